This design comes from an exercise in tuning for small area, a short achievable clock period and few clock cycles per item on the open sky130 flow, not from production work.
RTL that was checked went through simulation tests only; none was proved equivalent to the original.
The runs stand in the order in which they began. Some may have run side by side, so a run need not build on the results above it, and the first need not be the original design.
The series may have gaps, and a smaller design here may also do less where the tests do not look.
No functional check of the RTL was part of runs 2, 7 to 10, 12, 15, 17, 18 and 20.
Power and IR drop assume default switching activity.

`run.sh`:
```
#!/bin/bash
# synth_recipe.tcl (not shown) runs the flow's synth.tcl, then flattens the netlist and writes it again
# the make line also repeats each setting of config.mk as NAME=value (left out here)
make -C /OpenROAD-flow-scripts/flow DESIGN_CONFIG=/design/flow/config.mk WORK_HOME=/design/flow/orfs CLKGATE_MAP_FILE= SYNTH_SCRIPT=/design/flow/synth_recipe.tcl finish
```
`config.mk`:
```
export PLATFORM = sky130hd
export DESIGN_NAME = multserial
export DESIGN_NICKNAME = multserial
export VERILOG_FILES = /design/flow/design.v
export SDC_FILE = /design/flow/constraint.sdc
export NUM_CORES = 4
export LEC_CHECK = 0
export CAP_MARGIN = 20
export CORE_MARGIN = 2
export CORE_UTILIZATION = 40
export PLACE_DENSITY = 0.6
export SLEW_MARGIN = 20
```
`constraint.sdc`:
```
create_clock -name core_clock -period 5.0 [get_ports {CLK}]
set_input_delay 1.0000 -clock core_clock [delete_from_list [all_inputs] [get_ports {CLK}]]
set_output_delay 1.0000 -clock core_clock [all_outputs]
set_load 0.01 [all_outputs]
```
`design.v`:
```
module multserial(input wire CLK,
                  input wire RST,
                  input wire MST,
                  input wire MSGN,
                  input wire [31:0] SRCA,
                  input wire [31:0] SRCB,
                  output wire [63:0] PROD,
                  output wire PRODV);
    reg [2:0] state;  
    reg msgn;  
    reg [31:0] A, B;
    reg [63:0] P, T;  
    reg [63:0] temp_b;  
    reg prodv;
    assign PRODV = prodv;
    assign PROD = P;
    always @(posedge CLK) begin
        A <= SRCA;
        B <= SRCB;
        if(RST) begin  
            state <= 4;
            prodv <= 1'b0;
        end else begin
        case (state)
            0: begin  
                P <= 64'b0;
                prodv <= 1'b0;
                if(B < A)begin
                    temp_b[31:0] <= B;
                    T[31:0] <= A;
                    if(msgn) begin
                        temp_b[63:32] <= {32{B[31]}};
                        T[63:32] <= {32{A[31]}};
                    end else begin
                        temp_b[63:32] <= 32'b0;
                        T[63:32] <= 32'b0;
                    end
                end else begin
                    temp_b[31:0] <= A;
                    T[31:0] <= B;
                    if(msgn) begin
                        temp_b[63:32] <= {32{A[31]}};
                        T[63:32] <= {32{B[31]}};
                    end else begin
                        temp_b[63:32] <= 32'b0;
                        T[63:32] <= 32'b0;
                    end
                end
                state <= 1;
            end
            1: begin  
                if(temp_b[0] == 1'b1) begin
                    P <= P + T;
                end else begin  
                    P <= P;
                end
                if(temp_b == 0) begin  
                    state <= 2;
                end else begin  
                    temp_b <= temp_b>>1;  
                    T <= T<<1;  
                    state <= 1;
                end
            end
            2: begin  
                prodv <= 1'b1;
                state <= 3;
            end
            3: begin  
                if(MST) begin  
                    state <= 0;
                    msgn <= MSGN;
                    prodv <= 1'b0;
                end else begin
                    state <= 3;
                end
            end
            4: begin  
                temp_b <= 0;
                msgn <= 0;
                P <= 0;
                T <= 0;
                prodv <= 0;
                if(MST) begin
                    state <= 0;
                    msgn <= MSGN;
                end
                else begin
                    state <= 3;
                end
            end
            default: begin
                if(MST) begin  
                    state <= 0;
                    msgn <= MSGN;
                    prodv <= 1'b0;
                end else begin
                    state <= 3;
                end
            end
        endcase
        end
    end
endmodule
```
==> metrics.cfg, run 1 <==
[cts]
clockBufferDepth=3
hold_buffers=0
htreeDepth=1
clock-sinks=261
cts_root_buf=clkbuf_16
cts_resized=0
cts_setup_buffers=0
cts_tree=done
clk_transition_reported_paths_ns=0.06
clk_latency_ns=0.59
cts_made_buffers=30

[timing]
rsz0062_at_grt=no
period_share_pct=72.0
fin_setup_tns_ns=0
fmax_mhz=278
fin_ws_ns=1.40
period_needed_ns=3.60
slew_violations=0
worst_hold_slack_ns=0.529
slew_headroom_pct=31.7
clock-skew-final_ns=0.0365
hold_viol=0
setup_viol=0
worstMarginPinSlew_ns=1.02

[power]
max-vdd-ir-drop_mv=0.330
leakage_uw=0.00705
powerDensity_nw_per_um2=409

[route]
firstDrtPassIters=5
viasPerCell=5.40
routed_wl_mm=36.0
ant_nets=0
drt-initial-drc-count=766
post_drt_wl_per_cell_um=18.4
vias=10600
route.detailed.drc=0

[final_layout]
drive_gt1_share_pct=6.40
n_fill_cell=3283
n_antenna_cell=0
multi_input_area_um2=6520
fin_nets=1638
ff_latch_area_um2=7160
final_cell_mix=edfxtp_1 (193), clkdlybuf4s50_1 (132), nor2_1 (127), nand2_1 (120), a21oi_1 (111)
area_growth_pct=20.2
final_common_cell=edfxtp_1

[global_route]
grt_usage_pct=19.4
antenna_found_initial=0
grt_overflow_total=0
use_met1_pct=26.3
grt_start_max_net_pins=67
grt_busiest_layer=met2
use_met3_pct=2.25
grt_pass1_vias=10700
gr-usage-met2_pct=32.7
grt_pass1_wl_mm=56.8

[critical_path]
r2r-end=T[6]
required_ns=5.30
worstSetupPathType=reg2reg
startpoint_type=flop
critical_path.endpoint_type=flop
reg2reg_from=A[31]
r2r_cells=10
r2r_slack_ns=1.40
crit_arrival_ns=3.90
cp_max_fo=53

[floorplanning]
start_util_pct=40.3
die_w_um=193
core-area_um2=35300
dieArea_um2=37100
rows=69
die_y_um=193
ios=133

[logic_synthesis]
yosysTopAreaCellShare_pct=40.7
yosys_warnings=1
ys_ff_latch=261
synth_edf_count=193
synthFlopType=edfxtp_1
avgSynthCellArea_um2=10.4
ys_async_sr_fraction_pct=0
synthTopCellsByArea=edfxtp_1 (41%), dfxtp_1 (9.6%), ha_1 (8.3%)
syn_inst=1373
ys_seq_area_share_pct=50.3
yosys.area.top_type=edfxtp_1
netlist_area_um2=14200
yosysUniqueCellTypes=74

[placed_design]
portBuffers=132
gp_congestion=0.856
dp_slack_ns=1.44
dp_hpwl_mm=27.0

[hold_path]
min_to=prodv
min_from=prodv
hold_depth=2
hp-class=reg2reg

[job]
cap_violations=0

[status]
status=finished clean

[worst max-delay path: stages (launching register included)]
cell	delay (ns)
dfxtp_1	0.35
inv_1	0.05
ha_1	0.29
nand4_1	0.20
nor4_1	0.37
nor4b_1	0.35
a221o_4	0.57
buf_4	0.59
nor2_1	0.08
a21oi_1	0.26
o21ai_0	0.15
[cell usage after synthesis, drive strengths merged, types with 36 or more instances]
cell type  instances
a21o             107
a21oi            113
clkbuf            46
dfxtp             68
edfxtp           193
ha                94
inv               48
mux2i             36
nand2            121
nand4             36
nor2             132
o21ai            107
[per-stage QoR]
step / total power, uW / std cells / instance area (um2) / util [%]
floorplan: 3920 / 1373 / 14200 / -
global placement: 4410 / 1904 / 15900 / 45.0
detailed placement: 4430 / 1904 / 15900 / 45.0
CTS: 7060 / 1960 / 17100 / 48.5
global route: 7340 / 1960 / 17100 / 48.5
finish: 6990 / 1960 / 17100 / 48.5
[power by group]
group / switching [uW] / total (uW) / internal [uW]
clock: 927 / 2600 / 1680
sequential: 139 / 2740 / 2600
combinational: 955 / 1650 / 692
[kinds of logic after synthesis]
family                     count (synthesis)  share of synthesized area, %
buffers and inverters                    122                          4.24
AOI/OAI and AO/OA                        416                          18.6
and+or+nand+nor                          390                          12.7
adders and majority gates                 95                          8.40
DFF                                      261                          50.3
xor gates and xnor gates                  53                          3.26
muxes                                     36                          2.53
[layout make-up]
cell class | instances | share of cell area [%]
Clock inverter | 17 | 1.71
Timing Repair Buffer | 144 | 8.47
Inverter | 48 | 1.05
Multi-Input combinational cell | 990 | 38.1
Sequential cell | 261 | 41.8
Tap cell | 461 | 3.37
Clock buffer | 39 | 5.44
[flip-flops by register name (all words and copies together), names as in the netlist]
signal	cells
msgn	1
B	32
prodv	1
temp_b	64
P	64
A	32
T	64
state	3
[worst max path at each step]
stage | start | depth (start not counted) | end | slack (ns)
floorplan | state[1] | 6 | P[0] | 0.72
global placement | A[31] | 10 | T[6] | 1.51
detailed placement | A[30] | 10 | T[6] | 1.44
CTS | A[30] | 10 | T[6] | 1.39
global route | A[30] | 10 | T[6] | 1.05
finish | A[31] | 10 | T[6] | 1.40
[routing by layer]
| metal | vias to the layer above | routed length (um) |
|---|---|---|
| li1 | 5281 | - |
| met1 | 5033 | 16700 |
| met2 | 223 | 16900 |
| met3 | 52 | 1350 |
| met4 | 0 | 1050 |
| met5 | - | 0 |
Testbench counts, summed over its fixed seeds: cycles 55,565, items 2,000.
==> run 2: changes to the inputs <==
==> design.v (replaced) <==
module multserial(input wire CLK,
                  input wire RST,
                  input wire MST,
                  input wire MSGN,
                  input wire [31:0] SRCA,
                  input wire [31:0] SRCB,
                  output wire [63:0] PROD,
                  output wire PRODV);
    wire [32:0] a = {MSGN & SRCA[31], SRCA};
    wire [34:0] b = {MSGN & SRCB[31], MSGN & SRCB[31], SRCB, 1'b0};   
    wire [33:0] a1 = {a[32], a};         
    wire [33:0] a2 = {a, 1'b0};          
    wire [16:0] neg, one, two;
    wire [33:0] pp0;
    wire [33:0] pp1;
    wire [33:0] pp2;
    wire [33:0] pp3;
    wire [33:0] pp4;
    wire [33:0] pp5;
    wire [33:0] pp6;
    wire [33:0] pp7;
    wire [33:0] pp8;
    wire [33:0] pp9;
    wire [33:0] pp10;
    wire [33:0] pp11;
    wire [33:0] pp12;
    wire [33:0] pp13;
    wire [33:0] pp14;
    wire [33:0] pp15;
    wire [33:0] pp16;
    genvar gi;
    generate for (gi = 0; gi < 17; gi = gi + 1) begin : booth
        wire x2 = b[2*gi+2], x1 = b[2*gi+1], x0 = b[2*gi];
        assign neg[gi] = x2;
        assign one[gi] = x1 ^ x0;
        assign two[gi] = (x2 & ~x1 & ~x0) | (~x2 & x1 & x0);
    end endgenerate
    assign pp0 = ({34{one[0]}} & a1 | {34{two[0]}} & a2) ^ {34{neg[0]}};
    assign pp1 = ({34{one[1]}} & a1 | {34{two[1]}} & a2) ^ {34{neg[1]}};
    assign pp2 = ({34{one[2]}} & a1 | {34{two[2]}} & a2) ^ {34{neg[2]}};
    assign pp3 = ({34{one[3]}} & a1 | {34{two[3]}} & a2) ^ {34{neg[3]}};
    assign pp4 = ({34{one[4]}} & a1 | {34{two[4]}} & a2) ^ {34{neg[4]}};
    assign pp5 = ({34{one[5]}} & a1 | {34{two[5]}} & a2) ^ {34{neg[5]}};
    assign pp6 = ({34{one[6]}} & a1 | {34{two[6]}} & a2) ^ {34{neg[6]}};
    assign pp7 = ({34{one[7]}} & a1 | {34{two[7]}} & a2) ^ {34{neg[7]}};
    assign pp8 = ({34{one[8]}} & a1 | {34{two[8]}} & a2) ^ {34{neg[8]}};
    assign pp9 = ({34{one[9]}} & a1 | {34{two[9]}} & a2) ^ {34{neg[9]}};
    assign pp10 = ({34{one[10]}} & a1 | {34{two[10]}} & a2) ^ {34{neg[10]}};
    assign pp11 = ({34{one[11]}} & a1 | {34{two[11]}} & a2) ^ {34{neg[11]}};
    assign pp12 = ({34{one[12]}} & a1 | {34{two[12]}} & a2) ^ {34{neg[12]}};
    assign pp13 = ({34{one[13]}} & a1 | {34{two[13]}} & a2) ^ {34{neg[13]}};
    assign pp14 = ({34{one[14]}} & a1 | {34{two[14]}} & a2) ^ {34{neg[14]}};
    assign pp15 = ({34{one[15]}} & a1 | {34{two[15]}} & a2) ^ {34{neg[15]}};
    assign pp16 = ({34{one[16]}} & a1 | {34{two[16]}} & a2) ^ {34{neg[16]}};
    wire hs_0 = neg[12] ^ pp0[24];
    wire hc_0 = neg[12] & pp0[24];
    wire hs_1 = pp0[25] ^ pp1[23];
    wire hc_1 = pp0[25] & pp1[23];
    wire fs_0 = neg[13] ^ pp0[26] ^ pp1[24];
    wire fc_0 = (neg[13] & pp0[26]) | (neg[13] & pp1[24]) | (pp0[26] & pp1[24]);
    wire hs_2 = pp2[22] ^ pp3[20];
    wire hc_2 = pp2[22] & pp3[20];
    wire fs_1 = pp0[27] ^ pp1[25] ^ pp2[23];
    wire fc_1 = (pp0[27] & pp1[25]) | (pp0[27] & pp2[23]) | (pp1[25] & pp2[23]);
    wire hs_3 = pp3[21] ^ pp4[19];
    wire hc_3 = pp3[21] & pp4[19];
    wire fs_2 = neg[14] ^ pp0[28] ^ pp1[26];
    wire fc_2 = (neg[14] & pp0[28]) | (neg[14] & pp1[26]) | (pp0[28] & pp1[26]);
    wire fs_3 = pp2[24] ^ pp3[22] ^ pp4[20];
    wire fc_3 = (pp2[24] & pp3[22]) | (pp2[24] & pp4[20]) | (pp3[22] & pp4[20]);
    wire hs_4 = pp5[18] ^ pp6[16];
    wire hc_4 = pp5[18] & pp6[16];
    wire fs_4 = pp0[29] ^ pp1[27] ^ pp2[25];
    wire fc_4 = (pp0[29] & pp1[27]) | (pp0[29] & pp2[25]) | (pp1[27] & pp2[25]);
    wire fs_5 = pp3[23] ^ pp4[21] ^ pp5[19];
    wire fc_5 = (pp3[23] & pp4[21]) | (pp3[23] & pp5[19]) | (pp4[21] & pp5[19]);
    wire hs_5 = pp6[17] ^ pp7[15];
    wire hc_5 = pp6[17] & pp7[15];
    wire fs_6 = neg[15] ^ pp0[30] ^ pp1[28];
    wire fc_6 = (neg[15] & pp0[30]) | (neg[15] & pp1[28]) | (pp0[30] & pp1[28]);
    wire fs_7 = pp2[26] ^ pp3[24] ^ pp4[22];
    wire fc_7 = (pp2[26] & pp3[24]) | (pp2[26] & pp4[22]) | (pp3[24] & pp4[22]);
    wire fs_8 = pp5[20] ^ pp6[18] ^ pp7[16];
    wire fc_8 = (pp5[20] & pp6[18]) | (pp5[20] & pp7[16]) | (pp6[18] & pp7[16]);
    wire hs_6 = pp8[14] ^ pp9[12];
    wire hc_6 = pp8[14] & pp9[12];
    wire fs_9 = pp0[31] ^ pp1[29] ^ pp2[27];
    wire fc_9 = (pp0[31] & pp1[29]) | (pp0[31] & pp2[27]) | (pp1[29] & pp2[27]);
    wire fs_10 = pp3[25] ^ pp4[23] ^ pp5[21];
    wire fc_10 = (pp3[25] & pp4[23]) | (pp3[25] & pp5[21]) | (pp4[23] & pp5[21]);
    wire fs_11 = pp6[19] ^ pp7[17] ^ pp8[15];
    wire fc_11 = (pp6[19] & pp7[17]) | (pp6[19] & pp8[15]) | (pp7[17] & pp8[15]);
    wire hs_7 = pp9[13] ^ pp10[11];
    wire hc_7 = pp9[13] & pp10[11];
    wire fs_12 = neg[16] ^ pp0[32] ^ pp1[30];
    wire fc_12 = (neg[16] & pp0[32]) | (neg[16] & pp1[30]) | (pp0[32] & pp1[30]);
    wire fs_13 = pp2[28] ^ pp3[26] ^ pp4[24];
    wire fc_13 = (pp2[28] & pp3[26]) | (pp2[28] & pp4[24]) | (pp3[26] & pp4[24]);
    wire fs_14 = pp5[22] ^ pp6[20] ^ pp7[18];
    wire fc_14 = (pp5[22] & pp6[20]) | (pp5[22] & pp7[18]) | (pp6[20] & pp7[18]);
    wire fs_15 = pp8[16] ^ pp9[14] ^ pp10[12];
    wire fc_15 = (pp8[16] & pp9[14]) | (pp8[16] & pp10[12]) | (pp9[14] & pp10[12]);
    wire hs_8 = pp11[10] ^ pp12[8];
    wire hc_8 = pp11[10] & pp12[8];
    wire fs_16 = 1'b1 ^ ~pp0[33] ^ pp1[31];
    wire fc_16 = (1'b1 & ~pp0[33]) | (1'b1 & pp1[31]) | (~pp0[33] & pp1[31]);
    wire fs_17 = pp2[29] ^ pp3[27] ^ pp4[25];
    wire fc_17 = (pp2[29] & pp3[27]) | (pp2[29] & pp4[25]) | (pp3[27] & pp4[25]);
    wire fs_18 = pp5[23] ^ pp6[21] ^ pp7[19];
    wire fc_18 = (pp5[23] & pp6[21]) | (pp5[23] & pp7[19]) | (pp6[21] & pp7[19]);
    wire fs_19 = pp8[17] ^ pp9[15] ^ pp10[13];
    wire fc_19 = (pp8[17] & pp9[15]) | (pp8[17] & pp10[13]) | (pp9[15] & pp10[13]);
    wire fs_20 = pp11[11] ^ pp12[9] ^ pp13[7];
    wire fc_20 = (pp11[11] & pp12[9]) | (pp11[11] & pp13[7]) | (pp12[9] & pp13[7]);
    wire fs_21 = 1'b1 ^ pp1[32] ^ pp2[30];
    wire fc_21 = (1'b1 & pp1[32]) | (1'b1 & pp2[30]) | (pp1[32] & pp2[30]);
    wire fs_22 = pp3[28] ^ pp4[26] ^ pp5[24];
    wire fc_22 = (pp3[28] & pp4[26]) | (pp3[28] & pp5[24]) | (pp4[26] & pp5[24]);
    wire fs_23 = pp6[22] ^ pp7[20] ^ pp8[18];
    wire fc_23 = (pp6[22] & pp7[20]) | (pp6[22] & pp8[18]) | (pp7[20] & pp8[18]);
    wire fs_24 = pp9[16] ^ pp10[14] ^ pp11[12];
    wire fc_24 = (pp9[16] & pp10[14]) | (pp9[16] & pp11[12]) | (pp10[14] & pp11[12]);
    wire hs_9 = pp12[10] ^ pp13[8];
    wire hc_9 = pp12[10] & pp13[8];
    wire fs_25 = ~pp1[33] ^ pp2[31] ^ pp3[29];
    wire fc_25 = (~pp1[33] & pp2[31]) | (~pp1[33] & pp3[29]) | (pp2[31] & pp3[29]);
    wire fs_26 = pp4[27] ^ pp5[25] ^ pp6[23];
    wire fc_26 = (pp4[27] & pp5[25]) | (pp4[27] & pp6[23]) | (pp5[25] & pp6[23]);
    wire fs_27 = pp7[21] ^ pp8[19] ^ pp9[17];
    wire fc_27 = (pp7[21] & pp8[19]) | (pp7[21] & pp9[17]) | (pp8[19] & pp9[17]);
    wire fs_28 = pp10[15] ^ pp11[13] ^ pp12[11];
    wire fc_28 = (pp10[15] & pp11[13]) | (pp10[15] & pp12[11]) | (pp11[13] & pp12[11]);
    wire fs_29 = 1'b1 ^ pp2[32] ^ pp3[30];
    wire fc_29 = (1'b1 & pp2[32]) | (1'b1 & pp3[30]) | (pp2[32] & pp3[30]);
    wire fs_30 = pp4[28] ^ pp5[26] ^ pp6[24];
    wire fc_30 = (pp4[28] & pp5[26]) | (pp4[28] & pp6[24]) | (pp5[26] & pp6[24]);
    wire fs_31 = pp7[22] ^ pp8[20] ^ pp9[18];
    wire fc_31 = (pp7[22] & pp8[20]) | (pp7[22] & pp9[18]) | (pp8[20] & pp9[18]);
    wire hs_10 = pp10[16] ^ pp11[14];
    wire hc_10 = pp10[16] & pp11[14];
    wire fs_32 = ~pp2[33] ^ pp3[31] ^ pp4[29];
    wire fc_32 = (~pp2[33] & pp3[31]) | (~pp2[33] & pp4[29]) | (pp3[31] & pp4[29]);
    wire fs_33 = pp5[27] ^ pp6[25] ^ pp7[23];
    wire fc_33 = (pp5[27] & pp6[25]) | (pp5[27] & pp7[23]) | (pp6[25] & pp7[23]);
    wire fs_34 = pp8[21] ^ pp9[19] ^ pp10[17];
    wire fc_34 = (pp8[21] & pp9[19]) | (pp8[21] & pp10[17]) | (pp9[19] & pp10[17]);
    wire fs_35 = 1'b1 ^ pp3[32] ^ pp4[30];
    wire fc_35 = (1'b1 & pp3[32]) | (1'b1 & pp4[30]) | (pp3[32] & pp4[30]);
    wire fs_36 = pp5[28] ^ pp6[26] ^ pp7[24];
    wire fc_36 = (pp5[28] & pp6[26]) | (pp5[28] & pp7[24]) | (pp6[26] & pp7[24]);
    wire hs_11 = pp8[22] ^ pp9[20];
    wire hc_11 = pp8[22] & pp9[20];
    wire fs_37 = ~pp3[33] ^ pp4[31] ^ pp5[29];
    wire fc_37 = (~pp3[33] & pp4[31]) | (~pp3[33] & pp5[29]) | (pp4[31] & pp5[29]);
    wire fs_38 = pp6[27] ^ pp7[25] ^ pp8[23];
    wire fc_38 = (pp6[27] & pp7[25]) | (pp6[27] & pp8[23]) | (pp7[25] & pp8[23]);
    wire fs_39 = 1'b1 ^ pp4[32] ^ pp5[30];
    wire fc_39 = (1'b1 & pp4[32]) | (1'b1 & pp5[30]) | (pp4[32] & pp5[30]);
    wire hs_12 = pp6[28] ^ pp7[26];
    wire hc_12 = pp6[28] & pp7[26];
    wire fs_40 = ~pp4[33] ^ pp5[31] ^ pp6[29];
    wire fc_40 = (~pp4[33] & pp5[31]) | (~pp4[33] & pp6[29]) | (pp5[31] & pp6[29]);
    wire hs_13 = 1'b1 ^ pp5[32];
    wire hc_13 = 1'b1 & pp5[32];
    wire hs_14 = neg[8] ^ pp0[16];
    wire hc_14 = neg[8] & pp0[16];
    wire hs_15 = pp0[17] ^ pp1[15];
    wire hc_15 = pp0[17] & pp1[15];
    wire fs_41 = neg[9] ^ pp0[18] ^ pp1[16];
    wire fc_41 = (neg[9] & pp0[18]) | (neg[9] & pp1[16]) | (pp0[18] & pp1[16]);
    wire hs_16 = pp2[14] ^ pp3[12];
    wire hc_16 = pp2[14] & pp3[12];
    wire fs_42 = pp0[19] ^ pp1[17] ^ pp2[15];
    wire fc_42 = (pp0[19] & pp1[17]) | (pp0[19] & pp2[15]) | (pp1[17] & pp2[15]);
    wire hs_17 = pp3[13] ^ pp4[11];
    wire hc_17 = pp3[13] & pp4[11];
    wire fs_43 = neg[10] ^ pp0[20] ^ pp1[18];
    wire fc_43 = (neg[10] & pp0[20]) | (neg[10] & pp1[18]) | (pp0[20] & pp1[18]);
    wire fs_44 = pp2[16] ^ pp3[14] ^ pp4[12];
    wire fc_44 = (pp2[16] & pp3[14]) | (pp2[16] & pp4[12]) | (pp3[14] & pp4[12]);
    wire hs_18 = pp5[10] ^ pp6[8];
    wire hc_18 = pp5[10] & pp6[8];
    wire fs_45 = pp0[21] ^ pp1[19] ^ pp2[17];
    wire fc_45 = (pp0[21] & pp1[19]) | (pp0[21] & pp2[17]) | (pp1[19] & pp2[17]);
    wire fs_46 = pp3[15] ^ pp4[13] ^ pp5[11];
    wire fc_46 = (pp3[15] & pp4[13]) | (pp3[15] & pp5[11]) | (pp4[13] & pp5[11]);
    wire hs_19 = pp6[9] ^ pp7[7];
    wire hc_19 = pp6[9] & pp7[7];
    wire fs_47 = neg[11] ^ pp0[22] ^ pp1[20];
    wire fc_47 = (neg[11] & pp0[22]) | (neg[11] & pp1[20]) | (pp0[22] & pp1[20]);
    wire fs_48 = pp2[18] ^ pp3[16] ^ pp4[14];
    wire fc_48 = (pp2[18] & pp3[16]) | (pp2[18] & pp4[14]) | (pp3[16] & pp4[14]);
    wire fs_49 = pp5[12] ^ pp6[10] ^ pp7[8];
    wire fc_49 = (pp5[12] & pp6[10]) | (pp5[12] & pp7[8]) | (pp6[10] & pp7[8]);
    wire hs_20 = pp8[6] ^ pp9[4];
    wire hc_20 = pp8[6] & pp9[4];
    wire fs_50 = pp0[23] ^ pp1[21] ^ pp2[19];
    wire fc_50 = (pp0[23] & pp1[21]) | (pp0[23] & pp2[19]) | (pp1[21] & pp2[19]);
    wire fs_51 = pp3[17] ^ pp4[15] ^ pp5[13];
    wire fc_51 = (pp3[17] & pp4[15]) | (pp3[17] & pp5[13]) | (pp4[15] & pp5[13]);
    wire fs_52 = pp6[11] ^ pp7[9] ^ pp8[7];
    wire fc_52 = (pp6[11] & pp7[9]) | (pp6[11] & pp8[7]) | (pp7[9] & pp8[7]);
    wire hs_21 = pp9[5] ^ pp10[3];
    wire hc_21 = pp9[5] & pp10[3];
    wire fs_53 = pp1[22] ^ pp2[20] ^ pp3[18];
    wire fc_53 = (pp1[22] & pp2[20]) | (pp1[22] & pp3[18]) | (pp2[20] & pp3[18]);
    wire fs_54 = pp4[16] ^ pp5[14] ^ pp6[12];
    wire fc_54 = (pp4[16] & pp5[14]) | (pp4[16] & pp6[12]) | (pp5[14] & pp6[12]);
    wire fs_55 = pp7[10] ^ pp8[8] ^ pp9[6];
    wire fc_55 = (pp7[10] & pp8[8]) | (pp7[10] & pp9[6]) | (pp8[8] & pp9[6]);
    wire fs_56 = pp10[4] ^ pp11[2] ^ pp12[0];
    wire fc_56 = (pp10[4] & pp11[2]) | (pp10[4] & pp12[0]) | (pp11[2] & pp12[0]);
    wire fs_57 = pp2[21] ^ pp3[19] ^ pp4[17];
    wire fc_57 = (pp2[21] & pp3[19]) | (pp2[21] & pp4[17]) | (pp3[19] & pp4[17]);
    wire fs_58 = pp5[15] ^ pp6[13] ^ pp7[11];
    wire fc_58 = (pp5[15] & pp6[13]) | (pp5[15] & pp7[11]) | (pp6[13] & pp7[11]);
    wire fs_59 = pp8[9] ^ pp9[7] ^ pp10[5];
    wire fc_59 = (pp8[9] & pp9[7]) | (pp8[9] & pp10[5]) | (pp9[7] & pp10[5]);
    wire fs_60 = pp11[3] ^ pp12[1] ^ hc_0;
    wire fc_60 = (pp11[3] & pp12[1]) | (pp11[3] & hc_0) | (pp12[1] & hc_0);
    wire fs_61 = pp4[18] ^ pp5[16] ^ pp6[14];
    wire fc_61 = (pp4[18] & pp5[16]) | (pp4[18] & pp6[14]) | (pp5[16] & pp6[14]);
    wire fs_62 = pp7[12] ^ pp8[10] ^ pp9[8];
    wire fc_62 = (pp7[12] & pp8[10]) | (pp7[12] & pp9[8]) | (pp8[10] & pp9[8]);
    wire fs_63 = pp10[6] ^ pp11[4] ^ pp12[2];
    wire fc_63 = (pp10[6] & pp11[4]) | (pp10[6] & pp12[2]) | (pp11[4] & pp12[2]);
    wire fs_64 = pp13[0] ^ hc_1 ^ hs_2;
    wire fc_64 = (pp13[0] & hc_1) | (pp13[0] & hs_2) | (hc_1 & hs_2);
    wire fs_65 = pp5[17] ^ pp6[15] ^ pp7[13];
    wire fc_65 = (pp5[17] & pp6[15]) | (pp5[17] & pp7[13]) | (pp6[15] & pp7[13]);
    wire fs_66 = pp8[11] ^ pp9[9] ^ pp10[7];
    wire fc_66 = (pp8[11] & pp9[9]) | (pp8[11] & pp10[7]) | (pp9[9] & pp10[7]);
    wire fs_67 = pp11[5] ^ pp12[3] ^ pp13[1];
    wire fc_67 = (pp11[5] & pp12[3]) | (pp11[5] & pp13[1]) | (pp12[3] & pp13[1]);
    wire fs_68 = hc_2 ^ hs_3 ^ fc_0;
    wire fc_68 = (hc_2 & hs_3) | (hc_2 & fc_0) | (hs_3 & fc_0);
    wire fs_69 = pp7[14] ^ pp8[12] ^ pp9[10];
    wire fc_69 = (pp7[14] & pp8[12]) | (pp7[14] & pp9[10]) | (pp8[12] & pp9[10]);
    wire fs_70 = pp10[8] ^ pp11[6] ^ pp12[4];
    wire fc_70 = (pp10[8] & pp11[6]) | (pp10[8] & pp12[4]) | (pp11[6] & pp12[4]);
    wire fs_71 = pp13[2] ^ pp14[0] ^ hc_3;
    wire fc_71 = (pp13[2] & pp14[0]) | (pp13[2] & hc_3) | (pp14[0] & hc_3);
    wire fs_72 = hs_4 ^ fc_1 ^ fs_2;
    wire fc_72 = (hs_4 & fc_1) | (hs_4 & fs_2) | (fc_1 & fs_2);
    wire fs_73 = pp8[13] ^ pp9[11] ^ pp10[9];
    wire fc_73 = (pp8[13] & pp9[11]) | (pp8[13] & pp10[9]) | (pp9[11] & pp10[9]);
    wire fs_74 = pp11[7] ^ pp12[5] ^ pp13[3];
    wire fc_74 = (pp11[7] & pp12[5]) | (pp11[7] & pp13[3]) | (pp12[5] & pp13[3]);
    wire fs_75 = pp14[1] ^ hc_4 ^ hs_5;
    wire fc_75 = (pp14[1] & hc_4) | (pp14[1] & hs_5) | (hc_4 & hs_5);
    wire fs_76 = fc_2 ^ fc_3 ^ fs_4;
    wire fc_76 = (fc_2 & fc_3) | (fc_2 & fs_4) | (fc_3 & fs_4);
    wire fs_77 = pp10[10] ^ pp11[8] ^ pp12[6];
    wire fc_77 = (pp10[10] & pp11[8]) | (pp10[10] & pp12[6]) | (pp11[8] & pp12[6]);
    wire fs_78 = pp13[4] ^ pp14[2] ^ pp15[0];
    wire fc_78 = (pp13[4] & pp14[2]) | (pp13[4] & pp15[0]) | (pp14[2] & pp15[0]);
    wire fs_79 = hc_5 ^ hs_6 ^ fc_4;
    wire fc_79 = (hc_5 & hs_6) | (hc_5 & fc_4) | (hs_6 & fc_4);
    wire fs_80 = fc_5 ^ fs_6 ^ fs_7;
    wire fc_80 = (fc_5 & fs_6) | (fc_5 & fs_7) | (fs_6 & fs_7);
    wire fs_81 = pp11[9] ^ pp12[7] ^ pp13[5];
    wire fc_81 = (pp11[9] & pp12[7]) | (pp11[9] & pp13[5]) | (pp12[7] & pp13[5]);
    wire fs_82 = pp14[3] ^ pp15[1] ^ hc_6;
    wire fc_82 = (pp14[3] & pp15[1]) | (pp14[3] & hc_6) | (pp15[1] & hc_6);
    wire fs_83 = hs_7 ^ fc_6 ^ fc_7;
    wire fc_83 = (hs_7 & fc_6) | (hs_7 & fc_7) | (fc_6 & fc_7);
    wire fs_84 = fc_8 ^ fs_10 ^ fs_11;
    wire fc_84 = (fc_8 & fs_10) | (fc_8 & fs_11) | (fs_10 & fs_11);
    wire fs_85 = pp13[6] ^ pp14[4] ^ pp15[2];
    wire fc_85 = (pp13[6] & pp14[4]) | (pp13[6] & pp15[2]) | (pp14[4] & pp15[2]);
    wire fs_86 = pp16[0] ^ hc_7 ^ hs_8;
    wire fc_86 = (pp16[0] & hc_7) | (pp16[0] & hs_8) | (hc_7 & hs_8);
    wire fs_87 = fc_10 ^ fc_11 ^ fc_9;
    wire fc_87 = (fc_10 & fc_11) | (fc_10 & fc_9) | (fc_11 & fc_9);
    wire fs_88 = fs_12 ^ fs_13 ^ fs_14;
    wire fc_88 = (fs_12 & fs_13) | (fs_12 & fs_14) | (fs_13 & fs_14);
    wire fs_89 = pp14[5] ^ pp15[3] ^ pp16[1];
    wire fc_89 = (pp14[5] & pp15[3]) | (pp14[5] & pp16[1]) | (pp15[3] & pp16[1]);
    wire fs_90 = hc_8 ^ fc_12 ^ fc_13;
    wire fc_90 = (hc_8 & fc_12) | (hc_8 & fc_13) | (fc_12 & fc_13);
    wire fs_91 = fc_14 ^ fc_15 ^ fs_16;
    wire fc_91 = (fc_14 & fc_15) | (fc_14 & fs_16) | (fc_15 & fs_16);
    wire fs_92 = fs_17 ^ fs_18 ^ fs_19;
    wire fc_92 = (fs_17 & fs_18) | (fs_17 & fs_19) | (fs_18 & fs_19);
    wire fs_93 = pp14[6] ^ pp15[4] ^ pp16[2];
    wire fc_93 = (pp14[6] & pp15[4]) | (pp14[6] & pp16[2]) | (pp15[4] & pp16[2]);
    wire fs_94 = hs_9 ^ fc_16 ^ fc_17;
    wire fc_94 = (hs_9 & fc_16) | (hs_9 & fc_17) | (fc_16 & fc_17);
    wire fs_95 = fc_18 ^ fc_19 ^ fc_20;
    wire fc_95 = (fc_18 & fc_19) | (fc_18 & fc_20) | (fc_19 & fc_20);
    wire fs_96 = fs_21 ^ fs_22 ^ fs_23;
    wire fc_96 = (fs_21 & fs_22) | (fs_21 & fs_23) | (fs_22 & fs_23);
    wire fs_97 = pp13[9] ^ pp14[7] ^ pp15[5];
    wire fc_97 = (pp13[9] & pp14[7]) | (pp13[9] & pp15[5]) | (pp14[7] & pp15[5]);
    wire fs_98 = pp16[3] ^ hc_9 ^ fc_21;
    wire fc_98 = (pp16[3] & hc_9) | (pp16[3] & fc_21) | (hc_9 & fc_21);
    wire fs_99 = fc_22 ^ fc_23 ^ fc_24;
    wire fc_99 = (fc_22 & fc_23) | (fc_22 & fc_24) | (fc_23 & fc_24);
    wire fs_100 = fs_25 ^ fs_26 ^ fs_27;
    wire fc_100 = (fs_25 & fs_26) | (fs_25 & fs_27) | (fs_26 & fs_27);
    wire fs_101 = pp12[12] ^ pp13[10] ^ pp14[8];
    wire fc_101 = (pp12[12] & pp13[10]) | (pp12[12] & pp14[8]) | (pp13[10] & pp14[8]);
    wire fs_102 = pp15[6] ^ pp16[4] ^ hs_10;
    wire fc_102 = (pp15[6] & pp16[4]) | (pp15[6] & hs_10) | (pp16[4] & hs_10);
    wire fs_103 = fc_25 ^ fc_26 ^ fc_27;
    wire fc_103 = (fc_25 & fc_26) | (fc_25 & fc_27) | (fc_26 & fc_27);
    wire fs_104 = fc_28 ^ fs_29 ^ fs_30;
    wire fc_104 = (fc_28 & fs_29) | (fc_28 & fs_30) | (fs_29 & fs_30);
    wire fs_105 = pp11[15] ^ pp12[13] ^ pp13[11];
    wire fc_105 = (pp11[15] & pp12[13]) | (pp11[15] & pp13[11]) | (pp12[13] & pp13[11]);
    wire fs_106 = pp14[9] ^ pp15[7] ^ pp16[5];
    wire fc_106 = (pp14[9] & pp15[7]) | (pp14[9] & pp16[5]) | (pp15[7] & pp16[5]);
    wire fs_107 = hc_10 ^ fc_29 ^ fc_30;
    wire fc_107 = (hc_10 & fc_29) | (hc_10 & fc_30) | (fc_29 & fc_30);
    wire fs_108 = fc_31 ^ fs_32 ^ fs_33;
    wire fc_108 = (fc_31 & fs_32) | (fc_31 & fs_33) | (fs_32 & fs_33);
    wire fs_109 = pp10[18] ^ pp11[16] ^ pp12[14];
    wire fc_109 = (pp10[18] & pp11[16]) | (pp10[18] & pp12[14]) | (pp11[16] & pp12[14]);
    wire fs_110 = pp13[12] ^ pp14[10] ^ pp15[8];
    wire fc_110 = (pp13[12] & pp14[10]) | (pp13[12] & pp15[8]) | (pp14[10] & pp15[8]);
    wire fs_111 = pp16[6] ^ hs_11 ^ fc_32;
    wire fc_111 = (pp16[6] & hs_11) | (pp16[6] & fc_32) | (hs_11 & fc_32);
    wire fs_112 = fc_33 ^ fc_34 ^ fs_35;
    wire fc_112 = (fc_33 & fc_34) | (fc_33 & fs_35) | (fc_34 & fs_35);
    wire fs_113 = pp9[21] ^ pp10[19] ^ pp11[17];
    wire fc_113 = (pp9[21] & pp10[19]) | (pp9[21] & pp11[17]) | (pp10[19] & pp11[17]);
    wire fs_114 = pp12[15] ^ pp13[13] ^ pp14[11];
    wire fc_114 = (pp12[15] & pp13[13]) | (pp12[15] & pp14[11]) | (pp13[13] & pp14[11]);
    wire fs_115 = pp15[9] ^ pp16[7] ^ hc_11;
    wire fc_115 = (pp15[9] & pp16[7]) | (pp15[9] & hc_11) | (pp16[7] & hc_11);
    wire fs_116 = fc_35 ^ fc_36 ^ fs_37;
    wire fc_116 = (fc_35 & fc_36) | (fc_35 & fs_37) | (fc_36 & fs_37);
    wire fs_117 = pp8[24] ^ pp9[22] ^ pp10[20];
    wire fc_117 = (pp8[24] & pp9[22]) | (pp8[24] & pp10[20]) | (pp9[22] & pp10[20]);
    wire fs_118 = pp11[18] ^ pp12[16] ^ pp13[14];
    wire fc_118 = (pp11[18] & pp12[16]) | (pp11[18] & pp13[14]) | (pp12[16] & pp13[14]);
    wire fs_119 = pp14[12] ^ pp15[10] ^ pp16[8];
    wire fc_119 = (pp14[12] & pp15[10]) | (pp14[12] & pp16[8]) | (pp15[10] & pp16[8]);
    wire fs_120 = hs_12 ^ fc_37 ^ fc_38;
    wire fc_120 = (hs_12 & fc_37) | (hs_12 & fc_38) | (fc_37 & fc_38);
    wire fs_121 = pp7[27] ^ pp8[25] ^ pp9[23];
    wire fc_121 = (pp7[27] & pp8[25]) | (pp7[27] & pp9[23]) | (pp8[25] & pp9[23]);
    wire fs_122 = pp10[21] ^ pp11[19] ^ pp12[17];
    wire fc_122 = (pp10[21] & pp11[19]) | (pp10[21] & pp12[17]) | (pp11[19] & pp12[17]);
    wire fs_123 = pp13[15] ^ pp14[13] ^ pp15[11];
    wire fc_123 = (pp13[15] & pp14[13]) | (pp13[15] & pp15[11]) | (pp14[13] & pp15[11]);
    wire fs_124 = pp16[9] ^ hc_12 ^ fc_39;
    wire fc_124 = (pp16[9] & hc_12) | (pp16[9] & fc_39) | (hc_12 & fc_39);
    wire fs_125 = pp6[30] ^ pp7[28] ^ pp8[26];
    wire fc_125 = (pp6[30] & pp7[28]) | (pp6[30] & pp8[26]) | (pp7[28] & pp8[26]);
    wire fs_126 = pp9[24] ^ pp10[22] ^ pp11[20];
    wire fc_126 = (pp9[24] & pp10[22]) | (pp9[24] & pp11[20]) | (pp10[22] & pp11[20]);
    wire fs_127 = pp12[18] ^ pp13[16] ^ pp14[14];
    wire fc_127 = (pp12[18] & pp13[16]) | (pp12[18] & pp14[14]) | (pp13[16] & pp14[14]);
    wire fs_128 = pp15[12] ^ pp16[10] ^ hs_13;
    wire fc_128 = (pp15[12] & pp16[10]) | (pp15[12] & hs_13) | (pp16[10] & hs_13);
    wire fs_129 = ~pp5[33] ^ pp6[31] ^ pp7[29];
    wire fc_129 = (~pp5[33] & pp6[31]) | (~pp5[33] & pp7[29]) | (pp6[31] & pp7[29]);
    wire fs_130 = pp8[27] ^ pp9[25] ^ pp10[23];
    wire fc_130 = (pp8[27] & pp9[25]) | (pp8[27] & pp10[23]) | (pp9[25] & pp10[23]);
    wire fs_131 = pp11[21] ^ pp12[19] ^ pp13[17];
    wire fc_131 = (pp11[21] & pp12[19]) | (pp11[21] & pp13[17]) | (pp12[19] & pp13[17]);
    wire fs_132 = pp14[15] ^ pp15[13] ^ pp16[11];
    wire fc_132 = (pp14[15] & pp15[13]) | (pp14[15] & pp16[11]) | (pp15[13] & pp16[11]);
    wire fs_133 = 1'b1 ^ pp6[32] ^ pp7[30];
    wire fc_133 = (1'b1 & pp6[32]) | (1'b1 & pp7[30]) | (pp6[32] & pp7[30]);
    wire fs_134 = pp8[28] ^ pp9[26] ^ pp10[24];
    wire fc_134 = (pp8[28] & pp9[26]) | (pp8[28] & pp10[24]) | (pp9[26] & pp10[24]);
    wire fs_135 = pp11[22] ^ pp12[20] ^ pp13[18];
    wire fc_135 = (pp11[22] & pp12[20]) | (pp11[22] & pp13[18]) | (pp12[20] & pp13[18]);
    wire hs_22 = pp14[16] ^ pp15[14];
    wire hc_22 = pp14[16] & pp15[14];
    wire fs_136 = ~pp6[33] ^ pp7[31] ^ pp8[29];
    wire fc_136 = (~pp6[33] & pp7[31]) | (~pp6[33] & pp8[29]) | (pp7[31] & pp8[29]);
    wire fs_137 = pp9[27] ^ pp10[25] ^ pp11[23];
    wire fc_137 = (pp9[27] & pp10[25]) | (pp9[27] & pp11[23]) | (pp10[25] & pp11[23]);
    wire fs_138 = pp12[21] ^ pp13[19] ^ pp14[17];
    wire fc_138 = (pp12[21] & pp13[19]) | (pp12[21] & pp14[17]) | (pp13[19] & pp14[17]);
    wire fs_139 = 1'b1 ^ pp7[32] ^ pp8[30];
    wire fc_139 = (1'b1 & pp7[32]) | (1'b1 & pp8[30]) | (pp7[32] & pp8[30]);
    wire fs_140 = pp9[28] ^ pp10[26] ^ pp11[24];
    wire fc_140 = (pp9[28] & pp10[26]) | (pp9[28] & pp11[24]) | (pp10[26] & pp11[24]);
    wire hs_23 = pp12[22] ^ pp13[20];
    wire hc_23 = pp12[22] & pp13[20];
    wire fs_141 = ~pp7[33] ^ pp8[31] ^ pp9[29];
    wire fc_141 = (~pp7[33] & pp8[31]) | (~pp7[33] & pp9[29]) | (pp8[31] & pp9[29]);
    wire fs_142 = pp10[27] ^ pp11[25] ^ pp12[23];
    wire fc_142 = (pp10[27] & pp11[25]) | (pp10[27] & pp12[23]) | (pp11[25] & pp12[23]);
    wire fs_143 = 1'b1 ^ pp8[32] ^ pp9[30];
    wire fc_143 = (1'b1 & pp8[32]) | (1'b1 & pp9[30]) | (pp8[32] & pp9[30]);
    wire hs_24 = pp10[28] ^ pp11[26];
    wire hc_24 = pp10[28] & pp11[26];
    wire fs_144 = ~pp8[33] ^ pp9[31] ^ pp10[29];
    wire fc_144 = (~pp8[33] & pp9[31]) | (~pp8[33] & pp10[29]) | (pp9[31] & pp10[29]);
    wire hs_25 = 1'b1 ^ pp9[32];
    wire hc_25 = 1'b1 & pp9[32];
    wire hs_26 = neg[5] ^ pp0[10];
    wire hc_26 = neg[5] & pp0[10];
    wire hs_27 = pp0[11] ^ pp1[9];
    wire hc_27 = pp0[11] & pp1[9];
    wire fs_145 = neg[6] ^ pp0[12] ^ pp1[10];
    wire fc_145 = (neg[6] & pp0[12]) | (neg[6] & pp1[10]) | (pp0[12] & pp1[10]);
    wire hs_28 = pp2[8] ^ pp3[6];
    wire hc_28 = pp2[8] & pp3[6];
    wire fs_146 = pp0[13] ^ pp1[11] ^ pp2[9];
    wire fc_146 = (pp0[13] & pp1[11]) | (pp0[13] & pp2[9]) | (pp1[11] & pp2[9]);
    wire hs_29 = pp3[7] ^ pp4[5];
    wire hc_29 = pp3[7] & pp4[5];
    wire fs_147 = neg[7] ^ pp0[14] ^ pp1[12];
    wire fc_147 = (neg[7] & pp0[14]) | (neg[7] & pp1[12]) | (pp0[14] & pp1[12]);
    wire fs_148 = pp2[10] ^ pp3[8] ^ pp4[6];
    wire fc_148 = (pp2[10] & pp3[8]) | (pp2[10] & pp4[6]) | (pp3[8] & pp4[6]);
    wire hs_30 = pp5[4] ^ pp6[2];
    wire hc_30 = pp5[4] & pp6[2];
    wire fs_149 = pp0[15] ^ pp1[13] ^ pp2[11];
    wire fc_149 = (pp0[15] & pp1[13]) | (pp0[15] & pp2[11]) | (pp1[13] & pp2[11]);
    wire fs_150 = pp3[9] ^ pp4[7] ^ pp5[5];
    wire fc_150 = (pp3[9] & pp4[7]) | (pp3[9] & pp5[5]) | (pp4[7] & pp5[5]);
    wire hs_31 = pp6[3] ^ pp7[1];
    wire hc_31 = pp6[3] & pp7[1];
    wire fs_151 = pp1[14] ^ pp2[12] ^ pp3[10];
    wire fc_151 = (pp1[14] & pp2[12]) | (pp1[14] & pp3[10]) | (pp2[12] & pp3[10]);
    wire fs_152 = pp4[8] ^ pp5[6] ^ pp6[4];
    wire fc_152 = (pp4[8] & pp5[6]) | (pp4[8] & pp6[4]) | (pp5[6] & pp6[4]);
    wire fs_153 = pp7[2] ^ pp8[0] ^ hs_14;
    wire fc_153 = (pp7[2] & pp8[0]) | (pp7[2] & hs_14) | (pp8[0] & hs_14);
    wire fs_154 = pp2[13] ^ pp3[11] ^ pp4[9];
    wire fc_154 = (pp2[13] & pp3[11]) | (pp2[13] & pp4[9]) | (pp3[11] & pp4[9]);
    wire fs_155 = pp5[7] ^ pp6[5] ^ pp7[3];
    wire fc_155 = (pp5[7] & pp6[5]) | (pp5[7] & pp7[3]) | (pp6[5] & pp7[3]);
    wire fs_156 = pp8[1] ^ hc_14 ^ hs_15;
    wire fc_156 = (pp8[1] & hc_14) | (pp8[1] & hs_15) | (hc_14 & hs_15);
    wire fs_157 = pp4[10] ^ pp5[8] ^ pp6[6];
    wire fc_157 = (pp4[10] & pp5[8]) | (pp4[10] & pp6[6]) | (pp5[8] & pp6[6]);
    wire fs_158 = pp7[4] ^ pp8[2] ^ pp9[0];
    wire fc_158 = (pp7[4] & pp8[2]) | (pp7[4] & pp9[0]) | (pp8[2] & pp9[0]);
    wire fs_159 = hc_15 ^ hs_16 ^ fs_41;
    wire fc_159 = (hc_15 & hs_16) | (hc_15 & fs_41) | (hs_16 & fs_41);
    wire fs_160 = pp5[9] ^ pp6[7] ^ pp7[5];
    wire fc_160 = (pp5[9] & pp6[7]) | (pp5[9] & pp7[5]) | (pp6[7] & pp7[5]);
    wire fs_161 = pp8[3] ^ pp9[1] ^ hc_16;
    wire fc_161 = (pp8[3] & pp9[1]) | (pp8[3] & hc_16) | (pp9[1] & hc_16);
    wire fs_162 = hs_17 ^ fc_41 ^ fs_42;
    wire fc_162 = (hs_17 & fc_41) | (hs_17 & fs_42) | (fc_41 & fs_42);
    wire fs_163 = pp7[6] ^ pp8[4] ^ pp9[2];
    wire fc_163 = (pp7[6] & pp8[4]) | (pp7[6] & pp9[2]) | (pp8[4] & pp9[2]);
    wire fs_164 = pp10[0] ^ hc_17 ^ hs_18;
    wire fc_164 = (pp10[0] & hc_17) | (pp10[0] & hs_18) | (hc_17 & hs_18);
    wire fs_165 = fc_42 ^ fs_43 ^ fs_44;
    wire fc_165 = (fc_42 & fs_43) | (fc_42 & fs_44) | (fs_43 & fs_44);
    wire fs_166 = pp8[5] ^ pp9[3] ^ pp10[1];
    wire fc_166 = (pp8[5] & pp9[3]) | (pp8[5] & pp10[1]) | (pp9[3] & pp10[1]);
    wire fs_167 = hc_18 ^ hs_19 ^ fc_43;
    wire fc_167 = (hc_18 & hs_19) | (hc_18 & fc_43) | (hs_19 & fc_43);
    wire fs_168 = fc_44 ^ fs_45 ^ fs_46;
    wire fc_168 = (fc_44 & fs_45) | (fc_44 & fs_46) | (fs_45 & fs_46);
    wire fs_169 = pp10[2] ^ pp11[0] ^ hc_19;
    wire fc_169 = (pp10[2] & pp11[0]) | (pp10[2] & hc_19) | (pp11[0] & hc_19);
    wire fs_170 = hs_20 ^ fc_45 ^ fc_46;
    wire fc_170 = (hs_20 & fc_45) | (hs_20 & fc_46) | (fc_45 & fc_46);
    wire fs_171 = fs_47 ^ fs_48 ^ fs_49;
    wire fc_171 = (fs_47 & fs_48) | (fs_47 & fs_49) | (fs_48 & fs_49);
    wire fs_172 = pp11[1] ^ hc_20 ^ hs_21;
    wire fc_172 = (pp11[1] & hc_20) | (pp11[1] & hs_21) | (hc_20 & hs_21);
    wire fs_173 = fc_47 ^ fc_48 ^ fc_49;
    wire fc_173 = (fc_47 & fc_48) | (fc_47 & fc_49) | (fc_48 & fc_49);
    wire fs_174 = fs_50 ^ fs_51 ^ fs_52;
    wire fc_174 = (fs_50 & fs_51) | (fs_50 & fs_52) | (fs_51 & fs_52);
    wire fs_175 = hc_21 ^ hs_0 ^ fc_50;
    wire fc_175 = (hc_21 & hs_0) | (hc_21 & fc_50) | (hs_0 & fc_50);
    wire fs_176 = fc_51 ^ fc_52 ^ fs_53;
    wire fc_176 = (fc_51 & fc_52) | (fc_51 & fs_53) | (fc_52 & fs_53);
    wire fs_177 = fs_54 ^ fs_55 ^ fs_56;
    wire fc_177 = (fs_54 & fs_55) | (fs_54 & fs_56) | (fs_55 & fs_56);
    wire fs_178 = hs_1 ^ fc_53 ^ fc_54;
    wire fc_178 = (hs_1 & fc_53) | (hs_1 & fc_54) | (fc_53 & fc_54);
    wire fs_179 = fc_55 ^ fc_56 ^ fs_57;
    wire fc_179 = (fc_55 & fc_56) | (fc_55 & fs_57) | (fc_56 & fs_57);
    wire fs_180 = fs_58 ^ fs_59 ^ fs_60;
    wire fc_180 = (fs_58 & fs_59) | (fs_58 & fs_60) | (fs_59 & fs_60);
    wire fs_181 = fc_57 ^ fc_58 ^ fc_59;
    wire fc_181 = (fc_57 & fc_58) | (fc_57 & fc_59) | (fc_58 & fc_59);
    wire fs_182 = fs_0 ^ fs_61 ^ fs_62;
    wire fc_182 = (fs_0 & fs_61) | (fs_0 & fs_62) | (fs_61 & fs_62);
    wire fs_183 = fs_63 ^ fc_60 ^ fs_64;
    wire fc_183 = (fs_63 & fc_60) | (fs_63 & fs_64) | (fc_60 & fs_64);
    wire fs_184 = fc_61 ^ fc_62 ^ fc_63;
    wire fc_184 = (fc_61 & fc_62) | (fc_61 & fc_63) | (fc_62 & fc_63);
    wire fs_185 = fs_1 ^ fs_65 ^ fs_66;
    wire fc_185 = (fs_1 & fs_65) | (fs_1 & fs_66) | (fs_65 & fs_66);
    wire fs_186 = fs_67 ^ fc_64 ^ fs_68;
    wire fc_186 = (fs_67 & fc_64) | (fs_67 & fs_68) | (fc_64 & fs_68);
    wire fs_187 = fc_65 ^ fc_66 ^ fc_67;
    wire fc_187 = (fc_65 & fc_66) | (fc_65 & fc_67) | (fc_66 & fc_67);
    wire fs_188 = fs_3 ^ fs_69 ^ fs_70;
    wire fc_188 = (fs_3 & fs_69) | (fs_3 & fs_70) | (fs_69 & fs_70);
    wire fs_189 = fs_71 ^ fc_68 ^ fs_72;
    wire fc_189 = (fs_71 & fc_68) | (fs_71 & fs_72) | (fc_68 & fs_72);
    wire fs_190 = fc_69 ^ fc_70 ^ fs_5;
    wire fc_190 = (fc_69 & fc_70) | (fc_69 & fs_5) | (fc_70 & fs_5);
    wire fs_191 = fs_73 ^ fs_74 ^ fc_71;
    wire fc_191 = (fs_73 & fs_74) | (fs_73 & fc_71) | (fs_74 & fc_71);
    wire fs_192 = fs_75 ^ fc_72 ^ fs_76;
    wire fc_192 = (fs_75 & fc_72) | (fs_75 & fs_76) | (fc_72 & fs_76);
    wire fs_193 = fc_73 ^ fc_74 ^ fs_77;
    wire fc_193 = (fc_73 & fc_74) | (fc_73 & fs_77) | (fc_74 & fs_77);
    wire fs_194 = fs_78 ^ fs_8 ^ fc_75;
    wire fc_194 = (fs_78 & fs_8) | (fs_78 & fc_75) | (fs_8 & fc_75);
    wire fs_195 = fc_76 ^ fs_79 ^ fs_80;
    wire fc_195 = (fc_76 & fs_79) | (fc_76 & fs_80) | (fs_79 & fs_80);
    wire fs_196 = fc_77 ^ fc_78 ^ fs_81;
    wire fc_196 = (fc_77 & fc_78) | (fc_77 & fs_81) | (fc_78 & fs_81);
    wire fs_197 = fs_9 ^ fs_82 ^ fc_79;
    wire fc_197 = (fs_9 & fs_82) | (fs_9 & fc_79) | (fs_82 & fc_79);
    wire fs_198 = fc_80 ^ fs_83 ^ fs_84;
    wire fc_198 = (fc_80 & fs_83) | (fc_80 & fs_84) | (fs_83 & fs_84);
    wire fs_199 = fc_81 ^ fs_15 ^ fs_85;
    wire fc_199 = (fc_81 & fs_15) | (fc_81 & fs_85) | (fs_15 & fs_85);
    wire fs_200 = fc_82 ^ fc_83 ^ fs_86;
    wire fc_200 = (fc_82 & fc_83) | (fc_82 & fs_86) | (fc_83 & fs_86);
    wire fs_201 = fc_84 ^ fs_87 ^ fs_88;
    wire fc_201 = (fc_84 & fs_87) | (fc_84 & fs_88) | (fs_87 & fs_88);
    wire fs_202 = fc_85 ^ fs_20 ^ fs_89;
    wire fc_202 = (fc_85 & fs_20) | (fc_85 & fs_89) | (fs_20 & fs_89);
    wire fs_203 = fc_86 ^ fc_87 ^ fc_88;
    wire fc_203 = (fc_86 & fc_87) | (fc_86 & fc_88) | (fc_87 & fc_88);
    wire fs_204 = fs_90 ^ fs_91 ^ fs_92;
    wire fc_204 = (fs_90 & fs_91) | (fs_90 & fs_92) | (fs_91 & fs_92);
    wire fs_205 = fc_89 ^ fs_24 ^ fs_93;
    wire fc_205 = (fc_89 & fs_24) | (fc_89 & fs_93) | (fs_24 & fs_93);
    wire fs_206 = fc_90 ^ fc_91 ^ fc_92;
    wire fc_206 = (fc_90 & fc_91) | (fc_90 & fc_92) | (fc_91 & fc_92);
    wire fs_207 = fs_94 ^ fs_95 ^ fs_96;
    wire fc_207 = (fs_94 & fs_95) | (fs_94 & fs_96) | (fs_95 & fs_96);
    wire fs_208 = fc_93 ^ fs_28 ^ fs_97;
    wire fc_208 = (fc_93 & fs_28) | (fc_93 & fs_97) | (fs_28 & fs_97);
    wire fs_209 = fc_94 ^ fc_95 ^ fc_96;
    wire fc_209 = (fc_94 & fc_95) | (fc_94 & fc_96) | (fc_95 & fc_96);
    wire fs_210 = fs_98 ^ fs_99 ^ fs_100;
    wire fc_210 = (fs_98 & fs_99) | (fs_98 & fs_100) | (fs_99 & fs_100);
    wire fs_211 = fc_97 ^ fs_101 ^ fs_31;
    wire fc_211 = (fc_97 & fs_101) | (fc_97 & fs_31) | (fs_101 & fs_31);
    wire fs_212 = fc_98 ^ fc_99 ^ fs_102;
    wire fc_212 = (fc_98 & fc_99) | (fc_98 & fs_102) | (fc_99 & fs_102);
    wire fs_213 = fc_100 ^ fs_103 ^ fs_104;
    wire fc_213 = (fc_100 & fs_103) | (fc_100 & fs_104) | (fs_103 & fs_104);
    wire fs_214 = fc_101 ^ fs_105 ^ fs_106;
    wire fc_214 = (fc_101 & fs_105) | (fc_101 & fs_106) | (fs_105 & fs_106);
    wire fs_215 = fs_34 ^ fc_102 ^ fc_103;
    wire fc_215 = (fs_34 & fc_102) | (fs_34 & fc_103) | (fc_102 & fc_103);
    wire fs_216 = fc_104 ^ fs_107 ^ fs_108;
    wire fc_216 = (fc_104 & fs_107) | (fc_104 & fs_108) | (fs_107 & fs_108);
    wire fs_217 = fc_105 ^ fc_106 ^ fs_109;
    wire fc_217 = (fc_105 & fc_106) | (fc_105 & fs_109) | (fc_106 & fs_109);
    wire fs_218 = fs_110 ^ fs_36 ^ fc_107;
    wire fc_218 = (fs_110 & fs_36) | (fs_110 & fc_107) | (fs_36 & fc_107);
    wire fs_219 = fc_108 ^ fs_111 ^ fs_112;
    wire fc_219 = (fc_108 & fs_111) | (fc_108 & fs_112) | (fs_111 & fs_112);
    wire fs_220 = fc_109 ^ fc_110 ^ fs_113;
    wire fc_220 = (fc_109 & fc_110) | (fc_109 & fs_113) | (fc_110 & fs_113);
    wire fs_221 = fs_114 ^ fs_38 ^ fs_115;
    wire fc_221 = (fs_114 & fs_38) | (fs_114 & fs_115) | (fs_38 & fs_115);
    wire fs_222 = fc_111 ^ fc_112 ^ fs_116;
    wire fc_222 = (fc_111 & fc_112) | (fc_111 & fs_116) | (fc_112 & fs_116);
    wire fs_223 = fc_113 ^ fc_114 ^ fs_117;
    wire fc_223 = (fc_113 & fc_114) | (fc_113 & fs_117) | (fc_114 & fs_117);
    wire fs_224 = fs_118 ^ fs_119 ^ fs_39;
    wire fc_224 = (fs_118 & fs_119) | (fs_118 & fs_39) | (fs_119 & fs_39);
    wire fs_225 = fc_115 ^ fc_116 ^ fs_120;
    wire fc_225 = (fc_115 & fc_116) | (fc_115 & fs_120) | (fc_116 & fs_120);
    wire fs_226 = fc_117 ^ fc_118 ^ fc_119;
    wire fc_226 = (fc_117 & fc_118) | (fc_117 & fc_119) | (fc_118 & fc_119);
    wire fs_227 = fs_121 ^ fs_122 ^ fs_123;
    wire fc_227 = (fs_121 & fs_122) | (fs_121 & fs_123) | (fs_122 & fs_123);
    wire fs_228 = fs_40 ^ fc_120 ^ fs_124;
    wire fc_228 = (fs_40 & fc_120) | (fs_40 & fs_124) | (fc_120 & fs_124);
    wire fs_229 = fc_121 ^ fc_122 ^ fc_123;
    wire fc_229 = (fc_121 & fc_122) | (fc_121 & fc_123) | (fc_122 & fc_123);
    wire fs_230 = fc_40 ^ fs_125 ^ fs_126;
    wire fc_230 = (fc_40 & fs_125) | (fc_40 & fs_126) | (fs_125 & fs_126);
    wire fs_231 = fs_127 ^ fc_124 ^ fs_128;
    wire fc_231 = (fs_127 & fc_124) | (fs_127 & fs_128) | (fc_124 & fs_128);
    wire fs_232 = hc_13 ^ fc_125 ^ fc_126;
    wire fc_232 = (hc_13 & fc_125) | (hc_13 & fc_126) | (fc_125 & fc_126);
    wire fs_233 = fc_127 ^ fs_129 ^ fs_130;
    wire fc_233 = (fc_127 & fs_129) | (fc_127 & fs_130) | (fs_129 & fs_130);
    wire fs_234 = fs_131 ^ fs_132 ^ fc_128;
    wire fc_234 = (fs_131 & fs_132) | (fs_131 & fc_128) | (fs_132 & fc_128);
    wire fs_235 = pp16[12] ^ hs_22 ^ fc_129;
    wire fc_235 = (pp16[12] & hs_22) | (pp16[12] & fc_129) | (hs_22 & fc_129);
    wire fs_236 = fc_130 ^ fc_131 ^ fc_132;
    wire fc_236 = (fc_130 & fc_131) | (fc_130 & fc_132) | (fc_131 & fc_132);
    wire fs_237 = fs_133 ^ fs_134 ^ fs_135;
    wire fc_237 = (fs_133 & fs_134) | (fs_133 & fs_135) | (fs_134 & fs_135);
    wire fs_238 = pp15[15] ^ pp16[13] ^ hc_22;
    wire fc_238 = (pp15[15] & pp16[13]) | (pp15[15] & hc_22) | (pp16[13] & hc_22);
    wire fs_239 = fc_133 ^ fc_134 ^ fc_135;
    wire fc_239 = (fc_133 & fc_134) | (fc_133 & fc_135) | (fc_134 & fc_135);
    wire fs_240 = fs_136 ^ fs_137 ^ fs_138;
    wire fc_240 = (fs_136 & fs_137) | (fs_136 & fs_138) | (fs_137 & fs_138);
    wire fs_241 = pp14[18] ^ pp15[16] ^ pp16[14];
    wire fc_241 = (pp14[18] & pp15[16]) | (pp14[18] & pp16[14]) | (pp15[16] & pp16[14]);
    wire fs_242 = hs_23 ^ fc_136 ^ fc_137;
    wire fc_242 = (hs_23 & fc_136) | (hs_23 & fc_137) | (fc_136 & fc_137);
    wire fs_243 = fc_138 ^ fs_139 ^ fs_140;
    wire fc_243 = (fc_138 & fs_139) | (fc_138 & fs_140) | (fs_139 & fs_140);
    wire fs_244 = pp13[21] ^ pp14[19] ^ pp15[17];
    wire fc_244 = (pp13[21] & pp14[19]) | (pp13[21] & pp15[17]) | (pp14[19] & pp15[17]);
    wire fs_245 = pp16[15] ^ hc_23 ^ fc_139;
    wire fc_245 = (pp16[15] & hc_23) | (pp16[15] & fc_139) | (hc_23 & fc_139);
    wire fs_246 = fc_140 ^ fs_141 ^ fs_142;
    wire fc_246 = (fc_140 & fs_141) | (fc_140 & fs_142) | (fs_141 & fs_142);
    wire fs_247 = pp12[24] ^ pp13[22] ^ pp14[20];
    wire fc_247 = (pp12[24] & pp13[22]) | (pp12[24] & pp14[20]) | (pp13[22] & pp14[20]);
    wire fs_248 = pp15[18] ^ pp16[16] ^ hs_24;
    wire fc_248 = (pp15[18] & pp16[16]) | (pp15[18] & hs_24) | (pp16[16] & hs_24);
    wire fs_249 = fc_141 ^ fc_142 ^ fs_143;
    wire fc_249 = (fc_141 & fc_142) | (fc_141 & fs_143) | (fc_142 & fs_143);
    wire fs_250 = pp11[27] ^ pp12[25] ^ pp13[23];
    wire fc_250 = (pp11[27] & pp12[25]) | (pp11[27] & pp13[23]) | (pp12[25] & pp13[23]);
    wire fs_251 = pp14[21] ^ pp15[19] ^ pp16[17];
    wire fc_251 = (pp14[21] & pp15[19]) | (pp14[21] & pp16[17]) | (pp15[19] & pp16[17]);
    wire fs_252 = hc_24 ^ fc_143 ^ fs_144;
    wire fc_252 = (hc_24 & fc_143) | (hc_24 & fs_144) | (fc_143 & fs_144);
    wire fs_253 = pp10[30] ^ pp11[28] ^ pp12[26];
    wire fc_253 = (pp10[30] & pp11[28]) | (pp10[30] & pp12[26]) | (pp11[28] & pp12[26]);
    wire fs_254 = pp13[24] ^ pp14[22] ^ pp15[20];
    wire fc_254 = (pp13[24] & pp14[22]) | (pp13[24] & pp15[20]) | (pp14[22] & pp15[20]);
    wire fs_255 = pp16[18] ^ hs_25 ^ fc_144;
    wire fc_255 = (pp16[18] & hs_25) | (pp16[18] & fc_144) | (hs_25 & fc_144);
    wire fs_256 = ~pp9[33] ^ pp10[31] ^ pp11[29];
    wire fc_256 = (~pp9[33] & pp10[31]) | (~pp9[33] & pp11[29]) | (pp10[31] & pp11[29]);
    wire fs_257 = pp12[27] ^ pp13[25] ^ pp14[23];
    wire fc_257 = (pp12[27] & pp13[25]) | (pp12[27] & pp14[23]) | (pp13[25] & pp14[23]);
    wire fs_258 = pp15[21] ^ pp16[19] ^ hc_25;
    wire fc_258 = (pp15[21] & pp16[19]) | (pp15[21] & hc_25) | (pp16[19] & hc_25);
    wire fs_259 = 1'b1 ^ pp10[32] ^ pp11[30];
    wire fc_259 = (1'b1 & pp10[32]) | (1'b1 & pp11[30]) | (pp10[32] & pp11[30]);
    wire fs_260 = pp12[28] ^ pp13[26] ^ pp14[24];
    wire fc_260 = (pp12[28] & pp13[26]) | (pp12[28] & pp14[24]) | (pp13[26] & pp14[24]);
    wire hs_32 = pp15[22] ^ pp16[20];
    wire hc_32 = pp15[22] & pp16[20];
    wire fs_261 = ~pp10[33] ^ pp11[31] ^ pp12[29];
    wire fc_261 = (~pp10[33] & pp11[31]) | (~pp10[33] & pp12[29]) | (pp11[31] & pp12[29]);
    wire fs_262 = pp13[27] ^ pp14[25] ^ pp15[23];
    wire fc_262 = (pp13[27] & pp14[25]) | (pp13[27] & pp15[23]) | (pp14[25] & pp15[23]);
    wire fs_263 = 1'b1 ^ pp11[32] ^ pp12[30];
    wire fc_263 = (1'b1 & pp11[32]) | (1'b1 & pp12[30]) | (pp11[32] & pp12[30]);
    wire hs_33 = pp13[28] ^ pp14[26];
    wire hc_33 = pp13[28] & pp14[26];
    wire fs_264 = ~pp11[33] ^ pp12[31] ^ pp13[29];
    wire fc_264 = (~pp11[33] & pp12[31]) | (~pp11[33] & pp13[29]) | (pp12[31] & pp13[29]);
    wire hs_34 = 1'b1 ^ pp12[32];
    wire hc_34 = 1'b1 & pp12[32];
    wire hs_35 = neg[3] ^ pp0[6];
    wire hc_35 = neg[3] & pp0[6];
    wire hs_36 = pp0[7] ^ pp1[5];
    wire hc_36 = pp0[7] & pp1[5];
    wire fs_265 = neg[4] ^ pp0[8] ^ pp1[6];
    wire fc_265 = (neg[4] & pp0[8]) | (neg[4] & pp1[6]) | (pp0[8] & pp1[6]);
    wire hs_37 = pp2[4] ^ pp3[2];
    wire hc_37 = pp2[4] & pp3[2];
    wire fs_266 = pp0[9] ^ pp1[7] ^ pp2[5];
    wire fc_266 = (pp0[9] & pp1[7]) | (pp0[9] & pp2[5]) | (pp1[7] & pp2[5]);
    wire hs_38 = pp3[3] ^ pp4[1];
    wire hc_38 = pp3[3] & pp4[1];
    wire fs_267 = pp1[8] ^ pp2[6] ^ pp3[4];
    wire fc_267 = (pp1[8] & pp2[6]) | (pp1[8] & pp3[4]) | (pp2[6] & pp3[4]);
    wire fs_268 = pp4[2] ^ pp5[0] ^ hs_26;
    wire fc_268 = (pp4[2] & pp5[0]) | (pp4[2] & hs_26) | (pp5[0] & hs_26);
    wire fs_269 = pp2[7] ^ pp3[5] ^ pp4[3];
    wire fc_269 = (pp2[7] & pp3[5]) | (pp2[7] & pp4[3]) | (pp3[5] & pp4[3]);
    wire fs_270 = pp5[1] ^ hc_26 ^ hs_27;
    wire fc_270 = (pp5[1] & hc_26) | (pp5[1] & hs_27) | (hc_26 & hs_27);
    wire fs_271 = pp4[4] ^ pp5[2] ^ pp6[0];
    wire fc_271 = (pp4[4] & pp5[2]) | (pp4[4] & pp6[0]) | (pp5[2] & pp6[0]);
    wire fs_272 = hc_27 ^ hs_28 ^ fs_145;
    wire fc_272 = (hc_27 & hs_28) | (hc_27 & fs_145) | (hs_28 & fs_145);
    wire fs_273 = pp5[3] ^ pp6[1] ^ hc_28;
    wire fc_273 = (pp5[3] & pp6[1]) | (pp5[3] & hc_28) | (pp6[1] & hc_28);
    wire fs_274 = hs_29 ^ fc_145 ^ fs_146;
    wire fc_274 = (hs_29 & fc_145) | (hs_29 & fs_146) | (fc_145 & fs_146);
    wire fs_275 = pp7[0] ^ hc_29 ^ hs_30;
    wire fc_275 = (pp7[0] & hc_29) | (pp7[0] & hs_30) | (hc_29 & hs_30);
    wire fs_276 = fc_146 ^ fs_147 ^ fs_148;
    wire fc_276 = (fc_146 & fs_147) | (fc_146 & fs_148) | (fs_147 & fs_148);
    wire fs_277 = hc_30 ^ hs_31 ^ fc_147;
    wire fc_277 = (hc_30 & hs_31) | (hc_30 & fc_147) | (hs_31 & fc_147);
    wire fs_278 = fc_148 ^ fs_149 ^ fs_150;
    wire fc_278 = (fc_148 & fs_149) | (fc_148 & fs_150) | (fs_149 & fs_150);
    wire fs_279 = hc_31 ^ fc_149 ^ fc_150;
    wire fc_279 = (hc_31 & fc_149) | (hc_31 & fc_150) | (fc_149 & fc_150);
    wire fs_280 = fs_151 ^ fs_152 ^ fs_153;
    wire fc_280 = (fs_151 & fs_152) | (fs_151 & fs_153) | (fs_152 & fs_153);
    wire fs_281 = fc_151 ^ fc_152 ^ fs_154;
    wire fc_281 = (fc_151 & fc_152) | (fc_151 & fs_154) | (fc_152 & fs_154);
    wire fs_282 = fs_155 ^ fc_153 ^ fs_156;
    wire fc_282 = (fs_155 & fc_153) | (fs_155 & fs_156) | (fc_153 & fs_156);
    wire fs_283 = fc_154 ^ fc_155 ^ fs_157;
    wire fc_283 = (fc_154 & fc_155) | (fc_154 & fs_157) | (fc_155 & fs_157);
    wire fs_284 = fs_158 ^ fc_156 ^ fs_159;
    wire fc_284 = (fs_158 & fc_156) | (fs_158 & fs_159) | (fc_156 & fs_159);
    wire fs_285 = fc_157 ^ fc_158 ^ fs_160;
    wire fc_285 = (fc_157 & fc_158) | (fc_157 & fs_160) | (fc_158 & fs_160);
    wire fs_286 = fs_161 ^ fc_159 ^ fs_162;
    wire fc_286 = (fs_161 & fc_159) | (fs_161 & fs_162) | (fc_159 & fs_162);
    wire fs_287 = fc_160 ^ fs_163 ^ fc_161;
    wire fc_287 = (fc_160 & fs_163) | (fc_160 & fc_161) | (fs_163 & fc_161);
    wire fs_288 = fs_164 ^ fc_162 ^ fs_165;
    wire fc_288 = (fs_164 & fc_162) | (fs_164 & fs_165) | (fc_162 & fs_165);
    wire fs_289 = fc_163 ^ fs_166 ^ fc_164;
    wire fc_289 = (fc_163 & fs_166) | (fc_163 & fc_164) | (fs_166 & fc_164);
    wire fs_290 = fc_165 ^ fs_167 ^ fs_168;
    wire fc_290 = (fc_165 & fs_167) | (fc_165 & fs_168) | (fs_167 & fs_168);
    wire fs_291 = fc_166 ^ fs_169 ^ fc_167;
    wire fc_291 = (fc_166 & fs_169) | (fc_166 & fc_167) | (fs_169 & fc_167);
    wire fs_292 = fc_168 ^ fs_170 ^ fs_171;
    wire fc_292 = (fc_168 & fs_170) | (fc_168 & fs_171) | (fs_170 & fs_171);
    wire fs_293 = fc_169 ^ fc_170 ^ fs_172;
    wire fc_293 = (fc_169 & fc_170) | (fc_169 & fs_172) | (fc_170 & fs_172);
    wire fs_294 = fc_171 ^ fs_173 ^ fs_174;
    wire fc_294 = (fc_171 & fs_173) | (fc_171 & fs_174) | (fs_173 & fs_174);
    wire fs_295 = fc_172 ^ fc_173 ^ fc_174;
    wire fc_295 = (fc_172 & fc_173) | (fc_172 & fc_174) | (fc_173 & fc_174);
    wire fs_296 = fs_175 ^ fs_176 ^ fs_177;
    wire fc_296 = (fs_175 & fs_176) | (fs_175 & fs_177) | (fs_176 & fs_177);
    wire fs_297 = fc_175 ^ fc_176 ^ fc_177;
    wire fc_297 = (fc_175 & fc_176) | (fc_175 & fc_177) | (fc_176 & fc_177);
    wire fs_298 = fs_178 ^ fs_179 ^ fs_180;
    wire fc_298 = (fs_178 & fs_179) | (fs_178 & fs_180) | (fs_179 & fs_180);
    wire fs_299 = fc_178 ^ fc_179 ^ fs_181;
    wire fc_299 = (fc_178 & fc_179) | (fc_178 & fs_181) | (fc_179 & fs_181);
    wire fs_300 = fs_182 ^ fc_180 ^ fs_183;
    wire fc_300 = (fs_182 & fc_180) | (fs_182 & fs_183) | (fc_180 & fs_183);
    wire fs_301 = fc_181 ^ fc_182 ^ fs_184;
    wire fc_301 = (fc_181 & fc_182) | (fc_181 & fs_184) | (fc_182 & fs_184);
    wire fs_302 = fs_185 ^ fc_183 ^ fs_186;
    wire fc_302 = (fs_185 & fc_183) | (fs_185 & fs_186) | (fc_183 & fs_186);
    wire fs_303 = fc_184 ^ fc_185 ^ fs_187;
    wire fc_303 = (fc_184 & fc_185) | (fc_184 & fs_187) | (fc_185 & fs_187);
    wire fs_304 = fs_188 ^ fc_186 ^ fs_189;
    wire fc_304 = (fs_188 & fc_186) | (fs_188 & fs_189) | (fc_186 & fs_189);
    wire fs_305 = fc_187 ^ fc_188 ^ fs_190;
    wire fc_305 = (fc_187 & fc_188) | (fc_187 & fs_190) | (fc_188 & fs_190);
    wire fs_306 = fs_191 ^ fc_189 ^ fs_192;
    wire fc_306 = (fs_191 & fc_189) | (fs_191 & fs_192) | (fc_189 & fs_192);
    wire fs_307 = fc_190 ^ fc_191 ^ fs_193;
    wire fc_307 = (fc_190 & fc_191) | (fc_190 & fs_193) | (fc_191 & fs_193);
    wire fs_308 = fs_194 ^ fc_192 ^ fs_195;
    wire fc_308 = (fs_194 & fc_192) | (fs_194 & fs_195) | (fc_192 & fs_195);
    wire fs_309 = fc_193 ^ fs_196 ^ fc_194;
    wire fc_309 = (fc_193 & fs_196) | (fc_193 & fc_194) | (fs_196 & fc_194);
    wire fs_310 = fs_197 ^ fc_195 ^ fs_198;
    wire fc_310 = (fs_197 & fc_195) | (fs_197 & fs_198) | (fc_195 & fs_198);
    wire fs_311 = fc_196 ^ fs_199 ^ fc_197;
    wire fc_311 = (fc_196 & fs_199) | (fc_196 & fc_197) | (fs_199 & fc_197);
    wire fs_312 = fs_200 ^ fc_198 ^ fs_201;
    wire fc_312 = (fs_200 & fc_198) | (fs_200 & fs_201) | (fc_198 & fs_201);
    wire fs_313 = fc_199 ^ fs_202 ^ fc_200;
    wire fc_313 = (fc_199 & fs_202) | (fc_199 & fc_200) | (fs_202 & fc_200);
    wire fs_314 = fc_201 ^ fs_203 ^ fs_204;
    wire fc_314 = (fc_201 & fs_203) | (fc_201 & fs_204) | (fs_203 & fs_204);
    wire fs_315 = fc_202 ^ fs_205 ^ fc_203;
    wire fc_315 = (fc_202 & fs_205) | (fc_202 & fc_203) | (fs_205 & fc_203);
    wire fs_316 = fc_204 ^ fs_206 ^ fs_207;
    wire fc_316 = (fc_204 & fs_206) | (fc_204 & fs_207) | (fs_206 & fs_207);
    wire fs_317 = fc_205 ^ fs_208 ^ fc_206;
    wire fc_317 = (fc_205 & fs_208) | (fc_205 & fc_206) | (fs_208 & fc_206);
    wire fs_318 = fc_207 ^ fs_209 ^ fs_210;
    wire fc_318 = (fc_207 & fs_209) | (fc_207 & fs_210) | (fs_209 & fs_210);
    wire fs_319 = fc_208 ^ fs_211 ^ fc_209;
    wire fc_319 = (fc_208 & fs_211) | (fc_208 & fc_209) | (fs_211 & fc_209);
    wire fs_320 = fs_212 ^ fc_210 ^ fs_213;
    wire fc_320 = (fs_212 & fc_210) | (fs_212 & fs_213) | (fc_210 & fs_213);
    wire fs_321 = fc_211 ^ fs_214 ^ fc_212;
    wire fc_321 = (fc_211 & fs_214) | (fc_211 & fc_212) | (fs_214 & fc_212);
    wire fs_322 = fs_215 ^ fc_213 ^ fs_216;
    wire fc_322 = (fs_215 & fc_213) | (fs_215 & fs_216) | (fc_213 & fs_216);
    wire fs_323 = fc_214 ^ fs_217 ^ fc_215;
    wire fc_323 = (fc_214 & fs_217) | (fc_214 & fc_215) | (fs_217 & fc_215);
    wire fs_324 = fs_218 ^ fc_216 ^ fs_219;
    wire fc_324 = (fs_218 & fc_216) | (fs_218 & fs_219) | (fc_216 & fs_219);
    wire fs_325 = fc_217 ^ fs_220 ^ fc_218;
    wire fc_325 = (fc_217 & fs_220) | (fc_217 & fc_218) | (fs_220 & fc_218);
    wire fs_326 = fs_221 ^ fc_219 ^ fs_222;
    wire fc_326 = (fs_221 & fc_219) | (fs_221 & fs_222) | (fc_219 & fs_222);
    wire fs_327 = fc_220 ^ fs_223 ^ fs_224;
    wire fc_327 = (fc_220 & fs_223) | (fc_220 & fs_224) | (fs_223 & fs_224);
    wire fs_328 = fc_221 ^ fc_222 ^ fs_225;
    wire fc_328 = (fc_221 & fc_222) | (fc_221 & fs_225) | (fc_222 & fs_225);
    wire fs_329 = fc_223 ^ fc_224 ^ fs_226;
    wire fc_329 = (fc_223 & fc_224) | (fc_223 & fs_226) | (fc_224 & fs_226);
    wire fs_330 = fs_227 ^ fc_225 ^ fs_228;
    wire fc_330 = (fs_227 & fc_225) | (fs_227 & fs_228) | (fc_225 & fs_228);
    wire fs_331 = fc_226 ^ fc_227 ^ fs_229;
    wire fc_331 = (fc_226 & fc_227) | (fc_226 & fs_229) | (fc_227 & fs_229);
    wire fs_332 = fs_230 ^ fc_228 ^ fs_231;
    wire fc_332 = (fs_230 & fc_228) | (fs_230 & fs_231) | (fc_228 & fs_231);
    wire fs_333 = fc_229 ^ fc_230 ^ fs_232;
    wire fc_333 = (fc_229 & fc_230) | (fc_229 & fs_232) | (fc_230 & fs_232);
    wire fs_334 = fs_233 ^ fs_234 ^ fc_231;
    wire fc_334 = (fs_233 & fs_234) | (fs_233 & fc_231) | (fs_234 & fc_231);
    wire fs_335 = fc_232 ^ fc_233 ^ fs_235;
    wire fc_335 = (fc_232 & fc_233) | (fc_232 & fs_235) | (fc_233 & fs_235);
    wire fs_336 = fs_236 ^ fs_237 ^ fc_234;
    wire fc_336 = (fs_236 & fs_237) | (fs_236 & fc_234) | (fs_237 & fc_234);
    wire fs_337 = fs_238 ^ fc_235 ^ fc_236;
    wire fc_337 = (fs_238 & fc_235) | (fs_238 & fc_236) | (fc_235 & fc_236);
    wire fs_338 = fc_237 ^ fs_239 ^ fs_240;
    wire fc_338 = (fc_237 & fs_239) | (fc_237 & fs_240) | (fs_239 & fs_240);
    wire fs_339 = fs_241 ^ fc_238 ^ fc_239;
    wire fc_339 = (fs_241 & fc_238) | (fs_241 & fc_239) | (fc_238 & fc_239);
    wire fs_340 = fc_240 ^ fs_242 ^ fs_243;
    wire fc_340 = (fc_240 & fs_242) | (fc_240 & fs_243) | (fs_242 & fs_243);
    wire fs_341 = fc_241 ^ fs_244 ^ fc_242;
    wire fc_341 = (fc_241 & fs_244) | (fc_241 & fc_242) | (fs_244 & fc_242);
    wire fs_342 = fc_243 ^ fs_245 ^ fs_246;
    wire fc_342 = (fc_243 & fs_245) | (fc_243 & fs_246) | (fs_245 & fs_246);
    wire fs_343 = fc_244 ^ fs_247 ^ fc_245;
    wire fc_343 = (fc_244 & fs_247) | (fc_244 & fc_245) | (fs_247 & fc_245);
    wire fs_344 = fs_248 ^ fc_246 ^ fs_249;
    wire fc_344 = (fs_248 & fc_246) | (fs_248 & fs_249) | (fc_246 & fs_249);
    wire fs_345 = fc_247 ^ fs_250 ^ fs_251;
    wire fc_345 = (fc_247 & fs_250) | (fc_247 & fs_251) | (fs_250 & fs_251);
    wire fs_346 = fc_248 ^ fc_249 ^ fs_252;
    wire fc_346 = (fc_248 & fc_249) | (fc_248 & fs_252) | (fc_249 & fs_252);
    wire fs_347 = fc_250 ^ fc_251 ^ fs_253;
    wire fc_347 = (fc_250 & fc_251) | (fc_250 & fs_253) | (fc_251 & fs_253);
    wire fs_348 = fs_254 ^ fc_252 ^ fs_255;
    wire fc_348 = (fs_254 & fc_252) | (fs_254 & fs_255) | (fc_252 & fs_255);
    wire fs_349 = fc_253 ^ fc_254 ^ fs_256;
    wire fc_349 = (fc_253 & fc_254) | (fc_253 & fs_256) | (fc_254 & fs_256);
    wire fs_350 = fs_257 ^ fs_258 ^ fc_255;
    wire fc_350 = (fs_257 & fs_258) | (fs_257 & fc_255) | (fs_258 & fc_255);
    wire fs_351 = hs_32 ^ fc_256 ^ fc_257;
    wire fc_351 = (hs_32 & fc_256) | (hs_32 & fc_257) | (fc_256 & fc_257);
    wire fs_352 = fs_259 ^ fs_260 ^ fc_258;
    wire fc_352 = (fs_259 & fs_260) | (fs_259 & fc_258) | (fs_260 & fc_258);
    wire fs_353 = pp16[21] ^ hc_32 ^ fc_259;
    wire fc_353 = (pp16[21] & hc_32) | (pp16[21] & fc_259) | (hc_32 & fc_259);
    wire fs_354 = fc_260 ^ fs_261 ^ fs_262;
    wire fc_354 = (fc_260 & fs_261) | (fc_260 & fs_262) | (fs_261 & fs_262);
    wire fs_355 = pp15[24] ^ pp16[22] ^ hs_33;
    wire fc_355 = (pp15[24] & pp16[22]) | (pp15[24] & hs_33) | (pp16[22] & hs_33);
    wire fs_356 = fc_261 ^ fc_262 ^ fs_263;
    wire fc_356 = (fc_261 & fc_262) | (fc_261 & fs_263) | (fc_262 & fs_263);
    wire fs_357 = pp14[27] ^ pp15[25] ^ pp16[23];
    wire fc_357 = (pp14[27] & pp15[25]) | (pp14[27] & pp16[23]) | (pp15[25] & pp16[23]);
    wire fs_358 = hc_33 ^ fc_263 ^ fs_264;
    wire fc_358 = (hc_33 & fc_263) | (hc_33 & fs_264) | (fc_263 & fs_264);
    wire fs_359 = pp13[30] ^ pp14[28] ^ pp15[26];
    wire fc_359 = (pp13[30] & pp14[28]) | (pp13[30] & pp15[26]) | (pp14[28] & pp15[26]);
    wire fs_360 = pp16[24] ^ hs_34 ^ fc_264;
    wire fc_360 = (pp16[24] & hs_34) | (pp16[24] & fc_264) | (hs_34 & fc_264);
    wire fs_361 = ~pp12[33] ^ pp13[31] ^ pp14[29];
    wire fc_361 = (~pp12[33] & pp13[31]) | (~pp12[33] & pp14[29]) | (pp13[31] & pp14[29]);
    wire fs_362 = pp15[27] ^ pp16[25] ^ hc_34;
    wire fc_362 = (pp15[27] & pp16[25]) | (pp15[27] & hc_34) | (pp16[25] & hc_34);
    wire fs_363 = 1'b1 ^ pp13[32] ^ pp14[30];
    wire fc_363 = (1'b1 & pp13[32]) | (1'b1 & pp14[30]) | (pp13[32] & pp14[30]);
    wire hs_39 = pp15[28] ^ pp16[26];
    wire hc_39 = pp15[28] & pp16[26];
    wire fs_364 = ~pp13[33] ^ pp14[31] ^ pp15[29];
    wire fc_364 = (~pp13[33] & pp14[31]) | (~pp13[33] & pp15[29]) | (pp14[31] & pp15[29]);
    wire hs_40 = 1'b1 ^ pp14[32];
    wire hc_40 = 1'b1 & pp14[32];
    wire hs_41 = neg[2] ^ pp0[4];
    wire hc_41 = neg[2] & pp0[4];
    wire hs_42 = pp0[5] ^ pp1[3];
    wire hc_42 = pp0[5] & pp1[3];
    wire fs_365 = pp1[4] ^ pp2[2] ^ pp3[0];
    wire fc_365 = (pp1[4] & pp2[2]) | (pp1[4] & pp3[0]) | (pp2[2] & pp3[0]);
    wire fs_366 = pp2[3] ^ pp3[1] ^ hc_35;
    wire fc_366 = (pp2[3] & pp3[1]) | (pp2[3] & hc_35) | (pp3[1] & hc_35);
    wire fs_367 = pp4[0] ^ hc_36 ^ hs_37;
    wire fc_367 = (pp4[0] & hc_36) | (pp4[0] & hs_37) | (hc_36 & hs_37);
    wire fs_368 = hc_37 ^ hs_38 ^ fc_265;
    wire fc_368 = (hc_37 & hs_38) | (hc_37 & fc_265) | (hs_38 & fc_265);
    wire fs_369 = hc_38 ^ fc_266 ^ fs_267;
    wire fc_369 = (hc_38 & fc_266) | (hc_38 & fs_267) | (fc_266 & fs_267);
    wire fs_370 = fc_267 ^ fs_269 ^ fc_268;
    wire fc_370 = (fc_267 & fs_269) | (fc_267 & fc_268) | (fs_269 & fc_268);
    wire fs_371 = fc_269 ^ fs_271 ^ fc_270;
    wire fc_371 = (fc_269 & fs_271) | (fc_269 & fc_270) | (fs_271 & fc_270);
    wire fs_372 = fc_271 ^ fs_273 ^ fc_272;
    wire fc_372 = (fc_271 & fs_273) | (fc_271 & fc_272) | (fs_273 & fc_272);
    wire fs_373 = fc_273 ^ fs_275 ^ fc_274;
    wire fc_373 = (fc_273 & fs_275) | (fc_273 & fc_274) | (fs_275 & fc_274);
    wire fs_374 = fc_275 ^ fc_276 ^ fs_277;
    wire fc_374 = (fc_275 & fc_276) | (fc_275 & fs_277) | (fc_276 & fs_277);
    wire fs_375 = fc_277 ^ fc_278 ^ fs_279;
    wire fc_375 = (fc_277 & fc_278) | (fc_277 & fs_279) | (fc_278 & fs_279);
    wire fs_376 = fc_279 ^ fs_281 ^ fc_280;
    wire fc_376 = (fc_279 & fs_281) | (fc_279 & fc_280) | (fs_281 & fc_280);
    wire fs_377 = fc_281 ^ fs_283 ^ fc_282;
    wire fc_377 = (fc_281 & fs_283) | (fc_281 & fc_282) | (fs_283 & fc_282);
    wire fs_378 = fc_283 ^ fs_285 ^ fc_284;
    wire fc_378 = (fc_283 & fs_285) | (fc_283 & fc_284) | (fs_285 & fc_284);
    wire fs_379 = fc_285 ^ fs_287 ^ fc_286;
    wire fc_379 = (fc_285 & fs_287) | (fc_285 & fc_286) | (fs_287 & fc_286);
    wire fs_380 = fc_287 ^ fs_289 ^ fc_288;
    wire fc_380 = (fc_287 & fs_289) | (fc_287 & fc_288) | (fs_289 & fc_288);
    wire fs_381 = fc_289 ^ fs_291 ^ fc_290;
    wire fc_381 = (fc_289 & fs_291) | (fc_289 & fc_290) | (fs_291 & fc_290);
    wire fs_382 = fc_291 ^ fs_293 ^ fc_292;
    wire fc_382 = (fc_291 & fs_293) | (fc_291 & fc_292) | (fs_293 & fc_292);
    wire fs_383 = fc_293 ^ fc_294 ^ fs_295;
    wire fc_383 = (fc_293 & fc_294) | (fc_293 & fs_295) | (fc_294 & fs_295);
    wire fs_384 = fc_295 ^ fc_296 ^ fs_297;
    wire fc_384 = (fc_295 & fc_296) | (fc_295 & fs_297) | (fc_296 & fs_297);
    wire fs_385 = fc_297 ^ fs_299 ^ fc_298;
    wire fc_385 = (fc_297 & fs_299) | (fc_297 & fc_298) | (fs_299 & fc_298);
    wire fs_386 = fc_299 ^ fs_301 ^ fc_300;
    wire fc_386 = (fc_299 & fs_301) | (fc_299 & fc_300) | (fs_301 & fc_300);
    wire fs_387 = fc_301 ^ fs_303 ^ fc_302;
    wire fc_387 = (fc_301 & fs_303) | (fc_301 & fc_302) | (fs_303 & fc_302);
    wire fs_388 = fc_303 ^ fs_305 ^ fc_304;
    wire fc_388 = (fc_303 & fs_305) | (fc_303 & fc_304) | (fs_305 & fc_304);
    wire fs_389 = fc_305 ^ fs_307 ^ fc_306;
    wire fc_389 = (fc_305 & fs_307) | (fc_305 & fc_306) | (fs_307 & fc_306);
    wire fs_390 = fc_307 ^ fs_309 ^ fc_308;
    wire fc_390 = (fc_307 & fs_309) | (fc_307 & fc_308) | (fs_309 & fc_308);
    wire fs_391 = fc_309 ^ fs_311 ^ fc_310;
    wire fc_391 = (fc_309 & fs_311) | (fc_309 & fc_310) | (fs_311 & fc_310);
    wire fs_392 = fc_311 ^ fs_313 ^ fc_312;
    wire fc_392 = (fc_311 & fs_313) | (fc_311 & fc_312) | (fs_313 & fc_312);
    wire fs_393 = fc_313 ^ fs_315 ^ fc_314;
    wire fc_393 = (fc_313 & fs_315) | (fc_313 & fc_314) | (fs_315 & fc_314);
    wire fs_394 = fc_315 ^ fs_317 ^ fc_316;
    wire fc_394 = (fc_315 & fs_317) | (fc_315 & fc_316) | (fs_317 & fc_316);
    wire fs_395 = fc_317 ^ fs_319 ^ fc_318;
    wire fc_395 = (fc_317 & fs_319) | (fc_317 & fc_318) | (fs_319 & fc_318);
    wire fs_396 = fc_319 ^ fs_321 ^ fc_320;
    wire fc_396 = (fc_319 & fs_321) | (fc_319 & fc_320) | (fs_321 & fc_320);
    wire fs_397 = fc_321 ^ fs_323 ^ fc_322;
    wire fc_397 = (fc_321 & fs_323) | (fc_321 & fc_322) | (fs_323 & fc_322);
    wire fs_398 = fc_323 ^ fs_325 ^ fc_324;
    wire fc_398 = (fc_323 & fs_325) | (fc_323 & fc_324) | (fs_325 & fc_324);
    wire fs_399 = fs_327 ^ fc_325 ^ fc_326;
    wire fc_399 = (fs_327 & fc_325) | (fs_327 & fc_326) | (fc_325 & fc_326);
    wire fs_400 = fc_327 ^ fs_329 ^ fc_328;
    wire fc_400 = (fc_327 & fs_329) | (fc_327 & fc_328) | (fs_329 & fc_328);
    wire fs_401 = fc_329 ^ fs_331 ^ fc_330;
    wire fc_401 = (fc_329 & fs_331) | (fc_329 & fc_330) | (fs_331 & fc_330);
    wire fs_402 = fc_331 ^ fs_333 ^ fc_332;
    wire fc_402 = (fc_331 & fs_333) | (fc_331 & fc_332) | (fs_333 & fc_332);
    wire fs_403 = fc_333 ^ fs_335 ^ fc_334;
    wire fc_403 = (fc_333 & fs_335) | (fc_333 & fc_334) | (fs_335 & fc_334);
    wire fs_404 = fc_335 ^ fs_337 ^ fc_336;
    wire fc_404 = (fc_335 & fs_337) | (fc_335 & fc_336) | (fs_337 & fc_336);
    wire fs_405 = fc_337 ^ fs_339 ^ fc_338;
    wire fc_405 = (fc_337 & fs_339) | (fc_337 & fc_338) | (fs_339 & fc_338);
    wire fs_406 = fc_339 ^ fs_341 ^ fc_340;
    wire fc_406 = (fc_339 & fs_341) | (fc_339 & fc_340) | (fs_341 & fc_340);
    wire fs_407 = fc_341 ^ fs_343 ^ fc_342;
    wire fc_407 = (fc_341 & fs_343) | (fc_341 & fc_342) | (fs_343 & fc_342);
    wire fs_408 = fs_345 ^ fc_343 ^ fc_344;
    wire fc_408 = (fs_345 & fc_343) | (fs_345 & fc_344) | (fc_343 & fc_344);
    wire fs_409 = fc_345 ^ fs_347 ^ fc_346;
    wire fc_409 = (fc_345 & fs_347) | (fc_345 & fc_346) | (fs_347 & fc_346);
    wire fs_410 = fc_347 ^ fs_349 ^ fc_348;
    wire fc_410 = (fc_347 & fs_349) | (fc_347 & fc_348) | (fs_349 & fc_348);
    wire fs_411 = fc_349 ^ fs_351 ^ fs_352;
    wire fc_411 = (fc_349 & fs_351) | (fc_349 & fs_352) | (fs_351 & fs_352);
    wire fs_412 = fc_351 ^ fs_353 ^ fc_352;
    wire fc_412 = (fc_351 & fs_353) | (fc_351 & fc_352) | (fs_353 & fc_352);
    wire fs_413 = fc_353 ^ fs_355 ^ fc_354;
    wire fc_413 = (fc_353 & fs_355) | (fc_353 & fc_354) | (fs_355 & fc_354);
    wire fs_414 = fs_357 ^ fc_355 ^ fc_356;
    wire fc_414 = (fs_357 & fc_355) | (fs_357 & fc_356) | (fc_355 & fc_356);
    wire fs_415 = fc_357 ^ fs_359 ^ fc_358;
    wire fc_415 = (fc_357 & fs_359) | (fc_357 & fc_358) | (fs_359 & fc_358);
    wire fs_416 = fc_359 ^ fs_361 ^ fs_362;
    wire fc_416 = (fc_359 & fs_361) | (fc_359 & fs_362) | (fs_361 & fs_362);
    wire fs_417 = hs_39 ^ fc_361 ^ fs_363;
    wire fc_417 = (hs_39 & fc_361) | (hs_39 & fs_363) | (fc_361 & fs_363);
    wire fs_418 = pp16[27] ^ hc_39 ^ fc_363;
    wire fc_418 = (pp16[27] & hc_39) | (pp16[27] & fc_363) | (hc_39 & fc_363);
    wire fs_419 = pp15[30] ^ pp16[28] ^ hs_40;
    wire fc_419 = (pp15[30] & pp16[28]) | (pp15[30] & hs_40) | (pp16[28] & hs_40);
    wire fs_420 = ~pp14[33] ^ pp15[31] ^ pp16[29];
    wire fc_420 = (~pp14[33] & pp15[31]) | (~pp14[33] & pp16[29]) | (pp15[31] & pp16[29]);
    wire hs_43 = 1'b1 ^ pp15[32];
    wire hc_43 = 1'b1 & pp15[32];
    wire hs_44 = neg[1] ^ pp0[2];
    wire hc_44 = neg[1] & pp0[2];
    wire hs_45 = pp0[3] ^ pp1[1];
    wire hc_45 = pp0[3] & pp1[1];
    wire fs_421 = pp1[2] ^ pp2[0] ^ hs_41;
    wire fc_421 = (pp1[2] & pp2[0]) | (pp1[2] & hs_41) | (pp2[0] & hs_41);
    wire fs_422 = pp2[1] ^ hc_41 ^ hs_42;
    wire fc_422 = (pp2[1] & hc_41) | (pp2[1] & hs_42) | (hc_41 & hs_42);
    wire fs_423 = hc_42 ^ hs_35 ^ fs_365;
    wire fc_423 = (hc_42 & hs_35) | (hc_42 & fs_365) | (hs_35 & fs_365);
    wire fs_424 = hs_36 ^ fc_365 ^ fs_366;
    wire fc_424 = (hs_36 & fc_365) | (hs_36 & fs_366) | (fc_365 & fs_366);
    wire fs_425 = fs_265 ^ fc_366 ^ fs_367;
    wire fc_425 = (fs_265 & fc_366) | (fs_265 & fs_367) | (fc_366 & fs_367);
    wire fs_426 = fs_266 ^ fc_367 ^ fs_368;
    wire fc_426 = (fs_266 & fc_367) | (fs_266 & fs_368) | (fc_367 & fs_368);
    wire fs_427 = fc_368 ^ fs_268 ^ fs_369;
    wire fc_427 = (fc_368 & fs_268) | (fc_368 & fs_369) | (fs_268 & fs_369);
    wire fs_428 = fs_270 ^ fc_369 ^ fs_370;
    wire fc_428 = (fs_270 & fc_369) | (fs_270 & fs_370) | (fc_369 & fs_370);
    wire fs_429 = fs_272 ^ fc_370 ^ fs_371;
    wire fc_429 = (fs_272 & fc_370) | (fs_272 & fs_371) | (fc_370 & fs_371);
    wire fs_430 = fs_274 ^ fc_371 ^ fs_372;
    wire fc_430 = (fs_274 & fc_371) | (fs_274 & fs_372) | (fc_371 & fs_372);
    wire fs_431 = fs_276 ^ fc_372 ^ fs_373;
    wire fc_431 = (fs_276 & fc_372) | (fs_276 & fs_373) | (fc_372 & fs_373);
    wire fs_432 = fs_278 ^ fc_373 ^ fs_374;
    wire fc_432 = (fs_278 & fc_373) | (fs_278 & fs_374) | (fc_373 & fs_374);
    wire fs_433 = fc_374 ^ fs_280 ^ fs_375;
    wire fc_433 = (fc_374 & fs_280) | (fc_374 & fs_375) | (fs_280 & fs_375);
    wire fs_434 = fc_375 ^ fs_282 ^ fs_376;
    wire fc_434 = (fc_375 & fs_282) | (fc_375 & fs_376) | (fs_282 & fs_376);
    wire fs_435 = fs_284 ^ fc_376 ^ fs_377;
    wire fc_435 = (fs_284 & fc_376) | (fs_284 & fs_377) | (fc_376 & fs_377);
    wire fs_436 = fs_286 ^ fc_377 ^ fs_378;
    wire fc_436 = (fs_286 & fc_377) | (fs_286 & fs_378) | (fc_377 & fs_378);
    wire fs_437 = fs_288 ^ fc_378 ^ fs_379;
    wire fc_437 = (fs_288 & fc_378) | (fs_288 & fs_379) | (fc_378 & fs_379);
    wire fs_438 = fs_290 ^ fc_379 ^ fs_380;
    wire fc_438 = (fs_290 & fc_379) | (fs_290 & fs_380) | (fc_379 & fs_380);
    wire fs_439 = fs_292 ^ fc_380 ^ fs_381;
    wire fc_439 = (fs_292 & fc_380) | (fs_292 & fs_381) | (fc_380 & fs_381);
    wire fs_440 = fs_294 ^ fc_381 ^ fs_382;
    wire fc_440 = (fs_294 & fc_381) | (fs_294 & fs_382) | (fc_381 & fs_382);
    wire fs_441 = fs_296 ^ fc_382 ^ fs_383;
    wire fc_441 = (fs_296 & fc_382) | (fs_296 & fs_383) | (fc_382 & fs_383);
    wire fs_442 = fs_298 ^ fc_383 ^ fs_384;
    wire fc_442 = (fs_298 & fc_383) | (fs_298 & fs_384) | (fc_383 & fs_384);
    wire fs_443 = fc_384 ^ fs_300 ^ fs_385;
    wire fc_443 = (fc_384 & fs_300) | (fc_384 & fs_385) | (fs_300 & fs_385);
    wire fs_444 = fs_302 ^ fc_385 ^ fs_386;
    wire fc_444 = (fs_302 & fc_385) | (fs_302 & fs_386) | (fc_385 & fs_386);
    wire fs_445 = fs_304 ^ fc_386 ^ fs_387;
    wire fc_445 = (fs_304 & fc_386) | (fs_304 & fs_387) | (fc_386 & fs_387);
    wire fs_446 = fs_306 ^ fc_387 ^ fs_388;
    wire fc_446 = (fs_306 & fc_387) | (fs_306 & fs_388) | (fc_387 & fs_388);
    wire fs_447 = fs_308 ^ fc_388 ^ fs_389;
    wire fc_447 = (fs_308 & fc_388) | (fs_308 & fs_389) | (fc_388 & fs_389);
    wire fs_448 = fs_310 ^ fc_389 ^ fs_390;
    wire fc_448 = (fs_310 & fc_389) | (fs_310 & fs_390) | (fc_389 & fs_390);
    wire fs_449 = fs_312 ^ fc_390 ^ fs_391;
    wire fc_449 = (fs_312 & fc_390) | (fs_312 & fs_391) | (fc_390 & fs_391);
    wire fs_450 = fs_314 ^ fc_391 ^ fs_392;
    wire fc_450 = (fs_314 & fc_391) | (fs_314 & fs_392) | (fc_391 & fs_392);
    wire fs_451 = fs_316 ^ fc_392 ^ fs_393;
    wire fc_451 = (fs_316 & fc_392) | (fs_316 & fs_393) | (fc_392 & fs_393);
    wire fs_452 = fs_318 ^ fc_393 ^ fs_394;
    wire fc_452 = (fs_318 & fc_393) | (fs_318 & fs_394) | (fc_393 & fs_394);
    wire fs_453 = fs_320 ^ fc_394 ^ fs_395;
    wire fc_453 = (fs_320 & fc_394) | (fs_320 & fs_395) | (fc_394 & fs_395);
    wire fs_454 = fs_322 ^ fc_395 ^ fs_396;
    wire fc_454 = (fs_322 & fc_395) | (fs_322 & fs_396) | (fc_395 & fs_396);
    wire fs_455 = fs_324 ^ fc_396 ^ fs_397;
    wire fc_455 = (fs_324 & fc_396) | (fs_324 & fs_397) | (fc_396 & fs_397);
    wire fs_456 = fs_326 ^ fc_397 ^ fs_398;
    wire fc_456 = (fs_326 & fc_397) | (fs_326 & fs_398) | (fc_397 & fs_398);
    wire fs_457 = fs_328 ^ fc_398 ^ fs_399;
    wire fc_457 = (fs_328 & fc_398) | (fs_328 & fs_399) | (fc_398 & fs_399);
    wire fs_458 = fs_330 ^ fc_399 ^ fs_400;
    wire fc_458 = (fs_330 & fc_399) | (fs_330 & fs_400) | (fc_399 & fs_400);
    wire fs_459 = fs_332 ^ fc_400 ^ fs_401;
    wire fc_459 = (fs_332 & fc_400) | (fs_332 & fs_401) | (fc_400 & fs_401);
    wire fs_460 = fs_334 ^ fc_401 ^ fs_402;
    wire fc_460 = (fs_334 & fc_401) | (fs_334 & fs_402) | (fc_401 & fs_402);
    wire fs_461 = fs_336 ^ fc_402 ^ fs_403;
    wire fc_461 = (fs_336 & fc_402) | (fs_336 & fs_403) | (fc_402 & fs_403);
    wire fs_462 = fs_338 ^ fc_403 ^ fs_404;
    wire fc_462 = (fs_338 & fc_403) | (fs_338 & fs_404) | (fc_403 & fs_404);
    wire fs_463 = fs_340 ^ fc_404 ^ fs_405;
    wire fc_463 = (fs_340 & fc_404) | (fs_340 & fs_405) | (fc_404 & fs_405);
    wire fs_464 = fs_342 ^ fc_405 ^ fs_406;
    wire fc_464 = (fs_342 & fc_405) | (fs_342 & fs_406) | (fc_405 & fs_406);
    wire fs_465 = fs_344 ^ fc_406 ^ fs_407;
    wire fc_465 = (fs_344 & fc_406) | (fs_344 & fs_407) | (fc_406 & fs_407);
    wire fs_466 = fs_346 ^ fc_407 ^ fs_408;
    wire fc_466 = (fs_346 & fc_407) | (fs_346 & fs_408) | (fc_407 & fs_408);
    wire fs_467 = fs_348 ^ fc_408 ^ fs_409;
    wire fc_467 = (fs_348 & fc_408) | (fs_348 & fs_409) | (fc_408 & fs_409);
    wire fs_468 = fs_350 ^ fc_409 ^ fs_410;
    wire fc_468 = (fs_350 & fc_409) | (fs_350 & fs_410) | (fc_409 & fs_410);
    wire fs_469 = fc_350 ^ fs_411 ^ fc_410;
    wire fc_469 = (fc_350 & fs_411) | (fc_350 & fc_410) | (fs_411 & fc_410);
    wire fs_470 = fs_354 ^ fc_411 ^ fs_412;
    wire fc_470 = (fs_354 & fc_411) | (fs_354 & fs_412) | (fc_411 & fs_412);
    wire fs_471 = fs_356 ^ fc_412 ^ fs_413;
    wire fc_471 = (fs_356 & fc_412) | (fs_356 & fs_413) | (fc_412 & fs_413);
    wire fs_472 = fs_358 ^ fc_413 ^ fs_414;
    wire fc_472 = (fs_358 & fc_413) | (fs_358 & fs_414) | (fc_413 & fs_414);
    wire fs_473 = fs_360 ^ fc_414 ^ fs_415;
    wire fc_473 = (fs_360 & fc_414) | (fs_360 & fs_415) | (fc_414 & fs_415);
    wire fs_474 = fc_360 ^ fs_416 ^ fc_415;
    wire fc_474 = (fc_360 & fs_416) | (fc_360 & fc_415) | (fs_416 & fc_415);
    wire fs_475 = fc_362 ^ fs_417 ^ fc_416;
    wire fc_475 = (fc_362 & fs_417) | (fc_362 & fc_416) | (fs_417 & fc_416);
    wire fs_476 = fs_364 ^ fc_417 ^ fs_418;
    wire fc_476 = (fs_364 & fc_417) | (fs_364 & fs_418) | (fc_417 & fs_418);
    wire fs_477 = fc_364 ^ fc_418 ^ fs_419;
    wire fc_477 = (fc_364 & fc_418) | (fc_364 & fs_419) | (fc_418 & fs_419);
    wire fs_478 = hc_40 ^ fs_420 ^ fc_419;
    wire fc_478 = (hc_40 & fs_420) | (hc_40 & fc_419) | (fs_420 & fc_419);
    wire fs_479 = pp16[30] ^ hs_43 ^ fc_420;
    wire fc_479 = (pp16[30] & hs_43) | (pp16[30] & fc_420) | (hs_43 & fc_420);
    wire fs_480 = ~pp15[33] ^ pp16[31] ^ hc_43;
    wire fc_480 = (~pp15[33] & pp16[31]) | (~pp15[33] & hc_43) | (pp16[31] & hc_43);
    wire [63:0] s_d, c_d;
    assign s_d[0] = neg[0];
    assign c_d[0] = pp0[0];
    assign s_d[1] = pp0[1];
    assign c_d[1] = 1'b0;
    assign s_d[2] = pp1[0];
    assign c_d[2] = hs_44;
    assign s_d[3] = hc_44;
    assign c_d[3] = hs_45;
    assign s_d[4] = hc_45;
    assign c_d[4] = fs_421;
    assign s_d[5] = fc_421;
    assign c_d[5] = fs_422;
    assign s_d[6] = fc_422;
    assign c_d[6] = fs_423;
    assign s_d[7] = fc_423;
    assign c_d[7] = fs_424;
    assign s_d[8] = fc_424;
    assign c_d[8] = fs_425;
    assign s_d[9] = fc_425;
    assign c_d[9] = fs_426;
    assign s_d[10] = fc_426;
    assign c_d[10] = fs_427;
    assign s_d[11] = fc_427;
    assign c_d[11] = fs_428;
    assign s_d[12] = fc_428;
    assign c_d[12] = fs_429;
    assign s_d[13] = fc_429;
    assign c_d[13] = fs_430;
    assign s_d[14] = fc_430;
    assign c_d[14] = fs_431;
    assign s_d[15] = fc_431;
    assign c_d[15] = fs_432;
    assign s_d[16] = fc_432;
    assign c_d[16] = fs_433;
    assign s_d[17] = fc_433;
    assign c_d[17] = fs_434;
    assign s_d[18] = fc_434;
    assign c_d[18] = fs_435;
    assign s_d[19] = fc_435;
    assign c_d[19] = fs_436;
    assign s_d[20] = fc_436;
    assign c_d[20] = fs_437;
    assign s_d[21] = fc_437;
    assign c_d[21] = fs_438;
    assign s_d[22] = fc_438;
    assign c_d[22] = fs_439;
    assign s_d[23] = fc_439;
    assign c_d[23] = fs_440;
    assign s_d[24] = fc_440;
    assign c_d[24] = fs_441;
    assign s_d[25] = fc_441;
    assign c_d[25] = fs_442;
    assign s_d[26] = fc_442;
    assign c_d[26] = fs_443;
    assign s_d[27] = fc_443;
    assign c_d[27] = fs_444;
    assign s_d[28] = fc_444;
    assign c_d[28] = fs_445;
    assign s_d[29] = fc_445;
    assign c_d[29] = fs_446;
    assign s_d[30] = fc_446;
    assign c_d[30] = fs_447;
    assign s_d[31] = fc_447;
    assign c_d[31] = fs_448;
    assign s_d[32] = fc_448;
    assign c_d[32] = fs_449;
    assign s_d[33] = fc_449;
    assign c_d[33] = fs_450;
    assign s_d[34] = fc_450;
    assign c_d[34] = fs_451;
    assign s_d[35] = fc_451;
    assign c_d[35] = fs_452;
    assign s_d[36] = fc_452;
    assign c_d[36] = fs_453;
    assign s_d[37] = fc_453;
    assign c_d[37] = fs_454;
    assign s_d[38] = fc_454;
    assign c_d[38] = fs_455;
    assign s_d[39] = fc_455;
    assign c_d[39] = fs_456;
    assign s_d[40] = fc_456;
    assign c_d[40] = fs_457;
    assign s_d[41] = fc_457;
    assign c_d[41] = fs_458;
    assign s_d[42] = fc_458;
    assign c_d[42] = fs_459;
    assign s_d[43] = fc_459;
    assign c_d[43] = fs_460;
    assign s_d[44] = fc_460;
    assign c_d[44] = fs_461;
    assign s_d[45] = fc_461;
    assign c_d[45] = fs_462;
    assign s_d[46] = fc_462;
    assign c_d[46] = fs_463;
    assign s_d[47] = fc_463;
    assign c_d[47] = fs_464;
    assign s_d[48] = fc_464;
    assign c_d[48] = fs_465;
    assign s_d[49] = fc_465;
    assign c_d[49] = fs_466;
    assign s_d[50] = fc_466;
    assign c_d[50] = fs_467;
    assign s_d[51] = fc_467;
    assign c_d[51] = fs_468;
    assign s_d[52] = fc_468;
    assign c_d[52] = fs_469;
    assign s_d[53] = fs_470;
    assign c_d[53] = fc_469;
    assign s_d[54] = fc_470;
    assign c_d[54] = fs_471;
    assign s_d[55] = fc_471;
    assign c_d[55] = fs_472;
    assign s_d[56] = fc_472;
    assign c_d[56] = fs_473;
    assign s_d[57] = fc_473;
    assign c_d[57] = fs_474;
    assign s_d[58] = fs_475;
    assign c_d[58] = fc_474;
    assign s_d[59] = fs_476;
    assign c_d[59] = fc_475;
    assign s_d[60] = fc_476;
    assign c_d[60] = fs_477;
    assign s_d[61] = fs_478;
    assign c_d[61] = fc_477;
    assign s_d[62] = fs_479;
    assign c_d[62] = fc_478;
    assign s_d[63] = fs_480;
    assign c_d[63] = fc_479;
    reg [63:0] s_q, c_q;
    reg prodv;
    always @(posedge CLK) begin
        if (RST) prodv <= 1'b0;
        else if (MST) prodv <= 1'b1;
        if (MST) begin
            s_q <= s_d;
            c_q <= c_d;
        end
    end
    assign PROD = s_q + c_q;
    assign PRODV = prodv;
endmodule
--- a/config.mk
+++ b/config.mk
@@ -5,6 +5,7 @@
 export SDC_FILE = /design/flow/constraint.sdc
 export NUM_CORES = 4
 export LEC_CHECK = 0
+export ABC_AREA = 1
 export CAP_MARGIN = 20
 export CORE_MARGIN = 2
 export CORE_UTILIZATION = 40
==> run 2 against run 1 <==
Compared with the run above: still clean; utilization is 2.4 points higher; combinational power increased to 15 times the previous value; critical path depth rose by 5; final cell count increased to 2.8 times the previous value; sequential power increased by about 20%; non-clock buffer count increased by 471; sequential share of layout area fell by 32 points; area after synthesis is 120% higher; register-to-register slack improved by 3.0 ns; via count rose to 2.8 times the previous value.
==> metrics.cfg, run 2 <==
[floorplanning]
start_util_pct=40.4  ; +0.070 points
die_y_um=286  ; +49%
rows=103  ; +49%
ios=133  ; unchanged
core-area_um2=79000  ; +120%
dieArea_um2=82000  ; +120%
die_w_um=286  ; +49%

[logic_synthesis]
yosysTopAreaCellShare_pct=29.4  ; -11 points
synth_edf_count=127  ; -34%
yosys_warnings=1  ; unchanged
syn_inst=3976  ; +190%
ys_ff_latch=128  ; -51%
ys_async_sr_fraction_pct=0  ; unchanged
netlist_area_um2=31900  ; +120%
synth_most_common_cell=inv_1
synthTopCellsByArea=fa_1 (29%), xor2_1 (15%), edfxtp_1 (12%)
yosys-top-cells-count=inv_1 (886), nand2_1 (633), xor2_1 (557)
yosysUniqueCellTypes=41  ; -45%
synthFlopType=edfxtp_1
yosys.area.top_type=fa_1
avgSynthCellArea_um2=8.02  ; -23%
ys_seq_area_share_pct=12.0  ; -38 points

[power]
leakage_uw=0.0196  ; +180%
max-vdd-ir-drop_mv=0.591  ; +79%
powerDensity_nw_per_um2=724  ; +77%

[job]
cap_violations=0  ; unchanged

[route]
drt-initial-drc-count=2997  ; +290%
routed_wl_mm=122  ; +240%
ant_nets=0  ; unchanged
firstDrtPassIters=6  ; +1
viasPerCell=5.42  ; +0.27%
post_drt_wl_per_cell_um=22.6  ; +23%
route.detailed.drc=0  ; unchanged
vias=29300  ; +180%

[cts]
clockBufferDepth=2  ; -1
clk_latency_ns=0.44  ; -0.15 ns
hold_buffers=0  ; unchanged
cts_made_buffers=17  ; -43%
clock-sinks=128  ; -51%
cts_tree=done
cts_root_buf=clkbuf_16
htreeDepth=4  ; +3
clk_transition_reported_paths_ns=0.06  ; about the same

[timing]
rsz0062_at_grt=yes
period_needed_ns=4.95  ; +1.35 ns
hold_viol=0  ; unchanged
fmax_mhz=202  ; -27%
fin_setup_tns_ns=0  ; unchanged
period_share_pct=99.1  ; +27 points
slew_violations=0  ; unchanged
worstMarginPinSlew_ns=0.808  ; -0.215 ns
clock-skew-final_ns=0  ; -0.0365 ns
worst_hold_slack_ns=0.476  ; -0.0530 ns
setup_viol=0  ; unchanged
slew_headroom_pct=46.1  ; +14 points

[critical_path]
worst_path_most_repeated_cell=fa_1
cpPeakStageDelay_ns=0.57  ; -0.02 ns
critical_path.endpoint_type=flop
slowest_stage=fa_1
worstSetupPathType=in2reg
cp_max_fo=13  ; -75%
startpoint_type=primary input
crit_arrival_ns=5.13  ; +1.23 ns
path_cells=clkdlybuf4s50_1 > inv_1 > buf_12 > buf_6 > o22ai_2 > xor2_1 > fa_1 > fa_1 > inv_2 > fa_1 > fa_2 > inv_1 > fa_1 > inv_1 > fa_1
r2r_slack_ns=4.44  ; +3.04 ns
required_ns=5.18  ; -0.12 ns

[placed_design]
gp_congestion=1.01  ; +18%
dp_hpwl_mm=96.1  ; +260%
place_area_um2=37300  ; +130%
portBuffers=132  ; unchanged

[final_layout]
top_register=s_q
fin_nets=5000  ; +210%
top_regs=s_q: 64 flops, c_q: 63 flops, prodv: 1 flops
largest_reg_flops=64
drive_gt1_share_pct=20.5  ; +14 points
design_area_um2=40200  ; +130%
final_common_cell=inv_1
final_cell_mix=inv_1 (836), nand2_1 (602), xor2_1 (532), o22ai_1 (416), fa_1 (415)
final_util_pct=50.8  ; +2.4 points
area_growth_pct=25.9

[global_route]
grt_pass1_vias=29400  ; +170%
grt_overflow_total=0  ; unchanged
antenna_found_initial=3  ; +3
grt_pass1_wl_mm=181  ; +220%
grt_start_max_net_pins=129  ; +93%
grt_usage_pct=29.4  ; +10 points

[status]
status=finished clean

[hold_path]
hp-class=reg2reg

## run 2: cell count changes after synthesis, moves of 66 or more
cell      delta
a21o_1     -106
o21ai_0     -69
xor2_1     +537
fa_1       +468
nand2_1    +513
buf_2      +101
o22ai_1    +504
edfxtp_1    -66
dfxtp_1     -67
inv_1      +838
## run 2: where the power goes
group	internal [uW]	switching, uW	total, uW
clock	791	526	1320
sequential	3020	271	3290
combinational	9880	14600	24500
## run 2: cells by family after synthesis
family / share of synthesized area [%]
compound gates: 12.2
simple gates: 11.9
flops: 12.0
fa+ha+maj: 33.9
xor+xnor: 15.4
buf+inv: 14.5
## run 2: repair_timing
item,CTS,global route
gates cloned,8,6
setup buffers,24,43
pin swaps,94,96
setup endpoints to repair,59,59
resized for setup,177,207
## run 2: path summary, 6_finish.rpt
kind             from       to  depth (start not counted)
min reg2reg     prodv    prodv                          2
min             prodv    prodv                          2
max reg2reg     prodv    prodv                          2
max          SRCA[26]  c_q[30]                         15
## run 2: metrics by stage
| step | worst slack (ns) | std cells | total power, uW |
|---|---|---|---|
| floorplan | -0.0177 | 3976 | 17300 |
| global placement | -0.762 | 5300 | 26100 |
| detailed placement | -0.837 | 5300 | 26600 |
| CTS | -0.00747 | 5362 | 28500 |
| global route | -0.0562 | 5410 | 32000 |
| finish | 0.0471 | 5411 | 29100 |
## run 2: critical path: cells and delay by family
kind                     cells  cell delay [ns]
buffers and inverters        7             0.94
XOR/XNOR                     1             0.24
AO/OA/AOI/OAI                1             0.13
adder cells (fa/ha/maj)      6             2.77
## run 2: final cells by class
type                       count  area [um2]
clock buffer                  17         425
multi-input combinational   2686       24900
sequential                   128        3830
fill                        7462       38800
antenna                        1        2.50
inverter                     900        3400
clock inverter                14         181
tap                         1050        1310
timing repair buffer         615        6160
## run 2: metal layers
| layer | up-vias | part of all wire (%) | GRT usage, % |
|---|---|---|---|
| met1 | 14200 | 40 | 39.9 |
| met3 | 326 | 10 | 5.64 |
| met5 | - | 0.034 | 0 |
| met4 | 4 | 4.7 | 12.3 |
| met2 | 1661 | 44 | 45.9 |
| li1 | 13100 | - | - |
==> run 3: too many edits to list; what changed since run 2 <==
design.v: 1250 -> 1664 lines; modules unchanged: 0
  multserial: edited, 1250 -> 1327 lines, shown in part
  benc: new, 5 lines
  xnr: new, 3 lines
  bsel: new, 3 lines
  bseln: new, 3 lines
  fa: new, 4 lines
  ha: new, 4 lines
  pnode: new, 4 lines
  gnode: new, 3 lines
  cpa: new, 308 lines, not shown
==> module multserial, changes in run 3, first 22 of 2271 lines <==
@@ -8,1104 +8,1181 @@
                   output wire PRODV);
     wire [32:0] a = {MSGN & SRCA[31], SRCA};
     wire [34:0] b = {MSGN & SRCB[31], MSGN & SRCB[31], SRCB, 1'b0};   
-    wire [33:0] a1 = {a[32], a};         
-    wire [33:0] a2 = {a, 1'b0};          
-    wire [16:0] neg, one, two;
+    wire [16:0] neg, onen, twon;
+    benc u_benc0 (.x2(b[2]), .x1(b[1]), .x0(b[0]), .neg(neg[0]), .onen(onen[0]), .twon(twon[0]));
+    benc u_benc1 (.x2(b[4]), .x1(b[3]), .x0(b[2]), .neg(neg[1]), .onen(onen[1]), .twon(twon[1]));
+    benc u_benc2 (.x2(b[6]), .x1(b[5]), .x0(b[4]), .neg(neg[2]), .onen(onen[2]), .twon(twon[2]));
+    benc u_benc3 (.x2(b[8]), .x1(b[7]), .x0(b[6]), .neg(neg[3]), .onen(onen[3]), .twon(twon[3]));
+    benc u_benc4 (.x2(b[10]), .x1(b[9]), .x0(b[8]), .neg(neg[4]), .onen(onen[4]), .twon(twon[4]));
+    benc u_benc5 (.x2(b[12]), .x1(b[11]), .x0(b[10]), .neg(neg[5]), .onen(onen[5]), .twon(twon[5]));
+    benc u_benc6 (.x2(b[14]), .x1(b[13]), .x0(b[12]), .neg(neg[6]), .onen(onen[6]), .twon(twon[6]));
+    benc u_benc7 (.x2(b[16]), .x1(b[15]), .x0(b[14]), .neg(neg[7]), .onen(onen[7]), .twon(twon[7]));
+    benc u_benc8 (.x2(b[18]), .x1(b[17]), .x0(b[16]), .neg(neg[8]), .onen(onen[8]), .twon(twon[8]));
+    benc u_benc9 (.x2(b[20]), .x1(b[19]), .x0(b[18]), .neg(neg[9]), .onen(onen[9]), .twon(twon[9]));
+    benc u_benc10 (.x2(b[22]), .x1(b[21]), .x0(b[20]), .neg(neg[10]), .onen(onen[10]), .twon(twon[10]));
+    benc u_benc11 (.x2(b[24]), .x1(b[23]), .x0(b[22]), .neg(neg[11]), .onen(onen[11]), .twon(twon[11]));
+    benc u_benc12 (.x2(b[26]), .x1(b[25]), .x0(b[24]), .neg(neg[12]), .onen(onen[12]), .twon(twon[12]));
+    benc u_benc13 (.x2(b[28]), .x1(b[27]), .x0(b[26]), .neg(neg[13]), .onen(onen[13]), .twon(twon[13]));
==> module benc as of run 3 <==
module benc(input wire x2, input wire x1, input wire x0, output wire neg, output wire onen, output wire twon);
    assign neg = x2 & ~(x1 & x0);
    assign onen = ~(x1 ^ x0);
    assign twon = ~((x2 & ~x1 & ~x0) | (~x2 & x1 & x0));
endmodule
==> module xnr as of run 3 <==
module xnr(input wire a, input wire b, output wire y);
    assign y = ~(a ^ b);
endmodule
==> module bsel as of run 3 <==
module bsel(input wire onen, input wire twon, input wire xn1, input wire xn2, output wire pp);
    assign pp = ~((onen | xn1) & (twon | xn2));
endmodule
==> module bseln as of run 3 <==
module bseln(input wire onen, input wire twon, input wire xn1, input wire xn2, output wire ppn);
    assign ppn = (onen | xn1) & (twon | xn2);
endmodule
==> module fa as of run 3 <==
module fa(input wire a, input wire b, input wire c, output wire s, output wire co);
    assign s = a ^ b ^ c;
    assign co = (a & b) | (a & c) | (b & c);
endmodule
==> module ha as of run 3 <==
module ha(input wire a, input wire b, output wire s, output wire co);
    assign s = a ^ b;
    assign co = a & b;
endmodule
==> module pnode as of run 3 <==
module pnode(input wire gh, input wire ph, input wire gl, input wire pl, output wire g, output wire p);
    assign g = gh | (ph & gl);
    assign p = ph & pl;
endmodule
==> module gnode as of run 3 <==
module gnode(input wire gh, input wire ph, input wire gl, output wire g);
    assign g = gh | (ph & gl);
endmodule
--- a/config.mk
+++ b/config.mk
@@ -5,9 +5,9 @@
 export SDC_FILE = /design/flow/constraint.sdc
 export NUM_CORES = 4
 export LEC_CHECK = 0
-export ABC_AREA = 1
 export CAP_MARGIN = 20
 export CORE_MARGIN = 2
 export CORE_UTILIZATION = 40
 export PLACE_DENSITY = 0.6
 export SLEW_MARGIN = 20
+export SYNTH_HIERARCHICAL = 1
==> run 3 against run 2 <==
Compared with the run above: the layout now fails its checks (negative setup slack); worst setup slack got worse by 0.061 ns; final cell count fell by 29%; clock skew did not move; die area fell by 17%; sequential cell count did not move; largest power group unchanged.
==> metrics.cfg, run 3 <==
[final_layout]
final_cell_mix=xnor2_1 (507), o22ai_1 (502), fa_1 (412), buf_4 (401), edfxtp_1 (127)
top_regs=s_q: 64 flops, c_q: 63 flops, prodv: 1 flops
largest_reg_flops=64  ; unchanged
fin_nets=3619  ; -28%
final_common_cell=xnor2_1
final_util_pct=55.7  ; +4.9 points
drive_gt1_share_pct=28.6  ; +8.1 points
area_growth_pct=38.6
top_register=s_q

[timing]
slew_violations=0  ; unchanged
slew_headroom_pct=44.0  ; -2.1 points
setup_viol=3  ; +3
period_share_pct=100  ; +1.2 points
clock-skew-final_ns=0  ; unchanged
fmax_mhz=199  ; -1.2%
period_needed_ns=5.01  ; +0.0612 ns
fin_ws_ns=-0.0141  ; -0.0612 ns
hold_viol=0  ; unchanged
worst_hold_slack_ns=0.473  ; -0.00352 ns
rsz0062_at_grt=yes
worstMarginPinSlew_ns=0.839  ; +0.0317 ns

[cts]
hold_buffers=0  ; unchanged
htreeDepth=4  ; unchanged
cts_tree=done
clockBufferDepth=2  ; unchanged
clk_latency_ns=0.48  ; +0.04 ns
clock-sinks=128  ; unchanged
clk_transition_reported_paths_ns=0.06  ; about the same
cts_root_buf=clkbuf_16
cts_made_buffers=17  ; unchanged

[placed_design]
dp_hpwl_mm=86.0  ; -11%
dp_slack_ns=-0.690  ; +0.147 ns
portBuffers=132  ; unchanged
gp_congestion=1.02  ; +1.3%

[status]
status=finished with violations
so.violations=negative setup slack

[floorplanning]
dieArea_um2=67800  ; -17%
core-area_um2=65400  ; -17%
die_y_um=260  ; -9.1%
die_w_um=260  ; -9.1%
start_util_pct=40.2  ; -0.17 points
ios=133  ; unchanged
rows=94  ; -8.7%

[critical_path]
crit_buf_inv=3  ; -4
cp_max_fo=5  ; -8
startpoint_type=primary input
worstSetupPathType=in2reg
cpPeakStageDelay_ns=0.54  ; -0.03 ns
path_cells=clkdlybuf4s50_1 > ha_2 > nor2b_4 > buf_4 > xnor2_1 > buf_4 > o22ai_1 > fa_2 > fa_1 > fa_1 > fa_2 > fa_1 > fa_2
critical_path.endpoint_type=flop
crit_arrival_ns=5.24  ; +0.11 ns
slowest_stage=fa_1
crit_family=adder cells
required_ns=5.22  ; +0.04 ns

[logic_synthesis]
syn_inst=2225  ; -44%
synth_edf_count=127  ; unchanged
synth_most_common_cell=xnor2_1
avgSynthCellArea_um2=11.8  ; +47%
netlist_area_um2=26300  ; -18%
yosysTopAreaCellShare_pct=36.6  ; +7.2 points
ys_seq_area_share_pct=14.6  ; +2.6 points
yosys-top-cells-count=xnor2_1 (593), o22ai_1 (560), fa_1 (481)
yosys.area.top_type=fa_1
synthTopCellsByArea=fa_1 (37%), xnor2_1 (20%), edfxtp_1 (15%)
yosysUniqueCellTypes=17  ; -59%
synthFlopType=edfxtp_1
yosys_warnings=7  ; +6
ys_ff_latch=128  ; unchanged
ys_async_sr_fraction_pct=0  ; unchanged

[route]
vias=23000  ; -22%
ant_nets=0  ; unchanged
firstDrtPassIters=6  ; unchanged
route.detailed.drc=0  ; unchanged
routed_wl_mm=104  ; -15%
drt-initial-drc-count=2125  ; -29%
post_drt_wl_per_cell_um=27.3  ; +21%
viasPerCell=6.01  ; +11%

[global_route]
grt_pass1_wl_mm=154  ; -15%
grt_usage_pct=31.1  ; +1.7 points
grt_overflow_total=0  ; unchanged
grt_start_max_net_pins=73  ; -43%
antenna_found_initial=1  ; -2
grt_pass1_vias=24700  ; -16%

[job]
cap_violations=0  ; unchanged

[power]
powerDensity_nw_per_um2=632  ; -13%
leakage_uw=0.0146  ; -26%
max-vdd-ir-drop_mv=0.621  ; +5.1%

[hold_path]
hp-class=reg2reg

[run 3: changes by cell type after synthesis, sizes merged, moves of 48 or more]
cell    previous run  this run
nor2             147         0
nand2            660         0
xnor2              2       593
nand3             67         0
clkbuf            64         0
inv              897        17
xor2             558        63
o22ai            512       560
buf              201         1
and2               1        54
a21o               0       114
[run 3: stage by stage]
stage / instances / power [uW] / setup TNS [ns] / area, um2
finish: 3821 / 23000 / -0.0151 / 36400
global route: 3820 / 25400 / -0.201 / 36400
CTS: 3799 / 23400 / 0 / 35600
detailed placement: 3756 / 21800 / -35.12 / 34600
global placement: 3756 / 21300 / -31.93 / 34600
floorplan: 2260 / 14300 / -12.22 / 27100
[run 3: power by group]
group	switching, uW	internal, uW
Sequential	194	2910
Clock	580	788
Combinational	9350	9190
[run 3: routing by layer]
metal | GRT usage, % | share of wire (%) | vias to the layer above | wire length (um)
met3 | 5.29 | 7.1 | 300 | 7380
met4 | 16.5 | 5.7 | 0 | 5980
met5 | 0 | 0 | - | 0
li1 | - | - | 9761 | -
met2 | 53.9 | 50 | 1201 | 52000
met1 | 37.0 | 37 | 11700 | 39000
[run 3: cell families after synthesis]
logic type               share of synthesized area (%)
AO/OA/AOI/OAI                                     17.7
XOR/XNOR                                          21.8
adder cells (fa/ha/maj)                           42.7
buffers and inverters                            0.271
flip-flops                                        14.6
other                                           0.0286
AND/OR/NAND/NOR                                   2.90
[run 3: path summary, 6_finish.rpt]
check	from	end	slack (ns)	cells past startpoint
min	prodv	prodv	0.47	1
min reg2reg	prodv	prodv	0.47	1
max reg2reg	prodv	prodv	4.42	1
max	SRCB[6]	c_q[39]	-0.01	13
[run 3: area by class of cell]
| type | instances | area [um2] |
|---|---|---|
| fill | 5637 | 29000 |
| multi-input combinational | 2114 | 24000 |
| timing repair buffer | 665 | 6860 |
| sequential | 128 | 3830 |
| tap | 864 | 1080 |
| clock buffer | 17 | 425 |
| clock inverter | 15 | 183 |
| inverter | 17 | 63.8 |
| antenna | 1 | 2.50 |
[run 3: repair_timing]
action | 4_1_cts | 5_1_grt
resized for setup | 63 | 123
buffers inserted | 9 | 20
setup endpoints to repair | 44 | 46
gates cloned | 2 | 1
pin swaps | 18 | 38
[run 3: Yosys stat by module, one instance, submodules excluded]
module,times used,cells
xnr,593,1
benc,17,6
pnode,52,2
bsel,560,1
fa,481,1
bseln,16,1
ha,110,1
cpa,1,64
gnode,62,1
multserial,1,133
Testbench counts for the RTL of run 3, summed over its fixed seeds: cycles 2,000, items 2,000.
==> run 4: changes to the inputs <==
--- a/config.mk
+++ b/config.mk
@@ -7,7 +7,7 @@
 export LEC_CHECK = 0
 export CAP_MARGIN = 20
 export CORE_MARGIN = 2
-export CORE_UTILIZATION = 40
-export PLACE_DENSITY = 0.6
+export CORE_UTILIZATION = 65
+export PLACE_DENSITY = 0.75
 export SLEW_MARGIN = 20
 export SYNTH_HIERARCHICAL = 1
==> run 4 against run 3 <==
Compared with the run above: the layout still fails its checks (negative setup slack); non-clock buffer count is 77 lower; critical endpoint is now c_q[36]; global-route usage is 21 points higher; largest cell class unchanged; routed wire length is 5.9% higher; sequential share of layout area is 0.44 points higher; worst hold slack better by 0.017 ns; die area is 38% lower; cell area is 4.0% lower; count of clock-buffer cells in the layout is 2 higher; via count is 12% higher; first-iteration DRC count is 110% higher; critical path depth is 1 lower.
==> metrics.cfg, run 4 <==
[critical_path]
crit_buf_inv=2  ; -1
path_cells=dlygate4sd2_1 > ha_4 > nor2b_4 > clkbuf_16 > xnor2_2 > o22ai_1 > fa_2 > fa_2 > fa_2 > fa_2 > fa_2 > fa_1
critical_path.endpoint_type=flop
crit_arrival_ns=5.37  ; +0.13 ns
cpPeakStageDelay_ns=0.60  ; +0.06 ns
startpoint_type=primary input
required_ns=5.22  ; about the same
cp_max_fo=8  ; +3
crit_family=adder cells
cp-startpoint=SRCB[19]
slowest_stage=fa_2
reg2reg_from=prodv
worstSetupPathType=in2reg
worst_path_most_repeated_cell=fa_2

[cts]
clk_transition_reported_paths_ns=0.07  ; about the same
clk_latency_ns=0.48  ; about the same
cts_root_buf=clkbuf_16
cts_made_buffers=17  ; unchanged
clockBufferDepth=2  ; unchanged
hold_buffers=0  ; unchanged
htreeDepth=4  ; unchanged
cts_tree=done
clock-sinks=128  ; unchanged

[final_layout]
top_register=s_q
final_common_cell=xnor2_1
top_regs=s_q: 64 flops, c_q: 63 flops, prodv: 1 flops
largest_reg_flops=64  ; unchanged
n_fill_cell=1837  ; -67%
fin_nets=3542  ; -2.1%
design_area_um2=35000  ; -4.0%
area_growth_pct=33.0
final_cell_mix=xnor2_1 (523), o22ai_1 (517), fa_1 (408), buf_4 (350), edfxtp_1 (127)
drive_gt1_share_pct=26.1  ; -2.5 points

[route]
vias=25600  ; +12%
route.detailed.drc=0  ; unchanged
routed_wl_mm=111  ; +5.9%
ant_nets=0  ; unchanged
viasPerCell=7.53  ; +25%
drt-initial-drc-count=4553  ; +110%
post_drt_wl_per_cell_um=32.5  ; +19%
firstDrtPassIters=17  ; +11

[logic_synthesis]
ys_async_sr_fraction_pct=0  ; unchanged
yosysUniqueCellTypes=17  ; unchanged
yosys-top-cells-count=xnor2_1 (593), o22ai_1 (560), fa_1 (481)
yosys_warnings=7  ; unchanged
synthTopCellsByArea=fa_1 (37%), xnor2_1 (20%), edfxtp_1 (15%)
ys_seq_area_share_pct=14.6  ; unchanged
ys_ff_latch=128  ; unchanged
netlist_area_um2=26300  ; unchanged
yosys.area.top_type=fa_1
yosysTopAreaCellShare_pct=36.6  ; unchanged
syn_inst=2225  ; unchanged
avgSynthCellArea_um2=11.8  ; unchanged
synthFlopType=edfxtp_1
synth_most_common_cell=xnor2_1
synth_edf_count=127  ; unchanged

[global_route]
grt_pass1_wl_mm=158  ; +2.9%
grt_pass1_vias=27000  ; +9.5%
grt_usage_pct=51.9  ; +21 points
grt_start_max_net_pins=68  ; -6.8%
antenna_found_initial=4  ; +3
grt_overflow_total=0  ; unchanged

[power]
leakage_uw=0.0140  ; -4.2%
max-vdd-ir-drop_mv=0.863  ; +39%
powerDensity_nw_per_um2=680  ; +7.6%
power_uw=23800  ; +3.3%

[timing]
period_needed_ns=5.15  ; +0.140 ns
period_share_pct=103  ; +2.8 points
slew_violations=0  ; unchanged
fin_ws_ns=-0.154  ; -0.140 ns
slew_headroom_pct=38.7  ; -5.3 points
rsz0062_at_grt=yes
setup_viol=17  ; +14
fin_setup_tns_ns=-0.905  ; -0.890 ns
fmax_mhz=194  ; -2.7%
worstMarginPinSlew_ns=0.919  ; +0.0795 ns
clock-skew-final_ns=0  ; unchanged
hold_viol=0  ; unchanged

[placed_design]
dp_hpwl_mm=79.2  ; -7.9%
gp_congestion=1.07  ; +4.7%
portBuffers=132  ; unchanged
place_area_um2=33300  ; -3.8%

[floorplanning]
die_y_um=205  ; -21%
die_w_um=205  ; -21%
dieArea_um2=42100  ; -38%
core-area_um2=39800  ; -39%
start_util_pct=66.0  ; +26 points
rows=73  ; -22%
ios=133  ; unchanged

[job]
cap_violations=0  ; unchanged

[hold_path]
hp-class=reg2reg
min_from=prodv

[status]
so.violations=negative setup slack
status=finished with violations

-- run 4: cell counts after synthesis --
No cell type changed its count.
-- run 4: kinds of logic after synthesis --
logic type / count (synthesis) / synth area share (%)
other: 2 / 0.0286
flip-flops: 128 / 14.6
adder cells (fa/ha/maj): 608 / 42.7
buffers and inverters: 18 / 0.271
AO/OA/AOI/OAI: 708 / 17.7
AND/OR/NAND/NOR: 105 / 2.90
XOR/XNOR: 656 / 21.8
-- run 4: path summary, 6_finish.rpt --
path	to	slack (ns)	depth (start not counted)
setup / recovery	c_q[36]	-0.15	12
hold / removal	prodv	0.49	1
setup reg to reg	prodv	4.41	1
hold reg to reg	prodv	0.49	1
-- run 4: cell type report --
| type | instances | area (um2) | share of cell area [%] |
|---|---|---|---|
| sequential | 128 | 3830 | 11.0 |
| timing repair buffer | 588 | 5980 | 17.1 |
| inverter | 17 | 71.3 | 0.204 |
| clock buffer | 19 | 433 | 1.24 |
| antenna | 3 | 7.51 | 0.0215 |
| clock inverter | 13 | 161 | 0.461 |
| tap | 525 | 657 | 1.88 |
| multi-input combinational | 2114 | 23800 | 68.1 |
-- run 4: what timing repair did --
item                       CTS  global route
cloned                       3             4
setup buffers               13             9
gates resized for setup     88            95
pin swaps                   32            37
setup endpoints to repair   60            57
-- run 4: Yosys stat by module (local to each module, per instance), excerpt --
module      cells  cell area, um2  flops+latches  times used
benc            6            50.0              0          17
bsel            1            6.26              0         560
cpa            64             559              0           1
gnode           1            7.51              0          62
multserial    133            3860            128           1
xnr             1            8.76              0         593
-- run 4: metal layers --
metal | track usage [%] | share of wire (%) | vias to the layer above
li1 | - | - | 9604
met3 | 19.8 | 14 | 1122
met5 | 2.74 | 0.15 | -
met2 | 81.4 | 45 | 2658
met1 | 53.9 | 29 | 12300
met4 | 46.6 | 12 | 8
-- run 4: stage by stage --
stage	hold WS [ns]	std cells	utilization (%)	worst slack, ns
global route	0.505	3406	87.8	-0.147
global placement	0.454	3343	83.6	-0.600
detailed placement	0.475	3343	83.6	-0.765
CTS	0.487	3391	86.4	-0.0376
floorplan	0.516	2260	-	-0.487
finish	0.490	3407	87.8	-0.154
-- run 4: report_power, final --
| group | internal [uW] | total (uW) | switching, uW |
|---|---|---|---|
| Combinational | 9330 | 19300 | 10000 |
| Sequential | 2910 | 3100 | 185 |
| Clock | 782 | 1350 | 563 |
| Total | 13000 | 23800 | 10800 |
==> run 5: changes to the inputs <==
==> flow/run.sh (new file) <==
#!/bin/bash
set -e
cp standard.sh flow/standard.sh.seen 2>/dev/null || true
export BUFFER_PORTS_ARGS="-buffer_cell sky130_fd_sc_hd__buf_2"
bash standard.sh finish > standard.log 2>&1
==> flow/standard.sh.seen (new file) <==
#!/bin/bash
# The standard flow's own layout of this design, on the ORFS make targets given (by default finish). After
# finish it leaves the final layout's DEF at /design/flow/out/final.def.
set -euo pipefail
make -C /OpenROAD-flow-scripts/flow DESIGN_CONFIG=/design/flow/config.mk WORK_HOME=/design/flow/orfs CLKGATE_MAP_FILE= SYNTH_SCRIPT=/design/flow/synth_recipe.tcl CAP_MARGIN=20 CORE_MARGIN=2 CORE_UTILIZATION=40 PLACE_DENSITY=0.6 SLEW_MARGIN=20 SYNTH_HIERARCHICAL=1 "${@:-finish}"
if [[ -f /design/flow/orfs/results/sky130hd/multserial/base/6_final.odb ]]; then
  : # left out here: write the final layout as DEF
fi
==> standard.sh (new file) <==
#!/bin/bash
# synth_recipe.tcl (not shown) runs the flow's synth.tcl, then flattens the netlist and writes it again
# the make line also repeats each setting of config.mk as NAME=value (left out here)
make -C /OpenROAD-flow-scripts/flow DESIGN_CONFIG=/design/flow/config.mk WORK_HOME=/design/flow/orfs CLKGATE_MAP_FILE= SYNTH_SCRIPT=/design/flow/synth_recipe.tcl "${@:-finish}"
--- a/config.mk
+++ b/config.mk
@@ -7,7 +7,7 @@
 export LEC_CHECK = 0
 export CAP_MARGIN = 20
 export CORE_MARGIN = 2
-export CORE_UTILIZATION = 65
-export PLACE_DENSITY = 0.75
+export CORE_UTILIZATION = 40
+export PLACE_DENSITY = 0.6
 export SLEW_MARGIN = 20
 export SYNTH_HIERARCHICAL = 1
removed: run.sh
==> run 5 against run 4 <==
Compared with the run above: largest cell class unchanged; combinational power is 13% lower; sequential share of layout area is 0.74 points higher; non-clock buffer count is 125 lower; now clean on timing, DRC and antenna; sequential power hardly changed.
==> metrics.cfg, run 5 <==
[final_layout]
drive_gt1_share_pct=24.1  ; -2.0 points
final_common_cell=xnor2_1
design_area_um2=32800  ; -6.3%
top_register=s_q
finalNonFillerCells=3617  ; +6.2%
fin_nets=3417  ; -3.5%
top_regs=s_q: 64 flops, c_q: 63 flops, prodv: 1 flops
largest_reg_flops=64  ; unchanged
final_cell_mix=xnor2_1 (550), o22ai_1 (545), fa_1 (432), buf_4 (266), buf_2 (131)
n_antenna_cell=0  ; -3
area_growth_pct=24.6

[cts]
clock-sinks=128  ; unchanged
cts_made_buffers=17  ; unchanged
clk_latency_ns=0.47  ; about the same
htreeDepth=4  ; unchanged
clk_transition_reported_paths_ns=0.06  ; about the same
hold_buffers=0  ; unchanged
clockBufferDepth=2  ; unchanged
cts_tree=done
cts_root_buf=clkbuf_16
cts_setup_buffers=0  ; -13

[floorplanning]
die_y_um=260  ; +27%
die_w_um=260  ; +27%
ios=133  ; unchanged
start_util_pct=40.2  ; -26 points
core-area_um2=65400  ; +64%
rows=94  ; +29%
dieArea_um2=67800  ; +61%

[route]
ant_nets=0  ; unchanged
firstDrtPassIters=5  ; -12
vias=21800  ; -15%
post_drt_wl_per_cell_um=26.4  ; -19%
viasPerCell=6.03  ; -20%
drt-initial-drc-count=2243  ; -51%
routed_wl_mm=95.5  ; -14%
route.detailed.drc=0  ; unchanged

[job]
cap_violations=0  ; unchanged

[power]
powerDensity_nw_per_um2=645  ; -5.1%
leakage_uw=0.0129  ; -8.0%
power_uw=21100  ; -11%
max-vdd-ir-drop_mv=0.420  ; -51%

[hold_path]
hp-class=reg2reg
hold_depth=1  ; unchanged

[critical_path]
cpPeakStageDelay_ns=0.39  ; -0.21 ns
crit_arrival_ns=3.80  ; -1.57 ns
r2r_cells=1  ; unchanged
cp_max_fo=5  ; -3
startpoint_type=flop
critical_path.endpoint_type=output port
worst_path_most_repeated_cell=a21o_1
slowest_stage=edfxtp_1
worstSetupPathType=reg2out
required_ns=4.00  ; -1.22 ns
path_cells=ha_1 > a21o_1 > a21o_1 > a21o_2 > a21o_4 > a21o_4 > a21o_4 > a21o_4 > a21o_1 > a21o_1 > a21o_1 > xor2_1 > buf_2

[timing]
rsz0062_at_grt=no
period_needed_ns=4.80  ; -0.355 ns
period_share_pct=96.0  ; -7.1 points
clock-skew-final_ns=0  ; unchanged
fin_setup_tns_ns=0  ; +0.905 ns
hold_viol=0  ; unchanged
slew_violations=0  ; unchanged
worstMarginPinSlew_ns=0.692  ; -0.227 ns
fmax_mhz=208  ; +7.4%
setup_viol=0  ; -17
slew_headroom_pct=53.9  ; +15 points
fin_ws_ns=0.201  ; +0.355 ns

[placed_design]
dp.cells=3586  ; +7.3%
portBuffers=132  ; unchanged
gp_congestion=1.07  ; -0.61%
dp_hpwl_mm=78.8  ; -0.51%
dp_slack_ns=-0.215  ; +0.550 ns
place_area_um2=32200  ; -3.3%

[logic_synthesis]
synthAdderAreaFrac_pct=42.7  ; unchanged
yosys-top-cells-count=xnor2_1 (593), o22ai_1 (560), fa_1 (481)
yosysUniqueCellTypes=17  ; unchanged
synthMuxAreaShare_pct=0  ; unchanged
synth_edf_count=127  ; unchanged
ys_ff_latch=128  ; unchanged
avgSynthCellArea_um2=11.8  ; unchanged
syn_inst=2225  ; unchanged
yosys.area.top_type=fa_1
yosysTopAreaCellShare_pct=36.6  ; unchanged
synthFlopType=edfxtp_1
synth_most_common_cell=xnor2_1
synth_top_family_by_area=adder cells
synthXorXnorAreaFrac_pct=21.8  ; unchanged
yosys_warnings=7  ; unchanged
ys_seq_area_share_pct=14.6  ; unchanged
synthSimpleGateAreaFrac_pct=2.90  ; unchanged
ys_async_sr_fraction_pct=0  ; unchanged
synthTopCellsByArea=fa_1 (37%), xnor2_1 (20%), edfxtp_1 (15%)
synth-compound-area-share_pct=17.7  ; unchanged
netlist_area_um2=26300  ; unchanged

[global_route]
grt_usage_pct=28.7  ; -23 points
grt_pass1_vias=23400  ; -14%
grt_overflow_total=0  ; unchanged
grt_start_max_net_pins=64  ; -5.9%
antenna_found_initial=1  ; -3
grt_pass1_wl_mm=143  ; -9.6%

[status]
status=finished clean

==> run 5: changes by cell type in the layout (fill, tap and decap cells not counted), moves of 22 or more <==
cell             change
buf_4               -84
o22ai_2             -26
fa_1                +24
fa_2                -24
buf_2              +131
o22ai_1             +28
xnor2_2             -22
xnor2_1             +27
clkdlybuf4s50_1     -91
==> run 5: kinds of logic (layout without fill, tap and decap cells) <==
logic type,Yosys count,count (layout)
flops,128,128
xor+xnor,656,656
buf+inv,18,511
compound gates,708,708
other cells,2,37
simple gates,105,105
fa+ha+maj,608,608
==> run 5: Yosys stat by module, one instance, submodules excluded <==
module      flip-flops and latches  copies in the design
benc                             0                    17
gnode                            0                    62
cpa                              0                     1
bseln                            0                    16
multserial                     128                     1
xnr                              0                   593
ha                               0                   110
bsel                             0                   560
fa                               0                   481
pnode                            0                    52
==> run 5: final cells by class <==
| type | instances | area [um2] |
|---|---|---|
| fill | 5884 | 32600 |
| multi-input combinational | 2114 | 23300 |
| tap | 864 | 1080 |
| clock buffer | 17 | 425 |
| timing repair buffer | 463 | 3970 |
| inverter | 17 | 63.8 |
| sequential | 128 | 3830 |
| clock inverter | 14 | 130 |
==> run 5: critical path: cells and delay by family (launching register included) <==
family | cells | cell delay [ns]
xor+xnor | 1 | 0.14
fa+ha+maj | 1 | 0.34
buf+inv | 1 | 0.15
compound gates | 10 | 2.28
flops | 1 | 0.39
==> run 5: per-stage QoR <==
stage | hold slack, ns | utilization [%]
detailed placement | 0.464 | 49.2
floorplan | 0.516 | -
finish | 0.470 | 50.1
CTS | 0.481 | 50.1
global route | 0.513 | 50.1
global placement | 0.453 | 49.2
==> run 5: timing repair <==
action / CTS / global route
cloned: 0 / 0
gates resized for setup: 3 / 4
setup endpoints to repair: 2 / 1
==> run 5: worst paths after layout <==
path	from	end	slack, ns
worst max register to register	prodv	prodv	4.42
worst max-delay path	s_q[1]	PROD[63]	0.20
worst min-delay path	prodv	prodv	0.47
worst min register to register	prodv	prodv	0.47
==> run 5: power breakdown <==
| group | leakage (uW) | switching, uW | internal [uW] |
|---|---|---|---|
| Combinational | 0.0113 | 8960 | 7830 |
| Sequential | 0.00125 | 177 | 2910 |
| Clock | 0.000272 | 582 | 685 |
==> run 5: layer usage <==
| layer | up-vias | part of all wire, % | wire (um) | track usage, % |
|---|---|---|---|---|
| li1 | 9357 | - | - | - |
| met1 | 11000 | 38 | 36500 | 35.4 |
| met2 | 1172 | 49 | 46400 | 48.4 |
| met3 | 253 | 7.5 | 7140 | 4.71 |
| met4 | 0 | 5.7 | 5410 | 15.6 |
| met5 | - | 0 | 0 | 0 |
==> run 6: changes to the inputs <==
==> flow/run.sh (replaced) <==
#!/bin/bash
set -e
export BUFFER_PORTS_ARGS="-buffer_cell sky130_fd_sc_hd__buf_2"
bash standard.sh finish > standard.log 2>&1
removed: flow/standard.sh.seen
==> run 6 against run 5 <==
Compared with the run above: count of clock-buffer cells in the layout unchanged; global-route usage is the same; synthesized cell count unchanged; via count unchanged; cell area unchanged; clock power hardly changed; sequential cell count did not move; critical endpoint unchanged; highest routed layer unchanged.
==> metrics.cfg, run 6 <==
[status]
status=finished clean

[route]
ant_nets=0  ; unchanged
drt-initial-drc-count=2243  ; unchanged
routed_wl_mm=95.5  ; unchanged
firstDrtPassIters=5  ; unchanged
post_drt_wl_per_cell_um=26.4  ; unchanged
route.detailed.drc=0  ; unchanged
viasPerCell=6.03  ; unchanged
vias=21800  ; unchanged

[critical_path]
path_cells=ha_1 > a21o_1 > a21o_1 > a21o_2 > a21o_4 > a21o_4 > a21o_4 > a21o_4 > a21o_1 > a21o_1 > a21o_1 > xor2_1 > buf_2
startpoint_type=flop
cp_max_fo=5  ; unchanged
cpPeakStageDelay_ns=0.39  ; about the same
slowest_stage=edfxtp_1
worstSetupPathType=reg2out
crit_family=compound AO/OA/AOI/OAI gates
worst_path_most_repeated_cell=a21o_1
crit_arrival_ns=3.80  ; about the same
r2r-end=prodv
critical_path.endpoint_type=output port
required_ns=4.00  ; about the same
crit_buf_inv=1  ; unchanged
reg2reg_from=prodv
r2r_cells=1  ; unchanged
r2r_slack_ns=4.42  ; about the same

[timing]
hold_viol=0  ; unchanged
period_needed_ns=4.80  ; unchanged
clock-skew-final_ns=0  ; unchanged
fmax_mhz=208  ; unchanged
worstMarginPinSlew_ns=0.692  ; unchanged
slew_headroom_pct=53.9  ; unchanged
setup_viol=0  ; unchanged
period_share_pct=96.0  ; unchanged
rsz0062_at_grt=no
slew_violations=0  ; unchanged

[cts]
cts_resized=3  ; unchanged
cts_tree=done
clock-sinks=128  ; unchanged
clk_latency_ns=0.47  ; about the same
cts_made_buffers=17  ; unchanged
cts_setup_buffers=0  ; unchanged
clk_transition_reported_paths_ns=0.06  ; about the same
cts_root_buf=clkbuf_16
hold_buffers=0  ; unchanged
htreeDepth=4  ; unchanged
clockBufferDepth=2  ; unchanged

[power]
power_uw=21100  ; unchanged
powerDensity_nw_per_um2=645  ; unchanged
switchingPower_uw=9720  ; unchanged
pwr-share-clk_pct=6.0  ; about the same
max-vdd-ir-drop_mv=0.420  ; unchanged
sw_frac_of_total_pct=46.0  ; unchanged
pwr-share-seq_pct=14.6  ; about the same
leakage_uw=0.0129  ; unchanged
internal_power_uw=11400  ; unchanged
pwr-share-comb_pct=79.4  ; about the same

[global_route]
grt_pass1_vias=23400  ; unchanged
antenna_found_initial=1  ; unchanged
grt_overflow_total=0  ; unchanged
grt_start_max_net_pins=64  ; unchanged
grt_usage_pct=28.7  ; unchanged
grt_pass1_wl_mm=143  ; unchanged

[floorplanning]
core-area_um2=65400  ; unchanged
ios=133  ; unchanged
die_w_um=260  ; unchanged
dieArea_um2=67800  ; unchanged
die_y_um=260  ; unchanged
start_util_pct=40.2  ; unchanged
rows=94  ; unchanged

[final_layout]
fin_nets=3417  ; unchanged
drive_gt1_share_pct=24.1  ; unchanged
n_antenna_cell=0  ; unchanged
ff_latch_area_um2=3830  ; unchanged
top_regs=s_q: 64 flops, c_q: 63 flops, prodv: 1 flops
area_growth_pct=24.6  ; unchanged
top_register=s_q
design_area_um2=32800  ; unchanged
final_common_cell=xnor2_1
largest_reg_flops=64  ; unchanged
final_cell_mix=xnor2_1 (550), o22ai_1 (545), fa_1 (432), buf_4 (266), buf_2 (131)
multi_input_area_um2=23300  ; unchanged
n_fill_cell=5884  ; unchanged

[placed_design]
gp_congestion=1.07  ; unchanged
dp_hpwl_mm=78.8  ; unchanged
portBuffers=132  ; unchanged
place_area_um2=32200  ; unchanged

[hold_path]
hold_depth=1  ; unchanged
min_to=prodv
min_from=prodv
hp-class=reg2reg

[logic_synthesis]
yosys-top-cells-count=xnor2_1 (593), o22ai_1 (560), fa_1 (481)
ys_ff_latch=128  ; unchanged
ys_async_sr_fraction_pct=0  ; unchanged
ys_seq_area_share_pct=14.6  ; unchanged
synth_most_common_cell=xnor2_1
yosysTopAreaCellShare_pct=36.6  ; unchanged
synthTopCellsByArea=fa_1 (37%), xnor2_1 (20%), edfxtp_1 (15%)
synth_edf_count=127  ; unchanged
syn_inst=2225  ; unchanged
netlist_area_um2=26300  ; unchanged
synthFlopType=edfxtp_1
yosys_warnings=7  ; unchanged
yosysUniqueCellTypes=17  ; unchanged
avgSynthCellArea_um2=11.8  ; unchanged
yosys.area.top_type=fa_1

[job]
cap_violations=0  ; unchanged

-- run 6: cell counts in the layout (fill, tap and decap cells not counted) --
No cell type changed its count.
-- run 6: routing by layer --
metal	vias to the layer above	global-route usage, %	part of all wire, %
met5	-	0	0
met4	0	15.6	5.7
met3	253	4.71	7.5
met2	1172	48.4	49
met1	11000	35.4	38
li1	9357	-	-
-- run 6: layout make-up --
cell class                 count  share of cell area, %
multi-input combinational   2114                   71.0
sequential                   128                   11.7
tap                          864                   3.30
inverter                      17                  0.195
timing repair buffer         463                   12.1
clock buffer                  17                   1.30
clock inverter                14                  0.397
-- run 6: cells by family after synthesis --
logic type               count (synthesis)  synth area share, %
AND/OR/NAND/NOR                        105                 2.90
buffers and inverters                   18                0.271
XOR/XNOR                               656                 21.8
other                                    2               0.0286
AO/OA/AOI/OAI                          708                 17.7
flip-flops                             128                 14.6
adder cells (fa/ha/maj)                608                 42.7
-- run 6: Yosys stat by module, one instance, submodules excluded --
module	cells inside	cell area, um2	flip-flops and latches	copies in the design
benc	6	50.0	0	17
bsel	1	6.26	0	560
bseln	1	8.76	0	16
cpa	64	559	0	1
fa	1	20.0	0	481
gnode	1	7.51	0	62
ha	1	12.5	0	110
multserial	133	3860	128	1
pnode	2	13.8	0	52
xnr	1	8.76	0	593
-- run 6: how the worst max path moves through the flow --
| stage | cells past startpoint | to | startpoint | slack (ns) |
|---|---|---|---|---|
| floorplan | 11 | c_q[33] | MSGN | -0.49 |
| global placement | 13 | c_q[36] | MSGN | -0.18 |
| detailed placement | 13 | c_q[36] | MSGN | -0.21 |
| CTS | 13 | PROD[63] | s_q[1] | 0.02 |
| global route | 13 | PROD[63] | s_q[1] | 0.02 |
| finish | 13 | PROD[63] | s_q[1] | 0.20 |
-- run 6: stage by stage --
stage / util, % / instances / hold WS [ns] / setup WS, ns / TNS [ns]
after floorplan: - / 2260 / 0.516 / -0.487 / -12.22
after global placement: 49.2 / 3586 / 0.453 / -0.184 / -2.58
after detailed placement: 49.2 / 3586 / 0.464 / -0.215 / -3.69
after CTS: 50.1 / 3617 / 0.481 / 0.0235 / 0
after global routing: 50.1 / 3617 / 0.513 / 0.0242 / 0
final: 50.1 / 3617 / 0.470 / 0.201 / 0
-- run 6: power groups by stage --
stage / Sequential [uW] / Clock, uW / Combinational, uW
floorplan: 3030 / 0 / 11300
global placement: 3110 / 0 / 16700
detailed placement: 3110 / 0 / 17100
CTS: 3090 / 1310 / 17200
global route: 3140 / 1340 / 19000
finish: 3080 / 1270 / 16800
==> run 7: too many edits to list; what changed since run 6 <==
design.v: 1664 -> 1642 lines; modules unchanged: 8
  multserial: edited, 1327 -> 1341 lines, shown in part
  fa1: new, 4 lines
  cpa: edited, 308 -> 268 lines
==> module multserial, changes in run 7, first 39 of 761 lines <==
@@ -180,7 +180,7 @@
     wire hs_8, hc_8;
     ha u_ha8 (.a(pp4[24]), .b(pp5[22]), .s(hs_8), .co(hc_8));
     wire fs_16, fc_16;
-    fa u_fa16 (.a(1'b1), .b(pp10[13]), .c(pp11[11]), .s(fs_16), .co(fc_16));
+    fa1 u_fa16 (.a(pp10[13]), .b(pp11[11]), .s(fs_16), .co(fc_16));
     wire fs_17, fc_17;
     fa u_fa17 (.a(pp12[9]), .b(pp13[7]), .c(pp14[5]), .s(fs_17), .co(fc_17));
     wire fs_18, fc_18;
@@ -190,7 +190,7 @@
     wire fs_20, fc_20;
     fa u_fa20 (.a(pp5[23]), .b(pp6[21]), .c(pp7[19]), .s(fs_20), .co(fc_20));
     wire fs_21, fc_21;
-    fa u_fa21 (.a(1'b1), .b(pp10[14]), .c(pp11[12]), .s(fs_21), .co(fc_21));
+    fa1 u_fa21 (.a(pp10[14]), .b(pp11[12]), .s(fs_21), .co(fc_21));
     wire fs_22, fc_22;
     fa u_fa22 (.a(pp12[10]), .b(pp13[8]), .c(pp14[6]), .s(fs_22), .co(fc_22));
     wire fs_23, fc_23;
@@ -208,7 +208,7 @@
     wire fs_28, fc_28;
     fa u_fa28 (.a(pp4[27]), .b(pp5[25]), .c(pp6[23]), .s(fs_28), .co(fc_28));
     wire fs_29, fc_29;
-    fa u_fa29 (.a(1'b1), .b(pp10[16]), .c(pp11[14]), .s(fs_29), .co(fc_29));
+    fa1 u_fa29 (.a(pp10[16]), .b(pp11[14]), .s(fs_29), .co(fc_29));
     wire fs_30, fc_30;
     fa u_fa30 (.a(pp12[12]), .b(pp13[10]), .c(pp14[8]), .s(fs_30), .co(fc_30));
     wire fs_31, fc_31;
@@ -222,7 +222,7 @@
     wire fs_34, fc_34;
     fa u_fa34 (.a(pp16[5]), .b(pp3[31]), .c(pp4[29]), .s(fs_34), .co(fc_34));
     wire fs_35, fc_35;
-    fa u_fa35 (.a(1'b1), .b(pp10[18]), .c(pp11[16]), .s(fs_35), .co(fc_35));
+    fa1 u_fa35 (.a(pp10[18]), .b(pp11[16]), .s(fs_35), .co(fc_35));
     wire fs_36, fc_36;
     fa u_fa36 (.a(pp12[14]), .b(pp13[12]), .c(pp14[10]), .s(fs_36), .co(fc_36));
     wire hs_11, hc_11;
@@ -232,13 +232,13 @@
     wire fs_38, fc_38;
     fa u_fa38 (.a(pp13[13]), .b(pp14[11]), .c(pp15[9]), .s(fs_38), .co(fc_38));
==> module fa1 as of run 7 <==
module fa1(input wire a, input wire b, output wire s, output wire co);
    assign s = ~(a ^ b);
    assign co = a | b;
endmodule
==> module cpa as of run 7 <==
module cpa(input wire [55:0] x, input wire [55:0] y, input wire ci, output wire [55:0] s);
    wire [55:0] p, g;
    ha u_pg [55:0] (.a(x), .b(y), .s(p), .co(g));
    wire u1_1_g;
    gnode n_u1_1 (.gh(g[0]), .ph(p[0]), .gl(ci), .g(u1_1_g));
    wire u1_3_g, u1_3_p;
    pnode n_u1_3 (.gh(g[2]), .ph(p[2]), .gl(g[1]), .pl(p[1]), .g(u1_3_g), .p(u1_3_p));
    wire u1_5_g, u1_5_p;
    pnode n_u1_5 (.gh(g[4]), .ph(p[4]), .gl(g[3]), .pl(p[3]), .g(u1_5_g), .p(u1_5_p));
    wire u1_7_g, u1_7_p;
    pnode n_u1_7 (.gh(g[6]), .ph(p[6]), .gl(g[5]), .pl(p[5]), .g(u1_7_g), .p(u1_7_p));
    wire u1_9_g, u1_9_p;
    pnode n_u1_9 (.gh(g[8]), .ph(p[8]), .gl(g[7]), .pl(p[7]), .g(u1_9_g), .p(u1_9_p));
    wire u1_11_g, u1_11_p;
    pnode n_u1_11 (.gh(g[10]), .ph(p[10]), .gl(g[9]), .pl(p[9]), .g(u1_11_g), .p(u1_11_p));
    wire u1_13_g, u1_13_p;
    pnode n_u1_13 (.gh(g[12]), .ph(p[12]), .gl(g[11]), .pl(p[11]), .g(u1_13_g), .p(u1_13_p));
    wire u1_15_g, u1_15_p;
    pnode n_u1_15 (.gh(g[14]), .ph(p[14]), .gl(g[13]), .pl(p[13]), .g(u1_15_g), .p(u1_15_p));
    wire u1_17_g, u1_17_p;
    pnode n_u1_17 (.gh(g[16]), .ph(p[16]), .gl(g[15]), .pl(p[15]), .g(u1_17_g), .p(u1_17_p));
    wire u1_19_g, u1_19_p;
    pnode n_u1_19 (.gh(g[18]), .ph(p[18]), .gl(g[17]), .pl(p[17]), .g(u1_19_g), .p(u1_19_p));
    wire u1_21_g, u1_21_p;
    pnode n_u1_21 (.gh(g[20]), .ph(p[20]), .gl(g[19]), .pl(p[19]), .g(u1_21_g), .p(u1_21_p));
    wire u1_23_g, u1_23_p;
    pnode n_u1_23 (.gh(g[22]), .ph(p[22]), .gl(g[21]), .pl(p[21]), .g(u1_23_g), .p(u1_23_p));
    wire u1_25_g, u1_25_p;
    pnode n_u1_25 (.gh(g[24]), .ph(p[24]), .gl(g[23]), .pl(p[23]), .g(u1_25_g), .p(u1_25_p));
    wire u1_27_g, u1_27_p;
    pnode n_u1_27 (.gh(g[26]), .ph(p[26]), .gl(g[25]), .pl(p[25]), .g(u1_27_g), .p(u1_27_p));
    wire u1_29_g, u1_29_p;
    pnode n_u1_29 (.gh(g[28]), .ph(p[28]), .gl(g[27]), .pl(p[27]), .g(u1_29_g), .p(u1_29_p));
    wire u1_31_g, u1_31_p;
    pnode n_u1_31 (.gh(g[30]), .ph(p[30]), .gl(g[29]), .pl(p[29]), .g(u1_31_g), .p(u1_31_p));
    wire u1_33_g, u1_33_p;
    pnode n_u1_33 (.gh(g[32]), .ph(p[32]), .gl(g[31]), .pl(p[31]), .g(u1_33_g), .p(u1_33_p));
    wire u1_35_g, u1_35_p;
    pnode n_u1_35 (.gh(g[34]), .ph(p[34]), .gl(g[33]), .pl(p[33]), .g(u1_35_g), .p(u1_35_p));
    wire u1_37_g, u1_37_p;
    pnode n_u1_37 (.gh(g[36]), .ph(p[36]), .gl(g[35]), .pl(p[35]), .g(u1_37_g), .p(u1_37_p));
    wire u1_39_g, u1_39_p;
    pnode n_u1_39 (.gh(g[38]), .ph(p[38]), .gl(g[37]), .pl(p[37]), .g(u1_39_g), .p(u1_39_p));
    wire u1_41_g, u1_41_p;
    pnode n_u1_41 (.gh(g[40]), .ph(p[40]), .gl(g[39]), .pl(p[39]), .g(u1_41_g), .p(u1_41_p));
    wire u1_43_g, u1_43_p;
    pnode n_u1_43 (.gh(g[42]), .ph(p[42]), .gl(g[41]), .pl(p[41]), .g(u1_43_g), .p(u1_43_p));
    wire u1_45_g, u1_45_p;
    pnode n_u1_45 (.gh(g[44]), .ph(p[44]), .gl(g[43]), .pl(p[43]), .g(u1_45_g), .p(u1_45_p));
    wire u1_47_g, u1_47_p;
    pnode n_u1_47 (.gh(g[46]), .ph(p[46]), .gl(g[45]), .pl(p[45]), .g(u1_47_g), .p(u1_47_p));
    wire u1_49_g, u1_49_p;
    pnode n_u1_49 (.gh(g[48]), .ph(p[48]), .gl(g[47]), .pl(p[47]), .g(u1_49_g), .p(u1_49_p));
    wire u1_51_g, u1_51_p;
    pnode n_u1_51 (.gh(g[50]), .ph(p[50]), .gl(g[49]), .pl(p[49]), .g(u1_51_g), .p(u1_51_p));
    wire u1_53_g, u1_53_p;
    pnode n_u1_53 (.gh(g[52]), .ph(p[52]), .gl(g[51]), .pl(p[51]), .g(u1_53_g), .p(u1_53_p));
    wire u1_55_g, u1_55_p;
    pnode n_u1_55 (.gh(g[54]), .ph(p[54]), .gl(g[53]), .pl(p[53]), .g(u1_55_g), .p(u1_55_p));
    wire u2_3_g;
    gnode n_u2_3 (.gh(u1_3_g), .ph(u1_3_p), .gl(u1_1_g), .g(u2_3_g));
    wire u2_7_g, u2_7_p;
    pnode n_u2_7 (.gh(u1_7_g), .ph(u1_7_p), .gl(u1_5_g), .pl(u1_5_p), .g(u2_7_g), .p(u2_7_p));
    wire u2_11_g, u2_11_p;
    pnode n_u2_11 (.gh(u1_11_g), .ph(u1_11_p), .gl(u1_9_g), .pl(u1_9_p), .g(u2_11_g), .p(u2_11_p));
    wire u2_15_g, u2_15_p;
    pnode n_u2_15 (.gh(u1_15_g), .ph(u1_15_p), .gl(u1_13_g), .pl(u1_13_p), .g(u2_15_g), .p(u2_15_p));
    wire u2_19_g, u2_19_p;
    pnode n_u2_19 (.gh(u1_19_g), .ph(u1_19_p), .gl(u1_17_g), .pl(u1_17_p), .g(u2_19_g), .p(u2_19_p));
    wire u2_23_g, u2_23_p;
    pnode n_u2_23 (.gh(u1_23_g), .ph(u1_23_p), .gl(u1_21_g), .pl(u1_21_p), .g(u2_23_g), .p(u2_23_p));
    wire u2_27_g, u2_27_p;
    pnode n_u2_27 (.gh(u1_27_g), .ph(u1_27_p), .gl(u1_25_g), .pl(u1_25_p), .g(u2_27_g), .p(u2_27_p));
    wire u2_31_g, u2_31_p;
    pnode n_u2_31 (.gh(u1_31_g), .ph(u1_31_p), .gl(u1_29_g), .pl(u1_29_p), .g(u2_31_g), .p(u2_31_p));
    wire u2_35_g, u2_35_p;
    pnode n_u2_35 (.gh(u1_35_g), .ph(u1_35_p), .gl(u1_33_g), .pl(u1_33_p), .g(u2_35_g), .p(u2_35_p));
    wire u2_39_g, u2_39_p;
    pnode n_u2_39 (.gh(u1_39_g), .ph(u1_39_p), .gl(u1_37_g), .pl(u1_37_p), .g(u2_39_g), .p(u2_39_p));
    wire u2_43_g, u2_43_p;
    pnode n_u2_43 (.gh(u1_43_g), .ph(u1_43_p), .gl(u1_41_g), .pl(u1_41_p), .g(u2_43_g), .p(u2_43_p));
    wire u2_47_g, u2_47_p;
    pnode n_u2_47 (.gh(u1_47_g), .ph(u1_47_p), .gl(u1_45_g), .pl(u1_45_p), .g(u2_47_g), .p(u2_47_p));
    wire u2_51_g, u2_51_p;
    pnode n_u2_51 (.gh(u1_51_g), .ph(u1_51_p), .gl(u1_49_g), .pl(u1_49_p), .g(u2_51_g), .p(u2_51_p));
    wire u2_55_g, u2_55_p;
    pnode n_u2_55 (.gh(u1_55_g), .ph(u1_55_p), .gl(u1_53_g), .pl(u1_53_p), .g(u2_55_g), .p(u2_55_p));
    wire u4_7_g;
    gnode n_u4_7 (.gh(u2_7_g), .ph(u2_7_p), .gl(u2_3_g), .g(u4_7_g));
    wire u4_15_g, u4_15_p;
    pnode n_u4_15 (.gh(u2_15_g), .ph(u2_15_p), .gl(u2_11_g), .pl(u2_11_p), .g(u4_15_g), .p(u4_15_p));
    wire u4_23_g, u4_23_p;
    pnode n_u4_23 (.gh(u2_23_g), .ph(u2_23_p), .gl(u2_19_g), .pl(u2_19_p), .g(u4_23_g), .p(u4_23_p));
    wire u4_31_g, u4_31_p;
    pnode n_u4_31 (.gh(u2_31_g), .ph(u2_31_p), .gl(u2_27_g), .pl(u2_27_p), .g(u4_31_g), .p(u4_31_p));
    wire u4_39_g, u4_39_p;
    pnode n_u4_39 (.gh(u2_39_g), .ph(u2_39_p), .gl(u2_35_g), .pl(u2_35_p), .g(u4_39_g), .p(u4_39_p));
    wire u4_47_g, u4_47_p;
    pnode n_u4_47 (.gh(u2_47_g), .ph(u2_47_p), .gl(u2_43_g), .pl(u2_43_p), .g(u4_47_g), .p(u4_47_p));
    wire u4_55_g, u4_55_p;
    pnode n_u4_55 (.gh(u2_55_g), .ph(u2_55_p), .gl(u2_51_g), .pl(u2_51_p), .g(u4_55_g), .p(u4_55_p));
    wire u8_15_g;
    gnode n_u8_15 (.gh(u4_15_g), .ph(u4_15_p), .gl(u4_7_g), .g(u8_15_g));
    wire u8_31_g, u8_31_p;
    pnode n_u8_31 (.gh(u4_31_g), .ph(u4_31_p), .gl(u4_23_g), .pl(u4_23_p), .g(u8_31_g), .p(u8_31_p));
    wire u8_47_g, u8_47_p;
    pnode n_u8_47 (.gh(u4_47_g), .ph(u4_47_p), .gl(u4_39_g), .pl(u4_39_p), .g(u8_47_g), .p(u8_47_p));
    wire u16_31_g;
    gnode n_u16_31 (.gh(u8_31_g), .ph(u8_31_p), .gl(u8_15_g), .g(u16_31_g));
    wire d16_47_g;
    gnode n_d16_47 (.gh(u8_47_g), .ph(u8_47_p), .gl(u16_31_g), .g(d16_47_g));
    wire d8_23_g;
    gnode n_d8_23 (.gh(u4_23_g), .ph(u4_23_p), .gl(u8_15_g), .g(d8_23_g));
    wire d8_39_g;
    gnode n_d8_39 (.gh(u4_39_g), .ph(u4_39_p), .gl(u16_31_g), .g(d8_39_g));
    wire d8_55_g;
    gnode n_d8_55 (.gh(u4_55_g), .ph(u4_55_p), .gl(d16_47_g), .g(d8_55_g));
    wire d4_11_g;
    gnode n_d4_11 (.gh(u2_11_g), .ph(u2_11_p), .gl(u4_7_g), .g(d4_11_g));
    wire d4_19_g;
    gnode n_d4_19 (.gh(u2_19_g), .ph(u2_19_p), .gl(u8_15_g), .g(d4_19_g));
    wire d4_27_g;
    gnode n_d4_27 (.gh(u2_27_g), .ph(u2_27_p), .gl(d8_23_g), .g(d4_27_g));
    wire d4_35_g;
    gnode n_d4_35 (.gh(u2_35_g), .ph(u2_35_p), .gl(u16_31_g), .g(d4_35_g));
    wire d4_43_g;
    gnode n_d4_43 (.gh(u2_43_g), .ph(u2_43_p), .gl(d8_39_g), .g(d4_43_g));
    wire d4_51_g;
    gnode n_d4_51 (.gh(u2_51_g), .ph(u2_51_p), .gl(d16_47_g), .g(d4_51_g));
    wire d2_5_g;
    gnode n_d2_5 (.gh(u1_5_g), .ph(u1_5_p), .gl(u2_3_g), .g(d2_5_g));
    wire d2_9_g;
    gnode n_d2_9 (.gh(u1_9_g), .ph(u1_9_p), .gl(u4_7_g), .g(d2_9_g));
    wire d2_13_g;
    gnode n_d2_13 (.gh(u1_13_g), .ph(u1_13_p), .gl(d4_11_g), .g(d2_13_g));
    wire d2_17_g;
    gnode n_d2_17 (.gh(u1_17_g), .ph(u1_17_p), .gl(u8_15_g), .g(d2_17_g));
    wire d2_21_g;
    gnode n_d2_21 (.gh(u1_21_g), .ph(u1_21_p), .gl(d4_19_g), .g(d2_21_g));
    wire d2_25_g;
    gnode n_d2_25 (.gh(u1_25_g), .ph(u1_25_p), .gl(d8_23_g), .g(d2_25_g));
    wire d2_29_g;
    gnode n_d2_29 (.gh(u1_29_g), .ph(u1_29_p), .gl(d4_27_g), .g(d2_29_g));
    wire d2_33_g;
    gnode n_d2_33 (.gh(u1_33_g), .ph(u1_33_p), .gl(u16_31_g), .g(d2_33_g));
    wire d2_37_g;
    gnode n_d2_37 (.gh(u1_37_g), .ph(u1_37_p), .gl(d4_35_g), .g(d2_37_g));
    wire d2_41_g;
    gnode n_d2_41 (.gh(u1_41_g), .ph(u1_41_p), .gl(d8_39_g), .g(d2_41_g));
    wire d2_45_g;
    gnode n_d2_45 (.gh(u1_45_g), .ph(u1_45_p), .gl(d4_43_g), .g(d2_45_g));
    wire d2_49_g;
    gnode n_d2_49 (.gh(u1_49_g), .ph(u1_49_p), .gl(d16_47_g), .g(d2_49_g));
    wire d2_53_g;
    gnode n_d2_53 (.gh(u1_53_g), .ph(u1_53_p), .gl(d4_51_g), .g(d2_53_g));
    wire d1_2_g;
    gnode n_d1_2 (.gh(g[1]), .ph(p[1]), .gl(u1_1_g), .g(d1_2_g));
    wire d1_4_g;
    gnode n_d1_4 (.gh(g[3]), .ph(p[3]), .gl(u2_3_g), .g(d1_4_g));
    wire d1_6_g;
    gnode n_d1_6 (.gh(g[5]), .ph(p[5]), .gl(d2_5_g), .g(d1_6_g));
    wire d1_8_g;
    gnode n_d1_8 (.gh(g[7]), .ph(p[7]), .gl(u4_7_g), .g(d1_8_g));
    wire d1_10_g;
    gnode n_d1_10 (.gh(g[9]), .ph(p[9]), .gl(d2_9_g), .g(d1_10_g));
    wire d1_12_g;
    gnode n_d1_12 (.gh(g[11]), .ph(p[11]), .gl(d4_11_g), .g(d1_12_g));
    wire d1_14_g;
    gnode n_d1_14 (.gh(g[13]), .ph(p[13]), .gl(d2_13_g), .g(d1_14_g));
    wire d1_16_g;
    gnode n_d1_16 (.gh(g[15]), .ph(p[15]), .gl(u8_15_g), .g(d1_16_g));
    wire d1_18_g;
    gnode n_d1_18 (.gh(g[17]), .ph(p[17]), .gl(d2_17_g), .g(d1_18_g));
    wire d1_20_g;
    gnode n_d1_20 (.gh(g[19]), .ph(p[19]), .gl(d4_19_g), .g(d1_20_g));
    wire d1_22_g;
    gnode n_d1_22 (.gh(g[21]), .ph(p[21]), .gl(d2_21_g), .g(d1_22_g));
    wire d1_24_g;
    gnode n_d1_24 (.gh(g[23]), .ph(p[23]), .gl(d8_23_g), .g(d1_24_g));
    wire d1_26_g;
    gnode n_d1_26 (.gh(g[25]), .ph(p[25]), .gl(d2_25_g), .g(d1_26_g));
    wire d1_28_g;
    gnode n_d1_28 (.gh(g[27]), .ph(p[27]), .gl(d4_27_g), .g(d1_28_g));
    wire d1_30_g;
    gnode n_d1_30 (.gh(g[29]), .ph(p[29]), .gl(d2_29_g), .g(d1_30_g));
    wire d1_32_g;
    gnode n_d1_32 (.gh(g[31]), .ph(p[31]), .gl(u16_31_g), .g(d1_32_g));
    wire d1_34_g;
    gnode n_d1_34 (.gh(g[33]), .ph(p[33]), .gl(d2_33_g), .g(d1_34_g));
    wire d1_36_g;
    gnode n_d1_36 (.gh(g[35]), .ph(p[35]), .gl(d4_35_g), .g(d1_36_g));
    wire d1_38_g;
    gnode n_d1_38 (.gh(g[37]), .ph(p[37]), .gl(d2_37_g), .g(d1_38_g));
    wire d1_40_g;
    gnode n_d1_40 (.gh(g[39]), .ph(p[39]), .gl(d8_39_g), .g(d1_40_g));
    wire d1_42_g;
    gnode n_d1_42 (.gh(g[41]), .ph(p[41]), .gl(d2_41_g), .g(d1_42_g));
    wire d1_44_g;
    gnode n_d1_44 (.gh(g[43]), .ph(p[43]), .gl(d4_43_g), .g(d1_44_g));
    wire d1_46_g;
    gnode n_d1_46 (.gh(g[45]), .ph(p[45]), .gl(d2_45_g), .g(d1_46_g));
    wire d1_48_g;
    gnode n_d1_48 (.gh(g[47]), .ph(p[47]), .gl(d16_47_g), .g(d1_48_g));
    wire d1_50_g;
    gnode n_d1_50 (.gh(g[49]), .ph(p[49]), .gl(d2_49_g), .g(d1_50_g));
    wire d1_52_g;
    gnode n_d1_52 (.gh(g[51]), .ph(p[51]), .gl(d4_51_g), .g(d1_52_g));
    wire d1_54_g;
    gnode n_d1_54 (.gh(g[53]), .ph(p[53]), .gl(d2_53_g), .g(d1_54_g));
    wire d1_56_g;
    gnode n_d1_56 (.gh(g[55]), .ph(p[55]), .gl(d8_55_g), .g(d1_56_g));
    assign s[0] = p[0] ^ ci;
    assign s[1] = p[1] ^ u1_1_g;
    assign s[2] = p[2] ^ d1_2_g;
    assign s[3] = p[3] ^ u2_3_g;
    assign s[4] = p[4] ^ d1_4_g;
    assign s[5] = p[5] ^ d2_5_g;
    assign s[6] = p[6] ^ d1_6_g;
    assign s[7] = p[7] ^ u4_7_g;
    assign s[8] = p[8] ^ d1_8_g;
    assign s[9] = p[9] ^ d2_9_g;
    assign s[10] = p[10] ^ d1_10_g;
    assign s[11] = p[11] ^ d4_11_g;
    assign s[12] = p[12] ^ d1_12_g;
    assign s[13] = p[13] ^ d2_13_g;
    assign s[14] = p[14] ^ d1_14_g;
    assign s[15] = p[15] ^ u8_15_g;
    assign s[16] = p[16] ^ d1_16_g;
    assign s[17] = p[17] ^ d2_17_g;
    assign s[18] = p[18] ^ d1_18_g;
    assign s[19] = p[19] ^ d4_19_g;
    assign s[20] = p[20] ^ d1_20_g;
    assign s[21] = p[21] ^ d2_21_g;
    assign s[22] = p[22] ^ d1_22_g;
    assign s[23] = p[23] ^ d8_23_g;
    assign s[24] = p[24] ^ d1_24_g;
    assign s[25] = p[25] ^ d2_25_g;
    assign s[26] = p[26] ^ d1_26_g;
    assign s[27] = p[27] ^ d4_27_g;
    assign s[28] = p[28] ^ d1_28_g;
    assign s[29] = p[29] ^ d2_29_g;
    assign s[30] = p[30] ^ d1_30_g;
    assign s[31] = p[31] ^ u16_31_g;
    assign s[32] = p[32] ^ d1_32_g;
    assign s[33] = p[33] ^ d2_33_g;
    assign s[34] = p[34] ^ d1_34_g;
    assign s[35] = p[35] ^ d4_35_g;
    assign s[36] = p[36] ^ d1_36_g;
    assign s[37] = p[37] ^ d2_37_g;
    assign s[38] = p[38] ^ d1_38_g;
    assign s[39] = p[39] ^ d8_39_g;
    assign s[40] = p[40] ^ d1_40_g;
    assign s[41] = p[41] ^ d2_41_g;
    assign s[42] = p[42] ^ d1_42_g;
    assign s[43] = p[43] ^ d4_43_g;
    assign s[44] = p[44] ^ d1_44_g;
    assign s[45] = p[45] ^ d2_45_g;
    assign s[46] = p[46] ^ d1_46_g;
    assign s[47] = p[47] ^ d16_47_g;
    assign s[48] = p[48] ^ d1_48_g;
    assign s[49] = p[49] ^ d2_49_g;
    assign s[50] = p[50] ^ d1_50_g;
    assign s[51] = p[51] ^ d4_51_g;
    assign s[52] = p[52] ^ d1_52_g;
    assign s[53] = p[53] ^ d2_53_g;
    assign s[54] = p[54] ^ d1_54_g;
    assign s[55] = p[55] ^ d8_55_g;
endmodule
==> run 7 against run 6 <==
Compared with the run above: utilization rose by 0.30 points; sequential cell count fell by 6; sequential power fell by 1%; first-iteration DRC count fell by 7.0%; combinational power barely moved; area after synthesis fell by 0.82%; largest cell class unchanged; cell area fell by 0.82%; sequential share of layout area fell by 0.46 points; global-route usage fell by 0.32 points; non-clock buffer count rose by 43; critical path depth fell by 1; clock power rose by 4%.
==> metrics.cfg, run 7 <==
[final_layout]
design_area_um2=32500  ; -0.82%
fin_nets=3454  ; +1.1%
multi_input_area_um2=22800  ; -2.2%
ff_latch_area_um2=3650  ; -4.7%
final_common_cell=xnor2_1
final_cell_mix=xnor2_1 (561), o22ai_1 (552), fa_1 (451), buf_4 (320), buf_2 (131)
n_fill_cell=5841  ; -0.73%
drive_gt1_share_pct=23.7  ; -0.41 points
largest_reg_flops=64  ; unchanged
top_register=s_q
top_regs=s_q: 64 flops, c_q: 56 flops
final_util_pct=50.4  ; +0.30 points
area_growth_pct=24.6  ; about the same

[logic_synthesis]
synthTopCellsByArea=fa_1 (37%), xnor2_1 (20%), edfxtp_1 (14%)
yosysUniqueCellTypes=17  ; unchanged
avgSynthCellArea_um2=11.6  ; -1.8%
ys_async_sr_fraction_pct=0  ; unchanged
ys_seq_area_share_pct=14.0  ; -0.57 points
yosysTopAreaCellShare_pct=36.5  ; -0.080 points
yosys_warnings=7  ; unchanged
yosys-top-cells-count=xnor2_1 (593), o22ai_1 (560), fa_1 (476)
ys_ff_latch=122  ; -4.7%
synth_edf_count=121  ; -4.7%
yosys.area.top_type=fa_1
netlist_area_um2=26100  ; -0.82%
synthFlopType=edfxtp_1
syn_inst=2247  ; +0.99%
synth_most_common_cell=xnor2_1

[hold_path]
hp-class=reg2reg
hold_depth=1  ; unchanged

[placed_design]
dp_hpwl_mm=78.1  ; -0.88%
gp_congestion=0.974  ; -8.7%
portBuffers=132  ; unchanged
place_area_um2=31800  ; -1.1%

[timing]
fmax_mhz=204  ; -2.0%
period_needed_ns=4.90  ; +0.100 ns
rsz0062_at_grt=no
slew_headroom_pct=44.1  ; -9.8 points
setup_viol=0  ; unchanged
period_share_pct=98.0  ; +2.0 points
hold_viol=0  ; unchanged
slew_violations=0  ; unchanged
worstMarginPinSlew_ns=0.839  ; +0.147 ns
clock-skew-final_ns=0  ; unchanged

[global_route]
grt_usage_pct=28.4  ; -0.32 points
antenna_found_initial=1  ; unchanged
grt_pass1_wl_mm=142  ; -0.55%
grt_overflow_total=0  ; unchanged
grt_start_max_net_pins=68  ; +6.3%
grt_pass1_vias=22900  ; -2.2%

[route]
vias=21700  ; -0.37%
drt-initial-drc-count=2086  ; -7.0%
firstDrtPassIters=8  ; +3
post_drt_wl_per_cell_um=25.4  ; -3.6%
route.detailed.drc=0  ; unchanged
ant_nets=0  ; unchanged
viasPerCell=5.95  ; -1.3%
routed_wl_mm=92.9  ; -2.7%

[cts]
clockBufferDepth=2  ; unchanged
clock-sinks=122  ; -4.7%
clk_latency_ns=0.50  ; +0.03 ns
clk_transition_reported_paths_ns=0.06  ; about the same
cts_made_buffers=17  ; unchanged
cts_resized=0  ; -3
htreeDepth=4  ; unchanged
cts_root_buf=clkbuf_16
cts_tree=done

[floorplanning]
die_w_um=259  ; -0.41%
core-area_um2=64500  ; -1.4%
start_util_pct=40.5  ; +0.24 points
rows=93  ; -1.1%
dieArea_um2=67300  ; -0.81%
ios=133  ; unchanged
die_y_um=259  ; -0.41%

[status]
status=finished clean

[job]
cap_violations=0  ; unchanged

[power]
max-vdd-ir-drop_mv=0.403  ; -4.0%
powerDensity_nw_per_um2=657  ; +1.9%
leakage_uw=0.0129  ; +0.27%

[critical_path]
required_ns=5.24  ; +1.24 ns
worstSetupPathType=in2reg
r2r_cells=1  ; unchanged
critical_path.endpoint_type=flop
crit_arrival_ns=5.14  ; +1.34 ns
startpoint_type=primary input
cp_max_fo=7  ; +2

run 7: cell types whose count changed after synthesis, moves of 4 or more:
cell,delta
and2_1,-4
a21o_1,-11
inv_1,+49
fa_1,-5
buf_4,+7
xor2_1,-7
edfxtp_1,-6
run 7: power breakdown:
group	total, uW	internal [uW]	switching, uW
clock	1320	779	544
combinational	17000	7830	9170
sequential	3040	2870	175
total	21400	11500	9890
run 7: layout make-up:
| type | count | share of cell area [%] |
|---|---|---|
| multi-input combinational | 2070 | 70.0 |
| sequential | 122 | 11.2 |
| timing repair buffer | 506 | 12.8 |
| tap | 855 | 3.29 |
| clock inverter | 15 | 0.543 |
| antenna | 1 | 0.00770 |
| inverter | 66 | 0.762 |
| clock buffer | 17 | 1.31 |
run 7: cell families after synthesis:
kind of cell	after synthesis	share of synthesized area [%]
compound gates	697	17.5
other cells	1	0.0144
simple gates	101	2.83
buf+inv	74	1.18
xor+xnor	649	21.8
fa+ha+maj	603	42.6
flops	122	14.0
run 7: layer usage:
layer,track usage [%],routed length (um),vias up
met5,0,0,-
met4,10.8,3660,0
met3,6.06,7890,194
met2,43.3,41100,1077
met1,39.8,40300,11100
li1,-,-,9399
run 7: per-module statistics from Yosys (local to each module, per instance):
module      flops+latches  area (um2)  copies in the design
multserial            122        3760                     1
gnode                   0        7.51                    55
xnr                     0        8.76                   593
bseln                   0        8.76                    16
cpa                     0         490                     1
fa                      0        20.0                   476
benc                    0        50.0                    17
ha                      0        12.5                    99
pnode                   0        13.8                    48
bsel                    0        6.26                   560
fa1                     0        27.5                    11
run 7: stage by stage:
step	total power [uW]	worst slack (ns)	hold WS [ns]	setup TNS, ns	cells
final	21400	0.101	0.467	0	3652
after global routing	23800	0.0258	0.505	0	3651
after CTS	21700	0.0891	0.471	0	3645
after detailed placement	20200	-0.325	0.456	-9.92	3613
after global placement	19600	-0.325	0.448	-7.78	3613
after floorplan	14100	-0.434	0.516	-10.47	2266
run 7: worst max-delay path: stages:
cell	delay [ns]
buf_2	0.15
ha_4	0.17
nor2b_4	0.27
buf_4	0.23
xnor2_1	0.17
o22ai_1	0.16
fa_1	0.46
fa_1	0.44
fa_1	0.46
fa_1	0.66
fa_1	0.51
fa_1	0.45
run 7: repair_timing:
| action | CTS | global route |
|---|---|---|
| hold buffers | 0 | 0 |
| setup endpoints to repair | 0 | 1 |
| setup buffers | 0 | 6 |
run 7: worst paths after layout:
kind | endpoint | slack [ns] | startpoint
max | c_q[29] | 0.10 | SRCB[29]
min reg2reg | prodv | 0.47 | prodv
min | prodv | 0.47 | prodv
max reg2reg | prodv | 4.43 | prodv
==> run 8: changes to the inputs <==
--- a/config.mk
+++ b/config.mk
@@ -5,9 +5,9 @@
 export SDC_FILE = /design/flow/constraint.sdc
 export NUM_CORES = 4
 export LEC_CHECK = 0
-export CAP_MARGIN = 20
+export CAP_MARGIN = 0
 export CORE_MARGIN = 2
 export CORE_UTILIZATION = 40
 export PLACE_DENSITY = 0.6
-export SLEW_MARGIN = 20
+export SLEW_MARGIN = 0
 export SYNTH_HIERARCHICAL = 1
==> run 8 against run 7 <==
Compared with the run above: final cell count did not move; clock skew is the same; area after synthesis did not move; total power did not move; non-clock buffer count unchanged; combinational power about the same; critical endpoint unchanged; largest power group unchanged; highest routed layer unchanged.
==> metrics.cfg, run 8 <==
[final_layout]
design_area_um2=32500  ; unchanged
largest_reg_flops=64  ; unchanged
drive_gt1_share_pct=23.7  ; unchanged
final_cell_mix=xnor2_1 (561), o22ai_1 (552), fa_1 (451), buf_4 (320), buf_2 (131)
multi_input_area_um2=22800  ; unchanged
n_fill_cell=5841  ; unchanged
final_common_cell=xnor2_1
area_growth_pct=24.6  ; unchanged
final_util_pct=50.4  ; unchanged
ff_latch_area_um2=3650  ; unchanged
fin_nets=3454  ; unchanged
top_register=s_q
top_regs=s_q: 64 flops, c_q: 56 flops

[logic_synthesis]
synth_most_common_cell=xnor2_1
synthFlopType=edfxtp_1
synthXorXnorAreaFrac_pct=21.8  ; unchanged
synthSimpleGateAreaFrac_pct=2.83  ; unchanged
synthTopCellsByArea=fa_1 (37%), xnor2_1 (20%), edfxtp_1 (14%)
ys_async_sr_fraction_pct=0  ; unchanged
synthAdderAreaFrac_pct=42.6  ; unchanged
yosys.area.top_type=fa_1
yosys_warnings=7  ; unchanged
ys_ff_latch=122  ; unchanged
ys_seq_area_share_pct=14.0  ; unchanged
yosysUniqueCellTypes=17  ; unchanged
synth-compound-area-share_pct=17.5  ; unchanged
synthMuxAreaShare_pct=0  ; unchanged
synth_edf_count=121  ; unchanged
synth_top_family_by_area=adder cells
yosys-top-cells-count=xnor2_1 (593), o22ai_1 (560), fa_1 (476)
syn_inst=2247  ; unchanged
netlist_area_um2=26100  ; unchanged
avgSynthCellArea_um2=11.6  ; unchanged
yosysTopAreaCellShare_pct=36.5  ; unchanged

[global_route]
antenna_found_initial=1  ; unchanged
grt_overflow_total=0  ; unchanged
grt_pass1_vias=22900  ; unchanged
grt_pass1_wl_mm=142  ; unchanged
grt_start_max_net_pins=68  ; unchanged
grt_usage_pct=28.4  ; unchanged

[power]
internal_power_uw=11500  ; unchanged
switchingPower_uw=9890  ; unchanged
max-vdd-ir-drop_mv=0.403  ; unchanged
pwr-share-seq_pct=14.2  ; about the same
pwr-share-comb_pct=79.6  ; about the same
leakage_uw=0.0129  ; unchanged
sw_frac_of_total_pct=46.3  ; unchanged
pwr-share-clk_pct=6.2  ; about the same
power_uw=21400  ; unchanged
powerDensity_nw_per_um2=657  ; unchanged

[critical_path]
worstSetupPathType=in2reg
required_ns=5.24  ; about the same
startpoint_type=primary input
critical_path.endpoint_type=flop
cp_max_fo=7  ; unchanged
crit_arrival_ns=5.14  ; about the same

[timing]
worstMarginPinSlew_ns=0.839  ; unchanged
fmax_mhz=204  ; unchanged
rsz0062_at_grt=no
hold_viol=0  ; unchanged
fin_setup_tns_ns=0  ; unchanged
slew_headroom_pct=44.1  ; unchanged
slew_violations=0  ; unchanged
fin_ws_ns=0.101  ; unchanged
period_needed_ns=4.90  ; unchanged
clock-skew-final_ns=0  ; unchanged
period_share_pct=98.0  ; unchanged
setup_viol=0  ; unchanged

[placed_design]
dp_slack_ns=-0.325  ; unchanged
portBuffers=132  ; unchanged
place_area_um2=31800  ; unchanged
gp_congestion=0.974  ; unchanged
dp_hpwl_mm=78.1  ; unchanged

[cts]
cts_root_buf=clkbuf_16
cts_tree=done
clk_transition_reported_paths_ns=0.06  ; about the same
htreeDepth=4  ; unchanged
clockBufferDepth=2  ; unchanged
clk_latency_ns=0.50  ; about the same
clock-sinks=122  ; unchanged
cts_made_buffers=17  ; unchanged

[route]
viasPerCell=5.95  ; unchanged
drt-initial-drc-count=2086  ; unchanged
firstDrtPassIters=8  ; unchanged
post_drt_wl_per_cell_um=25.4  ; unchanged
ant_nets=0  ; unchanged
route.detailed.drc=0  ; unchanged
routed_wl_mm=92.9  ; unchanged
vias=21700  ; unchanged

[floorplanning]
die_w_um=259  ; unchanged
start_util_pct=40.5  ; unchanged
core-area_um2=64500  ; unchanged
ios=133  ; unchanged
die_y_um=259  ; unchanged
dieArea_um2=67300  ; unchanged
rows=93  ; unchanged

[hold_path]
hp-class=reg2reg

[status]
status=finished clean

[job]
cap_violations=0  ; unchanged

[run 8: per-module statistics from Yosys (local to each module, per instance), a selection]
module | cells inside | copies in the design | flip-flops and latches
bsel | 1 | 560 | 0
bseln | 1 | 16 | 0
cpa | 56 | 1 | 0
fa | 1 | 476 | 0
fa1 | 5 | 11 | 0
ha | 1 | 99 | 0
multserial | 139 | 1 | 122
xnr | 1 | 593 | 0
[run 8: final timing paths]
check | start | end | cells after the start | slack [ns]
setup / recovery | SRCB[29] | c_q[29] | 12 | 0.10
setup reg to reg | prodv | prodv | 1 | 4.43
hold / removal | prodv | prodv | 1 | 0.47
hold reg to reg | prodv | prodv | 1 | 0.47
[run 8: power by group through the flow]
stage                     combinational (uW)  sequential, uW  clock (uW)
after CTS                              17300            3050        1370
final                                  17000            3040        1320
after global routing                   19300            3100        1400
after detailed placement               17100            3070           0
after floorplan                        11100            2990           0
after global placement                 16600            3060           0
[run 8: cell type report]
| type | instances | share of cell area, % |
|---|---|---|
| Tap cell | 855 | 3.29 |
| Inverter | 66 | 0.762 |
| Antenna cell | 1 | 0.00770 |
| Clock buffer | 17 | 1.31 |
| Clock inverter | 15 | 0.543 |
| Timing Repair Buffer | 506 | 12.8 |
| Sequential cell | 122 | 11.2 |
| Multi-Input combinational cell | 2070 | 70.0 |
[run 8: critical path, stage by stage]
cell and delay (ns):
buf_2 0.15, ha_4 0.17, nor2b_4 0.27, buf_4 0.23, xnor2_1 0.17, o22ai_1 0.16
fa_1 0.46, fa_1 0.44, fa_1 0.46, fa_1 0.66, fa_1 0.51, fa_1 0.45
[run 8: metrics by stage]
| step | std cells | hold slack, ns |
|---|---|---|
| after floorplan | 2266 | 0.516 |
| after global placement | 3613 | 0.448 |
| after detailed placement | 3613 | 0.456 |
| after CTS | 3645 | 0.471 |
| after global routing | 3651 | 0.505 |
| final | 3652 | 0.467 |
[run 8: kinds of logic (layout without fill, tap and decap cells)]
family,Yosys count,after routing
and+or+nand+nor,101,101
adders and majority gates,603,603
buffers and inverters,74,604
AOI/OAI and AO/OA,697,697
xor gates and xnor gates,649,649
other,1,21
DFF,122,122
[run 8: what timing repair did]
action,in CTS,in global routing
setup buffers,0,6
gates resized for setup,0,0
hold buffers,0,0
endpoints found under the setup margin,0,1
[run 8: routing by layer]
metal,track usage [%],wire (um),vias up
met5,0,0,-
met1,39.8,40300,11100
met4,10.8,3660,0
met2,43.3,41100,1077
li1,-,-,9399
met3,6.06,7890,194
==> run 9: changes to the inputs <==
==> flow/run.sh (replaced) <==
#!/bin/bash
set -e
export BUFFER_PORTS_ARGS="-buffer_cell sky130_fd_sc_hd__buf_2"
export RECOVER_POWER=100
bash standard.sh finish > standard.log 2>&1
--- a/config.mk
+++ b/config.mk
@@ -5,9 +5,9 @@
 export SDC_FILE = /design/flow/constraint.sdc
 export NUM_CORES = 4
 export LEC_CHECK = 0
-export CAP_MARGIN = 0
+export CAP_MARGIN = 20
 export CORE_MARGIN = 2
 export CORE_UTILIZATION = 40
 export PLACE_DENSITY = 0.6
-export SLEW_MARGIN = 0
+export SLEW_MARGIN = 20
 export SYNTH_HIERARCHICAL = 1
==> run 9 against run 8 <==
Compared with the run above: critical path type unchanged; now fails the layout checks on max-capacitance violations, max-slew violations; clock power about the same; non-clock buffer count unchanged; die area unchanged; final cell count about the same; sequential power about the same; highest routed layer unchanged; worst setup slack better by 0.019 ns; critical path depth unchanged; combinational power about the same; area after synthesis unchanged; register-to-register slack worse by 0.02 ns; fmax up 0.39%; count of clock-buffer cells in the layout unchanged.
==> metrics.cfg, run 9 <==
[status]
status=finished with violations
so.violations=max-capacitance violations, max-slew violations

[timing]
worst_hold_slack_ns=0.471  ; +0.00409 ns
period_needed_ns=4.88  ; -0.0189 ns
slew_violations=57  ; +57
rsz0062_at_grt=no
setup_viol=0  ; unchanged
clock-skew-final_ns=0  ; unchanged
worstMarginPinSlew_ns=3.35  ; +2.52 ns
fin_ws_ns=0.119  ; +0.0189 ns
hold_viol=0  ; unchanged
slew_headroom_pct=-124  ; -170 points
fin_setup_tns_ns=0  ; unchanged
period_share_pct=97.6  ; -0.38 points
fmax_mhz=205  ; +0.39%

[cts]
cts_resized=0  ; unchanged
cts_root_buf=clkbuf_16
clk_latency_ns=0.50  ; about the same
htreeDepth=4  ; unchanged
cts_tree=done
clock-sinks=122  ; unchanged
clockBufferDepth=2  ; unchanged
clk_transition_reported_paths_ns=0.06  ; about the same
cts_made_buffers=17  ; unchanged

[logic_synthesis]
synth_most_common_cell=xnor2_1
synthXorXnorAreaFrac_pct=21.8  ; unchanged
synth_top_family_by_area=adder cells
synthMuxAreaShare_pct=0  ; unchanged
yosysTopAreaCellShare_pct=36.5  ; unchanged
synthTopCellsByArea=fa_1 (37%), xnor2_1 (20%), edfxtp_1 (14%)
ys_seq_area_share_pct=14.0  ; unchanged
yosys-top-cells-count=xnor2_1 (593), o22ai_1 (560), fa_1 (476)
ys_ff_latch=122  ; unchanged
yosysUniqueCellTypes=17  ; unchanged
netlist_area_um2=26100  ; unchanged
synthFlopType=edfxtp_1
synth_edf_count=121  ; unchanged
yosys_warnings=7  ; unchanged
synthAdderAreaFrac_pct=42.6  ; unchanged
yosys.area.top_type=fa_1
synthSimpleGateAreaFrac_pct=2.83  ; unchanged
synth-compound-area-share_pct=17.5  ; unchanged
ys_async_sr_fraction_pct=0  ; unchanged
avgSynthCellArea_um2=11.6  ; unchanged
syn_inst=2247  ; unchanged

[final_layout]
final_common_cell=xnor2_1
area_growth_pct=24.0
final_cell_mix=xnor2_1 (561), o22ai_1 (552), fa_1 (457), buf_4 (311), edfxtp_1 (121)
drive_gt1_share_pct=21.0  ; -2.7 points
ff_latch_area_um2=3650  ; unchanged
fin_nets=3454  ; unchanged
multi_input_area_um2=22700  ; -0.15%
top_register=s_q
n_fill_cell=5884  ; +0.74%
design_area_um2=32400  ; -0.46%
largest_reg_flops=64  ; unchanged
top_regs=s_q: 64 flops, c_q: 56 flops

[route]
post_drt_wl_per_cell_um=25.5  ; about the same
routed_wl_mm=93.0  ; +0.11%
ant_nets=0  ; unchanged
vias=21700  ; -0.25%
route.detailed.drc=0  ; unchanged
drt-initial-drc-count=2175  ; +4.3%
firstDrtPassIters=8  ; unchanged
viasPerCell=5.93  ; -0.28%

[placed_design]
dp_hpwl_mm=78.1  ; unchanged
portBuffers=132  ; unchanged
gp_congestion=0.974  ; unchanged
place_area_um2=31800  ; unchanged
dp_slack_ns=-0.325  ; unchanged

[job]
cap_violations=1  ; +1

[floorplanning]
ios=133  ; unchanged
start_util_pct=40.5  ; unchanged
die_y_um=259  ; unchanged
rows=93  ; unchanged
core-area_um2=64500  ; unchanged
die_w_um=259  ; unchanged
dieArea_um2=67300  ; unchanged

[global_route]
grt_usage_pct=28.4  ; unchanged
grt_start_max_net_pins=68  ; unchanged
grt_pass1_wl_mm=142  ; unchanged
grt_pass1_vias=22900  ; unchanged
antenna_found_initial=1  ; unchanged
grt_overflow_total=0  ; unchanged

[critical_path]
worst_path_most_repeated_cell=fa_1
startpoint_type=primary input
crit_family=adder cells
cpPeakStageDelay_ns=0.60  ; -0.06 ns
critical_path.endpoint_type=flop
cp-startpoint=SRCB[29]
r2r_slack_ns=4.41  ; -0.02 ns
r2r_cells=1  ; unchanged
crit_buf_inv=2  ; unchanged
path_cells=buf_2 > ha_4 > nor2b_4 > buf_4 > xnor2_1 > o22ai_1 > fa_1 > fa_1 > fa_1 > fa_1 > fa_1 > fa_1
cp_max_fo=7  ; unchanged
worstSetupPathType=in2reg
endpoint=c_q[29]
slowest_stage=fa_1
r2r-end=prodv
reg2reg_from=prodv
critical_path_cell_count=12  ; unchanged
required_ns=5.24  ; about the same
crit_arrival_ns=5.12  ; -0.02 ns

[power]
leakage_uw=0.0127  ; -1.5%
sw_frac_of_total_pct=47.0  ; +0.77 points
power_uw=21100  ; -1.4%
internal_power_uw=11200  ; -2.8%
pwr-share-seq_pct=14.5  ; +0.3 points
max-vdd-ir-drop_mv=0.362  ; -10%
switchingPower_uw=9910  ; +0.27%
pwr-share-comb_pct=79.3  ; -0.3 points
powerDensity_nw_per_um2=651  ; -0.91%
pwr-share-clk_pct=6.3  ; about the same

[hold_path]
min_from=prodv
hp-class=reg2reg

-- run 9: how the worst min path moves through the flow --
stage	slack (ns)	endpoint	depth (start not counted)
after floorplan	0.52	prodv	1
after global placement	0.45	prodv	1
after detailed placement	0.46	prodv	1
after CTS	0.47	prodv	1
after global routing	0.51	prodv	1
final	0.47	prodv	1
-- run 9: per-stage QoR --
| step | util (%) | cells |
|---|---|---|
| floorplan | - | 2266 |
| global placement | 49.4 | 3613 |
| detailed placement | 49.4 | 3613 |
| CTS | 50.3 | 3645 |
| global route | 50.2 | 3651 |
| finish | 50.2 | 3653 |
-- run 9: what timing repair did --
item | in CTS | in global routing
setup buffers | 0 | 6
setup endpoints to repair | 0 | 1
hold buffers | 0 | 0
-- run 9: cells by family (layout without fill, tap and decap cells) --
kind of cell	count (synthesis)	after routing
compound gates	697	697
xor+xnor	649	649
fa+ha+maj	603	603
flops	122	122
simple gates	101	101
buf+inv	74	604
other cells	1	22
-- run 9: per-layer routing --
| layer | share of wire (%) | vias to the layer above | track usage (%) |
|---|---|---|---|
| met5 | 0 | - | 0 |
| met4 | 3.9 | 0 | 10.8 |
| met3 | 8.6 | 181 | 6.06 |
| met2 | 44 | 1087 | 43.3 |
| met1 | 43 | 11000 | 39.8 |
| li1 | - | 9384 | - |
-- run 9: layout make-up --
cell class / instances / share of cell area (%)
Antenna cell: 2 / 0.0155
Inverter: 66 / 0.766
Clock inverter: 15 / 0.545
Multi-Input combinational cell: 2070 / 70.3
Sequential cell: 122 / 11.3
Timing Repair Buffer: 506 / 12.5
Clock buffer: 17 / 1.31
Tap cell: 855 / 3.31
-- run 9: power by group through the flow --
stage	clock network, uW	registers, uW	logic (uW)
finish	1320	3050	16700
global route	1400	3100	19000
CTS	1370	3050	17300
detailed placement	0	3070	17100
global placement	0	3060	16600
floorplan	0	2990	11100
-- run 9: Yosys stat by module (local to each module, per instance) --
module,flops+latches,cell area [um2],times used,cells
multserial,122,3760,1,139
fa1,0,27.5,11,5
benc,0,50.0,17,6
cpa,0,490,1,56
bsel,0,6.26,560,1
ha,0,12.5,99,1
xnr,0,8.76,593,1
bseln,0,8.76,16,1
pnode,0,13.8,48,2
gnode,0,7.51,55,1
fa,0,20.0,476,1
==> run 10: changes to the inputs <==
==> flow/run.sh (replaced) <==
#!/bin/bash
set -e
export BUFFER_PORTS_ARGS="-buffer_cell sky130_fd_sc_hd__buf_2"
bash standard.sh finish > standard.log 2>&1
--- a/config.mk
+++ b/config.mk
@@ -7,7 +7,7 @@
 export LEC_CHECK = 0
 export CAP_MARGIN = 20
 export CORE_MARGIN = 2
-export CORE_UTILIZATION = 40
-export PLACE_DENSITY = 0.6
+export CORE_UTILIZATION = 50
+export PLACE_DENSITY = 0.65
 export SLEW_MARGIN = 20
 export SYNTH_HIERARCHICAL = 1
==> run 10 against run 9 <==
Compared with the run above: the run now finishes clean; via count is 1.7% higher; synthesized cell count unchanged; register-to-register slack is essentially flat; critical path type unchanged; critical endpoint is now c_q[19]; largest cell class unchanged; largest power group unchanged.
==> metrics.cfg, run 10 <==
[critical_path]
worstSetupPathType=in2reg
required_ns=5.23  ; about the same
cp_max_fo=11  ; +4
crit_arrival_ns=5.08  ; -0.04 ns
startpoint_type=primary input
critical_path.endpoint_type=flop

[hold_path]
hp-class=reg2reg

[logic_synthesis]
ys_seq_area_share_pct=14.0  ; unchanged
netlist_area_um2=26100  ; unchanged
syn_inst=2247  ; unchanged
avgSynthCellArea_um2=11.6  ; unchanged
yosys.area.top_type=fa_1
synthFlopType=edfxtp_1
synth_edf_count=121  ; unchanged
yosys_warnings=7  ; unchanged
yosysUniqueCellTypes=17  ; unchanged
synthTopCellsByArea=fa_1 (37%), xnor2_1 (20%), edfxtp_1 (14%)
ys_async_sr_fraction_pct=0  ; unchanged
synth_most_common_cell=xnor2_1
yosys-top-cells-count=xnor2_1 (593), o22ai_1 (560), fa_1 (476)
ys_ff_latch=122  ; unchanged
yosysTopAreaCellShare_pct=36.5  ; unchanged

[final_layout]
largest_reg_flops=64  ; unchanged
n_antenna_cell=0  ; -2
fin_nets=3467  ; +0.38%
top_regs=s_q: 64 flops, c_q: 56 flops
drive_gt1_share_pct=24.1  ; +3.0 points
final_cell_mix=xnor2_1 (561), o22ai_1 (552), fa_1 (451), buf_4 (333), buf_2 (131)
top_register=s_q
final_common_cell=xnor2_1
area_growth_pct=24.1  ; about the same
final_util_pct=63.0  ; +13 points

[cts]
hold_buffers=0  ; unchanged
clk_latency_ns=0.50  ; about the same
cts_setup_buffers=0  ; unchanged
clk_transition_reported_paths_ns=0.06  ; about the same
cts_root_buf=clkbuf_16
clockBufferDepth=2  ; unchanged
htreeDepth=4  ; unchanged
clock-sinks=122  ; unchanged
cts_made_buffers=17  ; unchanged
cts_tree=done
cts_resized=0  ; unchanged

[route]
routed_wl_mm=92.3  ; -0.77%
viasPerCell=6.31  ; +6.4%
vias=22000  ; +1.7%
drt-initial-drc-count=2713  ; +25%
post_drt_wl_per_cell_um=26.5  ; +3.9%
firstDrtPassIters=6  ; -2
ant_nets=0  ; unchanged
route.detailed.drc=0  ; unchanged

[placed_design]
gp_congestion=1.01  ; +3.9%
dp_hpwl_mm=78.2  ; about the same
portBuffers=132  ; unchanged

[power]
powerDensity_nw_per_um2=670  ; +2.8%
power_uw=21700  ; +2.9%
max-vdd-ir-drop_mv=0.810  ; +120%
leakage_uw=0.0129  ; +2.0%

[timing]
fmax_mhz=206  ; +0.64%
rsz0062_at_grt=no
hold_viol=0  ; unchanged
period_share_pct=97.0  ; -0.62 points
worstMarginPinSlew_ns=1.08  ; -2.28 ns
slew_violations=0  ; -100%
clock-skew-final_ns=0  ; unchanged
setup_viol=0  ; unchanged
worst_hold_slack_ns=0.480  ; +0.00931 ns
slew_headroom_pct=28.1  ; +150 points
period_needed_ns=4.85  ; -0.0312 ns

[floorplanning]
rows=83  ; -11%
die_w_um=232  ; -10%
die_y_um=232  ; -10%
dieArea_um2=54000  ; -20%
ios=133  ; unchanged
core-area_um2=51400  ; -20%
start_util_pct=50.7  ; +10 points

[global_route]
grt_usage_pct=35.3  ; +6.9 points
grt_start_max_net_pins=69  ; +1.5%
grt_pass1_wl_mm=140  ; -1.6%
antenna_found_initial=0  ; -1
grt_pass1_vias=23000  ; +0.51%
grt_overflow_total=0  ; unchanged

[status]
status=finished clean

[job]
cap_violations=0  ; -1

[run 10: metal layers]
layer,track usage (%),wire length (um),up-vias
met1,48.4,37600,11200
li1,-,-,9398
met4,13.3,3290,0
met5,0,0,-
met2,53.6,41400,1223
met3,9.50,9990,186
[run 10: per-stage QoR]
step	TNS (ns)	std cells	instance area (um2)	setup slack [ns]
CTS	0	3489	32400	0.223
global placement	-6.33	3457	31800	-0.316
finish	0	3489	32400	0.151
floorplan	-10.47	2266	26700	-0.434
global route	0	3489	32400	0.0363
detailed placement	-8.95	3457	31800	-0.324
[run 10: area by class of cell]
cell class | count | area (um2)
Timing Repair Buffer | 519 | 4260
Multi-Input combinational cell | 2070 | 22800
Tap cell | 680 | 851
Clock inverter | 13 | 146
Inverter | 66 | 248
Sequential cell | 122 | 3650
Clock buffer | 19 | 443
Fill cell | 4172 | 19000
[run 10: worst max-delay path: stages]
cell and delay [ns]:
buf_2 0.10, buf_4 0.11, nor2b_4 0.48, buf_4 0.28, xnor2_1 0.12, o22ai_1 0.40, ha_1 0.33, fa_1 0.45
fa_1 0.41, fa_1 0.45, fa_1 0.51, fa_1 0.43
[run 10: modules after synthesis, one instance, submodules excluded, a selection]
module / flip-flops and latches / copies in the design / area (um2)
benc: 0 / 17 / 50.0
bsel: 0 / 560 / 6.26
bseln: 0 / 16 / 8.76
fa1: 0 / 11 / 27.5
ha: 0 / 99 / 12.5
multserial: 122 / 1 / 3760
pnode: 0 / 48 / 13.8
[run 10: final timing paths]
| check | start | end | slack, ns | cells past startpoint |
|---|---|---|---|---|
| setup / recovery | SRCB[1] | c_q[19] | 0.15 | 12 |
| hold / removal | prodv | prodv | 0.48 | 1 |
| setup reg to reg | prodv | prodv | 4.42 | 1 |
| hold reg to reg | prodv | prodv | 0.48 | 1 |
[run 10: logic make-up after synthesis]
group | Yosys count | synth area share (%)
flip-flops | 122 | 14.0
buffers and inverters | 74 | 1.18
XOR/XNOR | 649 | 21.8
adder cells (fa/ha/maj) | 603 | 42.6
AND/OR/NAND/NOR | 101 | 2.83
AO/OA/AOI/OAI | 697 | 17.5
other | 1 | 0.0144
[run 10: power breakdown]
part           switching [uW]  internal (uW)  total [uW]
Clock                     575            748        1320
Combinational            9350           7960       17300
Sequential                180           2870        3050
Total                   10100          11600       21700
==> run 11: too many edits to list; what changed since run 10 <==
design.v: 1642 -> 1667 lines; modules unchanged: 10
  multserial: edited, 1341 -> 1366 lines, shown in part
==> module multserial, changes in run 11, first 32 of 1983 lines <==
@@ -8,8 +8,10 @@
                   output wire PRODV);
     wire [32:0] a = {MSGN & SRCA[31], SRCA};
     wire [34:0] b = {MSGN & SRCB[31], MSGN & SRCB[31], SRCB, 1'b0};   
-    wire [16:0] neg, onen, twon;
-    benc u_benc0 (.x2(b[2]), .x1(b[1]), .x0(b[0]), .neg(neg[0]), .onen(onen[0]), .twon(twon[0]));
+    wire [15:0] neg, onen, twon;
+    assign neg[0] = b[2];
+    assign onen[0] = ~b[1];
+    assign twon[0] = ~(b[2] & ~b[1]);
     benc u_benc1 (.x2(b[4]), .x1(b[3]), .x0(b[2]), .neg(neg[1]), .onen(onen[1]), .twon(twon[1]));
     benc u_benc2 (.x2(b[6]), .x1(b[5]), .x0(b[4]), .neg(neg[2]), .onen(onen[2]), .twon(twon[2]));
     benc u_benc3 (.x2(b[8]), .x1(b[7]), .x0(b[6]), .neg(neg[3]), .onen(onen[3]), .twon(twon[3]));
@@ -25,110 +27,135 @@
     benc u_benc13 (.x2(b[28]), .x1(b[27]), .x0(b[26]), .neg(neg[13]), .onen(onen[13]), .twon(twon[13]));
     benc u_benc14 (.x2(b[30]), .x1(b[29]), .x0(b[28]), .neg(neg[14]), .onen(onen[14]), .twon(twon[14]));
     benc u_benc15 (.x2(b[32]), .x1(b[31]), .x0(b[30]), .neg(neg[15]), .onen(onen[15]), .twon(twon[15]));
-    benc u_benc16 (.x2(b[34]), .x1(b[33]), .x0(b[32]), .neg(neg[16]), .onen(onen[16]), .twon(twon[16]));
-    wire [34:0] av = {a[32], a, 1'b0};    
-    wire [34:0] xn0;
-    xnr u_xn0 [34:0] (.a(av), .b(neg[0]), .y(xn0));
+    wire [34:0] xn0;    
+    assign xn0[0] = ~neg[0];
+    xnr u_xn0 [32:0] (.a(a), .b(neg[0]), .y(xn0[33:1]));
+    assign xn0[34] = xn0[33];
     wire [33:0] pp0;
     bsel u_bs0 [33:0] (.onen(onen[0]), .twon(twon[0]), .xn1(xn0[34:1]), .xn2(xn0[33:0]), .pp(pp0));
     wire ppn0_33;
     bseln u_bsn0 (.onen(onen[0]), .twon(twon[0]), .xn1(xn0[34]), .xn2(xn0[33]), .ppn(ppn0_33));
-    wire [34:0] xn1;
-    xnr u_xn1 [34:0] (.a(av), .b(neg[1]), .y(xn1));
+    wire [34:0] xn1;    
--- a/config.mk
+++ b/config.mk
@@ -7,7 +7,7 @@
 export LEC_CHECK = 0
 export CAP_MARGIN = 20
 export CORE_MARGIN = 2
-export CORE_UTILIZATION = 50
-export PLACE_DENSITY = 0.65
+export CORE_UTILIZATION = 40
+export PLACE_DENSITY = 0.6
 export SLEW_MARGIN = 20
 export SYNTH_HIERARCHICAL = 1
==> run 11 against run 10 <==
Compared with the run above: combinational power fell by 8%; still clean; clock power barely moved; largest cell class unchanged; utilization fell by 14 points; sequential power fell by 3%; sequential share of layout area rose by 0.47 points; sequential cell count did not move; count of clock-buffer cells in the layout fell by 2; register-to-register slack got worse by 0.03 ns.
==> metrics.cfg, run 11 <==
[final_layout]
area_growth_pct=21.2
drive_gt1_share_pct=21.6  ; -2.5 points
n_fill_cell=5702  ; +37%
n_antenna_cell=0  ; unchanged
final_common_cell=o22ai_1
final_cell_mix=o22ai_1 (523), xnor2_1 (509), fa_1 (465), buf_4 (237), buf_2 (131)
largest_reg_flops=64  ; unchanged
top_register=s_q
top_regs=s_q: 64 flops, c_q: 56 flops
fin_nets=3286  ; -5.2%
final_util_pct=49.2  ; -14 points

[critical_path]
r2r-end=prodv
r2r_slack_ns=4.39  ; -0.03 ns
reg2reg_from=prodv
cp-startpoint=s_q[8]
r2r_cells=1  ; unchanged
cp_max_fo=6  ; -5
startpoint_type=flop
critical_path.endpoint_type=output port
crit_arrival_ns=3.81  ; -1.27 ns
endpoint=PROD[38]
required_ns=4.00  ; -1.23 ns
worstSetupPathType=reg2out

[cts]
cts_root_buf=clkbuf_16
clk_transition_reported_paths_ns=0.08  ; +0.02 ns
cts_tree=done
htreeDepth=4  ; unchanged
hold_buffers=0  ; unchanged
clock-sinks=122  ; unchanged
clockBufferDepth=2  ; unchanged
clk_latency_ns=0.48  ; -0.02 ns
cts_made_buffers=17  ; unchanged

[power]
power_uw=20300  ; -6.5%
leakage_uw=0.0124  ; -4.2%
powerDensity_nw_per_um2=652  ; -2.6%
max-vdd-ir-drop_mv=0.344  ; -58%

[timing]
worst_hold_slack_ns=0.483  ; +0.00279 ns
hold_viol=0  ; unchanged
slew_violations=0  ; unchanged
period_needed_ns=4.81  ; -0.0368 ns
fmax_mhz=208  ; +0.76%
period_share_pct=96.3  ; -0.74 points
slew_headroom_pct=34.8  ; +6.6 points
setup_viol=0  ; unchanged
fin_setup_tns_ns=0  ; unchanged
clock-skew-final_ns=0  ; unchanged
worstMarginPinSlew_ns=0.979  ; -0.0993 ns
fin_ws_ns=0.187  ; +0.0368 ns
rsz0062_at_grt=no

[hold_path]
min_from=prodv
hp-class=reg2reg

[route]
drt-initial-drc-count=2648  ; -2.4%
ant_nets=0  ; unchanged
post_drt_wl_per_cell_um=26.1  ; -1.2%
viasPerCell=6.13  ; -2.9%
firstDrtPassIters=8  ; +2
routed_wl_mm=90.9  ; -1.6%
route.detailed.drc=0  ; unchanged
vias=21300  ; -3.3%

[logic_synthesis]
ys_ff_latch=122  ; unchanged
yosysUniqueCellTypes=24  ; +7
synthTopCellsByArea=fa_1 (37%), xnor2_1 (18%), edfxtp_1 (14%)
synth_edf_count=121  ; unchanged
yosysTopAreaCellShare_pct=37.1  ; +0.56 points
ys_seq_area_share_pct=14.3  ; +0.25 points
synthFlopType=edfxtp_1
yosys.area.top_type=fa_1
syn_inst=2192  ; -2.4%
ys_async_sr_fraction_pct=0  ; unchanged
yosys-top-cells-count=o22ai_1 (528), xnor2_1 (528), fa_1 (475)
yosys_warnings=7  ; unchanged
avgSynthCellArea_um2=11.7  ; +0.74%
netlist_area_um2=25600  ; -1.7%

[global_route]
grt_overflow_total=0  ; unchanged
grt_pass1_wl_mm=139  ; -0.75%
grt_start_max_net_pins=65  ; -5.8%
grt_pass1_vias=22500  ; -2.2%
antenna_found_initial=2  ; +2
grt_usage_pct=28.0  ; -7.3 points

[placed_design]
gp_congestion=0.989  ; -2.3%
dp_hpwl_mm=74.4  ; -4.9%
dp_slack_ns=-0.193  ; +0.130 ns
portBuffers=132  ; unchanged

[floorplanning]
rows=92  ; +11%
core-area_um2=63200  ; +23%
die_w_um=257  ; +11%
die_y_um=257  ; +11%
start_util_pct=40.6  ; -10 points
ios=133  ; unchanged
dieArea_um2=66100  ; +22%

[job]
cap_violations=0  ; unchanged

[status]
status=finished clean

run 11: cell count changes after synthesis, sizes merged, moves of 2 or more:
cell and delta:
o22ai -32, xnor2 -65, and3b +32, buf +4
a21oi -2, nor3b -2, nor2b -4, inv +10
nand3b +5, clkbuf +3, ha -2
run 11: final cells by class:
| class | count | area, um2 | share of cell area, % |
|---|---|---|---|
| inverter | 76 | 285 | 0.918 |
| multi-input combinational | 1979 | 22000 | 70.7 |
| tap | 846 | 1060 | 3.41 |
| clock inverter | 15 | 175 | 0.564 |
| clock buffer | 17 | 425 | 1.37 |
| timing repair buffer | 422 | 3520 | 11.3 |
| sequential | 122 | 3650 | 11.8 |
run 11: worst min-delay path by stage:
stage               endpoint  slack (ns)  cells after the start
finish                 prodv        0.48                      1
global route           prodv        0.50                      1
detailed placement     prodv        0.47                      1
CTS                    prodv        0.49                      1
global placement       prodv        0.46                      1
floorplan              prodv        0.53                      1
run 11: critical path: stages, from the launching register on:
cell and delay [ns]:
edfxtp_1 0.38, ha_1 0.33, a21o_1 0.22, a21o_1 0.23, a21o_2 0.27, a21o_4 0.27
a21o_1 0.30, a21o_1 0.27, a21o_1 0.21, a21o_1 0.17, xor2_1 0.42, buf_2 0.23
run 11: repair_timing:
action | 4_1_cts | 5_1_grt
setup buffers | 0 | 0
setup endpoints to repair | 1 | 2
resized for setup | 1 | 4
run 11: routing by layer:
metal | part of all wire [%] | global-route usage (%)
met1 | 41 | 38.0
met2 | 44 | 42.2
met3 | 11 | 8.13
met4 | 4.1 | 10.9
met5 | 0.012 | 0
run 11: Yosys stat by module (local to each module, per instance), a selection:
module / cell area, um2 / flops+latches
bseln: 8.76 / 0
multserial: 4200 / 122
pnode: 13.8 / 0
fa: 20.0 / 0
benc: 50.0 / 0
gnode: 7.51 / 0
ha: 12.5 / 0
cpa: 490 / 0
fa1: 27.5 / 0
bsel: 6.26 / 0
run 11: cells by family after synthesis:
family	Yosys count	share of synthesized area, %
AO/OA/AOI/OAI	663	17.0
XOR/XNOR	584	20.0
adder cells (fa/ha/maj)	600	43.2
buffers and inverters	91	1.54
flip-flops	122	14.3
AND/OR/NAND/NOR	132	4.05
run 11: power breakdown:
group | internal [uW] | switching, uW
Sequential | 2790 | 173
Combinational | 7320 | 8650
Clock | 781 | 562
run 11: per-stage QoR:
stage	std cells	cell area, um2
2_1_floorplan	2192	26000
3_3_place_gp	3445	30500
3_5_place_dp	3445	30500
4_1_cts	3477	31100
5_1_grt	3477	31100
6_report	3477	31100
Testbench counts for the RTL of run 11, summed over its fixed seeds: cycles 2,000, items 2,000.
## Run 12: large edit since run 11, in outline
design.v: 1667 -> 2007 lines; modules unchanged: 9
  multserial: edited, 1366 -> 1587 lines, shown in part
  cpa: edited, 268 -> 387 lines, not shown
==> module multserial, changes in run 12, first 40 of 720 lines <==
@@ -1104,251 +1104,304 @@
     fa u_fa426 (.a(fc_367), .b(fs_267), .c(fs_368), .s(fs_426), .co(fc_426));
     wire fs_427, fc_427;
     fa u_fa427 (.a(fs_269), .b(fc_368), .c(fs_369), .s(fs_427), .co(fc_427));
+    wire hs_46, hc_46;
+    ha u_ha46 (.a(fs_271), .b(fc_369), .s(hs_46), .co(hc_46));
+    wire hs_47, hc_47;
+    ha u_ha47 (.a(fs_273), .b(fc_370), .s(hs_47), .co(hc_47));
+    wire hs_48, hc_48;
+    ha u_ha48 (.a(fs_275), .b(fc_371), .s(hs_48), .co(hc_48));
+    wire hs_49, hc_49;
+    ha u_ha49 (.a(fs_277), .b(fc_372), .s(hs_49), .co(hc_49));
+    wire hs_50, hc_50;
+    ha u_ha50 (.a(fc_373), .b(fs_279), .s(hs_50), .co(hc_50));
+    wire hs_51, hc_51;
+    ha u_ha51 (.a(fc_374), .b(fs_281), .s(hs_51), .co(hc_51));
+    wire hs_52, hc_52;
+    ha u_ha52 (.a(fs_283), .b(fc_375), .s(hs_52), .co(hc_52));
+    wire hs_53, hc_53;
+    ha u_ha53 (.a(fs_285), .b(fc_376), .s(hs_53), .co(hc_53));
+    wire hs_54, hc_54;
+    ha u_ha54 (.a(fs_287), .b(fc_377), .s(hs_54), .co(hc_54));
+    wire hs_55, hc_55;
+    ha u_ha55 (.a(fs_289), .b(fc_378), .s(hs_55), .co(hc_55));
+    wire hs_56, hc_56;
+    ha u_ha56 (.a(fs_291), .b(fc_379), .s(hs_56), .co(hc_56));
+    wire hs_57, hc_57;
+    ha u_ha57 (.a(fs_293), .b(fc_380), .s(hs_57), .co(hc_57));
+    wire hs_58, hc_58;
+    ha u_ha58 (.a(fs_295), .b(fc_381), .s(hs_58), .co(hc_58));
+    wire hs_59, hc_59;
+    ha u_ha59 (.a(fs_297), .b(fc_382), .s(hs_59), .co(hc_59));
+    wire hs_60, hc_60;
+    ha u_ha60 (.a(fc_383), .b(fs_299), .s(hs_60), .co(hc_60));
+    wire hs_61, hc_61;
+    ha u_ha61 (.a(fs_301), .b(fc_384), .s(hs_61), .co(hc_61));
+    wire hs_62, hc_62;
+    ha u_ha62 (.a(fs_303), .b(fc_385), .s(hs_62), .co(hc_62));
+    wire hs_63, hc_63;
+    ha u_ha63 (.a(fs_305), .b(fc_386), .s(hs_63), .co(hc_63));
--- a/config.mk
+++ b/config.mk
@@ -8,6 +8,6 @@
 export CAP_MARGIN = 20
 export CORE_MARGIN = 2
 export CORE_UTILIZATION = 40
-export PLACE_DENSITY = 0.6
+export PLACE_DENSITY = 0.7
 export SLEW_MARGIN = 20
 export SYNTH_HIERARCHICAL = 1
==> run 12 against run 11 <==
Compared with the run above: count of clock-buffer cells in the layout is 1 higher; cell area increased by 5.9%; die area up 12%; final cell count grew 5.7%; combinational power increased by 31%; area after synthesis increased by 12%; fmax rose by 0.86%; worst hold slack worse by 0.00089 ns; non-clock buffer count decreased by 125; sequential share of layout area grew 4.2 points; critical path depth did not move; critical path type unchanged; largest cell class unchanged; highest routed layer unchanged.
==> metrics.cfg, run 12 <==
[floorplanning]
core-area_um2=71200  ; +13%
die_w_um=272  ; +5.6%
ios=133  ; unchanged
dieArea_um2=73700  ; +12%
rows=98  ; +6.5%
die_y_um=272  ; +5.6%
start_util_pct=40.2  ; -0.36 points

[logic_synthesis]
ys_async_sr_fraction_pct=0  ; unchanged
synth_edf_count=174  ; +44%
yosys_warnings=7  ; unchanged
syn_inst=2409  ; +9.9%
yosysTopAreaCellShare_pct=33.1  ; -4.0 points
synthFlopType=edfxtp_1
avgSynthCellArea_um2=11.9  ; +1.7%
yosysUniqueCellTypes=25  ; +4.2%
yosys.area.top_type=fa_1
ys_seq_area_share_pct=18.3  ; +4.1 points
ys_ff_latch=175  ; +43%
synthTopCellsByArea=fa_1 (33%), edfxtp_1 (18%), xnor2_1 (16%)
yosys-top-cells-count=o22ai_1 (528), xnor2_1 (528), fa_1 (474)
netlist_area_um2=28600  ; +12%

[route]
route.detailed.drc=0  ; unchanged
ant_nets=0  ; unchanged
drt-initial-drc-count=2633  ; -0.57%
post_drt_wl_per_cell_um=24.9  ; -4.6%
vias=22200  ; +4.1%
firstDrtPassIters=6  ; -2
routed_wl_mm=91.6  ; +0.83%
viasPerCell=6.04  ; -1.5%

[power]
powerDensity_nw_per_um2=787  ; +21%
power_uw=25900  ; +28%
leakage_uw=0.0132  ; +6.5%
max-vdd-ir-drop_mv=0.526  ; +53%

[placed_design]
dp_hpwl_mm=72.1  ; -3.1%
gp_congestion=0.986  ; -0.29%
portBuffers=132  ; unchanged

[hold_path]
hp-class=reg2reg

[final_layout]
fin_nets=3431  ; +4.4%
top_regs=s_q: 64 flops, c_q: 57 flops, t_q: 52 flops
final_cell_mix=o22ai_1 (522), xnor2_1 (514), fa_1 (471), ha_1 (174), edfxtp_1 (174)
ff_latch_area_um2=5250  ; +44%
multi_input_area_um2=23300  ; +6.1%
n_fill_cell=6471  ; +13%
area_growth_pct=15.0
top_register=s_q
n_antenna_cell=0  ; unchanged
largest_reg_flops=64  ; unchanged
final_common_cell=o22ai_1
drive_gt1_share_pct=15.7  ; -5.8 points

[cts]
cts_tree=done
cts_root_buf=clkbuf_16
cts_made_buffers=17  ; unchanged
clock-sinks=175  ; +43%
htreeDepth=4  ; unchanged
clk_latency_ns=0.50  ; +0.02 ns
clockBufferDepth=2  ; unchanged
clk_transition_reported_paths_ns=0.08  ; about the same
hold_buffers=0  ; unchanged

[critical_path]
startpoint_type=flop
critical_path.endpoint_type=output port
reg2reg_from=prodv
worstSetupPathType=reg2out
r2r-end=prodv
path_cells=fa_1 > ha_1 > and2_1 > a21o_1 > a21o_1 > a21o_1 > a21o_1 > buf_4 > a21o_1 > xor2_1 > buf_2
r2r_cells=1  ; unchanged
r2r_slack_ns=4.39  ; about the same
cp-startpoint=s_q[17]
cpPeakStageDelay_ns=0.53  ; +0.11 ns
worst_path_most_repeated_cell=a21o_1
required_ns=4.00  ; about the same
crit_arrival_ns=3.77  ; -0.04 ns
slowest_stage=fa_1
cp_max_fo=26  ; +20
endpoint=PROD[45]

[global_route]
grt_usage_pct=25.2  ; -2.8 points
antenna_found_initial=3  ; +1
grt_pass1_vias=22600  ; +0.65%
grt_start_max_net_pins=116  ; +78%
grt_pass1_wl_mm=140  ; +0.64%
grt_overflow_total=0  ; unchanged

[timing]
rsz0062_at_grt=no
worstMarginPinSlew_ns=0.702  ; -0.277 ns
slew_headroom_pct=53.2  ; +18 points
worst_hold_slack_ns=0.482  ; -0.000889 ns
fmax_mhz=210  ; +0.86%
clock-skew-final_ns=0  ; unchanged
period_needed_ns=4.77  ; -0.0411 ns
setup_viol=0  ; unchanged
hold_viol=0  ; unchanged
period_share_pct=95.4  ; -0.82 points
slew_violations=0  ; unchanged
fin_setup_tns_ns=0  ; unchanged

[status]
status=finished clean

[job]
cap_violations=0  ; unchanged

-- run 12: repair_timing --
action,in CTS,in global routing
gates resized for setup,0,1
setup endpoints to repair,0,8
buffers inserted,0,0
-- run 12: worst min path at each step --
stage / start / end / slack (ns) / cells after the start
final: prodv / prodv / 0.48 / 1
after global routing: prodv / prodv / 0.51 / 1
after CTS: prodv / prodv / 0.49 / 1
after detailed placement: prodv / prodv / 0.47 / 1
after global placement: prodv / prodv / 0.46 / 1
after floorplan: prodv / prodv / 0.53 / 1
-- run 12: cell families (layout without fill, tap and decap cells) --
kind of cell               Yosys count  after routing  synth area share [%]
DFF                                175            175                  18.3
adders and majority gates          652            652                  40.9
AOI/OAI and AO/OA                  719            719                  16.7
other                                1              1                0.0131
and+or+nand+nor                    187            187                  4.83
xor gates and xnor gates           585            585                  17.9
buffers and inverters               90            405                  1.35
-- run 12: layer usage --
metal / part of all wire (%) / GRT usage, % / wire [um] / up-vias
li1: - / - / - / 9534
met1: 41 / 35.0 / 37800 / 11100
met2: 43 / 36.8 / 39400 / 1398
met3: 11 / 6.53 / 10200 / 190
met4: 4.6 / 11.6 / 4210 / 6
met5: 0.037 / 0 / 34 / -
-- run 12: final cells by class --
cell class / count / area share (%)
well taps: 950 / 3.61
multi-input cells: 2144 / 70.8
repair buffers: 297 / 7.08
inverters: 76 / 0.866
clock inverters: 14 / 0.452
clock buffers: 18 / 1.30
flip-flops and latches: 175 / 15.9
-- run 12: power by group --
group / switching, uW / total, uW / internal, uW
registers: 365 / 3630 / 3260
clock network: 687 / 1390 / 702
logic: 11500 / 20900 / 9420
total: 12500 / 25900 / 13400
-- run 12: critical path, delay by kind of cell (launching register included) --
family,cells,cell delay [ns]
adder cells (fa/ha/maj),2,0.88
AO/OA/AOI/OAI,5,1.13
buffers and inverters,2,0.40
flip-flops,1,0.42
AND/OR/NAND/NOR,1,0.18
XOR/XNOR,1,0.21
-- run 12: Yosys stat by module (local to each module, per instance), excerpt --
module,copies in the design,cells inside,flip-flops and latches,area [um2]
pnode,103,2,0,13.8
multserial,1,247,175,5790
gnode,56,1,0,7.51
ha,152,1,0,12.5
fa,474,1,0,20.0
xnr,528,1,0,8.76
bsel,528,1,0,6.26
benc,15,6,0,50.0
-- run 12: per-stage QoR --
| step | setup slack, ns | utilization, % | area (um2) | instances |
|---|---|---|---|---|
| floorplan | -0.0863 | - | 28900 | 2409 |
| global placement | 0.0386 | 45.4 | 32300 | 3642 |
| detailed placement | 0.0167 | 45.4 | 32300 | 3642 |
| CTS | 0.104 | 46.2 | 32900 | 3674 |
| global route | 0.00910 | 46.2 | 32900 | 3674 |
| finish | 0.229 | 46.2 | 32900 | 3674 |
==> run 13: changes to the inputs <==
==> design.v: back to that of run 11 <==
--- a/config.mk
+++ b/config.mk
@@ -8,6 +8,6 @@
 export CAP_MARGIN = 20
 export CORE_MARGIN = 2
 export CORE_UTILIZATION = 40
-export PLACE_DENSITY = 0.7
+export PLACE_DENSITY = 0.8
 export SLEW_MARGIN = 20
 export SYNTH_HIERARCHICAL = 1
==> run 13 against run 12 <==
Compared with the run above: via count shrank 2.1%; cell area shrank 5.6%; die area shrank 10%; sequential share of layout area shrank 4.2 points; register-to-register slack is essentially flat; sequential cell count shrank 53; area after synthesis shrank 10%; total power shrank 21%; worst hold slack gained 0.029 ns; first-iteration DRC count grew 24%; worst setup slack gained 0.065 ns; non-clock buffer count grew 111.
==> metrics.cfg, run 13 <==
[hold_path]
hp-class=reg2reg

[status]
status=finished clean

[route]
route.detailed.drc=0  ; unchanged
drt-initial-drc-count=3274  ; +24%
post_drt_wl_per_cell_um=25.6  ; +2.8%
vias=21700  ; -2.1%
ant_nets=0  ; unchanged
viasPerCell=6.26  ; +3.7%
routed_wl_mm=88.9  ; -2.9%
firstDrtPassIters=7  ; +1

[critical_path]
slowest_stage=fa_1
r2r_slack_ns=4.38  ; about the same
crit_family=adder cells
crit_arrival_ns=4.91  ; +1.14 ns
required_ns=5.21  ; +1.21 ns
crit_buf_inv=1  ; -1
cpPeakStageDelay_ns=0.52  ; about the same
startpoint_type=primary input
worst_path_most_repeated_cell=fa_1
critical_path.endpoint_type=flop
worstSetupPathType=in2reg
cp_max_fo=10  ; -62%
path_cells=buf_2 > ha_1 > nor2b_4 > xnor2_1 > o22ai_1 > fa_1 > fa_1 > fa_1 > fa_1 > fa_1 > fa_1

[timing]
slew_headroom_pct=42.8  ; -10 points
fin_ws_ns=0.293  ; +0.0646 ns
fmax_mhz=212  ; +1.4%
worstMarginPinSlew_ns=0.859  ; +0.157 ns
hold_viol=0  ; unchanged
setup_viol=0  ; unchanged
period_share_pct=94.1  ; -1.3 points
slew_violations=0  ; unchanged
period_needed_ns=4.71  ; -0.0646 ns
worst_hold_slack_ns=0.511  ; +0.0289 ns
clock-skew-final_ns=0  ; unchanged
rsz0062_at_grt=no

[floorplanning]
die_y_um=257  ; -5.3%
ios=133  ; unchanged
start_util_pct=40.6  ; +0.36 points
rows=92  ; -6.1%
core-area_um2=63200  ; -11%
die_w_um=257  ; -5.3%
dieArea_um2=66100  ; -10%

[placed_design]
gp_congestion=1.05  ; +6.6%
portBuffers=132  ; unchanged
place_area_um2=30500  ; -5.7%
dp_hpwl_mm=71.6  ; -0.65%
dp_slack_ns=-0.137  ; -0.154 ns

[cts]
clock-sinks=122  ; -30%
cts_setup_buffers=0  ; unchanged
clk_latency_ns=0.46  ; -0.04 ns
clockBufferDepth=2  ; unchanged
cts_root_buf=clkbuf_16
cts_made_buffers=17  ; unchanged
clk_transition_reported_paths_ns=0.07  ; about the same
htreeDepth=4  ; unchanged
cts_tree=done
hold_buffers=0  ; unchanged
cts_resized=0  ; unchanged

[logic_synthesis]
yosysTopAreaCellShare_pct=37.1  ; +4.0 points
syn_inst=2192  ; -9.0%
ys_seq_area_share_pct=14.3  ; -4.1 points
yosys.area.top_type=fa_1
synthFlopType=edfxtp_1
synthTopCellsByArea=fa_1 (37%), xnor2_1 (18%), edfxtp_1 (14%)
yosys_warnings=7  ; unchanged
yosysUniqueCellTypes=24  ; -4.0%
ys_ff_latch=122  ; -30%
yosys-top-cells-count=o22ai_1 (528), xnor2_1 (528), fa_1 (475)
netlist_area_um2=25600  ; -10%
synth_edf_count=121  ; -30%
ys_async_sr_fraction_pct=0  ; unchanged
avgSynthCellArea_um2=11.7  ; -1.6%

[power]
max-vdd-ir-drop_mv=0.358  ; -32%
leakage_uw=0.0124  ; -6.3%
powerDensity_nw_per_um2=660  ; -16%

[final_layout]
final_common_cell=o22ai_1
top_regs=s_q: 64 flops, c_q: 56 flops
fin_nets=3272  ; -4.6%
area_growth_pct=21.2
drive_gt1_share_pct=21.0  ; +5.3 points
final_util_pct=49.2  ; +3.0 points
final_cell_mix=o22ai_1 (523), xnor2_1 (509), fa_1 (465), buf_4 (211), buf_2 (131)
largest_reg_flops=64  ; unchanged
n_fill_cell=5459  ; -16%
design_area_um2=31100  ; -5.6%
top_register=s_q

[global_route]
grt_pass1_wl_mm=136  ; -2.5%
grt_start_max_net_pins=72  ; -38%
grt_pass1_vias=22400  ; -0.86%
antenna_found_initial=6  ; +3
grt_usage_pct=27.2  ; +2.0 points
grt_overflow_total=0  ; unchanged

[job]
cap_violations=0  ; unchanged

## run 13: changes by cell type in the layout (fill, tap and decap cells not counted), moves of 5 or more
cell      change
fa_2          +7
fa_1          -6
xnor2_1       -5
xnor2_2       +5
buf_4        +80
edfxtp_1     -53
buf_12       +32
diode_2       +6
a21o_1       -56
ha_1         -54
and2_1       -54
## run 13: report_power, final
part	internal [uW]	leakage (uW)	switching [uW]
combinational	7370	0.0109	8930
clock	680	0.000263	547
sequential	2790	0.00119	183
total	10800	0.0124	9660
## run 13: routing by layer
layer	up-vias	share of wire [%]	routed length (um)	GRT usage, %
li1	8936	-	-	-
met1	10600	36	32400	35.3
met2	1834	43	38600	40.8
met3	325	14	12800	8.56
met4	2	5.7	5060	13.9
met5	-	0.015	13	0
## run 13: Yosys stat by module (local to each module, per instance)
module	cells	times used	cell area [um2]	flops+latches
benc	6	15	50.0	0
bsel	1	528	6.26	0
bseln	1	16	8.76	0
cpa	56	1	490	0
fa	1	475	20.0	0
fa1	5	11	27.5	0
gnode	1	55	7.51	0
ha	1	99	12.5	0
multserial	194	1	4200	122
pnode	2	48	13.8	0
xnr	1	528	8.76	0
## run 13: cell type report
cell class | instances | area, um2 | area share (%)
multi-input combinational | 1979 | 21900 | 70.6
sequential | 122 | 3650 | 11.8
timing repair buffer | 408 | 3560 | 11.5
tap | 846 | 1060 | 3.41
clock buffer | 17 | 425 | 1.37
inverter | 76 | 285 | 0.918
clock inverter | 15 | 128 | 0.411
antenna | 6 | 15.0 | 0.0483
## run 13: logic make-up (layout without fill, tap and decap cells)
group | Yosys count | count (layout) | synth area share (%)
buffers and inverters | 91 | 516 | 1.54
AO/OA/AOI/OAI | 663 | 663 | 17.0
AND/OR/NAND/NOR | 132 | 132 | 4.05
other | 0 | 6 | 0
adder cells (fa/ha/maj) | 600 | 600 | 43.2
XOR/XNOR | 584 | 584 | 20.0
flip-flops | 122 | 122 | 14.3
## run 13: metrics by stage
step	instances	setup TNS (ns)	total power, uW
detailed placement	3431	-2.04	19100
floorplan	2192	-8.23	13400
global route	3467	0	22500
global placement	3431	-1.09	18500
CTS	3463	0	20600
finish	3469	0	20500
## run 13: path summary, 6_finish.rpt
path         endpoint  startpoint  cells past startpoint
min             prodv       prodv                      1
max reg2reg     prodv       prodv                      1
max           c_q[25]     SRCB[2]                     11
min reg2reg     prodv       prodv                      1
Testbench counts for the RTL of run 13, summed over its fixed seeds: cycles 2,000, items 2,000.
==> run 14: changes to the inputs <==
--- a/config.mk
+++ b/config.mk
@@ -8,6 +8,7 @@
 export CAP_MARGIN = 20
 export CORE_MARGIN = 2
 export CORE_UTILIZATION = 40
-export PLACE_DENSITY = 0.8
+export GPL_ROUTABILITY_DRIVEN = 0
+export PLACE_DENSITY = 0.7
 export SLEW_MARGIN = 20
 export SYNTH_HIERARCHICAL = 1
==> run 14 against run 13 <==
Compared with the run above: sequential cell count unchanged; count of clock-buffer cells in the layout is the same; worst hold slack worse by 0.028 ns; sequential power is essentially flat; via count up 0.34%; die area unchanged; combinational power about the same; utilization shrank 0.37 points.
==> metrics.cfg, run 14 <==
[status]
status=finished clean

[placed_design]
dp.cells=3417  ; -0.41%
place_area_um2=30200  ; -0.92%
portBuffers=132  ; unchanged
dp_hpwl_mm=69.2  ; -3.4%
dp_slack_ns=-0.199  ; -0.0624 ns

[route]
firstDrtPassIters=10  ; +3
route.detailed.drc=0  ; unchanged
viasPerCell=6.32  ; +0.92%
ant_nets=0  ; unchanged
drt-initial-drc-count=3334  ; +1.8%
routed_wl_mm=86.5  ; -2.7%
post_drt_wl_per_cell_um=25.1  ; -2.1%
vias=21800  ; +0.34%

[timing]
worstMarginPinSlew_ns=1.03  ; +0.167 ns
slew_headroom_pct=31.6  ; -11 points
fin_ws_ns=0.207  ; -0.0865 ns
period_needed_ns=4.79  ; +0.0865 ns
rsz0062_at_grt=no
fmax_mhz=209  ; -1.8%
period_share_pct=95.9  ; +1.7 points
slew_violations=0  ; unchanged
clock-skew-final_ns=0  ; unchanged
hold_viol=0  ; unchanged
setup_viol=0  ; unchanged

[final_layout]
final_cell_mix=o22ai_1 (523), xnor2_1 (509), fa_1 (465), buf_4 (211), buf_2 (131)
final_util_pct=48.8  ; -0.37 points
multi_input_area_um2=21900  ; unchanged
drive_gt1_share_pct=20.6  ; -0.39 points
fin_nets=3258  ; -0.43%
n_fill_cell=5540  ; +1.5%
top_register=s_q
finalNonFillerCells=3449  ; -0.58%
final_common_cell=o22ai_1
largest_reg_flops=64  ; unchanged
n_antenna_cell=0  ; -6
area_growth_pct=20.3
top_regs=s_q: 64 flops, c_q: 56 flops
design_area_um2=30800  ; -0.76%
ff_latch_area_um2=3650  ; unchanged

[logic_synthesis]
yosys_warnings=7  ; unchanged
yosysTopAreaCellShare_pct=37.1  ; unchanged
yosysUniqueCellTypes=24  ; unchanged
synthXorXnorAreaFrac_pct=20.0  ; unchanged
syn_inst=2192  ; unchanged
synth_top_family_by_area=adder cells
ys_seq_area_share_pct=14.3  ; unchanged
synthAdderAreaFrac_pct=43.2  ; unchanged
ys_ff_latch=122  ; unchanged
yosys-top-cells-count=o22ai_1 (528), xnor2_1 (528), fa_1 (475)
ys_async_sr_fraction_pct=0  ; unchanged
synthTopCellsByArea=fa_1 (37%), xnor2_1 (18%), edfxtp_1 (14%)
synthSimpleGateAreaFrac_pct=4.05  ; unchanged
synth_edf_count=121  ; unchanged
netlist_area_um2=25600  ; unchanged
synthFlopType=edfxtp_1
synthMuxAreaShare_pct=0  ; unchanged
avgSynthCellArea_um2=11.7  ; unchanged
yosys.area.top_type=fa_1
synth-compound-area-share_pct=17.0  ; unchanged

[cts]
cts_resized=0  ; unchanged
clk_latency_ns=0.49  ; +0.03 ns
hold_buffers=0  ; unchanged
htreeDepth=4  ; unchanged
cts_setup_buffers=0  ; unchanged
clk_transition_reported_paths_ns=0.06  ; about the same
clockBufferDepth=2  ; unchanged
cts_tree=done
clock-sinks=122  ; unchanged
cts_made_buffers=17  ; unchanged
cts_root_buf=clkbuf_16

[critical_path]
worstSetupPathType=in2reg
startpoint_type=primary input
crit_arrival_ns=5.02  ; +0.11 ns
required_ns=5.22  ; about the same
cp_max_fo=7  ; -3
critical_path.endpoint_type=flop

[power]
leakage_uw=0.0123  ; -0.80%
max-vdd-ir-drop_mv=0.444  ; +24%
power_uw=20400  ; -0.57%
powerDensity_nw_per_um2=661  ; +0.19%

[floorplanning]
dieArea_um2=66100  ; unchanged
core-area_um2=63200  ; unchanged
rows=92  ; unchanged
ios=133  ; unchanged
die_w_um=257  ; unchanged
die_y_um=257  ; unchanged
start_util_pct=40.6  ; unchanged

[global_route]
grt_start_max_net_pins=67  ; -6.9%
grt_usage_pct=26.4  ; -0.75 points
grt_overflow_total=0  ; unchanged
antenna_found_initial=0  ; -6
grt_pass1_vias=22800  ; +1.8%
grt_pass1_wl_mm=134  ; -2.0%

[hold_path]
hp-class=reg2reg

[job]
cap_violations=0  ; unchanged

[run 14: changes by cell type in the layout (fill, tap and decap cells not counted), sizes merged]
cell and delta:
diode -6, bufinv +2, buf -14, clkinvlp -2, clkinv -4, inv +4
[run 14: final cells by class]
class | instances | area share, %
clock buffers | 17 | 1.38
clock inverters | 15 | 0.609
inverters | 76 | 0.925
multi-input cells | 1979 | 71.2
flip-flops and latches | 122 | 11.8
well taps | 846 | 3.43
repair buffers | 394 | 10.6
[run 14: worst paths after layout]
check | startpoint | to | slack, ns | cells past startpoint
worst max-delay path | SRCB[27] | c_q[30] | 0.21 | 12
worst min-delay path | prodv | prodv | 0.48 | 1
worst max register to register | prodv | prodv | 4.39 | 1
worst min register to register | prodv | prodv | 0.48 | 1
[run 14: Yosys stat by module, one instance, submodules excluded]
module      cells  flip-flops and latches
gnode           1                       0
pnode           2                       0
fa              1                       0
bseln           1                       0
ha              1                       0
benc            6                       0
multserial    194                     122
bsel            1                       0
cpa            56                       0
xnr             1                       0
fa1             5                       0
[run 14: per-layer routing]
metal | wire length, um | vias up | track usage [%]
met4 | 5060 | 0 | 13.4
li1 | - | 8887 | -
met5 | 0 | - | 0
met1 | 32600 | 10800 | 34.1
met3 | 11100 | 377 | 8.60
met2 | 37800 | 1710 | 39.8
[run 14: logic make-up after synthesis]
family / Yosys count
adder cells (fa/ha/maj): 600
flip-flops: 122
buffers and inverters: 91
AND/OR/NAND/NOR: 132
AO/OA/AOI/OAI: 663
XOR/XNOR: 584
[run 14: worst max-delay path, stage by stage]
cell and delay [ns]:
buf_2 0.14, ha_2 0.19, nor2b_4 0.30, buf_4 0.21
xnor2_1 0.17, o22ai_1 0.17, fa_1 0.46, fa_1 0.59
fa_1 0.45, fa_1 0.41, fa_1 0.51, fa_1 0.42
[run 14: stage by stage]
step / setup TNS, ns / hold WS (ns)
detailed placement: -4.17 / 0.469
global placement: -2.83 / 0.462
finish: 0 / 0.483
floorplan: -8.23 / 0.525
global route: 0 / 0.503
CTS: 0 / 0.484
[run 14: power by group]
group,internal [uW],leakage (uW),switching (uW)
combinational,7340,0.0108,8740
clock,790,0.000297,547
sequential,2790,0.00119,171
total,10900,0.0123,9460
==> run 15: changes to the inputs <==
--- a/design.v
+++ b/design.v
@@ -8,153 +8,203 @@
                   output wire PRODV);
     wire [32:0] a = {MSGN & SRCA[31], SRCA};
     wire [34:0] b = {MSGN & SRCB[31], MSGN & SRCB[31], SRCB, 1'b0};   
-    wire [15:0] neg, onen, twon;
+    wire [15:0] neg, onen, twon, negh, onenh, twonh;
     assign neg[0] = b[2];
     assign onen[0] = ~b[1];
     assign twon[0] = ~(b[2] & ~b[1]);
+    assign negh[0] = b[2];
+    assign onenh[0] = ~b[1];
+    assign twonh[0] = ~(b[2] & ~b[1]);
     benc u_benc1 (.x2(b[4]), .x1(b[3]), .x0(b[2]), .neg(neg[1]), .onen(onen[1]), .twon(twon[1]));
+    benc u_bench1 (.x2(b[4]), .x1(b[3]), .x0(b[2]), .neg(negh[1]), .onen(onenh[1]), .twon(twonh[1]));
     benc u_benc2 (.x2(b[6]), .x1(b[5]), .x0(b[4]), .neg(neg[2]), .onen(onen[2]), .twon(twon[2]));
+    benc u_bench2 (.x2(b[6]), .x1(b[5]), .x0(b[4]), .neg(negh[2]), .onen(onenh[2]), .twon(twonh[2]));
     benc u_benc3 (.x2(b[8]), .x1(b[7]), .x0(b[6]), .neg(neg[3]), .onen(onen[3]), .twon(twon[3]));
+    benc u_bench3 (.x2(b[8]), .x1(b[7]), .x0(b[6]), .neg(negh[3]), .onen(onenh[3]), .twon(twonh[3]));
     benc u_benc4 (.x2(b[10]), .x1(b[9]), .x0(b[8]), .neg(neg[4]), .onen(onen[4]), .twon(twon[4]));
+    benc u_bench4 (.x2(b[10]), .x1(b[9]), .x0(b[8]), .neg(negh[4]), .onen(onenh[4]), .twon(twonh[4]));
     benc u_benc5 (.x2(b[12]), .x1(b[11]), .x0(b[10]), .neg(neg[5]), .onen(onen[5]), .twon(twon[5]));
+    benc u_bench5 (.x2(b[12]), .x1(b[11]), .x0(b[10]), .neg(negh[5]), .onen(onenh[5]), .twon(twonh[5]));
     benc u_benc6 (.x2(b[14]), .x1(b[13]), .x0(b[12]), .neg(neg[6]), .onen(onen[6]), .twon(twon[6]));
+    benc u_bench6 (.x2(b[14]), .x1(b[13]), .x0(b[12]), .neg(negh[6]), .onen(onenh[6]), .twon(twonh[6]));
     benc u_benc7 (.x2(b[16]), .x1(b[15]), .x0(b[14]), .neg(neg[7]), .onen(onen[7]), .twon(twon[7]));
+    benc u_bench7 (.x2(b[16]), .x1(b[15]), .x0(b[14]), .neg(negh[7]), .onen(onenh[7]), .twon(twonh[7]));
     benc u_benc8 (.x2(b[18]), .x1(b[17]), .x0(b[16]), .neg(neg[8]), .onen(onen[8]), .twon(twon[8]));
+    benc u_bench8 (.x2(b[18]), .x1(b[17]), .x0(b[16]), .neg(negh[8]), .onen(onenh[8]), .twon(twonh[8]));
     benc u_benc9 (.x2(b[20]), .x1(b[19]), .x0(b[18]), .neg(neg[9]), .onen(onen[9]), .twon(twon[9]));
+    benc u_bench9 (.x2(b[20]), .x1(b[19]), .x0(b[18]), .neg(negh[9]), .onen(onenh[9]), .twon(twonh[9]));
     benc u_benc10 (.x2(b[22]), .x1(b[21]), .x0(b[20]), .neg(neg[10]), .onen(onen[10]), .twon(twon[10]));
+    benc u_bench10 (.x2(b[22]), .x1(b[21]), .x0(b[20]), .neg(negh[10]), .onen(onenh[10]), .twon(twonh[10]));
     benc u_benc11 (.x2(b[24]), .x1(b[23]), .x0(b[22]), .neg(neg[11]), .onen(onen[11]), .twon(twon[11]));
+    benc u_bench11 (.x2(b[24]), .x1(b[23]), .x0(b[22]), .neg(negh[11]), .onen(onenh[11]), .twon(twonh[11]));
     benc u_benc12 (.x2(b[26]), .x1(b[25]), .x0(b[24]), .neg(neg[12]), .onen(onen[12]), .twon(twon[12]));
+    benc u_bench12 (.x2(b[26]), .x1(b[25]), .x0(b[24]), .neg(negh[12]), .onen(onenh[12]), .twon(twonh[12]));
     benc u_benc13 (.x2(b[28]), .x1(b[27]), .x0(b[26]), .neg(neg[13]), .onen(onen[13]), .twon(twon[13]));
+    benc u_bench13 (.x2(b[28]), .x1(b[27]), .x0(b[26]), .neg(negh[13]), .onen(onenh[13]), .twon(twonh[13]));
     benc u_benc14 (.x2(b[30]), .x1(b[29]), .x0(b[28]), .neg(neg[14]), .onen(onen[14]), .twon(twon[14]));
+    benc u_bench14 (.x2(b[30]), .x1(b[29]), .x0(b[28]), .neg(negh[14]), .onen(onenh[14]), .twon(twonh[14]));
     benc u_benc15 (.x2(b[32]), .x1(b[31]), .x0(b[30]), .neg(neg[15]), .onen(onen[15]), .twon(twon[15]));
+    benc u_bench15 (.x2(b[32]), .x1(b[31]), .x0(b[30]), .neg(negh[15]), .onen(onenh[15]), .twon(twonh[15]));
     wire [34:0] xn0;    
     assign xn0[0] = ~neg[0];
-    xnr u_xn0 [32:0] (.a(a), .b(neg[0]), .y(xn0[33:1]));
+    xnr u_xn0 [16:0] (.a(a[16:0]), .b(neg[0]), .y(xn0[17:1]));
+    xnr u_xnh0 [32:17] (.a(a[32:17]), .b(negh[0]), .y(xn0[33:18]));
     assign xn0[34] = xn0[33];
     wire [33:0] pp0;
-    bsel u_bs0 [33:0] (.onen(onen[0]), .twon(twon[0]), .xn1(xn0[34:1]), .xn2(xn0[33:0]), .pp(pp0));
+    bsel u_bs0 [16:0] (.onen(onen[0]), .twon(twon[0]), .xn1(xn0[17:1]), .xn2(xn0[16:0]), .pp(pp0[16:0]));
+    bsel u_bsh0 [33:17] (.onen(onenh[0]), .twon(twonh[0]), .xn1(xn0[34:18]), .xn2(xn0[33:17]), .pp(pp0[33:17]));
     wire ppn0_33;
-    bseln u_bsn0 (.onen(onen[0]), .twon(twon[0]), .xn1(xn0[34]), .xn2(xn0[33]), .ppn(ppn0_33));
+    bseln u_bsn0 (.onen(onenh[0]), .twon(twonh[0]), .xn1(xn0[34]), .xn2(xn0[33]), .ppn(ppn0_33));
     wire [34:0] xn1;    
     assign xn1[0] = ~neg[1];
-    xnr u_xn1 [32:0] (.a(a), .b(neg[1]), .y(xn1[33:1]));
+    xnr u_xn1 [16:0] (.a(a[16:0]), .b(neg[1]), .y(xn1[17:1]));
+    xnr u_xnh1 [32:17] (.a(a[32:17]), .b(negh[1]), .y(xn1[33:18]));
     assign xn1[34] = xn1[33];
     wire [33:0] pp1;
-    bsel u_bs1 [33:0] (.onen(onen[1]), .twon(twon[1]), .xn1(xn1[34:1]), .xn2(xn1[33:0]), .pp(pp1));
+    bsel u_bs1 [16:0] (.onen(onen[1]), .twon(twon[1]), .xn1(xn1[17:1]), .xn2(xn1[16:0]), .pp(pp1[16:0]));
+    bsel u_bsh1 [33:17] (.onen(onenh[1]), .twon(twonh[1]), .xn1(xn1[34:18]), .xn2(xn1[33:17]), .pp(pp1[33:17]));
     wire ppn1_33;
-    bseln u_bsn1 (.onen(onen[1]), .twon(twon[1]), .xn1(xn1[34]), .xn2(xn1[33]), .ppn(ppn1_33));
+    bseln u_bsn1 (.onen(onenh[1]), .twon(twonh[1]), .xn1(xn1[34]), .xn2(xn1[33]), .ppn(ppn1_33));
     wire [34:0] xn2;    
     assign xn2[0] = ~neg[2];
-    xnr u_xn2 [32:0] (.a(a), .b(neg[2]), .y(xn2[33:1]));
+    xnr u_xn2 [16:0] (.a(a[16:0]), .b(neg[2]), .y(xn2[17:1]));
+    xnr u_xnh2 [32:17] (.a(a[32:17]), .b(negh[2]), .y(xn2[33:18]));
     assign xn2[34] = xn2[33];
     wire [33:0] pp2;
-    bsel u_bs2 [33:0] (.onen(onen[2]), .twon(twon[2]), .xn1(xn2[34:1]), .xn2(xn2[33:0]), .pp(pp2));
+    bsel u_bs2 [16:0] (.onen(onen[2]), .twon(twon[2]), .xn1(xn2[17:1]), .xn2(xn2[16:0]), .pp(pp2[16:0]));
+    bsel u_bsh2 [33:17] (.onen(onenh[2]), .twon(twonh[2]), .xn1(xn2[34:18]), .xn2(xn2[33:17]), .pp(pp2[33:17]));
     wire ppn2_33;
-    bseln u_bsn2 (.onen(onen[2]), .twon(twon[2]), .xn1(xn2[34]), .xn2(xn2[33]), .ppn(ppn2_33));
+    bseln u_bsn2 (.onen(onenh[2]), .twon(twonh[2]), .xn1(xn2[34]), .xn2(xn2[33]), .ppn(ppn2_33));
     wire [34:0] xn3;    
     assign xn3[0] = ~neg[3];
-    xnr u_xn3 [32:0] (.a(a), .b(neg[3]), .y(xn3[33:1]));
+    xnr u_xn3 [16:0] (.a(a[16:0]), .b(neg[3]), .y(xn3[17:1]));
+    xnr u_xnh3 [32:17] (.a(a[32:17]), .b(negh[3]), .y(xn3[33:18]));
     assign xn3[34] = xn3[33];
     wire [33:0] pp3;
-    bsel u_bs3 [33:0] (.onen(onen[3]), .twon(twon[3]), .xn1(xn3[34:1]), .xn2(xn3[33:0]), .pp(pp3));
+    bsel u_bs3 [16:0] (.onen(onen[3]), .twon(twon[3]), .xn1(xn3[17:1]), .xn2(xn3[16:0]), .pp(pp3[16:0]));
+    bsel u_bsh3 [33:17] (.onen(onenh[3]), .twon(twonh[3]), .xn1(xn3[34:18]), .xn2(xn3[33:17]), .pp(pp3[33:17]));
     wire ppn3_33;
-    bseln u_bsn3 (.onen(onen[3]), .twon(twon[3]), .xn1(xn3[34]), .xn2(xn3[33]), .ppn(ppn3_33));
+    bseln u_bsn3 (.onen(onenh[3]), .twon(twonh[3]), .xn1(xn3[34]), .xn2(xn3[33]), .ppn(ppn3_33));
     wire [34:0] xn4;    
     assign xn4[0] = ~neg[4];
-    xnr u_xn4 [32:0] (.a(a), .b(neg[4]), .y(xn4[33:1]));
+    xnr u_xn4 [16:0] (.a(a[16:0]), .b(neg[4]), .y(xn4[17:1]));
+    xnr u_xnh4 [32:17] (.a(a[32:17]), .b(negh[4]), .y(xn4[33:18]));
     assign xn4[34] = xn4[33];
     wire [33:0] pp4;
-    bsel u_bs4 [33:0] (.onen(onen[4]), .twon(twon[4]), .xn1(xn4[34:1]), .xn2(xn4[33:0]), .pp(pp4));
+    bsel u_bs4 [16:0] (.onen(onen[4]), .twon(twon[4]), .xn1(xn4[17:1]), .xn2(xn4[16:0]), .pp(pp4[16:0]));
+    bsel u_bsh4 [33:17] (.onen(onenh[4]), .twon(twonh[4]), .xn1(xn4[34:18]), .xn2(xn4[33:17]), .pp(pp4[33:17]));
     wire ppn4_33;
-    bseln u_bsn4 (.onen(onen[4]), .twon(twon[4]), .xn1(xn4[34]), .xn2(xn4[33]), .ppn(ppn4_33));
+    bseln u_bsn4 (.onen(onenh[4]), .twon(twonh[4]), .xn1(xn4[34]), .xn2(xn4[33]), .ppn(ppn4_33));
     wire [34:0] xn5;    
     assign xn5[0] = ~neg[5];
-    xnr u_xn5 [32:0] (.a(a), .b(neg[5]), .y(xn5[33:1]));
+    xnr u_xn5 [16:0] (.a(a[16:0]), .b(neg[5]), .y(xn5[17:1]));
+    xnr u_xnh5 [32:17] (.a(a[32:17]), .b(negh[5]), .y(xn5[33:18]));
     assign xn5[34] = xn5[33];
     wire [33:0] pp5;
-    bsel u_bs5 [33:0] (.onen(onen[5]), .twon(twon[5]), .xn1(xn5[34:1]), .xn2(xn5[33:0]), .pp(pp5));
+    bsel u_bs5 [16:0] (.onen(onen[5]), .twon(twon[5]), .xn1(xn5[17:1]), .xn2(xn5[16:0]), .pp(pp5[16:0]));
+    bsel u_bsh5 [33:17] (.onen(onenh[5]), .twon(twonh[5]), .xn1(xn5[34:18]), .xn2(xn5[33:17]), .pp(pp5[33:17]));
     wire ppn5_33;
-    bseln u_bsn5 (.onen(onen[5]), .twon(twon[5]), .xn1(xn5[34]), .xn2(xn5[33]), .ppn(ppn5_33));
+    bseln u_bsn5 (.onen(onenh[5]), .twon(twonh[5]), .xn1(xn5[34]), .xn2(xn5[33]), .ppn(ppn5_33));
     wire [34:0] xn6;    
     assign xn6[0] = ~neg[6];
-    xnr u_xn6 [32:0] (.a(a), .b(neg[6]), .y(xn6[33:1]));
+    xnr u_xn6 [16:0] (.a(a[16:0]), .b(neg[6]), .y(xn6[17:1]));
+    xnr u_xnh6 [32:17] (.a(a[32:17]), .b(negh[6]), .y(xn6[33:18]));
     assign xn6[34] = xn6[33];
     wire [33:0] pp6;
-    bsel u_bs6 [33:0] (.onen(onen[6]), .twon(twon[6]), .xn1(xn6[34:1]), .xn2(xn6[33:0]), .pp(pp6));
+    bsel u_bs6 [16:0] (.onen(onen[6]), .twon(twon[6]), .xn1(xn6[17:1]), .xn2(xn6[16:0]), .pp(pp6[16:0]));
+    bsel u_bsh6 [33:17] (.onen(onenh[6]), .twon(twonh[6]), .xn1(xn6[34:18]), .xn2(xn6[33:17]), .pp(pp6[33:17]));
     wire ppn6_33;
-    bseln u_bsn6 (.onen(onen[6]), .twon(twon[6]), .xn1(xn6[34]), .xn2(xn6[33]), .ppn(ppn6_33));
+    bseln u_bsn6 (.onen(onenh[6]), .twon(twonh[6]), .xn1(xn6[34]), .xn2(xn6[33]), .ppn(ppn6_33));
     wire [34:0] xn7;    
     assign xn7[0] = ~neg[7];
-    xnr u_xn7 [32:0] (.a(a), .b(neg[7]), .y(xn7[33:1]));
+    xnr u_xn7 [16:0] (.a(a[16:0]), .b(neg[7]), .y(xn7[17:1]));
+    xnr u_xnh7 [32:17] (.a(a[32:17]), .b(negh[7]), .y(xn7[33:18]));
     assign xn7[34] = xn7[33];
     wire [33:0] pp7;
-    bsel u_bs7 [33:0] (.onen(onen[7]), .twon(twon[7]), .xn1(xn7[34:1]), .xn2(xn7[33:0]), .pp(pp7));
+    bsel u_bs7 [16:0] (.onen(onen[7]), .twon(twon[7]), .xn1(xn7[17:1]), .xn2(xn7[16:0]), .pp(pp7[16:0]));
+    bsel u_bsh7 [33:17] (.onen(onenh[7]), .twon(twonh[7]), .xn1(xn7[34:18]), .xn2(xn7[33:17]), .pp(pp7[33:17]));
     wire ppn7_33;
-    bseln u_bsn7 (.onen(onen[7]), .twon(twon[7]), .xn1(xn7[34]), .xn2(xn7[33]), .ppn(ppn7_33));
+    bseln u_bsn7 (.onen(onenh[7]), .twon(twonh[7]), .xn1(xn7[34]), .xn2(xn7[33]), .ppn(ppn7_33));
     wire [34:0] xn8;    
     assign xn8[0] = ~neg[8];
-    xnr u_xn8 [32:0] (.a(a), .b(neg[8]), .y(xn8[33:1]));
+    xnr u_xn8 [16:0] (.a(a[16:0]), .b(neg[8]), .y(xn8[17:1]));
+    xnr u_xnh8 [32:17] (.a(a[32:17]), .b(negh[8]), .y(xn8[33:18]));
     assign xn8[34] = xn8[33];
     wire [33:0] pp8;
-    bsel u_bs8 [33:0] (.onen(onen[8]), .twon(twon[8]), .xn1(xn8[34:1]), .xn2(xn8[33:0]), .pp(pp8));
+    bsel u_bs8 [16:0] (.onen(onen[8]), .twon(twon[8]), .xn1(xn8[17:1]), .xn2(xn8[16:0]), .pp(pp8[16:0]));
+    bsel u_bsh8 [33:17] (.onen(onenh[8]), .twon(twonh[8]), .xn1(xn8[34:18]), .xn2(xn8[33:17]), .pp(pp8[33:17]));
     wire ppn8_33;
-    bseln u_bsn8 (.onen(onen[8]), .twon(twon[8]), .xn1(xn8[34]), .xn2(xn8[33]), .ppn(ppn8_33));
+    bseln u_bsn8 (.onen(onenh[8]), .twon(twonh[8]), .xn1(xn8[34]), .xn2(xn8[33]), .ppn(ppn8_33));
     wire [34:0] xn9;    
     assign xn9[0] = ~neg[9];
-    xnr u_xn9 [32:0] (.a(a), .b(neg[9]), .y(xn9[33:1]));
+    xnr u_xn9 [16:0] (.a(a[16:0]), .b(neg[9]), .y(xn9[17:1]));
+    xnr u_xnh9 [32:17] (.a(a[32:17]), .b(negh[9]), .y(xn9[33:18]));
     assign xn9[34] = xn9[33];
     wire [33:0] pp9;
-    bsel u_bs9 [33:0] (.onen(onen[9]), .twon(twon[9]), .xn1(xn9[34:1]), .xn2(xn9[33:0]), .pp(pp9));
+    bsel u_bs9 [16:0] (.onen(onen[9]), .twon(twon[9]), .xn1(xn9[17:1]), .xn2(xn9[16:0]), .pp(pp9[16:0]));
+    bsel u_bsh9 [33:17] (.onen(onenh[9]), .twon(twonh[9]), .xn1(xn9[34:18]), .xn2(xn9[33:17]), .pp(pp9[33:17]));
     wire ppn9_33;
-    bseln u_bsn9 (.onen(onen[9]), .twon(twon[9]), .xn1(xn9[34]), .xn2(xn9[33]), .ppn(ppn9_33));
+    bseln u_bsn9 (.onen(onenh[9]), .twon(twonh[9]), .xn1(xn9[34]), .xn2(xn9[33]), .ppn(ppn9_33));
     wire [34:0] xn10;    
     assign xn10[0] = ~neg[10];
-    xnr u_xn10 [32:0] (.a(a), .b(neg[10]), .y(xn10[33:1]));
+    xnr u_xn10 [16:0] (.a(a[16:0]), .b(neg[10]), .y(xn10[17:1]));
+    xnr u_xnh10 [32:17] (.a(a[32:17]), .b(negh[10]), .y(xn10[33:18]));
     assign xn10[34] = xn10[33];
     wire [33:0] pp10;
-    bsel u_bs10 [33:0] (.onen(onen[10]), .twon(twon[10]), .xn1(xn10[34:1]), .xn2(xn10[33:0]), .pp(pp10));
+    bsel u_bs10 [16:0] (.onen(onen[10]), .twon(twon[10]), .xn1(xn10[17:1]), .xn2(xn10[16:0]), .pp(pp10[16:0]));
+    bsel u_bsh10 [33:17] (.onen(onenh[10]), .twon(twonh[10]), .xn1(xn10[34:18]), .xn2(xn10[33:17]), .pp(pp10[33:17]));
     wire ppn10_33;
-    bseln u_bsn10 (.onen(onen[10]), .twon(twon[10]), .xn1(xn10[34]), .xn2(xn10[33]), .ppn(ppn10_33));
+    bseln u_bsn10 (.onen(onenh[10]), .twon(twonh[10]), .xn1(xn10[34]), .xn2(xn10[33]), .ppn(ppn10_33));
     wire [34:0] xn11;    
     assign xn11[0] = ~neg[11];
-    xnr u_xn11 [32:0] (.a(a), .b(neg[11]), .y(xn11[33:1]));
+    xnr u_xn11 [16:0] (.a(a[16:0]), .b(neg[11]), .y(xn11[17:1]));
+    xnr u_xnh11 [32:17] (.a(a[32:17]), .b(negh[11]), .y(xn11[33:18]));
     assign xn11[34] = xn11[33];
     wire [33:0] pp11;
-    bsel u_bs11 [33:0] (.onen(onen[11]), .twon(twon[11]), .xn1(xn11[34:1]), .xn2(xn11[33:0]), .pp(pp11));
+    bsel u_bs11 [16:0] (.onen(onen[11]), .twon(twon[11]), .xn1(xn11[17:1]), .xn2(xn11[16:0]), .pp(pp11[16:0]));
+    bsel u_bsh11 [33:17] (.onen(onenh[11]), .twon(twonh[11]), .xn1(xn11[34:18]), .xn2(xn11[33:17]), .pp(pp11[33:17]));
     wire ppn11_33;
-    bseln u_bsn11 (.onen(onen[11]), .twon(twon[11]), .xn1(xn11[34]), .xn2(xn11[33]), .ppn(ppn11_33));
+    bseln u_bsn11 (.onen(onenh[11]), .twon(twonh[11]), .xn1(xn11[34]), .xn2(xn11[33]), .ppn(ppn11_33));
     wire [34:0] xn12;    
     assign xn12[0] = ~neg[12];
-    xnr u_xn12 [32:0] (.a(a), .b(neg[12]), .y(xn12[33:1]));
+    xnr u_xn12 [16:0] (.a(a[16:0]), .b(neg[12]), .y(xn12[17:1]));
+    xnr u_xnh12 [32:17] (.a(a[32:17]), .b(negh[12]), .y(xn12[33:18]));
     assign xn12[34] = xn12[33];
     wire [33:0] pp12;
-    bsel u_bs12 [33:0] (.onen(onen[12]), .twon(twon[12]), .xn1(xn12[34:1]), .xn2(xn12[33:0]), .pp(pp12));
+    bsel u_bs12 [16:0] (.onen(onen[12]), .twon(twon[12]), .xn1(xn12[17:1]), .xn2(xn12[16:0]), .pp(pp12[16:0]));
+    bsel u_bsh12 [33:17] (.onen(onenh[12]), .twon(twonh[12]), .xn1(xn12[34:18]), .xn2(xn12[33:17]), .pp(pp12[33:17]));
     wire ppn12_33;
-    bseln u_bsn12 (.onen(onen[12]), .twon(twon[12]), .xn1(xn12[34]), .xn2(xn12[33]), .ppn(ppn12_33));
+    bseln u_bsn12 (.onen(onenh[12]), .twon(twonh[12]), .xn1(xn12[34]), .xn2(xn12[33]), .ppn(ppn12_33));
     wire [34:0] xn13;    
     assign xn13[0] = ~neg[13];
-    xnr u_xn13 [32:0] (.a(a), .b(neg[13]), .y(xn13[33:1]));
+    xnr u_xn13 [16:0] (.a(a[16:0]), .b(neg[13]), .y(xn13[17:1]));
+    xnr u_xnh13 [32:17] (.a(a[32:17]), .b(negh[13]), .y(xn13[33:18]));
     assign xn13[34] = xn13[33];
     wire [33:0] pp13;
-    bsel u_bs13 [33:0] (.onen(onen[13]), .twon(twon[13]), .xn1(xn13[34:1]), .xn2(xn13[33:0]), .pp(pp13));
+    bsel u_bs13 [16:0] (.onen(onen[13]), .twon(twon[13]), .xn1(xn13[17:1]), .xn2(xn13[16:0]), .pp(pp13[16:0]));
+    bsel u_bsh13 [33:17] (.onen(onenh[13]), .twon(twonh[13]), .xn1(xn13[34:18]), .xn2(xn13[33:17]), .pp(pp13[33:17]));
     wire ppn13_33;
-    bseln u_bsn13 (.onen(onen[13]), .twon(twon[13]), .xn1(xn13[34]), .xn2(xn13[33]), .ppn(ppn13_33));
+    bseln u_bsn13 (.onen(onenh[13]), .twon(twonh[13]), .xn1(xn13[34]), .xn2(xn13[33]), .ppn(ppn13_33));
     wire [34:0] xn14;    
     assign xn14[0] = ~neg[14];
-    xnr u_xn14 [32:0] (.a(a), .b(neg[14]), .y(xn14[33:1]));
+    xnr u_xn14 [16:0] (.a(a[16:0]), .b(neg[14]), .y(xn14[17:1]));
+    xnr u_xnh14 [32:17] (.a(a[32:17]), .b(negh[14]), .y(xn14[33:18]));
     assign xn14[34] = xn14[33];
     wire [33:0] pp14;
-    bsel u_bs14 [33:0] (.onen(onen[14]), .twon(twon[14]), .xn1(xn14[34:1]), .xn2(xn14[33:0]), .pp(pp14));
+    bsel u_bs14 [16:0] (.onen(onen[14]), .twon(twon[14]), .xn1(xn14[17:1]), .xn2(xn14[16:0]), .pp(pp14[16:0]));
+    bsel u_bsh14 [33:17] (.onen(onenh[14]), .twon(twonh[14]), .xn1(xn14[34:18]), .xn2(xn14[33:17]), .pp(pp14[33:17]));
     wire ppn14_33;
-    bseln u_bsn14 (.onen(onen[14]), .twon(twon[14]), .xn1(xn14[34]), .xn2(xn14[33]), .ppn(ppn14_33));
+    bseln u_bsn14 (.onen(onenh[14]), .twon(twonh[14]), .xn1(xn14[34]), .xn2(xn14[33]), .ppn(ppn14_33));
     wire [34:0] xn15;    
     assign xn15[0] = ~neg[15];
-    xnr u_xn15 [32:0] (.a(a), .b(neg[15]), .y(xn15[33:1]));
+    xnr u_xn15 [16:0] (.a(a[16:0]), .b(neg[15]), .y(xn15[17:1]));
+    xnr u_xnh15 [32:17] (.a(a[32:17]), .b(negh[15]), .y(xn15[33:18]));
     assign xn15[34] = xn15[33];
     wire [33:0] pp15;
-    bsel u_bs15 [33:0] (.onen(onen[15]), .twon(twon[15]), .xn1(xn15[34:1]), .xn2(xn15[33:0]), .pp(pp15));
+    bsel u_bs15 [16:0] (.onen(onen[15]), .twon(twon[15]), .xn1(xn15[17:1]), .xn2(xn15[16:0]), .pp(pp15[16:0]));
+    bsel u_bsh15 [33:17] (.onen(onenh[15]), .twon(twonh[15]), .xn1(xn15[34:18]), .xn2(xn15[33:17]), .pp(pp15[33:17]));
     wire ppn15_33;
-    bseln u_bsn15 (.onen(onen[15]), .twon(twon[15]), .xn1(xn15[34]), .xn2(xn15[33]), .ppn(ppn15_33));
+    bseln u_bsn15 (.onen(onenh[15]), .twon(twonh[15]), .xn1(xn15[34]), .xn2(xn15[33]), .ppn(ppn15_33));
     wire [31:0] ppt = {32{~MSGN & SRCB[31]}} & SRCA[31:0];
     wire hs_0, hc_0;
     ha u_ha0 (.a(neg[12]), .b(pp0[24]), .s(hs_0), .co(hc_0));
--- a/config.mk
+++ b/config.mk
@@ -8,7 +8,6 @@
 export CAP_MARGIN = 20
 export CORE_MARGIN = 2
 export CORE_UTILIZATION = 40
-export GPL_ROUTABILITY_DRIVEN = 0
 export PLACE_DENSITY = 0.7
 export SLEW_MARGIN = 20
 export SYNTH_HIERARCHICAL = 1
==> run 15 against run 14 <==
Compared with the run above: sequential cell count unchanged; routed wire length grew 5.5%; sequential power barely moved; total power is 2.1% lower; final cell count up 3.9%; synthesized cell count rose by 4.1%; still clean; register-to-register slack barely moved; utilization down 0.71 points; count of clock-buffer cells in the layout increased by 3; fmax is 0.59% lower.
==> metrics.cfg, run 15 <==
[global_route]
antenna_found_initial=5  ; +5
grt_overflow_total=0  ; unchanged
grt_pass1_vias=23000  ; +1.0%
grt_pass1_wl_mm=140  ; +4.4%
grt_start_max_net_pins=66  ; -1.5%
grt_usage_pct=27.5  ; +1.1 points

[floorplanning]
dieArea_um2=68000  ; +2.9%
rows=94  ; +2.2%
start_util_pct=40.3  ; -0.29 points
die_y_um=261  ; +1.4%
core-area_um2=65500  ; +3.7%
die_w_um=261  ; +1.4%
ios=133  ; unchanged

[logic_synthesis]
yosysTopAreaCellShare_pct=36.0  ; -1.1 points
netlist_area_um2=26400  ; +2.9%
ys_seq_area_share_pct=13.8  ; -0.41 points
synthFlopType=edfxtp_1
yosys-top-cells-count=o22ai_1 (528), xnor2_1 (528), fa_1 (475)
avgSynthCellArea_um2=11.6  ; -1.1%
yosysUniqueCellTypes=24  ; unchanged
ys_async_sr_fraction_pct=0  ; unchanged
ys_ff_latch=122  ; unchanged
syn_inst=2282  ; +4.1%
synthTopCellsByArea=fa_1 (36%), xnor2_1 (18%), edfxtp_1 (14%)
yosys.area.top_type=fa_1
yosys_warnings=7  ; unchanged
synth_edf_count=121  ; unchanged

[cts]
clk_latency_ns=0.48  ; about the same
cts_tree=done
clock-sinks=122  ; unchanged
htreeDepth=4  ; unchanged
cts_made_buffers=17  ; unchanged
cts_setup_buffers=0  ; unchanged
cts_root_buf=clkbuf_16
clockBufferDepth=2  ; unchanged
clk_transition_reported_paths_ns=0.06  ; about the same

[timing]
rsz0062_at_grt=no
period_share_pct=96.4  ; +0.57 points
fin_ws_ns=0.178  ; -0.0284 ns
clock-skew-final_ns=0  ; unchanged
fmax_mhz=207  ; -0.59%
setup_viol=0  ; unchanged
period_needed_ns=4.82  ; +0.0284 ns
slew_violations=0  ; unchanged
worstMarginPinSlew_ns=0.958  ; -0.0677 ns
slew_headroom_pct=36.2  ; +4.5 points
hold_viol=0  ; unchanged

[route]
viasPerCell=6.13  ; -3.0%
firstDrtPassIters=5  ; -5
post_drt_wl_per_cell_um=25.5  ; +1.6%
drt-initial-drc-count=2382  ; -29%
ant_nets=0  ; unchanged
vias=22000  ; +0.74%
routed_wl_mm=91.3  ; +5.5%
route.detailed.drc=0  ; unchanged

[final_layout]
top_register=s_q
final_common_cell=o22ai_1
drive_gt1_share_pct=20.7  ; +0.062 points
fin_nets=3386  ; +3.9%
n_fill_cell=5891  ; +6.3%
final_util_pct=48.1  ; -0.71 points
area_growth_pct=19.4
top_regs=s_q: 64 flops, c_q: 56 flops
final_cell_mix=o22ai_1 (528), xnor2_1 (527), fa_1 (475), buf_4 (234), ha_1 (140)
largest_reg_flops=64  ; unchanged

[placed_design]
dp_hpwl_mm=75.9  ; +9.7%
dp_slack_ns=-0.232  ; -0.0323 ns
portBuffers=132  ; unchanged
gp_congestion=0.983

[critical_path]
critical_path.endpoint_type=output port
worstSetupPathType=reg2out
crit_arrival_ns=3.82  ; -1.20 ns
required_ns=4.00  ; -1.22 ns
cp_max_fo=5  ; -2
startpoint_type=flop

[power]
powerDensity_nw_per_um2=634  ; -4.1%
max-vdd-ir-drop_mv=0.598  ; +35%
leakage_uw=0.0126  ; +2.5%

[job]
cap_violations=0  ; unchanged

[status]
status=finished clean

[hold_path]
hp-class=reg2reg

==> run 15: cell types whose count changed after synthesis <==
cell | before | now
nor2b_1 | 30 | 60
nor3b_2 | 15 | 30
a21oi_2 | 15 | 30
ha_1 | 125 | 140
inv_1 | 76 | 91
==> run 15: critical path: stages (launching register included) <==
cell and delay, ns:
edfxtp_1 0.37, ha_1 0.34, a21o_1 0.23, a21o_1 0.23, a21o_1 0.28, a21o_1 0.30, a21o_2 0.30, a21o_1 0.30
a21o_1 0.24, a21o_1 0.19, a21o_1 0.16, xor2_1 0.21, buf_2 0.17
==> run 15: per-module statistics from Yosys (local to each module, per instance), excerpt <==
| module | cells | times used | area, um2 |
|---|---|---|---|
| fa | 1 | 475 | 20.0 |
| cpa | 56 | 1 | 490 |
| xnr | 1 | 528 | 8.76 |
| ha | 1 | 99 | 12.5 |
| multserial | 194 | 1 | 4200 |
| bsel | 1 | 528 | 6.26 |
| fa1 | 5 | 11 | 27.5 |
| pnode | 2 | 48 | 13.8 |
| bseln | 1 | 16 | 8.76 |
==> run 15: worst paths after layout <==
path,endpoint,slack (ns),from,depth (start not counted)
setup / recovery,PROD[62],0.18,s_q[8],12
hold reg to reg,prodv,0.48,prodv,1
setup reg to reg,prodv,4.39,prodv,1
hold / removal,prodv,0.48,prodv,1
==> run 15: cell type report <==
| type | count | area (um2) | area share, % |
|---|---|---|---|
| Antenna cell | 2 | 5.00 | 0.0159 |
| Clock buffer | 20 | 437 | 1.39 |
| Clock inverter | 12 | 100 | 0.318 |
| Inverter | 91 | 342 | 1.08 |
| Multi-Input combinational cell | 2054 | 22400 | 71.2 |
| Sequential cell | 122 | 3650 | 11.6 |
| Tap cell | 864 | 1080 | 3.43 |
| Timing Repair Buffer | 417 | 3450 | 11.0 |
==> run 15: per-stage QoR <==
stage	area [um2]	TNS (ns)	instances	hold slack, ns	power [uW]
final	31500	0	3582	0.482	20000
after global routing	31500	0	3581	0.535	22100
after CTS	31500	0	3580	0.491	20300
after detailed placement	31000	-5.40	3548	0.476	19000
after global placement	31000	-3.41	3548	0.471	18300
after floorplan	26500	-0.0602	2282	0.525	13400
==> run 15: logic make-up after synthesis <==
| group | synth area share [%] |
|---|---|
| AOI/OAI and AO/OA | 17.0 |
| adders and majority gates | 42.7 |
| xor gates and xnor gates | 19.4 |
| and+or+nand+nor | 5.36 |
| DFF | 13.8 |
| buffers and inverters | 1.71 |
==> run 15: timing repair <==
item,4_1_cts,5_1_grt
setup endpoints to repair,0,1
gates resized for setup,0,1
hold buffers,0,0
==> run 15: power by group <==
group | internal [uW] | leakage (uW) | switching, uW | total, uW
Sequential | 2790 | 0.00119 | 161 | 2950
Clock | 675 | 0.000253 | 530 | 1210
Combinational | 7260 | 0.0111 | 8550 | 15800
Total | 10700 | 0.0126 | 9240 | 20000
==> run 15: layer usage <==
layer / global-route usage [%] / up-vias / share of wire, %
met5: 0 / - / 0.047
met1: 35.4 / 11000 / 39
met2: 44.8 / 1393 / 47
met4: 10.4 / 6 / 4.1
li1: - / 9257 / -
met3: 6.62 / 258 / 10
==> run 16: changes to the inputs <==
==> design.v: back to that of run 11 <==
==> run 16 against run 15 <==
Compared with the run above: global-route usage rose by 0.25 points; largest cell class unchanged; worst hold slack is essentially flat; first-iteration DRC count rose by 12%; critical path depth unchanged; total power rose by 1.2%; still clean on timing, DRC and antenna.
==> metrics.cfg, run 16 <==
[status]
status=finished clean

[timing]
slew_headroom_pct=37.2  ; +1.0 points
setup_viol=0  ; unchanged
fmax_mhz=210  ; +1.2%
slew_violations=0  ; unchanged
fin_setup_tns_ns=0  ; unchanged
clock-skew-final_ns=0  ; unchanged
period_needed_ns=4.77  ; -0.0563 ns
rsz0062_at_grt=no
worstMarginPinSlew_ns=0.942  ; -0.0157 ns
period_share_pct=95.3  ; -1.1 points
hold_viol=0  ; unchanged

[power]
powerDensity_nw_per_um2=653  ; +3.0%
pwr-share-comb_pct=78.9  ; -0.3 points
power_uw=20200  ; +1.2%
max-vdd-ir-drop_mv=0.453  ; -24%
internal_power_uw=10800  ; +0.93%
sw_frac_of_total_pct=46.5  ; +0.16 points
switchingPower_uw=9390  ; +1.6%
leakage_uw=0.0123  ; -2.2%
pwr-share-seq_pct=14.6  ; -0.2 points
pwr-share-clk_pct=6.5  ; +0.5 points

[floorplanning]
die_y_um=257  ; -1.4%
die_w_um=257  ; -1.4%
dieArea_um2=66100  ; -2.8%
start_util_pct=40.6  ; +0.29 points
rows=92  ; -2.1%
core-area_um2=63200  ; -3.5%
ios=133  ; unchanged

[logic_synthesis]
ys_async_sr_fraction_pct=0  ; unchanged
syn_inst=2192  ; -3.9%
yosys.area.top_type=fa_1
ys_ff_latch=122  ; unchanged
synthTopCellsByArea=fa_1 (37%), xnor2_1 (18%), edfxtp_1 (14%)
synthFlopType=edfxtp_1
yosysTopAreaCellShare_pct=37.1  ; +1.1 points
ys_seq_area_share_pct=14.3  ; +0.41 points
yosysUniqueCellTypes=24  ; unchanged
yosys-top-cells-count=o22ai_1 (528), xnor2_1 (528), fa_1 (475)
synth_edf_count=121  ; unchanged
avgSynthCellArea_um2=11.7  ; +1.1%
netlist_area_um2=25600  ; -2.8%
yosys_warnings=7  ; unchanged

[cts]
htreeDepth=4  ; unchanged
clockBufferDepth=2  ; unchanged
cts_setup_buffers=0  ; unchanged
cts_tree=done
clk_transition_reported_paths_ns=0.06  ; about the same
cts_root_buf=clkbuf_16
cts_resized=0  ; unchanged
clock-sinks=122  ; unchanged
hold_buffers=0  ; unchanged
clk_latency_ns=0.49  ; about the same
cts_made_buffers=17  ; unchanged

[global_route]
antenna_found_initial=1  ; -4
grt_usage_pct=27.7  ; +0.25 points
grt_pass1_vias=22800  ; -0.91%
grt_pass1_wl_mm=139  ; -0.49%
grt_start_max_net_pins=66  ; unchanged
grt_overflow_total=0  ; unchanged

[route]
viasPerCell=6.24  ; +1.7%
ant_nets=0  ; unchanged
routed_wl_mm=90.2  ; -1.2%
route.detailed.drc=0  ; unchanged
drt-initial-drc-count=2671  ; +12%
vias=21600  ; -1.8%
post_drt_wl_per_cell_um=26.1  ; +2.4%
firstDrtPassIters=6  ; +1

[critical_path]
required_ns=4.00  ; about the same
critical_path.endpoint_type=output port
r2r_slack_ns=4.40  ; about the same
crit_arrival_ns=3.77  ; -0.05 ns
startpoint_type=flop
worstSetupPathType=reg2out
cp_max_fo=3  ; -2

[placed_design]
portBuffers=132  ; unchanged
dp_hpwl_mm=72.5  ; -4.5%
gp_congestion=0.990  ; +0.77%

[job]
cap_violations=0  ; unchanged

[final_layout]
largest_reg_flops=64  ; unchanged
area_growth_pct=20.8
top_regs=s_q: 64 flops, c_q: 56 flops
drive_gt1_share_pct=20.8  ; +0.12 points
n_fill_cell=5641  ; -4.2%
top_register=s_q
final_cell_mix=o22ai_1 (523), xnor2_1 (509), fa_1 (465), buf_4 (210), buf_2 (131)
multi_input_area_um2=21900  ; -2.2%
final_common_cell=o22ai_1
ff_latch_area_um2=3650  ; unchanged
fin_nets=3264  ; -3.6%

[hold_path]
hp-class=reg2reg

[run 16: cell type report]
cell class	count	area share (%)
diodes	2	0.0162
clock buffers	17	1.37
clock inverters	15	0.534
inverters	76	0.922
multi-input cells	1979	70.9
flip-flops and latches	122	11.8
well taps	846	3.42
repair buffers	400	11.0
[run 16: layer usage]
layer	GRT usage, %	up-vias	wire length [um]
li1	-	8924	-
met1	37.3	10900	35600
met2	41.9	1527	39900
met3	7.63	249	10600
met4	12.3	2	4030
met5	0	-	13
[run 16: final timing paths]
path / startpoint / to / cells past startpoint
max reg2reg: prodv / prodv / 1
min reg2reg: prodv / prodv / 1
max: c_q[22] / PROD[62] / 12
min: prodv / prodv / 1
[run 16: cell families (layout without fill, tap and decap cells)]
logic type | after synthesis | in the layout | share of synthesized area [%]
flip-flops | 122 | 122 | 14.3
AND/OR/NAND/NOR | 132 | 132 | 4.05
AO/OA/AOI/OAI | 663 | 663 | 17.0
XOR/XNOR | 584 | 584 | 20.0
adder cells (fa/ha/maj) | 600 | 600 | 43.2
buffers and inverters | 91 | 508 | 1.54
other | 0 | 2 | 0
[run 16: power groups by stage]
stage          Sequential (uW)  Combinational (uW)  Clock (uW)
2_1_floorplan             2910               10500           0
3_3_place_gp              2970               15400           0
3_5_place_dp              2980               15900           0
4_1_cts                   2970               16100        1340
5_1_grt                   3010               18000        1380
6_report                  2960               15900        1300
[run 16: critical path, stage by stage, from the launching register on]
cell,delay (ns)
edfxtp_1,0.55
ha_1,0.40
and2_1,0.18
and2_1,0.16
a21o_1,0.30
a21o_1,0.23
a21o_1,0.28
a21o_1,0.30
a21o_1,0.23
a21o_1,0.18
a21o_1,0.16
xor2_1,0.15
buf_2,0.14
[run 16: modules after synthesis, one instance, submodules excluded]
module | copies in the design | cell area [um2]
fa | 475 | 20.0
bsel | 528 | 6.26
benc | 15 | 50.0
bseln | 16 | 8.76
multserial | 1 | 4200
gnode | 55 | 7.51
ha | 99 | 12.5
xnr | 528 | 8.76
pnode | 48 | 13.8
cpa | 1 | 490
fa1 | 11 | 27.5
[run 16: through the flow]
step           instance area (um2)  hold WS, ns  instances  setup WS, ns  utilization, %
2_1_floorplan                26000        0.525       2192        -0.363               -
3_3_place_gp                 30400        0.460       3423        -0.136            48.0
3_5_place_dp                 30400        0.470       3423        -0.205            48.0
4_1_cts                      30900        0.480       3455         0.200            49.0
5_1_grt                      30900        0.510       3455        0.0556            49.0
6_report                     31000        0.481       3457         0.235            49.0
Testbench counts for the RTL of run 16, summed over its fixed seeds: cycles 2,000, items 2,000.
==> run 17: changes to the inputs <==
--- a/design.v
+++ b/design.v
@@ -1365,9 +1365,10 @@
     assign PRODV = prodv;
 endmodule
 module benc(input wire x2, input wire x1, input wire x0, output wire neg, output wire onen, output wire twon);
+    wire d = x1 ^ x0;
     assign neg = x2 & ~(x1 & x0);
-    assign onen = ~(x1 ^ x0);
-    assign twon = ~((x2 & ~x1 & ~x0) | (~x2 & x1 & x0));
+    assign onen = ~d;
+    assign twon = d | ~(x2 ^ x1);
 endmodule
 module xnr(input wire a, input wire b, output wire y);
     assign y = ~(a ^ b);
==> run 17 against run 16 <==
Compared with the run above: still clean; via count shrank 2.6%; critical path depth is the same; sequential share of layout area grew 0.18 points; worst hold slack is essentially flat; first-iteration DRC count grew 1.7%; clock skew is the same; global-route usage grew 0.078 points; final cell count shrank 0.58%; routed wire length is essentially flat; highest routed layer unchanged.
==> metrics.cfg, run 17 <==
[status]
status=finished clean

[cts]
cts_tree=done
clock-sinks=122  ; unchanged
cts_root_buf=clkbuf_16
clk_latency_ns=0.49  ; about the same
clockBufferDepth=2  ; unchanged
hold_buffers=0  ; unchanged
cts_setup_buffers=0  ; unchanged
cts_made_buffers=17  ; unchanged
clk_transition_reported_paths_ns=0.06  ; about the same
cts_resized=0  ; unchanged
htreeDepth=4  ; unchanged

[power]
leakage_uw=0.0121  ; -1.8%
max-vdd-ir-drop_mv=0.571  ; +26%
power_uw=21100  ; +4.7%
powerDensity_nw_per_um2=694  ; +6.3%

[logic_synthesis]
yosysUniqueCellTypes=23  ; -4.2%
synth_edf_count=121  ; unchanged
avgSynthCellArea_um2=11.7  ; -0.20%
yosysTopAreaCellShare_pct=37.4  ; +0.33 points
ys_ff_latch=122  ; unchanged
ys_seq_area_share_pct=14.4  ; +0.13 points
syn_inst=2177  ; -0.68%
yosys.area.top_type=fa_1
yosys-top-cells-count=o22ai_1 (528), xnor2_1 (528), fa_1 (475)
synthFlopType=edfxtp_1
synthTopCellsByArea=fa_1 (37%), xnor2_1 (18%), edfxtp_1 (14%)
yosys_warnings=7  ; unchanged
netlist_area_um2=25400  ; -0.88%
ys_async_sr_fraction_pct=0  ; unchanged

[final_layout]
final_common_cell=o22ai_1
area_growth_pct=20.0
top_regs=s_q: 64 flops, c_q: 56 flops
top_register=s_q
n_antenna_cell=0  ; -2
fin_nets=3246  ; -0.55%
drive_gt1_share_pct=20.4  ; -0.43 points
largest_reg_flops=64  ; unchanged
n_fill_cell=5668  ; +0.48%
final_cell_mix=o22ai_1 (525), xnor2_1 (512), fa_1 (470), buf_4 (225), buf_2 (131)

[route]
drt-initial-drc-count=2716  ; +1.7%
route.detailed.drc=0  ; unchanged
firstDrtPassIters=6  ; unchanged
viasPerCell=6.11  ; -2.0%
ant_nets=0  ; unchanged
post_drt_wl_per_cell_um=26.3  ; +0.57%
routed_wl_mm=90.2  ; about the same
vias=21000  ; -2.6%

[timing]
period_share_pct=96.4  ; +1.1 points
period_needed_ns=4.82  ; +0.0561 ns
worstMarginPinSlew_ns=0.984  ; +0.0420 ns
slew_headroom_pct=34.4  ; -2.8 points
fmax_mhz=207  ; -1.2%
rsz0062_at_grt=no
setup_viol=0  ; unchanged
clock-skew-final_ns=0  ; unchanged
hold_viol=0  ; unchanged
fin_setup_tns_ns=0  ; unchanged
slew_violations=0  ; unchanged

[global_route]
grt_pass1_wl_mm=137  ; -1.3%
grt_pass1_vias=22100  ; -3.1%
grt_usage_pct=27.8  ; +0.078 points
grt_start_max_net_pins=62  ; -6.1%
grt_overflow_total=0  ; unchanged
antenna_found_initial=3  ; +2

[critical_path]
required_ns=5.23  ; +1.23 ns
worstSetupPathType=in2reg
cp-startpoint=SRCB[28]
crit_family=adder cells
r2r_cells=1  ; unchanged
slowest_stage=fa_1
r2r_slack_ns=4.39  ; about the same
cp_max_fo=8  ; +5
startpoint_type=primary input
crit_arrival_ns=5.05  ; +1.28 ns
worst_path_most_repeated_cell=fa_1
cpPeakStageDelay_ns=0.52  ; -0.03 ns
reg2reg_from=prodv
path_cells=buf_2 > ha_1 > nor2b_4 > buf_4 > xnor2_1 > o22ai_1 > fa_1 > fa_1 > fa_1 > fa_1 > fa_1 > fa_1
crit_buf_inv=2  ; +1
r2r-end=prodv
critical_path.endpoint_type=flop

[floorplanning]
dieArea_um2=65500  ; -0.87%
ios=133  ; unchanged
start_util_pct=40.4  ; -0.21 points
die_w_um=256  ; -0.43%
rows=92  ; unchanged
die_y_um=256  ; -0.43%
core-area_um2=63000  ; -0.36%

[hold_path]
min_from=prodv
min_to=prodv
hold_depth=1  ; unchanged
hp-class=reg2reg

[placed_design]
gp_congestion=0.983  ; -0.72%
dp_hpwl_mm=72.2  ; -0.45%
portBuffers=132  ; unchanged

[job]
cap_violations=0  ; unchanged

-- run 17: cell count changes after synthesis --
cell | previous run | this run
a21oi_2 | 15 | 0
nand2_1 | 0 | 15
nor2b_1 | 30 | 15
nor3b_2 | 15 | 0
xor2_1 | 56 | 71
-- run 17: kinds of logic after synthesis --
group | count (synthesis) | share of synthesized area, %
xor gates and xnor gates | 599 | 20.6
AOI/OAI and AO/OA | 648 | 16.6
buffers and inverters | 91 | 1.55
DFF | 122 | 14.4
adders and majority gates | 600 | 43.6
and+or+nand+nor | 117 | 3.20
-- run 17: power by group --
group	switching, uW	leakage, uW	total [uW]	internal, uW
Sequential	172	0.00119	3070	2900
Combinational	9170	0.0106	16800	7640
Clock	580	0.000265	1270	689
-- run 17: layout make-up --
type | instances | area [um2] | share of cell area [%]
multi-input combinational | 1964 | 21700 | 71.2
sequential | 122 | 3650 | 12.0
timing repair buffer | 397 | 3170 | 10.4
tap | 846 | 1060 | 3.47
clock buffer | 18 | 429 | 1.41
inverter | 76 | 342 | 1.12
clock inverter | 14 | 135 | 0.443
-- run 17: worst max path at each step --
stage | endpoint | cells after the start
floorplan | c_q[28] | 10
global placement | c_q[30] | 12
detailed placement | c_q[30] | 12
CTS | PROD[54] | 12
global route | c_q[29] | 12
finish | c_q[29] | 12
-- run 17: modules after synthesis (local to each module, per instance), a selection --
module	flip-flops and latches	cells inside
multserial	122	194
cpa	0	56
benc	0	5
fa1	0	5
fa	0	1
pnode	0	2
ha	0	1
-- run 17: metrics by stage --
stage | instance area [um2] | setup WS, ns | instances | hold WS (ns) | utilization [%]
detailed placement | 29900 | -0.318 | 3405 | 0.473 | 47.5
floorplan | 25800 | -0.373 | 2177 | 0.525 | -
CTS | 30500 | 0.152 | 3437 | 0.482 | 48.4
global route | 30500 | 0.0622 | 3437 | 0.529 | 48.4
finish | 30500 | 0.178 | 3437 | 0.481 | 48.4
global placement | 29900 | -0.256 | 3405 | 0.460 | 47.5
-- run 17: layer usage --
| metal | global-route usage (%) | vias to the layer above | share of wire [%] |
|---|---|---|---|
| li1 | - | 8829 | - |
| met1 | 37.9 | 10600 | 41 |
| met2 | 42.2 | 1343 | 44 |
| met3 | 6.56 | 262 | 10 |
| met4 | 12.4 | 6 | 4.9 |
| met5 | 0 | - | 0.042 |
==> run 18: changes to the inputs <==
--- a/design.v
+++ b/design.v
@@ -1366,10 +1366,13 @@
 endmodule
 module benc(input wire x2, input wire x1, input wire x0, output wire neg, output wire onen, output wire twon);
     wire d = x1 ^ x0;
-    assign neg = x2 & ~(x1 & x0);
+    bneg u_neg (.x2(x2), .x1(x1), .x0(x0), .neg(neg));
     assign onen = ~d;
     assign twon = d | ~(x2 ^ x1);
 endmodule
+module bneg(input wire x2, input wire x1, input wire x0, output wire neg);
+    assign neg = x2 & ~(x1 & x0);
+endmodule
 module xnr(input wire a, input wire b, output wire y);
     assign y = ~(a ^ b);
 endmodule
@@ -1401,268 +1404,378 @@
 module cpa(input wire [55:0] x, input wire [55:0] y, input wire ci, output wire [55:0] s);
     wire [55:0] p, g;
     ha u_pg [55:0] (.a(x), .b(y), .s(p), .co(g));
-    wire u1_1_g;
-    gnode n_u1_1 (.gh(g[0]), .ph(p[0]), .gl(ci), .g(u1_1_g));
-    wire u1_3_g, u1_3_p;
-    pnode n_u1_3 (.gh(g[2]), .ph(p[2]), .gl(g[1]), .pl(p[1]), .g(u1_3_g), .p(u1_3_p));
-    wire u1_5_g, u1_5_p;
-    pnode n_u1_5 (.gh(g[4]), .ph(p[4]), .gl(g[3]), .pl(p[3]), .g(u1_5_g), .p(u1_5_p));
-    wire u1_7_g, u1_7_p;
-    pnode n_u1_7 (.gh(g[6]), .ph(p[6]), .gl(g[5]), .pl(p[5]), .g(u1_7_g), .p(u1_7_p));
-    wire u1_9_g, u1_9_p;
-    pnode n_u1_9 (.gh(g[8]), .ph(p[8]), .gl(g[7]), .pl(p[7]), .g(u1_9_g), .p(u1_9_p));
-    wire u1_11_g, u1_11_p;
-    pnode n_u1_11 (.gh(g[10]), .ph(p[10]), .gl(g[9]), .pl(p[9]), .g(u1_11_g), .p(u1_11_p));
-    wire u1_13_g, u1_13_p;
-    pnode n_u1_13 (.gh(g[12]), .ph(p[12]), .gl(g[11]), .pl(p[11]), .g(u1_13_g), .p(u1_13_p));
-    wire u1_15_g, u1_15_p;
-    pnode n_u1_15 (.gh(g[14]), .ph(p[14]), .gl(g[13]), .pl(p[13]), .g(u1_15_g), .p(u1_15_p));
-    wire u1_17_g, u1_17_p;
-    pnode n_u1_17 (.gh(g[16]), .ph(p[16]), .gl(g[15]), .pl(p[15]), .g(u1_17_g), .p(u1_17_p));
-    wire u1_19_g, u1_19_p;
-    pnode n_u1_19 (.gh(g[18]), .ph(p[18]), .gl(g[17]), .pl(p[17]), .g(u1_19_g), .p(u1_19_p));
-    wire u1_21_g, u1_21_p;
-    pnode n_u1_21 (.gh(g[20]), .ph(p[20]), .gl(g[19]), .pl(p[19]), .g(u1_21_g), .p(u1_21_p));
-    wire u1_23_g, u1_23_p;
-    pnode n_u1_23 (.gh(g[22]), .ph(p[22]), .gl(g[21]), .pl(p[21]), .g(u1_23_g), .p(u1_23_p));
-    wire u1_25_g, u1_25_p;
-    pnode n_u1_25 (.gh(g[24]), .ph(p[24]), .gl(g[23]), .pl(p[23]), .g(u1_25_g), .p(u1_25_p));
-    wire u1_27_g, u1_27_p;
-    pnode n_u1_27 (.gh(g[26]), .ph(p[26]), .gl(g[25]), .pl(p[25]), .g(u1_27_g), .p(u1_27_p));
-    wire u1_29_g, u1_29_p;
-    pnode n_u1_29 (.gh(g[28]), .ph(p[28]), .gl(g[27]), .pl(p[27]), .g(u1_29_g), .p(u1_29_p));
-    wire u1_31_g, u1_31_p;
-    pnode n_u1_31 (.gh(g[30]), .ph(p[30]), .gl(g[29]), .pl(p[29]), .g(u1_31_g), .p(u1_31_p));
-    wire u1_33_g, u1_33_p;
-    pnode n_u1_33 (.gh(g[32]), .ph(p[32]), .gl(g[31]), .pl(p[31]), .g(u1_33_g), .p(u1_33_p));
-    wire u1_35_g, u1_35_p;
-    pnode n_u1_35 (.gh(g[34]), .ph(p[34]), .gl(g[33]), .pl(p[33]), .g(u1_35_g), .p(u1_35_p));
-    wire u1_37_g, u1_37_p;
-    pnode n_u1_37 (.gh(g[36]), .ph(p[36]), .gl(g[35]), .pl(p[35]), .g(u1_37_g), .p(u1_37_p));
-    wire u1_39_g, u1_39_p;
-    pnode n_u1_39 (.gh(g[38]), .ph(p[38]), .gl(g[37]), .pl(p[37]), .g(u1_39_g), .p(u1_39_p));
-    wire u1_41_g, u1_41_p;
-    pnode n_u1_41 (.gh(g[40]), .ph(p[40]), .gl(g[39]), .pl(p[39]), .g(u1_41_g), .p(u1_41_p));
-    wire u1_43_g, u1_43_p;
-    pnode n_u1_43 (.gh(g[42]), .ph(p[42]), .gl(g[41]), .pl(p[41]), .g(u1_43_g), .p(u1_43_p));
-    wire u1_45_g, u1_45_p;
-    pnode n_u1_45 (.gh(g[44]), .ph(p[44]), .gl(g[43]), .pl(p[43]), .g(u1_45_g), .p(u1_45_p));
-    wire u1_47_g, u1_47_p;
-    pnode n_u1_47 (.gh(g[46]), .ph(p[46]), .gl(g[45]), .pl(p[45]), .g(u1_47_g), .p(u1_47_p));
-    wire u1_49_g, u1_49_p;
-    pnode n_u1_49 (.gh(g[48]), .ph(p[48]), .gl(g[47]), .pl(p[47]), .g(u1_49_g), .p(u1_49_p));
-    wire u1_51_g, u1_51_p;
-    pnode n_u1_51 (.gh(g[50]), .ph(p[50]), .gl(g[49]), .pl(p[49]), .g(u1_51_g), .p(u1_51_p));
-    wire u1_53_g, u1_53_p;
-    pnode n_u1_53 (.gh(g[52]), .ph(p[52]), .gl(g[51]), .pl(p[51]), .g(u1_53_g), .p(u1_53_p));
-    wire u1_55_g, u1_55_p;
-    pnode n_u1_55 (.gh(g[54]), .ph(p[54]), .gl(g[53]), .pl(p[53]), .g(u1_55_g), .p(u1_55_p));
-    wire u2_3_g;
-    gnode n_u2_3 (.gh(u1_3_g), .ph(u1_3_p), .gl(u1_1_g), .g(u2_3_g));
-    wire u2_7_g, u2_7_p;
-    pnode n_u2_7 (.gh(u1_7_g), .ph(u1_7_p), .gl(u1_5_g), .pl(u1_5_p), .g(u2_7_g), .p(u2_7_p));
-    wire u2_11_g, u2_11_p;
-    pnode n_u2_11 (.gh(u1_11_g), .ph(u1_11_p), .gl(u1_9_g), .pl(u1_9_p), .g(u2_11_g), .p(u2_11_p));
-    wire u2_15_g, u2_15_p;
-    pnode n_u2_15 (.gh(u1_15_g), .ph(u1_15_p), .gl(u1_13_g), .pl(u1_13_p), .g(u2_15_g), .p(u2_15_p));
-    wire u2_19_g, u2_19_p;
-    pnode n_u2_19 (.gh(u1_19_g), .ph(u1_19_p), .gl(u1_17_g), .pl(u1_17_p), .g(u2_19_g), .p(u2_19_p));
-    wire u2_23_g, u2_23_p;
-    pnode n_u2_23 (.gh(u1_23_g), .ph(u1_23_p), .gl(u1_21_g), .pl(u1_21_p), .g(u2_23_g), .p(u2_23_p));
-    wire u2_27_g, u2_27_p;
-    pnode n_u2_27 (.gh(u1_27_g), .ph(u1_27_p), .gl(u1_25_g), .pl(u1_25_p), .g(u2_27_g), .p(u2_27_p));
-    wire u2_31_g, u2_31_p;
-    pnode n_u2_31 (.gh(u1_31_g), .ph(u1_31_p), .gl(u1_29_g), .pl(u1_29_p), .g(u2_31_g), .p(u2_31_p));
-    wire u2_35_g, u2_35_p;
-    pnode n_u2_35 (.gh(u1_35_g), .ph(u1_35_p), .gl(u1_33_g), .pl(u1_33_p), .g(u2_35_g), .p(u2_35_p));
-    wire u2_39_g, u2_39_p;
-    pnode n_u2_39 (.gh(u1_39_g), .ph(u1_39_p), .gl(u1_37_g), .pl(u1_37_p), .g(u2_39_g), .p(u2_39_p));
-    wire u2_43_g, u2_43_p;
-    pnode n_u2_43 (.gh(u1_43_g), .ph(u1_43_p), .gl(u1_41_g), .pl(u1_41_p), .g(u2_43_g), .p(u2_43_p));
-    wire u2_47_g, u2_47_p;
-    pnode n_u2_47 (.gh(u1_47_g), .ph(u1_47_p), .gl(u1_45_g), .pl(u1_45_p), .g(u2_47_g), .p(u2_47_p));
-    wire u2_51_g, u2_51_p;
-    pnode n_u2_51 (.gh(u1_51_g), .ph(u1_51_p), .gl(u1_49_g), .pl(u1_49_p), .g(u2_51_g), .p(u2_51_p));
-    wire u2_55_g, u2_55_p;
-    pnode n_u2_55 (.gh(u1_55_g), .ph(u1_55_p), .gl(u1_53_g), .pl(u1_53_p), .g(u2_55_g), .p(u2_55_p));
-    wire u4_7_g;
-    gnode n_u4_7 (.gh(u2_7_g), .ph(u2_7_p), .gl(u2_3_g), .g(u4_7_g));
-    wire u4_15_g, u4_15_p;
-    pnode n_u4_15 (.gh(u2_15_g), .ph(u2_15_p), .gl(u2_11_g), .pl(u2_11_p), .g(u4_15_g), .p(u4_15_p));
-    wire u4_23_g, u4_23_p;
-    pnode n_u4_23 (.gh(u2_23_g), .ph(u2_23_p), .gl(u2_19_g), .pl(u2_19_p), .g(u4_23_g), .p(u4_23_p));
-    wire u4_31_g, u4_31_p;
-    pnode n_u4_31 (.gh(u2_31_g), .ph(u2_31_p), .gl(u2_27_g), .pl(u2_27_p), .g(u4_31_g), .p(u4_31_p));
-    wire u4_39_g, u4_39_p;
-    pnode n_u4_39 (.gh(u2_39_g), .ph(u2_39_p), .gl(u2_35_g), .pl(u2_35_p), .g(u4_39_g), .p(u4_39_p));
-    wire u4_47_g, u4_47_p;
-    pnode n_u4_47 (.gh(u2_47_g), .ph(u2_47_p), .gl(u2_43_g), .pl(u2_43_p), .g(u4_47_g), .p(u4_47_p));
-    wire u4_55_g, u4_55_p;
-    pnode n_u4_55 (.gh(u2_55_g), .ph(u2_55_p), .gl(u2_51_g), .pl(u2_51_p), .g(u4_55_g), .p(u4_55_p));
-    wire u8_15_g;
-    gnode n_u8_15 (.gh(u4_15_g), .ph(u4_15_p), .gl(u4_7_g), .g(u8_15_g));
-    wire u8_31_g, u8_31_p;
-    pnode n_u8_31 (.gh(u4_31_g), .ph(u4_31_p), .gl(u4_23_g), .pl(u4_23_p), .g(u8_31_g), .p(u8_31_p));
-    wire u8_47_g, u8_47_p;
-    pnode n_u8_47 (.gh(u4_47_g), .ph(u4_47_p), .gl(u4_39_g), .pl(u4_39_p), .g(u8_47_g), .p(u8_47_p));
-    wire u16_31_g;
-    gnode n_u16_31 (.gh(u8_31_g), .ph(u8_31_p), .gl(u8_15_g), .g(u16_31_g));
-    wire d16_47_g;
-    gnode n_d16_47 (.gh(u8_47_g), .ph(u8_47_p), .gl(u16_31_g), .g(d16_47_g));
-    wire d8_23_g;
-    gnode n_d8_23 (.gh(u4_23_g), .ph(u4_23_p), .gl(u8_15_g), .g(d8_23_g));
-    wire d8_39_g;
-    gnode n_d8_39 (.gh(u4_39_g), .ph(u4_39_p), .gl(u16_31_g), .g(d8_39_g));
-    wire d8_55_g;
-    gnode n_d8_55 (.gh(u4_55_g), .ph(u4_55_p), .gl(d16_47_g), .g(d8_55_g));
-    wire d4_11_g;
-    gnode n_d4_11 (.gh(u2_11_g), .ph(u2_11_p), .gl(u4_7_g), .g(d4_11_g));
-    wire d4_19_g;
-    gnode n_d4_19 (.gh(u2_19_g), .ph(u2_19_p), .gl(u8_15_g), .g(d4_19_g));
-    wire d4_27_g;
-    gnode n_d4_27 (.gh(u2_27_g), .ph(u2_27_p), .gl(d8_23_g), .g(d4_27_g));
-    wire d4_35_g;
-    gnode n_d4_35 (.gh(u2_35_g), .ph(u2_35_p), .gl(u16_31_g), .g(d4_35_g));
-    wire d4_43_g;
-    gnode n_d4_43 (.gh(u2_43_g), .ph(u2_43_p), .gl(d8_39_g), .g(d4_43_g));
-    wire d4_51_g;
-    gnode n_d4_51 (.gh(u2_51_g), .ph(u2_51_p), .gl(d16_47_g), .g(d4_51_g));
-    wire d2_5_g;
-    gnode n_d2_5 (.gh(u1_5_g), .ph(u1_5_p), .gl(u2_3_g), .g(d2_5_g));
-    wire d2_9_g;
-    gnode n_d2_9 (.gh(u1_9_g), .ph(u1_9_p), .gl(u4_7_g), .g(d2_9_g));
-    wire d2_13_g;
-    gnode n_d2_13 (.gh(u1_13_g), .ph(u1_13_p), .gl(d4_11_g), .g(d2_13_g));
-    wire d2_17_g;
-    gnode n_d2_17 (.gh(u1_17_g), .ph(u1_17_p), .gl(u8_15_g), .g(d2_17_g));
-    wire d2_21_g;
-    gnode n_d2_21 (.gh(u1_21_g), .ph(u1_21_p), .gl(d4_19_g), .g(d2_21_g));
-    wire d2_25_g;
-    gnode n_d2_25 (.gh(u1_25_g), .ph(u1_25_p), .gl(d8_23_g), .g(d2_25_g));
-    wire d2_29_g;
-    gnode n_d2_29 (.gh(u1_29_g), .ph(u1_29_p), .gl(d4_27_g), .g(d2_29_g));
-    wire d2_33_g;
-    gnode n_d2_33 (.gh(u1_33_g), .ph(u1_33_p), .gl(u16_31_g), .g(d2_33_g));
-    wire d2_37_g;
-    gnode n_d2_37 (.gh(u1_37_g), .ph(u1_37_p), .gl(d4_35_g), .g(d2_37_g));
-    wire d2_41_g;
-    gnode n_d2_41 (.gh(u1_41_g), .ph(u1_41_p), .gl(d8_39_g), .g(d2_41_g));
-    wire d2_45_g;
-    gnode n_d2_45 (.gh(u1_45_g), .ph(u1_45_p), .gl(d4_43_g), .g(d2_45_g));
-    wire d2_49_g;
-    gnode n_d2_49 (.gh(u1_49_g), .ph(u1_49_p), .gl(d16_47_g), .g(d2_49_g));
-    wire d2_53_g;
-    gnode n_d2_53 (.gh(u1_53_g), .ph(u1_53_p), .gl(d4_51_g), .g(d2_53_g));
-    wire d1_2_g;
-    gnode n_d1_2 (.gh(g[1]), .ph(p[1]), .gl(u1_1_g), .g(d1_2_g));
-    wire d1_4_g;
-    gnode n_d1_4 (.gh(g[3]), .ph(p[3]), .gl(u2_3_g), .g(d1_4_g));
-    wire d1_6_g;
-    gnode n_d1_6 (.gh(g[5]), .ph(p[5]), .gl(d2_5_g), .g(d1_6_g));
-    wire d1_8_g;
-    gnode n_d1_8 (.gh(g[7]), .ph(p[7]), .gl(u4_7_g), .g(d1_8_g));
-    wire d1_10_g;
-    gnode n_d1_10 (.gh(g[9]), .ph(p[9]), .gl(d2_9_g), .g(d1_10_g));
-    wire d1_12_g;
-    gnode n_d1_12 (.gh(g[11]), .ph(p[11]), .gl(d4_11_g), .g(d1_12_g));
-    wire d1_14_g;
-    gnode n_d1_14 (.gh(g[13]), .ph(p[13]), .gl(d2_13_g), .g(d1_14_g));
-    wire d1_16_g;
-    gnode n_d1_16 (.gh(g[15]), .ph(p[15]), .gl(u8_15_g), .g(d1_16_g));
-    wire d1_18_g;
-    gnode n_d1_18 (.gh(g[17]), .ph(p[17]), .gl(d2_17_g), .g(d1_18_g));
-    wire d1_20_g;
-    gnode n_d1_20 (.gh(g[19]), .ph(p[19]), .gl(d4_19_g), .g(d1_20_g));
-    wire d1_22_g;
-    gnode n_d1_22 (.gh(g[21]), .ph(p[21]), .gl(d2_21_g), .g(d1_22_g));
-    wire d1_24_g;
-    gnode n_d1_24 (.gh(g[23]), .ph(p[23]), .gl(d8_23_g), .g(d1_24_g));
-    wire d1_26_g;
-    gnode n_d1_26 (.gh(g[25]), .ph(p[25]), .gl(d2_25_g), .g(d1_26_g));
-    wire d1_28_g;
-    gnode n_d1_28 (.gh(g[27]), .ph(p[27]), .gl(d4_27_g), .g(d1_28_g));
-    wire d1_30_g;
-    gnode n_d1_30 (.gh(g[29]), .ph(p[29]), .gl(d2_29_g), .g(d1_30_g));
-    wire d1_32_g;
-    gnode n_d1_32 (.gh(g[31]), .ph(p[31]), .gl(u16_31_g), .g(d1_32_g));
-    wire d1_34_g;
-    gnode n_d1_34 (.gh(g[33]), .ph(p[33]), .gl(d2_33_g), .g(d1_34_g));
-    wire d1_36_g;
-    gnode n_d1_36 (.gh(g[35]), .ph(p[35]), .gl(d4_35_g), .g(d1_36_g));
-    wire d1_38_g;
-    gnode n_d1_38 (.gh(g[37]), .ph(p[37]), .gl(d2_37_g), .g(d1_38_g));
-    wire d1_40_g;
-    gnode n_d1_40 (.gh(g[39]), .ph(p[39]), .gl(d8_39_g), .g(d1_40_g));
-    wire d1_42_g;
-    gnode n_d1_42 (.gh(g[41]), .ph(p[41]), .gl(d2_41_g), .g(d1_42_g));
-    wire d1_44_g;
-    gnode n_d1_44 (.gh(g[43]), .ph(p[43]), .gl(d4_43_g), .g(d1_44_g));
-    wire d1_46_g;
-    gnode n_d1_46 (.gh(g[45]), .ph(p[45]), .gl(d2_45_g), .g(d1_46_g));
-    wire d1_48_g;
-    gnode n_d1_48 (.gh(g[47]), .ph(p[47]), .gl(d16_47_g), .g(d1_48_g));
-    wire d1_50_g;
-    gnode n_d1_50 (.gh(g[49]), .ph(p[49]), .gl(d2_49_g), .g(d1_50_g));
-    wire d1_52_g;
-    gnode n_d1_52 (.gh(g[51]), .ph(p[51]), .gl(d4_51_g), .g(d1_52_g));
-    wire d1_54_g;
-    gnode n_d1_54 (.gh(g[53]), .ph(p[53]), .gl(d2_53_g), .g(d1_54_g));
-    wire d1_56_g;
-    gnode n_d1_56 (.gh(g[55]), .ph(p[55]), .gl(d8_55_g), .g(d1_56_g));
+    wire s1_1_g;
+    gnode n_s1_1 (.gh(g[0]), .ph(p[0]), .gl(ci), .g(s1_1_g));
+    wire s1_3_g, s1_3_p;
+    pnode n_s1_3 (.gh(g[2]), .ph(p[2]), .gl(g[1]), .pl(p[1]), .g(s1_3_g), .p(s1_3_p));
+    wire s1_5_g, s1_5_p;
+    pnode n_s1_5 (.gh(g[4]), .ph(p[4]), .gl(g[3]), .pl(p[3]), .g(s1_5_g), .p(s1_5_p));
+    wire s1_7_g, s1_7_p;
+    pnode n_s1_7 (.gh(g[6]), .ph(p[6]), .gl(g[5]), .pl(p[5]), .g(s1_7_g), .p(s1_7_p));
+    wire s1_9_g, s1_9_p;
+    pnode n_s1_9 (.gh(g[8]), .ph(p[8]), .gl(g[7]), .pl(p[7]), .g(s1_9_g), .p(s1_9_p));
+    wire s1_11_g, s1_11_p;
+    pnode n_s1_11 (.gh(g[10]), .ph(p[10]), .gl(g[9]), .pl(p[9]), .g(s1_11_g), .p(s1_11_p));
+    wire s1_13_g, s1_13_p;
+    pnode n_s1_13 (.gh(g[12]), .ph(p[12]), .gl(g[11]), .pl(p[11]), .g(s1_13_g), .p(s1_13_p));
+    wire s1_15_g, s1_15_p;
+    pnode n_s1_15 (.gh(g[14]), .ph(p[14]), .gl(g[13]), .pl(p[13]), .g(s1_15_g), .p(s1_15_p));
+    wire s1_17_g, s1_17_p;
+    pnode n_s1_17 (.gh(g[16]), .ph(p[16]), .gl(g[15]), .pl(p[15]), .g(s1_17_g), .p(s1_17_p));
+    wire s1_19_g, s1_19_p;
+    pnode n_s1_19 (.gh(g[18]), .ph(p[18]), .gl(g[17]), .pl(p[17]), .g(s1_19_g), .p(s1_19_p));
+    wire s1_21_g, s1_21_p;
+    pnode n_s1_21 (.gh(g[20]), .ph(p[20]), .gl(g[19]), .pl(p[19]), .g(s1_21_g), .p(s1_21_p));
+    wire s1_23_g, s1_23_p;
+    pnode n_s1_23 (.gh(g[22]), .ph(p[22]), .gl(g[21]), .pl(p[21]), .g(s1_23_g), .p(s1_23_p));
+    wire s1_25_g, s1_25_p;
+    pnode n_s1_25 (.gh(g[24]), .ph(p[24]), .gl(g[23]), .pl(p[23]), .g(s1_25_g), .p(s1_25_p));
+    wire s1_27_g, s1_27_p;
+    pnode n_s1_27 (.gh(g[26]), .ph(p[26]), .gl(g[25]), .pl(p[25]), .g(s1_27_g), .p(s1_27_p));
+    wire s1_29_g, s1_29_p;
+    pnode n_s1_29 (.gh(g[28]), .ph(p[28]), .gl(g[27]), .pl(p[27]), .g(s1_29_g), .p(s1_29_p));
+    wire s1_31_g, s1_31_p;
+    pnode n_s1_31 (.gh(g[30]), .ph(p[30]), .gl(g[29]), .pl(p[29]), .g(s1_31_g), .p(s1_31_p));
+    wire s1_33_g, s1_33_p;
+    pnode n_s1_33 (.gh(g[32]), .ph(p[32]), .gl(g[31]), .pl(p[31]), .g(s1_33_g), .p(s1_33_p));
+    wire s1_35_g, s1_35_p;
+    pnode n_s1_35 (.gh(g[34]), .ph(p[34]), .gl(g[33]), .pl(p[33]), .g(s1_35_g), .p(s1_35_p));
+    wire s1_37_g, s1_37_p;
+    pnode n_s1_37 (.gh(g[36]), .ph(p[36]), .gl(g[35]), .pl(p[35]), .g(s1_37_g), .p(s1_37_p));
+    wire s1_39_g, s1_39_p;
+    pnode n_s1_39 (.gh(g[38]), .ph(p[38]), .gl(g[37]), .pl(p[37]), .g(s1_39_g), .p(s1_39_p));
+    wire s1_41_g, s1_41_p;
+    pnode n_s1_41 (.gh(g[40]), .ph(p[40]), .gl(g[39]), .pl(p[39]), .g(s1_41_g), .p(s1_41_p));
+    wire s1_43_g, s1_43_p;
+    pnode n_s1_43 (.gh(g[42]), .ph(p[42]), .gl(g[41]), .pl(p[41]), .g(s1_43_g), .p(s1_43_p));
+    wire s1_45_g, s1_45_p;
+    pnode n_s1_45 (.gh(g[44]), .ph(p[44]), .gl(g[43]), .pl(p[43]), .g(s1_45_g), .p(s1_45_p));
+    wire s1_47_g, s1_47_p;
+    pnode n_s1_47 (.gh(g[46]), .ph(p[46]), .gl(g[45]), .pl(p[45]), .g(s1_47_g), .p(s1_47_p));
+    wire s1_49_g, s1_49_p;
+    pnode n_s1_49 (.gh(g[48]), .ph(p[48]), .gl(g[47]), .pl(p[47]), .g(s1_49_g), .p(s1_49_p));
+    wire s1_51_g, s1_51_p;
+    pnode n_s1_51 (.gh(g[50]), .ph(p[50]), .gl(g[49]), .pl(p[49]), .g(s1_51_g), .p(s1_51_p));
+    wire s1_53_g, s1_53_p;
+    pnode n_s1_53 (.gh(g[52]), .ph(p[52]), .gl(g[51]), .pl(p[51]), .g(s1_53_g), .p(s1_53_p));
+    wire s1_55_g, s1_55_p;
+    pnode n_s1_55 (.gh(g[54]), .ph(p[54]), .gl(g[53]), .pl(p[53]), .g(s1_55_g), .p(s1_55_p));
+    wire s2_2_g;
+    gnode n_s2_2 (.gh(g[1]), .ph(p[1]), .gl(s1_1_g), .g(s2_2_g));
+    wire s2_3_g;
+    gnode n_s2_3 (.gh(s1_3_g), .ph(s1_3_p), .gl(s1_1_g), .g(s2_3_g));
+    wire s2_6_g, s2_6_p;
+    pnode n_s2_6 (.gh(g[5]), .ph(p[5]), .gl(s1_5_g), .pl(s1_5_p), .g(s2_6_g), .p(s2_6_p));
+    wire s2_7_g, s2_7_p;
+    pnode n_s2_7 (.gh(s1_7_g), .ph(s1_7_p), .gl(s1_5_g), .pl(s1_5_p), .g(s2_7_g), .p(s2_7_p));
+    wire s2_10_g, s2_10_p;
+    pnode n_s2_10 (.gh(g[9]), .ph(p[9]), .gl(s1_9_g), .pl(s1_9_p), .g(s2_10_g), .p(s2_10_p));
+    wire s2_11_g, s2_11_p;
+    pnode n_s2_11 (.gh(s1_11_g), .ph(s1_11_p), .gl(s1_9_g), .pl(s1_9_p), .g(s2_11_g), .p(s2_11_p));
+    wire s2_14_g, s2_14_p;
+    pnode n_s2_14 (.gh(g[13]), .ph(p[13]), .gl(s1_13_g), .pl(s1_13_p), .g(s2_14_g), .p(s2_14_p));
+    wire s2_15_g, s2_15_p;
+    pnode n_s2_15 (.gh(s1_15_g), .ph(s1_15_p), .gl(s1_13_g), .pl(s1_13_p), .g(s2_15_g), .p(s2_15_p));
+    wire s2_18_g, s2_18_p;
+    pnode n_s2_18 (.gh(g[17]), .ph(p[17]), .gl(s1_17_g), .pl(s1_17_p), .g(s2_18_g), .p(s2_18_p));
+    wire s2_19_g, s2_19_p;
+    pnode n_s2_19 (.gh(s1_19_g), .ph(s1_19_p), .gl(s1_17_g), .pl(s1_17_p), .g(s2_19_g), .p(s2_19_p));
+    wire s2_22_g, s2_22_p;
+    pnode n_s2_22 (.gh(g[21]), .ph(p[21]), .gl(s1_21_g), .pl(s1_21_p), .g(s2_22_g), .p(s2_22_p));
+    wire s2_23_g, s2_23_p;
+    pnode n_s2_23 (.gh(s1_23_g), .ph(s1_23_p), .gl(s1_21_g), .pl(s1_21_p), .g(s2_23_g), .p(s2_23_p));
+    wire s2_26_g, s2_26_p;
+    pnode n_s2_26 (.gh(g[25]), .ph(p[25]), .gl(s1_25_g), .pl(s1_25_p), .g(s2_26_g), .p(s2_26_p));
+    wire s2_27_g, s2_27_p;
+    pnode n_s2_27 (.gh(s1_27_g), .ph(s1_27_p), .gl(s1_25_g), .pl(s1_25_p), .g(s2_27_g), .p(s2_27_p));
+    wire s2_30_g, s2_30_p;
+    pnode n_s2_30 (.gh(g[29]), .ph(p[29]), .gl(s1_29_g), .pl(s1_29_p), .g(s2_30_g), .p(s2_30_p));
+    wire s2_31_g, s2_31_p;
+    pnode n_s2_31 (.gh(s1_31_g), .ph(s1_31_p), .gl(s1_29_g), .pl(s1_29_p), .g(s2_31_g), .p(s2_31_p));
+    wire s2_34_g, s2_34_p;
+    pnode n_s2_34 (.gh(g[33]), .ph(p[33]), .gl(s1_33_g), .pl(s1_33_p), .g(s2_34_g), .p(s2_34_p));
+    wire s2_35_g, s2_35_p;
+    pnode n_s2_35 (.gh(s1_35_g), .ph(s1_35_p), .gl(s1_33_g), .pl(s1_33_p), .g(s2_35_g), .p(s2_35_p));
+    wire s2_38_g, s2_38_p;
+    pnode n_s2_38 (.gh(g[37]), .ph(p[37]), .gl(s1_37_g), .pl(s1_37_p), .g(s2_38_g), .p(s2_38_p));
+    wire s2_39_g, s2_39_p;
+    pnode n_s2_39 (.gh(s1_39_g), .ph(s1_39_p), .gl(s1_37_g), .pl(s1_37_p), .g(s2_39_g), .p(s2_39_p));
+    wire s2_42_g, s2_42_p;
+    pnode n_s2_42 (.gh(g[41]), .ph(p[41]), .gl(s1_41_g), .pl(s1_41_p), .g(s2_42_g), .p(s2_42_p));
+    wire s2_43_g, s2_43_p;
+    pnode n_s2_43 (.gh(s1_43_g), .ph(s1_43_p), .gl(s1_41_g), .pl(s1_41_p), .g(s2_43_g), .p(s2_43_p));
+    wire s2_46_g, s2_46_p;
+    pnode n_s2_46 (.gh(g[45]), .ph(p[45]), .gl(s1_45_g), .pl(s1_45_p), .g(s2_46_g), .p(s2_46_p));
+    wire s2_47_g, s2_47_p;
+    pnode n_s2_47 (.gh(s1_47_g), .ph(s1_47_p), .gl(s1_45_g), .pl(s1_45_p), .g(s2_47_g), .p(s2_47_p));
+    wire s2_50_g, s2_50_p;
+    pnode n_s2_50 (.gh(g[49]), .ph(p[49]), .gl(s1_49_g), .pl(s1_49_p), .g(s2_50_g), .p(s2_50_p));
+    wire s2_51_g, s2_51_p;
+    pnode n_s2_51 (.gh(s1_51_g), .ph(s1_51_p), .gl(s1_49_g), .pl(s1_49_p), .g(s2_51_g), .p(s2_51_p));
+    wire s2_54_g, s2_54_p;
+    pnode n_s2_54 (.gh(g[53]), .ph(p[53]), .gl(s1_53_g), .pl(s1_53_p), .g(s2_54_g), .p(s2_54_p));
+    wire s2_55_g, s2_55_p;
+    pnode n_s2_55 (.gh(s1_55_g), .ph(s1_55_p), .gl(s1_53_g), .pl(s1_53_p), .g(s2_55_g), .p(s2_55_p));
+    wire s4_4_g;
+    gnode n_s4_4 (.gh(g[3]), .ph(p[3]), .gl(s2_3_g), .g(s4_4_g));
+    wire s4_5_g;
+    gnode n_s4_5 (.gh(s1_5_g), .ph(s1_5_p), .gl(s2_3_g), .g(s4_5_g));
+    wire s4_6_g;
+    gnode n_s4_6 (.gh(s2_6_g), .ph(s2_6_p), .gl(s2_3_g), .g(s4_6_g));
+    wire s4_7_g;
+    gnode n_s4_7 (.gh(s2_7_g), .ph(s2_7_p), .gl(s2_3_g), .g(s4_7_g));
+    wire s4_12_g, s4_12_p;
+    pnode n_s4_12 (.gh(g[11]), .ph(p[11]), .gl(s2_11_g), .pl(s2_11_p), .g(s4_12_g), .p(s4_12_p));
+    wire s4_13_g, s4_13_p;
+    pnode n_s4_13 (.gh(s1_13_g), .ph(s1_13_p), .gl(s2_11_g), .pl(s2_11_p), .g(s4_13_g), .p(s4_13_p));
+    wire s4_14_g, s4_14_p;
+    pnode n_s4_14 (.gh(s2_14_g), .ph(s2_14_p), .gl(s2_11_g), .pl(s2_11_p), .g(s4_14_g), .p(s4_14_p));
+    wire s4_15_g, s4_15_p;
+    pnode n_s4_15 (.gh(s2_15_g), .ph(s2_15_p), .gl(s2_11_g), .pl(s2_11_p), .g(s4_15_g), .p(s4_15_p));
+    wire s4_20_g, s4_20_p;
+    pnode n_s4_20 (.gh(g[19]), .ph(p[19]), .gl(s2_19_g), .pl(s2_19_p), .g(s4_20_g), .p(s4_20_p));
+    wire s4_21_g, s4_21_p;
+    pnode n_s4_21 (.gh(s1_21_g), .ph(s1_21_p), .gl(s2_19_g), .pl(s2_19_p), .g(s4_21_g), .p(s4_21_p));
+    wire s4_22_g, s4_22_p;
+    pnode n_s4_22 (.gh(s2_22_g), .ph(s2_22_p), .gl(s2_19_g), .pl(s2_19_p), .g(s4_22_g), .p(s4_22_p));
+    wire s4_23_g, s4_23_p;
+    pnode n_s4_23 (.gh(s2_23_g), .ph(s2_23_p), .gl(s2_19_g), .pl(s2_19_p), .g(s4_23_g), .p(s4_23_p));
+    wire s4_28_g, s4_28_p;
+    pnode n_s4_28 (.gh(g[27]), .ph(p[27]), .gl(s2_27_g), .pl(s2_27_p), .g(s4_28_g), .p(s4_28_p));
+    wire s4_29_g, s4_29_p;
+    pnode n_s4_29 (.gh(s1_29_g), .ph(s1_29_p), .gl(s2_27_g), .pl(s2_27_p), .g(s4_29_g), .p(s4_29_p));
+    wire s4_30_g, s4_30_p;
+    pnode n_s4_30 (.gh(s2_30_g), .ph(s2_30_p), .gl(s2_27_g), .pl(s2_27_p), .g(s4_30_g), .p(s4_30_p));
+    wire s4_31_g, s4_31_p;
+    pnode n_s4_31 (.gh(s2_31_g), .ph(s2_31_p), .gl(s2_27_g), .pl(s2_27_p), .g(s4_31_g), .p(s4_31_p));
+    wire s4_36_g, s4_36_p;
+    pnode n_s4_36 (.gh(g[35]), .ph(p[35]), .gl(s2_35_g), .pl(s2_35_p), .g(s4_36_g), .p(s4_36_p));
+    wire s4_37_g, s4_37_p;
+    pnode n_s4_37 (.gh(s1_37_g), .ph(s1_37_p), .gl(s2_35_g), .pl(s2_35_p), .g(s4_37_g), .p(s4_37_p));
+    wire s4_38_g, s4_38_p;
+    pnode n_s4_38 (.gh(s2_38_g), .ph(s2_38_p), .gl(s2_35_g), .pl(s2_35_p), .g(s4_38_g), .p(s4_38_p));
+    wire s4_39_g, s4_39_p;
+    pnode n_s4_39 (.gh(s2_39_g), .ph(s2_39_p), .gl(s2_35_g), .pl(s2_35_p), .g(s4_39_g), .p(s4_39_p));
+    wire s4_44_g, s4_44_p;
+    pnode n_s4_44 (.gh(g[43]), .ph(p[43]), .gl(s2_43_g), .pl(s2_43_p), .g(s4_44_g), .p(s4_44_p));
+    wire s4_45_g, s4_45_p;
+    pnode n_s4_45 (.gh(s1_45_g), .ph(s1_45_p), .gl(s2_43_g), .pl(s2_43_p), .g(s4_45_g), .p(s4_45_p));
+    wire s4_46_g, s4_46_p;
+    pnode n_s4_46 (.gh(s2_46_g), .ph(s2_46_p), .gl(s2_43_g), .pl(s2_43_p), .g(s4_46_g), .p(s4_46_p));
+    wire s4_47_g, s4_47_p;
+    pnode n_s4_47 (.gh(s2_47_g), .ph(s2_47_p), .gl(s2_43_g), .pl(s2_43_p), .g(s4_47_g), .p(s4_47_p));
+    wire s4_52_g, s4_52_p;
+    pnode n_s4_52 (.gh(g[51]), .ph(p[51]), .gl(s2_51_g), .pl(s2_51_p), .g(s4_52_g), .p(s4_52_p));
+    wire s4_53_g, s4_53_p;
+    pnode n_s4_53 (.gh(s1_53_g), .ph(s1_53_p), .gl(s2_51_g), .pl(s2_51_p), .g(s4_53_g), .p(s4_53_p));
+    wire s4_54_g, s4_54_p;
+    pnode n_s4_54 (.gh(s2_54_g), .ph(s2_54_p), .gl(s2_51_g), .pl(s2_51_p), .g(s4_54_g), .p(s4_54_p));
+    wire s4_55_g, s4_55_p;
+    pnode n_s4_55 (.gh(s2_55_g), .ph(s2_55_p), .gl(s2_51_g), .pl(s2_51_p), .g(s4_55_g), .p(s4_55_p));
+    wire s8_8_g;
+    gnode n_s8_8 (.gh(g[7]), .ph(p[7]), .gl(s4_7_g), .g(s8_8_g));
+    wire s8_9_g;
+    gnode n_s8_9 (.gh(s1_9_g), .ph(s1_9_p), .gl(s4_7_g), .g(s8_9_g));
+    wire s8_10_g;
+    gnode n_s8_10 (.gh(s2_10_g), .ph(s2_10_p), .gl(s4_7_g), .g(s8_10_g));
+    wire s8_11_g;
+    gnode n_s8_11 (.gh(s2_11_g), .ph(s2_11_p), .gl(s4_7_g), .g(s8_11_g));
+    wire s8_12_g;
+    gnode n_s8_12 (.gh(s4_12_g), .ph(s4_12_p), .gl(s4_7_g), .g(s8_12_g));
+    wire s8_13_g;
+    gnode n_s8_13 (.gh(s4_13_g), .ph(s4_13_p), .gl(s4_7_g), .g(s8_13_g));
+    wire s8_14_g;
+    gnode n_s8_14 (.gh(s4_14_g), .ph(s4_14_p), .gl(s4_7_g), .g(s8_14_g));
+    wire s8_15_g;
+    gnode n_s8_15 (.gh(s4_15_g), .ph(s4_15_p), .gl(s4_7_g), .g(s8_15_g));
+    wire s8_24_g, s8_24_p;
+    pnode n_s8_24 (.gh(g[23]), .ph(p[23]), .gl(s4_23_g), .pl(s4_23_p), .g(s8_24_g), .p(s8_24_p));
+    wire s8_25_g, s8_25_p;
+    pnode n_s8_25 (.gh(s1_25_g), .ph(s1_25_p), .gl(s4_23_g), .pl(s4_23_p), .g(s8_25_g), .p(s8_25_p));
+    wire s8_26_g, s8_26_p;
+    pnode n_s8_26 (.gh(s2_26_g), .ph(s2_26_p), .gl(s4_23_g), .pl(s4_23_p), .g(s8_26_g), .p(s8_26_p));
+    wire s8_27_g, s8_27_p;
+    pnode n_s8_27 (.gh(s2_27_g), .ph(s2_27_p), .gl(s4_23_g), .pl(s4_23_p), .g(s8_27_g), .p(s8_27_p));
+    wire s8_28_g, s8_28_p;
+    pnode n_s8_28 (.gh(s4_28_g), .ph(s4_28_p), .gl(s4_23_g), .pl(s4_23_p), .g(s8_28_g), .p(s8_28_p));
+    wire s8_29_g, s8_29_p;
+    pnode n_s8_29 (.gh(s4_29_g), .ph(s4_29_p), .gl(s4_23_g), .pl(s4_23_p), .g(s8_29_g), .p(s8_29_p));
+    wire s8_30_g, s8_30_p;
+    pnode n_s8_30 (.gh(s4_30_g), .ph(s4_30_p), .gl(s4_23_g), .pl(s4_23_p), .g(s8_30_g), .p(s8_30_p));
+    wire s8_31_g, s8_31_p;
+    pnode n_s8_31 (.gh(s4_31_g), .ph(s4_31_p), .gl(s4_23_g), .pl(s4_23_p), .g(s8_31_g), .p(s8_31_p));
+    wire s8_40_g, s8_40_p;
+    pnode n_s8_40 (.gh(g[39]), .ph(p[39]), .gl(s4_39_g), .pl(s4_39_p), .g(s8_40_g), .p(s8_40_p));
+    wire s8_41_g, s8_41_p;
+    pnode n_s8_41 (.gh(s1_41_g), .ph(s1_41_p), .gl(s4_39_g), .pl(s4_39_p), .g(s8_41_g), .p(s8_41_p));
+    wire s8_42_g, s8_42_p;
+    pnode n_s8_42 (.gh(s2_42_g), .ph(s2_42_p), .gl(s4_39_g), .pl(s4_39_p), .g(s8_42_g), .p(s8_42_p));
+    wire s8_43_g, s8_43_p;
+    pnode n_s8_43 (.gh(s2_43_g), .ph(s2_43_p), .gl(s4_39_g), .pl(s4_39_p), .g(s8_43_g), .p(s8_43_p));
+    wire s8_44_g, s8_44_p;
+    pnode n_s8_44 (.gh(s4_44_g), .ph(s4_44_p), .gl(s4_39_g), .pl(s4_39_p), .g(s8_44_g), .p(s8_44_p));
+    wire s8_45_g, s8_45_p;
+    pnode n_s8_45 (.gh(s4_45_g), .ph(s4_45_p), .gl(s4_39_g), .pl(s4_39_p), .g(s8_45_g), .p(s8_45_p));
+    wire s8_46_g, s8_46_p;
+    pnode n_s8_46 (.gh(s4_46_g), .ph(s4_46_p), .gl(s4_39_g), .pl(s4_39_p), .g(s8_46_g), .p(s8_46_p));
+    wire s8_47_g, s8_47_p;
+    pnode n_s8_47 (.gh(s4_47_g), .ph(s4_47_p), .gl(s4_39_g), .pl(s4_39_p), .g(s8_47_g), .p(s8_47_p));
+    wire s8_56_g, s8_56_p;
+    pnode n_s8_56 (.gh(g[55]), .ph(p[55]), .gl(s4_55_g), .pl(s4_55_p), .g(s8_56_g), .p(s8_56_p));
+    wire s16_16_g;
+    gnode n_s16_16 (.gh(g[15]), .ph(p[15]), .gl(s8_15_g), .g(s16_16_g));
+    wire s16_17_g;
+    gnode n_s16_17 (.gh(s1_17_g), .ph(s1_17_p), .gl(s8_15_g), .g(s16_17_g));
+    wire s16_18_g;
+    gnode n_s16_18 (.gh(s2_18_g), .ph(s2_18_p), .gl(s8_15_g), .g(s16_18_g));
+    wire s16_19_g;
+    gnode n_s16_19 (.gh(s2_19_g), .ph(s2_19_p), .gl(s8_15_g), .g(s16_19_g));
+    wire s16_20_g;
+    gnode n_s16_20 (.gh(s4_20_g), .ph(s4_20_p), .gl(s8_15_g), .g(s16_20_g));
+    wire s16_21_g;
+    gnode n_s16_21 (.gh(s4_21_g), .ph(s4_21_p), .gl(s8_15_g), .g(s16_21_g));
+    wire s16_22_g;
+    gnode n_s16_22 (.gh(s4_22_g), .ph(s4_22_p), .gl(s8_15_g), .g(s16_22_g));
+    wire s16_23_g;
+    gnode n_s16_23 (.gh(s4_23_g), .ph(s4_23_p), .gl(s8_15_g), .g(s16_23_g));
+    wire s16_24_g;
+    gnode n_s16_24 (.gh(s8_24_g), .ph(s8_24_p), .gl(s8_15_g), .g(s16_24_g));
+    wire s16_25_g;
+    gnode n_s16_25 (.gh(s8_25_g), .ph(s8_25_p), .gl(s8_15_g), .g(s16_25_g));
+    wire s16_26_g;
+    gnode n_s16_26 (.gh(s8_26_g), .ph(s8_26_p), .gl(s8_15_g), .g(s16_26_g));
+    wire s16_27_g;
+    gnode n_s16_27 (.gh(s8_27_g), .ph(s8_27_p), .gl(s8_15_g), .g(s16_27_g));
+    wire s16_28_g;
+    gnode n_s16_28 (.gh(s8_28_g), .ph(s8_28_p), .gl(s8_15_g), .g(s16_28_g));
+    wire s16_29_g;
+    gnode n_s16_29 (.gh(s8_29_g), .ph(s8_29_p), .gl(s8_15_g), .g(s16_29_g));
+    wire s16_30_g;
+    gnode n_s16_30 (.gh(s8_30_g), .ph(s8_30_p), .gl(s8_15_g), .g(s16_30_g));
+    wire s16_31_g;
+    gnode n_s16_31 (.gh(s8_31_g), .ph(s8_31_p), .gl(s8_15_g), .g(s16_31_g));
+    wire s16_48_g, s16_48_p;
+    pnode n_s16_48 (.gh(g[47]), .ph(p[47]), .gl(s8_47_g), .pl(s8_47_p), .g(s16_48_g), .p(s16_48_p));
+    wire s16_49_g, s16_49_p;
+    pnode n_s16_49 (.gh(s1_49_g), .ph(s1_49_p), .gl(s8_47_g), .pl(s8_47_p), .g(s16_49_g), .p(s16_49_p));
+    wire s16_50_g, s16_50_p;
+    pnode n_s16_50 (.gh(s2_50_g), .ph(s2_50_p), .gl(s8_47_g), .pl(s8_47_p), .g(s16_50_g), .p(s16_50_p));
+    wire s16_51_g, s16_51_p;
+    pnode n_s16_51 (.gh(s2_51_g), .ph(s2_51_p), .gl(s8_47_g), .pl(s8_47_p), .g(s16_51_g), .p(s16_51_p));
+    wire s16_52_g, s16_52_p;
+    pnode n_s16_52 (.gh(s4_52_g), .ph(s4_52_p), .gl(s8_47_g), .pl(s8_47_p), .g(s16_52_g), .p(s16_52_p));
+    wire s16_53_g, s16_53_p;
+    pnode n_s16_53 (.gh(s4_53_g), .ph(s4_53_p), .gl(s8_47_g), .pl(s8_47_p), .g(s16_53_g), .p(s16_53_p));
+    wire s16_54_g, s16_54_p;
+    pnode n_s16_54 (.gh(s4_54_g), .ph(s4_54_p), .gl(s8_47_g), .pl(s8_47_p), .g(s16_54_g), .p(s16_54_p));
+    wire s16_55_g, s16_55_p;
+    pnode n_s16_55 (.gh(s4_55_g), .ph(s4_55_p), .gl(s8_47_g), .pl(s8_47_p), .g(s16_55_g), .p(s16_55_p));
+    wire s16_56_g, s16_56_p;
+    pnode n_s16_56 (.gh(s8_56_g), .ph(s8_56_p), .gl(s8_47_g), .pl(s8_47_p), .g(s16_56_g), .p(s16_56_p));
+    wire s32_32_g;
+    gnode n_s32_32 (.gh(g[31]), .ph(p[31]), .gl(s16_31_g), .g(s32_32_g));
+    wire s32_33_g;
+    gnode n_s32_33 (.gh(s1_33_g), .ph(s1_33_p), .gl(s16_31_g), .g(s32_33_g));
+    wire s32_34_g;
+    gnode n_s32_34 (.gh(s2_34_g), .ph(s2_34_p), .gl(s16_31_g), .g(s32_34_g));
+    wire s32_35_g;
+    gnode n_s32_35 (.gh(s2_35_g), .ph(s2_35_p), .gl(s16_31_g), .g(s32_35_g));
+    wire s32_36_g;
+    gnode n_s32_36 (.gh(s4_36_g), .ph(s4_36_p), .gl(s16_31_g), .g(s32_36_g));
+    wire s32_37_g;
+    gnode n_s32_37 (.gh(s4_37_g), .ph(s4_37_p), .gl(s16_31_g), .g(s32_37_g));
+    wire s32_38_g;
+    gnode n_s32_38 (.gh(s4_38_g), .ph(s4_38_p), .gl(s16_31_g), .g(s32_38_g));
+    wire s32_39_g;
+    gnode n_s32_39 (.gh(s4_39_g), .ph(s4_39_p), .gl(s16_31_g), .g(s32_39_g));
+    wire s32_40_g;
+    gnode n_s32_40 (.gh(s8_40_g), .ph(s8_40_p), .gl(s16_31_g), .g(s32_40_g));
+    wire s32_41_g;
+    gnode n_s32_41 (.gh(s8_41_g), .ph(s8_41_p), .gl(s16_31_g), .g(s32_41_g));
+    wire s32_42_g;
+    gnode n_s32_42 (.gh(s8_42_g), .ph(s8_42_p), .gl(s16_31_g), .g(s32_42_g));
+    wire s32_43_g;
+    gnode n_s32_43 (.gh(s8_43_g), .ph(s8_43_p), .gl(s16_31_g), .g(s32_43_g));
+    wire s32_44_g;
+    gnode n_s32_44 (.gh(s8_44_g), .ph(s8_44_p), .gl(s16_31_g), .g(s32_44_g));
+    wire s32_45_g;
+    gnode n_s32_45 (.gh(s8_45_g), .ph(s8_45_p), .gl(s16_31_g), .g(s32_45_g));
+    wire s32_46_g;
+    gnode n_s32_46 (.gh(s8_46_g), .ph(s8_46_p), .gl(s16_31_g), .g(s32_46_g));
+    wire s32_47_g;
+    gnode n_s32_47 (.gh(s8_47_g), .ph(s8_47_p), .gl(s16_31_g), .g(s32_47_g));
+    wire s32_48_g;
+    gnode n_s32_48 (.gh(s16_48_g), .ph(s16_48_p), .gl(s16_31_g), .g(s32_48_g));
+    wire s32_49_g;
+    gnode n_s32_49 (.gh(s16_49_g), .ph(s16_49_p), .gl(s16_31_g), .g(s32_49_g));
+    wire s32_50_g;
+    gnode n_s32_50 (.gh(s16_50_g), .ph(s16_50_p), .gl(s16_31_g), .g(s32_50_g));
+    wire s32_51_g;
+    gnode n_s32_51 (.gh(s16_51_g), .ph(s16_51_p), .gl(s16_31_g), .g(s32_51_g));
+    wire s32_52_g;
+    gnode n_s32_52 (.gh(s16_52_g), .ph(s16_52_p), .gl(s16_31_g), .g(s32_52_g));
+    wire s32_53_g;
+    gnode n_s32_53 (.gh(s16_53_g), .ph(s16_53_p), .gl(s16_31_g), .g(s32_53_g));
+    wire s32_54_g;
+    gnode n_s32_54 (.gh(s16_54_g), .ph(s16_54_p), .gl(s16_31_g), .g(s32_54_g));
+    wire s32_55_g;
+    gnode n_s32_55 (.gh(s16_55_g), .ph(s16_55_p), .gl(s16_31_g), .g(s32_55_g));
+    wire s32_56_g;
+    gnode n_s32_56 (.gh(s16_56_g), .ph(s16_56_p), .gl(s16_31_g), .g(s32_56_g));
     assign s[0] = p[0] ^ ci;
-    assign s[1] = p[1] ^ u1_1_g;
-    assign s[2] = p[2] ^ d1_2_g;
-    assign s[3] = p[3] ^ u2_3_g;
-    assign s[4] = p[4] ^ d1_4_g;
-    assign s[5] = p[5] ^ d2_5_g;
-    assign s[6] = p[6] ^ d1_6_g;
-    assign s[7] = p[7] ^ u4_7_g;
-    assign s[8] = p[8] ^ d1_8_g;
-    assign s[9] = p[9] ^ d2_9_g;
-    assign s[10] = p[10] ^ d1_10_g;
-    assign s[11] = p[11] ^ d4_11_g;
-    assign s[12] = p[12] ^ d1_12_g;
-    assign s[13] = p[13] ^ d2_13_g;
-    assign s[14] = p[14] ^ d1_14_g;
-    assign s[15] = p[15] ^ u8_15_g;
-    assign s[16] = p[16] ^ d1_16_g;
-    assign s[17] = p[17] ^ d2_17_g;
-    assign s[18] = p[18] ^ d1_18_g;
-    assign s[19] = p[19] ^ d4_19_g;
-    assign s[20] = p[20] ^ d1_20_g;
-    assign s[21] = p[21] ^ d2_21_g;
-    assign s[22] = p[22] ^ d1_22_g;
-    assign s[23] = p[23] ^ d8_23_g;
-    assign s[24] = p[24] ^ d1_24_g;
-    assign s[25] = p[25] ^ d2_25_g;
-    assign s[26] = p[26] ^ d1_26_g;
-    assign s[27] = p[27] ^ d4_27_g;
-    assign s[28] = p[28] ^ d1_28_g;
-    assign s[29] = p[29] ^ d2_29_g;
-    assign s[30] = p[30] ^ d1_30_g;
-    assign s[31] = p[31] ^ u16_31_g;
-    assign s[32] = p[32] ^ d1_32_g;
-    assign s[33] = p[33] ^ d2_33_g;
-    assign s[34] = p[34] ^ d1_34_g;
-    assign s[35] = p[35] ^ d4_35_g;
-    assign s[36] = p[36] ^ d1_36_g;
-    assign s[37] = p[37] ^ d2_37_g;
-    assign s[38] = p[38] ^ d1_38_g;
-    assign s[39] = p[39] ^ d8_39_g;
-    assign s[40] = p[40] ^ d1_40_g;
-    assign s[41] = p[41] ^ d2_41_g;
-    assign s[42] = p[42] ^ d1_42_g;
-    assign s[43] = p[43] ^ d4_43_g;
-    assign s[44] = p[44] ^ d1_44_g;
-    assign s[45] = p[45] ^ d2_45_g;
-    assign s[46] = p[46] ^ d1_46_g;
-    assign s[47] = p[47] ^ d16_47_g;
-    assign s[48] = p[48] ^ d1_48_g;
-    assign s[49] = p[49] ^ d2_49_g;
-    assign s[50] = p[50] ^ d1_50_g;
-    assign s[51] = p[51] ^ d4_51_g;
-    assign s[52] = p[52] ^ d1_52_g;
-    assign s[53] = p[53] ^ d2_53_g;
-    assign s[54] = p[54] ^ d1_54_g;
-    assign s[55] = p[55] ^ d8_55_g;
+    assign s[1] = p[1] ^ s1_1_g;
+    assign s[2] = p[2] ^ s2_2_g;
+    assign s[3] = p[3] ^ s2_3_g;
+    assign s[4] = p[4] ^ s4_4_g;
+    assign s[5] = p[5] ^ s4_5_g;
+    assign s[6] = p[6] ^ s4_6_g;
+    assign s[7] = p[7] ^ s4_7_g;
+    assign s[8] = p[8] ^ s8_8_g;
+    assign s[9] = p[9] ^ s8_9_g;
+    assign s[10] = p[10] ^ s8_10_g;
+    assign s[11] = p[11] ^ s8_11_g;
+    assign s[12] = p[12] ^ s8_12_g;
+    assign s[13] = p[13] ^ s8_13_g;
+    assign s[14] = p[14] ^ s8_14_g;
+    assign s[15] = p[15] ^ s8_15_g;
+    assign s[16] = p[16] ^ s16_16_g;
+    assign s[17] = p[17] ^ s16_17_g;
+    assign s[18] = p[18] ^ s16_18_g;
+    assign s[19] = p[19] ^ s16_19_g;
+    assign s[20] = p[20] ^ s16_20_g;
+    assign s[21] = p[21] ^ s16_21_g;
+    assign s[22] = p[22] ^ s16_22_g;
+    assign s[23] = p[23] ^ s16_23_g;
+    assign s[24] = p[24] ^ s16_24_g;
+    assign s[25] = p[25] ^ s16_25_g;
+    assign s[26] = p[26] ^ s16_26_g;
+    assign s[27] = p[27] ^ s16_27_g;
+    assign s[28] = p[28] ^ s16_28_g;
+    assign s[29] = p[29] ^ s16_29_g;
+    assign s[30] = p[30] ^ s16_30_g;
+    assign s[31] = p[31] ^ s16_31_g;
+    assign s[32] = p[32] ^ s32_32_g;
+    assign s[33] = p[33] ^ s32_33_g;
+    assign s[34] = p[34] ^ s32_34_g;
+    assign s[35] = p[35] ^ s32_35_g;
+    assign s[36] = p[36] ^ s32_36_g;
+    assign s[37] = p[37] ^ s32_37_g;
+    assign s[38] = p[38] ^ s32_38_g;
+    assign s[39] = p[39] ^ s32_39_g;
+    assign s[40] = p[40] ^ s32_40_g;
+    assign s[41] = p[41] ^ s32_41_g;
+    assign s[42] = p[42] ^ s32_42_g;
+    assign s[43] = p[43] ^ s32_43_g;
+    assign s[44] = p[44] ^ s32_44_g;
+    assign s[45] = p[45] ^ s32_45_g;
+    assign s[46] = p[46] ^ s32_46_g;
+    assign s[47] = p[47] ^ s32_47_g;
+    assign s[48] = p[48] ^ s32_48_g;
+    assign s[49] = p[49] ^ s32_49_g;
+    assign s[50] = p[50] ^ s32_50_g;
+    assign s[51] = p[51] ^ s32_51_g;
+    assign s[52] = p[52] ^ s32_52_g;
+    assign s[53] = p[53] ^ s32_53_g;
+    assign s[54] = p[54] ^ s32_54_g;
+    assign s[55] = p[55] ^ s32_55_g;
 endmodule
==> run 18 against run 17 <==
Compared with the run above: area after synthesis up 3.2%; sequential power is 4% lower; synthesized cell count rose by 4.9%; fmax increased by 1.6%; utilization is 0.37 points lower; still clean; final cell count increased by 2.2%.
==> metrics.cfg, run 18 <==
[status]
status=finished clean

[logic_synthesis]
yosys.area.top_type=fa_1
synth_edf_count=121  ; unchanged
yosys-top-cells-count=xnor2_1 (543), o22ai_1 (528), fa_1 (475)
ys_ff_latch=122  ; unchanged
synthAdderAreaFrac_pct=41.5  ; -2.1 points
yosysUniqueCellTypes=24  ; +4.3%
synth_top_family_by_area=adder cells
synthTopCellsByArea=fa_1 (36%), xnor2_1 (18%), edfxtp_1 (14%)
synth_most_common_cell=xnor2_1
netlist_area_um2=26200  ; +3.2%
yosys_warnings=7  ; unchanged
avgSynthCellArea_um2=11.5  ; -1.6%
synthSimpleGateAreaFrac_pct=4.51  ; +1.3 points
synthMuxAreaShare_pct=0  ; unchanged
synth-compound-area-share_pct=18.8  ; +2.1 points
synthFlopType=edfxtp_1
yosysTopAreaCellShare_pct=36.3  ; -1.2 points
ys_async_sr_fraction_pct=0  ; unchanged
synthXorXnorAreaFrac_pct=20.0  ; -0.65 points
syn_inst=2283  ; +4.9%
ys_seq_area_share_pct=13.9  ; -0.45 points

[timing]
fmax_mhz=211  ; +1.6%
worstMarginPinSlew_ns=0.887  ; -0.0974 ns
period_needed_ns=4.74  ; -0.0766 ns
period_share_pct=94.9  ; -1.5 points
setup_viol=0  ; unchanged
slew_violations=0  ; unchanged
worst_hold_slack_ns=0.478  ; -0.00332 ns
rsz0062_at_grt=no
slew_headroom_pct=40.9  ; +6.5 points
clock-skew-final_ns=0  ; unchanged
hold_viol=0  ; unchanged

[critical_path]
worstSetupPathType=in2reg
cpPeakStageDelay_ns=0.62  ; +0.10 ns
required_ns=5.19  ; -0.04 ns
cp_max_fo=23  ; +15
startpoint_type=primary input
critical_path.endpoint_type=flop
path_cells=buf_2 > a21boi_4 > buf_12 > xnor2_1 > o22ai_1 > fa_1 > fa_1 > fa_1 > fa_1 > fa_1
slowest_stage=xnor2_1
crit_arrival_ns=4.93  ; -0.12 ns
worst_path_most_repeated_cell=fa_1

[cts]
cts_made_buffers=17  ; unchanged
cts_root_buf=clkbuf_16
clk_latency_ns=0.48  ; about the same
clk_transition_reported_paths_ns=0.06  ; about the same
cts_resized=0  ; unchanged
clockBufferDepth=2  ; unchanged
hold_buffers=0  ; unchanged
cts_setup_buffers=0  ; unchanged
htreeDepth=4  ; unchanged
clock-sinks=122  ; unchanged
cts_tree=done

[final_layout]
fin_nets=3294  ; +1.5%
final_common_cell=o22ai_1
final_util_pct=48.1  ; -0.37 points
largest_reg_flops=64  ; unchanged
drive_gt1_share_pct=18.8  ; -1.6 points
top_regs=s_q: 64 flops, c_q: 56 flops
top_register=s_q
area_growth_pct=18.5
final_cell_mix=o22ai_1 (528), xnor2_1 (527), fa_1 (435), buf_4 (171), a21o_1 (156)

[route]
firstDrtPassIters=6  ; unchanged
post_drt_wl_per_cell_um=25.8  ; -1.7%
vias=21900  ; +4.1%
viasPerCell=6.22  ; +1.9%
route.detailed.drc=0  ; unchanged
ant_nets=0  ; unchanged
routed_wl_mm=90.6  ; +0.43%
drt-initial-drc-count=2590  ; -4.6%

[floorplanning]
core-area_um2=64700  ; +2.8%
ios=133  ; unchanged
rows=93  ; +1.1%
die_y_um=260  ; +1.6%
dieArea_um2=67600  ; +3.2%
die_w_um=260  ; +1.6%
start_util_pct=40.5  ; +0.19 points

[placed_design]
portBuffers=132  ; unchanged
gp_congestion=0.997  ; +1.4%
dp_hpwl_mm=73.3  ; +1.6%

[power]
leakage_uw=0.0125  ; +3.2%
powerDensity_nw_per_um2=687  ; -0.94%
max-vdd-ir-drop_mv=0.463  ; -19%

[global_route]
grt_pass1_wl_mm=139  ; +1.0%
grt_pass1_vias=22600  ; +2.3%
antenna_found_initial=8  ; +5
grt_usage_pct=27.2  ; -0.64 points
grt_overflow_total=0  ; unchanged
grt_start_max_net_pins=68  ; +9.7%

[hold_path]
hp-class=reg2reg

[job]
cap_violations=0  ; unchanged

==> run 18: stage by stage <==
| step | instances | power (uW) | TNS [ns] | setup WS [ns] | instance area [um2] |
|---|---|---|---|---|---|
| floorplan | 2283 | 14200 | -4.20 | -0.255 | 26600 |
| global placement | 3477 | 19500 | -0.341 | -0.105 | 30500 |
| detailed placement | 3477 | 20000 | -1.00 | -0.130 | 30500 |
| CTS | 3509 | 21500 | 0 | 0.398 | 31100 |
| global route | 3513 | 23500 | 0 | 0.236 | 31100 |
| finish | 3513 | 21400 | 0 | 0.255 | 31100 |
==> run 18: layout make-up <==
type	count	area, um2
multi-input combinational	2085	22600
timing repair buffer	354	2980
tap	855	1070
antenna	4	10.0
inverter	61	229
clock buffer	17	425
fill	5816	33600
sequential	122	3650
clock inverter	15	149
==> run 18: cells by family (layout without fill, tap and decap cells) <==
logic type      Yosys count  count (layout)
compound gates          731             731
simple gates            170             170
other cells               0               4
flops                   122             122
xor+xnor                599             599
buf+inv                  76             447
fa+ha+maj               585             585
==> run 18: power by group <==
group | total (uW) | switching, uW | internal [uW]
clock network | 1250 | 526 | 727
registers | 2950 | 162 | 2790
logic | 17200 | 9320 | 7840
total | 21400 | 10000 | 11400
==> run 18: worst paths after layout <==
path	slack, ns	startpoint	end	depth (start not counted)
hold reg to reg	0.48	prodv	prodv	1
setup / recovery	0.26	SRCB[17]	s_q[39]	10
setup reg to reg	4.40	prodv	prodv	1
hold / removal	0.48	prodv	prodv	1
==> run 18: per-layer routing <==
metal	up-vias	wire [um]	global-route usage, %
li1	9185	-	-
met4	8	3790	11.6
met1	11000	36500	36.2
met5	-	48	0
met3	262	10000	8.02
met2	1426	40300	41.2
==> run 18: critical path: cells and delay by family <==
family | cells | cell delay (ns)
adders and majority gates | 5 | 2.53
xor gates and xnor gates | 1 | 0.62
AOI/OAI and AO/OA | 2 | 0.39
buffers and inverters | 2 | 0.34
==> run 18: per-module statistics from Yosys (local to each module, per instance), a selection <==
module / cell area [um2] / times used
gnode: 7.51 / 55
ha: 12.5 / 99
pnode: 13.8 / 101
bseln: 8.76 / 16
bsel: 6.26 / 528
xnr: 8.76 / 528
fa1: 27.5 / 11
bneg: 11.3 / 15
multserial: 4200 / 1
benc: 30.0 / 15
==> run 19: changes to the inputs <==
--- a/design.v
+++ b/design.v
@@ -1404,378 +1404,268 @@
 module cpa(input wire [55:0] x, input wire [55:0] y, input wire ci, output wire [55:0] s);
     wire [55:0] p, g;
     ha u_pg [55:0] (.a(x), .b(y), .s(p), .co(g));
-    wire s1_1_g;
-    gnode n_s1_1 (.gh(g[0]), .ph(p[0]), .gl(ci), .g(s1_1_g));
-    wire s1_3_g, s1_3_p;
-    pnode n_s1_3 (.gh(g[2]), .ph(p[2]), .gl(g[1]), .pl(p[1]), .g(s1_3_g), .p(s1_3_p));
-    wire s1_5_g, s1_5_p;
-    pnode n_s1_5 (.gh(g[4]), .ph(p[4]), .gl(g[3]), .pl(p[3]), .g(s1_5_g), .p(s1_5_p));
-    wire s1_7_g, s1_7_p;
-    pnode n_s1_7 (.gh(g[6]), .ph(p[6]), .gl(g[5]), .pl(p[5]), .g(s1_7_g), .p(s1_7_p));
-    wire s1_9_g, s1_9_p;
-    pnode n_s1_9 (.gh(g[8]), .ph(p[8]), .gl(g[7]), .pl(p[7]), .g(s1_9_g), .p(s1_9_p));
-    wire s1_11_g, s1_11_p;
-    pnode n_s1_11 (.gh(g[10]), .ph(p[10]), .gl(g[9]), .pl(p[9]), .g(s1_11_g), .p(s1_11_p));
-    wire s1_13_g, s1_13_p;
-    pnode n_s1_13 (.gh(g[12]), .ph(p[12]), .gl(g[11]), .pl(p[11]), .g(s1_13_g), .p(s1_13_p));
-    wire s1_15_g, s1_15_p;
-    pnode n_s1_15 (.gh(g[14]), .ph(p[14]), .gl(g[13]), .pl(p[13]), .g(s1_15_g), .p(s1_15_p));
-    wire s1_17_g, s1_17_p;
-    pnode n_s1_17 (.gh(g[16]), .ph(p[16]), .gl(g[15]), .pl(p[15]), .g(s1_17_g), .p(s1_17_p));
-    wire s1_19_g, s1_19_p;
-    pnode n_s1_19 (.gh(g[18]), .ph(p[18]), .gl(g[17]), .pl(p[17]), .g(s1_19_g), .p(s1_19_p));
-    wire s1_21_g, s1_21_p;
-    pnode n_s1_21 (.gh(g[20]), .ph(p[20]), .gl(g[19]), .pl(p[19]), .g(s1_21_g), .p(s1_21_p));
-    wire s1_23_g, s1_23_p;
-    pnode n_s1_23 (.gh(g[22]), .ph(p[22]), .gl(g[21]), .pl(p[21]), .g(s1_23_g), .p(s1_23_p));
-    wire s1_25_g, s1_25_p;
-    pnode n_s1_25 (.gh(g[24]), .ph(p[24]), .gl(g[23]), .pl(p[23]), .g(s1_25_g), .p(s1_25_p));
-    wire s1_27_g, s1_27_p;
-    pnode n_s1_27 (.gh(g[26]), .ph(p[26]), .gl(g[25]), .pl(p[25]), .g(s1_27_g), .p(s1_27_p));
-    wire s1_29_g, s1_29_p;
-    pnode n_s1_29 (.gh(g[28]), .ph(p[28]), .gl(g[27]), .pl(p[27]), .g(s1_29_g), .p(s1_29_p));
-    wire s1_31_g, s1_31_p;
-    pnode n_s1_31 (.gh(g[30]), .ph(p[30]), .gl(g[29]), .pl(p[29]), .g(s1_31_g), .p(s1_31_p));
-    wire s1_33_g, s1_33_p;
-    pnode n_s1_33 (.gh(g[32]), .ph(p[32]), .gl(g[31]), .pl(p[31]), .g(s1_33_g), .p(s1_33_p));
-    wire s1_35_g, s1_35_p;
-    pnode n_s1_35 (.gh(g[34]), .ph(p[34]), .gl(g[33]), .pl(p[33]), .g(s1_35_g), .p(s1_35_p));
-    wire s1_37_g, s1_37_p;
-    pnode n_s1_37 (.gh(g[36]), .ph(p[36]), .gl(g[35]), .pl(p[35]), .g(s1_37_g), .p(s1_37_p));
-    wire s1_39_g, s1_39_p;
-    pnode n_s1_39 (.gh(g[38]), .ph(p[38]), .gl(g[37]), .pl(p[37]), .g(s1_39_g), .p(s1_39_p));
-    wire s1_41_g, s1_41_p;
-    pnode n_s1_41 (.gh(g[40]), .ph(p[40]), .gl(g[39]), .pl(p[39]), .g(s1_41_g), .p(s1_41_p));
-    wire s1_43_g, s1_43_p;
-    pnode n_s1_43 (.gh(g[42]), .ph(p[42]), .gl(g[41]), .pl(p[41]), .g(s1_43_g), .p(s1_43_p));
-    wire s1_45_g, s1_45_p;
-    pnode n_s1_45 (.gh(g[44]), .ph(p[44]), .gl(g[43]), .pl(p[43]), .g(s1_45_g), .p(s1_45_p));
-    wire s1_47_g, s1_47_p;
-    pnode n_s1_47 (.gh(g[46]), .ph(p[46]), .gl(g[45]), .pl(p[45]), .g(s1_47_g), .p(s1_47_p));
-    wire s1_49_g, s1_49_p;
-    pnode n_s1_49 (.gh(g[48]), .ph(p[48]), .gl(g[47]), .pl(p[47]), .g(s1_49_g), .p(s1_49_p));
-    wire s1_51_g, s1_51_p;
-    pnode n_s1_51 (.gh(g[50]), .ph(p[50]), .gl(g[49]), .pl(p[49]), .g(s1_51_g), .p(s1_51_p));
-    wire s1_53_g, s1_53_p;
-    pnode n_s1_53 (.gh(g[52]), .ph(p[52]), .gl(g[51]), .pl(p[51]), .g(s1_53_g), .p(s1_53_p));
-    wire s1_55_g, s1_55_p;
-    pnode n_s1_55 (.gh(g[54]), .ph(p[54]), .gl(g[53]), .pl(p[53]), .g(s1_55_g), .p(s1_55_p));
-    wire s2_2_g;
-    gnode n_s2_2 (.gh(g[1]), .ph(p[1]), .gl(s1_1_g), .g(s2_2_g));
-    wire s2_3_g;
-    gnode n_s2_3 (.gh(s1_3_g), .ph(s1_3_p), .gl(s1_1_g), .g(s2_3_g));
-    wire s2_6_g, s2_6_p;
-    pnode n_s2_6 (.gh(g[5]), .ph(p[5]), .gl(s1_5_g), .pl(s1_5_p), .g(s2_6_g), .p(s2_6_p));
-    wire s2_7_g, s2_7_p;
-    pnode n_s2_7 (.gh(s1_7_g), .ph(s1_7_p), .gl(s1_5_g), .pl(s1_5_p), .g(s2_7_g), .p(s2_7_p));
-    wire s2_10_g, s2_10_p;
-    pnode n_s2_10 (.gh(g[9]), .ph(p[9]), .gl(s1_9_g), .pl(s1_9_p), .g(s2_10_g), .p(s2_10_p));
-    wire s2_11_g, s2_11_p;
-    pnode n_s2_11 (.gh(s1_11_g), .ph(s1_11_p), .gl(s1_9_g), .pl(s1_9_p), .g(s2_11_g), .p(s2_11_p));
-    wire s2_14_g, s2_14_p;
-    pnode n_s2_14 (.gh(g[13]), .ph(p[13]), .gl(s1_13_g), .pl(s1_13_p), .g(s2_14_g), .p(s2_14_p));
-    wire s2_15_g, s2_15_p;
-    pnode n_s2_15 (.gh(s1_15_g), .ph(s1_15_p), .gl(s1_13_g), .pl(s1_13_p), .g(s2_15_g), .p(s2_15_p));
-    wire s2_18_g, s2_18_p;
-    pnode n_s2_18 (.gh(g[17]), .ph(p[17]), .gl(s1_17_g), .pl(s1_17_p), .g(s2_18_g), .p(s2_18_p));
-    wire s2_19_g, s2_19_p;
-    pnode n_s2_19 (.gh(s1_19_g), .ph(s1_19_p), .gl(s1_17_g), .pl(s1_17_p), .g(s2_19_g), .p(s2_19_p));
-    wire s2_22_g, s2_22_p;
-    pnode n_s2_22 (.gh(g[21]), .ph(p[21]), .gl(s1_21_g), .pl(s1_21_p), .g(s2_22_g), .p(s2_22_p));
-    wire s2_23_g, s2_23_p;
-    pnode n_s2_23 (.gh(s1_23_g), .ph(s1_23_p), .gl(s1_21_g), .pl(s1_21_p), .g(s2_23_g), .p(s2_23_p));
-    wire s2_26_g, s2_26_p;
-    pnode n_s2_26 (.gh(g[25]), .ph(p[25]), .gl(s1_25_g), .pl(s1_25_p), .g(s2_26_g), .p(s2_26_p));
-    wire s2_27_g, s2_27_p;
-    pnode n_s2_27 (.gh(s1_27_g), .ph(s1_27_p), .gl(s1_25_g), .pl(s1_25_p), .g(s2_27_g), .p(s2_27_p));
-    wire s2_30_g, s2_30_p;
-    pnode n_s2_30 (.gh(g[29]), .ph(p[29]), .gl(s1_29_g), .pl(s1_29_p), .g(s2_30_g), .p(s2_30_p));
-    wire s2_31_g, s2_31_p;
-    pnode n_s2_31 (.gh(s1_31_g), .ph(s1_31_p), .gl(s1_29_g), .pl(s1_29_p), .g(s2_31_g), .p(s2_31_p));
-    wire s2_34_g, s2_34_p;
-    pnode n_s2_34 (.gh(g[33]), .ph(p[33]), .gl(s1_33_g), .pl(s1_33_p), .g(s2_34_g), .p(s2_34_p));
-    wire s2_35_g, s2_35_p;
-    pnode n_s2_35 (.gh(s1_35_g), .ph(s1_35_p), .gl(s1_33_g), .pl(s1_33_p), .g(s2_35_g), .p(s2_35_p));
-    wire s2_38_g, s2_38_p;
-    pnode n_s2_38 (.gh(g[37]), .ph(p[37]), .gl(s1_37_g), .pl(s1_37_p), .g(s2_38_g), .p(s2_38_p));
-    wire s2_39_g, s2_39_p;
-    pnode n_s2_39 (.gh(s1_39_g), .ph(s1_39_p), .gl(s1_37_g), .pl(s1_37_p), .g(s2_39_g), .p(s2_39_p));
-    wire s2_42_g, s2_42_p;
-    pnode n_s2_42 (.gh(g[41]), .ph(p[41]), .gl(s1_41_g), .pl(s1_41_p), .g(s2_42_g), .p(s2_42_p));
-    wire s2_43_g, s2_43_p;
-    pnode n_s2_43 (.gh(s1_43_g), .ph(s1_43_p), .gl(s1_41_g), .pl(s1_41_p), .g(s2_43_g), .p(s2_43_p));
-    wire s2_46_g, s2_46_p;
-    pnode n_s2_46 (.gh(g[45]), .ph(p[45]), .gl(s1_45_g), .pl(s1_45_p), .g(s2_46_g), .p(s2_46_p));
-    wire s2_47_g, s2_47_p;
-    pnode n_s2_47 (.gh(s1_47_g), .ph(s1_47_p), .gl(s1_45_g), .pl(s1_45_p), .g(s2_47_g), .p(s2_47_p));
-    wire s2_50_g, s2_50_p;
-    pnode n_s2_50 (.gh(g[49]), .ph(p[49]), .gl(s1_49_g), .pl(s1_49_p), .g(s2_50_g), .p(s2_50_p));
-    wire s2_51_g, s2_51_p;
-    pnode n_s2_51 (.gh(s1_51_g), .ph(s1_51_p), .gl(s1_49_g), .pl(s1_49_p), .g(s2_51_g), .p(s2_51_p));
-    wire s2_54_g, s2_54_p;
-    pnode n_s2_54 (.gh(g[53]), .ph(p[53]), .gl(s1_53_g), .pl(s1_53_p), .g(s2_54_g), .p(s2_54_p));
-    wire s2_55_g, s2_55_p;
-    pnode n_s2_55 (.gh(s1_55_g), .ph(s1_55_p), .gl(s1_53_g), .pl(s1_53_p), .g(s2_55_g), .p(s2_55_p));
-    wire s4_4_g;
-    gnode n_s4_4 (.gh(g[3]), .ph(p[3]), .gl(s2_3_g), .g(s4_4_g));
-    wire s4_5_g;
-    gnode n_s4_5 (.gh(s1_5_g), .ph(s1_5_p), .gl(s2_3_g), .g(s4_5_g));
-    wire s4_6_g;
-    gnode n_s4_6 (.gh(s2_6_g), .ph(s2_6_p), .gl(s2_3_g), .g(s4_6_g));
-    wire s4_7_g;
-    gnode n_s4_7 (.gh(s2_7_g), .ph(s2_7_p), .gl(s2_3_g), .g(s4_7_g));
-    wire s4_12_g, s4_12_p;
-    pnode n_s4_12 (.gh(g[11]), .ph(p[11]), .gl(s2_11_g), .pl(s2_11_p), .g(s4_12_g), .p(s4_12_p));
-    wire s4_13_g, s4_13_p;
-    pnode n_s4_13 (.gh(s1_13_g), .ph(s1_13_p), .gl(s2_11_g), .pl(s2_11_p), .g(s4_13_g), .p(s4_13_p));
-    wire s4_14_g, s4_14_p;
-    pnode n_s4_14 (.gh(s2_14_g), .ph(s2_14_p), .gl(s2_11_g), .pl(s2_11_p), .g(s4_14_g), .p(s4_14_p));
-    wire s4_15_g, s4_15_p;
-    pnode n_s4_15 (.gh(s2_15_g), .ph(s2_15_p), .gl(s2_11_g), .pl(s2_11_p), .g(s4_15_g), .p(s4_15_p));
-    wire s4_20_g, s4_20_p;
-    pnode n_s4_20 (.gh(g[19]), .ph(p[19]), .gl(s2_19_g), .pl(s2_19_p), .g(s4_20_g), .p(s4_20_p));
-    wire s4_21_g, s4_21_p;
-    pnode n_s4_21 (.gh(s1_21_g), .ph(s1_21_p), .gl(s2_19_g), .pl(s2_19_p), .g(s4_21_g), .p(s4_21_p));
-    wire s4_22_g, s4_22_p;
-    pnode n_s4_22 (.gh(s2_22_g), .ph(s2_22_p), .gl(s2_19_g), .pl(s2_19_p), .g(s4_22_g), .p(s4_22_p));
-    wire s4_23_g, s4_23_p;
-    pnode n_s4_23 (.gh(s2_23_g), .ph(s2_23_p), .gl(s2_19_g), .pl(s2_19_p), .g(s4_23_g), .p(s4_23_p));
-    wire s4_28_g, s4_28_p;
-    pnode n_s4_28 (.gh(g[27]), .ph(p[27]), .gl(s2_27_g), .pl(s2_27_p), .g(s4_28_g), .p(s4_28_p));
-    wire s4_29_g, s4_29_p;
-    pnode n_s4_29 (.gh(s1_29_g), .ph(s1_29_p), .gl(s2_27_g), .pl(s2_27_p), .g(s4_29_g), .p(s4_29_p));
-    wire s4_30_g, s4_30_p;
-    pnode n_s4_30 (.gh(s2_30_g), .ph(s2_30_p), .gl(s2_27_g), .pl(s2_27_p), .g(s4_30_g), .p(s4_30_p));
-    wire s4_31_g, s4_31_p;
-    pnode n_s4_31 (.gh(s2_31_g), .ph(s2_31_p), .gl(s2_27_g), .pl(s2_27_p), .g(s4_31_g), .p(s4_31_p));
-    wire s4_36_g, s4_36_p;
-    pnode n_s4_36 (.gh(g[35]), .ph(p[35]), .gl(s2_35_g), .pl(s2_35_p), .g(s4_36_g), .p(s4_36_p));
-    wire s4_37_g, s4_37_p;
-    pnode n_s4_37 (.gh(s1_37_g), .ph(s1_37_p), .gl(s2_35_g), .pl(s2_35_p), .g(s4_37_g), .p(s4_37_p));
-    wire s4_38_g, s4_38_p;
-    pnode n_s4_38 (.gh(s2_38_g), .ph(s2_38_p), .gl(s2_35_g), .pl(s2_35_p), .g(s4_38_g), .p(s4_38_p));
-    wire s4_39_g, s4_39_p;
-    pnode n_s4_39 (.gh(s2_39_g), .ph(s2_39_p), .gl(s2_35_g), .pl(s2_35_p), .g(s4_39_g), .p(s4_39_p));
-    wire s4_44_g, s4_44_p;
-    pnode n_s4_44 (.gh(g[43]), .ph(p[43]), .gl(s2_43_g), .pl(s2_43_p), .g(s4_44_g), .p(s4_44_p));
-    wire s4_45_g, s4_45_p;
-    pnode n_s4_45 (.gh(s1_45_g), .ph(s1_45_p), .gl(s2_43_g), .pl(s2_43_p), .g(s4_45_g), .p(s4_45_p));
-    wire s4_46_g, s4_46_p;
-    pnode n_s4_46 (.gh(s2_46_g), .ph(s2_46_p), .gl(s2_43_g), .pl(s2_43_p), .g(s4_46_g), .p(s4_46_p));
-    wire s4_47_g, s4_47_p;
-    pnode n_s4_47 (.gh(s2_47_g), .ph(s2_47_p), .gl(s2_43_g), .pl(s2_43_p), .g(s4_47_g), .p(s4_47_p));
-    wire s4_52_g, s4_52_p;
-    pnode n_s4_52 (.gh(g[51]), .ph(p[51]), .gl(s2_51_g), .pl(s2_51_p), .g(s4_52_g), .p(s4_52_p));
-    wire s4_53_g, s4_53_p;
-    pnode n_s4_53 (.gh(s1_53_g), .ph(s1_53_p), .gl(s2_51_g), .pl(s2_51_p), .g(s4_53_g), .p(s4_53_p));
-    wire s4_54_g, s4_54_p;
-    pnode n_s4_54 (.gh(s2_54_g), .ph(s2_54_p), .gl(s2_51_g), .pl(s2_51_p), .g(s4_54_g), .p(s4_54_p));
-    wire s4_55_g, s4_55_p;
-    pnode n_s4_55 (.gh(s2_55_g), .ph(s2_55_p), .gl(s2_51_g), .pl(s2_51_p), .g(s4_55_g), .p(s4_55_p));
-    wire s8_8_g;
-    gnode n_s8_8 (.gh(g[7]), .ph(p[7]), .gl(s4_7_g), .g(s8_8_g));
-    wire s8_9_g;
-    gnode n_s8_9 (.gh(s1_9_g), .ph(s1_9_p), .gl(s4_7_g), .g(s8_9_g));
-    wire s8_10_g;
-    gnode n_s8_10 (.gh(s2_10_g), .ph(s2_10_p), .gl(s4_7_g), .g(s8_10_g));
-    wire s8_11_g;
-    gnode n_s8_11 (.gh(s2_11_g), .ph(s2_11_p), .gl(s4_7_g), .g(s8_11_g));
-    wire s8_12_g;
-    gnode n_s8_12 (.gh(s4_12_g), .ph(s4_12_p), .gl(s4_7_g), .g(s8_12_g));
-    wire s8_13_g;
-    gnode n_s8_13 (.gh(s4_13_g), .ph(s4_13_p), .gl(s4_7_g), .g(s8_13_g));
-    wire s8_14_g;
-    gnode n_s8_14 (.gh(s4_14_g), .ph(s4_14_p), .gl(s4_7_g), .g(s8_14_g));
-    wire s8_15_g;
-    gnode n_s8_15 (.gh(s4_15_g), .ph(s4_15_p), .gl(s4_7_g), .g(s8_15_g));
-    wire s8_24_g, s8_24_p;
-    pnode n_s8_24 (.gh(g[23]), .ph(p[23]), .gl(s4_23_g), .pl(s4_23_p), .g(s8_24_g), .p(s8_24_p));
-    wire s8_25_g, s8_25_p;
-    pnode n_s8_25 (.gh(s1_25_g), .ph(s1_25_p), .gl(s4_23_g), .pl(s4_23_p), .g(s8_25_g), .p(s8_25_p));
-    wire s8_26_g, s8_26_p;
-    pnode n_s8_26 (.gh(s2_26_g), .ph(s2_26_p), .gl(s4_23_g), .pl(s4_23_p), .g(s8_26_g), .p(s8_26_p));
-    wire s8_27_g, s8_27_p;
-    pnode n_s8_27 (.gh(s2_27_g), .ph(s2_27_p), .gl(s4_23_g), .pl(s4_23_p), .g(s8_27_g), .p(s8_27_p));
-    wire s8_28_g, s8_28_p;
-    pnode n_s8_28 (.gh(s4_28_g), .ph(s4_28_p), .gl(s4_23_g), .pl(s4_23_p), .g(s8_28_g), .p(s8_28_p));
-    wire s8_29_g, s8_29_p;
-    pnode n_s8_29 (.gh(s4_29_g), .ph(s4_29_p), .gl(s4_23_g), .pl(s4_23_p), .g(s8_29_g), .p(s8_29_p));
-    wire s8_30_g, s8_30_p;
-    pnode n_s8_30 (.gh(s4_30_g), .ph(s4_30_p), .gl(s4_23_g), .pl(s4_23_p), .g(s8_30_g), .p(s8_30_p));
-    wire s8_31_g, s8_31_p;
-    pnode n_s8_31 (.gh(s4_31_g), .ph(s4_31_p), .gl(s4_23_g), .pl(s4_23_p), .g(s8_31_g), .p(s8_31_p));
-    wire s8_40_g, s8_40_p;
-    pnode n_s8_40 (.gh(g[39]), .ph(p[39]), .gl(s4_39_g), .pl(s4_39_p), .g(s8_40_g), .p(s8_40_p));
-    wire s8_41_g, s8_41_p;
-    pnode n_s8_41 (.gh(s1_41_g), .ph(s1_41_p), .gl(s4_39_g), .pl(s4_39_p), .g(s8_41_g), .p(s8_41_p));
-    wire s8_42_g, s8_42_p;
-    pnode n_s8_42 (.gh(s2_42_g), .ph(s2_42_p), .gl(s4_39_g), .pl(s4_39_p), .g(s8_42_g), .p(s8_42_p));
-    wire s8_43_g, s8_43_p;
-    pnode n_s8_43 (.gh(s2_43_g), .ph(s2_43_p), .gl(s4_39_g), .pl(s4_39_p), .g(s8_43_g), .p(s8_43_p));
-    wire s8_44_g, s8_44_p;
-    pnode n_s8_44 (.gh(s4_44_g), .ph(s4_44_p), .gl(s4_39_g), .pl(s4_39_p), .g(s8_44_g), .p(s8_44_p));
-    wire s8_45_g, s8_45_p;
-    pnode n_s8_45 (.gh(s4_45_g), .ph(s4_45_p), .gl(s4_39_g), .pl(s4_39_p), .g(s8_45_g), .p(s8_45_p));
-    wire s8_46_g, s8_46_p;
-    pnode n_s8_46 (.gh(s4_46_g), .ph(s4_46_p), .gl(s4_39_g), .pl(s4_39_p), .g(s8_46_g), .p(s8_46_p));
-    wire s8_47_g, s8_47_p;
-    pnode n_s8_47 (.gh(s4_47_g), .ph(s4_47_p), .gl(s4_39_g), .pl(s4_39_p), .g(s8_47_g), .p(s8_47_p));
-    wire s8_56_g, s8_56_p;
-    pnode n_s8_56 (.gh(g[55]), .ph(p[55]), .gl(s4_55_g), .pl(s4_55_p), .g(s8_56_g), .p(s8_56_p));
-    wire s16_16_g;
-    gnode n_s16_16 (.gh(g[15]), .ph(p[15]), .gl(s8_15_g), .g(s16_16_g));
-    wire s16_17_g;
-    gnode n_s16_17 (.gh(s1_17_g), .ph(s1_17_p), .gl(s8_15_g), .g(s16_17_g));
-    wire s16_18_g;
-    gnode n_s16_18 (.gh(s2_18_g), .ph(s2_18_p), .gl(s8_15_g), .g(s16_18_g));
-    wire s16_19_g;
-    gnode n_s16_19 (.gh(s2_19_g), .ph(s2_19_p), .gl(s8_15_g), .g(s16_19_g));
-    wire s16_20_g;
-    gnode n_s16_20 (.gh(s4_20_g), .ph(s4_20_p), .gl(s8_15_g), .g(s16_20_g));
-    wire s16_21_g;
-    gnode n_s16_21 (.gh(s4_21_g), .ph(s4_21_p), .gl(s8_15_g), .g(s16_21_g));
-    wire s16_22_g;
-    gnode n_s16_22 (.gh(s4_22_g), .ph(s4_22_p), .gl(s8_15_g), .g(s16_22_g));
-    wire s16_23_g;
-    gnode n_s16_23 (.gh(s4_23_g), .ph(s4_23_p), .gl(s8_15_g), .g(s16_23_g));
-    wire s16_24_g;
-    gnode n_s16_24 (.gh(s8_24_g), .ph(s8_24_p), .gl(s8_15_g), .g(s16_24_g));
-    wire s16_25_g;
-    gnode n_s16_25 (.gh(s8_25_g), .ph(s8_25_p), .gl(s8_15_g), .g(s16_25_g));
-    wire s16_26_g;
-    gnode n_s16_26 (.gh(s8_26_g), .ph(s8_26_p), .gl(s8_15_g), .g(s16_26_g));
-    wire s16_27_g;
-    gnode n_s16_27 (.gh(s8_27_g), .ph(s8_27_p), .gl(s8_15_g), .g(s16_27_g));
-    wire s16_28_g;
-    gnode n_s16_28 (.gh(s8_28_g), .ph(s8_28_p), .gl(s8_15_g), .g(s16_28_g));
-    wire s16_29_g;
-    gnode n_s16_29 (.gh(s8_29_g), .ph(s8_29_p), .gl(s8_15_g), .g(s16_29_g));
-    wire s16_30_g;
-    gnode n_s16_30 (.gh(s8_30_g), .ph(s8_30_p), .gl(s8_15_g), .g(s16_30_g));
-    wire s16_31_g;
-    gnode n_s16_31 (.gh(s8_31_g), .ph(s8_31_p), .gl(s8_15_g), .g(s16_31_g));
-    wire s16_48_g, s16_48_p;
-    pnode n_s16_48 (.gh(g[47]), .ph(p[47]), .gl(s8_47_g), .pl(s8_47_p), .g(s16_48_g), .p(s16_48_p));
-    wire s16_49_g, s16_49_p;
-    pnode n_s16_49 (.gh(s1_49_g), .ph(s1_49_p), .gl(s8_47_g), .pl(s8_47_p), .g(s16_49_g), .p(s16_49_p));
-    wire s16_50_g, s16_50_p;
-    pnode n_s16_50 (.gh(s2_50_g), .ph(s2_50_p), .gl(s8_47_g), .pl(s8_47_p), .g(s16_50_g), .p(s16_50_p));
-    wire s16_51_g, s16_51_p;
-    pnode n_s16_51 (.gh(s2_51_g), .ph(s2_51_p), .gl(s8_47_g), .pl(s8_47_p), .g(s16_51_g), .p(s16_51_p));
-    wire s16_52_g, s16_52_p;
-    pnode n_s16_52 (.gh(s4_52_g), .ph(s4_52_p), .gl(s8_47_g), .pl(s8_47_p), .g(s16_52_g), .p(s16_52_p));
-    wire s16_53_g, s16_53_p;
-    pnode n_s16_53 (.gh(s4_53_g), .ph(s4_53_p), .gl(s8_47_g), .pl(s8_47_p), .g(s16_53_g), .p(s16_53_p));
-    wire s16_54_g, s16_54_p;
-    pnode n_s16_54 (.gh(s4_54_g), .ph(s4_54_p), .gl(s8_47_g), .pl(s8_47_p), .g(s16_54_g), .p(s16_54_p));
-    wire s16_55_g, s16_55_p;
-    pnode n_s16_55 (.gh(s4_55_g), .ph(s4_55_p), .gl(s8_47_g), .pl(s8_47_p), .g(s16_55_g), .p(s16_55_p));
-    wire s16_56_g, s16_56_p;
-    pnode n_s16_56 (.gh(s8_56_g), .ph(s8_56_p), .gl(s8_47_g), .pl(s8_47_p), .g(s16_56_g), .p(s16_56_p));
-    wire s32_32_g;
-    gnode n_s32_32 (.gh(g[31]), .ph(p[31]), .gl(s16_31_g), .g(s32_32_g));
-    wire s32_33_g;
-    gnode n_s32_33 (.gh(s1_33_g), .ph(s1_33_p), .gl(s16_31_g), .g(s32_33_g));
-    wire s32_34_g;
-    gnode n_s32_34 (.gh(s2_34_g), .ph(s2_34_p), .gl(s16_31_g), .g(s32_34_g));
-    wire s32_35_g;
-    gnode n_s32_35 (.gh(s2_35_g), .ph(s2_35_p), .gl(s16_31_g), .g(s32_35_g));
-    wire s32_36_g;
-    gnode n_s32_36 (.gh(s4_36_g), .ph(s4_36_p), .gl(s16_31_g), .g(s32_36_g));
-    wire s32_37_g;
-    gnode n_s32_37 (.gh(s4_37_g), .ph(s4_37_p), .gl(s16_31_g), .g(s32_37_g));
-    wire s32_38_g;
-    gnode n_s32_38 (.gh(s4_38_g), .ph(s4_38_p), .gl(s16_31_g), .g(s32_38_g));
-    wire s32_39_g;
-    gnode n_s32_39 (.gh(s4_39_g), .ph(s4_39_p), .gl(s16_31_g), .g(s32_39_g));
-    wire s32_40_g;
-    gnode n_s32_40 (.gh(s8_40_g), .ph(s8_40_p), .gl(s16_31_g), .g(s32_40_g));
-    wire s32_41_g;
-    gnode n_s32_41 (.gh(s8_41_g), .ph(s8_41_p), .gl(s16_31_g), .g(s32_41_g));
-    wire s32_42_g;
-    gnode n_s32_42 (.gh(s8_42_g), .ph(s8_42_p), .gl(s16_31_g), .g(s32_42_g));
-    wire s32_43_g;
-    gnode n_s32_43 (.gh(s8_43_g), .ph(s8_43_p), .gl(s16_31_g), .g(s32_43_g));
-    wire s32_44_g;
-    gnode n_s32_44 (.gh(s8_44_g), .ph(s8_44_p), .gl(s16_31_g), .g(s32_44_g));
-    wire s32_45_g;
-    gnode n_s32_45 (.gh(s8_45_g), .ph(s8_45_p), .gl(s16_31_g), .g(s32_45_g));
-    wire s32_46_g;
-    gnode n_s32_46 (.gh(s8_46_g), .ph(s8_46_p), .gl(s16_31_g), .g(s32_46_g));
-    wire s32_47_g;
-    gnode n_s32_47 (.gh(s8_47_g), .ph(s8_47_p), .gl(s16_31_g), .g(s32_47_g));
-    wire s32_48_g;
-    gnode n_s32_48 (.gh(s16_48_g), .ph(s16_48_p), .gl(s16_31_g), .g(s32_48_g));
-    wire s32_49_g;
-    gnode n_s32_49 (.gh(s16_49_g), .ph(s16_49_p), .gl(s16_31_g), .g(s32_49_g));
-    wire s32_50_g;
-    gnode n_s32_50 (.gh(s16_50_g), .ph(s16_50_p), .gl(s16_31_g), .g(s32_50_g));
-    wire s32_51_g;
-    gnode n_s32_51 (.gh(s16_51_g), .ph(s16_51_p), .gl(s16_31_g), .g(s32_51_g));
-    wire s32_52_g;
-    gnode n_s32_52 (.gh(s16_52_g), .ph(s16_52_p), .gl(s16_31_g), .g(s32_52_g));
-    wire s32_53_g;
-    gnode n_s32_53 (.gh(s16_53_g), .ph(s16_53_p), .gl(s16_31_g), .g(s32_53_g));
-    wire s32_54_g;
-    gnode n_s32_54 (.gh(s16_54_g), .ph(s16_54_p), .gl(s16_31_g), .g(s32_54_g));
-    wire s32_55_g;
-    gnode n_s32_55 (.gh(s16_55_g), .ph(s16_55_p), .gl(s16_31_g), .g(s32_55_g));
-    wire s32_56_g;
-    gnode n_s32_56 (.gh(s16_56_g), .ph(s16_56_p), .gl(s16_31_g), .g(s32_56_g));
+    wire u1_1_g;
+    gnode n_u1_1 (.gh(g[0]), .ph(p[0]), .gl(ci), .g(u1_1_g));
+    wire u1_3_g, u1_3_p;
+    pnode n_u1_3 (.gh(g[2]), .ph(p[2]), .gl(g[1]), .pl(p[1]), .g(u1_3_g), .p(u1_3_p));
+    wire u1_5_g, u1_5_p;
+    pnode n_u1_5 (.gh(g[4]), .ph(p[4]), .gl(g[3]), .pl(p[3]), .g(u1_5_g), .p(u1_5_p));
+    wire u1_7_g, u1_7_p;
+    pnode n_u1_7 (.gh(g[6]), .ph(p[6]), .gl(g[5]), .pl(p[5]), .g(u1_7_g), .p(u1_7_p));
+    wire u1_9_g, u1_9_p;
+    pnode n_u1_9 (.gh(g[8]), .ph(p[8]), .gl(g[7]), .pl(p[7]), .g(u1_9_g), .p(u1_9_p));
+    wire u1_11_g, u1_11_p;
+    pnode n_u1_11 (.gh(g[10]), .ph(p[10]), .gl(g[9]), .pl(p[9]), .g(u1_11_g), .p(u1_11_p));
+    wire u1_13_g, u1_13_p;
+    pnode n_u1_13 (.gh(g[12]), .ph(p[12]), .gl(g[11]), .pl(p[11]), .g(u1_13_g), .p(u1_13_p));
+    wire u1_15_g, u1_15_p;
+    pnode n_u1_15 (.gh(g[14]), .ph(p[14]), .gl(g[13]), .pl(p[13]), .g(u1_15_g), .p(u1_15_p));
+    wire u1_17_g, u1_17_p;
+    pnode n_u1_17 (.gh(g[16]), .ph(p[16]), .gl(g[15]), .pl(p[15]), .g(u1_17_g), .p(u1_17_p));
+    wire u1_19_g, u1_19_p;
+    pnode n_u1_19 (.gh(g[18]), .ph(p[18]), .gl(g[17]), .pl(p[17]), .g(u1_19_g), .p(u1_19_p));
+    wire u1_21_g, u1_21_p;
+    pnode n_u1_21 (.gh(g[20]), .ph(p[20]), .gl(g[19]), .pl(p[19]), .g(u1_21_g), .p(u1_21_p));
+    wire u1_23_g, u1_23_p;
+    pnode n_u1_23 (.gh(g[22]), .ph(p[22]), .gl(g[21]), .pl(p[21]), .g(u1_23_g), .p(u1_23_p));
+    wire u1_25_g, u1_25_p;
+    pnode n_u1_25 (.gh(g[24]), .ph(p[24]), .gl(g[23]), .pl(p[23]), .g(u1_25_g), .p(u1_25_p));
+    wire u1_27_g, u1_27_p;
+    pnode n_u1_27 (.gh(g[26]), .ph(p[26]), .gl(g[25]), .pl(p[25]), .g(u1_27_g), .p(u1_27_p));
+    wire u1_29_g, u1_29_p;
+    pnode n_u1_29 (.gh(g[28]), .ph(p[28]), .gl(g[27]), .pl(p[27]), .g(u1_29_g), .p(u1_29_p));
+    wire u1_31_g, u1_31_p;
+    pnode n_u1_31 (.gh(g[30]), .ph(p[30]), .gl(g[29]), .pl(p[29]), .g(u1_31_g), .p(u1_31_p));
+    wire u1_33_g, u1_33_p;
+    pnode n_u1_33 (.gh(g[32]), .ph(p[32]), .gl(g[31]), .pl(p[31]), .g(u1_33_g), .p(u1_33_p));
+    wire u1_35_g, u1_35_p;
+    pnode n_u1_35 (.gh(g[34]), .ph(p[34]), .gl(g[33]), .pl(p[33]), .g(u1_35_g), .p(u1_35_p));
+    wire u1_37_g, u1_37_p;
+    pnode n_u1_37 (.gh(g[36]), .ph(p[36]), .gl(g[35]), .pl(p[35]), .g(u1_37_g), .p(u1_37_p));
+    wire u1_39_g, u1_39_p;
+    pnode n_u1_39 (.gh(g[38]), .ph(p[38]), .gl(g[37]), .pl(p[37]), .g(u1_39_g), .p(u1_39_p));
+    wire u1_41_g, u1_41_p;
+    pnode n_u1_41 (.gh(g[40]), .ph(p[40]), .gl(g[39]), .pl(p[39]), .g(u1_41_g), .p(u1_41_p));
+    wire u1_43_g, u1_43_p;
+    pnode n_u1_43 (.gh(g[42]), .ph(p[42]), .gl(g[41]), .pl(p[41]), .g(u1_43_g), .p(u1_43_p));
+    wire u1_45_g, u1_45_p;
+    pnode n_u1_45 (.gh(g[44]), .ph(p[44]), .gl(g[43]), .pl(p[43]), .g(u1_45_g), .p(u1_45_p));
+    wire u1_47_g, u1_47_p;
+    pnode n_u1_47 (.gh(g[46]), .ph(p[46]), .gl(g[45]), .pl(p[45]), .g(u1_47_g), .p(u1_47_p));
+    wire u1_49_g, u1_49_p;
+    pnode n_u1_49 (.gh(g[48]), .ph(p[48]), .gl(g[47]), .pl(p[47]), .g(u1_49_g), .p(u1_49_p));
+    wire u1_51_g, u1_51_p;
+    pnode n_u1_51 (.gh(g[50]), .ph(p[50]), .gl(g[49]), .pl(p[49]), .g(u1_51_g), .p(u1_51_p));
+    wire u1_53_g, u1_53_p;
+    pnode n_u1_53 (.gh(g[52]), .ph(p[52]), .gl(g[51]), .pl(p[51]), .g(u1_53_g), .p(u1_53_p));
+    wire u1_55_g, u1_55_p;
+    pnode n_u1_55 (.gh(g[54]), .ph(p[54]), .gl(g[53]), .pl(p[53]), .g(u1_55_g), .p(u1_55_p));
+    wire u2_3_g;
+    gnode n_u2_3 (.gh(u1_3_g), .ph(u1_3_p), .gl(u1_1_g), .g(u2_3_g));
+    wire u2_7_g, u2_7_p;
+    pnode n_u2_7 (.gh(u1_7_g), .ph(u1_7_p), .gl(u1_5_g), .pl(u1_5_p), .g(u2_7_g), .p(u2_7_p));
+    wire u2_11_g, u2_11_p;
+    pnode n_u2_11 (.gh(u1_11_g), .ph(u1_11_p), .gl(u1_9_g), .pl(u1_9_p), .g(u2_11_g), .p(u2_11_p));
+    wire u2_15_g, u2_15_p;
+    pnode n_u2_15 (.gh(u1_15_g), .ph(u1_15_p), .gl(u1_13_g), .pl(u1_13_p), .g(u2_15_g), .p(u2_15_p));
+    wire u2_19_g, u2_19_p;
+    pnode n_u2_19 (.gh(u1_19_g), .ph(u1_19_p), .gl(u1_17_g), .pl(u1_17_p), .g(u2_19_g), .p(u2_19_p));
+    wire u2_23_g, u2_23_p;
+    pnode n_u2_23 (.gh(u1_23_g), .ph(u1_23_p), .gl(u1_21_g), .pl(u1_21_p), .g(u2_23_g), .p(u2_23_p));
+    wire u2_27_g, u2_27_p;
+    pnode n_u2_27 (.gh(u1_27_g), .ph(u1_27_p), .gl(u1_25_g), .pl(u1_25_p), .g(u2_27_g), .p(u2_27_p));
+    wire u2_31_g, u2_31_p;
+    pnode n_u2_31 (.gh(u1_31_g), .ph(u1_31_p), .gl(u1_29_g), .pl(u1_29_p), .g(u2_31_g), .p(u2_31_p));
+    wire u2_35_g, u2_35_p;
+    pnode n_u2_35 (.gh(u1_35_g), .ph(u1_35_p), .gl(u1_33_g), .pl(u1_33_p), .g(u2_35_g), .p(u2_35_p));
+    wire u2_39_g, u2_39_p;
+    pnode n_u2_39 (.gh(u1_39_g), .ph(u1_39_p), .gl(u1_37_g), .pl(u1_37_p), .g(u2_39_g), .p(u2_39_p));
+    wire u2_43_g, u2_43_p;
+    pnode n_u2_43 (.gh(u1_43_g), .ph(u1_43_p), .gl(u1_41_g), .pl(u1_41_p), .g(u2_43_g), .p(u2_43_p));
+    wire u2_47_g, u2_47_p;
+    pnode n_u2_47 (.gh(u1_47_g), .ph(u1_47_p), .gl(u1_45_g), .pl(u1_45_p), .g(u2_47_g), .p(u2_47_p));
+    wire u2_51_g, u2_51_p;
+    pnode n_u2_51 (.gh(u1_51_g), .ph(u1_51_p), .gl(u1_49_g), .pl(u1_49_p), .g(u2_51_g), .p(u2_51_p));
+    wire u2_55_g, u2_55_p;
+    pnode n_u2_55 (.gh(u1_55_g), .ph(u1_55_p), .gl(u1_53_g), .pl(u1_53_p), .g(u2_55_g), .p(u2_55_p));
+    wire u4_7_g;
+    gnode n_u4_7 (.gh(u2_7_g), .ph(u2_7_p), .gl(u2_3_g), .g(u4_7_g));
+    wire u4_15_g, u4_15_p;
+    pnode n_u4_15 (.gh(u2_15_g), .ph(u2_15_p), .gl(u2_11_g), .pl(u2_11_p), .g(u4_15_g), .p(u4_15_p));
+    wire u4_23_g, u4_23_p;
+    pnode n_u4_23 (.gh(u2_23_g), .ph(u2_23_p), .gl(u2_19_g), .pl(u2_19_p), .g(u4_23_g), .p(u4_23_p));
+    wire u4_31_g, u4_31_p;
+    pnode n_u4_31 (.gh(u2_31_g), .ph(u2_31_p), .gl(u2_27_g), .pl(u2_27_p), .g(u4_31_g), .p(u4_31_p));
+    wire u4_39_g, u4_39_p;
+    pnode n_u4_39 (.gh(u2_39_g), .ph(u2_39_p), .gl(u2_35_g), .pl(u2_35_p), .g(u4_39_g), .p(u4_39_p));
+    wire u4_47_g, u4_47_p;
+    pnode n_u4_47 (.gh(u2_47_g), .ph(u2_47_p), .gl(u2_43_g), .pl(u2_43_p), .g(u4_47_g), .p(u4_47_p));
+    wire u4_55_g, u4_55_p;
+    pnode n_u4_55 (.gh(u2_55_g), .ph(u2_55_p), .gl(u2_51_g), .pl(u2_51_p), .g(u4_55_g), .p(u4_55_p));
+    wire u8_15_g;
+    gnode n_u8_15 (.gh(u4_15_g), .ph(u4_15_p), .gl(u4_7_g), .g(u8_15_g));
+    wire u8_31_g, u8_31_p;
+    pnode n_u8_31 (.gh(u4_31_g), .ph(u4_31_p), .gl(u4_23_g), .pl(u4_23_p), .g(u8_31_g), .p(u8_31_p));
+    wire u8_47_g, u8_47_p;
+    pnode n_u8_47 (.gh(u4_47_g), .ph(u4_47_p), .gl(u4_39_g), .pl(u4_39_p), .g(u8_47_g), .p(u8_47_p));
+    wire u16_31_g;
+    gnode n_u16_31 (.gh(u8_31_g), .ph(u8_31_p), .gl(u8_15_g), .g(u16_31_g));
+    wire d16_47_g;
+    gnode n_d16_47 (.gh(u8_47_g), .ph(u8_47_p), .gl(u16_31_g), .g(d16_47_g));
+    wire d8_23_g;
+    gnode n_d8_23 (.gh(u4_23_g), .ph(u4_23_p), .gl(u8_15_g), .g(d8_23_g));
+    wire d8_39_g;
+    gnode n_d8_39 (.gh(u4_39_g), .ph(u4_39_p), .gl(u16_31_g), .g(d8_39_g));
+    wire d8_55_g;
+    gnode n_d8_55 (.gh(u4_55_g), .ph(u4_55_p), .gl(d16_47_g), .g(d8_55_g));
+    wire d4_11_g;
+    gnode n_d4_11 (.gh(u2_11_g), .ph(u2_11_p), .gl(u4_7_g), .g(d4_11_g));
+    wire d4_19_g;
+    gnode n_d4_19 (.gh(u2_19_g), .ph(u2_19_p), .gl(u8_15_g), .g(d4_19_g));
+    wire d4_27_g;
+    gnode n_d4_27 (.gh(u2_27_g), .ph(u2_27_p), .gl(d8_23_g), .g(d4_27_g));
+    wire d4_35_g;
+    gnode n_d4_35 (.gh(u2_35_g), .ph(u2_35_p), .gl(u16_31_g), .g(d4_35_g));
+    wire d4_43_g;
+    gnode n_d4_43 (.gh(u2_43_g), .ph(u2_43_p), .gl(d8_39_g), .g(d4_43_g));
+    wire d4_51_g;
+    gnode n_d4_51 (.gh(u2_51_g), .ph(u2_51_p), .gl(d16_47_g), .g(d4_51_g));
+    wire d2_5_g;
+    gnode n_d2_5 (.gh(u1_5_g), .ph(u1_5_p), .gl(u2_3_g), .g(d2_5_g));
+    wire d2_9_g;
+    gnode n_d2_9 (.gh(u1_9_g), .ph(u1_9_p), .gl(u4_7_g), .g(d2_9_g));
+    wire d2_13_g;
+    gnode n_d2_13 (.gh(u1_13_g), .ph(u1_13_p), .gl(d4_11_g), .g(d2_13_g));
+    wire d2_17_g;
+    gnode n_d2_17 (.gh(u1_17_g), .ph(u1_17_p), .gl(u8_15_g), .g(d2_17_g));
+    wire d2_21_g;
+    gnode n_d2_21 (.gh(u1_21_g), .ph(u1_21_p), .gl(d4_19_g), .g(d2_21_g));
+    wire d2_25_g;
+    gnode n_d2_25 (.gh(u1_25_g), .ph(u1_25_p), .gl(d8_23_g), .g(d2_25_g));
+    wire d2_29_g;
+    gnode n_d2_29 (.gh(u1_29_g), .ph(u1_29_p), .gl(d4_27_g), .g(d2_29_g));
+    wire d2_33_g;
+    gnode n_d2_33 (.gh(u1_33_g), .ph(u1_33_p), .gl(u16_31_g), .g(d2_33_g));
+    wire d2_37_g;
+    gnode n_d2_37 (.gh(u1_37_g), .ph(u1_37_p), .gl(d4_35_g), .g(d2_37_g));
+    wire d2_41_g;
+    gnode n_d2_41 (.gh(u1_41_g), .ph(u1_41_p), .gl(d8_39_g), .g(d2_41_g));
+    wire d2_45_g;
+    gnode n_d2_45 (.gh(u1_45_g), .ph(u1_45_p), .gl(d4_43_g), .g(d2_45_g));
+    wire d2_49_g;
+    gnode n_d2_49 (.gh(u1_49_g), .ph(u1_49_p), .gl(d16_47_g), .g(d2_49_g));
+    wire d2_53_g;
+    gnode n_d2_53 (.gh(u1_53_g), .ph(u1_53_p), .gl(d4_51_g), .g(d2_53_g));
+    wire d1_2_g;
+    gnode n_d1_2 (.gh(g[1]), .ph(p[1]), .gl(u1_1_g), .g(d1_2_g));
+    wire d1_4_g;
+    gnode n_d1_4 (.gh(g[3]), .ph(p[3]), .gl(u2_3_g), .g(d1_4_g));
+    wire d1_6_g;
+    gnode n_d1_6 (.gh(g[5]), .ph(p[5]), .gl(d2_5_g), .g(d1_6_g));
+    wire d1_8_g;
+    gnode n_d1_8 (.gh(g[7]), .ph(p[7]), .gl(u4_7_g), .g(d1_8_g));
+    wire d1_10_g;
+    gnode n_d1_10 (.gh(g[9]), .ph(p[9]), .gl(d2_9_g), .g(d1_10_g));
+    wire d1_12_g;
+    gnode n_d1_12 (.gh(g[11]), .ph(p[11]), .gl(d4_11_g), .g(d1_12_g));
+    wire d1_14_g;
+    gnode n_d1_14 (.gh(g[13]), .ph(p[13]), .gl(d2_13_g), .g(d1_14_g));
+    wire d1_16_g;
+    gnode n_d1_16 (.gh(g[15]), .ph(p[15]), .gl(u8_15_g), .g(d1_16_g));
+    wire d1_18_g;
+    gnode n_d1_18 (.gh(g[17]), .ph(p[17]), .gl(d2_17_g), .g(d1_18_g));
+    wire d1_20_g;
+    gnode n_d1_20 (.gh(g[19]), .ph(p[19]), .gl(d4_19_g), .g(d1_20_g));
+    wire d1_22_g;
+    gnode n_d1_22 (.gh(g[21]), .ph(p[21]), .gl(d2_21_g), .g(d1_22_g));
+    wire d1_24_g;
+    gnode n_d1_24 (.gh(g[23]), .ph(p[23]), .gl(d8_23_g), .g(d1_24_g));
+    wire d1_26_g;
+    gnode n_d1_26 (.gh(g[25]), .ph(p[25]), .gl(d2_25_g), .g(d1_26_g));
+    wire d1_28_g;
+    gnode n_d1_28 (.gh(g[27]), .ph(p[27]), .gl(d4_27_g), .g(d1_28_g));
+    wire d1_30_g;
+    gnode n_d1_30 (.gh(g[29]), .ph(p[29]), .gl(d2_29_g), .g(d1_30_g));
+    wire d1_32_g;
+    gnode n_d1_32 (.gh(g[31]), .ph(p[31]), .gl(u16_31_g), .g(d1_32_g));
+    wire d1_34_g;
+    gnode n_d1_34 (.gh(g[33]), .ph(p[33]), .gl(d2_33_g), .g(d1_34_g));
+    wire d1_36_g;
+    gnode n_d1_36 (.gh(g[35]), .ph(p[35]), .gl(d4_35_g), .g(d1_36_g));
+    wire d1_38_g;
+    gnode n_d1_38 (.gh(g[37]), .ph(p[37]), .gl(d2_37_g), .g(d1_38_g));
+    wire d1_40_g;
+    gnode n_d1_40 (.gh(g[39]), .ph(p[39]), .gl(d8_39_g), .g(d1_40_g));
+    wire d1_42_g;
+    gnode n_d1_42 (.gh(g[41]), .ph(p[41]), .gl(d2_41_g), .g(d1_42_g));
+    wire d1_44_g;
+    gnode n_d1_44 (.gh(g[43]), .ph(p[43]), .gl(d4_43_g), .g(d1_44_g));
+    wire d1_46_g;
+    gnode n_d1_46 (.gh(g[45]), .ph(p[45]), .gl(d2_45_g), .g(d1_46_g));
+    wire d1_48_g;
+    gnode n_d1_48 (.gh(g[47]), .ph(p[47]), .gl(d16_47_g), .g(d1_48_g));
+    wire d1_50_g;
+    gnode n_d1_50 (.gh(g[49]), .ph(p[49]), .gl(d2_49_g), .g(d1_50_g));
+    wire d1_52_g;
+    gnode n_d1_52 (.gh(g[51]), .ph(p[51]), .gl(d4_51_g), .g(d1_52_g));
+    wire d1_54_g;
+    gnode n_d1_54 (.gh(g[53]), .ph(p[53]), .gl(d2_53_g), .g(d1_54_g));
+    wire d1_56_g;
+    gnode n_d1_56 (.gh(g[55]), .ph(p[55]), .gl(d8_55_g), .g(d1_56_g));
     assign s[0] = p[0] ^ ci;
-    assign s[1] = p[1] ^ s1_1_g;
-    assign s[2] = p[2] ^ s2_2_g;
-    assign s[3] = p[3] ^ s2_3_g;
-    assign s[4] = p[4] ^ s4_4_g;
-    assign s[5] = p[5] ^ s4_5_g;
-    assign s[6] = p[6] ^ s4_6_g;
-    assign s[7] = p[7] ^ s4_7_g;
-    assign s[8] = p[8] ^ s8_8_g;
-    assign s[9] = p[9] ^ s8_9_g;
-    assign s[10] = p[10] ^ s8_10_g;
-    assign s[11] = p[11] ^ s8_11_g;
-    assign s[12] = p[12] ^ s8_12_g;
-    assign s[13] = p[13] ^ s8_13_g;
-    assign s[14] = p[14] ^ s8_14_g;
-    assign s[15] = p[15] ^ s8_15_g;
-    assign s[16] = p[16] ^ s16_16_g;
-    assign s[17] = p[17] ^ s16_17_g;
-    assign s[18] = p[18] ^ s16_18_g;
-    assign s[19] = p[19] ^ s16_19_g;
-    assign s[20] = p[20] ^ s16_20_g;
-    assign s[21] = p[21] ^ s16_21_g;
-    assign s[22] = p[22] ^ s16_22_g;
-    assign s[23] = p[23] ^ s16_23_g;
-    assign s[24] = p[24] ^ s16_24_g;
-    assign s[25] = p[25] ^ s16_25_g;
-    assign s[26] = p[26] ^ s16_26_g;
-    assign s[27] = p[27] ^ s16_27_g;
-    assign s[28] = p[28] ^ s16_28_g;
-    assign s[29] = p[29] ^ s16_29_g;
-    assign s[30] = p[30] ^ s16_30_g;
-    assign s[31] = p[31] ^ s16_31_g;
-    assign s[32] = p[32] ^ s32_32_g;
-    assign s[33] = p[33] ^ s32_33_g;
-    assign s[34] = p[34] ^ s32_34_g;
-    assign s[35] = p[35] ^ s32_35_g;
-    assign s[36] = p[36] ^ s32_36_g;
-    assign s[37] = p[37] ^ s32_37_g;
-    assign s[38] = p[38] ^ s32_38_g;
-    assign s[39] = p[39] ^ s32_39_g;
-    assign s[40] = p[40] ^ s32_40_g;
-    assign s[41] = p[41] ^ s32_41_g;
-    assign s[42] = p[42] ^ s32_42_g;
-    assign s[43] = p[43] ^ s32_43_g;
-    assign s[44] = p[44] ^ s32_44_g;
-    assign s[45] = p[45] ^ s32_45_g;
-    assign s[46] = p[46] ^ s32_46_g;
-    assign s[47] = p[47] ^ s32_47_g;
-    assign s[48] = p[48] ^ s32_48_g;
-    assign s[49] = p[49] ^ s32_49_g;
-    assign s[50] = p[50] ^ s32_50_g;
-    assign s[51] = p[51] ^ s32_51_g;
-    assign s[52] = p[52] ^ s32_52_g;
-    assign s[53] = p[53] ^ s32_53_g;
-    assign s[54] = p[54] ^ s32_54_g;
-    assign s[55] = p[55] ^ s32_55_g;
+    assign s[1] = p[1] ^ u1_1_g;
+    assign s[2] = p[2] ^ d1_2_g;
+    assign s[3] = p[3] ^ u2_3_g;
+    assign s[4] = p[4] ^ d1_4_g;
+    assign s[5] = p[5] ^ d2_5_g;
+    assign s[6] = p[6] ^ d1_6_g;
+    assign s[7] = p[7] ^ u4_7_g;
+    assign s[8] = p[8] ^ d1_8_g;
+    assign s[9] = p[9] ^ d2_9_g;
+    assign s[10] = p[10] ^ d1_10_g;
+    assign s[11] = p[11] ^ d4_11_g;
+    assign s[12] = p[12] ^ d1_12_g;
+    assign s[13] = p[13] ^ d2_13_g;
+    assign s[14] = p[14] ^ d1_14_g;
+    assign s[15] = p[15] ^ u8_15_g;
+    assign s[16] = p[16] ^ d1_16_g;
+    assign s[17] = p[17] ^ d2_17_g;
+    assign s[18] = p[18] ^ d1_18_g;
+    assign s[19] = p[19] ^ d4_19_g;
+    assign s[20] = p[20] ^ d1_20_g;
+    assign s[21] = p[21] ^ d2_21_g;
+    assign s[22] = p[22] ^ d1_22_g;
+    assign s[23] = p[23] ^ d8_23_g;
+    assign s[24] = p[24] ^ d1_24_g;
+    assign s[25] = p[25] ^ d2_25_g;
+    assign s[26] = p[26] ^ d1_26_g;
+    assign s[27] = p[27] ^ d4_27_g;
+    assign s[28] = p[28] ^ d1_28_g;
+    assign s[29] = p[29] ^ d2_29_g;
+    assign s[30] = p[30] ^ d1_30_g;
+    assign s[31] = p[31] ^ u16_31_g;
+    assign s[32] = p[32] ^ d1_32_g;
+    assign s[33] = p[33] ^ d2_33_g;
+    assign s[34] = p[34] ^ d1_34_g;
+    assign s[35] = p[35] ^ d4_35_g;
+    assign s[36] = p[36] ^ d1_36_g;
+    assign s[37] = p[37] ^ d2_37_g;
+    assign s[38] = p[38] ^ d1_38_g;
+    assign s[39] = p[39] ^ d8_39_g;
+    assign s[40] = p[40] ^ d1_40_g;
+    assign s[41] = p[41] ^ d2_41_g;
+    assign s[42] = p[42] ^ d1_42_g;
+    assign s[43] = p[43] ^ d4_43_g;
+    assign s[44] = p[44] ^ d1_44_g;
+    assign s[45] = p[45] ^ d2_45_g;
+    assign s[46] = p[46] ^ d1_46_g;
+    assign s[47] = p[47] ^ d16_47_g;
+    assign s[48] = p[48] ^ d1_48_g;
+    assign s[49] = p[49] ^ d2_49_g;
+    assign s[50] = p[50] ^ d1_50_g;
+    assign s[51] = p[51] ^ d4_51_g;
+    assign s[52] = p[52] ^ d1_52_g;
+    assign s[53] = p[53] ^ d2_53_g;
+    assign s[54] = p[54] ^ d1_54_g;
+    assign s[55] = p[55] ^ d8_55_g;
 endmodule
==> run 19 against run 18 <==
Compared with the run above: worst setup slack improved by 0.0038 ns; cell area decreased by 0.83%; critical path depth grew 2; non-clock buffer count grew 51; sequential share of layout area rose by 0.098 points; fmax barely moved; sequential cell count is the same; worst hold slack worse by 0.0021 ns; register-to-register slack about the same; count of clock-buffer cells in the layout stayed put; routed wire length up 3.5%; total power down 3.5%; largest power group unchanged; highest routed layer unchanged.
==> metrics.cfg, run 19 <==
[global_route]
gr-usage-met2_pct=45.5  ; +4.3 points
grt_overflow_total=0  ; unchanged
grt_pass1_wl_mm=141  ; +2.0%
grt_busiest_layer=met2
grt_usage_pct=28.8  ; +1.6 points
grt_pass1_vias=22800  ; +0.48%
use_met3_pct=8.32  ; +0.30 points
use_met1_pct=36.1  ; -0.095 points
antenna_found_initial=0  ; -8
grt_start_max_net_pins=64  ; -5.9%

[timing]
period_needed_ns=4.74  ; -0.00378 ns
clock-skew-final_ns=0  ; unchanged
period_share_pct=94.8  ; about the same
hold_viol=0  ; unchanged
slew_violations=0  ; unchanged
setup_viol=0  ; unchanged
slew_headroom_pct=41.3  ; +0.42 points
worstMarginPinSlew_ns=0.880  ; -0.00633 ns
worst_hold_slack_ns=0.475  ; -0.00207 ns
fin_ws_ns=0.259  ; +0.00378 ns
fmax_mhz=211  ; about the same
rsz0062_at_grt=no

[critical_path]
cp-startpoint=s_q[8]
crit_buf_inv=1  ; -1
cpPeakStageDelay_ns=0.36  ; -0.26 ns
r2r_cells=1  ; unchanged
r2r_slack_ns=4.40  ; about the same
crit_arrival_ns=3.74  ; -1.19 ns
cp_max_fo=5  ; -78%
reg2reg_from=prodv
worstSetupPathType=reg2out
crit_family=compound AO/OA/AOI/OAI gates
required_ns=4.00  ; -1.19 ns
worst_path_most_repeated_cell=a21o_1
startpoint_type=flop
critical_path.endpoint_type=output port
path_cells=ha_1 > a21o_1 > a21o_1 > a21o_1 > a21o_2 > a21o_2 > a21o_2 > a21o_1 > a21o_1 > a21o_1 > xor2_1 > buf_2
slowest_stage=edfxtp_1
endpoint=PROD[62]
critical_path_cell_count=12  ; +2
r2r-end=prodv

[job]
cap_violations=0  ; unchanged

[route]
post_drt_wl_per_cell_um=27.2  ; +5.5%
route.detailed.drc=0  ; unchanged
ant_nets=0  ; unchanged
firstDrtPassIters=6  ; unchanged
routed_wl_mm=93.8  ; +3.5%
vias=21300  ; -2.5%
drt-initial-drc-count=2448  ; -5.5%
viasPerCell=6.18  ; -0.63%

[logic_synthesis]
synthFlopType=edfxtp_1
ys_async_sr_fraction_pct=0  ; unchanged
synth_edf_count=121  ; unchanged
ys_ff_latch=122  ; unchanged
syn_inst=2177  ; -4.6%
yosysTopAreaCellShare_pct=37.3  ; +1.0 points
yosys-top-cells-count=xnor2_1 (543), o22ai_1 (528), fa_1 (475)
yosysUniqueCellTypes=24  ; unchanged
yosys_warnings=7  ; unchanged
avgSynthCellArea_um2=11.7  ; +2.0%
synth_most_common_cell=xnor2_1
netlist_area_um2=25500  ; -2.8%
ys_seq_area_share_pct=14.3  ; +0.40 points
synthTopCellsByArea=fa_1 (37%), xnor2_1 (19%), edfxtp_1 (14%)
yosys.area.top_type=fa_1

[final_layout]
n_fill_cell=5711  ; -1.8%
final_cell_mix=o22ai_1 (528), xnor2_1 (527), fa_1 (435), buf_4 (211), buf_2 (131)
top_regs=s_q: 64 flops, c_q: 56 flops
finalNonFillerCells=3446  ; -1.9%
design_area_um2=30800  ; -0.83%
largest_reg_flops=64  ; unchanged
top_register=s_q
final_common_cell=o22ai_1
fin_nets=3239  ; -1.7%
drive_gt1_share_pct=21.2  ; +2.4 points
multi_input_area_um2=21800  ; -3.2%
area_growth_pct=20.9
ff_latch_area_um2=3650  ; unchanged

[floorplanning]
dieArea_um2=65800  ; -2.7%
core-area_um2=63100  ; -2.5%
start_util_pct=40.4  ; -0.12 points
ios=133  ; unchanged
die_y_um=256  ; -1.4%
rows=92  ; -1.1%
die_w_um=256  ; -1.4%

[power]
powerDensity_nw_per_um2=669  ; -2.7%
power_uw=20600  ; -3.5%
leakage_uw=0.0122  ; -2.5%
max-vdd-ir-drop_mv=0.579  ; +25%

[status]
status=finished clean

[placed_design]
dp.cells=3413  ; -1.8%
dp_slack_ns=-0.0818  ; +0.0479 ns
place_area_um2=30300  ; -0.72%
portBuffers=132  ; unchanged
dp_hpwl_mm=75.4  ; +2.9%
gp_congestion=1.00  ; +0.26%

[cts]
cts_root_buf=clkbuf_16
clk_latency_ns=0.49  ; about the same
clockBufferDepth=2  ; unchanged
htreeDepth=4  ; unchanged
clk_transition_reported_paths_ns=0.06  ; about the same
hold_buffers=0  ; unchanged
cts_made_buffers=17  ; unchanged
cts_tree=done
clock-sinks=122  ; unchanged

[hold_path]
hp-class=reg2reg

run 19: cell types whose count changed in the layout (fill, tap and decap cells not counted), moves of 3 or more:
cell | before | now
buf_12 | 52 | 63
diode_2 | 4 | 1
clkinv_2 | 4 | 1
buf_4 | 171 | 211
a21o_2 | 0 | 3
inv_6 | 2 | 5
and2_1 | 101 | 48
a21o_1 | 156 | 100
run 19: power by group:
| group | internal (uW) | total, uW | switching (uW) |
|---|---|---|---|
| Clock | 637 | 1200 | 559 |
| Combinational | 7510 | 16500 | 8970 |
| Sequential | 2790 | 2950 | 162 |
| Total | 10900 | 20600 | 9700 |
run 19: worst min path at each step:
stage                     start  endpoint  slack (ns)  cells after the start
after floorplan           prodv     prodv        0.53                      1
after global placement    prodv     prodv        0.46                      1
after detailed placement  prodv     prodv        0.46                      1
after CTS                 prodv     prodv        0.48                      1
after global routing      prodv     prodv        0.52                      1
final                     prodv     prodv        0.48                      1
run 19: through the flow:
stage               util (%)  setup TNS [ns]
floorplan                  -           -4.20
global placement        48.0          -0.385
detailed placement      48.0          -0.601
CTS                     48.9               0
global route            48.9               0
finish                  48.9               0
run 19: what timing repair did:
action	4_1_cts	5_1_grt
setup buffers	0	0
setup endpoints to repair	1	4
gates resized for setup	1	2
run 19: cell type report:
| type | instances | share of cell area, % |
|---|---|---|
| Antenna cell | 1 | 0.00812 |
| Inverter | 61 | 0.743 |
| Timing Repair Buffer | 405 | 11.4 |
| Tap cell | 846 | 3.43 |
| Sequential cell | 122 | 11.8 |
| Multi-Input combinational cell | 1979 | 70.9 |
| Clock inverter | 15 | 0.377 |
| Clock buffer | 17 | 1.38 |
run 19: cells by family after synthesis:
logic type               share of synthesized area, %
buffers and inverters                            1.32
AO/OA/AOI/OAI                                    17.8
flip-flops                                       14.3
adder cells (fa/ha/maj)                          42.7
XOR/XNOR                                         20.6
AND/OR/NAND/NOR                                  3.34
run 19: modules after synthesis, one instance, submodules excluded:
| module | cells | flip-flops and latches |
|---|---|---|
| multserial | 194 | 122 |
| cpa | 56 | 0 |
| benc | 4 | 0 |
| fa1 | 5 | 0 |
| fa | 1 | 0 |
| pnode | 2 | 0 |
| ha | 1 | 0 |
| bneg | 1 | 0 |
| bseln | 1 | 0 |
| xnr | 1 | 0 |
| gnode | 1 | 0 |
| bsel | 1 | 0 |
run 19: layer usage:
| metal | wire length (um) | up-vias | part of all wire, % |
|---|---|---|---|
| met5 | 163 | - | 0.17 |
| met4 | 5270 | 2 | 5.6 |
| met3 | 10200 | 272 | 11 |
| met2 | 42600 | 1412 | 45 |
| met1 | 35600 | 10700 | 38 |
| li1 | - | 8906 | - |
Testbench counts for the RTL of run 19, summed over its fixed seeds: cycles 2,000, items 2,000.
==> run 20: changes to the inputs <==
--- a/design.v
+++ b/design.v
@@ -1224,6 +1224,84 @@
     fa u_fa484 (.a(fc_421), .b(fs_422), .c(fc_483), .s(fs_484), .co(fc_484));
     wire fs_485, fc_485;
     fa u_fa485 (.a(fc_422), .b(fs_423), .c(fc_484), .s(fs_485), .co(fc_485));
+    wire hs_48, hc_48;
+    ha u_ha48 (.a(fc_423), .b(fs_424), .s(hs_48), .co(hc_48));
+    wire hs_49, hc_49;
+    ha u_ha49 (.a(fc_424), .b(fs_425), .s(hs_49), .co(hc_49));
+    wire hs_50, hc_50;
+    ha u_ha50 (.a(fc_425), .b(fs_426), .s(hs_50), .co(hc_50));
+    wire hs_51, hc_51;
+    ha u_ha51 (.a(fc_426), .b(fs_427), .s(hs_51), .co(hc_51));
+    wire hs_52, hc_52;
+    ha u_ha52 (.a(fc_427), .b(fs_428), .s(hs_52), .co(hc_52));
+    wire hs_53, hc_53;
+    ha u_ha53 (.a(fc_428), .b(fs_429), .s(hs_53), .co(hc_53));
+    wire hs_54, hc_54;
+    ha u_ha54 (.a(fc_429), .b(fs_430), .s(hs_54), .co(hc_54));
+    wire hs_55, hc_55;
+    ha u_ha55 (.a(fc_430), .b(fs_431), .s(hs_55), .co(hc_55));
+    wire hs_56, hc_56;
+    ha u_ha56 (.a(fc_431), .b(fs_432), .s(hs_56), .co(hc_56));
+    wire hs_57, hc_57;
+    ha u_ha57 (.a(fc_432), .b(fs_433), .s(hs_57), .co(hc_57));
+    wire hs_58, hc_58;
+    ha u_ha58 (.a(fc_433), .b(fs_434), .s(hs_58), .co(hc_58));
+    wire hs_59, hc_59;
+    ha u_ha59 (.a(fc_434), .b(fs_435), .s(hs_59), .co(hc_59));
+    wire hs_60, hc_60;
+    ha u_ha60 (.a(fc_435), .b(fs_436), .s(hs_60), .co(hc_60));
+    wire hs_61, hc_61;
+    ha u_ha61 (.a(fc_436), .b(fs_437), .s(hs_61), .co(hc_61));
+    wire hs_62, hc_62;
+    ha u_ha62 (.a(fc_437), .b(fs_438), .s(hs_62), .co(hc_62));
+    wire hs_63, hc_63;
+    ha u_ha63 (.a(fc_438), .b(fs_439), .s(hs_63), .co(hc_63));
+    wire hs_64, hc_64;
+    ha u_ha64 (.a(fc_439), .b(fs_440), .s(hs_64), .co(hc_64));
+    wire hs_65, hc_65;
+    ha u_ha65 (.a(fc_440), .b(fs_441), .s(hs_65), .co(hc_65));
+    wire hs_66, hc_66;
+    ha u_ha66 (.a(fc_458), .b(fs_459), .s(hs_66), .co(hc_66));
+    wire hs_67, hc_67;
+    ha u_ha67 (.a(fs_460), .b(fc_459), .s(hs_67), .co(hc_67));
+    wire hs_68, hc_68;
+    ha u_ha68 (.a(fc_460), .b(fs_461), .s(hs_68), .co(hc_68));
+    wire hs_69, hc_69;
+    ha u_ha69 (.a(fc_461), .b(fs_462), .s(hs_69), .co(hc_69));
+    wire hs_70, hc_70;
+    ha u_ha70 (.a(fc_462), .b(fs_463), .s(hs_70), .co(hc_70));
+    wire hs_71, hc_71;
+    ha u_ha71 (.a(fc_463), .b(fs_464), .s(hs_71), .co(hc_71));
+    wire hs_72, hc_72;
+    ha u_ha72 (.a(fc_464), .b(fs_465), .s(hs_72), .co(hc_72));
+    wire hs_73, hc_73;
+    ha u_ha73 (.a(fc_465), .b(fs_466), .s(hs_73), .co(hc_73));
+    wire hs_74, hc_74;
+    ha u_ha74 (.a(fc_466), .b(fs_467), .s(hs_74), .co(hc_74));
+    wire hs_75, hc_75;
+    ha u_ha75 (.a(fc_467), .b(fs_468), .s(hs_75), .co(hc_75));
+    wire hs_76, hc_76;
+    ha u_ha76 (.a(fs_469), .b(fc_468), .s(hs_76), .co(hc_76));
+    wire hs_77, hc_77;
+    ha u_ha77 (.a(fc_469), .b(fs_470), .s(hs_77), .co(hc_77));
+    wire hs_78, hc_78;
+    ha u_ha78 (.a(fc_470), .b(fs_471), .s(hs_78), .co(hc_78));
+    wire hs_79, hc_79;
+    ha u_ha79 (.a(fc_471), .b(fs_472), .s(hs_79), .co(hc_79));
+    wire hs_80, hc_80;
+    ha u_ha80 (.a(fc_472), .b(fs_473), .s(hs_80), .co(hc_80));
+    wire hs_81, hc_81;
+    ha u_ha81 (.a(fs_474), .b(fc_473), .s(hs_81), .co(hc_81));
+    wire hs_82, hc_82;
+    ha u_ha82 (.a(fc_474), .b(fs_475), .s(hs_82), .co(hc_82));
+    wire hs_83, hc_83;
+    ha u_ha83 (.a(fs_476), .b(fc_475), .s(hs_83), .co(hc_83));
+    wire hs_84, hc_84;
+    ha u_ha84 (.a(fc_476), .b(fs_477), .s(hs_84), .co(hc_84));
+    wire hs_85, hc_85;
+    ha u_ha85 (.a(fc_477), .b(fs_478), .s(hs_85), .co(hc_85));
+    wire hs_86, hc_86;
+    ha u_ha86 (.a(fs_479), .b(fc_478), .s(hs_86), .co(hc_86));
     wire [63:0] s_d;
     wire [55:0] c_d;
     wire ci_d = fc_485;
@@ -1235,24 +1313,24 @@
     assign s_d[5] = fs_483;
     assign s_d[6] = fs_484;
     assign s_d[7] = fs_485;
-    assign s_d[8] = fc_423;
-    assign s_d[9] = fc_424;
-    assign s_d[10] = fc_425;
-    assign s_d[11] = fc_426;
-    assign s_d[12] = fc_427;
-    assign s_d[13] = fc_428;
-    assign s_d[14] = fc_429;
-    assign s_d[15] = fc_430;
-    assign s_d[16] = fc_431;
-    assign s_d[17] = fc_432;
-    assign s_d[18] = fc_433;
-    assign s_d[19] = fc_434;
-    assign s_d[20] = fc_435;
-    assign s_d[21] = fc_436;
-    assign s_d[22] = fc_437;
-    assign s_d[23] = fc_438;
-    assign s_d[24] = fc_439;
-    assign s_d[25] = fc_440;
+    assign s_d[8] = hs_48;
+    assign s_d[9] = hs_49;
+    assign s_d[10] = hs_50;
+    assign s_d[11] = hs_51;
+    assign s_d[12] = hs_52;
+    assign s_d[13] = hs_53;
+    assign s_d[14] = hs_54;
+    assign s_d[15] = hs_55;
+    assign s_d[16] = hs_56;
+    assign s_d[17] = hs_57;
+    assign s_d[18] = hs_58;
+    assign s_d[19] = hs_59;
+    assign s_d[20] = hs_60;
+    assign s_d[21] = hs_61;
+    assign s_d[22] = hs_62;
+    assign s_d[23] = hs_63;
+    assign s_d[24] = hs_64;
+    assign s_d[25] = hs_65;
     assign s_d[26] = fc_441;
     assign s_d[27] = fc_442;
     assign s_d[28] = fc_443;
@@ -1270,45 +1348,45 @@
     assign s_d[40] = fc_455;
     assign s_d[41] = fc_456;
     assign s_d[42] = fc_457;
-    assign s_d[43] = fc_458;
-    assign s_d[44] = fs_460;
-    assign s_d[45] = fc_460;
-    assign s_d[46] = fc_461;
-    assign s_d[47] = fc_462;
-    assign s_d[48] = fc_463;
-    assign s_d[49] = fc_464;
-    assign s_d[50] = fc_465;
-    assign s_d[51] = fc_466;
-    assign s_d[52] = fc_467;
-    assign s_d[53] = fs_469;
-    assign s_d[54] = fc_469;
-    assign s_d[55] = fc_470;
-    assign s_d[56] = fc_471;
-    assign s_d[57] = fc_472;
-    assign s_d[58] = fs_474;
-    assign s_d[59] = fc_474;
-    assign s_d[60] = fs_476;
-    assign s_d[61] = fc_476;
-    assign s_d[62] = fc_477;
-    assign s_d[63] = fs_479;
-    assign c_d[0] = fs_424;
-    assign c_d[1] = fs_425;
-    assign c_d[2] = fs_426;
-    assign c_d[3] = fs_427;
-    assign c_d[4] = fs_428;
-    assign c_d[5] = fs_429;
-    assign c_d[6] = fs_430;
-    assign c_d[7] = fs_431;
-    assign c_d[8] = fs_432;
-    assign c_d[9] = fs_433;
-    assign c_d[10] = fs_434;
-    assign c_d[11] = fs_435;
-    assign c_d[12] = fs_436;
-    assign c_d[13] = fs_437;
-    assign c_d[14] = fs_438;
-    assign c_d[15] = fs_439;
-    assign c_d[16] = fs_440;
-    assign c_d[17] = fs_441;
+    assign s_d[43] = hs_66;
+    assign s_d[44] = hs_67;
+    assign s_d[45] = hs_68;
+    assign s_d[46] = hs_69;
+    assign s_d[47] = hs_70;
+    assign s_d[48] = hs_71;
+    assign s_d[49] = hs_72;
+    assign s_d[50] = hs_73;
+    assign s_d[51] = hs_74;
+    assign s_d[52] = hs_75;
+    assign s_d[53] = hs_76;
+    assign s_d[54] = hs_77;
+    assign s_d[55] = hs_78;
+    assign s_d[56] = hs_79;
+    assign s_d[57] = hs_80;
+    assign s_d[58] = hs_81;
+    assign s_d[59] = hs_82;
+    assign s_d[60] = hs_83;
+    assign s_d[61] = hs_84;
+    assign s_d[62] = hs_85;
+    assign s_d[63] = hs_86;
+    assign c_d[0] = hc_48;
+    assign c_d[1] = hc_49;
+    assign c_d[2] = hc_50;
+    assign c_d[3] = hc_51;
+    assign c_d[4] = hc_52;
+    assign c_d[5] = hc_53;
+    assign c_d[6] = hc_54;
+    assign c_d[7] = hc_55;
+    assign c_d[8] = hc_56;
+    assign c_d[9] = hc_57;
+    assign c_d[10] = hc_58;
+    assign c_d[11] = hc_59;
+    assign c_d[12] = hc_60;
+    assign c_d[13] = hc_61;
+    assign c_d[14] = hc_62;
+    assign c_d[15] = hc_63;
+    assign c_d[16] = hc_64;
+    assign c_d[17] = hc_65;
     assign c_d[18] = fs_442;
     assign c_d[19] = fs_443;
     assign c_d[20] = fs_444;
@@ -1326,27 +1404,27 @@
     assign c_d[32] = fs_456;
     assign c_d[33] = fs_457;
     assign c_d[34] = fs_458;
-    assign c_d[35] = fs_459;
-    assign c_d[36] = fc_459;
-    assign c_d[37] = fs_461;
-    assign c_d[38] = fs_462;
-    assign c_d[39] = fs_463;
-    assign c_d[40] = fs_464;
-    assign c_d[41] = fs_465;
-    assign c_d[42] = fs_466;
-    assign c_d[43] = fs_467;
-    assign c_d[44] = fs_468;
-    assign c_d[45] = fc_468;
-    assign c_d[46] = fs_470;
-    assign c_d[47] = fs_471;
-    assign c_d[48] = fs_472;
-    assign c_d[49] = fs_473;
-    assign c_d[50] = fc_473;
-    assign c_d[51] = fs_475;
-    assign c_d[52] = fc_475;
-    assign c_d[53] = fs_477;
-    assign c_d[54] = fs_478;
-    assign c_d[55] = fc_478;
+    assign c_d[35] = hc_66;
+    assign c_d[36] = hc_67;
+    assign c_d[37] = hc_68;
+    assign c_d[38] = hc_69;
+    assign c_d[39] = hc_70;
+    assign c_d[40] = hc_71;
+    assign c_d[41] = hc_72;
+    assign c_d[42] = hc_73;
+    assign c_d[43] = hc_74;
+    assign c_d[44] = hc_75;
+    assign c_d[45] = hc_76;
+    assign c_d[46] = hc_77;
+    assign c_d[47] = hc_78;
+    assign c_d[48] = hc_79;
+    assign c_d[49] = hc_80;
+    assign c_d[50] = hc_81;
+    assign c_d[51] = hc_82;
+    assign c_d[52] = hc_83;
+    assign c_d[53] = hc_84;
+    assign c_d[54] = hc_85;
+    assign c_d[55] = hc_86;
     reg [63:0] s_q;
     reg [55:0] c_q;
     reg ci_q;
@@ -1403,7 +1481,101 @@
 endmodule
 module cpa(input wire [55:0] x, input wire [55:0] y, input wire ci, output wire [55:0] s);
     wire [55:0] p, g;
-    ha u_pg [55:0] (.a(x), .b(y), .s(p), .co(g));
+    assign p[0] = x[0];
+    assign g[0] = y[0];
+    assign p[1] = x[1];
+    assign g[1] = y[1];
+    assign p[2] = x[2];
+    assign g[2] = y[2];
+    assign p[3] = x[3];
+    assign g[3] = y[3];
+    assign p[4] = x[4];
+    assign g[4] = y[4];
+    assign p[5] = x[5];
+    assign g[5] = y[5];
+    assign p[6] = x[6];
+    assign g[6] = y[6];
+    assign p[7] = x[7];
+    assign g[7] = y[7];
+    assign p[8] = x[8];
+    assign g[8] = y[8];
+    assign p[9] = x[9];
+    assign g[9] = y[9];
+    assign p[10] = x[10];
+    assign g[10] = y[10];
+    assign p[11] = x[11];
+    assign g[11] = y[11];
+    assign p[12] = x[12];
+    assign g[12] = y[12];
+    assign p[13] = x[13];
+    assign g[13] = y[13];
+    assign p[14] = x[14];
+    assign g[14] = y[14];
+    assign p[15] = x[15];
+    assign g[15] = y[15];
+    assign p[16] = x[16];
+    assign g[16] = y[16];
+    assign p[17] = x[17];
+    assign g[17] = y[17];
+    ha u_pg18 (.a(x[18]), .b(y[18]), .s(p[18]), .co(g[18]));
+    ha u_pg19 (.a(x[19]), .b(y[19]), .s(p[19]), .co(g[19]));
+    ha u_pg20 (.a(x[20]), .b(y[20]), .s(p[20]), .co(g[20]));
+    ha u_pg21 (.a(x[21]), .b(y[21]), .s(p[21]), .co(g[21]));
+    ha u_pg22 (.a(x[22]), .b(y[22]), .s(p[22]), .co(g[22]));
+    ha u_pg23 (.a(x[23]), .b(y[23]), .s(p[23]), .co(g[23]));
+    ha u_pg24 (.a(x[24]), .b(y[24]), .s(p[24]), .co(g[24]));
+    ha u_pg25 (.a(x[25]), .b(y[25]), .s(p[25]), .co(g[25]));
+    ha u_pg26 (.a(x[26]), .b(y[26]), .s(p[26]), .co(g[26]));
+    ha u_pg27 (.a(x[27]), .b(y[27]), .s(p[27]), .co(g[27]));
+    ha u_pg28 (.a(x[28]), .b(y[28]), .s(p[28]), .co(g[28]));
+    ha u_pg29 (.a(x[29]), .b(y[29]), .s(p[29]), .co(g[29]));
+    ha u_pg30 (.a(x[30]), .b(y[30]), .s(p[30]), .co(g[30]));
+    ha u_pg31 (.a(x[31]), .b(y[31]), .s(p[31]), .co(g[31]));
+    ha u_pg32 (.a(x[32]), .b(y[32]), .s(p[32]), .co(g[32]));
+    ha u_pg33 (.a(x[33]), .b(y[33]), .s(p[33]), .co(g[33]));
+    ha u_pg34 (.a(x[34]), .b(y[34]), .s(p[34]), .co(g[34]));
+    assign p[35] = x[35];
+    assign g[35] = y[35];
+    assign p[36] = x[36];
+    assign g[36] = y[36];
+    assign p[37] = x[37];
+    assign g[37] = y[37];
+    assign p[38] = x[38];
+    assign g[38] = y[38];
+    assign p[39] = x[39];
+    assign g[39] = y[39];
+    assign p[40] = x[40];
+    assign g[40] = y[40];
+    assign p[41] = x[41];
+    assign g[41] = y[41];
+    assign p[42] = x[42];
+    assign g[42] = y[42];
+    assign p[43] = x[43];
+    assign g[43] = y[43];
+    assign p[44] = x[44];
+    assign g[44] = y[44];
+    assign p[45] = x[45];
+    assign g[45] = y[45];
+    assign p[46] = x[46];
+    assign g[46] = y[46];
+    assign p[47] = x[47];
+    assign g[47] = y[47];
+    assign p[48] = x[48];
+    assign g[48] = y[48];
+    assign p[49] = x[49];
+    assign g[49] = y[49];
+    assign p[50] = x[50];
+    assign g[50] = y[50];
+    assign p[51] = x[51];
+    assign g[51] = y[51];
+    assign p[52] = x[52];
+    assign g[52] = y[52];
+    assign p[53] = x[53];
+    assign g[53] = y[53];
+    assign p[54] = x[54];
+    assign g[54] = y[54];
+    assign p[55] = x[55];
+    assign g[55] = y[55];
     wire u1_1_g;
     gnode n_u1_1 (.gh(g[0]), .ph(p[0]), .gl(ci), .g(u1_1_g));
     wire u1_3_g, u1_3_p;
==> run 20 against run 19 <==
Compared with the run above: combinational power fell by 3%; via count rose by 0.43%; largest cell class unchanged; first-iteration DRC count rose by 24%; final cell count rose by 0.20%; count of clock-buffer cells in the layout did not move; area after synthesis fell by 0.12%; global-route usage fell by 1.2 points; total power fell by 0.24%.
==> metrics.cfg, run 20 <==
[status]
status=finished clean

[timing]
fmax_mhz=209  ; -1.1%
hold_viol=0  ; unchanged
setup_viol=0  ; unchanged
fin_setup_tns_ns=0  ; unchanged
worstMarginPinSlew_ns=0.878  ; -0.00189 ns
slew_violations=0  ; unchanged
period_share_pct=95.8  ; +1.0 points
period_needed_ns=4.79  ; +0.0511 ns
clock-skew-final_ns=0  ; unchanged
rsz0062_at_grt=no
slew_headroom_pct=41.4  ; +0.13 points

[global_route]
grt_usage_pct=27.6  ; -1.2 points
grt_pass1_wl_mm=137  ; -3.2%
grt_pass1_vias=22400  ; -1.5%
grt_overflow_total=0  ; unchanged
grt_start_max_net_pins=62  ; -3.1%
antenna_found_initial=8  ; +8

[logic_synthesis]
avgSynthCellArea_um2=11.7  ; about the same
yosys_warnings=7  ; unchanged
syn_inst=2176  ; -0.046%
netlist_area_um2=25500  ; -0.12%

[route]
viasPerCell=6.20  ; +0.22%
route.detailed.drc=0  ; unchanged
drt-initial-drc-count=3027  ; +24%
routed_wl_mm=89.5  ; -4.5%
vias=21400  ; +0.43%
firstDrtPassIters=6  ; unchanged
post_drt_wl_per_cell_um=25.9  ; -4.7%
ant_nets=0  ; unchanged

[final_layout]
top_regs=s_q: 64 flops, c_q: 55 flops
fin_nets=3241  ; +0.062%
top_register=s_q
largest_reg_flops=64  ; unchanged
final_common_cell=o22ai_1
design_area_um2=31000  ; +0.58%
drive_gt1_share_pct=22.4  ; +1.1 points
final_cell_mix=o22ai_1 (528), xnor2_1 (526), fa_1 (409), buf_4 (209), buf_2 (131)
area_growth_pct=21.8

[floorplanning]
start_util_pct=40.5  ; about the same
rows=92  ; unchanged
dieArea_um2=65700  ; -0.12%
ios=133  ; unchanged
die_y_um=256  ; about the same
core-area_um2=63000  ; -0.18%
die_w_um=256  ; about the same

[hold_path]
hold_depth=1  ; unchanged
min_from=prodv
hp-class=reg2reg
min_to=prodv

[critical_path]
r2r_slack_ns=4.39  ; about the same
worstSetupPathType=in2reg
r2r-end=prodv
critical_path.endpoint_type=flop
cpPeakStageDelay_ns=0.53  ; +0.17 ns
r2r_cells=1  ; unchanged
worst_path_most_repeated_cell=fa_1
reg2reg_from=prodv
cp_max_fo=19  ; +14
startpoint_type=primary input
slowest_stage=fa_1
crit_arrival_ns=5.02  ; +1.28 ns
required_ns=5.23  ; +1.23 ns
path_cells=buf_2 > a21boi_4 > buf_12 > xnor2_1 > o22ai_1 > fa_1 > fa_1 > fa_1 > fa_1 > fa_1 > fa_1

[job]
cap_violations=0  ; unchanged

[cts]
clockBufferDepth=2  ; unchanged
cts_made_buffers=17  ; unchanged
cts_setup_buffers=0  ; unchanged
cts_tree=done
hold_buffers=0  ; unchanged
htreeDepth=4  ; unchanged
cts_resized=0  ; -1
clk_transition_reported_paths_ns=0.06  ; about the same
clock-sinks=121  ; -0.82%
clk_latency_ns=0.49  ; about the same
cts_root_buf=clkbuf_16

[power]
leakage_uw=0.0120  ; -1.4%
max-vdd-ir-drop_mv=0.415  ; -28%
powerDensity_nw_per_um2=663  ; -0.82%

[placed_design]
dp_hpwl_mm=72.4  ; -4.0%
gp_congestion=1.02  ; +2.2%
place_area_um2=30400  ; +0.43%
portBuffers=132  ; unchanged

run 20: area by class of cell:
class / instances / area, um2
well taps: 846 / 1060
multi-input cells: 1979 / 21900
diodes: 6 / 15.0
clock buffers: 17 / 425
repair buffers: 408 / 3590
inverters: 61 / 229
flip-flops and latches: 121 / 3620
fillers: 5652 / 32000
clock inverters: 15 / 158
run 20: worst max path at each step:
stage / startpoint / to / slack, ns / depth (start not counted)
4_1_cts: ci_q / PROD[62] / 0.21 / 11
2_1_floorplan: SRCB[20] / c_q[32] / -0.27 / 9
3_5_place_dp: SRCB[27] / c_q[29] / -0.26 / 11
3_3_place_gp: SRCB[27] / c_q[28] / -0.25 / 11
6_report: SRCB[27] / c_q[29] / 0.21 / 11
5_1_grt: s_q[10] / PROD[54] / 0.1 / 12
run 20: power by group:
part / internal [uW] / leakage (uW) / switching [uW]
Combinational: 7520 / 0.0105 / 8520
Clock: 700 / 0.000282 / 563
Sequential: 3020 / 0.00118 / 263
Total: 11200 / 0.0120 / 9340
run 20: critical path, delay by kind of cell:
| kind | cells | cell delay [ns] |
|---|---|---|
| compound gates | 2 | 0.73 |
| xor+xnor | 1 | 0.10 |
| fa+ha+maj | 6 | 2.83 |
| buf+inv | 2 | 0.36 |
run 20: stage by stage:
stage	power (uW)	util, %	hold slack, ns	setup slack, ns	instances
final	20600	49.3	0.484	0.208	3453
after global routing	23000	49.2	0.509	0.0961	3450
after CTS	20900	49.2	0.491	0.208	3447
after detailed placement	19500	48.3	0.475	-0.265	3415
after global placement	18800	48.3	0.470	-0.250	3415
after floorplan	13900	-	0.525	-0.270	2176
run 20: routing by layer:
metal	vias to the layer above	track usage, %	wire length (um)
met3	296	6.80	9950
met1	10700	36.3	34700
li1	8905	-	-
met4	2	11.9	4180
met5	-	0	15
met2	1495	43.3	40600

[port drivers added, routing unchanged]
How much do the figures lean on ideal ports? The routed layouts below were timed once more, with nothing changed but the port constraints.
Step 1 (the two cells are an assumption about what drives the block):
set clk [get_ports {CLK}]
set_driving_cell -lib_cell sky130_fd_sc_hd__clkbuf_16 $clk
set_driving_cell -lib_cell sky130_fd_sc_hd__buf_2 [delete_from_list [all_inputs] $clk]
Step 2 moves the port delays by t, midway between the first and last clock arrival at a register: inputs arrive t later, outputs are due t later. That takes back most of the time a late clock gives input paths.
a / b / c = ideal / step 1 / step 2; a / b = the first two.
run	shift t [ns]	slack for setup (ns)	hold slack, ns	clock arrival spread, ns	slew at the worst register clock pin (ns)
run 1	0.619	1.402 / 1.402 / 1.402	0.529 / 0.529 / 0.529	0.037 / 0.037	0.06 / 0.06
run 2	0.500	0.047 / 0.084 / -0.417	0.476 / 0.476 / 0.476	0.017 / 0.017	0.07 / 0.07
run 3	0.542	-0.014 / 0.016 / -0.526	0.473 / 0.473 / 0.473	0.012 / 0.011	0.07 / 0.07
run 4	0.540	-0.154 / -0.122 / -0.661	0.490 / 0.490 / 0.490	0.023 / 0.023	0.07 / 0.07
run 5	0.548	0.201 / 0.133 / -0.246	0.470 / 0.470 / 0.470	0.029 / 0.029	0.08 / 0.08
run 6	0.548	0.201 / 0.133 / -0.246	0.470 / 0.470 / 0.470	0.029 / 0.029	0.08 / 0.08
run 7	0.555	0.101 / 0.134 / -0.413	0.467 / 0.467 / 0.467	0.008 / 0.008	0.06 / 0.06
run 8	0.555	0.101 / 0.134 / -0.413	0.467 / 0.467 / 0.467	0.008 / 0.008	0.06 / 0.06
run 9	0.557	0.119 / 0.135 / -0.396	0.471 / 0.471 / 0.471	0.010 / 0.010	0.07 / 0.07
run 10	0.559	0.151 / 0.191 / -0.369	0.480 / 0.480 / 0.480	0.025 / 0.025	0.08 / 0.08
run 11	0.546	0.187 / 0.127 / -0.268	0.483 / 0.483 / 0.483	0.019 / 0.019	0.08 / 0.08
run 12	0.563	0.229 / 0.167 / -0.056	0.482 / 0.482 / 0.482	0.021 / 0.022	0.08 / 0.08
run 13	0.519	0.293 / 0.257 / -0.211	0.511 / 0.511 / 0.511	0.012 / 0.012	0.07 / 0.07
run 14	0.546	0.207 / 0.233 / -0.313	0.483 / 0.483 / 0.483	0.015 / 0.015	0.07 / 0.07
run 15	0.548	0.178 / 0.117 / -0.294	0.482 / 0.482 / 0.482	0.013 / 0.012	0.06 / 0.06
run 16	0.550	0.235 / 0.177 / -0.236	0.481 / 0.481 / 0.481	0.009 / 0.010	0.07 / 0.07
run 17	0.552	0.178 / 0.137 / -0.335	0.481 / 0.481 / 0.481	0.021 / 0.021	0.07 / 0.07
run 18	0.534	0.255 / 0.288 / -0.245	0.478 / 0.478 / 0.478	0.015 / 0.015	0.07 / 0.07
run 19	0.554	0.259 / 0.201 / -0.132	0.475 / 0.475 / 0.475	0.014 / 0.014	0.07 / 0.07
run 20	0.544	0.208 / 0.241 / -0.302	0.484 / 0.484 / 0.484	0.017 / 0.017	0.07 / 0.07
